This is an optimization exercise on Yosys and OpenROAD, whose aim is small area and a short achievable clock period, not a production implementation. Where RTL was checked, it was by simulation tests only, not by an equivalence proof against the original. Runs are listed by start time; runs that overlapped did not see each other's results, and the first one shown may already differ from the original design. The series may have gaps, and a smaller design here may also do less where the tests do not look. For runs 2, 5, 6, 9 to 11, 16, 20, 26 to 28, 31 to 33 and 35 to 38, only the layout was checked, not whether the RTL still works. Power and IR drop assume default switching activity.

===== flow/run.sh =====
#!/bin/bash
# synth_recipe.tcl (not shown) runs the flow's synth.tcl, then flattens the netlist and writes it again
# the make line also repeats each setting of config.mk as NAME=value (left out here)
make -C /OpenROAD-flow-scripts/flow DESIGN_CONFIG=/design/flow/config.mk WORK_HOME=/design/flow/orfs CLKGATE_MAP_FILE= SYNTH_SCRIPT=/design/flow/synth_recipe.tcl finish

===== flow/config.mk =====
export PLATFORM = sky130hd
export DESIGN_NAME = RISC_TOY_SYS
export DESIGN_NICKNAME = RISC_TOY_SYS
export VERILOG_FILES = /design/flow/design.v
export SDC_FILE = /design/flow/constraint.sdc
export NUM_CORES = 8
export LEC_CHECK = 0
export CAP_MARGIN = 30
export CORE_MARGIN = 2
export CORE_UTILIZATION = 40
export SETUP_SLACK_MARGIN = 0.2
export SLEW_MARGIN = 30

===== flow/constraint.sdc =====
create_clock -name core_clock -period 14.0 [get_ports {CLK}]
set_input_delay 2.8000 -clock core_clock [delete_from_list [all_inputs] [get_ports {CLK}]]
set_output_delay 2.8000 -clock core_clock [all_outputs]
set_load 0.01 [all_outputs]

===== flow/design.v =====
module REGFILE #(parameter AW = 5, ENTRY = 32) (
    input    wire                CLK, 
    input    wire                RSTN,	  
    input    wire                WEN,     
    input    wire    [AW-1:0]    WA,      
    input    wire    [31:0]      DI,      
    input    wire    [AW-1:0]    RA0,     
    input    wire    [AW-1:0]    RA1,     
    output   wire    [31:0]      DOUT0,   
    output   wire    [31:0]      DOUT1,   
	output   wire    [31:0]      CONSIG   
);
    reg        [31:0]        ram[0:ENTRY-1];
    always @ (posedge CLK or negedge RSTN)
    begin
        if(~RSTN)
        begin
            ram[0] 	<= 32'b0;	ram[1] 	<= 32'b0;	ram[2] 	<= 32'b0;   ram[3] 	<= 32'b0;
            ram[4] 	<= 32'b0;	ram[5] 	<= 32'b0;   ram[6] 	<= 32'b0;   ram[7] 	<= 32'b0;
            ram[8] 	<= 32'b0;  	ram[9] 	<= 32'b0;   ram[10] <= 32'b0;  	ram[11] <= 32'b0;
            ram[12] <= 32'b0;  	ram[13] <= 32'b0;  	ram[14] <= 32'b0;  	ram[15] <= 32'b0;
            ram[16] <= 32'b0;  	ram[17] <= 32'b0;  	ram[18] <= 32'b0;  	ram[19] <= 32'b0;
            ram[20] <= 32'b0;  	ram[21] <= 32'b0;  	ram[22] <= 32'b0;  	ram[23] <= 32'b0;
            ram[24] <= 32'b0;  	ram[25] <= 32'b0;  	ram[26] <= 32'b0;  	ram[27] <= 32'b0;
            ram[28] <= 32'b0;  	ram[29] <= 32'b0;  	ram[30] <= 32'b0;  	ram[31] <= 32'b0;
        end
        else
        begin
            if (~WEN)    ram[WA] <= DI;		 
        end
    end
    assign  DOUT0   = ram[RA0];
    assign  DOUT1   = ram[RA1];
	assign				CONSIG	= ram[31];	
endmodule
module CONTROL (
    input  wire [4:0]  opcode,
    input  wire [4:0]  rb,
    input  wire [2:0]  br_cond_field,
    output reg         RegWrite_ID,
    output reg  [2:0]  MemRW_ID,
    output reg  [1:0]  ALUSrc_ID,
    output reg  [3:0]  ALUControl_ID,
    output reg         Branch_ID,
    output reg         Jump_ID,
    output reg  [1:0]  ResultSrc_ID,
    output reg         rb1111check_ID,
    output reg  [1:0]  LoadStoreSrc_ID,
    output reg  [2:0]  BR_cond_ID
);
    always @(*) begin
        RegWrite_ID     = 1'b0;
        MemRW_ID        = 3'b000;   
        ALUSrc_ID       = 2'b00; 
        ALUControl_ID   = 4'b0000;
        Branch_ID       = 1'b0;
        Jump_ID         = 1'b0;
        ResultSrc_ID    = 2'b00; 
        LoadStoreSrc_ID = 2'b00; 
        rb1111check_ID  = (rb == 5'b11111);
		  BR_cond_ID      = 3'b000;
        case (opcode)
            5'b00000: begin RegWrite_ID = 1; ALUControl_ID = 4'b0000; end  
            5'b00010: begin RegWrite_ID = 1; ALUControl_ID = 4'b0001; end  
            5'b00011: begin RegWrite_ID = 1; ALUControl_ID = 4'b0110; end  
            5'b00100: begin RegWrite_ID = 1; ALUControl_ID = 4'b0101; end  
            5'b00101: begin RegWrite_ID = 1; ALUControl_ID = 4'b0010; end  
            5'b00111: begin RegWrite_ID = 1; ALUControl_ID = 4'b0011; end  
            5'b01001: begin RegWrite_ID = 1; ALUControl_ID = 4'b0100; end  
            5'b01010: begin RegWrite_ID = 1; ALUControl_ID = 4'b1000; end  
            5'b01011: begin RegWrite_ID = 1; ALUControl_ID = 4'b1001; end  
            5'b01100: begin RegWrite_ID = 1; ALUControl_ID = 4'b0111; end  
            5'b01101: begin RegWrite_ID = 1; ALUControl_ID = 4'b1010; end  
            5'b00001: begin  
                RegWrite_ID = 1; ALUSrc_ID = 2'b01; ALUControl_ID = 4'b0000;
            end
            5'b00110: begin  
                RegWrite_ID = 1; ALUSrc_ID = 2'b01; ALUControl_ID = 4'b0010;
            end
            5'b01000: begin  
                RegWrite_ID = 1; ALUSrc_ID = 2'b01; ALUControl_ID = 4'b0011;
            end
            5'b01110: begin  
                RegWrite_ID = 1; ALUSrc_ID = 2'b01; ALUControl_ID = 4'b1011; 
            end
            5'b01111: begin  
                Jump_ID = 1; ALUSrc_ID = 2'b11; ALUControl_ID = 4'b1111;
            end
            5'b10000: begin  
                RegWrite_ID = 1; ResultSrc_ID = 2'b11; Jump_ID = 1; ALUControl_ID = 4'b1011; ALUSrc_ID = 2'b11;
                LoadStoreSrc_ID = 2'b01;
            end
            5'b10001: begin  
                Branch_ID = 1'b1; BR_cond_ID = br_cond_field; ALUControl_ID = 4'b1011; ALUSrc_ID = 2'b00;
            end
            5'b10010: begin  
                RegWrite_ID = 1; ResultSrc_ID = 2'b10; 
                Branch_ID = 1'b1; BR_cond_ID = br_cond_field;
                ALUControl_ID = 4'b1011; ALUSrc_ID = 2'b00;
                LoadStoreSrc_ID = 2'b00;  
            end
            5'b10011: begin  
                MemRW_ID = 3'b001; ALUSrc_ID = 2'b01; LoadStoreSrc_ID = 2'b00;
                ALUControl_ID = 4'b0000; 
                rb1111check_ID = (rb == 5'b11111);
            end
            5'b10100: begin  
                MemRW_ID = 3'b001; ALUSrc_ID = 2'b01; LoadStoreSrc_ID = 2'b01; 
                ALUControl_ID = 4'b0000; 
            end
            5'b10101: begin  
                RegWrite_ID = 1; MemRW_ID = 3'b101; ALUSrc_ID = 2'b01; LoadStoreSrc_ID = 2'b00;
                ResultSrc_ID = 2'b01; ALUControl_ID = 4'b0000;
                rb1111check_ID = (rb == 5'b11111);
            end
            5'b10110: begin  
                RegWrite_ID = 1; MemRW_ID = 3'b101; ALUSrc_ID = 2'b01; LoadStoreSrc_ID = 2'b01; 
                ResultSrc_ID = 2'b01; ALUControl_ID = 4'b0000;
            end
            5'b10111: begin  
                RegWrite_ID = 1'b0; MemRW_ID = 3'b111; ALUSrc_ID = 2'b01; 
                LoadStoreSrc_ID = 2'b10; 
                ResultSrc_ID = 2'b01; ALUControl_ID = 4'b1011; 
            end
            5'b11000: begin  
                MemRW_ID = 3'b011; ALUSrc_ID = 2'b01; 
                LoadStoreSrc_ID = 2'b10; 
                ALUControl_ID = 4'b1011; 
            end
            5'b11111: begin
                ALUControl_ID = 4'b1111;  
            end
        endcase
    end
endmodule
module HAZARD_UNIT (
    input  wire [4:0] ra_ID,
    input  wire [4:0] rb_ID,
    input  wire [4:0] rac_EX,
    input  wire [2:0] MemRW_EX,  
    output reg        stall_pipeline
);
    always @(*) begin
        stall_pipeline = 1'b0;  
        if (MemRW_EX[2] == 1'b1) begin
            if ( (rac_EX != 5'b0) && ((rac_EX == ra_ID) || (rac_EX == rb_ID)) ) begin
                stall_pipeline = 1'b1;
            end
        end
    end
endmodule
module FORWARDING (
    input  wire       RSTN,
    input  wire [4:0] ra_EX,  
    input  wire [4:0] rb_EX,  
    input  wire [4:0] ra_MEM,  
    input  wire       RegWrite_MEM,
    input  wire [4:0] ra_WB,   
    input  wire       RegWrite_WB,
    output reg [1:0]  ForwardA,  
    output reg [1:0]  ForwardB   
);
    always @(*) begin
        ForwardA = 2'b00;
        ForwardB = 2'b00;
        if (!RSTN) begin
            ForwardA = 2'b00;
            ForwardB = 2'b00;
        end else begin
            if (RegWrite_MEM && (ra_MEM != 5'b0) && (ra_MEM == ra_EX)) begin
                ForwardA = 2'b10;  
            end
            else if (RegWrite_WB && (ra_WB != 5'b0) && (ra_WB == ra_EX)) begin
                ForwardA = 2'b01;  
            end
            if (RegWrite_MEM && (ra_MEM != 5'b0) && (ra_MEM == rb_EX)) begin
                ForwardB = 2'b10;  
            end
            else if (RegWrite_WB && (ra_WB != 5'b0) && (ra_WB == rb_EX)) begin
                ForwardB = 2'b01;  
            end
        end
    end
endmodule
module stage_IF (
    input  wire        CLK,
    input  wire        RSTN,
    input  wire        branch_ID,  
	 input  wire        stall_PC, 
    input  wire [1:0]  PCSrc_ID,
    input  wire [31:0] PCTarget_ID,
    input  wire [1:0]  PCSrc_EX,     
    input  wire [31:0] PCTarget_EX,
    output wire [31:0] PC_IF,
    output wire [31:0] PCadd4_IF,
    output wire        IREQ,
    output wire [29:0] IADDR  
);
    reg [31:0] PC;
    reg [31:0] PC_next;
    reg        PCWrite_IF;
	 always @(*) begin
        if (stall_PC) begin
            PC_next = PC; 
        end
        else if (PCSrc_ID != 2'b00) begin
            PC_next = PCTarget_ID;
        end 
        else if (PCSrc_EX != 2'b00) begin
            PC_next = PCTarget_EX;
        end 
        else begin
            PC_next = PC + 32'd4;
        end
    end
    always @(*) begin
        if (!RSTN) begin
             PCWrite_IF = 1'b0;
		  end else if (stall_PC) begin   
             PCWrite_IF = 1'b0;
        end else begin
             PCWrite_IF = 1'b1;  
        end
    end
    always @(posedge CLK or negedge RSTN) begin
        if (!RSTN) begin
            PC <= 32'b0;
        end else if (PCWrite_IF) begin
            PC <= PC_next;
        end 
    end
    assign PC_IF = PC;
    assign PCadd4_IF = PC+32'd4; 
    assign IREQ = (RSTN) ? 1'b1 : 1'b0;     
    assign IADDR = PC[29:0]; 
endmodule
module stage_ID (
    input  wire [31:0] instruction_ID,
    input  wire [31:0] RD1,
    input  wire [31:0] RD2,
    input  wire [31:0] PC_ID,  
    output wire         RegWrite_ID,
    output wire  [2:0]  MemRW_ID,
    output wire  [1:0]  ALUSrc_ID,
    output wire  [3:0]  ALUControl_ID,
    output wire         Branch_ID,
    output wire         Jump_ID,
    output wire  [1:0]  ResultSrc_ID,
    output wire         rb1111check_ID,
    output wire  [1:0]  LoadStoreSrc_ID,
    output wire [5:0]   shift_amount_ID,
    output reg  [4:0]  ra,  
    output reg  [4:0]  rb,  
    output wire [4:0]  rac_ID,  
    output wire [2:0]  BR_cond_ID,  
    output wire [31:0] RD1_ID,
    output wire [31:0] RD2_ID,
    output reg  [31:0] immExtend_ID,
    output wire [31:0] PCTarget_ID,  
    output wire [1:0]  PCSrc_ID      
);
    wire [4:0] opcode_field = instruction_ID[31:27];
    wire [4:0] ra_field     = instruction_ID[26:22];
    wire [4:0] rb_field     = instruction_ID[21:17];
    wire [4:0] rc_field     = instruction_ID[16:12];
    wire [4:0] shamt_field  = instruction_ID[4:0];
    wire [2:0] br_cond_field = instruction_ID[2:0];
    wire [16:0] imm17       = instruction_ID[16:0];
    wire [21:0] imm22       = instruction_ID[21:0];
    wire [2:0]  cond_field  = instruction_ID[2:0];
    CONTROL control_unit (
        .opcode         (opcode_field),
        .rb             (rb_field),
        .RegWrite_ID    (RegWrite_ID),
        .MemRW_ID       (MemRW_ID),
        .ALUSrc_ID      (ALUSrc_ID),
        .ALUControl_ID  (ALUControl_ID),
        .Branch_ID      (Branch_ID),
        .Jump_ID        (Jump_ID),
        .ResultSrc_ID   (ResultSrc_ID),
        .rb1111check_ID (rb1111check_ID),
        .LoadStoreSrc_ID(LoadStoreSrc_ID)
    );
    assign shift_amount_ID = instruction_ID[5:0];
    assign RD1_ID = RD1;
    assign RD2_ID = RD2;
    assign BR_cond_ID = cond_field;
    assign rac_ID = ra_field;
    always @(*) begin
        ra = rb_field;
        rb = rc_field;
        case (opcode_field)
            5'b10011: begin 
                ra = rb_field; 
                rb = ra_field; 
            end
            5'b10100: begin 
                ra = 5'b00000; 
                rb = ra_field; 
            end
				5'b00011, 5'b00100: begin
                ra = rc_field;  
                rb = 5'b00000; 
            end
            default: begin
            end
        endcase
    end
    always @(*) begin
        immExtend_ID = 32'b0;
        case (opcode_field)
            5'b01111: begin  
                immExtend_ID = {{10{imm22[21]}}, imm22}; 
            end
            5'b10000: begin  
                immExtend_ID = {{10{imm22[21]}}, imm22}; 
            end
            5'b10011: begin  
                if (rb_field == 5'b11111) begin
                    immExtend_ID = {15'b0, imm17};  
                end else begin
                    immExtend_ID = {{15{imm17[16]}}, imm17};  
                end
            end
            5'b10100: begin  
                immExtend_ID = {{10{imm22[21]}}, imm22}; 
            end
            5'b10101: begin  
                if (rb_field == 5'b11111) begin
                    immExtend_ID = {15'b0, imm17};  
                end else begin
                    immExtend_ID = {{15{imm17[16]}}, imm17};  
                end
            end
            5'b10110: begin  
                immExtend_ID = {{10{imm22[21]}}, imm22}; 
            end
            5'b10111: begin  
                immExtend_ID = {10'b0, imm22}; 
            end
            5'b11000: begin  
                immExtend_ID = {10'b0, imm22}; 
            end
            default: begin
                immExtend_ID = {{15{imm17[16]}}, imm17};
            end
        endcase
    end
	assign PCTarget_ID = (Jump_ID) ? (PC_ID + 32'd4 + immExtend_ID) : 32'b0;
    assign PCSrc_ID    = (Jump_ID) ? 2'b01 : 2'b00;  
endmodule
module stage_EX (
    input  wire [31:0] RD1_EX,
    input  wire [31:0] RD2_EX,
    input  wire [31:0] Result_WB,
    input  wire [31:0] ALU_result_MEM,
    input  wire [1:0]  ForwardA,
    input  wire [1:0]  ForwardB,   
    input  wire [2:0]  BR_cond_ID,
    input  wire [1:0]  ALUSrc_EX,         
    input  wire [1:0]  LoadStoreSrc_EX,   
    input  wire [3:0]  ALUControl_EX,
    input  wire [31:0] immExtend_EX,
    input  wire [31:0] PC_EX,
    input  wire [5:0]  shift_amount_EX,
    input  wire        Branch_EX,         
    input  wire        Jump_EX,
    input  wire        rb1111check_EX,
    input  wire [2:0]  BR_cond_EX,  
    output wire [31:0] RD1_EX_a,          
    output wire [31:0] RD2_EX_a,          
    output wire [31:0] ALU_result_EX,
    output wire [31:0] PCTarget_EX,
    output wire [1:0]  PCSrc_EX           
);
    reg [31:0] RD1_fwd;
    reg [31:0] RD2_fwd;
    always @(*) begin
        case (ForwardA)
            2'b00: RD1_fwd = RD1_EX;
            2'b01: RD1_fwd = Result_WB;
            2'b10: RD1_fwd = ALU_result_MEM;
            2'b11: RD1_fwd = Result_WB;
            default: RD1_fwd = RD1_EX;
        endcase
    end
    always @(*) begin
        case (ForwardB)
            2'b00: RD2_fwd = RD2_EX;
            2'b01: RD2_fwd = Result_WB;
            2'b10: RD2_fwd = ALU_result_MEM;
            default: RD2_fwd = RD2_EX;
        endcase
    end
    assign RD1_EX_a = RD1_fwd;  
    assign RD2_EX_a = RD2_fwd;  
    reg [31:0] ALU_in_A;
    reg [31:0] ALU_in_B;
    always @(*) begin
        case (LoadStoreSrc_EX)
            2'b01: ALU_in_A = PC_EX;     
            2'b10: ALU_in_A = 32'b0;
            default: ALU_in_A = (rb1111check_EX) ? 32'b0 : RD1_fwd;  
        endcase
        case (ALUSrc_EX)
            2'b00: ALU_in_B = RD2_fwd;       
            2'b01: ALU_in_B = immExtend_EX;  
            2'b10: ALU_in_B = immExtend_EX + PC_EX;  
            2'b11: ALU_in_B = immExtend_EX + PC_EX + 32'd4;  
            default: ALU_in_B = RD2_fwd;
        endcase
    end
	 wire [4:0] final_shamt = (shift_amount_EX[5]) ? ALU_in_B[4:0] : shift_amount_EX[4:0];
    reg [31:0] alu_out;
    reg        zero_flag;  
    always @(*) begin
        case (ALUControl_EX)
            4'b0000: alu_out = ALU_in_A + ALU_in_B;                
            4'b0001: alu_out = ALU_in_A - ALU_in_B;                
            4'b0010: alu_out = ALU_in_A & ALU_in_B;                
            4'b0011: alu_out = ALU_in_A | ALU_in_B;                
            4'b0100: alu_out = ALU_in_A ^ ALU_in_B;                
            4'b0101: alu_out = ~ALU_in_A;                          
            4'b0110: alu_out = -ALU_in_A;                          
            4'b0111: alu_out = ALU_in_A <<  final_shamt;       
            4'b1000: alu_out = ALU_in_A >>  final_shamt;       
            4'b1001: alu_out = $signed(ALU_in_A) >>> final_shamt;  
            4'b1010: alu_out = (ALU_in_A >> final_shamt) | (ALU_in_A << (32 - final_shamt));    
            4'b1011: alu_out = ALU_in_B;                           
            4'b1111: alu_out = 32'b0;                         
            default: alu_out = 32'b0;
        endcase
        case (BR_cond_EX)
            3'b000: zero_flag = 1'b0;  
            3'b001: zero_flag = 1'b1;  
            3'b010: zero_flag = (alu_out == 32'b0);  
            3'b011: zero_flag = (alu_out != 32'b0);  
            3'b100: zero_flag = ($signed(alu_out) >= 0);  
            3'b101: zero_flag = ($signed(alu_out) < 0);   
            default: zero_flag = 1'b0;
        endcase
    end
    assign ALU_result_EX = alu_out;   
    assign PCTarget_EX = (Branch_EX & zero_flag) ? ALU_in_A : 32'b0;  
    wire branch_taken;
    assign branch_taken = (Branch_EX & zero_flag);  
    assign PCSrc_EX = (branch_taken) ? 2'b01 : 2'b00;
endmodule
module stage_MEM (
    input  wire [2:0]  MemRW_MEM,       
    input  wire [31:0] ALU_result_MEM,  
    input  wire [31:0] RD2_MEM,  
    input  wire [31:0] ALU_result_EX,
    output wire        DREQ,            
    output wire [1:0]  DRW,             
    output wire [31:0] DADDR,           
    output wire [31:0] DWDATA,          
    input  wire [31:0] DRDATA,          
    output wire [31:0] ReadData_Out     
);
    assign DREQ = MemRW_MEM[0];
    assign DRW[1:0] = MemRW_MEM[2:1]; 
    assign DADDR = ALU_result_MEM; 
    assign DWDATA = RD2_MEM;
    assign ReadData_Out = DRDATA;
endmodule
module stage_WB (
    input  wire [1:0]  ResultSrc_WB,
    input  wire [31:0] ALU_result_WB,
    input  wire [31:0] ReadData_MEM,
    input  wire [31:0] PCadd4_WB,
    input  wire [31:0] PC_WB,   
    output reg [31:0] Result_WB
);
    always @(*) begin
        case (ResultSrc_WB)
            2'b00: Result_WB = ALU_result_WB;
            2'b01: Result_WB = ReadData_MEM;
            2'b10: Result_WB = PC_WB;
            2'b11: Result_WB = PC_WB+32'd4;
            default: Result_WB = 32'b0;
        endcase
    end
endmodule
module reg_IFID (
    input  wire        CLK,
    input  wire        RSTN,
    input  wire        stall_IFID,
    input  wire        flush_IFID,
    input  wire [31:0] instruction_IF,
    input  wire [31:0] PC_IF,
    input  wire [31:0] PCadd4_IF,
    output wire  [31:0] instruction_ID,
    output reg  [31:0] PC_ID,
    output reg  [31:0] PCadd4_ID
);
	 assign instruction_ID = (!RSTN || flush_IFID) ? 32'hF8000000 : instruction_IF;    
    always @(posedge CLK or negedge RSTN) begin
        if (!RSTN) begin
            PC_ID          <= 32'b0;
            PCadd4_ID      <= 32'b0;
        end else if (flush_IFID) begin
            PC_ID          <= 32'b0;
            PCadd4_ID      <= 32'b0;
        end else if (!stall_IFID) begin
            PC_ID          <= PC_IF;
            PCadd4_ID      <= PCadd4_IF;
        end 
    end
endmodule
module reg_IDEX (
    input  wire        CLK,
    input  wire        RSTN,
    input  wire        stall_IDEX,
    input  wire        flush_IDEX,
    input  wire        RegWrite_ID,
    input  wire [2:0]  MemRW_ID,
    input  wire [1:0]  ALUSrc_ID,
    input  wire [3:0]  ALUControl_ID,
    input  wire        Branch_ID,
    input  wire        Jump_ID,
    input  wire [1:0]  ResultSrc_ID,
    input  wire        rb1111check_ID,
    input  wire [1:0]  LoadStoreSrc_ID,
    input  wire [5:0]  shift_amount_ID,
    input  wire [2:0]  BR_cond_ID,
    input  wire [31:0] PC_ID,
    input  wire [31:0] RD1_ID,
    input  wire [31:0] RD2_ID,
    input  wire [31:0] immExtend_ID,
    input  wire [4:0]  ra_ID,
    input  wire [4:0]  rb_ID,
    input  wire [4:0]  rac_ID,
    output reg         RegWrite_EX,
    output reg  [2:0]  MemRW_EX,
    output reg  [1:0]  ALUSrc_EX,
    output reg  [3:0]  ALUControl_EX,
    output reg         Branch_EX,
    output reg         Jump_EX,
    output reg  [1:0]  ResultSrc_EX,
    output reg         rb1111check_EX,
    output reg  [1:0]  LoadStoreSrc_EX,
    output reg  [5:0]  shift_amount_EX,
    output reg  [2:0]  BR_cond_EX,
    output reg  [31:0] PC_EX,
    output reg  [31:0] RD1_EX,
    output reg  [31:0] RD2_EX,
    output reg  [31:0] immExtend_EX,
    output reg  [4:0]  ra_EX,
    output reg  [4:0]  rb_EX,
    output reg  [4:0]  rac_EX
);
    always @(posedge CLK or negedge RSTN) begin
        if (!RSTN) begin
            RegWrite_EX      <= 1'b0;
            MemRW_EX         <= 3'b000;
            ALUSrc_EX        <= 2'b00;
            ALUControl_EX    <= 4'b0000;
            Branch_EX        <= 1'b0;
            Jump_EX          <= 1'b0;
            ResultSrc_EX     <= 2'b00;
            rb1111check_EX   <= 1'b0;
            LoadStoreSrc_EX  <= 2'b00;
            shift_amount_EX  <= 6'b0;
            BR_cond_EX       <= 3'b0;
            PC_EX            <= 32'b0;
            RD1_EX           <= 32'b0;
            RD2_EX           <= 32'b0;
            immExtend_EX     <= 32'b0;
            ra_EX            <= 5'b0;
            rb_EX            <= 5'b0;
            rac_EX           <= 5'b0;
        end else if (flush_IDEX) begin
            RegWrite_EX      <= 1'b0;
            MemRW_EX         <= 3'b000;
            ALUSrc_EX        <= 2'b00;
            ALUControl_EX    <= 4'b1111;  
            Branch_EX        <= 1'b0;
            Jump_EX          <= 1'b0;
            ResultSrc_EX     <= 2'b00;
            rb1111check_EX   <= 1'b0;
            LoadStoreSrc_EX  <= 2'b00;
            shift_amount_EX  <= 5'b0;
            BR_cond_EX       <= 3'b0;
            PC_EX            <= 32'b0;
            RD1_EX           <= 32'b0;
            RD2_EX           <= 32'b0;
            immExtend_EX     <= 32'b0;
            ra_EX            <= 5'b0;
            rb_EX            <= 5'b0;
            rac_EX           <= 5'b0;
        end else if (!stall_IDEX) begin
            RegWrite_EX      <= RegWrite_ID;
            MemRW_EX         <= MemRW_ID;
            ALUSrc_EX        <= ALUSrc_ID;
            ALUControl_EX    <= ALUControl_ID;
            Branch_EX        <= Branch_ID;
            Jump_EX          <= Jump_ID;
            ResultSrc_EX     <= ResultSrc_ID;
            rb1111check_EX   <= rb1111check_ID;
            LoadStoreSrc_EX  <= LoadStoreSrc_ID;
            shift_amount_EX  <= shift_amount_ID;
            BR_cond_EX       <= BR_cond_ID;
            PC_EX            <= PC_ID;
            RD1_EX           <= RD1_ID;
            RD2_EX           <= RD2_ID;
            immExtend_EX     <= immExtend_ID;
            ra_EX            <= ra_ID;
            rb_EX            <= rb_ID;
            rac_EX           <= rac_ID;
        end
    end
endmodule
module reg_EXMEM (
    input  wire        CLK,
    input  wire        RSTN,
    input  wire        stall_EXMEM,
    input  wire        flush_EXMEM,
    input  wire        RegWrite_EX,
    input  wire [2:0]  MemRW_EX,
    input  wire [1:0]  ResultSrc_EX,
    input  wire [31:0] PC_EX,
    input  wire [31:0] PCadd4_EX,
    input  wire [31:0] ALU_result_EX,
    input  wire [31:0] RD2_EX,
    input  wire [4:0]  rac_EX,
    output reg         RegWrite_MEM,
    output reg  [2:0]  MemRW_MEM,
    output reg  [1:0]  ResultSrc_MEM,
    output reg  [31:0] PC_MEM,
    output reg  [31:0] PCadd4_MEM,
    output reg  [31:0] ALU_result_MEM,
    output reg  [31:0] RD2_MEM,
    output reg  [4:0]  rac_MEM
);
    always @(posedge CLK or negedge RSTN) begin
        if (!RSTN) begin
            RegWrite_MEM     <= 1'b0;
            MemRW_MEM        <= 3'b000;
            ResultSrc_MEM    <= 2'b00;
            PC_MEM           <= 32'b0;
            PCadd4_MEM       <= 32'b0;
            ALU_result_MEM   <= 32'b0;
            RD2_MEM          <= 32'b0;
            rac_MEM          <= 5'b0;
        end else if (flush_EXMEM) begin
            RegWrite_MEM     <= 1'b0;
            MemRW_MEM        <= 3'b000;
            ResultSrc_MEM    <= 2'b00;
            PC_MEM           <= 32'b0;
            PCadd4_MEM       <= 32'b0;
            ALU_result_MEM   <= 32'b0;
            RD2_MEM          <= 32'b0;
            rac_MEM          <= 5'b0;
        end else if (!stall_EXMEM) begin
            RegWrite_MEM     <= RegWrite_EX;
            MemRW_MEM        <= MemRW_EX;
            ResultSrc_MEM    <= ResultSrc_EX;
            PC_MEM           <= PC_EX;
            PCadd4_MEM       <= PCadd4_EX;
            ALU_result_MEM   <= ALU_result_EX;
            RD2_MEM          <= RD2_EX;
            rac_MEM          <= rac_EX;
        end
    end
endmodule
module reg_MEMWB (
    input  wire        CLK,
    input  wire        RSTN,
    input  wire        flush_MEMWB,
    input  wire        RegWrite_MEM,
    input  wire [1:0]  ResultSrc_MEM,
    input  wire [31:0] ReadData_MEM, 
    input  wire [31:0] ALU_result_MEM,
    input  wire [31:0] PC_MEM,
    input  wire [31:0] PCadd4_MEM,
    input  wire [4:0]  rac_MEM,
    output reg         RegWrite_WB,
    output reg  [1:0]  ResultSrc_WB,
    output reg  [31:0] ReadData_WB, 
    output reg  [31:0] ALU_result_WB,
    output reg  [31:0] PCadd4_WB,
    output reg  [4:0]  rac_WB,
    output reg  [31:0] PC_WB
);
    always @(posedge CLK or negedge RSTN) begin
        if (!RSTN) begin
            RegWrite_WB    <= 1'b0;
            ResultSrc_WB   <= 2'b00;
            ReadData_WB    <= 32'b0;
            ALU_result_WB  <= 32'b0;
            PCadd4_WB      <= 32'b0;
            rac_WB         <= 5'b0;
        end else if (flush_MEMWB) begin
            RegWrite_WB    <= 1'b0;
            ResultSrc_WB   <= 2'b00;
            ReadData_WB    <= 32'b0;
            ALU_result_WB  <= 32'b0;
            PCadd4_WB      <= 32'b0;
            rac_WB         <= 5'b0;
        end else begin
            RegWrite_WB    <= RegWrite_MEM;
            ResultSrc_WB   <= ResultSrc_MEM;
            ReadData_WB    <= ReadData_MEM;
            ALU_result_WB  <= ALU_result_MEM;
            PC_WB          <= PC_MEM;
            PCadd4_WB      <= PCadd4_MEM;
            rac_WB         <= rac_MEM;
        end
    end
endmodule
module RISC_TOY (
    input      wire              CLK,
    input      wire              RSTN,
    output     wire              IREQ,
    output     wire    [29:0]    IADDR,
    input      wire    [31:0]    INSTR,
    output     wire              DREQ,
    output     wire    [1:0]     DRW,
    output     wire    [29:0]    DADDR,
    output     wire    [31:0]    DWDATA,
    output     wire    [31:0]    CONSIG,
    input      wire    [31:0]    DRDATA
);
    wire [31:0] PC_IF;
    wire [31:0] PCadd4_IF;
    wire [31:0] instruction_IF = INSTR;
    wire [31:0] PCTarget_ID;
    wire [1:0]  PCSrc_ID;
    wire [31:0] PCTarget_EX;
    wire [1:0]  PCSrc_EX;
    wire Branch_ID;
    wire Jump_ID;
    wire stall_branch_signal = (Branch_ID || Jump_ID);
    wire stall_pipeline;  
    stage_IF stage_if_inst (
        .CLK(CLK),
        .RSTN(RSTN),
        .branch_ID(stall_branch_signal),
        .stall_PC(stall_pipeline),         
        .PCSrc_ID(PCSrc_ID),               
        .PCTarget_ID(PCTarget_ID),         
        .PCTarget_EX(PCTarget_EX),         
        .PCSrc_EX(PCSrc_EX),               
        .IREQ(IREQ),
        .IADDR(IADDR),
        .PC_IF(PC_IF),
        .PCadd4_IF(PCadd4_IF)
    );
    wire stall_IFID  = stall_pipeline;
    wire stall_IDEX  = 1'b0;
    wire stall_EXMEM = 1'b0;
    reg PCSrc_ID_delayed;
    always @(posedge CLK or negedge RSTN) begin
        if (!RSTN) 
            PCSrc_ID_delayed <= 1'b0;
        else 
            PCSrc_ID_delayed <= (PCSrc_ID != 2'b00); 
    end
    assign flush_IFID  = (RSTN) ? ((PCSrc_EX != 2'b00) || PCSrc_ID_delayed) : 1'b0;    
    assign flush_IDEX  = stall_pipeline;
    wire flush_EXMEM = 1'b0;
    wire flush_MEMWB = 1'b0;
    wire [31:0] instruction_ID;
    wire [31:0] PC_ID;
    wire [31:0] PCadd4_ID;
    reg_IFID reg_ifid (
        .CLK(CLK),
        .RSTN(RSTN),
        .stall_IFID(stall_IFID),
        .flush_IFID(flush_IFID),
        .instruction_IF(instruction_IF),
        .PC_IF(PC_IF),
        .PCadd4_IF(PCadd4_IF),
        .instruction_ID(instruction_ID),
        .PC_ID(PC_ID),
        .PCadd4_ID(PCadd4_ID)
    );
    wire        RegWrite_WB;
    wire [4:0]  rac_WB;
    wire [31:0] Result_WB;
    wire [31:0] RD1_RF;
    wire [31:0] RD2_RF;
    wire [4:0]  ra_ID;
    wire [4:0]  rb_ID;
    REGFILE #(.AW(5), .ENTRY(32)) RegFile (
        .CLK   (CLK),
        .RSTN  (RSTN),
        .WEN   (~RegWrite_WB),
        .WA    (rac_WB),
        .DI    (Result_WB),
        .RA0   (ra_ID),
        .RA1   (rb_ID),
        .DOUT0 (RD1_RF),
        .DOUT1 (RD2_RF),
        .CONSIG(CONSIG)
    );
    wire        RegWrite_ID;
    wire [2:0]  MemRW_ID;
    wire [1:0]  ALUSrc_ID;
    wire [3:0]  ALUControl_ID;
    wire [1:0]  ResultSrc_ID;
    wire        rb1111check_ID;
    wire [1:0]  LoadStoreSrc_ID;
    wire [5:0]  shift_amount_ID;
    wire [4:0]  rac_ID;
    wire [2:0]  BR_cond_ID;  
    wire [31:0] RD1_ID;
    wire [31:0] RD2_ID;
    wire [31:0] immExtend_ID;
    wire [31:0] RD1_Final = (RegWrite_WB && (rac_WB != 5'b0) && (rac_WB == ra_ID)) ? Result_WB : RD1_RF;
    wire [31:0] RD2_Final = (RegWrite_WB && (rac_WB != 5'b0) && (rac_WB == rb_ID)) ? Result_WB : RD2_RF;
    stage_ID stage_id (
        .instruction_ID(instruction_ID),
        .RD1(RD1_Final),  
        .RD2(RD2_Final),  
        .PC_ID(PC_ID),    
        .RegWrite_ID(RegWrite_ID),
        .MemRW_ID(MemRW_ID),
        .ALUSrc_ID(ALUSrc_ID),
        .ALUControl_ID(ALUControl_ID),
        .Branch_ID(Branch_ID),
        .Jump_ID(Jump_ID),
        .ResultSrc_ID(ResultSrc_ID),
        .rb1111check_ID(rb1111check_ID),
        .LoadStoreSrc_ID(LoadStoreSrc_ID),
        .shift_amount_ID(shift_amount_ID),
        .BR_cond_ID(BR_cond_ID),  
        .ra(ra_ID),
        .rb(rb_ID),
        .rac_ID(rac_ID),
        .RD1_ID(RD1_ID),
        .RD2_ID(RD2_ID),
        .immExtend_ID(immExtend_ID),
        .PCTarget_ID(PCTarget_ID),  
        .PCSrc_ID(PCSrc_ID)         
    );
    wire        RegWrite_EX;
    wire [2:0]  MemRW_EX;       
    wire [1:0]  ALUSrc_EX;
    wire [3:0]  ALUControl_EX;
    wire        Branch_EX;
    wire        Jump_EX;
    wire [1:0]  ResultSrc_EX;
    wire        rb1111check_EX;
    wire [1:0]  LoadStoreSrc_EX;
    wire [5:0]  shift_amount_EX;
    wire [2:0]  BR_cond_EX; 
    wire [31:0] PC_EX;
    wire [31:0] RD1_EX;
    wire [31:0] RD2_EX;
    wire [31:0] immExtend_EX;
    wire [4:0]  ra_EX;
    wire [4:0]  rb_EX;
    wire [4:0]  rac_EX;         
    HAZARD_UNIT hazard_unit (
        .ra_ID(ra_ID),          
        .rb_ID(rb_ID),          
        .rac_EX(rac_EX),        
        .MemRW_EX(MemRW_EX),    
        .stall_pipeline(stall_pipeline) 
    );
    reg_IDEX reg_idex (
        .CLK(CLK),
        .RSTN(RSTN),
        .stall_IDEX(stall_IDEX),
        .flush_IDEX(flush_IDEX),
        .RegWrite_ID(RegWrite_ID),
        .MemRW_ID(MemRW_ID),
        .ALUSrc_ID(ALUSrc_ID),
        .ALUControl_ID(ALUControl_ID),
        .Branch_ID(Branch_ID),
        .Jump_ID(Jump_ID),
        .ResultSrc_ID(ResultSrc_ID),
        .rb1111check_ID(rb1111check_ID),
        .LoadStoreSrc_ID(LoadStoreSrc_ID),
        .shift_amount_ID(shift_amount_ID),
        .BR_cond_ID(BR_cond_ID), 
        .PC_ID(PC_ID),
        .RD1_ID(RD1_ID),
        .RD2_ID(RD2_ID),
        .immExtend_ID(immExtend_ID),
        .ra_ID(ra_ID),
        .rb_ID(rb_ID),
        .rac_ID(rac_ID),
        .RegWrite_EX(RegWrite_EX),
        .MemRW_EX(MemRW_EX),
        .ALUSrc_EX(ALUSrc_EX),
        .ALUControl_EX(ALUControl_EX),
        .Branch_EX(Branch_EX),
        .Jump_EX(Jump_EX),
        .ResultSrc_EX(ResultSrc_EX),
        .rb1111check_EX(rb1111check_EX),
        .LoadStoreSrc_EX(LoadStoreSrc_EX),
        .shift_amount_EX(shift_amount_EX),
        .BR_cond_EX(BR_cond_EX), 
        .PC_EX(PC_EX),
        .RD1_EX(RD1_EX),
        .RD2_EX(RD2_EX),
        .immExtend_EX(immExtend_EX),
        .ra_EX(ra_EX),
        .rb_EX(rb_EX),
        .rac_EX(rac_EX)
    );
    wire [1:0] ForwardA;
    wire [1:0] ForwardB;
    wire [4:0]  rac_MEM; 
    wire        RegWrite_MEM;
    FORWARDING forwarding_inst (
        .RSTN(RSTN),
        .ra_EX(ra_EX),
        .rb_EX(rb_EX),
        .ra_MEM(rac_MEM),
        .RegWrite_MEM(RegWrite_MEM),
        .ra_WB(rac_WB),
        .RegWrite_WB(RegWrite_WB),
        .ForwardA(ForwardA),
        .ForwardB(ForwardB)
    );
    wire [31:0] ALU_result_EX;
    wire [31:0] RD1_EX_a;  
    wire [31:0] RD2_EX_a;  
    wire [31:0] PCadd4_EX = PC_EX + 32'd4;
    wire [31:0] ALU_result_MEM;
    stage_EX stage_ex (
        .ALUSrc_EX(ALUSrc_EX),
        .ALUControl_EX(ALUControl_EX),
        .Branch_EX(Branch_EX),
        .Jump_EX(Jump_EX),
        .rb1111check_EX(rb1111check_EX),
        .LoadStoreSrc_EX(LoadStoreSrc_EX),
        .shift_amount_EX(shift_amount_EX),
        .BR_cond_EX(BR_cond_EX),  
        .RD1_EX(RD1_EX),
        .RD2_EX(RD2_EX),
        .immExtend_EX(immExtend_EX),
        .PC_EX(PC_EX),
        .ForwardA(ForwardA),
        .ForwardB(ForwardB),
        .Result_WB(Result_WB),
        .ALU_result_MEM(ALU_result_MEM), 
        .PCSrc_EX(PCSrc_EX),
        .PCTarget_EX(PCTarget_EX),
        .ALU_result_EX(ALU_result_EX),
        .RD1_EX_a(RD1_EX_a),
        .RD2_EX_a(RD2_EX_a)
    );
    wire [2:0]  MemRW_MEM;
    wire [1:0]  ResultSrc_MEM;
    wire [31:0] PC_MEM;
    wire [31:0] PCadd4_MEM;
    wire [31:0] RD2_MEM;
    reg_EXMEM reg_exmem (
        .CLK(CLK),
        .RSTN(RSTN),
        .stall_EXMEM(stall_EXMEM),
        .flush_EXMEM(flush_EXMEM),
        .RegWrite_EX(RegWrite_EX),
        .MemRW_EX(MemRW_EX),
        .ResultSrc_EX(ResultSrc_EX),
        .PC_EX(PC_EX),
        .PCadd4_EX(PCadd4_EX),
        .ALU_result_EX(ALU_result_EX),
        .RD2_EX(RD2_EX_a),  
        .rac_EX(rac_EX),
        .RegWrite_MEM(RegWrite_MEM),
        .MemRW_MEM(MemRW_MEM),
        .ResultSrc_MEM(ResultSrc_MEM),
        .PC_MEM(PC_MEM),
        .PCadd4_MEM(PCadd4_MEM),
        .ALU_result_MEM(ALU_result_MEM),
        .RD2_MEM(RD2_MEM),
        .rac_MEM(rac_MEM)
    );
    wire [31:0] ReadData_MEM;
    stage_MEM stage_mem (
        .MemRW_MEM(MemRW_MEM),
        .ALU_result_MEM(ALU_result_MEM),
        .RD2_MEM(RD2_MEM),
        .DREQ(DREQ),
        .DRW(DRW),
        .DADDR(DADDR),
        .DWDATA(DWDATA),
        .DRDATA(DRDATA),
        .ReadData_Out(ReadData_MEM)
    );
    wire [1:0]  ResultSrc_WB;
    wire [31:0] ReadData_WB;
    wire [31:0] ALU_result_WB;
    wire [31:0] PCadd4_WB;
    wire [31:0] PC_WB;   
    reg_MEMWB reg_memwb (
        .CLK(CLK),
        .RSTN(RSTN),
        .flush_MEMWB(flush_MEMWB),
        .RegWrite_MEM(RegWrite_MEM),
        .ResultSrc_MEM(ResultSrc_MEM),
        .ReadData_MEM(ReadData_MEM),
        .ALU_result_MEM(ALU_result_MEM),
        .PC_MEM(PC_MEM),
        .PCadd4_MEM(PCadd4_MEM),
        .rac_MEM(rac_MEM),
        .RegWrite_WB(RegWrite_WB),
        .ResultSrc_WB(ResultSrc_WB),
        .ReadData_WB(ReadData_WB),
        .ALU_result_WB(ALU_result_WB),
        .PCadd4_WB(PCadd4_WB),
        .PC_WB(PC_WB), 
        .rac_WB(rac_WB)
    );
    stage_WB stage_wb (
        .ResultSrc_WB(ResultSrc_WB),
        .ALU_result_WB(ALU_result_WB),
        .ReadData_MEM(ReadData_MEM),
        .PCadd4_WB(PCadd4_WB),
        .PC_WB(PC_WB), 
        .Result_WB(Result_WB)
    );
endmodule
module MAC (
    input  wire signed[3:0]  a_in,
    input  wire signed[3:0]  b_in,
    input  wire               CLK,
    input  wire               RSTN,
    input  wire               clr,  
    output reg  signed[3:0]  a_out,
    output reg  signed[3:0]  b_out,
    output reg  signed[19:0] result,
    output reg                done,
    input  wire               enable,
    input  wire               update_ready
);
    wire acc_en  = enable & update_ready;
    always @(posedge CLK or negedge RSTN) begin
        if (!RSTN) begin
            a_out <= 4'sd0;
            b_out <= 4'sd0;
            done  <= 1'b0;
        end else begin
            done <= acc_en;
            if (enable) begin
                a_out <= a_in;
                b_out <= b_in;
            end
        end
    end
    always @(posedge CLK or negedge RSTN) begin
        if (!RSTN) begin
            result <= 20'sd0;
        end else if (!acc_en) begin
            result <= result;
        end else if (clr) begin
            result <= 20'sd0;
        end else begin
            result <= result + ($signed(a_in) * $signed(b_in));
        end
    end
endmodule
module macarray_4x4 (
    input  wire               CLK,
    input  wire               RSTN,
    input  wire               clr,
    input  wire        [1:0]  enable,
    input  wire               update_ready,
    input  wire signed [3:0]  a_in_row0,
    input  wire signed [3:0]  a_in_row1,
    input  wire signed [3:0]  a_in_row2,
    input  wire signed [3:0]  a_in_row3,
    input  wire signed [3:0]  b_in_col0,
    input  wire signed [3:0]  b_in_col1,
    input  wire signed [3:0]  b_in_col2,
    input  wire signed [3:0]  b_in_col3,
    output wire signed [19:0] C00, C01, C02, C03,
    output wire signed [19:0] C10, C11, C12, C13,
    output wire signed [19:0] C20, C21, C22, C23,
    output wire signed [19:0] C30, C31, C32, C33,
    output wire signed [15:0] a_out
);
    wire signed [3:0] a_0_1, a_0_2, a_0_3;
    wire signed [3:0] a_1_1, a_1_2, a_1_3;
    wire signed [3:0] a_2_1, a_2_2, a_2_3;
    wire signed [3:0] a_3_1, a_3_2, a_3_3;
    wire signed [3:0] b_1_0, b_2_0, b_3_0;
    wire signed [3:0] b_1_1, b_2_1, b_3_1;
    wire signed [3:0] b_1_2, b_2_2, b_3_2;
    wire signed [3:0] b_1_3, b_2_3, b_3_3;
    wire d00, d01, d02, d03;
    wire d10, d11, d12, d13;
    wire d20, d21, d22, d23;
    wire d30, d31, d32, d33;
    assign a_out = {a_in_row3, a_in_row2, a_in_row1, a_in_row0};
    MAC pe00 (.a_in(a_in_row0), .b_in(b_in_col0), .CLK(CLK), .RSTN(RSTN), .clr(clr), .a_out(a_0_1), .b_out(b_1_0), .result(C00), .done(d00), .enable(enable[0]), .update_ready(update_ready));
    MAC pe01 (.a_in(a_0_1),     .b_in(b_in_col1), .CLK(CLK), .RSTN(RSTN), .clr(clr), .a_out(a_0_2), .b_out(b_1_1), .result(C01), .done(d01), .enable(enable[0]), .update_ready(update_ready));
    MAC pe02 (.a_in(a_0_2),     .b_in(b_in_col2), .CLK(CLK), .RSTN(RSTN), .clr(clr), .a_out(a_0_3), .b_out(b_1_2), .result(C02), .done(d02), .enable(enable[0]), .update_ready(update_ready));
    MAC pe03 (.a_in(a_0_3),     .b_in(b_in_col3), .CLK(CLK), .RSTN(RSTN), .clr(clr), .a_out( ), .b_out(b_1_3), .result(C03), .done(d03), .enable(enable[1]), .update_ready(update_ready));
    MAC pe10 (.a_in(a_in_row1), .b_in(b_1_0), .CLK(CLK), .RSTN(RSTN), .clr(clr), .a_out(a_1_1), .b_out(b_2_0), .result(C10), .done(d10), .enable(enable[0]), .update_ready(update_ready));
    MAC pe11 (.a_in(a_1_1),     .b_in(b_1_1), .CLK(CLK), .RSTN(RSTN), .clr(clr), .a_out(a_1_2), .b_out(b_2_1), .result(C11), .done(d11), .enable(enable[0]), .update_ready(update_ready));
    MAC pe12 (.a_in(a_1_2),     .b_in(b_1_2), .CLK(CLK), .RSTN(RSTN), .clr(clr), .a_out(a_1_3), .b_out(b_2_2), .result(C12), .done(d12), .enable(enable[0]), .update_ready(update_ready));
    MAC pe13 (.a_in(a_1_3),     .b_in(b_1_3), .CLK(CLK), .RSTN(RSTN), .clr(clr), .a_out( ), .b_out(b_2_3), .result(C13), .done(d13), .enable(enable[1]), .update_ready(update_ready));
    MAC pe20 (.a_in(a_in_row2), .b_in(b_2_0), .CLK(CLK), .RSTN(RSTN), .clr(clr), .a_out(a_2_1), .b_out(b_3_0), .result(C20), .done(d20), .enable(enable[0]), .update_ready(update_ready));
    MAC pe21 (.a_in(a_2_1),     .b_in(b_2_1), .CLK(CLK), .RSTN(RSTN), .clr(clr), .a_out(a_2_2), .b_out(b_3_1), .result(C21), .done(d21), .enable(enable[0]), .update_ready(update_ready));
    MAC pe22 (.a_in(a_2_2),     .b_in(b_2_2), .CLK(CLK), .RSTN(RSTN), .clr(clr), .a_out(a_2_3), .b_out(b_3_2), .result(C22), .done(d22), .enable(enable[0]), .update_ready(update_ready));
    MAC pe23 (.a_in(a_2_3),     .b_in(b_2_3), .CLK(CLK), .RSTN(RSTN), .clr(clr), .a_out( ), .b_out(b_3_3), .result(C23), .done(d23), .enable(enable[1]), .update_ready(update_ready));
    MAC pe30 (.a_in(a_in_row3), .b_in(b_3_0), .CLK(CLK), .RSTN(RSTN), .clr(clr), .a_out(a_3_1), .b_out( ), .result(C30), .done(d30), .enable(enable[1]), .update_ready(update_ready));
    MAC pe31 (.a_in(a_3_1),     .b_in(b_3_1), .CLK(CLK), .RSTN(RSTN), .clr(clr), .a_out(a_3_2), .b_out( ), .result(C31), .done(d31), .enable(enable[1]), .update_ready(update_ready));
    MAC pe32 (.a_in(a_3_2),     .b_in(b_3_2), .CLK(CLK), .RSTN(RSTN), .clr(clr), .a_out(a_3_3), .b_out( ), .result(C32), .done(d32), .enable(enable[1]), .update_ready(update_ready));
    MAC pe33 (.a_in(a_3_3),     .b_in(b_3_3), .CLK(CLK), .RSTN(RSTN), .clr(clr), .a_out( ), .b_out( ), .result(C33), .done(d33), .enable(enable[1]), .update_ready(update_ready));
endmodule
module CUSTOM_IP(
    input   wire            CLK,
    input   wire            RSTN,
    input   wire   [31:0]   IPIN,
    input   wire   [31:0]   CON,     
    output  wire    [31:0]   IPOUT
);
    reg [16:0] input_buffer [0:7];
    reg [31:0] IPOUT_reg;
    reg receiving_enable; 
    reg computing_enable;
    reg [3:0] cnt; 
    reg [4:0] exec_cnt;  
    wire start_bit = CON[2];
    wire is_3x3    = CON[0];
    wire init_bit   = CON[1];  
    integer i;
    reg clr_mac;
    reg update_ready;
    reg [1:0] mac_enable;
    reg signed [3:0] a_in_row [0:3];
    reg signed [3:0] b_in_col [0:3];
    wire signed [19:0] C[0:3][0:3];
    macarray_4x4 u_mac_array (
        .CLK(CLK),
        .RSTN(RSTN),
        .clr(clr_mac),
        .enable(mac_enable),
        .update_ready(update_ready),
        .a_in_row0(a_in_row[0]), .a_in_row1(a_in_row[1]), .a_in_row2(a_in_row[2]), .a_in_row3(a_in_row[3]),
        .b_in_col0(b_in_col[0]), .b_in_col1(b_in_col[1]), .b_in_col2(b_in_col[2]), .b_in_col3(b_in_col[3]),
        .C00(C[0][0]), .C01(C[0][1]), .C02(C[0][2]), .C03(C[0][3]),
        .C10(C[1][0]), .C11(C[1][1]), .C12(C[1][2]), .C13(C[1][3]),
        .C20(C[2][0]), .C21(C[2][1]), .C22(C[2][2]), .C23(C[2][3]),
        .C30(C[3][0]), .C31(C[3][1]), .C32(C[3][2]), .C33(C[3][3]),
        .a_out()
    );
    reg last_start_bit;
    reg last_init_bit;
    always @(posedge CLK or negedge RSTN) begin
        if (!RSTN) begin
            receiving_enable <= 1'b0;
            computing_enable <= 1'b0;
            cnt <= 0;
            exec_cnt <= 0;
            clr_mac <= 0;
            last_start_bit <= 0;
            last_init_bit <= 0;
            for(i=0; i<8; i=i+1) begin
                input_buffer[i] <= 17'd0;
            end
        end
        else begin
            last_start_bit <= start_bit;
            last_init_bit <= init_bit;
            if (init_bit) begin
                for(i=0; i<8; i=i+1) begin
                    input_buffer[i] <= 17'd0;
                end
                receiving_enable <= 1'b0;
                computing_enable <= 1'b0;
                cnt <= 0;
                exec_cnt <= 0;
                clr_mac <= 1'b1;
                update_ready <= 1'b1;
                mac_enable <= (is_3x3) ? 2'b01 : 2'b11;
            end
            if (start_bit && !last_start_bit && !receiving_enable && !computing_enable) begin
                receiving_enable <= 1'b1;
                cnt <= 1; 
                for(i=0; i<8; i=i+1) begin
                    input_buffer[i] <= 17'd0;
                end
                input_buffer[0] <= IPIN[16:0];  
            end
            else if (receiving_enable) begin
                if (is_3x3 && (cnt == 3 || cnt == 7)) begin
                    input_buffer[cnt] <= 17'd0;
                end
                else begin
                    input_buffer[cnt] <= IPIN[16:0];
                end
                if (cnt == 7) begin
                    receiving_enable <= 1'b0;
                    cnt <= 0;
                    computing_enable <= 1'b1;
                    exec_cnt <= 0;
                end
                else begin
                    cnt <= cnt + 1;
                end
            end
            if (computing_enable && !init_bit) begin
                exec_cnt <= exec_cnt + 1;
                if (exec_cnt == 0) begin
                    clr_mac <= 1'b1;
                    update_ready <= 1'b1; 
                    mac_enable <= (is_3x3) ? 2'b01 : 2'b11;
                end
                else if (exec_cnt == 1) begin
                    clr_mac <= 1'b0;  
                end
                else if (exec_cnt > 12) begin 
                    computing_enable <= 1'b0;
                    update_ready <= 1'b0;
                    mac_enable <= 2'b00;
                    exec_cnt <= 0;
                end
            end
            else begin
                if (init_bit) begin
                    clr_mac <= 1'b1;
                    update_ready <= 1'b1;
                    mac_enable <= (is_3x3) ? 2'b01 : 2'b11;
                end
                else begin
                    clr_mac <= 1'b0;
                    update_ready <= 1'b0;
                    mac_enable <= 2'b00;
                end
            end
        end
    end
    function signed [3:0] get_element;
        input [16:0] row_data;
        input integer idx;
        begin
            case (idx)
                0: get_element = row_data[3:0];
                1: get_element = row_data[7:4];
                2: get_element = row_data[11:8];
                3: begin
                    if (is_3x3) get_element = 4'sd0;
                    else        get_element = row_data[15:12];
                end
                default: get_element = 4'sd0;
            endcase
        end
    endfunction
    integer k, r, c;
    always @(*) begin
        for (r=0; r<4; r=r+1) a_in_row[r] = 4'sd0;
        for (c=0; c<4; c=c+1) b_in_col[c] = 4'sd0;
        if (computing_enable && exec_cnt >= 2) begin
            k = exec_cnt - 2;  
            for (r=0; r<4; r=r+1) begin
                if ((k >= r) && (k < r + 4)) begin
                   if (!is_3x3 || r < 3) begin
                        a_in_row[r] = get_element(input_buffer[r], k - r);
                   end
                end
            end
            for (c=0; c<4; c=c+1) begin
                if ((k >= c) && (k < c + 4)) begin
                    if (!is_3x3 || c < 3) begin
                         b_in_col[c] = get_element(input_buffer[4 + (k - c)], c);
                    end
                end
            end
        end
    end
    always @(*) begin
        if(CON[8]) begin
            IPOUT_reg = C[CON[7:6]][CON[5:4]];
        end else begin
            IPOUT_reg = 32'd0;
        end
    end 
assign IPOUT = IPOUT_reg;
endmodule
module RISC_TOY_SYS (
    input  wire          CLK,
    input  wire          RSTN,
    output wire          IREQ,
    output wire [29:0]   IADDR,
    input  wire [31:0]   INSTR,
    output wire          DREQ,
    output wire [1:0]    DRW,
    output wire [29:0]   DADDR,
    output wire [31:0]   DWDATA,
    input  wire [31:0]   DRDATA,
    output wire [31:0]   CONSIG,
    input  wire [31:0]   IPIN,
    output wire [31:0]   IPOUT
);
    RISC_TOY u_core (
        .CLK    (CLK),
        .RSTN   (RSTN),
        .IREQ   (IREQ),
        .IADDR  (IADDR),
        .INSTR  (INSTR),
        .DREQ   (DREQ),
        .DRW    (DRW),
        .DADDR  (DADDR),
        .DWDATA (DWDATA),
        .CONSIG (CONSIG),
        .DRDATA (DRDATA)
    );
    CUSTOM_IP u_ip (
        .CLK    (CLK),
        .RSTN   (RSTN),
        .IPIN   (IPIN),
        .CON    (CONSIG),
        .IPOUT  (IPOUT)
    );
endmodule

==> metrics.cfg, run 1 <==
[global_routing]
grtUsageTotal = 0.437
grt_max_degree = 175
met2_usage = 0.612
gr-usage-met3 = 0.161
antenna_found_initial = 94
top_usage_layer = met2
grtUsageMet1 = 0.551
overflow = 0
grt_pass1_vias = 127000
grt_pass1_wl_um = 1020000

[timing]
fmax_mhz = 74.3
worst_slew_pin_slew_ns = 1.26
period_share = 0.961
skew_ns = 0.160
rsz0062_at_grt = no
finalMaxSlewViolations = 0
relSlewSlack = 0.157
hold_viol = 0
holdWs_ns = 0.304
setup_viol = 0
fin_crit_ns = 13.46

[hold_path]
min-delay-start = u_core.reg_exmem.PC_MEM[26]
min_to = u_core.reg_memwb.PC_WB[26]
worstHoldPathCells = 0
hold_class = reg2reg

[setup_path]
rrSetupSlack_ns = 0.90
start_kind = input port
critPathCaptureType = register
cp_slowest_cell = or4_1
cp_data_arrival_time_ns = 14.28
path_max_fanout = 13
reg2reg_to = u_core.stage_if_inst.PC[31]
crit_buf_inv = 8
regToRegStartpoint = u_core.reg_idex.PC_EX[0]
cp.required_ns = 14.83
crit_family = compound AO/OA/AOI/OAI gates
reg2reg_depth = 61
slowest_delay_ns = 0.56
critical_path_class = in2reg

[layout]
fillers = 30900
final_common_cell = nand2_1
regMostFlops = u_core.RegFile.ram
area_growth_pct = 22.2
final_cell_mix = nand2_1, dfrtp_1, buf_4
drive_gt1_frac = 0.176
largest_register_ffs = 1024
layout.nets = 16900
design_area_um2 = 160000
largestRegisters = u_core.RegFile.ram x1024, u_ip.input_buffer x128
fin_cells = 20500

[clock_network]
root_buffer = clkbuf_16
tritoncts = built
cts_sinks = 1977
htreeDepth = 4
clock_latency_ns = 1.10
clockBufferDepth = 4
cts_inserted_buffers = 234
path_clk_slew_ns = 0.06

[route]
viasPerCell = 6.62
drtIter0Drc = 21400
remaining_drc_errors = 0
drt-total-wl_um = 747000
avgRoutedWirePerCell_um = 36.4
vias = 136000
firstDrtPassIters = 9
ant_nets = 0

[flow_run]
maxCapViolCount = 0

[run_status]
status = timing/DRC/antenna clean

[yosys]
synth_area_um2 = 131000
synth_enable_flop_cells = 35
synthFlopType = dfrtp_1
yosysSeqAreaShare = 0.380
async_flop_share = 0.982
ys_ff_latch = 1977
syn_inst = 14700
synth.avg_cell_area_um2 = 8.87
synth_cell_types = 123
yosysWarningCount = 25

[floorplan]
io_pins = 258
num_rows = 209
dieArea_um2 = 331000
die_h_um = 576
start_util = 0.403
die_x_um = 576
coreArea_um2 = 325000

[placement]
portBuffers = 241
routabilityCongestion = 1.09
dp_hpwl_um = 544000
post_dp_cell_area_um2 = 150000
place_inst = 20000

[pwr]
powerDensity_nw_per_um2 = 147
p_leak_nw = 73.3
vdd_drop_max_v = 0.000126

[power by group]
| part | total, mW | internal, mW | leakage, nW | switching (mW) |
|---|---|---|---|---|
| clock | 6.78 | 3.96 | 4.05 | 2.81 |
| sequential | 7.89 | 6.67 | 22.9 | 1.21 |
| combinational | 8.80 | 3.27 | 46.4 | 5.53 |
[Yosys cell counts (56+ instances only)]
master	n	area, µm²
nand2_1	2118	7950
dfrtp_1	1942	48600
o21ai_0	1457	7290
clkbuf_1	853	3200
a21oi_1	839	4200
ha_1	715	8950
inv_1	560	2100
a22oi_1	546	4100
nor2_1	535	2010
nand3_1	456	2280
a22o_1	443	3880
xnor2_1	368	3220
a221oi_1	242	2120
and2_1	216	1350
xor2_1	213	1870
nor3_1	207	1040
nand4_1	200	1250
fa_1	163	3260
o21bai_1	149	1120
a211oi_1	130	976
a21o_1	128	961
buf_2	128	641
o211ai_1	122	916
nand2b_1	120	751
mux2_2	108	1220
mux2i_1	107	1070
buf_4	94	706
a32oi_1	92	806
a31oi_1	89	557
nor4_1	86	538
and3_1	81	507
nor2b_1	80	500
o22ai_1	75	469
buf_1	69	259
o221ai_1	62	543
a222oi_1	57	571
o31ai_1	56	420
[metrics by stage]
step,power (mW),util,setup TNS [ns],worst slack (ns)
finish,23.5,0.492,0,0.544
global route,24.0,0.492,0,0.197
CTS,22.9,0.490,0,0.220
detailed placement,16.2,0.464,-10.29,-1.49
global placement,16.2,0.463,-11.02,-1.54
floorplan,11.0,-,0,0.212
[layout make-up]
class	count	area [µm²]	share of cell area
multi-input combinational	11000	75600	0.474
sequential	1977	49700	0.311
timing repair buffer	2123	18400	0.115
clock buffer	324	6720	0.0420
tap	4325	5410	0.0339
inverter	579	2180	0.0136
clock inverter	108	1600	0.0100
antenna	65	163	0.00102
[repair_timing]
action / in CTS / in global routing
pin swaps: 21 / 57
gates resized for setup: 41 / 67
hold buffers: 0 / 0
setup endpoints to repair: 7 / 9
gates cloned: 0 / 0
buffers inserted: 4 / 16
[metal layers]
metal / part of all wire / vias to the layer above
met4: 0.092 / 72
met3: 0.13 / 3248
li1: - / 56500
met5: 0.0014 / -
met2: 0.40 / 10000
met1: 0.38 / 66100
[logic make-up after synthesis]
group / Yosys count / synth area share
adder cells (fa/ha/maj): 879 / 0.0935
AND/OR/NAND/NOR: 4305 / 0.152
XOR/XNOR: 581 / 0.0389
AO/OA/AOI/OAI: 5024 / 0.260
flip-flops: 1977 / 0.380
multiplexers: 240 / 0.0206
buffers and inverters: 1733 / 0.0543
[worst max path at each step]
stage,slack [ns],cells after the start,startpoint,to
after global placement,-1.54,61,RSTN,u_core.stage_if_inst.PC[31]
after detailed placement,-1.49,61,RSTN,u_core.stage_if_inst.PC[31]
after CTS,0.22,65,RSTN,u_core.stage_if_inst.PC[31]
after floorplan,0.21,61,RSTN,u_core.stage_if_inst.PC[31]
after global routing,0.20,61,RSTN,u_core.stage_if_inst.PC[31]
final,0.54,61,RSTN,u_core.stage_if_inst.PC[31]
## Run 2: large edit since run 1, in outline
flow/design.v: 1314 -> 508 lines; modules unchanged: 1
  REGFILE: edited, 35 -> 42 lines, not shown
  RISC_TOY: edited, 308 -> 252 lines, shown in part
  CUSTOM_IP: edited, 170 -> 178 lines, not shown
  removed: CONTROL, HAZARD_UNIT, FORWARDING, stage_IF, stage_ID, stage_EX, stage_MEM, stage_WB, reg_IFID, reg_IDEX, reg_EXMEM, reg_MEMWB, MAC, macarray_4x4
==> module RISC_TOY, changes in run 2, first 29 of 556 lines <==
@@ -1,308 +1,252 @@
 module RISC_TOY (
-    input      wire              CLK,
-    input      wire              RSTN,
-    output     wire              IREQ,
-    output     wire    [29:0]    IADDR,
-    input      wire    [31:0]    INSTR,
-    output     wire              DREQ,
-    output     wire    [1:0]     DRW,
-    output     wire    [29:0]    DADDR,
-    output     wire    [31:0]    DWDATA,
-    output     wire    [31:0]    CONSIG,
-    input      wire    [31:0]    DRDATA
+    input  wire        CLK,
+    input  wire        RSTN,
+    output wire        IREQ,
+    output wire [29:0] IADDR,
+    input  wire [31:0] INSTR,
+    output wire        DREQ,
+    output wire [1:0]  DRW,
+    output wire [29:0] DADDR,
+    output wire [31:0] DWDATA,
+    output wire [31:0] CONSIG,
+    input  wire [31:0] DRDATA
 );
-    wire [31:0] PC_IF;
-    wire [31:0] PCadd4_IF;
-    wire [31:0] instruction_IF = INSTR;
-    wire [31:0] PCTarget_ID;
==> run 2 against run 1 <==
  * Clock skew fell by 0.036 ns
  * Largest power group is now registers
  * Still clean on timing, DRC and antenna
  * Maximum frequency grew 51%
  * Die area down 22%
  * Clock power is 19% lower
  * Cell area down 28%
==> metrics.cfg, run 2 <==
[run_status]
status = timing/DRC/antenna clean

[pwr]
p_int_mw = 11.3  ; -19%
p_leak_nw = 44.4  ; -39%
seq_power_share = 0.410  ; +0.074
powerDensity_nw_per_um2 = 153  ; +4.3%
p_sw_mw = 6.32  ; -34%
p_sw_frac = 0.359  ; -0.0488
pwr-share-comb = 0.277  ; -0.098
clockPowerShare = 0.313  ; +0.024
vdd_drop_max_v = 0.000138  ; +10%

[global_routing]
grtUsageTotal = 0.338  ; -0.0994
grt_max_degree = 88  ; -50%
overflow = 0  ; unchanged
grt_pass1_vias = 80900  ; -36%
grt_pass1_wl_um = 619000  ; -39%
antenna_found_initial = 60  ; -36%

[yosys]
yosysSeqAreaShare = 0.490  ; +0.110
post_synth_mux_area_share = 0.0625  ; +0.0419
synthTopCellsByArea = edfxtp_1, dfrtp_1, ha_1, dfxtp_1, a22oi_1
synth-adder-area-share = 0.0926  ; -0.000903
synth_cell_types = 92  ; -25%
yosysWarningCount = 389  ; +1500%
synth_area_um2 = 101000  ; -22%
synth.avg_cell_area_um2 = 11.4  ; +28%
synthFlopType = edfxtp_1
async_flop_share = 0.142  ; -0.840
yosysMostFrequentCell = edfxtp_1
yosysTopAreaCell = edfxtp_1
syn_inst = 8893  ; -40%
synth_common_cells = edfxtp_1, nand2_1, a22oi_1, nor2_1, ha_1
synth-compound-area-share = 0.171  ; -0.0897
synth_top_cell_area_share = 0.379  ; +0.00762
synth_enable_flop_cells = 1280  ; +3600%
synth_top_family_by_area = compound AO/OA/AOI/OAI gates
synth-simple-area-share = 0.103  ; -0.0497
ys_ff_latch = 1775  ; -10%
synth_xor_xnor_area_share = 0.0399  ; +0.00101

[route]
drt-total-wl_um = 451000  ; -40%
vias = 85600  ; -37%
drtIter0Drc = 17900  ; -16%
avgRoutedWirePerCell_um = 36.1  ; -0.74%
ant_nets = 0  ; unchanged
viasPerCell = 6.85  ; +3.5%
firstDrtPassIters = 13  ; +4
remaining_drc_errors = 0  ; unchanged

[floorplan]
dieArea_um2 = 257000  ; -22%
coreArea_um2 = 252000  ; -22%
die_h_um = 507  ; -12%
start_util = 0.403  ; about the same
die_x_um = 507  ; -12%
io_pins = 258  ; unchanged
num_rows = 184  ; -12%

[layout]
largestRegisters = u_core.u_rf.rf x992, u_ip.acc_q x160
fillers = 22600  ; -27%
largest_register_ffs = 992  ; -3.1%
design_area_um2 = 115000  ; -28%
drive_gt1_frac = 0.120  ; -0.0555
regMostFlops = u_core.u_rf.rf
seqCellArea_um2 = 49600  ; about the same
final_cell_mix = edfxtp_1, nand2_1, a22oi_1
layout.nets = 9683  ; -43%
final_common_cell = edfxtp_1
multi_input_area_um2 = 48500  ; -36%
area_growth_pct = 13.5
fin_util = 0.457  ; -0.0352

[setup_path]
start_kind = register
path_max_fanout = 19  ; +6
critical_path_class = reg2reg
critPathCaptureType = register
cp_data_arrival_time_ns = 9.48  ; -4.80 ns
cp.required_ns = 14.57  ; -0.26 ns

[timing]
setup_viol = 0  ; unchanged
finalMaxSlewViolations = 0  ; unchanged
skew_ns = 0.124  ; -0.0364 ns
relSlewSlack = 0.178  ; +0.0206
fmax_mhz = 112  ; +51%
rsz0062_at_grt = no
fin_tns_setup_ns = 0  ; unchanged
hold_viol = 0  ; unchanged
worst_slew_pin_slew_ns = 1.22  ; -0.0434 ns
period_share = 0.636  ; -0.325
holdWs_ns = 0.325  ; +0.0211 ns
fin_crit_ns = 8.91  ; -4.55 ns

[clock_network]
cts_resized = 0  ; -100%
path_clk_slew_ns = 0.06  ; about the same
cts_sinks = 1775  ; -10%
clock_latency_ns = 0.96  ; -0.14 ns
tritoncts = built
postCtsHoldBufs = 0  ; unchanged
htreeDepth = 4  ; unchanged
root_buffer = clkbuf_16
postCtsSetupBuffers = 0  ; -4
cts_inserted_buffers = 197  ; -16%
clockBufferDepth = 3  ; -1

[flow_run]
maxCapViolCount = 0  ; unchanged

[hold_path]
hold_class = reg2reg

[placement]
dp_hpwl_um = 290000  ; -47%
portBuffers = 241  ; unchanged
routabilityCongestion = 1.01  ; -7.6%
post_dp_cell_area_um2 = 108000  ; -28%

run 2: cell families after synthesis:
| group | count (synthesis) |
|---|---|
| XOR/XNOR | 450 |
| adder cells (fa/ha/maj) | 652 |
| AO/OA/AOI/OAI | 2347 |
| buffers and inverters | 1026 |
| AND/OR/NAND/NOR | 2153 |
| multiplexers | 490 |
| flip-flops | 1775 |
run 2: metal layers:
layer  track usage  wire length (µm)  vias up  part of all wire
li1              -                 -    34100                 -
met1         0.438            166000    41700              0.37
met2         0.475            181000     7760              0.40
met3         0.137             71100     1936              0.16
met4         0.191             32200       42             0.072
met5       0.00815               528        -            0.0012
run 2: power by group through the flow:
stage / clock [mW] / sequential (mW) / combinational [mW]
after floorplan: 0 / 6.85 / 2.96
after global placement: 0 / 7.27 / 4.60
after detailed placement: 0 / 7.28 / 4.67
after CTS: 5.54 / 7.18 / 4.69
after global routing: 5.75 / 7.23 / 5.12
final: 5.52 / 7.22 / 4.88
run 2: worst max-delay path: stages, from the launching register on:
cell and delay [ns]:
dfrtp_1 0.68, inv_1 0.31, ha_1 0.88, inv_1 0.29
ha_1 0.57, nor4b_1 0.72, a22oi_1 0.20, a21oi_1 0.66
nand2_1 0.16, fa_1 0.51, fa_1 0.51, fa_1 0.54
inv_1 0.04, ha_1 0.21, fa_1 0.40, a21o_1 0.19
a21oi_1 0.18, xnor2_1 0.11, xnor2_1 0.54, ha_1 0.34
inv_1 0.10, o21bai_1 0.10, a21oi_1 0.16, xor3_1 0.17
nor2_1 0.04
run 2: worst paths after layout:
kind | start | to | slack [ns] | depth (start not counted)
max | u_ip.exec_cnt[1] | u_ip.acc_q[49] | 5.09 | 24
max reg2reg | u_ip.exec_cnt[1] | u_ip.acc_q[49] | 5.09 | 24
min | u_core.LDRES_EX | u_core.LDRES_MEM | 0.32 | 0
min reg2reg | u_core.LDRES_EX | u_core.LDRES_MEM | 0.32 | 0
max in group asynchronous | RSTN | u_core.PC[28] | 10.22 | 3
min in group asynchronous | RSTN | u_core.u_rf.r31[17] | 1.81 | 1
run 2: final cells by class:
class	instances	share of cell area
diodes	32	0.000696
well taps	3348	0.0364
inverters	395	0.0129
clock buffers	248	0.0469
multi-input cells	6092	0.421
flip-flops and latches	1775	0.432
clock inverters	126	0.0132
repair buffers	473	0.0370
run 2: through the flow:
stage	cells	power, mW	setup slack [ns]
5_1_grt	12500	18.1	4.66
2_1_floorplan	8893	9.82	6.63
4_1_cts	12500	17.4	5.17
3_5_place_dp	12100	12.0	5.17
6_report	12500	17.6	5.09
3_3_place_gp	12100	11.9	5.23
==> run 3, diff against run 2 <==
--- a/flow/design.v
+++ b/flow/design.v
@@ -14,10 +14,10 @@
     reg [30:0] valid;
     reg [31*32-1:0] rf;
     wire [31:0] wdec = WE ? (32'd1 << WA) : 32'd0;
-    integer k;
+    integer w;
     always @(posedge CLK) begin
-        for (k = 0; k < 31; k = k + 1)
-            if (wdec[k]) rf[k*32 +: 32] <= DI;
+        for (w = 0; w < 31; w = w + 1)
+            if (wdec[w]) rf[w*32 +: 32] <= DI;
     end
     always @(posedge CLK or negedge RSTN) begin
         if (!RSTN) begin
@@ -31,6 +31,7 @@
     assign CONSIG = r31;
     wire [31:0] s0 = (32'd1 << RA0) & {1'b1, valid};
     wire [31:0] s1 = (32'd1 << RA1) & {1'b1, valid};
+    integer k;
     always @(*) begin
         DOUT0 = {32{s0[31]}} & r31;
         DOUT1 = {32{s1[31]}} & r31;
@@ -175,7 +176,7 @@
             jump_d <= jump & ~flush;
         end
     end
-    assign IREQ  = RSTN;
+    assign IREQ  = RSTN ? 1'b1 : 1'b0;
     assign IADDR = PC[29:0];
     wire [2:0] bc = INSTR[2:0];
     always @(posedge CLK or negedge RSTN) begin
@@ -392,56 +393,58 @@
     assign row[5] = buf5 & zm;
     assign row[6] = buf6 & zm;
     assign row[7] = buf7;
-    function [3:0] get_element;
-        input [15:0] rd;
-        input integer idx;
-        input         m3;
-        begin
-            case (idx)
-                0: get_element = rd[3:0];
-                1: get_element = rd[7:4];
-                2: get_element = rd[11:8];
-                3: get_element = m3 ? 4'd0 : rd[15:12];
-                default: get_element = 4'd0;
-            endcase
+    wire [13:0] d;
+    genvar ge;
+    generate
+        for (ge = 0; ge < 14; ge = ge + 1) begin : g_dec
+            assign d[ge] = computing_enable & (exec_cnt == ge);
         end
-    endfunction
+    endgenerate
     reg [3:0] a_in_row [0:3];
     reg [3:0] b_in_col [0:3];
-    integer k, r, c;
+    integer r, c, t;
     always @(*) begin
-        for (r = 0; r < 4; r = r + 1) a_in_row[r] = 4'd0;
-        for (c = 0; c < 4; c = c + 1) b_in_col[c] = 4'd0;
-        k = 0;
-        if (computing_enable && exec_cnt >= 5'd2) begin
-            k = exec_cnt - 2;
-            for (r = 0; r < 4; r = r + 1)
-                if ((k >= r) && (k < r + 4) && (!is_3x3 || r < 3))
-                    a_in_row[r] = get_element(row[r], k - r, is_3x3);
-            for (c = 0; c < 4; c = c + 1)
-                if ((k >= c) && (k < c + 4) && (!is_3x3 || c < 3))
-                    b_in_col[c] = get_element(row[4 + (k - c)], c, is_3x3);
+        for (r = 0; r < 4; r = r + 1) begin
+            a_in_row[r] = 4'd0;
+            for (t = 0; t < 4; t = t + 1)
+                if (d[r + t + 2] && !(is_3x3 && (r == 3 || t == 3)))
+                    a_in_row[r] = a_in_row[r] | row[r][t*4 +: 4];
+        end
+        for (c = 0; c < 4; c = c + 1) begin
+            b_in_col[c] = 4'd0;
+            for (t = 0; t < 4; t = t + 1)
+                if (d[c + t + 2] && !(is_3x3 && c == 3))
+                    b_in_col[c] = b_in_col[c] | row[4 + t][c*4 +: 4];
         end
     end
     reg  [63:0]  a_q, b_q;
     reg  [159:0] acc_q;
     reg  [1:0]   gvalid;
-    reg  [63:0]  pa, pb;
-    reg  [15:0]  en;
-    reg  [159:0] acc_d;
-    reg  [7:0]   prod;
-    integer i, j, n;
-    always @(*) begin
-        for (i = 0; i < 4; i = i + 1)
-            for (j = 0; j < 4; j = j + 1) begin
-                n = i * 4 + j;
-                en[n] = (i == 3 || j == 3) ? mac_enable[1] : mac_enable[0];
-                pa[n*4 +: 4] = (j == 0) ? a_in_row[i] : a_q[(n-1)*4 +: 4];
-                pb[n*4 +: 4] = (i == 0) ? b_in_col[j] : b_q[(n-4)*4 +: 4];
-                prod = $signed(pa[n*4 +: 4]) * $signed(pb[n*4 +: 4]);
-                acc_d[n*10 +: 10] = clr_mac ? 10'd0 : acc_q[n*10 +: 10] + {{2{prod[7]}}, prod};
+    wire [63:0]  pa, pb;
+    wire [15:0]  en;
+    wire [159:0] acc_d;
+    genvar gi, gj;
+    generate
+        for (gi = 0; gi < 4; gi = gi + 1) begin : g_i
+            for (gj = 0; gj < 4; gj = gj + 1) begin : g_j
+                localparam integer N = gi * 4 + gj;
+                wire signed [7:0] prod;
+                assign en[N] = (gi == 3 || gj == 3) ? mac_enable[1] : mac_enable[0];
+                if (gj == 0) begin : g_a0
+                    assign pa[N*4 +: 4] = a_in_row[gi];
+                end else begin : g_a1
+                    assign pa[N*4 +: 4] = a_q[(N-1)*4 +: 4];
+                end
+                if (gi == 0) begin : g_b0
+                    assign pb[N*4 +: 4] = b_in_col[gj];
+                end else begin : g_b1
+                    assign pb[N*4 +: 4] = b_q[(N-4)*4 +: 4];
+                end
+                assign prod = $signed(pa[N*4 +: 4]) * $signed(pb[N*4 +: 4]);
+                assign acc_d[N*10 +: 10] = clr_mac ? 10'd0 : acc_q[N*10 +: 10] + {{2{prod[7]}}, prod};
             end
-    end
+        end
+    endgenerate
     integer m;
     always @(posedge CLK or negedge RSTN) begin
         if (!RSTN) begin
--- a/flow/config.mk
+++ b/flow/config.mk
@@ -8,5 +8,5 @@
 export CAP_MARGIN = 30
 export CORE_MARGIN = 2
 export CORE_UTILIZATION = 40
-export SETUP_SLACK_MARGIN = 0.2
+export SETUP_SLACK_MARGIN = 5
 export SLEW_MARGIN = 30
==> run 3 against run 2 <==
  * Final cell count shrank 2.0%
  * Clock power shrank 1%
  * Power grew 10%
  * Die area shrank 1.5%
==> metrics.cfg, run 3 <==
[run_status]
status = timing/DRC/antenna clean

[layout]
largest_register_ffs = 992  ; unchanged
layout.nets = 9443  ; -2.5%
largestRegisters = u_core.u_rf.rf x992, u_ip.acc_q x160
final_common_cell = edfxtp_1
area_growth_pct = 14.0
regMostFlops = u_core.u_rf.rf
fin_util = 0.458  ; +0.000869
drive_gt1_frac = 0.128  ; +0.00772
final_cell_mix = edfxtp_1, a22oi_1, nand2_1

[route]
ant_nets = 0  ; unchanged
remaining_drc_errors = 0  ; unchanged
firstDrtPassIters = 14  ; +1
avgRoutedWirePerCell_um = 36.6  ; +1.3%
vias = 83900  ; -2.0%
drtIter0Drc = 18000  ; +0.37%
viasPerCell = 6.86  ; about the same
drt-total-wl_um = 447000  ; -0.79%

[floorplan]
io_pins = 258  ; unchanged
start_util = 0.402  ; -0.000829
num_rows = 183  ; -0.54%
coreArea_um2 = 248000  ; -1.3%
die_x_um = 504  ; -0.73%
die_h_um = 504  ; -0.73%
dieArea_um2 = 254000  ; -1.5%

[clock_network]
cts_inserted_buffers = 193  ; -2.0%
clockBufferDepth = 3  ; unchanged
path_clk_slew_ns = 0.06  ; about the same
cts_resized = 0  ; unchanged
clock_latency_ns = 0.91  ; -0.05 ns
tritoncts = built
htreeDepth = 4  ; unchanged
cts_sinks = 1775  ; unchanged
root_buffer = clkbuf_16
postCtsHoldBufs = 0  ; unchanged
postCtsSetupBuffers = 0  ; unchanged

[timing]
worst_slew_pin_slew_ns = 1.19  ; -0.0281 ns
finalMaxSlewViolations = 0  ; unchanged
relSlewSlack = 0.207  ; +0.0293
rsz0062_at_grt = no
skew_ns = 0.0925  ; -0.0316 ns
fin_crit_ns = 8.15  ; -0.764 ns
fin_tns_setup_ns = 0  ; unchanged
period_share = 0.582  ; -0.0546
setup_viol = 0  ; unchanged
fmax_mhz = 123  ; +9.4%
hold_viol = 0  ; unchanged

[yosys]
synthTopCellsByArea = edfxtp_1, dfrtp_1, ha_1, dfxtp_1, a22oi_1
synth_top_cell_area_share = 0.385  ; +0.00568
synth_enable_flop_cells = 1280  ; unchanged
synth_common_cells = edfxtp_1, nor2_1, a22oi_1, nand2_1, ha_1
synth_area_um2 = 99800  ; -1.5%
ys_ff_latch = 1775  ; unchanged
yosysWarningCount = 5  ; -99%
yosysTopAreaCell = edfxtp_1
async_flop_share = 0.142  ; unchanged
synth.avg_cell_area_um2 = 11.6  ; +2.2%
synth_cell_types = 107  ; +16%
syn_inst = 8576  ; -3.6%
yosysSeqAreaShare = 0.497  ; +0.00733
synthFlopType = edfxtp_1
yosysMostFrequentCell = edfxtp_1

[pwr]
seq_power_share = 0.391  ; -0.019
clockPowerShare = 0.281  ; -0.032
p_int_mw = 12.2  ; +7.9%
power.total_mw = 19.4  ; +10%
p_leak_nw = 43.8  ; -1.5%
pwr-share-comb = 0.327  ; +0.050
p_sw_mw = 7.18  ; +14%
powerDensity_nw_per_um2 = 170  ; +11%
p_sw_frac = 0.370  ; +0.0117
vdd_drop_max_v = 0.000110  ; -20%

[setup_path]
crit_family = buffers and inverters
start_kind = input port
cpMostUsedCell = buf_4
rrSetupSlack_ns = 6.25  ; +1.16 ns
slowest_delay_ns = 1.02  ; +0.14 ns
cp.required_ns = 14.71  ; +0.14 ns
critical_path_class = in2reg
path_max_fanout = 46  ; +27
regToRegStartpoint = u_ip.computing_enable
reg2reg_depth = 22  ; -8.3%
cp_slowest_cell = nor4b_4
cp_data_arrival_time_ns = 8.86  ; -0.62 ns
path_cells = clkdlybuf4s50_1 -> nand3b_1 -> nor2_4 -> buf_4 -> a211oi_2 -> nor4b_4 -> buf_4 -> buf_4 -> a221oi_1 -> nand4_1 -> o22ai_1 -> o21ai_0
crit_buf_inv = 4  ; unchanged
reg2reg_to = u_ip.acc_q[129]
critPathCaptureType = register

[placement]
dp_hpwl_um = 290000  ; +0.13%
portBuffers = 241  ; unchanged
routabilityCongestion = 1.03  ; +2.0%

[global_routing]
antenna_found_initial = 35  ; -42%
overflow = 0  ; unchanged
grt_max_degree = 84  ; -4.5%
grt_pass1_vias = 78700  ; -2.7%
grtUsageTotal = 0.343  ; +0.00478
grt_pass1_wl_um = 613000  ; -1.0%

[hold_path]
min-delay-start = u_core.DRW0_EX
min_to = u_core.DRW_MEM[0]
hold_class = reg2reg
worstHoldPathCells = 0  ; unchanged

[flow_run]
maxCapViolCount = 0  ; unchanged

## run 3: changes by cell type after synthesis, moves of 29 or more
| cell | before | now |
|---|---|---|
| a22oi_1 | 589 | 544 |
| mux2i_1 | 167 | 130 |
| a31oi_1 | 68 | 35 |
| nand2_1 | 688 | 535 |
| a211oi_1 | 36 | 68 |
| a21oi_1 | 320 | 380 |
| nand3_1 | 151 | 96 |
| mux2_2 | 232 | 200 |
| clkbuf_1 | 446 | 309 |
| buf_2 | 48 | 137 |
| xor2_1 | 100 | 129 |
| nor4b_1 | 48 | 1 |
## run 3: layout make-up
type,instances,area (µm²)
antenna,23,57.6
clock buffer,250,5300
sequential,1775,49600
inverter,377,1420
fill,22400,135000
tap,3330,4170
timing repair buffer,541,4820
clock inverter,116,1420
multi-input combinational,5821,47000
## run 3: how the worst max path moves through the flow
stage	from	endpoint	slack, ns	depth (start not counted)
floorplan	DRDATA[1]	u_core.ALU_MEM[31]	7.75	16
global placement	INSTR[29]	u_core.RD2_EX[11]	5.42	13
detailed placement	INSTR[30]	u_core.RD1_EX[16]	5.45	12
CTS	u_ip.computing_enable	u_ip.acc_q[129]	6.19	22
global route	u_ip.computing_enable	u_ip.acc_q[129]	5.84	22
finish	INSTR[30]	u_core.RD1_EX[16]	5.85	12
## run 3: metal layers
metal | wire (µm) | track usage
met1 | 161000 | 0.439
met2 | 179000 | 0.470
met3 | 72900 | 0.152
met4 | 34400 | 0.212
met5 | 161 | 0
## run 3: kinds of logic (layout without fill, tap and decap cells)
logic type                 after synthesis  count (layout)  share of synthesized area
DFF                                   1775            1775                      0.497
adders and majority gates              637             637                     0.0921
buffers and inverters                  980            1284                     0.0430
xor gates and xnor gates               452             452                     0.0398
other                                    0              23                          0
AOI/OAI and AO/OA                     2356            2356                      0.175
muxes                                  429             429                     0.0578
and+or+nand+nor                       1947            1947                     0.0957
## run 3: power groups by stage
stage	clock [mW]	combinational, mW	sequential, mW
2_1_floorplan	0	4.11	7.15
3_3_place_gp	0	5.98	7.62
3_5_place_dp	0	6.12	7.63
4_1_cts	5.46	6.15	7.53
5_1_grt	5.66	6.77	7.61
6_report	5.45	6.34	7.59
## run 3: stage by stage
stage / cells / setup slack [ns] / hold slack, ns / cell area, µm²
final: 12200 / 5.85 / 0.333 / 114000
after global routing: 12200 / 5.84 / 0.333 / 114000
after CTS: 12200 / 6.19 / 0.330 / 114000
after detailed placement: 11800 / 5.45 / 0.312 / 107000
after global placement: 11800 / 5.42 / 0.312 / 107000
after floorplan: 8576 / 7.75 / 0.310 / 99800
==> run 4, diff against run 3 <==
==> flow/flow/run.sh (new file) <==
#!/bin/bash
# Own flow: the standard layout (standard synthesis unchanged), with
# small port buffers instead of the delay cells buffer_ports picks by
# default, and repair_timing aimed at a shorter period than the clock's.
set -euo pipefail
bash standard.sh \
  "BUFFER_PORTS_ARGS=-buffer_cell sky130_fd_sc_hd__buf_2" \
  "SETUP_SLACK_MARGIN=7.5" \
  finish > standard_flow.log 2>&1
==> flow/standard.sh (new file) <==
#!/bin/bash
# synth_recipe.tcl (not shown) runs the flow's synth.tcl, then flattens the netlist and writes it again
# the make line also repeats each setting of config.mk as NAME=value (left out here)
make -C /OpenROAD-flow-scripts/flow DESIGN_CONFIG=/design/flow/config.mk WORK_HOME=/design/flow/orfs CLKGATE_MAP_FILE= SYNTH_SCRIPT=/design/flow/synth_recipe.tcl "${@:-finish}"
--- a/flow/config.mk
+++ b/flow/config.mk
@@ -8,5 +8,5 @@
 export CAP_MARGIN = 30
 export CORE_MARGIN = 2
 export CORE_UTILIZATION = 40
-export SETUP_SLACK_MARGIN = 5
+export SETUP_SLACK_MARGIN = 0.2
 export SLEW_MARGIN = 30
removed: flow/run.sh
==> run 4 against run 3 <==
  * Power down 0.53%
  * Critical path depth down 3
  * Still clean on timing, DRC and antenna
  * Synthesized area unchanged
  * Routed wire length up 0.48%
  * Highest routed layer unchanged
  * Final cell count up 0.16%
  * Combinational power down 2%
  * Hold slack worse by 0.010 ns
  * Die area unchanged
  * Maximum frequency up 22%
  * Cell area down 0.55%
  * Sequential share of layout area up 0.25 points
  * Worst setup slack better by 1.5 ns
==> metrics.cfg, run 4 <==
[setup_path]
path_cells = buf_2 -> or3b_1 -> a21oi_4 -> nand3_2 -> a2111oi_4 -> buf_4 -> a211oi_1 -> nand4_1 -> a2bb2oi_1
crit_family = compound AO/OA/AOI/OAI gates
path_max_fanout = 28  ; -39%
cp_data_arrival_time_ns = 7.41  ; -1.45 ns
cp_slowest_cell = a2111oi_4
crit_buf_inv = 2  ; -2
critical_path_class = in2reg
slowest_delay_ns = 0.97  ; -0.05 ns
cp.required_ns = 14.74  ; +0.03 ns
critPathCaptureType = register
start_kind = input port

[route]
firstDrtPassIters = 12  ; -2
vias = 83700  ; -0.25%
viasPerCell = 6.83  ; -0.40%
drt-total-wl_um = 449000  ; +0.48%
avgRoutedWirePerCell_um = 36.7  ; +0.32%
drtIter0Drc = 17500  ; -2.8%
ant_nets = 0  ; unchanged
remaining_drc_errors = 0  ; unchanged

[pwr]
vdd_drop_max_v = 0.000122  ; +11%
power.total_mw = 19.3  ; -0.53%
powerDensity_nw_per_um2 = 170  ; about the same
p_leak_nw = 44.1  ; +0.83%

[yosys]
synthFlopType = edfxtp_1
yosysTopAreaCell = edfxtp_1
synth_cell_types = 107  ; unchanged
synth_common_cells = edfxtp_1, nor2_1, a22oi_1, nand2_1, ha_1
syn_inst = 8576  ; unchanged
synth_enable_flop_cells = 1280  ; unchanged
synthTopCellsByArea = edfxtp_1, dfrtp_1, ha_1, dfxtp_1, a22oi_1
synth.avg_cell_area_um2 = 11.6  ; unchanged
async_flop_share = 0.142  ; unchanged
synth_top_cell_area_share = 0.385  ; unchanged
yosysWarningCount = 5  ; unchanged
ys_ff_latch = 1775  ; unchanged
synth_area_um2 = 99800  ; unchanged
yosysSeqAreaShare = 0.497  ; unchanged
yosysMostFrequentCell = edfxtp_1

[global_routing]
overflow = 0  ; unchanged
gr-usage-met3 = 0.148  ; -0.00430
grt_max_degree = 122  ; +45%
met2_usage = 0.476  ; +0.00515
grtUsageTotal = 0.345  ; +0.00182
antenna_found_initial = 45  ; +29%
top_usage_layer = met2
grt_pass1_vias = 79000  ; +0.40%
grtUsageMet1 = 0.440  ; +0.00165
grt_pass1_wl_um = 616000  ; +0.53%

[floorplan]
die_h_um = 504  ; unchanged
dieArea_um2 = 254000  ; unchanged
die_x_um = 504  ; unchanged
num_rows = 183  ; unchanged
io_pins = 258  ; unchanged
start_util = 0.402  ; unchanged
coreArea_um2 = 248000  ; unchanged

[timing]
worst_slew_pin_slew_ns = 1.16  ; -0.0315 ns
fin_crit_ns = 6.66  ; -1.48 ns
rsz0062_at_grt = yes
setup_viol = 0  ; unchanged
period_share = 0.476  ; -0.106
hold_viol = 0  ; unchanged
finalMaxSlewViolations = 0  ; unchanged
fin_tns_setup_ns = 0  ; unchanged
holdWs_ns = 0.323  ; -0.0102 ns
fmax_mhz = 150  ; +22%
skew_ns = 0.0811  ; -0.0114 ns
relSlewSlack = 0.207  ; about the same

[hold_path]
hold_class = reg2reg

[clock_network]
postCtsHoldBufs = 0  ; unchanged
clock_latency_ns = 0.93  ; +0.02 ns
root_buffer = clkbuf_16
clockBufferDepth = 3  ; unchanged
cts_inserted_buffers = 193  ; unchanged
tritoncts = built
htreeDepth = 4  ; unchanged
cts_sinks = 1775  ; unchanged
path_clk_slew_ns = 0.06  ; about the same

[layout]
largest_register_ffs = 992  ; unchanged
drive_gt1_frac = 0.162  ; +0.0343
final_cell_mix = edfxtp_1, a22oi_1, nand2_1
area_growth_pct = 13.4
layout.nets = 9456  ; +0.14%
fin_cells = 12300  ; +0.16%
largestRegisters = u_core.u_rf.rf x992, u_ip.acc_q x160
regMostFlops = u_core.u_rf.rf
fillers = 22500  ; +0.42%
final_common_cell = edfxtp_1

[placement]
routabilityCongestion = 1.01  ; -1.6%
place_inst = 11800  ; -0.13%
portBuffers = 241  ; unchanged
dp_hpwl_um = 289000  ; -0.51%

[flow_run]
maxCapViolCount = 0  ; unchanged

[run_status]
status = timing/DRC/antenna clean

-- run 4: cell types whose count changed in the layout (fill, tap and decap cells not counted), sizes merged --
cell and change:
clkdlybuf4s50 -240, inv -1, clkinv -7, clkinvlp -4
and2 +1, diode +6, clkbuf +10, buf +252
bufinv +2
-- run 4: cells by family (layout without fill, tap and decap cells) --
group | count (synthesis) | after routing | synth area share
compound gates | 2356 | 2356 | 0.175
xor+xnor | 452 | 452 | 0.0398
fa+ha+maj | 637 | 637 | 0.0921
buf+inv | 980 | 1296 | 0.0430
flops | 1775 | 1775 | 0.497
mux | 429 | 429 | 0.0578
other cells | 0 | 29 | 0
simple gates | 1947 | 1948 | 0.0957
-- run 4: area by class of cell --
cell class	instances	area, µm²	share of cell area
Clock buffer	260	5300	0.0468
Tap cell	3330	4170	0.0368
Sequential cell	1775	49600	0.439
Timing Repair Buffer	553	3760	0.0332
Clock inverter	106	1430	0.0126
Antenna cell	29	72.6	0.000641
Inverter	377	1420	0.0125
Multi-Input combinational cell	5822	47400	0.419
-- run 4: through the flow --
stage,worst slack [ns],instance area [µm²],util
after detailed placement,6.02,105000,0.425
after CTS,7.47,112000,0.453
after global placement,6.08,105000,0.424
final,7.34,113000,0.455
after global routing,7.49,113000,0.455
after floorplan,7.75,99800,-
-- run 4: per-layer routing --
metal	part of all wire	vias to the layer above
met4	0.078	34
li1	-	33300
met1	0.36	41000
met2	0.40	7424
met3	0.16	1904
met5	0.0011	-
-- run 4: what timing repair did --
action,CTS,global route
pin swaps,3,14
gates resized for setup,62,58
gates cloned,1,0
setup buffers,4,23
setup endpoints to repair,99,72
-- run 4: power by group --
part | internal [mW] | switching (mW) | total (mW) | leakage [nW]
logic | 2.29 | 3.93 | 6.22 | 24.0
clock network | 3.13 | 2.34 | 5.47 | 3.25
registers | 6.67 | 0.918 | 7.59 | 16.9
total | 12.1 | 7.18 | 19.3 | 44.1
-- run 4: final timing paths --
kind,cells after the start,slack (ns),startpoint,to
worst min-delay path,0,0.32,u_core.LINK_EX,u_core.LINK_MEM
worst max-delay path,9,7.34,INSTR[29],u_core.RD2_EX[12]
worst min register to register,0,0.32,u_core.LINK_EX,u_core.LINK_MEM
min in group asynchronous,1,1.93,RSTN,u_core.DREQ_MEM
worst max register to register,21,7.82,u_ip.exec_cnt[4],u_ip.acc_q[89]
max in group asynchronous,3,9.98,RSTN,u_ip.b_q[9]
-- run 4: worst reg2reg max path: cells and delay by family (launching register included) --
kind,cells,cell delay (ns)
buffers and inverters,2,0.34
AO/OA/AOI/OAI,6,1.31
AND/OR/NAND/NOR,4,0.81
flip-flops,1,0.44
adder cells (fa/ha/maj),6,2.45
XOR/XNOR,3,0.56
## Run 5: large edit since run 4, in outline
flow/design.v: 511 -> 582 lines; modules unchanged: 0
  REGFILE: edited, 43 -> 34 lines, not shown
  RFREAD: new, 12 lines, not shown
  RISC_TOY: edited, 252 -> 258 lines, not shown
  MAC10: new, 46 lines, not shown
  CUSTOM_IP: edited, 180 -> 193 lines, not shown
  and 1 more new or edited module, 0 of them shown
changed, not shown: flow/flow/run.sh
==> flow/flow/gen_rfread.py (new file) <==
#!/usr/bin/env python3
"""Writes flow/rfread_gl.v: a gate-level RFREAD (34-way one-hot AND-OR,
32 bits) from sky130hd cells, used by flow/run.sh in place of the RTL one."""
import sys
NT, W = 34, 32
P = "sky130_fd_sc_hd__"
o = []
o.append("// Generated by gen/gen_rfread.py: gate-level RFREAD for the own flow.")
o.append("module RFREAD (S, D, Y);")
o.append(f"  input [{NT-1}:0] S;")
o.append(f"  input [{NT*W-1}:0] D;")
o.append(f"  output [{W-1}:0] Y;")
for b in range(W):
    o.append(f"  wire [11:0] n{b};")
    o.append(f"  wire [2:0] p{b};")
    for g in range(11):
        t = [3*g, 3*g+1, 3*g+2]
        o.append(f"  {P}a222oi_1 a{b}_{g} (.A1(S[{t[0]}]), .A2(D[{t[0]*W+b}]), .B1(S[{t[1]}]), .B2(D[{t[1]*W+b}]), .C1(S[{t[2]}]), .C2(D[{t[2]*W+b}]), .Y(n{b}[{g}]));")
    o.append(f"  {P}nand2_1 x{b} (.A(S[33]), .B(D[{33*W+b}]), .Y(n{b}[11]));")
    for g in range(3):
        o.append(f"  {P}nand4_1 q{b}_{g} (.A(n{b}[{4*g}]), .B(n{b}[{4*g+1}]), .C(n{b}[{4*g+2}]), .D(n{b}[{4*g+3}]), .Y(p{b}[{g}]));")
    o.append(f"  {P}or3_1 r{b} (.A(p{b}[0]), .B(p{b}[1]), .C(p{b}[2]), .X(Y[{b}]));")
o.append("endmodule")
open(sys.argv[1] if len(sys.argv) > 1 else "rfread_gl.v", "w").write("\n".join(o) + "\n")
==> run 5 against run 4 <==
  * Global-route usage decreased by 1.1 points
  * Clock-buffer cell count increased by 12
  * Largest power group unchanged
  * Register-to-register slack improved by 0.64 ns
  * Clock skew increased by 0.057 ns
  * Power decreased by 6.4%
  * Flip-flop and latch count increased by 16
  * Still clean
  * Synthesized area decreased by 6.4%
  * Via count decreased by 5.9%
==> metrics.cfg, run 5 <==
[floorplan]
coreArea_um2 = 232000  ; -6.5%
die_x_um = 487  ; -3.2%
io_pins = 258  ; unchanged
start_util = 0.402  ; about the same
dieArea_um2 = 237000  ; -6.4%
die_h_um = 487  ; -3.2%
num_rows = 177  ; -3.3%

[layout]
drive_gt1_frac = 0.186  ; +0.0232
area_growth_pct = 16.1
final_cell_mix = edfxtp_1, a222oi_1, nand2_1
final_common_cell = edfxtp_1
largestRegisters = u_core.u_rf.rf x992, u_ip.acc_q x160
fin_util = 0.467  ; +0.0115
largest_register_ffs = 992  ; unchanged
regMostFlops = u_core.u_rf.rf
layout.nets = 8659  ; -8.4%

[setup_path]
cp.required_ns = 14.78  ; +0.04 ns
critPathCaptureType = register
cp_data_arrival_time_ns = 7.11  ; -0.30 ns
critical_path_class = in2reg
path_max_fanout = 7  ; -75%
start_kind = input port

[route]
firstDrtPassIters = 15  ; +3
avgRoutedWirePerCell_um = 37.4  ; +1.9%
vias = 78700  ; -5.9%
drtIter0Drc = 16000  ; -8.1%
ant_nets = 0  ; unchanged
drt-total-wl_um = 424000  ; -5.7%
remaining_drc_errors = 0  ; unchanged
viasPerCell = 6.94  ; +1.6%

[timing]
finalMaxSlewViolations = 0  ; unchanged
fmax_mhz = 158  ; +5.3%
relSlewSlack = 0.0908  ; -0.116
period_share = 0.452  ; -0.0239
skew_ns = 0.138  ; +0.0571 ns
fin_tns_setup_ns = 0  ; unchanged
rsz0062_at_grt = yes
fin_crit_ns = 6.33  ; -0.335 ns
holdWs_ns = 0.253  ; -0.0702 ns
worst_slew_pin_slew_ns = 1.36  ; +0.206 ns
hold_viol = 0  ; unchanged
setup_viol = 0  ; unchanged

[global_routing]
grt_max_degree = 145  ; +19%
grtUsageTotal = 0.333  ; -0.0112
grt_pass1_wl_um = 562000  ; -8.8%
antenna_found_initial = 67  ; +49%
grt_pass1_vias = 72000  ; -8.9%
overflow = 0  ; unchanged

[yosys]
ys_ff_latch = 1791  ; +0.90%
synth_area_um2 = 93400  ; -6.4%
synth-simple-area-share = 0.108  ; +0.0128
synth-compound-area-share = 0.165  ; -0.00984
yosysTopAreaCell = edfxtp_1
synthFlopType = edfxtp_1
async_flop_share = 0.150  ; +0.00767
synth_enable_flop_cells = 1280  ; unchanged
synth_xor_xnor_area_share = 0.0299  ; -0.00993
post_synth_mux_area_share = 0.0458  ; -0.0120
yosysWarningCount = 5  ; unchanged
syn_inst = 7711  ; -10%
synth_common_cells = edfxtp_1, a222oi_1, nand2_1, nor2_1, inv_1
synth_top_cell_area_share = 0.412  ; +0.0264
synthTopCellsByArea = edfxtp_1, a222oi_1, dfrtp_1, dfxtp_1, fa_1
yosysMostFrequentCell = edfxtp_1
synth-adder-area-share = 0.0787  ; -0.0134
synth_top_family_by_area = compound AO/OA/AOI/OAI gates
synth.avg_cell_area_um2 = 12.1  ; +4.1%
yosysSeqAreaShare = 0.535  ; +0.0383
synth_cell_types = 96  ; -10%

[clock_network]
clockBufferDepth = 3  ; unchanged
tritoncts = built
cts_inserted_buffers = 190  ; -1.6%
path_clk_slew_ns = 0.07  ; about the same
htreeDepth = 4  ; unchanged
cts_sinks = 1791  ; +0.90%
root_buffer = clkbuf_16
clock_latency_ns = 0.92  ; about the same

[hold_path]
hold_class = reg2reg

[pwr]
p_leak_nw = 40.3  ; -8.7%
vdd_drop_max_v = 0.000132  ; +8.3%
powerDensity_nw_per_um2 = 166  ; -2.4%
power.total_mw = 18.0  ; -6.4%

[run_status]
status = timing/DRC/antenna clean

[placement]
dp_hpwl_um = 270000  ; -6.6%
routabilityCongestion = 1.00  ; -1.2%
portBuffers = 241  ; unchanged

[flow_run]
maxCapViolCount = 0  ; unchanged

## run 5: cell families (layout without fill, tap and decap cells)
logic type      Yosys count  in the layout
fa+ha+maj               461            461
simple gates           2079           2122
xor+xnor                317            317
mux                     365            365
other cells               0             33
buf+inv                 790           1304
compound gates         1908           1908
flops                  1791           1791
## run 5: timing repair
item	CTS	global route
pin swaps	78	194
hold buffers	0	0
resized for setup	157	212
gates cloned	21	29
buffers inserted	57	93
endpoints found under the setup margin	185	143
## run 5: worst paths after layout
| check | startpoint | endpoint | slack (ns) | cells past startpoint |
|---|---|---|---|---|
| max | INSTR[29] | u_core.RD1_EX[29] | 7.67 | 16 |
| min in group asynchronous | RSTN | u_core.u_rf.r31[1] | 1.86 | 1 |
| max in group asynchronous | RSTN | u_core.PC_ID[21] | 8.79 | 6 |
| min reg2reg | u_core.LDRES_EX | u_core.LDRES_MEM | 0.25 | 0 |
| min | u_core.LDRES_EX | u_core.LDRES_MEM | 0.25 | 0 |
| max reg2reg | u_ip.exec_cnt[4] | u_ip.acc_q[129] | 8.46 | 19 |
## run 5: worst max-delay path, stage by stage
cell,delay [ns]
buf_12,0.11
and3b_2,0.30
o21ai_4,0.07
buf_12,0.17
mux2i_4,0.20
nor2_4,0.27
xnor2_2,0.17
o2111ai_2,0.16
o211ai_1,0.31
buf_4,0.25
nor2_4,0.07
and3_4,0.23
buf_12,0.14
a222oi_1,0.51
nand4_1,0.70
or3_4,0.63
## run 5: final cells by class
type / count / area, µm²
diodes: 33 / 82.6
clock buffers: 272 / 5350
clock inverters: 88 / 1290
fillers: 20700 / 124000
inverters: 397 / 1510
multi-input cells: 5173 / 42200
flip-flops and latches: 1791 / 50000
well taps: 3043 / 3810
repair buffers: 547 / 4250
## run 5: power by group
part,leakage (nW),switching [mW],internal (mW)
Sequential,17.2,0.898,6.59
Clock,3.19,2.28,3.06
Combinational,20.0,3.51,1.71
## run 5: metrics by stage
step                worst slack [ns]  area, µm²  cells
finish                          7.67     108000  11300
global route                    7.75     108000  11300
CTS                             8.08     106000  11200
detailed placement              6.00      98300  10800
global placement                6.08      98300  10700
floorplan                       8.05      93800   7711
## run 5: per-layer routing
layer  routed length, µm  global-route usage  up-vias  share of wire
li1                    -                   -    31500              -
met1              157000               0.443    39400           0.37
met2              174000               0.474     6392           0.41
met3               58700               0.101     1352           0.14
met4               33600               0.207       36          0.079
met5                 251                   0        -        0.00059
==> run 6, diff against run 5 <==
--- a/flow/config.mk
+++ b/flow/config.mk
@@ -7,6 +7,7 @@
 export LEC_CHECK = 0
 export CAP_MARGIN = 30
 export CORE_MARGIN = 2
-export CORE_UTILIZATION = 40
+export CORE_UTILIZATION = 55
+export CTS_BUF_LIST = sky130_fd_sc_hd__clkbuf_4 sky130_fd_sc_hd__clkbuf_8
 export SETUP_SLACK_MARGIN = 0.2
 export SLEW_MARGIN = 30
==> run 6 against run 5 <==
  * Sequential share of layout area increased by 1.2 points
  * Critical path type unchanged
  * Largest cell class unchanged
  * Still clean on timing, DRC and antenna
  * Die area decreased by 27%
  * First-iteration DRC count decreased by 12%
==> metrics.cfg, run 6 <==
[layout]
largest_register_ffs = 992  ; unchanged
drive_gt1_frac = 0.189  ; +0.00386
regMostFlops = u_core.u_rf.rf
layout.nets = 8707  ; +0.55%
final_cell_mix = edfxtp_1, a222oi_1, nand2_1
area_growth_pct = 13.1
largestRegisters = u_core.u_rf.rf x992, u_ip.acc_q x160
final_common_cell = edfxtp_1

[pwr]
p_int_mw = 10.9  ; -3.7%
pg_seq_mw = 7.52  ; about the same
vdd_drop_max_v = 0.000147  ; +11%
comb_cell_power_mw = 4.85  ; -7.1%
seq_power_share = 0.434  ; +0.019
power.total_mw = 17.3  ; -4.0%
maxPowerGroup = registers
clk-power_mw = 4.95  ; -7.1%
p_leak_nw = 39.9  ; -0.98%
pwr-share-comb = 0.280  ; -0.009
p_sw_frac = 0.368  ; -0.00229
p_sw_mw = 6.38  ; -4.6%
powerDensity_nw_per_um2 = 164  ; -1.5%
clockPowerShare = 0.286  ; -0.010

[global_routing]
grtUsageTotal = 0.435  ; +0.102
antenna_found_initial = 65  ; -3.0%
grt_pass1_wl_um = 536000  ; -4.7%
grt_max_degree = 145  ; unchanged
overflow = 0  ; unchanged
grt_pass1_vias = 72200  ; +0.40%

[floorplan]
dieArea_um2 = 173000  ; -27%
coreArea_um2 = 169000  ; -27%
die_h_um = 416  ; -15%
start_util = 0.552  ; +0.150
io_pins = 258  ; unchanged
die_x_um = 416  ; -15%
num_rows = 151  ; -15%

[timing]
skew_ns = 0.0761  ; -0.0621 ns
relSlewSlack = 0.124  ; +0.0337
hold_viol = 0  ; unchanged
worst_slew_pin_slew_ns = 1.31  ; -0.0550 ns
fin_crit_ns = 6.16  ; -0.172 ns
finalMaxSlewViolations = 0  ; unchanged
period_share = 0.440  ; -0.0123
rsz0062_at_grt = yes
fmax_mhz = 162  ; +2.8%
fin_tns_setup_ns = 0  ; unchanged
setup_viol = 0  ; unchanged

[yosys]
synth_top_cell_area_share = 0.412  ; unchanged
synth.avg_cell_area_um2 = 12.1  ; unchanged
yosysMostFrequentCell = edfxtp_1
ys_ff_latch = 1791  ; unchanged
yosysSeqAreaShare = 0.535  ; unchanged
synthTopCellsByArea = edfxtp_1, a222oi_1, dfrtp_1, dfxtp_1, fa_1
async_flop_share = 0.150  ; unchanged
yosysTopAreaCell = edfxtp_1
synthFlopType = edfxtp_1
syn_inst = 7711  ; unchanged
synth_cell_types = 96  ; unchanged
synth_common_cells = edfxtp_1, a222oi_1, nand2_1, nor2_1, inv_1
synth_area_um2 = 93400  ; unchanged
yosysWarningCount = 5  ; unchanged
synth_enable_flop_cells = 1280  ; unchanged

[placement]
routabilityCongestion = 1.03  ; +3.1%
dp_hpwl_um = 252000  ; -6.7%
portBuffers = 241  ; unchanged

[flow_run]
maxCapViolCount = 0  ; unchanged

[setup_path]
critPathCaptureType = register
path_max_fanout = 10  ; +3
cp_data_arrival_time_ns = 7.12  ; about the same
cp.required_ns = 14.96  ; +0.18 ns
start_kind = input port
critical_path_class = in2reg

[route]
viasPerCell = 7.23  ; +4.2%
drtIter0Drc = 14100  ; -12%
ant_nets = 0  ; unchanged
vias = 77200  ; -2.0%
remaining_drc_errors = 0  ; unchanged
drt-total-wl_um = 392000  ; -7.5%
avgRoutedWirePerCell_um = 36.7  ; -1.7%
firstDrtPassIters = 14  ; -1

[clock_network]
clock_latency_ns = 1.12  ; +0.20 ns
clockBufferDepth = 4  ; +1
htreeDepth = 5  ; +1
tritoncts = built
cts_inserted_buffers = 320  ; +68%
root_buffer = clkbuf_8
cts_sinks = 1791  ; unchanged
path_clk_slew_ns = 0.06  ; about the same

[hold_path]
hold_class = reg2reg

[run_status]
status = timing/DRC/antenna clean

run 6: cell counts after synthesis:
Identical to the previous run, type by type.
run 6: kinds of logic (layout without fill, tap and decap cells):
| group | Yosys count | count (layout) | share of synthesized area |
|---|---|---|---|
| flops | 1791 | 1791 | 0.535 |
| mux | 365 | 365 | 0.0458 |
| xor+xnor | 317 | 317 | 0.0299 |
| compound gates | 1908 | 1909 | 0.165 |
| simple gates | 2079 | 2111 | 0.108 |
| fa+ha+maj | 461 | 461 | 0.0787 |
| buf+inv | 790 | 1436 | 0.0371 |
| other cells | 0 | 60 | 0 |
run 6: area by class of cell:
type | count | area [µm²]
Antenna cell | 60 | 150
Inverter | 397 | 1490
Timing Repair Buffer | 475 | 3360
Clock inverter | 86 | 488
Multi-Input combinational cell | 5163 | 41500
Fill cell | 13400 | 63400
Clock buffer | 478 | 5850
Sequential cell | 1791 | 50000
Tap cell | 2218 | 2780
run 6: critical path, stage by stage:
cell       delay (ns)
buf_16           0.13
nor3b_4          0.23
buf_6            0.14
o21ai_4          0.05
buf_12           0.16
mux2i_4          0.21
nor2_2           0.21
and4_1           0.23
o2111ai_2        0.14
o211ai_1         0.14
buf_4            0.21
nor2_4           0.08
and3_4           0.28
buf_6            0.14
a222oi_1         0.31
nand4_1          0.90
or3_1            0.69
run 6: metrics by stage:
step	worst slack (ns)	std cells	instance area [µm²]	util	hold slack, ns
after floorplan	8.05	7711	93800	-	0.310
after global placement	6.15	9898	97000	0.574	0.311
after detailed placement	6.15	9899	97100	0.574	0.314
after CTS	8.14	10500	104000	0.617	0.328
after global routing	7.96	10700	106000	0.625	0.346
final	7.84	10700	106000	0.625	0.326
run 6: metal layers:
| metal | GRT usage | vias up | part of all wire |
|---|---|---|---|
| li1 | - | 31600 | - |
| met1 | 0.542 | 38100 | 0.35 |
| met2 | 0.647 | 6010 | 0.43 |
| met3 | 0.131 | 1390 | 0.13 |
| met4 | 0.315 | 16 | 0.090 |
| met5 | 0.000278 | - | 0.00025 |
run 6: what timing repair did:
action / CTS / global route
gates resized for setup: 79 / 111
buffers inserted: 35 / 70
hold buffers: 0 / 0
endpoints found under the setup margin: 119 / 86
pin swaps: 47 / 98
cloned: 23 / 13
run 6: worst paths after layout:
kind	start	end	slack (ns)	depth (start not counted)
max	INSTR[28]	u_core.RD1_EX[30]	7.84	17
min	u_core.DRW0_EX	u_core.DRW_MEM[0]	0.33	0
max reg2reg	u_ip.exec_cnt[4]	u_ip.acc_q[39]	8.42	19
min reg2reg	u_core.DRW0_EX	u_core.DRW_MEM[0]	0.33	0
max in group asynchronous	RSTN	u_core.u_rf.r31[28]	10.11	6
min in group asynchronous	RSTN	u_ip.b_q[16]	1.64	1
--- run 7: outline of the changes from run 6 ---
flow/design.v: 582 -> 603 lines; modules unchanged: 5
  RISC_TOY: edited, 258 -> 279 lines, not shown
--- a/flow/flow/run.sh
+++ b/flow/flow/run.sh
@@ -31,5 +31,5 @@
   "VERILOG_FILES=$W/design_gl.v" \
   "SYNTH_SCRIPT=$W/my_synth.tcl" \
   "BUFFER_PORTS_ARGS=-buffer_cell sky130_fd_sc_hd__buf_2" \
-  "SETUP_SLACK_MARGIN=8.2" \
+  "SETUP_SLACK_MARGIN=8.5" \
   finish > standard_flow.log 2>&1
--- a/flow/config.mk
+++ b/flow/config.mk
@@ -8,6 +8,7 @@
 export CAP_MARGIN = 30
 export CORE_MARGIN = 2
 export CORE_UTILIZATION = 55
-export CTS_BUF_LIST = sky130_fd_sc_hd__clkbuf_4 sky130_fd_sc_hd__clkbuf_8
+export CTS_CLUSTER_DIAMETER = 150
+export CTS_CLUSTER_SIZE = 20
 export SETUP_SLACK_MARGIN = 0.2
 export SLEW_MARGIN = 30
==> run 7 against run 6 <==
  * Global-route usage decreased by 0.89 points
  * Still clean
  * Maximum frequency up 5.3%
  * Register-to-register slack better by 0.26 ns
  * Clock-buffer cell count is 297 lower
  * First-iteration DRC count is 5.6% higher
  * Critical path type is now in2out
  * Cell area decreased by 1.3%
  * Sequential power decreased by 2%
  * Synthesized cell count increased by 2.5%
==> metrics.cfg, run 7 <==
[timing]
hold_viol = 0  ; unchanged
skew_ns = 0.0517  ; -0.0244 ns
worst_slew_pin_slew_ns = 1.04  ; -0.265 ns
setup_viol = 0  ; unchanged
relSlewSlack = 0.305  ; +0.180
period_share = 0.418  ; -0.0220
finalMaxSlewViolations = 0  ; unchanged
fin_tns_setup_ns = 0  ; unchanged
rsz0062_at_grt = yes
fin_crit_ns = 5.85  ; -0.308 ns
fmax_mhz = 171  ; +5.3%
setup_slack_ns = 8.15  ; +0.308 ns

[global_routing]
grt_max_degree = 152  ; +4.8%
overflow = 0  ; unchanged
grtUsageTotal = 0.426  ; -0.00895
grt_pass1_wl_um = 531000  ; -0.82%
antenna_found_initial = 65  ; unchanged
grt_pass1_vias = 71200  ; -1.4%

[setup_path]
reg2reg_depth = 22  ; +3
start_kind = input port
critPathCaptureType = primary output
cp_slowest_cell = buf_16
cp.depth = 2  ; -15
crit_buf_inv = 2  ; -3
path_cells = buf_16 -> buf_6
path_max_fanout = 3  ; -7
cp.required_ns = 11.20  ; -3.76 ns
crit_family = buffers and inverters
slowest_delay_ns = 0.12  ; -0.78 ns
critical_path_class = in2out
cp_data_arrival_time_ns = 3.05  ; -4.07 ns

[hold_path]
hold_class = reg2reg
worstHoldPathCells = 0  ; unchanged

[floorplan]
num_rows = 152  ; +0.66%
start_util = 0.552  ; -0.000601
die_x_um = 418  ; +0.55%
dieArea_um2 = 175000  ; +1.1%
io_pins = 258  ; unchanged
die_h_um = 418  ; +0.55%
coreArea_um2 = 171000  ; +1.2%

[yosys]
synth_enable_flop_cells = 1280  ; unchanged
yosysSeqAreaShare = 0.530  ; -0.00505
synth.avg_cell_area_um2 = 11.9  ; -1.4%
synth_xor_xnor_area_share = 0.0306  ; +0.000717
synth-adder-area-share = 0.0778  ; -0.000868
synth_area_um2 = 94400  ; +1.1%
syn_inst = 7904  ; +2.5%
yosysTopAreaCell = edfxtp_1
synth_top_family_by_area = compound AO/OA/AOI/OAI gates
synthTopCellsByArea = edfxtp_1, a222oi_1, dfrtp_1, dfxtp_1, fa_1
synthFlopType = edfxtp_1
async_flop_share = 0.149  ; -0.000333
post_synth_mux_area_share = 0.0425  ; -0.00333
yosysMostFrequentCell = edfxtp_1
yosysWarningCount = 5  ; unchanged
synth-simple-area-share = 0.109  ; +0.000593
synth_common_cells = edfxtp_1, a222oi_1, nand2_1, nor2_1, inv_1
synth_top_cell_area_share = 0.407  ; -0.00454
synth_cell_types = 92  ; -4.2%
ys_ff_latch = 1795  ; +0.22%
synth-compound-area-share = 0.170  ; +0.00543

[route]
wl_met1_um = 137000  ; +0.90%
drt-total-wl_um = 384000  ; -1.9%
avgRoutedWirePerCell_um = 36.6  ; -0.32%
met2_length_um = 167000  ; -1.2%
firstDrtPassIters = 14  ; unchanged
viasPerCell = 7.37  ; +1.9%
ant_nets = 0  ; unchanged
vias = 77400  ; +0.30%
top_layer = met5
wl_met3_um = 49800  ; -4.4%
drtIter0Drc = 14900  ; +5.6%
remaining_drc_errors = 0  ; unchanged

[placement]
place_inst = 10100  ; +2.3%
place_ws_ns = 6.57  ; +0.417 ns
dp_hpwl_um = 258000  ; +2.3%
routabilityCongestion = 1.00  ; -2.5%
portBuffers = 241  ; unchanged

[layout]
fillers = 13800  ; +2.6%
final_cell_mix = edfxtp_1, a222oi_1, nand2_1
layout.nets = 8667  ; -0.46%
fin_cells = 10500  ; -1.6%
largest_register_ffs = 992  ; unchanged
drive_gt1_frac = 0.155  ; -0.0344
largestRegisters = u_core.u_rf.rf x992, u_ip.acc_q x160
final_common_cell = edfxtp_1
regMostFlops = u_core.u_rf.rf
area_growth_pct = 10.5

[pwr]
power.total_mw = 15.2  ; -13%
powerDensity_nw_per_um2 = 145  ; -11%
p_leak_nw = 38.1  ; -4.5%
vdd_drop_max_v = 0.000127  ; -14%

[clock_network]
cts_sinks = 1795  ; +0.22%
cts_inserted_buffers = 101  ; -68%
clock_latency_ns = 0.82  ; -0.30 ns
htreeDepth = 3  ; -2
clockBufferDepth = 3  ; -1
tritoncts = built
path_clk_slew_ns = 0.08  ; +0.02 ns
root_buffer = clkbuf_16

[flow_run]
maxCapViolCount = 0  ; unchanged

[run_status]
status = timing/DRC/antenna clean

run 7: final cells by class:
class                   instances  area (µm²)  share of cell area
repair buffers                531        3950              0.0378
well taps                    2233        2790              0.0268
inverters                     419        1630              0.0156
diodes                         67         168             0.00161
clock buffers                 181        2850              0.0273
clock inverters                10         188             0.00180
multi-input cells            5260       42700               0.409
flip-flops and latches       1795       50100               0.480
run 7: report_power, final:
part | internal [mW] | total [mW] | leakage [nW] | switching [mW]
combinational | 1.52 | 4.54 | 19.5 | 3.02
clock | 1.41 | 3.24 | 1.44 | 1.83
sequential | 6.54 | 7.37 | 17.2 | 0.835
run 7: final timing paths:
check                            startpoint             endpoint  slack, ns
setup / recovery                       RSTN                 IREQ       8.15
hold / removal               u_core.LINK_EX      u_core.LINK_MEM       0.33
setup reg to reg           u_ip.exec_cnt[2]      u_ip.acc_q[128]       8.68
hold reg to reg              u_core.LINK_EX      u_core.LINK_MEM       0.33
max in group asynchronous              RSTN  u_core.u_rf.r31[20]       9.63
min in group asynchronous              RSTN   u_ip.mac_enable[1]       1.97
run 7: metrics by stage:
step / hold WS [ns] / utilization / cell area, µm²
3_5_place_dp: 0.314 / 0.577 / 98800
2_1_floorplan: 0.310 / - / 95200
6_report: 0.332 / 0.610 / 104000
3_3_place_gp: 0.315 / 0.577 / 98700
5_1_grt: 0.341 / 0.610 / 104000
4_1_cts: 0.334 / 0.601 / 103000
run 7: timing repair:
action | CTS | global route
setup endpoints to repair | 211 | 148
setup buffers | 31 | 67
gates cloned | 6 | 5
resized for setup | 160 | 148
pin swaps | 36 | 71
hold buffers | 0 | 0
run 7: logic make-up (layout without fill, tap and decap cells):
group | count (synthesis) | in the layout
AOI/OAI and AO/OA | 2014 | 2014
xor gates and xnor gates | 330 | 330
adders and majority gates | 461 | 461
buffers and inverters | 850 | 1141
DFF | 1795 | 1795
muxes | 345 | 345
other | 0 | 67
and+or+nand+nor | 2109 | 2110
run 7: worst register-to-register path: cells and delay by family (launching register included):
| kind | cells | cell delay (ns) |
|---|---|---|
| AO/OA/AOI/OAI | 3 | 0.52 |
| XOR/XNOR | 1 | 0.13 |
| adder cells (fa/ha/maj) | 5 | 2.09 |
| buffers and inverters | 7 | 0.90 |
| flip-flops | 1 | 0.45 |
| AND/OR/NAND/NOR | 6 | 0.95 |
run 7: per-layer routing:
layer,up-vias,track usage
met2,5892,0.632
met5,-,0
met3,1032,0.0993
met1,38700,0.561
met4,18,0.282
li1,31700,-
==> run 8, diff against run 7 <==
==> flow/config.mk (replaced) <==
export PLATFORM = sky130hd
export DESIGN_NAME = RISC_TOY_SYS
export DESIGN_NICKNAME = RISC_TOY_SYS
export VERILOG_FILES = /design/flow/design.v
export SDC_FILE = /design/flow/constraint.sdc
export NUM_CORES = 8
export LEC_CHECK = 0
export CAP_MARGIN = 20
export CORE_MARGIN = 2
export CORE_UTILIZATION = 55
export CTS_CLUSTER_DIAMETER = 100
export CTS_CLUSTER_SIZE = 24
export SETUP_SLACK_MARGIN = 0.2
export SLEW_MARGIN = 20
==> run 8 against run 7 <==
  * Still clean
  * Clock power decreased by 3%
  * Maximum frequency hardly changed
  * Synthesized cell count unchanged
  * Routed wire length is 0.13% lower
  * Critical path depth is the same
  * Flip-flop and latch count unchanged
  * Worst setup slack gained 0.0037 ns
  * Die area stayed put
  * Sequential power is essentially flat
  * Power fell by 0.81%
  * Largest cell class unchanged
==> metrics.cfg, run 8 <==
[clock_network]
clock_latency_ns = 0.83  ; about the same
htreeDepth = 3  ; unchanged
root_buffer = clkbuf_16
postCtsHoldBufs = 0  ; unchanged
cts_sinks = 1795  ; unchanged
clockBufferDepth = 3  ; unchanged
cts_inserted_buffers = 90  ; -11%
path_clk_slew_ns = 0.10  ; +0.02 ns
tritoncts = built

[floorplan]
die_x_um = 418  ; unchanged
die_h_um = 418  ; unchanged
dieArea_um2 = 175000  ; unchanged
coreArea_um2 = 171000  ; unchanged
io_pins = 258  ; unchanged
num_rows = 152  ; unchanged
start_util = 0.552  ; unchanged

[layout]
regMostFlops = u_core.u_rf.rf
final_common_cell = edfxtp_1
fillers = 13800  ; +0.55%
design_area_um2 = 104000  ; -0.28%
multi_input_area_um2 = 42600  ; -0.11%
final_cell_mix = edfxtp_1, a222oi_1, nand2_1
area_growth_pct = 10.2
largestRegisters = u_core.u_rf.rf x992, u_ip.acc_q x160
seqCellArea_um2 = 50100  ; about the same
drive_gt1_frac = 0.154  ; -0.00131
layout.nets = 8650  ; -0.20%
largest_register_ffs = 992  ; unchanged

[timing]
hold_viol = 0  ; unchanged
fmax_mhz = 171  ; about the same
worst_slew_pin_slew_ns = 1.21  ; +0.164 ns
period_share = 0.418  ; about the same
fin_tns_setup_ns = 0  ; unchanged
setup_viol = 0  ; unchanged
rsz0062_at_grt = yes
fin_crit_ns = 5.85  ; -0.00371 ns
skew_ns = 0.0524  ; +0.000659 ns
relSlewSlack = 0.195  ; -0.110
holdWs_ns = 0.335  ; +0.00282 ns
finalMaxSlewViolations = 0  ; unchanged

[setup_path]
cp_slowest_cell = buf_16
start_kind = input port
slowest_delay_ns = 0.12  ; about the same
path_cells = buf_16 -> buf_6
reg2reg_to = u_ip.acc_q[128]
critical_path_class = in2out
crit_family = buffers and inverters
cp_data_arrival_time_ns = 3.05  ; about the same
reg2reg_depth = 22  ; unchanged
rrSetupSlack_ns = 8.68  ; about the same
critPathCaptureType = primary output
crit_buf_inv = 2  ; unchanged
regToRegStartpoint = u_ip.exec_cnt[1]
cp.required_ns = 11.20  ; about the same
path_max_fanout = 3  ; unchanged

[global_routing]
overflow = 0  ; unchanged
grtUsageTotal = 0.427  ; +0.00103
grt_max_degree = 152  ; unchanged
grtUsageMet1 = 0.556  ; -0.00492
top_usage_layer = met2
grt_pass1_vias = 71400  ; +0.19%
gr-usage-met3 = 0.111  ; +0.0120
grt_pass1_wl_um = 532000  ; +0.16%
met2_usage = 0.629  ; -0.00331
antenna_found_initial = 60  ; -7.7%

[yosys]
synth_area_um2 = 94400  ; unchanged
synth_enable_flop_cells = 1280  ; unchanged
async_flop_share = 0.149  ; unchanged
synth_top_family_by_area = compound AO/OA/AOI/OAI gates
post_synth_mux_area_share = 0.0425  ; unchanged
synth_common_cells = edfxtp_1, a222oi_1, nand2_1, nor2_1, inv_1
yosysWarningCount = 5  ; unchanged
synthTopCellsByArea = edfxtp_1, a222oi_1, dfrtp_1, dfxtp_1, fa_1
yosysMostFrequentCell = edfxtp_1
synth_top_cell_area_share = 0.407  ; unchanged
synth.avg_cell_area_um2 = 11.9  ; unchanged
ys_ff_latch = 1795  ; unchanged
syn_inst = 7904  ; unchanged
yosysSeqAreaShare = 0.530  ; unchanged
synth-simple-area-share = 0.109  ; unchanged
synth-adder-area-share = 0.0778  ; unchanged
synth_xor_xnor_area_share = 0.0306  ; unchanged
synthFlopType = edfxtp_1
synth_cell_types = 92  ; unchanged
yosysTopAreaCell = edfxtp_1
synth-compound-area-share = 0.170  ; unchanged

[route]
drt-total-wl_um = 384000  ; -0.13%
vias = 76800  ; -0.80%
viasPerCell = 7.32  ; -0.66%
ant_nets = 0  ; unchanged
remaining_drc_errors = 0  ; unchanged
firstDrtPassIters = 15  ; +1
drtIter0Drc = 15000  ; +0.27%
avgRoutedWirePerCell_um = 36.6  ; about the same

[pwr]
vdd_drop_max_v = 0.000138  ; +8.8%
p_leak_nw = 38.0  ; -0.34%
powerDensity_nw_per_um2 = 144  ; -0.53%

[flow_run]
maxCapViolCount = 0  ; unchanged

[placement]
dp_hpwl_um = 257000  ; about the same
routabilityCongestion = 1.00  ; unchanged
portBuffers = 241  ; unchanged
post_dp_cell_area_um2 = 98700  ; about the same

[hold_path]
min_to = u_core.DRW_MEM[0]
worstHoldPathCells = 0  ; unchanged
hold_class = reg2reg
min-delay-start = u_core.DRW0_EX

[run_status]
status = timing/DRC/antenna clean

run 8: cell counts after synthesis:
No cell type changed its count.
run 8: kinds of logic after synthesis:
group,after synthesis
flops,1795
mux,345
buf+inv,850
xor+xnor,330
fa+ha+maj,461
compound gates,2014
simple gates,2109
run 8: worst max-delay path by stage:
stage / endpoint / slack [ns] / start / cells after the start
after detailed placement: u_core.RD2_EX[15] / 6.60 / INSTR[31] / 11
after global routing: IREQ / 8.15 / RSTN / 2
after CTS: IREQ / 8.15 / RSTN / 2
after global placement: u_core.RD2_EX[15] / 6.61 / INSTR[31] / 11
final: IREQ / 8.15 / RSTN / 2
after floorplan: u_core.ALU_MEM[24] / 8.27 / DRDATA[1] / 16
run 8: final cells by class:
type / instances / share of cell area
well taps: 2233 / 0.0268
flip-flops and latches: 1795 / 0.482
multi-input cells: 5260 / 0.410
clock buffers: 146 / 0.0239
repair buffers: 525 / 0.0369
inverters: 419 / 0.0156
clock inverters: 23 / 0.00379
diodes: 80 / 0.00192
run 8: power by group:
| group | switching [mW] | internal (mW) |
|---|---|---|
| Sequential | 0.833 | 6.54 |
| Combinational | 3.01 | 1.51 |
| Clock | 1.84 | 1.30 |
| Total | 5.69 | 9.34 |
run 8: timing repair:
action,in CTS,in global routing
pin swaps,44,62
setup buffers,38,58
gates resized for setup,168,137
cloned,7,2
setup endpoints to repair,215,120
run 8: stage by stage:
stage | power [mW] | setup slack (ns) | util | std cells
finish | 15.0 | 8.15 | 0.608 | 10500
global route | 15.5 | 8.15 | 0.608 | 10500
CTS | 14.7 | 8.15 | 0.601 | 10300
detailed placement | 11.6 | 6.60 | 0.577 | 10100
global placement | 11.5 | 6.61 | 0.577 | 10100
floorplan | 9.79 | 8.27 | - | 7904
run 8: routing by layer:
layer,share of wire,vias up,routed length (µm)
li1,-,31700,-
met1,0.35,38400,136000
met2,0.43,5701,167000
met3,0.13,978,50200
met4,0.081,10,31000
met5,0.00018,-,69
--- run 9: outline of the changes from run 8 ---
flow/design.v: 603 -> 614 lines; modules unchanged: 4
  RFREAD: edited, 12 -> 12 lines
  OPMUX: new, 8 lines
  RISC_TOY: edited, 279 -> 282 lines, shown in part
==> module RFREAD as of run 9 <==
module RFREAD (
    input  wire [32:0]      S,
    input  wire [33*32-1:0] D,
    output reg  [31:0]      Y
);
    integer k;
    always @(*) begin
        Y = 32'd0;
        for (k = 0; k < 33; k = k + 1)
            Y = Y | ({32{S[k]}} & D[k*32 +: 32]);
    end
endmodule
==> module OPMUX as of run 9 <==
module OPMUX (
    input  wire [31:0] E,
    input  wire        S,
    input  wire [31:0] L,
    output wire [31:0] Y
);
    assign Y = E | ({32{S}} & L);
endmodule
==> module RISC_TOY, changes in run 9, first 12 of 121 lines <==
@@ -17,14 +17,14 @@
     reg [31:0] RD1_EX, RD2_EX, IMM_EX;
     reg        RW_EX, DREQ_EX, LD_EX;                    
     reg        BAL_EX, BZ_EX, BNZ_EX, BPOS_EX, BNEG_EX;   
-    reg        DRW0_EX, LDRES_EX, LINK_EX, BRL_EX;
+    reg        DRW0_EX, LDRES_EX, LINK_EX;
     reg [4:0]  RAC_EX;
     reg [3:0]  SA_EX, SB_EX;         
     reg [4:0]  SBB_EX;               
     reg        SHREG_EX;             
     reg [4:0]  SHIMM_EX;
     reg        OP_ADD, OP_SUB, OP_NEG, OP_AND, OP_OR, OP_XOR, OP_NOT, OP_PASSB;
changed, not shown: flow/flow/run.sh
new, not shown: flow/flow/gen_gl.py
removed: flow/flow/gen_rfread.py
==> run 9 against run 8 <==
  * Critical path depth rose by 17
  * Worst setup slack got worse by 0.11 ns
  * Flip-flop and latch count did not move
  * Sequential power rose by 0.9%
  * Cell area rose by 0.10%
  * Global-route usage fell by 0.97 points
  * Sequential share of layout area barely moved
  * Power rose by 0.59%
  * Clock-buffer cell count rose by 5
==> metrics.cfg, run 9 <==
[placement]
place_ws_ns = 6.52  ; -0.0749 ns
post_dp_cell_area_um2 = 98300  ; -0.41%
dp_hpwl_um = 246000  ; -4.3%
portBuffers = 241  ; unchanged
routabilityCongestion = 0.995  ; -0.97%

[layout]
largest_register_ffs = 992  ; unchanged
drive_gt1_frac = 0.159  ; +0.00524
layout.nets = 8563  ; -1.0%
fin_util = 0.609  ; +0.00131
largestRegisters = u_core.u_rf.rf x992, u_ip.acc_q x160
fillers = 13800  ; -0.37%
regMostFlops = u_core.u_rf.rf
area_growth_pct = 10.4
design_area_um2 = 104000  ; +0.10%
final_common_cell = edfxtp_1
final_cell_mix = edfxtp_1, a222oi_1, nand2_1

[clock_network]
postCtsHoldBufs = 0  ; unchanged
root_buffer = clkbuf_16
clockBufferDepth = 3  ; unchanged
clock_latency_ns = 0.82  ; about the same
tritoncts = built
cts_sinks = 1795  ; unchanged
htreeDepth = 3  ; unchanged
path_clk_slew_ns = 0.10  ; about the same
cts_inserted_buffers = 89  ; -1.1%

[global_routing]
grt_max_degree = 71  ; -53%
grt_pass1_wl_um = 523000  ; -1.7%
antenna_found_initial = 56  ; -6.7%
overflow = 0  ; unchanged
grtUsageTotal = 0.418  ; -0.00974
grt_pass1_vias = 71500  ; +0.14%

[route]
viasPerCell = 7.35  ; +0.39%
avgRoutedWirePerCell_um = 36.3  ; -0.87%
vias = 76300  ; -0.60%
remaining_drc_errors = 0  ; unchanged
firstDrtPassIters = 17  ; +2
drtIter0Drc = 15100  ; +1.0%
drt-total-wl_um = 377000  ; -1.8%
ant_nets = 0  ; unchanged

[pwr]
p_leak_nw = 39.4  ; +3.8%
power.total_mw = 15.1  ; +0.59%
powerDensity_nw_per_um2 = 145  ; +0.49%
vdd_drop_max_v = 0.000152  ; +9.8%

[timing]
relSlewSlack = 0.142  ; -0.0528
period_share = 0.426  ; +0.00817
setup_slack_ns = 8.04  ; -0.114 ns
hold_viol = 0  ; unchanged
finalMaxSlewViolations = 0  ; unchanged
rsz0062_at_grt = yes
fmax_mhz = 168  ; -1.9%
worst_slew_pin_slew_ns = 1.28  ; +0.0779 ns
fin_tns_setup_ns = 0  ; unchanged
setup_viol = 0  ; unchanged
fin_crit_ns = 5.96  ; +0.114 ns
skew_ns = 0.0659  ; +0.0135 ns

[yosys]
synthTopCellsByArea = edfxtp_1, a222oi_1, dfrtp_1, dfxtp_1, fa_1
ys_ff_latch = 1795  ; unchanged
synth_enable_flop_cells = 1280  ; unchanged
synth_area_um2 = 94400  ; about the same
synthFlopType = edfxtp_1
async_flop_share = 0.149  ; unchanged
syn_inst = 7808  ; -1.2%
yosysSeqAreaShare = 0.531  ; about the same
synth_top_cell_area_share = 0.407  ; about the same
yosysMostFrequentCell = edfxtp_1
synth_cell_types = 100  ; +8.7%
yosysWarningCount = 5  ; unchanged
synth_common_cells = edfxtp_1, a222oi_1, nand2_1, inv_1, nor2_1
yosysTopAreaCell = edfxtp_1
synth.avg_cell_area_um2 = 12.1  ; +1.2%

[floorplan]
start_util = 0.552  ; about the same
num_rows = 152  ; unchanged
coreArea_um2 = 171000  ; -0.11%
dieArea_um2 = 175000  ; about the same
die_x_um = 418  ; about the same
die_h_um = 418  ; about the same
io_pins = 258  ; unchanged

[setup_path]
path_max_fanout = 5  ; +2
cp.required_ns = 14.64  ; +3.44 ns
start_kind = input port
rrSetupSlack_ns = 8.72  ; +0.04 ns
critical_path_class = in2reg
cp_data_arrival_time_ns = 6.60  ; +3.55 ns
critPathCaptureType = register

[run_status]
status = timing/DRC/antenna clean

[hold_path]
hold_class = reg2reg

[flow_run]
maxCapViolCount = 0  ; unchanged

==> run 9: cell types whose count changed after synthesis, moves of 64 or more <==
cell     before  now
nand2_1     647  542
nand4_1     235  171
a21o_1       29  122
inv_1       412  483
nand3_1      99  179
a22oi_1     224  130
nor3_1      162   94
==> run 9: layout make-up <==
type	count	area (µm²)	area share
repair buffers	522	3950	0.0379
flip-flops and latches	1795	50100	0.481
well taps	2233	2790	0.0268
clock buffers	151	2500	0.0240
diodes	64	160	0.00154
multi-input cells	5112	42500	0.408
inverters	484	1820	0.0174
clock inverters	17	325	0.00312
==> run 9: cell families after synthesis <==
kind of cell,Yosys count,share of synthesized area
fa+ha+maj,461,0.0779
compound gates,2019,0.172
buf+inv,907,0.0416
flops,1795,0.531
simple gates,1935,0.101
mux,366,0.0460
xor+xnor,325,0.0302
==> run 9: power by group <==
group | total, mW | internal (mW) | switching, mW | leakage [nW]
sequential | 7.44 | 6.53 | 0.905 | 17.2
combinational | 4.57 | 1.65 | 2.92 | 20.9
clock | 3.11 | 1.29 | 1.82 | 1.33
total | 15.1 | 9.48 | 5.64 | 39.4
==> run 9: metal layers <==
metal | GRT usage | wire length (µm) | vias up
li1 | - | - | 31300
met1 | 0.559 | 138000 | 38200
met2 | 0.606 | 162000 | 5762
met3 | 0.103 | 48500 | 1048
met4 | 0.275 | 28800 | 10
met5 | 0 | 97 | -
==> run 9: final timing paths <==
path	from	endpoint	depth (start not counted)
max	INSTR[30]	u_core.IMM_EX[25]	19
min	u_core.DRW0_EX	u_core.DRW_MEM[0]	0
max reg2reg	u_ip.exec_cnt[0]	u_ip.acc_q[129]	22
min reg2reg	u_core.DRW0_EX	u_core.DRW_MEM[0]	0
max in group asynchronous	RSTN	u_core.u_rf.r31[10]	6
min in group asynchronous	RSTN	u_ip.a_q[53]	1
==> run 9: critical path, cell delays in order <==
cell	delay (ns)
buf_12	0.10
or4b_4	0.56
buf_6	0.15
o21ai_4	0.18
buf_12	0.16
buf_8	0.12
nand2_2	0.06
xnor2_2	0.14
ha_1	0.34
o211ai_1	0.16
o211a_4	0.30
o21a_4	0.25
nor3_4	0.19
nor2_4	0.09
buf_6	0.13
o21ai_4	0.15
a21oi_2	0.08
xor2_1	0.15
o211ai_1	0.48
==> run 9: what timing repair did <==
item,CTS,global route
cloned,9,4
setup buffers,47,59
pin swaps,52,114
gates resized for setup,172,178
endpoints found under the setup margin,174,144
==> run 9: metrics by stage <==
step / hold slack, ns / instances
finish: 0.340 / 10400
floorplan: 0.310 / 7808
global route: 0.348 / 10400
CTS: 0.341 / 10200
detailed placement: 0.318 / 10000
global placement: 0.310 / 10000
--- run 10: outline of the changes from run 9 ---
flow/design.v: 614 -> 612 lines; modules unchanged: 5
  RISC_TOY: edited, 282 -> 281 lines, not shown
  CUSTOM_IP: edited, 193 -> 192 lines, not shown
--- a/flow/flow/run.sh
+++ b/flow/flow/run.sh
@@ -7,7 +7,7 @@
 #     gate (OPMUX, a21o). They have no registers, so the registers are the
 #     standard synthesis's.
 #  2. Synthesis is synth_recipe.tcl with the ABC pass called through a Tcl
-#     proc (same script and arguments).
+#     proc (same arguments; the script is flow/abc.script if present).
 #  3. the standard layout (standard.sh) with small port buffers
 #     (buf_2) instead of buffer_ports' default delay cells, and repair_timing
 #     aimed below the clock period (the SDC is unchanged).
@@ -26,14 +26,20 @@
 open(sys.argv[3], "w").write(src + "\n" + gl)
 print("design_gl.v written")
 PY
+# ABC: ORFS's script, or flow/abc.script when there is one
+if [[ -f flow/abc.script ]]; then
+  ABCP="set i [lsearch \$args -script]; if {\$i >= 0} { lset args [expr {\$i+1}] $W/flow/abc.script }; "
+else
+  ABCP=""
+fi
 {
   echo 'proc synth {args} { yosys synth -nofsm -noshare {*}$args }'
-  echo 'proc abc {args} { yosys abc {*}$args }'
+  echo "proc abc {args} { ${ABCP}yosys abc {*}\$args }"
   tail -n +2 synth_recipe.tcl
 } > my_synth.tcl
 bash standard.sh \
   "VERILOG_FILES=$W/design_gl.v" \
   "SYNTH_SCRIPT=$W/my_synth.tcl" \
   "BUFFER_PORTS_ARGS=-buffer_cell sky130_fd_sc_hd__buf_2" \
-  "SETUP_SLACK_MARGIN=8.5" \
+  "SETUP_SLACK_MARGIN=8.4" \
   finish > standard_flow.log 2>&1
==> run 10 against run 9 <==
  * Still clean on timing, DRC and antenna
  * Maximum frequency rose by 2.3%
  * Core utilization fell by 0.16 points
  * Global-route usage is 0.97 points higher
  * Clock power hardly changed
==> metrics.cfg, run 10 <==
[run_status]
status = timing/DRC/antenna clean

[hold_path]
worstHoldPathCells = 0  ; unchanged
hold_class = reg2reg
min-delay-start = u_core.DRW0_EX
min_to = u_core.DRW_MEM[0]

[pwr]
p_int_mw = 11.4  ; +20%
p_sw_frac = 0.404  ; +0.0305
power.total_mw = 19.1  ; +26%
pwr-share-comb = 0.412  ; +0.110
p_sw_mw = 7.70  ; +37%
seq_power_share = 0.425  ; -0.067
vdd_drop_max_v = 0.000167  ; +9.8%
powerDensity_nw_per_um2 = 186  ; +28%
clockPowerShare = 0.162  ; -0.044
p_leak_nw = 38.8  ; -1.7%

[timing]
fin_tns_setup_ns = 0  ; unchanged
setup_viol = 0  ; unchanged
hold_viol = 0  ; unchanged
skew_ns = 0.0657  ; -0.000125 ns
rsz0062_at_grt = yes
worst_slew_pin_slew_ns = 1.35  ; +0.0608 ns
period_share = 0.416  ; -0.00938
relSlewSlack = 0.0938  ; -0.0479
fmax_mhz = 172  ; +2.3%
finalMaxSlewViolations = 0  ; unchanged
fin_crit_ns = 5.83  ; -0.131 ns

[yosys]
synth_xor_xnor_area_share = 0.0270  ; -0.00319
async_flop_share = 0.149  ; about the same
synth-simple-area-share = 0.106  ; +0.00435
synth_top_family_by_area = compound AO/OA/AOI/OAI gates
ys_ff_latch = 1794  ; -0.056%
synth_common_cells = edfxtp_1, a222oi_1, nand2_1, nor2_1, inv_1
synth-adder-area-share = 0.0700  ; -0.00786
yosysTopAreaCell = edfxtp_1
synthFlopType = edfxtp_1
syn_inst = 7684  ; -1.6%
post_synth_mux_area_share = 0.0496  ; +0.00365
synth_cell_types = 90  ; -10%
synth_enable_flop_cells = 1280  ; unchanged
yosysSeqAreaShare = 0.537  ; +0.00618
synth_area_um2 = 93300  ; -1.2%
synth_top_cell_area_share = 0.412  ; +0.00491
synth-compound-area-share = 0.172  ; -0.000726
yosysWarningCount = 5  ; unchanged
synthTopCellsByArea = edfxtp_1, a222oi_1, dfrtp_1, dfxtp_1, fa_1
yosysMostFrequentCell = edfxtp_1
synth.avg_cell_area_um2 = 12.1  ; +0.40%

[floorplan]
num_rows = 151  ; -0.66%
die_h_um = 416  ; -0.59%
die_x_um = 416  ; -0.59%
start_util = 0.552  ; about the same
io_pins = 258  ; unchanged
coreArea_um2 = 169000  ; -1.2%
dieArea_um2 = 173000  ; -1.2%

[global_routing]
grt_pass1_wl_um = 527000  ; +0.71%
grt_pass1_vias = 70600  ; -1.2%
gr-usage-met3 = 0.106  ; +0.00302
grtUsageTotal = 0.427  ; +0.00966
top_usage_layer = met2
antenna_found_initial = 42  ; -25%
overflow = 0  ; unchanged
grt_max_degree = 129  ; +82%
met2_usage = 0.632  ; +0.0262
grtUsageMet1 = 0.557  ; -0.00124

[layout]
layout.nets = 8364  ; -2.3%
final_common_cell = edfxtp_1
design_area_um2 = 103000  ; -1.5%
drive_gt1_frac = 0.155  ; -0.00429
regMostFlops = u_core.u_rf.rf
fin_cells = 10200  ; -1.7%
area_growth_pct = 10.0
largestRegisters = u_core.u_rf.rf x992, u_ip.acc_q x160
fin_util = 0.608  ; -0.00164
largest_register_ffs = 992  ; unchanged
final_cell_mix = edfxtp_1, a222oi_1, nand2_1

[setup_path]
slowest_delay_ns = 0.11  ; -0.45 ns
path_cells = buf_16 -> buf_6
cp.required_ns = 11.20  ; -3.44 ns
reg2reg_to = u_ip.acc_q[29]
reg2reg_depth = 20  ; -9.1%
path_max_fanout = 3  ; -2
crit_family = buffers and inverters
critPathCaptureType = primary output
cp_data_arrival_time_ns = 3.03  ; -3.57 ns
crit_buf_inv = 2  ; -3
rrSetupSlack_ns = 8.60  ; -0.12 ns
critical_path_class = in2out
start_kind = input port
cp_slowest_cell = buf_16
cp.depth = 2  ; -17
regToRegStartpoint = u_ip.exec_cnt[0]

[route]
firstDrtPassIters = 13  ; -4
viasPerCell = 7.39  ; +0.56%
vias = 75400  ; -1.1%
ant_nets = 0  ; unchanged
drtIter0Drc = 15900  ; +4.8%
avgRoutedWirePerCell_um = 37.4  ; +3.1%
drt-total-wl_um = 382000  ; +1.3%
remaining_drc_errors = 0  ; unchanged

[flow_run]
maxCapViolCount = 0  ; unchanged

[clock_network]
clock_latency_ns = 0.82  ; about the same
tritoncts = built
htreeDepth = 3  ; unchanged
cts_sinks = 1794  ; -0.056%
postCtsHoldBufs = 0  ; unchanged
path_clk_slew_ns = 0.10  ; about the same
clockBufferDepth = 3  ; unchanged
cts_inserted_buffers = 90  ; +1.1%
root_buffer = clkbuf_16

[placement]
place_inst = 9863  ; -1.6%
post_dp_cell_area_um2 = 97200  ; -1.1%
portBuffers = 241  ; unchanged
routabilityCongestion = 1.02  ; +2.2%
dp_hpwl_um = 254000  ; +3.1%

run 10: cell types whose count changed in the layout (fill, tap and decap cells not counted), moves of 22 or more:
| cell | change |
|---|---|
| mux2_2 | -25 |
| diode_2 | -22 |
| nor2_1 | +54 |
| a31oi_1 | +35 |
| ha_1 | -79 |
| a222oi_1 | +40 |
| mux2i_1 | +36 |
| inv_1 | -70 |
| a21o_1 | +26 |
| a22oi_1 | -57 |
| and2_1 | +27 |
run 10: worst max-delay path by stage:
stage	start	endpoint
after floorplan	INSTR[27]	u_core.RD1_EX[0]
after global placement	INSTR[31]	u_core.IMM_EX[22]
after detailed placement	INSTR[31]	u_core.IMM_EX[22]
after CTS	RSTN	IREQ
after global routing	INSTR[30]	u_core.IMM_EX[28]
final	RSTN	IREQ
run 10: layout make-up:
cell class,count,area (µm²)
fill,13600,66300
sequential,1794,50100
multi-input combinational,5048,41400
timing repair buffer,520,3870
tap,2218,2780
clock buffer,146,2500
inverter,416,1570
clock inverter,19,294
antenna,42,105
run 10: per-layer routing:
metal  up-vias  share of wire
li1      30900              -
met2      5743           0.43
met5         -        0.00018
met1     37700           0.36
met4        10          0.082
met3      1091           0.13
run 10: repair_timing:
item | CTS | global route
buffers inserted | 60 | 58
setup endpoints to repair | 169 | 111
pin swaps | 49 | 82
resized for setup | 119 | 131
cloned | 7 | 4
run 10: power groups by stage:
stage | combinational, mW | sequential (mW) | clock (mW)
2_1_floorplan | 5.55 | 7.48 | 0
3_3_place_gp | 7.17 | 8.15 | 0
3_5_place_dp | 7.35 | 8.16 | 0
4_1_cts | 7.57 | 8.05 | 3.11
5_1_grt | 8.64 | 8.15 | 3.27
6_report | 7.87 | 8.12 | 3.09
run 10: kinds of logic (layout without fill, tap and decap cells):
| group | Yosys count | in the layout |
|---|---|---|
| adders and majority gates | 396 | 396 |
| and+or+nand+nor | 2008 | 2011 |
| AOI/OAI and AO/OA | 1968 | 1968 |
| muxes | 385 | 385 |
| buffers and inverters | 845 | 1101 |
| other | 0 | 42 |
| DFF | 1794 | 1794 |
| xor gates and xnor gates | 288 | 288 |
run 10: per-stage QoR:
stage               worst slack, ns  hold WS, ns
floorplan                      7.76        0.310
global placement               6.72        0.314
detailed placement             6.68        0.318
CTS                            8.16        0.341
global route                   8.14        0.343
finish                         8.17        0.338
==> run 11, diff against run 10 <==
--- a/flow/design.v
+++ b/flow/design.v
@@ -154,7 +154,8 @@
     wire [31:0] sext22 = {{10{INSTR[21]}}, INSTR[21:0]};
     wire [31:0] zext22 = {10'd0, INSTR[21:0]};
     wire [31:0] P4_ID  = PC_ID + 32'd4;
-    wire [31:0] target = (jump ? P4_ID : PC_ID) + sext22;
+    wire        tbase  = ~(INSTR[31] & INSTR[29]);
+    wire [31:0] target = (tbase ? P4_ID : PC_ID) + sext22;
     reg [31:0] imm_ID;
     always @(*) begin
         if (jump)                      imm_ID = P4_ID;       
==> run 11 against run 10 <==
  * Core utilization fell by 0.31 points
  * Largest cell class unchanged
  * Register-to-register slack worse by 0.03 ns
  * Critical path type unchanged
  * Sequential share of layout area is 0.68 points higher
  * Routed wire length is 1.6% lower
  * Die area fell by 0.43%
==> metrics.cfg, run 11 <==
[timing]
fmax_mhz = 171  ; -0.15%
holdWs_ns = 0.353  ; +0.0146 ns
fin_tns_setup_ns = 0  ; unchanged
period_share = 0.417  ; +0.000619
finalMaxSlewViolations = 0  ; unchanged
relSlewSlack = 0.185  ; +0.0910
setup_viol = 0  ; unchanged
skew_ns = 0.0971  ; +0.0314 ns
fin_crit_ns = 5.84  ; +0.00866 ns
rsz0062_at_grt = yes
worst_slew_pin_slew_ns = 1.22  ; -0.124 ns
hold_viol = 0  ; unchanged

[flow_run]
maxCapViolCount = 0  ; unchanged

[setup_path]
slowest_delay_ns = 0.12  ; about the same
path_cells = buf_16 -> buf_6
critPathCaptureType = primary output
path_max_fanout = 3  ; unchanged
crit_buf_inv = 2  ; unchanged
cp_slowest_cell = buf_16
critical_path_class = in2out
cp_data_arrival_time_ns = 3.04  ; about the same
cp.required_ns = 11.20  ; about the same
start_kind = input port
crit_family = buffers and inverters

[yosys]
ys_ff_latch = 1794  ; unchanged
synth.avg_cell_area_um2 = 12.3  ; +1.0%
yosysWarningCount = 5  ; unchanged
yosysMostFrequentCell = edfxtp_1
synth_cell_types = 88  ; -2.2%
syn_inst = 7571  ; -1.5%
synth_area_um2 = 92900  ; -0.44%
synthTopCellsByArea = edfxtp_1, a222oi_1, dfrtp_1, dfxtp_1, fa_1
synth_top_cell_area_share = 0.414  ; +0.00182
yosysSeqAreaShare = 0.539  ; +0.00237
synth_common_cells = edfxtp_1, a222oi_1, nand2_1, nor2_1, inv_1
synthFlopType = edfxtp_1
yosysTopAreaCell = edfxtp_1
async_flop_share = 0.149  ; unchanged
synth_enable_flop_cells = 1280  ; unchanged

[clock_network]
path_clk_slew_ns = 0.10  ; about the same
cts_inserted_buffers = 88  ; -2.2%
postCtsHoldBufs = 0  ; unchanged
htreeDepth = 3  ; unchanged
clock_latency_ns = 0.83  ; about the same
tritoncts = built
cts_sinks = 1794  ; unchanged
clockBufferDepth = 3  ; unchanged
root_buffer = clkbuf_16

[layout]
layout.nets = 8214  ; -1.8%
drive_gt1_frac = 0.147  ; -0.00784
seqCellArea_um2 = 50100  ; about the same
fin_cells = 10000  ; -1.7%
regMostFlops = u_core.u_rf.rf
fin_util = 0.605  ; -0.00311
final_cell_mix = edfxtp_1, a222oi_1, nand2_1
area_growth_pct = 8.99
largest_register_ffs = 992  ; unchanged
fillers = 13600  ; +0.29%
largestRegisters = u_core.u_rf.rf x992, u_ip.acc_q x160
multi_input_area_um2 = 40700  ; -1.8%
final_common_cell = edfxtp_1

[route]
avgRoutedWirePerCell_um = 37.5  ; about the same
remaining_drc_errors = 0  ; unchanged
viasPerCell = 7.42  ; +0.39%
vias = 74500  ; -1.3%
drt-total-wl_um = 376000  ; -1.6%
drtIter0Drc = 17000  ; +6.9%
firstDrtPassIters = 14  ; +1
ant_nets = 0  ; unchanged

[pwr]
p_sw_mw = 7.52  ; -2.4%
p_int_mw = 11.2  ; -1.8%
powerDensity_nw_per_um2 = 185  ; -0.68%
vdd_drop_max_v = 0.000149  ; -10%
p_leak_nw = 37.9  ; -2.3%
pwr-share-comb = 0.404  ; -0.008
seq_power_share = 0.431  ; +0.006
clockPowerShare = 0.164  ; +0.002
p_sw_frac = 0.402  ; -0.00156
power.total_mw = 18.7  ; -2.1%

[floorplan]
io_pins = 258  ; unchanged
start_util = 0.555  ; +0.00248
num_rows = 150  ; -0.66%
die_h_um = 415  ; -0.22%
dieArea_um2 = 172000  ; -0.43%
coreArea_um2 = 167000  ; -0.88%
die_x_um = 415  ; -0.22%

[hold_path]
hold_class = reg2reg

[placement]
portBuffers = 241  ; unchanged
routabilityCongestion = 0.998  ; -1.9%
dp_hpwl_um = 247000  ; -2.9%
place_inst = 9773  ; -0.91%

[global_routing]
grtUsageTotal = 0.423  ; -0.00423
grt_pass1_vias = 69400  ; -1.7%
grt_pass1_wl_um = 521000  ; -1.1%
gr-usage-met3 = 0.105  ; -0.00144
antenna_found_initial = 42  ; unchanged
top_usage_layer = met2
grtUsageMet1 = 0.558  ; +0.000609
met2_usage = 0.618  ; -0.0137
grt_max_degree = 78  ; -40%
overflow = 0  ; unchanged

[run_status]
status = timing/DRC/antenna clean

-- run 11: path summary, 6_finish.rpt --
check | to | cells past startpoint | slack (ns) | startpoint
worst max-delay path | IREQ | 2 | 8.16 | RSTN
worst max register to register | u_ip.acc_q[29] | 19 | 8.57 | u_ip.exec_cnt[2]
worst min-delay path | u_core.LDRES_MEM | 0 | 0.35 | u_core.LDRES_EX
min in group asynchronous | u_ip.b_q[23] | 1 | 1.93 | RSTN
worst min register to register | u_core.LDRES_MEM | 0 | 0.35 | u_core.LDRES_EX
max in group asynchronous | u_core.PC[6] | 4 | 9.85 | RSTN
-- run 11: timing repair --
| action | CTS | global route |
|---|---|---|
| setup buffers | 12 | 38 |
| cloned | 4 | 5 |
| pin swaps | 20 | 43 |
| setup endpoints to repair | 176 | 157 |
| gates resized for setup | 60 | 117 |
-- run 11: cell type report --
class,count,share of cell area
Sequential cell,1794,0.495
Clock inverter,18,0.00297
Multi-Input combinational cell,4961,0.402
Timing Repair Buffer,479,0.0332
Tap cell,2204,0.0272
Antenna cell,32,0.000791
Inverter,396,0.0147
Clock buffer,147,0.0243
-- run 11: routing by layer --
layer | wire (µm) | vias up
met1 | 134000 | 37100
met5 | 53 | -
li1 | - | 30400
met2 | 161000 | 5787
met3 | 49100 | 1105
met4 | 31400 | 8
-- run 11: logic make-up (layout without fill, tap and decap cells) --
family	count (synthesis)	count (layout)	synth area share
muxes	380	380	0.0532
and+or+nand+nor	1952	1954	0.102
other	0	32	0
AOI/OAI and AO/OA	1934	1934	0.169
buffers and inverters	818	1040	0.0385
adders and majority gates	396	396	0.0703
DFF	1794	1794	0.539
xor gates and xnor gates	297	297	0.0280
-- run 11: power by group through the flow --
stage | registers (mW) | clock network [mW] | logic (mW)
floorplan | 7.47 | 0 | 5.50
finish | 8.06 | 3.07 | 7.55
global placement | 8.09 | 0 | 7.10
detailed placement | 8.10 | 0 | 7.30
CTS | 7.99 | 3.08 | 7.38
global route | 8.09 | 3.25 | 8.31
-- run 11: metrics by stage --
| stage | area [µm²] | setup WS [ns] |
|---|---|---|
| final | 101000 | 8.16 |
| after global routing | 101000 | 8.16 |
| after CTS | 100000 | 8.16 |
| after detailed placement | 97000 | 6.90 |
| after global placement | 97000 | 6.87 |
| after floorplan | 93100 | 8.21 |
==> run 12, diff against run 11 <==
--- a/flow/design.v
+++ b/flow/design.v
@@ -340,45 +340,43 @@
     input  wire [3:0] b,
     output wire [9:0] s
 );
-    wire t1 = acc[1] ^ (a[0] & b[1]) ^ (a[1] & b[0]);
-    wire t2 = (acc[1] & (a[0] & b[1])) | (acc[1] & (a[1] & b[0])) | ((a[0] & b[1]) & (a[1] & b[0]));
-    wire t3 = acc[2] ^ (a[0] & b[2]) ^ (a[1] & b[1]);
-    wire t4 = (acc[2] & (a[0] & b[2])) | (acc[2] & (a[1] & b[1])) | ((a[0] & b[2]) & (a[1] & b[1]));
-    wire t5 = acc[3] ^ (a[1] & b[2]) ^ (a[2] & b[1]);
-    wire t6 = (acc[3] & (a[1] & b[2])) | (acc[3] & (a[2] & b[1])) | ((a[1] & b[2]) & (a[2] & b[1]));
-    wire t7 = ~(a[3] & b[0]) ^ ~(a[0] & b[3]);
-    wire t8 = ~(a[3] & b[0]) & ~(a[0] & b[3]);
-    wire t9 = acc[4] ^ (a[2] & b[2]) ^ ~(a[3] & b[1]);
-    wire t10 = (acc[4] & (a[2] & b[2])) | (acc[4] & ~(a[3] & b[1])) | ((a[2] & b[2]) & ~(a[3] & b[1]));
-    wire t11 = ~(a[1] & b[3]) ^ 1'b1;
-    wire t12 = ~(a[1] & b[3]) & 1'b1;
-    wire t13 = acc[5] ^ ~(a[3] & b[2]) ^ ~(a[2] & b[3]);
-    wire t14 = (acc[5] & ~(a[3] & b[2])) | (acc[5] & ~(a[2] & b[3])) | (~(a[3] & b[2]) & ~(a[2] & b[3]));
-    wire t15 = t2 ^ t3 ^ (a[2] & b[0]);
-    wire t16 = (t2 & t3) | (t2 & (a[2] & b[0])) | (t3 & (a[2] & b[0]));
-    wire t17 = t4 ^ t5 ^ t7;
-    wire t18 = (t4 & t5) | (t4 & t7) | (t5 & t7);
-    wire t19 = t6 ^ t8 ^ t9;
-    wire t20 = (t6 & t8) | (t6 & t9) | (t8 & t9);
-    wire t21 = t10 ^ t12 ^ t13;
-    wire t22 = (t10 & t12) | (t10 & t13) | (t12 & t13);
-    wire t23 = t14 ^ acc[6] ^ (a[3] & b[3]);
-    wire t24 = (t14 & acc[6]) | (t14 & (a[3] & b[3])) | (acc[6] & (a[3] & b[3]));
-    wire t25 = t18 ^ t19 ^ t11;
-    wire t26 = (t18 & t19) | (t18 & t11) | (t19 & t11);
-    wire t27 = t24 ^ acc[7] ^ 1'b1;
-    wire t28 = (t24 & acc[7]) | (t24 & 1'b1) | (acc[7] & 1'b1);
-    wire t29 = t26 ^ t20 ^ t21;
-    wire t30 = (t26 & t20) | (t26 & t21) | (t20 & t21);
-    wire t31 = t28 ^ acc[8] ^ 1'b1;
-    wire t32 = (t28 & acc[8]) | (t28 & 1'b1) | (acc[8] & 1'b1);
-    wire t33 = t30 ^ t22 ^ t23;
-    wire t34 = (t30 & t22) | (t30 & t23) | (t22 & t23);
-    wire t35 = t32 ^ acc[9] ^ 1'b1;
-    wire t36 = (t32 & acc[9]) | (t32 & 1'b1) | (acc[9] & 1'b1);
-    wire [9:0] x = {t35, t31, t34, t33, t29, t25, t16, t15, t1, acc[0]};
-    wire [9:0] y = {1'b0, 1'b0, t27, 1'b0, 1'b0, 1'b0, t17, 1'b0, 1'b0, (a[0] & b[0])};
-    assign s = x + y;
+    wire t1 = acc[3] ^ (a[1] & b[2]);
+    wire t2 = acc[3] & (a[1] & b[2]);
+    wire t3 = acc[4] ^ (a[2] & b[2]) ^ ~(a[3] & b[1]);
+    wire t4 = (acc[4] & (a[2] & b[2])) | (acc[4] & ~(a[3] & b[1])) | ((a[2] & b[2]) & ~(a[3] & b[1]));
+    wire t5 = acc[2] ^ (a[0] & b[2]);
+    wire t6 = acc[2] & (a[0] & b[2]);
+    wire t7 = (a[2] & b[1]) ^ ~(a[3] & b[0]) ^ ~(a[0] & b[3]);
+    wire t8 = ((a[2] & b[1]) & ~(a[3] & b[0])) | ((a[2] & b[1]) & ~(a[0] & b[3])) | (~(a[3] & b[0]) & ~(a[0] & b[3]));
+    wire t9 = ~(a[1] & b[3]) ^ 1'b1 ^ t3;
+    wire t10 = (~(a[1] & b[3]) & 1'b1) | (~(a[1] & b[3]) & t3) | (1'b1 & t3);
+    wire t11 = acc[5] ^ ~(a[3] & b[2]) ^ ~(a[2] & b[3]);
+    wire t12 = (acc[5] & ~(a[3] & b[2])) | (acc[5] & ~(a[2] & b[3])) | (~(a[3] & b[2]) & ~(a[2] & b[3]));
+    wire t13 = acc[1] ^ (a[0] & b[1]);
+    wire t14 = acc[1] & (a[0] & b[1]);
+    wire t15 = (a[1] & b[1]) ^ (a[2] & b[0]) ^ t5;
+    wire t16 = ((a[1] & b[1]) & (a[2] & b[0])) | ((a[1] & b[1]) & t5) | ((a[2] & b[0]) & t5);
+    wire t17 = t1 ^ t7 ^ t6;
+    wire t18 = (t1 & t7) | (t1 & t6) | (t7 & t6);
+    wire t19 = t2 ^ t9 ^ t8;
+    wire t20 = (t2 & t9) | (t2 & t8) | (t9 & t8);
+    wire t21 = t4 ^ t11 ^ t10;
+    wire t22 = (t4 & t11) | (t4 & t10) | (t11 & t10);
+    wire t23 = acc[6] ^ (a[3] & b[3]) ^ t12;
+    wire t24 = (acc[6] & (a[3] & b[3])) | (acc[6] & t12) | ((a[3] & b[3]) & t12);
+    wire t25 = acc[7] ^ 1'b1;
+    wire t26 = acc[7] & 1'b1;
+    wire t27 = acc[8] ^ 1'b1;
+    wire t28 = acc[8] & 1'b1;
+    wire t29 = acc[9] ^ 1'b1;
+    wire t30 = acc[9] & 1'b1;
+    wire [9:0] x = {t29, t27, t25, t23, t21, t19, t17, t15, (a[1] & b[0]), acc[0]};
+    wire [9:0] y = {t28, t26, t24, t22, t20, t18, t16, t14, t13, (a[0] & b[0])};
+    wire [10:0] c; assign c[0] = 1'b0;
+    genvar i; generate for (i = 0; i < 10; i = i + 1) begin : g
+        assign s[i] = x[i] ^ y[i] ^ c[i];
+        assign c[i+1] = (x[i] & y[i]) | (x[i] & c[i]) | (y[i] & c[i]);
+    end endgenerate
 endmodule
 module CUSTOM_IP (
     input  wire        CLK,
--- a/flow/flow/run.sh
+++ b/flow/flow/run.sh
@@ -10,7 +10,8 @@
 #     proc (same arguments; the script is flow/abc.script if present).
 #  3. the standard layout (standard.sh) with small port buffers
 #     (buf_2) instead of buffer_ports' default delay cells, and repair_timing
-#     aimed below the clock period (the SDC is unchanged).
+#     aimed below the clock period (the SDC is unchanged); RSTN and IREQ
+#     pins placed side by side (flow/io.tcl).
 # Each tool's output goes to a log file of its own here.
 set -euo pipefail
 W=$(pwd)
@@ -42,4 +43,5 @@
   "SYNTH_SCRIPT=$W/my_synth.tcl" \
   "BUFFER_PORTS_ARGS=-buffer_cell sky130_fd_sc_hd__buf_2" \
   "SETUP_SLACK_MARGIN=8.4" \
+  "IO_CONSTRAINTS=$W/flow/io.tcl" \
   finish > standard_flow.log 2>&1
==> flow/flow/io.tcl (new file) <==
# Keep RSTN and IREQ (IREQ = RSTN through the two port buffers) side by side.
set_io_pin_constraint -pin_names {RSTN IREQ} -group -order
==> run 12 against run 11 <==
  * Sequential share of layout area is 0.49 points higher
  * Core utilization is 0.20 points higher
  * Flip-flop and latch count unchanged
  * Synthesized cell count shrank 4.2%
  * Highest routed layer unchanged
  * Critical path depth is the same
  * Clock-buffer cell count up 1
  * Via count shrank 1.9%
  * Largest power group unchanged
  * Worst setup slack better by 0.027 ns
  * Routed wire length shrank 3.4%
  * Global-route usage down 0.87 points
  * First-iteration DRC count is 2.6% lower
==> metrics.cfg, run 12 <==
[run_status]
status = timing/DRC/antenna clean

[setup_path]
cp_slowest_cell = buf_6
critical_path_class = in2out
rrSetupSlack_ns = 8.22  ; -0.35 ns
start_kind = input port
path_max_fanout = 3  ; unchanged
crit_family = buffers and inverters
path_cells = buf_16 -> buf_6
critPathCaptureType = primary output
cp_data_arrival_time_ns = 3.01  ; -0.03 ns
cp.required_ns = 11.20  ; about the same
crit_buf_inv = 2  ; unchanged
slowest_delay_ns = 0.11  ; about the same

[timing]
relSlewSlack = 0.160  ; -0.0251
skew_ns = 0.0553  ; -0.0419 ns
fin_tns_setup_ns = 0  ; unchanged
holdWs_ns = 0.336  ; -0.0167 ns
finalMaxSlewViolations = 0  ; unchanged
setup_viol = 0  ; unchanged
rsz0062_at_grt = yes
hold_viol = 0  ; unchanged
worst_slew_pin_slew_ns = 1.24  ; +0.0198 ns
fin_crit_ns = 5.81  ; -0.0273 ns
period_share = 0.415  ; -0.00195
fmax_mhz = 172  ; +0.47%

[route]
viasPerCell = 7.50  ; +0.98%
drt-total-wl_um = 363000  ; -3.4%
vias = 73100  ; -1.9%
remaining_drc_errors = 0  ; unchanged
ant_nets = 0  ; unchanged
firstDrtPassIters = 15  ; +1
drtIter0Drc = 16500  ; -2.6%
avgRoutedWirePerCell_um = 37.2  ; -0.62%

[pwr]
vdd_drop_max_v = 0.000149  ; about the same
maxPowerGroup = registers
p_sw_mw = 6.76  ; -10%
pwr-share-comb = 0.364  ; -0.040
pg_seq_mw = 8.09  ; about the same
p_int_mw = 10.7  ; -3.9%
powerDensity_nw_per_um2 = 175  ; -5.4%
comb_cell_power_mw = 6.37  ; -16%
seq_power_share = 0.462  ; +0.031
p_leak_nw = 37.6  ; -0.86%
clockPowerShare = 0.174  ; +0.010
p_sw_frac = 0.386  ; -0.0158
clk-power_mw = 3.05  ; about the same

[placement]
post_dp_cell_area_um2 = 95600  ; -1.4%
dp_hpwl_um = 240000  ; -2.6%
place_inst = 9460  ; -3.2%
routabilityCongestion = 1.04  ; +4.7%
portBuffers = 241  ; unchanged

[global_routing]
grt_pass1_vias = 66700  ; -3.9%
grtUsageTotal = 0.414  ; -0.00868
grt_pass1_wl_um = 501000  ; -3.8%
overflow = 0  ; unchanged
grt_max_degree = 172  ; +120%
antenna_found_initial = 51  ; +21%

[floorplan]
die_h_um = 412  ; -0.73%
io_pins = 258  ; unchanged
die_x_um = 412  ; -0.73%
start_util = 0.554  ; -0.000699
dieArea_um2 = 170000  ; -1.4%
coreArea_um2 = 165000  ; -1.3%
num_rows = 149  ; -0.67%

[layout]
final_cell_mix = edfxtp_1, a222oi_1, nand2_1
area_growth_pct = 9.49
fin_cells = 9746  ; -2.8%
drive_gt1_frac = 0.165  ; +0.0181
design_area_um2 = 100000  ; -1.0%
layout.nets = 7971  ; -3.0%
largest_register_ffs = 992  ; unchanged
final_common_cell = edfxtp_1
largestRegisters = u_core.u_rf.rf x992, u_ip.acc_q x160
regMostFlops = u_core.u_rf.rf

[yosys]
synth.avg_cell_area_um2 = 12.6  ; +2.9%
synth_top_cell_area_share = 0.420  ; +0.00613
ys_ff_latch = 1794  ; unchanged
synthFlopType = edfxtp_1
synthTopCellsByArea = edfxtp_1, a222oi_1, dfrtp_1, fa_1, dfxtp_1
synth_common_cells = edfxtp_1, a222oi_1, nand2_1, nor2_1, inv_1
syn_inst = 7253  ; -4.2%
yosysSeqAreaShare = 0.547  ; +0.00798
async_flop_share = 0.149  ; unchanged
synth_area_um2 = 91500  ; -1.5%
yosysTopAreaCell = edfxtp_1
yosysWarningCount = 5  ; unchanged
synth_cell_types = 94  ; +6.8%
synth_enable_flop_cells = 1280  ; unchanged
yosysMostFrequentCell = edfxtp_1

[clock_network]
postCtsHoldBufs = 0  ; unchanged
clockBufferDepth = 3  ; unchanged
cts_inserted_buffers = 88  ; unchanged
tritoncts = built
root_buffer = clkbuf_16
cts_sinks = 1794  ; unchanged
path_clk_slew_ns = 0.10  ; about the same
clock_latency_ns = 0.80  ; -0.03 ns
htreeDepth = 3  ; unchanged

[flow_run]
maxCapViolCount = 0  ; unchanged

[hold_path]
hold_class = reg2reg

==> run 12: area by class of cell <==
type / count / area (µm²)
Clock buffer: 148 / 2450
Multi-Input combinational cell: 4675 / 39600
Antenna cell: 19 / 47.5
Clock inverter: 18 / 289
Sequential cell: 1794 / 50100
Tap cell: 2189 / 2740
Fill cell: 13200 / 65000
Timing Repair Buffer: 528 / 3550
Inverter: 375 / 1410
==> run 12: metal layers <==
layer / wire (µm) / up-vias / track usage
met4: 18400 / 44 / 0.165
met2: 152000 / 5812 / 0.591
met3: 55600 / 941 / 0.135
li1: - / 29400 / -
met5: 292 / - / 0
met1: 137000 / 36900 / 0.586
==> run 12: what timing repair did <==
action                                  in CTS  in global routing
endpoints found under the hold margin        0                  0
resized for setup                          160                120
cloned                                       7                  2
endpoints found under the setup margin     169                121
setup buffers                               52                 40
pin swaps                                   60                 87
==> run 12: worst paths after layout <==
kind	from	endpoint	depth (start not counted)
setup reg to reg	u_ip.computing_enable	u_ip.acc_q[8]	24
min in group asynchronous	RSTN	u_ip.rsel[14]	1
hold / removal	u_core.LDRES_EX	u_core.LDRES_MEM	0
max in group asynchronous	RSTN	u_core.u_rf.r31[29]	4
hold reg to reg	u_core.LDRES_EX	u_core.LDRES_MEM	0
setup / recovery	RSTN	IREQ	2
==> run 12: stage by stage <==
| step | util | total power, mW | setup WS [ns] |
|---|---|---|---|
| 2_1_floorplan | - | 11.9 | 7.79 |
| 3_3_place_gp | 0.579 | 14.1 | 6.99 |
| 3_5_place_dp | 0.579 | 14.3 | 6.99 |
| 4_1_cts | 0.602 | 17.3 | 8.19 |
| 5_1_grt | 0.606 | 18.3 | 8.11 |
| 6_report | 0.607 | 17.5 | 8.19 |
==> run 12: worst reg2reg max path: stages (launching register included) <==
cell and delay, ns:
dfrtp_1 0.39, nor2b_4 0.13, and3b_2 0.25, buf_6 0.13, and2_4 0.13, nor2b_4 0.13, buf_6 0.12, buf_6 0.12
nor2b_4 0.14, buf_4 0.16, buf_6 0.12, a221oi_4 0.28, nor2_2 0.07, fa_1 0.53, inv_1 0.04, ha_1 0.26
inv_1 0.05, fa_1 0.47, fa_2 0.36, fa_2 0.37, fa_2 0.40, fa_2 0.36, inv_2 0.07, fa_2 0.42
nor2_1 0.10
==> run 12: cell families after synthesis <==
logic type | share of synthesized area
AO/OA/AOI/OAI | 0.168
AND/OR/NAND/NOR | 0.0995
flip-flops | 0.547
buffers and inverters | 0.0375
adder cells (fa/ha/maj) | 0.0774
multiplexers | 0.0491
XOR/XNOR | 0.0211
==> run 13, diff against run 12 <==
--- a/flow/flow/run.sh
+++ b/flow/flow/run.sh
@@ -10,8 +10,7 @@
 #     proc (same arguments; the script is flow/abc.script if present).
 #  3. the standard layout (standard.sh) with small port buffers
 #     (buf_2) instead of buffer_ports' default delay cells, and repair_timing
-#     aimed below the clock period (the SDC is unchanged); RSTN and IREQ
-#     pins placed side by side (flow/io.tcl).
+#     aimed below the clock period (the SDC is unchanged).
 # Each tool's output goes to a log file of its own here.
 set -euo pipefail
 W=$(pwd)
@@ -43,5 +42,4 @@
   "SYNTH_SCRIPT=$W/my_synth.tcl" \
   "BUFFER_PORTS_ARGS=-buffer_cell sky130_fd_sc_hd__buf_2" \
   "SETUP_SLACK_MARGIN=8.4" \
-  "IO_CONSTRAINTS=$W/flow/io.tcl" \
   finish > standard_flow.log 2>&1
==> flow/flow/abc.script (new file) <==
strash
dch
amap
topo
stime -c
buffer -c
upsize -c
dnsize -c
removed: flow/flow/io.tcl
==> run 13 against run 12 <==
  * Flip-flop and latch count unchanged
  * Clock-buffer cell count increased by 2
  * First-iteration DRC count increased by 4.9%
  * Largest power group unchanged
  * Critical path type is now reg2out
  * Critical path depth increased by 10
  * Highest routed layer unchanged
  * Final cell count increased by 6.0%
  * Synthesized area decreased by 1.4%
  * Maximum frequency decreased by 12%
  * Register-to-register slack got worse by 0.14 ns
  * Still clean on timing, DRC and antenna
==> metrics.cfg, run 13 <==
[route]
met2_length_um = 159000  ; +4.8%
wl_met3_um = 61600  ; +11%
viasPerCell = 7.54  ; +0.57%
remaining_drc_errors = 0  ; unchanged
ant_nets = 0  ; unchanged
drtIter0Drc = 17300  ; +4.9%
avgRoutedWirePerCell_um = 37.2  ; about the same
drt-total-wl_um = 384000  ; +5.9%
top_layer = met5
wl_met1_um = 136000  ; -0.36%
vias = 77900  ; +6.6%
firstDrtPassIters = 15  ; unchanged

[clock_network]
cts_resized = 464  ; +190%
clockBufferDepth = 3  ; unchanged
clock_latency_ns = 0.79  ; about the same
postCtsSetupBuffers = 207  ; +300%
cts_sinks = 1794  ; unchanged
htreeDepth = 3  ; unchanged
path_clk_slew_ns = 0.10  ; about the same
root_buffer = clkbuf_16
tritoncts = built
cts_inserted_buffers = 90  ; +2.3%
postCtsHoldBufs = 0  ; unchanged

[floorplan]
dieArea_um2 = 167000  ; -1.4%
die_x_um = 409  ; -0.70%
start_util = 0.554  ; about the same
coreArea_um2 = 163000  ; -1.5%
io_pins = 258  ; unchanged
num_rows = 148  ; -0.67%
die_h_um = 409  ; -0.70%

[flow_run]
maxCapViolCount = 0  ; unchanged

[setup_path]
path_max_fanout = 5  ; +2
start_kind = register
critPathCaptureType = primary output
cp_data_arrival_time_ns = 3.82  ; +0.81 ns
cp.required_ns = 11.20  ; about the same
critical_path_class = reg2out

[yosys]
yosysWarningCount = 5  ; unchanged
synth.avg_cell_area_um2 = 11.8  ; -6.6%
yosysSeqAreaShare = 0.555  ; +0.00785
syn_inst = 7657  ; +5.6%
synthFlopType = edfxtp_1
async_flop_share = 0.149  ; unchanged
synth_top_cell_area_share = 0.426  ; +0.00603
synth_area_um2 = 90200  ; -1.4%
synthTopCellsByArea = edfxtp_1, a222oi_1, dfrtp_1, fa_1, dfxtp_1
yosysMostFrequentCell = edfxtp_1
synth_enable_flop_cells = 1280  ; unchanged
synth_common_cells = edfxtp_1, a222oi_1, inv_1, nor2_1, nand2_1
synth_cell_types = 80  ; -15%
yosysTopAreaCell = edfxtp_1
ys_ff_latch = 1794  ; unchanged

[pwr]
pwr-share-comb = 0.353  ; -0.011
powerDensity_nw_per_um2 = 159  ; -8.9%
p_sw_mw = 6.48  ; -4.2%
p_sw_frac = 0.394  ; +0.00738
clockPowerShare = 0.191  ; +0.017
seq_power_share = 0.457  ; -0.005
power.total_mw = 16.4  ; -6.0%
p_leak_nw = 37.8  ; +0.65%
p_int_mw = 9.97  ; -7.1%
vdd_drop_max_v = 0.000141  ; -5.9%

[timing]
setup_viol = 0  ; unchanged
finalMaxSlewViolations = 0  ; unchanged
relSlewSlack = 0.147  ; -0.0130
fmax_mhz = 151  ; -12%
fin_crit_ns = 6.62  ; +0.813 ns
fin_tns_setup_ns = 0  ; unchanged
worst_slew_pin_slew_ns = 1.28  ; +0.0392 ns
hold_viol = 0  ; unchanged
skew_ns = 0.0676  ; +0.0124 ns
period_share = 0.473  ; +0.0581
rsz0062_at_grt = yes

[run_status]
status = timing/DRC/antenna clean

[placement]
post_dp_cell_area_um2 = 94800  ; -0.81%
routabilityCongestion = 1.03  ; -1.2%
portBuffers = 241  ; unchanged
dp_hpwl_um = 245000  ; +1.8%

[layout]
largestRegisters = u_core.u_rf.rf x992, u_ip.acc_q x160
drive_gt1_frac = 0.195  ; +0.0301
fillers = 12600  ; -4.6%
final_cell_mix = edfxtp_1, a222oi_1, inv_1
area_growth_pct = 14.6
design_area_um2 = 103000  ; +3.2%
final_common_cell = edfxtp_1
layout.nets = 8555  ; +7.3%
largest_register_ffs = 992  ; unchanged
regMostFlops = u_core.u_rf.rf

[global_routing]
grtUsageMet1 = 0.581  ; -0.00508
grt_pass1_vias = 72900  ; +9.3%
grtUsageTotal = 0.442  ; +0.0275
top_usage_layer = met2
gr-usage-met3 = 0.173  ; +0.0379
met2_usage = 0.621  ; +0.0300
grt_max_degree = 112  ; -35%
antenna_found_initial = 48  ; -5.9%
grt_pass1_wl_um = 529000  ; +5.5%
overflow = 0  ; unchanged

[hold_path]
hold_class = reg2reg

run 13: changes by cell type after synthesis, sizes merged, moves of 102 or more:
| cell | previous run | this run |
|---|---|---|
| nand2 | 498 | 396 |
| inv | 374 | 744 |
| o22ai | 27 | 392 |
| o22a | 7 | 138 |
| nor2 | 378 | 576 |
| xor2 | 110 | 0 |
| xnor2 | 110 | 1 |
| and2 | 169 | 0 |
| mux2 | 206 | 0 |
run 13: logic make-up after synthesis:
family	share of synthesized area
AOI/OAI and AO/OA	0.213
xor gates and xnor gates	0.0000971
adders and majority gates	0.0785
buffers and inverters	0.0558
DFF	0.555
and+or+nand+nor	0.0980
run 13: through the flow:
stage          worst slack (ns)  hold slack [ns]  utilization  cells
6_report                   7.38            0.349        0.635  10300
3_5_place_dp               5.94            0.316        0.582   9827
4_1_cts                    7.43            0.349        0.622  10200
5_1_grt                    7.21            0.352        0.635  10300
3_3_place_gp               5.92            0.313        0.582   9827
2_1_floorplan              7.68            0.310            -   7657
run 13: path summary, 6_finish.rpt:
check / start / end / slack (ns) / depth (start not counted)
max: u_ip.rsel[1] / IPOUT[6] / 7.38 / 12
min in group asynchronous: RSTN / u_core.PC_ID[9] / 1.97 / 1
max reg2reg: u_ip.exec_cnt[0] / u_ip.acc_q[49] / 8.08 / 27
min: u_core.LDRES_EX / u_core.LDRES_MEM / 0.35 / 0
min reg2reg: u_core.LDRES_EX / u_core.LDRES_MEM / 0.35 / 0
max in group asynchronous: RSTN / u_ip.mac_enable[0] / 9.24 / 6
run 13: power groups by stage:
stage	Clock [mW]	Combinational (mW)	Sequential [mW]
floorplan	0	3.20	7.19
global placement	0	4.78	7.53
detailed placement	0	4.85	7.54
CTS	3.13	5.27	7.44
global route	3.31	6.13	7.53
finish	3.14	5.80	7.51
run 13: area by class of cell:
cell class,instances,area [µm²],share of cell area
Inverter,753,2940,0.0284
Clock buffer,150,2530,0.0245
Sequential cell,1794,50100,0.484
Multi-Input combinational cell,4661,38800,0.375
Clock inverter,18,357,0.00345
Timing Repair Buffer,742,5890,0.0570
Tap cell,2175,2720,0.0263
Timing Repair inverter,4,25.0,0.000242
Antenna cell,32,80.1,0.000774
run 13: worst max-delay path, cell delays in order, from the launching register on:
cell and delay [ns]:
dfrtp_2 0.48, a222oi_1 0.58, o21ai_1 0.16, a21oi_1 0.18, o21ai_1 0.13, a221oi_2 0.23, o21ai_1 0.14, a221oi_2 0.28
o21ai_2 0.13, a221oi_2 0.26, o21ai_1 0.13, o21bai_1 0.18, buf_2 0.16
==> run 14, diff against run 13 <==
removed: flow/flow/abc.script
==> run 14 against run 13 <==
  * Sequential share of layout area rose by 1.4 points
  * Global-route usage down 2.8 points
  * Critical path type is now in2out
  * Via count is 6.2% lower
  * Combinational power up about 10%
  * Flip-flop and latch count unchanged
  * Sequential power up 7.7%
  * Hold slack improved by 0.00050 ns
  * Final cell count is 5.6% lower
==> metrics.cfg, run 14 <==
[timing]
skew_ns = 0.0588  ; -0.00884 ns
setup_slack_ns = 8.19  ; +0.816 ns
fin_tns_setup_ns = 0  ; unchanged
worst_slew_pin_slew_ns = 1.32  ; +0.0355 ns
fin_crit_ns = 5.81  ; -0.816 ns
setup_viol = 0  ; unchanged
hold_viol = 0  ; unchanged
finalMaxSlewViolations = 0  ; unchanged
relSlewSlack = 0.114  ; -0.0329
fmax_mhz = 172  ; +14%
rsz0062_at_grt = yes
period_share = 0.415  ; -0.0583

[yosys]
async_flop_share = 0.149  ; unchanged
synthFlopType = edfxtp_1
synth_cell_types = 94  ; +18%
synth_xor_xnor_area_share = 0.0211  ; +0.0210
synth-compound-area-share = 0.168  ; -0.0444
yosysTopAreaCell = edfxtp_1
synth_area_um2 = 91500  ; +1.4%
synthTopCellsByArea = edfxtp_1, a222oi_1, dfrtp_1, fa_1, dfxtp_1
synth_common_cells = edfxtp_1, a222oi_1, nand2_1, nor2_1, inv_1
yosysMostFrequentCell = edfxtp_1
ys_ff_latch = 1794  ; unchanged
yosysWarningCount = 5  ; unchanged
syn_inst = 7253  ; -5.3%
synth-adder-area-share = 0.0774  ; -0.00111
synth_top_family_by_area = compound AO/OA/AOI/OAI gates
synth_enable_flop_cells = 1280  ; unchanged
synth_top_cell_area_share = 0.420  ; -0.00603
synth.avg_cell_area_um2 = 12.6  ; +7.1%
yosysSeqAreaShare = 0.547  ; -0.00785
synth-simple-area-share = 0.0995  ; +0.00153
post_synth_mux_area_share = 0.0491  ; +0.0491

[placement]
dp_hpwl_um = 241000  ; -1.4%
post_dp_cell_area_um2 = 95600  ; +0.88%
routabilityCongestion = 1.03  ; -0.71%
place_ws_ns = 6.85  ; +0.902 ns
portBuffers = 241  ; unchanged

[setup_path]
crit_buf_inv = 2  ; +1
cp_data_arrival_time_ns = 3.01  ; -0.81 ns
path_max_fanout = 3  ; -2
critical_path_class = in2out
cp.required_ns = 11.20  ; about the same
cp_slowest_cell = buf_6
path_cells = buf_16 -> buf_6
crit_family = buffers and inverters
slowest_delay_ns = 0.11  ; -0.47 ns
critPathCaptureType = primary output
start_kind = input port

[hold_path]
hold_class = reg2reg

[global_routing]
antenna_found_initial = 43  ; -10%
grt_pass1_wl_um = 500000  ; -5.4%
grt_pass1_vias = 67100  ; -8.0%
overflow = 0  ; unchanged
grtUsageTotal = 0.414  ; -0.0277
grt_max_degree = 90  ; -20%

[layout]
drive_gt1_frac = 0.168  ; -0.0275
largestRegisters = u_core.u_rf.rf x992, u_ip.acc_q x160
regMostFlops = u_core.u_rf.rf
final_cell_mix = edfxtp_1, a222oi_1, nand2_1
largest_register_ffs = 992  ; unchanged
area_growth_pct = 9.78
design_area_um2 = 100000  ; -2.8%
layout.nets = 7973  ; -6.8%
final_common_cell = edfxtp_1

[route]
avgRoutedWirePerCell_um = 37.3  ; +0.17%
remaining_drc_errors = 0  ; unchanged
viasPerCell = 7.49  ; -0.66%
ant_nets = 0  ; unchanged
vias = 73000  ; -6.2%
firstDrtPassIters = 17  ; +2
drt-total-wl_um = 363000  ; -5.4%
drtIter0Drc = 16500  ; -4.5%

[floorplan]
dieArea_um2 = 170000  ; +1.4%
start_util = 0.554  ; about the same
coreArea_um2 = 165000  ; +1.5%
die_h_um = 412  ; +0.71%
num_rows = 149  ; +0.68%
io_pins = 258  ; unchanged
die_x_um = 412  ; +0.71%

[clock_network]
clock_latency_ns = 0.79  ; about the same
cts_sinks = 1794  ; unchanged
postCtsHoldBufs = 0  ; unchanged
tritoncts = built
clockBufferDepth = 3  ; unchanged
root_buffer = clkbuf_16
htreeDepth = 3  ; unchanged
cts_inserted_buffers = 90  ; unchanged
path_clk_slew_ns = 0.09  ; about the same

[pwr]
power.total_mw = 17.6  ; +7.1%
powerDensity_nw_per_um2 = 175  ; +10%
vdd_drop_max_v = 0.000119  ; -16%
p_leak_nw = 37.6  ; -0.49%

[flow_run]
maxCapViolCount = 0  ; unchanged

[run_status]
status = timing/DRC/antenna clean

-- run 14: path summary, 6_finish.rpt --
check	startpoint	end	slack [ns]	cells past startpoint
hold / removal	u_core.DRW0_EX	u_core.DRW_MEM[0]	0.35	0
max in group asynchronous	RSTN	u_ip.clr_mac	9.15	5
hold reg to reg	u_core.DRW0_EX	u_core.DRW_MEM[0]	0.35	0
setup / recovery	RSTN	IREQ	8.19	2
setup reg to reg	u_ip.computing_enable	u_ip.acc_q[8]	8.42	18
min in group asynchronous	RSTN	u_core.PC_ID[16]	1.96	1
-- run 14: power by group --
| group | leakage [nW] | switching [mW] | internal [mW] |
|---|---|---|---|
| sequential | 17.1 | 1.17 | 6.93 |
| clock | 1.35 | 1.82 | 1.30 |
| combinational | 19.2 | 3.83 | 2.57 |
-- run 14: what timing repair did --
item,in CTS,in global routing
gates cloned,6,4
endpoints found under the hold margin,0,0
endpoints found under the setup margin,202,115
setup buffers,49,36
resized for setup,158,142
pin swaps,72,105
-- run 14: area by class of cell --
| cell class | instances | area, µm² |
|---|---|---|
| fill | 13200 | 64700 |
| sequential | 1794 | 50100 |
| multi-input combinational | 4673 | 39700 |
| timing repair buffer | 530 | 3660 |
| tap | 2189 | 2740 |
| clock buffer | 148 | 2520 |
| inverter | 375 | 1410 |
| clock inverter | 19 | 314 |
| antenna | 24 | 60.1 |
-- run 14: logic make-up after synthesis --
group	Yosys count
xor+xnor	220
buf+inv	788
fa+ha+maj	411
compound gates	1862
simple gates	1830
flops	1794
mux	348
-- run 14: metal layers --
metal / vias to the layer above / GRT usage / routed length, µm
met5: - / 0 / 198
met4: 32 / 0.184 / 18700
met3: 887 / 0.125 / 54400
met2: 5825 / 0.589 / 153000
met1: 36900 / 0.586 / 137000
li1: 29400 / - / -
-- run 14: per-stage QoR --
step | util | hold slack [ns] | std cells
after floorplan | - | 0.310 | 7253
after global placement | 0.579 | 0.336 | 9465
after detailed placement | 0.579 | 0.336 | 9466
after CTS | 0.603 | 0.356 | 9688
after global routing | 0.608 | 0.372 | 9732
final | 0.608 | 0.349 | 9752
==> run 15, diff against run 14 <==
--- a/flow/config.mk
+++ b/flow/config.mk
@@ -7,8 +7,9 @@
 export LEC_CHECK = 0
 export CAP_MARGIN = 20
 export CORE_MARGIN = 2
-export CORE_UTILIZATION = 55
+export CORE_UTILIZATION = 65
 export CTS_CLUSTER_DIAMETER = 100
 export CTS_CLUSTER_SIZE = 24
+export PLACE_DENSITY = 0.72
 export SETUP_SLACK_MARGIN = 0.2
 export SLEW_MARGIN = 20
==> run 15 against run 14 <==
  * Now fails the layout checks on antenna rules
  * Maximum frequency is essentially flat
  * Cell area shrank 1.2%
  * Clock power shrank 4%
  * Critical path depth is the same
  * Clock-buffer cell count is the same
  * Register-to-register slack lost 0.06 ns
  * Core utilization grew 10 points
  * Die area shrank 15%
  * Critical endpoint unchanged
  * Largest cell class unchanged
==> metrics.cfg, run 15 <==
[global_routing]
grt_max_degree = 145  ; +61%
top_usage_layer = met2
grtUsageTotal = 0.471  ; +0.0566
grt_pass1_vias = 68200  ; +1.6%
grt_pass1_wl_um = 485000  ; -3.1%
met2_usage = 0.656  ; +0.0669
gr-usage-met3 = 0.177  ; +0.0516
antenna_found_initial = 56  ; +30%
grtUsageMet1 = 0.651  ; +0.0644
overflow = 0  ; unchanged

[timing]
fin_crit_ns = 5.81  ; +0.00225 ns
hold_viol = 0  ; unchanged
fin_tns_setup_ns = 0  ; unchanged
worst_slew_pin_slew_ns = 1.07  ; -0.249 ns
rsz0062_at_grt = yes
finalMaxSlewViolations = 0  ; unchanged
fmax_mhz = 172  ; about the same
setup_slack_ns = 8.19  ; -0.00225 ns
setup_viol = 0  ; unchanged
relSlewSlack = 0.280  ; +0.166
period_share = 0.415  ; about the same
skew_ns = 0.0546  ; -0.00423 ns

[layout]
largestRegisters = u_core.u_rf.rf x992, u_ip.acc_q x160
regMostFlops = u_core.u_rf.rf
layout.nets = 7945  ; -0.35%
final_cell_mix = edfxtp_1, a222oi_1, nand2_1
fillers = 9554  ; -28%
final_common_cell = edfxtp_1
fin_util = 0.711  ; +0.102
design_area_um2 = 99300  ; -1.2%
drive_gt1_frac = 0.156  ; -0.0111
area_growth_pct = 8.49
multi_input_area_um2 = 39300  ; -1.0%
seqCellArea_um2 = 50100  ; about the same
largest_register_ffs = 992  ; unchanged

[route]
remaining_drc_errors = 0  ; unchanged
firstDrtPassIters = 17  ; unchanged
avgRoutedWirePerCell_um = 36.9  ; -0.90%
drt-total-wl_um = 347000  ; -4.4%
vias = 74300  ; +1.7%
ant_nets = 1  ; +1
drtIter0Drc = 19100  ; +15%
viasPerCell = 7.89  ; +5.3%

[yosys]
async_flop_share = 0.149  ; unchanged
synth_area_um2 = 91500  ; unchanged
synth.avg_cell_area_um2 = 12.6  ; unchanged
yosysSeqAreaShare = 0.547  ; unchanged
yosysTopAreaCell = edfxtp_1
yosysWarningCount = 5  ; unchanged
yosysMostFrequentCell = edfxtp_1
ys_ff_latch = 1794  ; unchanged
synthFlopType = edfxtp_1
synth_cell_types = 94  ; unchanged
syn_inst = 7253  ; unchanged
synth_top_cell_area_share = 0.420  ; unchanged
synth_common_cells = edfxtp_1, a222oi_1, nand2_1, nor2_1, inv_1
synthTopCellsByArea = edfxtp_1, a222oi_1, dfrtp_1, fa_1, dfxtp_1
synth_enable_flop_cells = 1280  ; unchanged

[setup_path]
critical_path_class = in2out
cp_data_arrival_time_ns = 3.01  ; about the same
slowest_delay_ns = 0.11  ; about the same
critPathCaptureType = primary output
path_max_fanout = 3  ; unchanged
path_cells = buf_16 -> buf_6
start_kind = input port
crit_buf_inv = 2  ; unchanged
cp.required_ns = 11.20  ; about the same
crit_family = buffers and inverters
cp_slowest_cell = buf_6

[clock_network]
tritoncts = built
htreeDepth = 3  ; unchanged
root_buffer = clkbuf_16
clockBufferDepth = 3  ; unchanged
cts_inserted_buffers = 87  ; -3.3%
path_clk_slew_ns = 0.10  ; about the same
clock_latency_ns = 0.78  ; about the same
cts_sinks = 1794  ; unchanged

[pwr]
vdd_drop_max_v = 0.000160  ; +35%
powerDensity_nw_per_um2 = 176  ; +0.15%
p_int_mw = 10.7  ; -0.91%
clockPowerShare = 0.172  ; -0.005
power.total_mw = 17.4  ; -1.0%
seq_power_share = 0.466  ; +0.007
p_leak_nw = 37.5  ; -0.38%
pwr-share-comb = 0.362  ; about the same
p_sw_frac = 0.386  ; -0.000775
p_sw_mw = 6.73  ; -1.2%

[floorplan]
die_x_um = 379  ; -7.9%
die_h_um = 379  ; -7.9%
io_pins = 258  ; unchanged
num_rows = 137  ; -8.1%
coreArea_um2 = 140000  ; -15%
start_util = 0.655  ; +0.101
dieArea_um2 = 144000  ; -15%

[run_status]
status = failed layout checks
so_faults = antenna rules

[placement]
post_dp_cell_area_um2 = 94900  ; -0.72%
place_ws_ns = 6.86  ; +0.0115 ns
routabilityCongestion = 1.09  ; +6.0%
dp_hpwl_um = 231000  ; -4.3%
portBuffers = 241  ; unchanged

[flow_run]
maxCapViolCount = 0  ; unchanged

[hold_path]
hold_class = reg2reg

-- run 15: cell counts after synthesis --
No cell type changed its count.
-- run 15: layout make-up --
cell class,instances,share of cell area
tap,1876,0.0236
clock buffer,148,0.0245
timing repair buffer,503,0.0346
antenna,26,0.000655
inverter,375,0.0142
multi-input combinational,4675,0.395
clock inverter,15,0.00256
sequential,1794,0.504
-- run 15: power groups by stage --
stage / clock network, mW / logic (mW) / registers (mW)
after floorplan: 0 / 4.41 / 7.50
after global placement: 0 / 5.77 / 8.10
final: 3.00 / 6.31 / 8.13
after CTS: 2.98 / 6.09 / 8.02
after global routing: 3.16 / 6.90 / 8.13
after detailed placement: 0 / 6.02 / 8.12
-- run 15: logic make-up (layout without fill, tap and decap cells) --
logic type	Yosys count	in the layout	synth area share
mux	348	348	0.0491
simple gates	1830	1833	0.0995
flops	1794	1794	0.547
xor+xnor	220	220	0.0211
buf+inv	788	1041	0.0375
compound gates	1862	1863	0.168
other cells	0	26	0
fa+ha+maj	411	411	0.0774
-- run 15: per-stage QoR --
stage	instances	hold slack [ns]
4_1_cts	9350	0.343
3_3_place_gp	9134	0.315
5_1_grt	9391	0.346
2_1_floorplan	7253	0.310
3_5_place_dp	9134	0.320
6_report	9412	0.340
-- run 15: final timing paths --
kind / startpoint / to / slack [ns] / cells past startpoint
min in group asynchronous: RSTN / u_core.PC[25] / 1.97 / 1
max in group asynchronous: RSTN / u_ip.mac_enable[0] / 10.55 / 3
max: RSTN / IREQ / 8.19 / 2
min reg2reg: u_core.DRW0_EX / u_core.DRW_MEM[0] / 0.34 / 0
min: u_core.DRW0_EX / u_core.DRW_MEM[0] / 0.34 / 0
max reg2reg: u_ip.computing_enable / u_ip.acc_q[8] / 8.36 / 22
-- run 15: layer usage --
| layer | vias to the layer above | wire length [µm] | part of all wire |
|---|---|---|---|
| li1 | 29300 | - | - |
| met5 | - | 388 | 0.0011 |
| met2 | 7088 | 142000 | 0.41 |
| met1 | 36500 | 121000 | 0.35 |
| met4 | 56 | 22300 | 0.064 |
| met3 | 1265 | 61800 | 0.18 |
-- run 15: timing repair --
action / CTS / global route
hold buffers: 0 / 0
setup buffers: 49 / 31
gates cloned: 4 / 4
endpoints found under the hold margin: 0 / 0
setup endpoints to repair: 176 / 113
resized for setup: 109 / 118
pin swaps: 46 / 81
--- run 16: outline of the changes from run 15 ---
flow/design.v: 611 -> 610 lines; modules unchanged: 4
  REGFILE: edited, 34 -> 43 lines, not shown
  RFREAD: edited, 12 -> 12 lines
  RISC_TOY: edited, 282 -> 272 lines, not shown
==> module RFREAD as of run 16 <==
module RFREAD (
    input  wire [31:0]      S,
    input  wire [32*32-1:0] D,
    output reg  [31:0]      Y
);
    integer k;
    always @(*) begin
        Y = 32'd0;
        for (k = 0; k < 32; k = k + 1)
            Y = Y | ({32{S[k]}} & D[k*32 +: 32]);
    end
endmodule
changed, not shown: flow/flow/gen_gl.py
--- a/flow/config.mk
+++ b/flow/config.mk
@@ -7,9 +7,8 @@
 export LEC_CHECK = 0
 export CAP_MARGIN = 20
 export CORE_MARGIN = 2
-export CORE_UTILIZATION = 65
+export CORE_UTILIZATION = 55
 export CTS_CLUSTER_DIAMETER = 100
 export CTS_CLUSTER_SIZE = 24
-export PLACE_DENSITY = 0.72
 export SETUP_SLACK_MARGIN = 0.2
 export SLEW_MARGIN = 20
==> run 16 against run 15 <==
  * The run now finishes clean
  * Routed wire length is 4.2% higher
  * Synthesized area decreased by 1.0%
  * Core utilization fell by 9.0 points
  * Largest cell class unchanged
  * Flip-flop and latch count down 21
==> metrics.cfg, run 16 <==
[pwr]
comb_cell_power_mw = 6.60  ; +4.6%
power.total_mw = 17.6  ; +1.2%
vdd_drop_max_v = 0.000181  ; +13%
clk-power_mw = 3.02  ; about the same
pg_seq_mw = 8.01  ; -1%
clockPowerShare = 0.171  ; about the same
maxPowerGroup = registers
p_int_mw = 10.8  ; +1.2%
p_sw_mw = 6.81  ; +1.2%
p_sw_frac = 0.386  ; about the same
p_leak_nw = 37.9  ; +1.0%
seq_power_share = 0.454  ; -0.012
pwr-share-comb = 0.374  ; +0.012
powerDensity_nw_per_um2 = 174  ; -0.77%

[placement]
place_inst = 9247  ; +1.2%
portBuffers = 241  ; unchanged
place_ws_ns = 7.02  ; +0.160 ns
dp_hpwl_um = 232000  ; +0.39%
routabilityCongestion = 1.02  ; -6.4%

[yosys]
synth_cell_types = 83  ; -12%
synthFlopType = edfxtp_1
synth_common_cells = edfxtp_1, a222oi_1, nand2_1, inv_1, nor2_1
synth_top_cell_area_share = 0.435  ; +0.0150
yosysWarningCount = 5  ; unchanged
async_flop_share = 0.152  ; +0.00233
syn_inst = 7042  ; -2.9%
yosysSeqAreaShare = 0.552  ; +0.00466
synth_area_um2 = 90600  ; -1.0%
synth.avg_cell_area_um2 = 12.9  ; +1.9%
yosysMostFrequentCell = edfxtp_1
synthTopCellsByArea = edfxtp_1, a222oi_1, dfrtp_1, fa_1, dfxtp_1
yosysTopAreaCell = edfxtp_1
synth_enable_flop_cells = 1312  ; +2.5%
ys_ff_latch = 1773  ; -1.2%

[global_routing]
overflow = 0  ; unchanged
grtUsageTotal = 0.415  ; -0.0558
grt_pass1_wl_um = 496000  ; +2.4%
grt_max_degree = 75  ; -48%
antenna_found_initial = 39  ; -30%
grt_pass1_vias = 67400  ; -1.1%

[layout]
final_cell_mix = edfxtp_1, a222oi_1, nand2_1
drive_gt1_frac = 0.200  ; +0.0439
layout.nets = 7847  ; -1.2%
final_common_cell = edfxtp_1
area_growth_pct = 11.8
fin_cells = 9608  ; +2.1%
fin_util = 0.621  ; -0.0901
regMostFlops = u_core.u_rf.rf
largest_register_ffs = 992  ; unchanged
largestRegisters = u_core.u_rf.rf x992, u_ip.acc_q x160

[setup_path]
reg2reg_depth = 19  ; -14%
critical_path_class = reg2reg
path_max_fanout = 8  ; +5
regToRegStartpoint = u_core.RB_EX[4]
critPathCaptureType = register
cp.required_ns = 14.65  ; +3.45 ns
start_kind = register
rrSetupSlack_ns = 8.08  ; -0.28 ns
cp_data_arrival_time_ns = 6.57  ; +3.56 ns
reg2reg_to = u_core.ALU_MEM[30]

[clock_network]
root_buffer = clkbuf_16
path_clk_slew_ns = 0.10  ; about the same
cts_sinks = 1773  ; -1.2%
clock_latency_ns = 0.78  ; about the same
tritoncts = built
postCtsHoldBufs = 0  ; unchanged
cts_inserted_buffers = 87  ; unchanged
htreeDepth = 3  ; unchanged
clockBufferDepth = 3  ; unchanged

[route]
drtIter0Drc = 15000  ; -22%
viasPerCell = 7.42  ; -6.0%
drt-total-wl_um = 362000  ; +4.2%
remaining_drc_errors = 0  ; unchanged
firstDrtPassIters = 15  ; -2
vias = 71300  ; -4.0%
avgRoutedWirePerCell_um = 37.7  ; +2.1%
ant_nets = 0  ; -1

[run_status]
status = timing/DRC/antenna clean

[flow_run]
maxCapViolCount = 0  ; unchanged

[timing]
setup_viol = 0  ; unchanged
finalMaxSlewViolations = 0  ; unchanged
rsz0062_at_grt = yes
period_share = 0.423  ; +0.00802
fin_crit_ns = 5.92  ; +0.112 ns
fmax_mhz = 169  ; -1.9%
relSlewSlack = 0.229  ; -0.0513
worst_slew_pin_slew_ns = 1.16  ; +0.0905 ns
hold_viol = 0  ; unchanged
setup_slack_ns = 8.08  ; -0.112 ns
fin_tns_setup_ns = 0  ; unchanged
skew_ns = 0.0505  ; -0.00403 ns

[hold_path]
min_to = u_core.DRW_MEM[0]
hold_class = reg2reg
worstHoldPathCells = 0  ; unchanged
min-delay-start = u_core.DRW0_EX

[floorplan]
die_x_um = 410  ; +8.1%
coreArea_um2 = 163000  ; +17%
die_h_um = 410  ; +8.1%
num_rows = 148  ; +8.0%
dieArea_um2 = 168000  ; +17%
io_pins = 258  ; unchanged
start_util = 0.555  ; -0.0999

[run 16: cell types whose count changed after synthesis, sizes merged, moves of 32 or more]
cell,previous run,this run
a21oi,205,171
edfxtp,1280,1312
and3,42,90
nand2,498,454
nor2,378,331
a222oi,822,763
a22oi,68,123
dfxtp,246,192
[run 16: final cells by class]
| type | count | area (µm²) |
|---|---|---|
| clock buffer | 147 | 2410 |
| timing repair buffer | 604 | 4700 |
| fill | 12600 | 61900 |
| multi-input combinational | 4521 | 39800 |
| tap | 2175 | 2720 |
| inverter | 351 | 1320 |
| sequential | 1773 | 50000 |
| clock inverter | 16 | 253 |
| antenna | 21 | 52.6 |
[run 16: repair_timing]
item	CTS	global route
setup buffers	80	81
gates resized for setup	286	355
pin swaps	123	221
cloned	8	8
endpoints found under the setup margin	168	134
[run 16: logic make-up after synthesis]
family | Yosys count | synth area share
adder cells (fa/ha/maj) | 411 | 0.0782
flip-flops | 1773 | 0.552
AND/OR/NAND/NOR | 1766 | 0.0986
AO/OA/AOI/OAI | 1771 | 0.162
XOR/XNOR | 203 | 0.0196
buffers and inverters | 749 | 0.0363
multiplexers | 369 | 0.0540
[run 16: worst max path at each step]
stage                    start                  to  slack [ns]  cells after the start
2_1_floorplan             RSTN                IREQ        8.30                      1
3_3_place_gp         INSTR[29]   u_core.IMM_EX[26]        7.04                     14
3_5_place_dp         INSTR[29]   u_core.IMM_EX[26]        7.02                     14
4_1_cts                   RSTN                IREQ        8.13                      2
5_1_grt                   RSTN                IREQ        8.14                      2
6_report       u_core.RB_EX[4]  u_core.ALU_MEM[30]        8.08                     19
[run 16: worst max-delay path: stages (launching register included)]
cell and delay, ns:
dfxtp_4 0.42, and3b_2 0.27, and3_4 0.22, buf_12 0.17
buf_8 0.16, a222oi_1 0.39, nand4_1 0.40, or3_1 0.65
a222oi_1 0.40, nand2_1 0.09, a21o_1 0.24, xor2_1 0.17
ha_1 0.44, nor2b_1 0.12, a221oi_4 0.50, nand2_1 0.17
a221oi_1 0.25, o21ai_0 0.21, a31oi_4 0.36, o21ai_2 0.14
[run 16: through the flow]
step / hold WS, ns / instance area [µm²]
3_5_place_dp: 0.318 / 94400
6_report: 0.345 / 101000
2_1_floorplan: 0.310 / 90700
3_3_place_gp: 0.313 / 94400
5_1_grt: 0.344 / 101000
4_1_cts: 0.340 / 99000
[run 16: metal layers]
metal | wire length (µm) | share of wire | global-route usage
met5 | 276 | 0.00076 | 0.00230
met1 | 126000 | 0.35 | 0.533
met2 | 158000 | 0.44 | 0.619
met3 | 49400 | 0.14 | 0.119
met4 | 27800 | 0.077 | 0.266
==> run 17, diff against run 16 <==
==> flow/design.v: back to that of run 12 <==
--- a/flow/flow/run.sh
+++ b/flow/flow/run.sh
@@ -10,7 +10,8 @@
 #     proc (same arguments; the script is flow/abc.script if present).
 #  3. the standard layout (standard.sh) with small port buffers
 #     (buf_2) instead of buffer_ports' default delay cells, and repair_timing
-#     aimed below the clock period (the SDC is unchanged).
+#     aimed below the clock period (the SDC is unchanged); clock tree
+#     synthesis without dummy loads.
 # Each tool's output goes to a log file of its own here.
 set -euo pipefail
 W=$(pwd)
@@ -42,4 +43,5 @@
   "SYNTH_SCRIPT=$W/my_synth.tcl" \
   "BUFFER_PORTS_ARGS=-buffer_cell sky130_fd_sc_hd__buf_2" \
   "SETUP_SLACK_MARGIN=8.4" \
+  "CTS_ARGS=-sink_clustering_enable -repair_clock_nets -sink_clustering_size 24 -sink_clustering_max_diameter 100 -dont_use_dummy_load" \
   finish > standard_flow.log 2>&1
--- a/flow/flow/gen_gl.py
+++ b/flow/flow/gen_gl.py
@@ -1,11 +1,11 @@
 #!/usr/bin/env python3
 """Writes gate-level (sky130hd cells) versions of two RTL modules, used by
 flow/run.sh in place of the RTL ones:
-  RFREAD (rtl/model.v): 32-way one-hot AND-OR, 32 bits (a222oi tree);
+  RFREAD (rtl/model.v): 33-way one-hot AND-OR, 32 bits (a222oi tree);
   OPMUX (rtl/stage_EX.v): Y = E | (S & L), 32 bits (one a21o per bit)."""
 import sys
 P = "sky130_fd_sc_hd__"
-NT, W = 32, 32
+NT, W = 33, 32
 o = ["// Generated by flow/gen_gl.py for the own flow.",
      "module RFREAD (S, D, Y);",
      f"  input [{NT-1}:0] S;",
@@ -14,10 +14,9 @@
 for b in range(W):
     o.append(f"  wire [10:0] n{b};")
     o.append(f"  wire [2:0] p{b};")
-    for g in range(10):
+    for g in range(11):
         t = [3*g, 3*g+1, 3*g+2]
         o.append(f"  {P}a222oi_1 a{b}_{g} (.A1(S[{t[0]}]), .A2(D[{t[0]*W+b}]), .B1(S[{t[1]}]), .B2(D[{t[1]*W+b}]), .C1(S[{t[2]}]), .C2(D[{t[2]*W+b}]), .Y(n{b}[{g}]));")
-    o.append(f"  {P}a22oi_1 a{b}_10 (.A1(S[30]), .A2(D[{30*W+b}]), .B1(S[31]), .B2(D[{31*W+b}]), .Y(n{b}[10]));")
     o.append(f"  {P}nand4_1 q{b}_0 (.A(n{b}[0]), .B(n{b}[1]), .C(n{b}[2]), .D(n{b}[3]), .Y(p{b}[0]));")
     o.append(f"  {P}nand4_1 q{b}_1 (.A(n{b}[4]), .B(n{b}[5]), .C(n{b}[6]), .D(n{b}[7]), .Y(p{b}[1]));")
     o.append(f"  {P}nand3_1 q{b}_2 (.A(n{b}[8]), .B(n{b}[9]), .C(n{b}[10]), .Y(p{b}[2]));")
==> run 17 against run 16 <==
  * Still clean on timing, DRC and antenna
  * First-iteration DRC count increased by 6.0%
  * Clock power down 6%
  * Non-clock buffer count is 84 lower
  * Hold slack got worse by 0.0013 ns
  * Synthesized area increased by 1.0%
  * Power decreased by 1.6%
  * Sequential power up 1%
  * Core utilization is 1.6 points lower
  * Clock skew grew 0.082 ns
  * Final cell count is 0.60% higher
  * Flip-flop and latch count up 21
  * Critical path type is now in2out
==> metrics.cfg, run 17 <==
[run_status]
status = timing/DRC/antenna clean

[setup_path]
start_kind = input port
cp_data_arrival_time_ns = 3.01  ; -3.56 ns
critPathCaptureType = primary output
critical_path_class = in2out
crit_buf_inv = 2  ; unchanged
path_max_fanout = 3  ; -5
crit_family = buffers and inverters
cp_slowest_cell = buf_6
reg2reg_to = u_ip.acc_q[48]
rrSetupSlack_ns = 8.37  ; +0.29 ns
regToRegStartpoint = u_ip.computing_enable
cp.required_ns = 11.20  ; -3.45 ns
path_cells = buf_16 -> buf_6
slowest_delay_ns = 0.11  ; -0.54 ns
reg2reg_depth = 20  ; +1

[layout]
seqCellArea_um2 = 50100  ; +0.12%
fin_cells = 9666  ; +0.60%
regMostFlops = u_core.u_rf.rf
layout.nets = 7963  ; +1.5%
fin_util = 0.604  ; -0.0164
design_area_um2 = 99800  ; -1.4%
multi_input_area_um2 = 39700  ; -0.13%
largestRegisters = u_core.u_rf.rf x992, u_ip.acc_q x160
area_growth_pct = 9.06
final_common_cell = edfxtp_1
largest_register_ffs = 992  ; unchanged
drive_gt1_frac = 0.166  ; -0.0342
fillers = 13300  ; +5.1%
final_cell_mix = edfxtp_1, a222oi_1, nand2_1

[global_routing]
grt_pass1_vias = 66900  ; -0.74%
grtUsageTotal = 0.414  ; -0.00102
grt_pass1_wl_um = 500000  ; +0.72%
grt_max_degree = 90  ; +20%
overflow = 0  ; unchanged
antenna_found_initial = 49  ; +26%

[floorplan]
die_h_um = 412  ; +0.52%
dieArea_um2 = 170000  ; +1.0%
io_pins = 258  ; unchanged
num_rows = 149  ; +0.68%
die_x_um = 412  ; +0.52%
start_util = 0.554  ; -0.00111
coreArea_um2 = 165000  ; +1.2%

[timing]
setup_slack_ns = 8.19  ; +0.114 ns
holdWs_ns = 0.344  ; -0.00132 ns
setup_viol = 0  ; unchanged
rsz0062_at_grt = yes
finalMaxSlewViolations = 0  ; unchanged
skew_ns = 0.132  ; +0.0817 ns
worst_slew_pin_slew_ns = 1.27  ; +0.108 ns
fin_crit_ns = 5.81  ; -0.114 ns
period_share = 0.415  ; -0.00812
relSlewSlack = 0.148  ; -0.0810
fmax_mhz = 172  ; +2.0%
fin_tns_setup_ns = 0  ; unchanged
hold_viol = 0  ; unchanged

[pwr]
powerDensity_nw_per_um2 = 174  ; -0.20%
power.total_mw = 17.4  ; -1.6%
vdd_drop_max_v = 0.000114  ; -37%
p_leak_nw = 37.3  ; -1.4%

[placement]
routabilityCongestion = 1.03  ; +0.89%
post_dp_cell_area_um2 = 95600  ; +1.3%
portBuffers = 241  ; unchanged
place_inst = 9466  ; +2.4%
dp_hpwl_um = 241000  ; +4.1%
place_ws_ns = 6.85  ; -0.171 ns

[clock_network]
clock_latency_ns = 0.79  ; about the same
path_clk_slew_ns = 0.09  ; about the same
clockBufferDepth = 3  ; unchanged
cts_inserted_buffers = 90  ; +3.4%
htreeDepth = 3  ; unchanged
tritoncts = built
cts_sinks = 1794  ; +1.2%
postCtsHoldBufs = 0  ; unchanged
root_buffer = clkbuf_16

[yosys]
synthTopCellsByArea = edfxtp_1, a222oi_1, dfrtp_1, fa_1, dfxtp_1
yosysTopAreaCell = edfxtp_1
yosysMostFrequentCell = edfxtp_1
yosysWarningCount = 5  ; unchanged
synth_cell_types = 94  ; +13%
synthFlopType = edfxtp_1
async_flop_share = 0.149  ; -0.00233
syn_inst = 7253  ; +3.0%
synth_enable_flop_cells = 1280  ; -2.4%
synth_top_cell_area_share = 0.420  ; -0.0150
synth.avg_cell_area_um2 = 12.6  ; -1.9%
synth_common_cells = edfxtp_1, a222oi_1, nand2_1, nor2_1, inv_1
ys_ff_latch = 1794  ; +1.2%
yosysSeqAreaShare = 0.547  ; -0.00466
synth_area_um2 = 91500  ; +1.0%

[route]
ant_nets = 0  ; unchanged
drtIter0Drc = 15900  ; +6.0%
viasPerCell = 7.54  ; +1.7%
firstDrtPassIters = 15  ; unchanged
drt-total-wl_um = 363000  ; +0.18%
vias = 72900  ; +2.3%
avgRoutedWirePerCell_um = 37.5  ; -0.43%
remaining_drc_errors = 0  ; unchanged

[hold_path]
min-delay-start = u_core.DREQ_EX
min_to = u_core.DREQ_MEM
hold_class = reg2reg
worstHoldPathCells = 0  ; unchanged

[flow_run]
maxCapViolCount = 0  ; unchanged

==> run 17: cell count changes after synthesis, moves of 33 or more <==
cell	change
and3_1	-48
a21oi_1	+33
a222oi_1	+59
nor2_1	+47
a22oi_1	-55
dfxtp_1	+54
nand2_1	+44
==> run 17: area by class of cell <==
class / instances / area share
sequential: 1794 / 0.502
multi-input combinational: 4673 / 0.398
timing repair buffer: 520 / 0.0356
tap: 2189 / 0.0274
clock buffer: 90 / 0.0226
inverter: 375 / 0.0141
antenna: 25 / 0.000627
==> run 17: how the worst max path moves through the flow <==
stage                              end      start  slack (ns)  cells after the start
floorplan             u_core.RD1_EX[0]  INSTR[28]        7.79                     10
global placement    u_core.ALU_MEM[30]  DRDATA[0]        6.85                     13
detailed placement  u_core.ALU_MEM[30]  DRDATA[0]        6.85                     13
CTS                               IREQ       RSTN        8.19                      2
global route                      IREQ       RSTN        8.19                      2
finish                            IREQ       RSTN        8.19                      2
==> run 17: report_power, final <==
| part | switching, mW | internal [mW] |
|---|---|---|
| Combinational | 3.85 | 2.59 |
| Sequential | 1.17 | 6.93 |
| Clock | 1.68 | 1.15 |
==> run 17: metal layers <==
layer | routed length (µm) | global-route usage | vias up
li1 | - | - | 29300
met1 | 137000 | 0.582 | 36700
met2 | 152000 | 0.590 | 5887
met3 | 54300 | 0.131 | 911
met4 | 18900 | 0.181 | 40
met5 | 391 | 0.00311 | -
==> run 17: kinds of logic after synthesis <==
family	Yosys count	share of synthesized area
compound gates	1862	0.168
xor+xnor	220	0.0211
fa+ha+maj	411	0.0774
buf+inv	788	0.0375
flops	1794	0.547
mux	348	0.0491
simple gates	1830	0.0995
==> run 17: what timing repair did <==
action	CTS	global route
setup buffers	45	32
gates cloned	6	2
setup endpoints to repair	205	110
gates resized for setup	168	132
pin swaps	70	92
==> run 18, diff against run 17 <==
--- a/flow/flow/run.sh
+++ b/flow/flow/run.sh
@@ -10,8 +10,7 @@
 #     proc (same arguments; the script is flow/abc.script if present).
 #  3. the standard layout (standard.sh) with small port buffers
 #     (buf_2) instead of buffer_ports' default delay cells, and repair_timing
-#     aimed below the clock period (the SDC is unchanged); clock tree
-#     synthesis without dummy loads.
+#     aimed below the clock period (the SDC is unchanged).
 # Each tool's output goes to a log file of its own here.
 set -euo pipefail
 W=$(pwd)
@@ -43,5 +42,4 @@
   "SYNTH_SCRIPT=$W/my_synth.tcl" \
   "BUFFER_PORTS_ARGS=-buffer_cell sky130_fd_sc_hd__buf_2" \
   "SETUP_SLACK_MARGIN=8.4" \
-  "CTS_ARGS=-sink_clustering_enable -repair_clock_nets -sink_clustering_size 24 -sink_clustering_max_diameter 100 -dont_use_dummy_load" \
   finish > standard_flow.log 2>&1
--- a/flow/config.mk
+++ b/flow/config.mk
@@ -8,7 +8,8 @@
 export CAP_MARGIN = 20
 export CORE_MARGIN = 2
 export CORE_UTILIZATION = 55
-export CTS_CLUSTER_DIAMETER = 100
-export CTS_CLUSTER_SIZE = 24
+export CTS_BUF_LIST = sky130_fd_sc_hd__clkbuf_8
+export CTS_CLUSTER_DIAMETER = 80
+export CTS_CLUSTER_SIZE = 14
 export SETUP_SLACK_MARGIN = 0.2
 export SLEW_MARGIN = 20
==> run 18 against run 17 <==
  * Critical path depth unchanged
  * Hold slack worse by 0.0052 ns
  * Die area unchanged
  * Core utilization up 0.20 points
  * Power up 0.83%
  * Combinational power down 0.8%
  * Routed wire length up 0.41%
  * Global-route usage up 0.28 points
  * Largest power group unchanged
  * Sequential share of layout area down 0.15 points
  * Critical endpoint unchanged
==> metrics.cfg, run 18 <==
[global_routing]
overflow = 0  ; unchanged
antenna_found_initial = 54  ; +10%
grt_pass1_vias = 67700  ; +1.2%
grtUsageTotal = 0.417  ; +0.00281
grt_pass1_wl_um = 503000  ; +0.59%
grt_max_degree = 90  ; unchanged

[setup_path]
path_cells = buf_16 -> buf_6
rrSetupSlack_ns = 8.42  ; +0.05 ns
cp_slowest_cell = buf_6
start_kind = input port
reg2reg_depth = 23  ; +15%
path_max_fanout = 3  ; unchanged
cp.required_ns = 11.20  ; about the same
crit_buf_inv = 2  ; unchanged
worstSetupStartpoint = RSTN
critPathCaptureType = primary output
critical_path_class = in2out
cp.depth = 2  ; unchanged
regToRegStartpoint = u_ip.computing_enable
slowest_delay_ns = 0.11  ; about the same
cp_data_arrival_time_ns = 3.01  ; about the same
reg2reg_to = u_ip.acc_q[129]
crit_family = buffers and inverters

[layout]
layout.nets = 8019  ; +0.70%
regMostFlops = u_core.u_rf.rf
area_growth_pct = 9.43
design_area_um2 = 100000  ; +0.34%
final_cell_mix = edfxtp_1, a222oi_1, nand2_1
fin_util = 0.606  ; +0.00204
drive_gt1_frac = 0.170  ; +0.00372
final_common_cell = edfxtp_1
largestRegisters = u_core.u_rf.rf x992, u_ip.acc_q x160
largest_register_ffs = 992  ; unchanged

[yosys]
synth_top_family_by_area = compound AO/OA/AOI/OAI gates
synth_xor_xnor_area_share = 0.0211  ; unchanged
synthTopCellsByArea = edfxtp_1, a222oi_1, dfrtp_1, fa_1, dfxtp_1
synthFlopType = edfxtp_1
yosysMostFrequentCell = edfxtp_1
yosysTopAreaCell = edfxtp_1
synth-simple-area-share = 0.0995  ; unchanged
synth.avg_cell_area_um2 = 12.6  ; unchanged
synth_area_um2 = 91500  ; unchanged
synth_common_cells = edfxtp_1, a222oi_1, nand2_1, nor2_1, inv_1
synth-adder-area-share = 0.0774  ; unchanged
synth_top_cell_area_share = 0.420  ; unchanged
ys_ff_latch = 1794  ; unchanged
yosysSeqAreaShare = 0.547  ; unchanged
synth-compound-area-share = 0.168  ; unchanged
yosysWarningCount = 5  ; unchanged
post_synth_mux_area_share = 0.0491  ; unchanged
syn_inst = 7253  ; unchanged
synth_enable_flop_cells = 1280  ; unchanged
synth_cell_types = 94  ; unchanged
async_flop_share = 0.149  ; unchanged

[route]
top_layer = met5
avgRoutedWirePerCell_um = 37.0  ; -1.4%
ant_nets = 0  ; unchanged
viasPerCell = 7.43  ; -1.6%
firstDrtPassIters = 17  ; +2
wl_met1_um = 136000  ; -0.52%
wl_met3_um = 55800  ; +2.6%
met2_length_um = 152000  ; +0.18%
drtIter0Drc = 15900  ; +0.069%
vias = 73100  ; +0.25%
drt-total-wl_um = 364000  ; +0.41%
remaining_drc_errors = 0  ; unchanged

[timing]
fin_tns_setup_ns = 0  ; unchanged
relSlewSlack = 0.0922  ; -0.0555
finalMaxSlewViolations = 0  ; unchanged
hold_viol = 0  ; unchanged
fin_crit_ns = 5.81  ; -0.000630 ns
skew_ns = 0.0674  ; -0.0649 ns
fmax_mhz = 172  ; about the same
setup_viol = 0  ; unchanged
worst_slew_pin_slew_ns = 1.35  ; +0.0824 ns
rsz0062_at_grt = yes
period_share = 0.415  ; about the same

[clock_network]
htreeDepth = 4  ; +1
root_buffer = clkbuf_8
postCtsHoldBufs = 0  ; unchanged
cts_inserted_buffers = 153  ; +70%
clockBufferDepth = 3  ; unchanged
tritoncts = built
path_clk_slew_ns = 0.09  ; about the same
clock_latency_ns = 0.97  ; +0.18 ns
cts_sinks = 1794  ; unchanged

[placement]
portBuffers = 241  ; unchanged
post_dp_cell_area_um2 = 95600  ; unchanged
dp_hpwl_um = 241000  ; unchanged
routabilityCongestion = 1.03  ; unchanged

[hold_path]
min_to = u_core.DREQ_MEM
min-delay-start = u_core.DREQ_EX
worstHoldPathCells = 0  ; unchanged
hold_class = reg2reg

[floorplan]
coreArea_um2 = 165000  ; unchanged
dieArea_um2 = 170000  ; unchanged
die_h_um = 412  ; unchanged
die_x_um = 412  ; unchanged
num_rows = 149  ; unchanged
start_util = 0.554  ; unchanged
io_pins = 258  ; unchanged

[pwr]
powerDensity_nw_per_um2 = 175  ; +0.49%
p_leak_nw = 37.9  ; +1.6%
vdd_drop_max_v = 0.000124  ; +8.5%

[flow_run]
maxCapViolCount = 0  ; unchanged

[run_status]
status = timing/DRC/antenna clean

## run 18: cell counts after synthesis
Identical to the previous run, type by type.
## run 18: repair_timing
item                                    in CTS  in global routing
endpoints found under the setup margin     118                 84
resized for setup                          157                101
cloned                                       6                  0
setup buffers                               50                 22
pin swaps                                   70                 51
## run 18: layer usage
metal / vias up / global-route usage
li1: 29500 / -
met1: 36500 / 0.582
met2: 5988 / 0.590
met3: 1000 / 0.141
met4: 50 / 0.188
met5: - / 0
## run 18: kinds of logic after synthesis
kind of cell               count (synthesis)
AOI/OAI and AO/OA                       1862
and+or+nand+nor                         1830
DFF                                     1794
buffers and inverters                    788
adders and majority gates                411
muxes                                    348
xor gates and xnor gates                 220
## run 18: layout make-up
| type | instances | area [µm²] |
|---|---|---|
| Fill cell | 13300 | 65000 |
| Sequential cell | 1794 | 50100 |
| Multi-Input combinational cell | 4672 | 39500 |
| Timing Repair Buffer | 514 | 3490 |
| Tap cell | 2189 | 2740 |
| Clock buffer | 161 | 2220 |
| Inverter | 375 | 1410 |
| Clock inverter | 120 | 659 |
| Antenna cell | 18 | 45.0 |
## run 18: how the worst max path moves through the flow
stage | to | slack (ns)
floorplan | u_core.RD1_EX[0] | 7.79
global placement | u_core.ALU_MEM[30] | 6.85
detailed placement | u_core.ALU_MEM[30] | 6.85
CTS | IREQ | 8.19
global route | IREQ | 8.19
finish | IREQ | 8.19
## run 18: metrics by stage
step / cells / power [mW] / setup slack, ns / hold WS [ns]
final: 9843 / 17.5 / 8.19 / 0.339
after global routing: 9830 / 18.3 / 8.19 / 0.355
after CTS: 9803 / 17.3 / 8.19 / 0.339
after detailed placement: 9466 / 14.3 / 6.85 / 0.336
after global placement: 9465 / 14.1 / 6.85 / 0.336
after floorplan: 7253 / 11.9 / 7.79 / 0.310
## run 18: power by group
| part | total, mW | switching, mW | internal (mW) | leakage [nW] |
|---|---|---|---|---|
| clock network | 3.02 | 1.88 | 1.14 | 1.79 |
| registers | 8.10 | 1.17 | 6.93 | 17.0 |
| logic | 6.38 | 3.82 | 2.56 | 19.1 |
==> run 19, diff against run 18 <==
--- a/flow/flow/run.sh
+++ b/flow/flow/run.sh
@@ -9,8 +9,9 @@
 #  2. Synthesis is synth_recipe.tcl with the ABC pass called through a Tcl
 #     proc (same arguments; the script is flow/abc.script if present).
 #  3. the standard layout (standard.sh) with small port buffers
-#     (buf_2) instead of buffer_ports' default delay cells, and repair_timing
-#     aimed below the clock period (the SDC is unchanged).
+#     (buf_1) instead of buffer_ports' default delay cells, and repair_timing
+#     aimed below the clock period (the SDC is unchanged); clock tree
+#     synthesis without dummy loads.
 # Each tool's output goes to a log file of its own here.
 set -euo pipefail
 W=$(pwd)
@@ -40,6 +41,8 @@
 bash standard.sh \
   "VERILOG_FILES=$W/design_gl.v" \
   "SYNTH_SCRIPT=$W/my_synth.tcl" \
-  "BUFFER_PORTS_ARGS=-buffer_cell sky130_fd_sc_hd__buf_2" \
+  "BUFFER_PORTS_ARGS=-buffer_cell sky130_fd_sc_hd__buf_1" \
   "SETUP_SLACK_MARGIN=8.4" \
+  "MAX_REPAIR_ANTENNAS_ITER_DRT=10" \
+  "CTS_ARGS=-sink_clustering_enable -repair_clock_nets -sink_clustering_size 14 -sink_clustering_max_diameter 80 -buf_list sky130_fd_sc_hd__clkbuf_8 -dont_use_dummy_load" \
   finish > standard_flow.log 2>&1
--- a/flow/config.mk
+++ b/flow/config.mk
@@ -7,9 +7,10 @@
 export LEC_CHECK = 0
 export CAP_MARGIN = 20
 export CORE_MARGIN = 2
-export CORE_UTILIZATION = 55
+export CORE_UTILIZATION = 62
 export CTS_BUF_LIST = sky130_fd_sc_hd__clkbuf_8
 export CTS_CLUSTER_DIAMETER = 80
 export CTS_CLUSTER_SIZE = 14
+export PLACE_DENSITY = 0.68
 export SETUP_SLACK_MARGIN = 0.2
 export SLEW_MARGIN = 20
==> run 19 against run 18 <==
  * Non-clock buffer count increased by 8
  * Die area down 11%
  * Still clean on timing, DRC and antenna
  * Cell area shrank 1.2%
  * Clock skew grew 0.053 ns
  * Clock power is 12% lower
  * Combinational power hardly changed
  * Clock-buffer cell count shrank 9
  * Maximum frequency decreased by 0.36%
  * Via count increased by 1.6%
  * Core utilization up 7.1 points
==> metrics.cfg, run 19 <==
[run_status]
status = timing/DRC/antenna clean

[layout]
area_growth_pct = 8.08
largest_register_ffs = 992  ; unchanged
largestRegisters = u_core.u_rf.rf x992, u_ip.acc_q x160
layout.nets = 8031  ; +0.15%
regMostFlops = u_core.u_rf.rf
fin_util = 0.677  ; +0.0707
drive_gt1_frac = 0.141  ; -0.0290
final_common_cell = edfxtp_1
final_cell_mix = edfxtp_1, a222oi_1, nand2_1

[timing]
fmax_mhz = 172  ; -0.36%
setup_viol = 0  ; unchanged
worst_slew_pin_slew_ns = 1.08  ; -0.269 ns
hold_viol = 0  ; unchanged
finalMaxSlewViolations = 0  ; unchanged
skew_ns = 0.120  ; +0.0529 ns
rsz0062_at_grt = yes
fin_crit_ns = 5.83  ; +0.0210 ns
fin_tns_setup_ns = 0  ; unchanged
period_share = 0.416  ; +0.00150
relSlewSlack = 0.281  ; +0.189

[yosys]
synth_xor_xnor_area_share = 0.0211  ; unchanged
synthFlopType = edfxtp_1
synth_enable_flop_cells = 1280  ; unchanged
ys_ff_latch = 1794  ; unchanged
synth-simple-area-share = 0.0995  ; unchanged
yosysTopAreaCell = edfxtp_1
yosysWarningCount = 5  ; unchanged
synth_cell_types = 94  ; unchanged
synth_area_um2 = 91500  ; unchanged
synth-adder-area-share = 0.0774  ; unchanged
synth.avg_cell_area_um2 = 12.6  ; unchanged
yosysSeqAreaShare = 0.547  ; unchanged
synthTopCellsByArea = edfxtp_1, a222oi_1, dfrtp_1, fa_1, dfxtp_1
synth_top_family_by_area = compound AO/OA/AOI/OAI gates
yosysMostFrequentCell = edfxtp_1
synth_common_cells = edfxtp_1, a222oi_1, nand2_1, nor2_1, inv_1
post_synth_mux_area_share = 0.0491  ; unchanged
syn_inst = 7253  ; unchanged
synth_top_cell_area_share = 0.420  ; unchanged
synth-compound-area-share = 0.168  ; unchanged
async_flop_share = 0.149  ; unchanged

[clock_network]
clockBufferDepth = 3  ; unchanged
cts_sinks = 1794  ; unchanged
clock_latency_ns = 0.97  ; about the same
cts_inserted_buffers = 152  ; -0.65%
root_buffer = clkbuf_8
path_clk_slew_ns = 0.05  ; -0.04 ns
tritoncts = built
htreeDepth = 4  ; unchanged

[pwr]
vdd_drop_max_v = 0.000137  ; +11%
pwr-share-comb = 0.371  ; +0.007
p_sw_mw = 6.72  ; -2.1%
powerDensity_nw_per_um2 = 173  ; -0.74%
p_leak_nw = 36.5  ; -3.7%
seq_power_share = 0.474  ; +0.011
clockPowerShare = 0.155  ; -0.018
p_int_mw = 10.4  ; -1.9%
p_sw_frac = 0.392  ; -0.000596

[floorplan]
die_x_um = 388  ; -5.8%
io_pins = 258  ; unchanged
die_h_um = 388  ; -5.8%
start_util = 0.626  ; +0.0724
coreArea_um2 = 146000  ; -12%
dieArea_um2 = 151000  ; -11%
num_rows = 140  ; -6.0%

[placement]
portBuffers = 241  ; unchanged
dp_hpwl_um = 235000  ; -2.5%
routabilityCongestion = 1.09  ; +6.5%

[route]
avgRoutedWirePerCell_um = 37.6  ; +1.5%
remaining_drc_errors = 0  ; unchanged
ant_nets = 0  ; unchanged
drt-total-wl_um = 355000  ; -2.5%
firstDrtPassIters = 19  ; +2
drtIter0Drc = 17500  ; +10%
vias = 74200  ; +1.6%
viasPerCell = 7.85  ; +5.7%

[setup_path]
cp.depth = 2  ; unchanged
cp_data_arrival_time_ns = 3.03  ; +0.02 ns
path_cells = clkbuf_16 -> buf_6
rrSetupSlack_ns = 8.28  ; -0.14 ns
critPathCaptureType = primary output
reg2reg_depth = 20  ; -13%
slowest_delay_ns = 0.12  ; about the same
start_kind = input port
critical_path_class = in2out
cp.required_ns = 11.20  ; about the same
crit_buf_inv = 2  ; unchanged
cp_slowest_cell = clkbuf_16
path_max_fanout = 2  ; -1
crit_family = buffers and inverters

[global_routing]
overflow = 0  ; unchanged
grtUsageTotal = 0.459  ; +0.0421
grt_max_degree = 151  ; +68%
grt_pass1_wl_um = 497000  ; -1.1%
grt_pass1_vias = 69000  ; +1.9%
antenna_found_initial = 59  ; +9.3%

[hold_path]
worstHoldPathCells = 0  ; unchanged
hold_class = reg2reg

[flow_run]
maxCapViolCount = 0  ; unchanged

[run 19: routing by layer]
metal	part of all wire	up-vias	track usage
met2	0.41	7016	0.647
met5	0.0010	-	0
met3	0.17	1349	0.176
li1	-	29400	-
met1	0.35	36400	0.622
met4	0.063	56	0.229
[run 19: final cells by class]
class / count / area [µm²]
diodes: 20 / 50.0
clock buffers: 152 / 2090
fillers: 10600 / 47200
inverters: 375 / 1410
multi-input cells: 4677 / 39600
flip-flops and latches: 1794 / 50100
well taps: 1917 / 2400
repair buffers: 522 / 3220
[run 19: logic make-up (layout without fill, tap and decap cells)]
| kind of cell | count (synthesis) | count (layout) |
|---|---|---|
| DFF | 1794 | 1794 |
| muxes | 348 | 348 |
| other | 0 | 20 |
| xor gates and xnor gates | 220 | 220 |
| buffers and inverters | 788 | 1049 |
| and+or+nand+nor | 1830 | 1832 |
| adders and majority gates | 411 | 411 |
| AOI/OAI and AO/OA | 1862 | 1866 |
[run 19: metrics by stage]
stage	cell area, µm²	hold WS (ns)	power, mW	setup slack [ns]	instances
after detailed placement	94800	0.327	14.2	6.32	9178
final	98900	0.340	17.2	8.17	9457
after CTS	98000	0.339	16.8	8.17	9394
after global routing	98900	0.338	18.0	8.15	9440
after global placement	94800	0.311	13.9	6.42	9177
after floorplan	91800	0.310	11.9	7.79	7253
[run 19: power groups by stage]
stage	Sequential [mW]	Combinational (mW)	Clock, mW
after detailed placement	8.13	6.06	0
final	8.13	6.36	2.67
after floorplan	7.50	4.41	0
after global routing	8.15	6.97	2.83
after CTS	8.03	6.13	2.65
after global placement	8.11	5.83	0
[run 19: final timing paths]
kind | startpoint | endpoint
worst max-delay path | RSTN | IREQ
max in group asynchronous | RSTN | u_ip.clr_mac
worst min register to register | u_core.DRW0_EX | u_core.DRW_MEM[0]
worst max register to register | u_ip.computing_enable | u_ip.acc_q[18]
min in group asynchronous | RSTN | u_core.PC_ID[5]
worst min-delay path | u_core.DRW0_EX | u_core.DRW_MEM[0]
[run 19: what timing repair did]
item / 4_1_cts / 5_1_grt
gates resized for setup: 152 / 138
buffers inserted: 59 / 37
hold buffers: 0 / 0
pin swaps: 57 / 115
endpoints found under the setup margin: 213 / 171
gates cloned: 5 / 4
==> run 20, diff against run 19 <==
--- a/flow/design.v
+++ b/flow/design.v
@@ -530,18 +530,19 @@
             end
         end
     endgenerate
-    integer m;
+    reg  [1:0] flush;
     always @(posedge CLK or negedge RSTN) begin
-        if (!RSTN) begin
-            a_q <= 64'd0;
-            b_q <= 64'd0;
-        end else begin
-            for (m = 0; m < 16; m = m + 1)
-                if (en[m]) begin
-                    a_q[m*4 +: 4] <= pa[m*4 +: 4];
-                    b_q[m*4 +: 4] <= pb[m*4 +: 4];
-                end
-        end
+        if (!RSTN)               flush <= 2'd3;
+        else if (flush != 2'd0)  flush <= flush - 2'd1;
+    end
+    wire fl = (flush != 2'd0);
+    integer m;
+    always @(posedge CLK) begin
+        for (m = 0; m < 16; m = m + 1)
+            if (en[m] | fl) begin
+                a_q[m*4 +: 4] <= pa[m*4 +: 4];
+                b_q[m*4 +: 4] <= pb[m*4 +: 4];
+            end
     end
     integer q;
     always @(posedge CLK) begin
--- a/flow/flow/run.sh
+++ b/flow/flow/run.sh
@@ -9,7 +9,7 @@
 #  2. Synthesis is synth_recipe.tcl with the ABC pass called through a Tcl
 #     proc (same arguments; the script is flow/abc.script if present).
 #  3. the standard layout (standard.sh) with small port buffers
-#     (buf_1) instead of buffer_ports' default delay cells, and repair_timing
+#     (buf_2) instead of buffer_ports' default delay cells, and repair_timing
 #     aimed below the clock period (the SDC is unchanged); clock tree
 #     synthesis without dummy loads.
 # Each tool's output goes to a log file of its own here.
@@ -41,8 +41,7 @@
 bash standard.sh \
   "VERILOG_FILES=$W/design_gl.v" \
   "SYNTH_SCRIPT=$W/my_synth.tcl" \
-  "BUFFER_PORTS_ARGS=-buffer_cell sky130_fd_sc_hd__buf_1" \
+  "BUFFER_PORTS_ARGS=-buffer_cell sky130_fd_sc_hd__buf_2" \
   "SETUP_SLACK_MARGIN=8.4" \
-  "MAX_REPAIR_ANTENNAS_ITER_DRT=10" \
   "CTS_ARGS=-sink_clustering_enable -repair_clock_nets -sink_clustering_size 14 -sink_clustering_max_diameter 80 -buf_list sky130_fd_sc_hd__clkbuf_8 -dont_use_dummy_load" \
   finish > standard_flow.log 2>&1
--- a/flow/config.mk
+++ b/flow/config.mk
@@ -7,10 +7,9 @@
 export LEC_CHECK = 0
 export CAP_MARGIN = 20
 export CORE_MARGIN = 2
-export CORE_UTILIZATION = 62
+export CORE_UTILIZATION = 55
 export CTS_BUF_LIST = sky130_fd_sc_hd__clkbuf_8
 export CTS_CLUSTER_DIAMETER = 80
 export CTS_CLUSTER_SIZE = 14
-export PLACE_DENSITY = 0.68
 export SETUP_SLACK_MARGIN = 0.2
 export SLEW_MARGIN = 20
==> run 20 against run 19 <==
  * Worst setup slack got worse by 0.081 ns
  * Still clean on timing, DRC and antenna
  * Combinational power decreased by 23%
  * Largest power group unchanged
  * Largest cell class unchanged
  * Via count down 4.1%
==> metrics.cfg, run 20 <==
[run_status]
status = timing/DRC/antenna clean

[timing]
period_share = 0.422  ; +0.00576
finalMaxSlewViolations = 0  ; unchanged
setup_slack_ns = 8.09  ; -0.0806 ns
setup_viol = 0  ; unchanged
fin_tns_setup_ns = 0  ; unchanged
rsz0062_at_grt = yes
skew_ns = 0.123  ; +0.00237 ns
hold_viol = 0  ; unchanged
relSlewSlack = 0.180  ; -0.101
fin_crit_ns = 5.91  ; +0.0806 ns
fmax_mhz = 169  ; -1.4%
worst_slew_pin_slew_ns = 1.23  ; +0.151 ns

[yosys]
synth_cell_types = 85  ; -9.6%
yosysSeqAreaShare = 0.559  ; +0.0120
synthFlopType = edfxtp_1
synth_area_um2 = 90500  ; -1.1%
syn_inst = 7064  ; -2.6%
yosysTopAreaCell = edfxtp_1
yosysWarningCount = 5  ; unchanged
synthTopCellsByArea = edfxtp_1, a222oi_1, fa_1, dfxtp_1, dfrtp_1
synth_enable_flop_cells = 1376  ; +7.5%
synth_top_cell_area_share = 0.457  ; +0.0366
synth.avg_cell_area_um2 = 12.8  ; +1.5%
synth_common_cells = edfxtp_1, a222oi_1, nand2_1, inv_1, nor2_1
async_flop_share = 0.0969  ; -0.0525
ys_ff_latch = 1796  ; +0.11%
yosysMostFrequentCell = edfxtp_1

[route]
firstDrtPassIters = 14  ; -5
drtIter0Drc = 15600  ; -11%
ant_nets = 0  ; unchanged
viasPerCell = 7.48  ; -4.8%
drt-total-wl_um = 354000  ; -0.50%
avgRoutedWirePerCell_um = 37.1  ; -1.2%
remaining_drc_errors = 0  ; unchanged
vias = 71200  ; -4.1%

[pwr]
p_leak_nw = 36.8  ; +0.62%
powerDensity_nw_per_um2 = 156  ; -10%
power.total_mw = 15.3  ; -11%
vdd_drop_max_v = 0.000120  ; -13%

[hold_path]
worstHoldPathCells = 0  ; unchanged
hold_class = reg2reg

[clock_network]
cts_sinks = 1796  ; +0.11%
clockBufferDepth = 3  ; unchanged
root_buffer = clkbuf_8
path_clk_slew_ns = 0.10  ; +0.05 ns
postCtsHoldBufs = 0  ; unchanged
htreeDepth = 4  ; unchanged
clock_latency_ns = 0.97  ; about the same
tritoncts = built
cts_inserted_buffers = 150  ; -1.3%

[layout]
drive_gt1_frac = 0.164  ; +0.0229
regMostFlops = u_core.u_rf.rf
area_growth_pct = 8.77
fin_util = 0.603  ; -0.0736
layout.nets = 7848  ; -2.3%
fillers = 13000  ; +22%
largestRegisters = u_core.u_rf.rf x992, u_ip.acc_q x160
final_common_cell = edfxtp_1
largest_register_ffs = 992  ; unchanged
final_cell_mix = edfxtp_1, a222oi_1, nand2_1
design_area_um2 = 98400  ; -0.47%

[global_routing]
grt_pass1_wl_um = 494000  ; -0.70%
overflow = 0  ; unchanged
antenna_found_initial = 58  ; -1.7%
grt_max_degree = 76  ; -50%
grt_pass1_vias = 66500  ; -3.6%
grtUsageTotal = 0.410  ; -0.0485

[flow_run]
maxCapViolCount = 0  ; unchanged

[floorplan]
start_util = 0.555  ; -0.0717
num_rows = 148  ; +5.7%
coreArea_um2 = 163000  ; +12%
die_x_um = 410  ; +5.5%
dieArea_um2 = 168000  ; +11%
die_h_um = 410  ; +5.5%
io_pins = 258  ; unchanged

[setup_path]
critical_path_class = reg2reg
cp_data_arrival_time_ns = 6.54  ; +3.51 ns
cpMostUsedCell = fa_2
critPathCaptureType = register
cp.required_ns = 14.63  ; +3.43 ns
path_max_fanout = 6  ; +4
reg2reg_depth = 25  ; +25%
start_kind = register
cp_slowest_cell = fa_1
slowest_delay_ns = 0.54  ; +0.42 ns

[placement]
portBuffers = 241  ; unchanged
post_dp_cell_area_um2 = 94400  ; -0.44%
place_ws_ns = 6.54  ; +0.224 ns
dp_hpwl_um = 234000  ; -0.52%
routabilityCongestion = 1.00  ; -8.1%

[run 20: path summary, 6_finish.rpt]
check,from,to,slack (ns)
worst min-delay path,u_core.DRW0_EX,u_core.DRW_MEM[0],0.35
min in group asynchronous,RSTN,u_core.PC[30],1.79
max in group asynchronous,RSTN,u_ip.clr_mac,10.09
worst max-delay path,u_ip.exec_cnt[2],u_ip.acc_q[19],8.09
worst max register to register,u_ip.exec_cnt[2],u_ip.acc_q[19],8.09
worst min register to register,u_core.DRW0_EX,u_core.DRW_MEM[0],0.35
[run 20: power breakdown]
| group | switching (mW) | internal, mW |
|---|---|---|
| sequential | 0.983 | 6.79 |
| combinational | 3.04 | 1.84 |
| clock | 1.72 | 0.958 |
| total | 5.74 | 9.59 |
[run 20: metal layers]
layer,GRT usage,up-vias,part of all wire
li1,-,28700,-
met1,0.586,35700,0.38
met2,0.587,5857,0.42
met3,0.128,897,0.16
met4,0.159,44,0.045
met5,0,-,0.0010
[run 20: cell families after synthesis]
logic type / after synthesis / synth area share
adders and majority gates: 413 / 0.0785
AOI/OAI and AO/OA: 1790 / 0.164
xor gates and xnor gates: 218 / 0.0211
muxes: 286 / 0.0418
buffers and inverters: 767 / 0.0371
DFF: 1796 / 0.559
and+or+nand+nor: 1794 / 0.0983
[run 20: stage by stage]
| stage | hold WS, ns | std cells |
|---|---|---|
| finish | 0.348 | 9525 |
| global placement | 0.315 | 9249 |
| floorplan | 0.310 | 7064 |
| CTS | 0.343 | 9485 |
| detailed placement | 0.316 | 9250 |
| global route | 0.360 | 9515 |
[run 20: what timing repair did]
item / in CTS / in global routing
buffers inserted: 80 / 22
gates cloned: 5 / 2
pin swaps: 89 / 71
gates resized for setup: 196 / 78
endpoints found under the setup margin: 149 / 110
[run 20: area by class of cell]
type,count,area [µm²],share of cell area
inverter,373,1400,0.0142
antenna,15,37.5,0.000381
multi-input combinational,4504,38000,0.386
sequential,1796,50600,0.514
timing repair buffer,512,3550,0.0361
tap,2175,2720,0.0276
clock buffer,150,2060,0.0210
[run 20: critical path, delay by kind of cell, from the launching register on]
kind,cells,cell delay [ns]
xor+xnor,2,0.32
simple gates,6,0.72
fa+ha+maj,9,2.90
buf+inv,7,0.79
flops,1,0.42
compound gates,1,0.42
==> run 21, diff against run 20 <==
--- a/flow/design.v
+++ b/flow/design.v
@@ -372,12 +372,60 @@
     wire t30 = acc[9] & 1'b1;
     wire [9:0] x = {t29, t27, t25, t23, t21, t19, t17, t15, (a[1] & b[0]), acc[0]};
     wire [9:0] y = {t28, t26, t24, t22, t20, t18, t16, t14, t13, (a[0] & b[0])};
-    wire [10:0] c; assign c[0] = 1'b0;
-    genvar i; generate for (i = 0; i < 10; i = i + 1) begin : g
+    wire [10:0] c;
+    assign c[0] = 1'b0;
+    genvar i;
+    generate for (i = 0; i < 10; i = i + 1) begin : g_rc
         assign s[i] = x[i] ^ y[i] ^ c[i];
         assign c[i+1] = (x[i] & y[i]) | (x[i] & c[i]) | (y[i] & c[i]);
     end endgenerate
 endmodule
+module MAC10F (
+    input  wire [9:0] acc,
+    input  wire [3:0] a,
+    input  wire [3:0] b,
+    output wire [9:0] s
+);
+    wire t1 = acc[1] ^ (a[0] & b[1]) ^ (a[1] & b[0]);
+    wire t2 = (acc[1] & (a[0] & b[1])) | (acc[1] & (a[1] & b[0])) | ((a[0] & b[1]) & (a[1] & b[0]));
+    wire t3 = acc[2] ^ (a[0] & b[2]) ^ (a[1] & b[1]);
+    wire t4 = (acc[2] & (a[0] & b[2])) | (acc[2] & (a[1] & b[1])) | ((a[0] & b[2]) & (a[1] & b[1]));
+    wire t5 = acc[3] ^ (a[1] & b[2]) ^ (a[2] & b[1]);
+    wire t6 = (acc[3] & (a[1] & b[2])) | (acc[3] & (a[2] & b[1])) | ((a[1] & b[2]) & (a[2] & b[1]));
+    wire t7 = ~(a[3] & b[0]) ^ ~(a[0] & b[3]);
+    wire t8 = ~(a[3] & b[0]) & ~(a[0] & b[3]);
+    wire t9 = acc[4] ^ (a[2] & b[2]) ^ ~(a[3] & b[1]);
+    wire t10 = (acc[4] & (a[2] & b[2])) | (acc[4] & ~(a[3] & b[1])) | ((a[2] & b[2]) & ~(a[3] & b[1]));
+    wire t11 = ~(a[1] & b[3]) ^ 1'b1;
+    wire t12 = ~(a[1] & b[3]) & 1'b1;
+    wire t13 = acc[5] ^ ~(a[3] & b[2]) ^ ~(a[2] & b[3]);
+    wire t14 = (acc[5] & ~(a[3] & b[2])) | (acc[5] & ~(a[2] & b[3])) | (~(a[3] & b[2]) & ~(a[2] & b[3]));
+    wire t15 = t2 ^ t3 ^ (a[2] & b[0]);
+    wire t16 = (t2 & t3) | (t2 & (a[2] & b[0])) | (t3 & (a[2] & b[0]));
+    wire t17 = t4 ^ t5 ^ t7;
+    wire t18 = (t4 & t5) | (t4 & t7) | (t5 & t7);
+    wire t19 = t6 ^ t8 ^ t9;
+    wire t20 = (t6 & t8) | (t6 & t9) | (t8 & t9);
+    wire t21 = t10 ^ t12 ^ t13;
+    wire t22 = (t10 & t12) | (t10 & t13) | (t12 & t13);
+    wire t23 = t14 ^ acc[6] ^ (a[3] & b[3]);
+    wire t24 = (t14 & acc[6]) | (t14 & (a[3] & b[3])) | (acc[6] & (a[3] & b[3]));
+    wire t25 = t18 ^ t19 ^ t11;
+    wire t26 = (t18 & t19) | (t18 & t11) | (t19 & t11);
+    wire t27 = t24 ^ acc[7] ^ 1'b1;
+    wire t28 = (t24 & acc[7]) | (t24 & 1'b1) | (acc[7] & 1'b1);
+    wire t29 = t26 ^ t20 ^ t21;
+    wire t30 = (t26 & t20) | (t26 & t21) | (t20 & t21);
+    wire t31 = t28 ^ acc[8] ^ 1'b1;
+    wire t32 = (t28 & acc[8]) | (t28 & 1'b1) | (acc[8] & 1'b1);
+    wire t33 = t30 ^ t22 ^ t23;
+    wire t34 = (t30 & t22) | (t30 & t23) | (t22 & t23);
+    wire t35 = t32 ^ acc[9] ^ 1'b1;
+    wire t36 = (t32 & acc[9]) | (t32 & 1'b1) | (acc[9] & 1'b1);
+    wire [9:0] x = {t35, t31, t34, t33, t29, t25, t16, t15, t1, acc[0]};
+    wire [9:0] y = {1'b0, 1'b0, t27, 1'b0, 1'b0, 1'b0, t17, 1'b0, 1'b0, (a[0] & b[0])};
+    assign s = x + y;
+endmodule
 module CUSTOM_IP (
     input  wire        CLK,
     input  wire        RSTN,
@@ -525,7 +573,11 @@
                 end else begin : g_b1
                     assign pb[N*4 +: 4] = b_q[(N-4)*4 +: 4];
                 end
-                MAC10 u_mac (.acc(acc_q[N*10 +: 10]), .a(pa[N*4 +: 4]), .b(pb[N*4 +: 4]), .s(macs));
+                if (gi == 0 || gj == 0) begin : g_fast    
+                    MAC10F u_mac (.acc(acc_q[N*10 +: 10]), .a(pa[N*4 +: 4]), .b(pb[N*4 +: 4]), .s(macs));
+                end else begin : g_small
+                    MAC10  u_mac (.acc(acc_q[N*10 +: 10]), .a(pa[N*4 +: 4]), .b(pb[N*4 +: 4]), .s(macs));
+                end
                 assign acc_d[N*10 +: 10] = clr_mac ? 10'd0 : macs;
             end
         end
==> run 21 against run 20 <==
  * Flip-flop and latch count unchanged
  * Register-to-register slack improved by 0.50 ns
  * Hold slack lost 0.012 ns
  * Die area rose by 1.0%
  * Sequential power shrank 0.9%
  * First-iteration DRC count is 0.58% lower
  * Global-route usage is 0.26 points higher
  * Via count grew 0.95%
  * Cell area up 0.20%
  * Critical endpoint is now IREQ
  * Largest power group unchanged
==> metrics.cfg, run 21 <==
[layout]
fin_cells = 9644  ; +1.2%
largestRegisters = u_core.u_rf.rf x992, u_ip.acc_q x160
drive_gt1_frac = 0.142  ; -0.0222
largest_register_ffs = 992  ; unchanged
final_common_cell = edfxtp_1
layout.nets = 7910  ; +0.79%
regMostFlops = u_core.u_rf.rf
design_area_um2 = 98600  ; +0.20%
fin_util = 0.598  ; -0.00555
area_growth_pct = 7.90
fillers = 13300  ; +2.0%
final_cell_mix = edfxtp_1, a222oi_1, nand2_1

[setup_path]
critPathCaptureType = primary output
regToRegStartpoint = u_ip.exec_cnt[4]
cp-endpoint = IREQ
path_max_fanout = 3  ; -3
rrSetupSlack_ns = 8.59  ; +0.50 ns
worstSetupStartpoint = RSTN
start_kind = input port
slowest_delay_ns = 0.13  ; -0.41 ns
cp_slowest_cell = buf_16
crit_family = buffers and inverters
cp.required_ns = 11.20  ; -3.43 ns
path_cells = buf_16 -> buf_6
cp_data_arrival_time_ns = 3.07  ; -3.47 ns
crit_buf_inv = 2  ; -5
cp.depth = 2  ; -92%
critical_path_class = in2out
reg2reg_depth = 19  ; -24%
reg2reg_to = u_ip.acc_q[88]

[placement]
place_ws_ns = 6.65  ; +0.114 ns
post_dp_cell_area_um2 = 95500  ; +1.2%
portBuffers = 241  ; unchanged
dp_hpwl_um = 234000  ; about the same
place_inst = 9410  ; +1.7%
routabilityCongestion = 1.01  ; +0.45%

[yosys]
synth_cell_types = 90  ; +5.9%
synth_common_cells = edfxtp_1, a222oi_1, nand2_1, inv_1, nor2_1
synthTopCellsByArea = edfxtp_1, a222oi_1, dfxtp_1, fa_1, dfrtp_1
syn_inst = 7212  ; +2.1%
synth_top_cell_area_share = 0.452  ; -0.00456
ys_ff_latch = 1796  ; unchanged
yosysSeqAreaShare = 0.554  ; -0.00558
synth_area_um2 = 91400  ; +1.0%
synthFlopType = edfxtp_1
yosysWarningCount = 5  ; unchanged
yosysTopAreaCell = edfxtp_1
yosysMostFrequentCell = edfxtp_1
async_flop_share = 0.0969  ; unchanged
synth.avg_cell_area_um2 = 12.7  ; -1.1%
synth_enable_flop_cells = 1376  ; unchanged

[clock_network]
cts_inserted_buffers = 150  ; unchanged
clockBufferDepth = 3  ; unchanged
path_clk_slew_ns = 0.09  ; about the same
cts_sinks = 1796  ; unchanged
postCtsHoldBufs = 0  ; unchanged
tritoncts = built
htreeDepth = 4  ; unchanged
root_buffer = clkbuf_8
clock_latency_ns = 0.99  ; +0.02 ns

[pwr]
p_sw_frac = 0.376  ; +0.00198
p_int_mw = 9.58  ; -0.13%
p_sw_mw = 5.78  ; +0.72%
powerDensity_nw_per_um2 = 156  ; about the same
clockPowerShare = 0.174  ; about the same
vdd_drop_max_v = 0.000105  ; -13%
pwr-share-comb = 0.324  ; +0.006
p_leak_nw = 36.7  ; -0.23%
power.total_mw = 15.4  ; +0.19%
seq_power_share = 0.502  ; -0.005

[global_routing]
grt_max_degree = 81  ; +6.6%
overflow = 0  ; unchanged
antenna_found_initial = 43  ; -26%
grtUsageTotal = 0.413  ; +0.00259
grt_pass1_vias = 67500  ; +1.4%
grt_pass1_wl_um = 499000  ; +1.1%

[floorplan]
coreArea_um2 = 165000  ; +1.1%
num_rows = 149  ; +0.68%
die_h_um = 412  ; +0.50%
start_util = 0.554  ; -0.000685
io_pins = 258  ; unchanged
dieArea_um2 = 169000  ; +1.0%
die_x_um = 412  ; +0.50%

[timing]
setup_slack_ns = 8.13  ; +0.0356 ns
finalMaxSlewViolations = 0  ; unchanged
setup_viol = 0  ; unchanged
period_share = 0.420  ; -0.00254
skew_ns = 0.119  ; -0.00398 ns
rsz0062_at_grt = yes
fin_crit_ns = 5.87  ; -0.0356 ns
fmax_mhz = 170  ; +0.61%
hold_viol = 0  ; unchanged
worst_slew_pin_slew_ns = 1.26  ; +0.0255 ns
relSlewSlack = 0.161  ; -0.0190
fin_tns_setup_ns = 0  ; unchanged
holdWs_ns = 0.336  ; -0.0124 ns

[route]
avgRoutedWirePerCell_um = 37.1  ; about the same
ant_nets = 0  ; unchanged
firstDrtPassIters = 14  ; unchanged
vias = 71900  ; +0.95%
drtIter0Drc = 15500  ; -0.58%
viasPerCell = 7.45  ; -0.30%
remaining_drc_errors = 0  ; unchanged
drt-total-wl_um = 358000  ; +1.3%

[flow_run]
maxCapViolCount = 0  ; unchanged

[hold_path]
hold_class = reg2reg

[run_status]
status = timing/DRC/antenna clean

[run 21: cell count changes after synthesis, moves of 19 or more]
cell	delta
nand3_1	+30
nor2_1	+20
a22oi_1	+19
fa_1	-21
nor2b_1	-33
xor2_1	+24
[run 21: cell type report]
type | instances | area [µm²] | area share
multi-input combinational | 4640 | 38700 | 0.393
timing repair buffer | 434 | 2910 | 0.0295
inverter | 384 | 1440 | 0.0146
clock buffer | 150 | 2060 | 0.0209
sequential | 1796 | 50600 | 0.513
antenna | 51 | 128 | 0.00129
tap | 2189 | 2740 | 0.0278
[run 21: repair_timing]
item	in CTS	in global routing
endpoints found under the hold margin	0	0
buffers inserted	10	13
pin swaps	10	16
resized for setup	59	73
cloned	3	4
setup endpoints to repair	175	82
[run 21: cell families (layout without fill, tap and decap cells)]
| family | Yosys count | after routing | share of synthesized area |
|---|---|---|---|
| AND/OR/NAND/NOR | 1830 | 1831 | 0.0991 |
| adder cells (fa/ha/maj) | 406 | 406 | 0.0750 |
| other | 0 | 51 | 0 |
| AO/OA/AOI/OAI | 1841 | 1841 | 0.166 |
| XOR/XNOR | 259 | 259 | 0.0249 |
| buffers and inverters | 777 | 968 | 0.0372 |
| flip-flops | 1796 | 1796 | 0.554 |
| multiplexers | 303 | 303 | 0.0439 |
[run 21: layer usage]
layer / track usage / share of wire
met1: 0.562 / 0.37
met3: 0.0988 / 0.13
met2: 0.602 / 0.43
met5: 0 / 0.00015
met4: 0.249 / 0.072
[run 21: worst min path at each step]
stage	start	end	cells after the start	slack [ns]
after floorplan	u_core.DRW0_EX	u_core.DRW_MEM[0]	0	0.31
after global placement	u_core.DRW0_EX	u_core.DRW_MEM[0]	0	0.31
after detailed placement	u_core.DRW0_EX	u_core.DRW_MEM[0]	0	0.31
after CTS	u_core.LDRES_EX	u_core.LDRES_MEM	0	0.33
after global routing	u_core.DRW0_EX	u_core.DRW_MEM[0]	0	0.35
final	u_core.LDRES_EX	u_core.LDRES_MEM	0	0.34
[run 21: worst reg2reg max path, delay by kind of cell (launching register included)]
| family | cells | cell delay [ns] |
|---|---|---|
| adders and majority gates | 5 | 2.23 |
| xor gates and xnor gates | 1 | 0.15 |
| buffers and inverters | 3 | 0.47 |
| AOI/OAI and AO/OA | 2 | 0.25 |
| DFF | 1 | 0.41 |
| and+or+nand+nor | 8 | 1.61 |
[run 21: power by group through the flow]
| stage | logic [mW] | clock network, mW | registers [mW] |
|---|---|---|---|
| after global routing | 5.40 | 2.86 | 7.73 |
| after detailed placement | 4.79 | 0 | 7.76 |
| after CTS | 4.84 | 2.69 | 7.65 |
| after global placement | 4.69 | 0 | 7.75 |
| final | 4.98 | 2.67 | 7.71 |
| after floorplan | 3.36 | 0 | 7.24 |
==> run 22, diff against run 21 <==
==> flow/design.v: back to that of run 12 <==
==> run 22 against run 21 <==
  * Combinational power is 28% higher
  * Clock power hardly changed
  * Critical path type unchanged
  * Non-clock buffer count is 90 higher
  * Global-route usage is 0.35 points higher
  * Critical path depth stayed put
  * Register-to-register slack worse by 0.22 ns
  * Power is 12% higher
  * Hold slack worse by 0.043 ns
  * Still clean on timing, DRC and antenna
  * Worst setup slack better by 0.066 ns
  * Synthesized area is 0.11% higher
  * Synthesized cell count is 0.57% higher
  * First-iteration DRC count is 3.2% higher
==> metrics.cfg, run 22 <==
[run_status]
status = timing/DRC/antenna clean

[yosys]
ys_ff_latch = 1794  ; -0.11%
syn_inst = 7253  ; +0.57%
synth_top_cell_area_share = 0.420  ; -0.0320
async_flop_share = 0.149  ; +0.0525
yosysTopAreaCell = edfxtp_1
synth_area_um2 = 91500  ; +0.11%
synth.avg_cell_area_um2 = 12.6  ; -0.46%
yosysMostFrequentCell = edfxtp_1
yosysWarningCount = 5  ; unchanged
synthTopCellsByArea = edfxtp_1, a222oi_1, dfrtp_1, fa_1, dfxtp_1
yosysSeqAreaShare = 0.547  ; -0.00643
synth_cell_types = 94  ; +4.4%
synthFlopType = edfxtp_1
synth_enable_flop_cells = 1280  ; -7.0%
synth_common_cells = edfxtp_1, a222oi_1, nand2_1, nor2_1, inv_1

[clock_network]
tritoncts = built
cts_sinks = 1794  ; -0.11%
root_buffer = clkbuf_8
clock_latency_ns = 0.96  ; -0.03 ns
clockBufferDepth = 3  ; unchanged
cts_inserted_buffers = 153  ; +2.0%
path_clk_slew_ns = 0.09  ; about the same
postCtsHoldBufs = 0  ; unchanged
htreeDepth = 4  ; unchanged

[floorplan]
dieArea_um2 = 170000  ; +0.11%
coreArea_um2 = 165000  ; +0.11%
num_rows = 149  ; unchanged
io_pins = 258  ; unchanged
start_util = 0.554  ; about the same
die_x_um = 412  ; about the same
die_h_um = 412  ; about the same

[setup_path]
crit_family = buffers and inverters
crit_buf_inv = 2  ; unchanged
slowest_delay_ns = 0.11  ; -0.02 ns
start_kind = input port
cp.depth = 2  ; unchanged
critPathCaptureType = primary output
cp.required_ns = 11.20  ; about the same
critical_path_class = in2out
regToRegStartpoint = u_ip.computing_enable
cp_slowest_cell = buf_6
reg2reg_depth = 23  ; +4
path_max_fanout = 3  ; unchanged
path_cells = buf_16 -> buf_6
worstSetupStartpoint = RSTN
cp_data_arrival_time_ns = 3.01  ; -0.06 ns

[route]
top_layer = met5
drt-total-wl_um = 364000  ; +1.5%
ant_nets = 0  ; unchanged
vias = 72800  ; +1.3%
viasPerCell = 7.49  ; +0.50%
wl_met1_um = 138000  ; +4.0%
wl_met3_um = 53800  ; +14%
met2_length_um = 152000  ; -0.20%
drtIter0Drc = 16000  ; +3.2%
avgRoutedWirePerCell_um = 37.4  ; +0.70%
firstDrtPassIters = 14  ; unchanged
remaining_drc_errors = 0  ; unchanged

[layout]
largestRegisters = u_core.u_rf.rf x992, u_ip.acc_q x160
final_common_cell = edfxtp_1
fillers = 13300  ; +0.66%
final_cell_mix = edfxtp_1, a222oi_1, nand2_1
drive_gt1_frac = 0.171  ; +0.0298
layout.nets = 8029  ; +1.5%
fin_cells = 9724  ; +0.83%
regMostFlops = u_core.u_rf.rf
area_growth_pct = 8.78
largest_register_ffs = 992  ; unchanged

[timing]
period_share = 0.415  ; -0.00472
rsz0062_at_grt = yes
relSlewSlack = 0.150  ; -0.0113
fin_crit_ns = 5.81  ; -0.0661 ns
hold_viol = 0  ; unchanged
holdWs_ns = 0.293  ; -0.0431 ns
skew_ns = 0.111  ; -0.00806 ns
setup_viol = 0  ; unchanged
fin_tns_setup_ns = 0  ; unchanged
worst_slew_pin_slew_ns = 1.26  ; +0.00666 ns
finalMaxSlewViolations = 0  ; unchanged
fmax_mhz = 172  ; +1.1%

[global_routing]
grt_pass1_wl_um = 502000  ; +0.71%
antenna_found_initial = 56  ; +30%
grt_max_degree = 90  ; +11%
overflow = 0  ; unchanged
grt_pass1_vias = 67500  ; +0.040%
grtUsageTotal = 0.416  ; +0.00347

[hold_path]
hold_class = reg2reg
worstHoldPathCells = 0  ; unchanged
min-delay-start = u_core.DREQ_EX

[pwr]
powerDensity_nw_per_um2 = 173  ; +11%
clockPowerShare = 0.157  ; -0.017
p_sw_mw = 6.72  ; +16%
p_int_mw = 10.5  ; +9.3%
power.total_mw = 17.2  ; +12%
p_sw_frac = 0.391  ; +0.0145
vdd_drop_max_v = 0.000117  ; +12%
p_leak_nw = 37.3  ; +1.8%
pwr-share-comb = 0.372  ; +0.048
seq_power_share = 0.471  ; -0.031

[placement]
routabilityCongestion = 1.03  ; +1.8%
dp_hpwl_um = 241000  ; +3.2%
place_inst = 9466  ; +0.60%
portBuffers = 241  ; unchanged

[flow_run]
maxCapViolCount = 0  ; unchanged

[run 22: changes by cell type after synthesis, sizes merged, moves of 18 or more]
cell    before   now
dfrtp      172   268
edfxtp    1376  1280
mux2       148   206
nor2b      104   141
a22oi       90    68
o21ai      192   170
fa         237   258
xnor2      131   110
a21oi      187   205
a31oi       58    76
xor2       128   110
[run 22: metal layers]
layer	global-route usage	vias to the layer above
li1	-	29400
met1	0.583	36500
met2	0.588	5875
met5	0	-
met3	0.140	978
met4	0.190	52
[run 22: logic make-up after synthesis]
| group | synth area share |
|---|---|
| AND/OR/NAND/NOR | 0.0995 |
| AO/OA/AOI/OAI | 0.168 |
| flip-flops | 0.547 |
| XOR/XNOR | 0.0211 |
| adder cells (fa/ha/maj) | 0.0774 |
| buffers and inverters | 0.0375 |
| multiplexers | 0.0491 |
[run 22: power groups by stage]
stage | logic [mW] | registers (mW) | clock network, mW
after floorplan | 4.41 | 7.50 | 0
after global placement | 5.98 | 8.11 | 0
after detailed placement | 6.19 | 8.12 | 0
after CTS | 6.24 | 8.01 | 2.70
after global routing | 7.01 | 8.13 | 2.88
final | 6.39 | 8.09 | 2.70
[run 22: cell type report]
type,count,area (µm²),share of cell area
Tap cell,2189,2740,0.0275
Inverter,375,1410,0.0141
Multi-Input combinational cell,4672,39600,0.397
Timing Repair Buffer,524,3590,0.0361
Antenna cell,17,42.5,0.000427
Sequential cell,1794,50100,0.503
Clock buffer,153,2110,0.0212
[run 22: path summary, 6_finish.rpt]
kind | slack (ns) | end
max in group asynchronous | 9.23 | u_ip.clr_mac
worst min register to register | 0.29 | u_core.DREQ_MEM
worst max-delay path | 8.19 | IREQ
worst min-delay path | 0.29 | u_core.DREQ_MEM
worst max register to register | 8.37 | u_ip.acc_q[38]
min in group asynchronous | 1.82 | u_core.PC[15]
[run 22: per-stage QoR]
stage / setup slack [ns] / utilization / cell area (µm²)
after floorplan: 7.79 / - / 91800
after global placement: 6.85 / 0.579 / 95600
after detailed placement: 6.85 / 0.579 / 95600
after CTS: 8.19 / 0.599 / 98900
after global routing: 8.19 / 0.602 / 99500
final: 8.19 / 0.603 / 99500
[run 22: repair_timing]
item	CTS	global route
pin swaps	74	84
setup endpoints to repair	125	93
cloned	6	1
gates resized for setup	162	111
buffers inserted	52	29
==> run 23, diff against run 22 <==
==> flow/design.v: back to that of run 21 <==
==> flow/flow/abc.script (new file) <==
&get -n
&st
&dch
&nf
&st
&syn2
&if -g -K 6
&synch2
&nf
&st
&syn2
&if -g -K 6
&synch2
&nf
&st
&syn2
&if -g -K 6
&synch2
&nf
&st
&syn2
&if -g -K 6
&synch2
&nf
&st
&syn2
&if -g -K 6
&synch2
&nf
&put
topo
stime -c
==> run 23 against run 22 <==
  * Still clean
  * Clock power hardly changed
  * Critical path depth stayed put
  * Flip-flop and latch count is 2 higher
  * Routed wire length is 1.7% lower
  * Critical path type unchanged
  * Critical endpoint unchanged
  * Largest power group unchanged
==> metrics.cfg, run 23 <==
[floorplan]
start_util = 0.554  ; about the same
die_h_um = 409  ; -0.70%
io_pins = 258  ; unchanged
dieArea_um2 = 167000  ; -1.4%
num_rows = 148  ; -0.67%
coreArea_um2 = 163000  ; -1.5%
die_x_um = 409  ; -0.70%

[pwr]
p_leak_nw = 35.2  ; -5.7%
powerDensity_nw_per_um2 = 156  ; -9.9%
vdd_drop_max_v = 0.000127  ; +8.0%

[global_routing]
met2_usage = 0.598  ; +0.0104
grtUsageTotal = 0.416  ; about the same
antenna_found_initial = 51  ; -8.9%
overflow = 0  ; unchanged
grt_pass1_vias = 66400  ; -1.6%
grt_max_degree = 86  ; -4.4%
grt_pass1_wl_um = 496000  ; -1.2%
grtUsageMet1 = 0.562  ; -0.0211
top_usage_layer = met2
gr-usage-met3 = 0.118  ; -0.0220

[timing]
fmax_mhz = 171  ; -0.92%
period_share = 0.419  ; +0.00383
fin_tns_setup_ns = 0  ; unchanged
worst_slew_pin_slew_ns = 1.27  ; +0.00516 ns
skew_ns = 0.141  ; +0.0300 ns
hold_viol = 0  ; unchanged
finalMaxSlewViolations = 0  ; unchanged
setup_viol = 0  ; unchanged
rsz0062_at_grt = yes
holdWs_ns = 0.308  ; +0.0151 ns
relSlewSlack = 0.153  ; +0.00345
fin_crit_ns = 5.86  ; +0.0536 ns

[yosys]
syn_inst = 6934  ; -4.4%
yosysMostFrequentCell = edfxtp_1
synthFlopType = edfxtp_1
synth_top_cell_area_share = 0.458  ; +0.0379
synthTopCellsByArea = edfxtp_1, a222oi_1, dfxtp_1, fa_1, dfrtp_1
synth_cell_types = 73  ; -22%
yosysSeqAreaShare = 0.561  ; +0.0137
async_flop_share = 0.0969  ; -0.0525
synth_enable_flop_cells = 1376  ; +7.5%
yosysTopAreaCell = edfxtp_1
synth_area_um2 = 90200  ; -1.4%
synth_common_cells = edfxtp_1, a222oi_1, nand2_1, clkinv_1, nor2_1
ys_ff_latch = 1796  ; +0.11%
yosysWarningCount = 5  ; unchanged
synth.avg_cell_area_um2 = 13.0  ; +3.1%

[setup_path]
critPathCaptureType = primary output
cp.required_ns = 11.20  ; about the same
slowest_delay_ns = 0.13  ; +0.02 ns
cp_slowest_cell = buf_16
rrSetupSlack_ns = 8.61  ; +0.24 ns
path_cells = buf_16 -> buf_6
cp_data_arrival_time_ns = 3.06  ; +0.05 ns
path_max_fanout = 2  ; -1
start_kind = input port
critical_path_class = in2out
crit_buf_inv = 2  ; unchanged
crit_family = buffers and inverters

[layout]
design_area_um2 = 98700  ; -0.79%
layout.nets = 7936  ; -1.2%
largestRegisters = u_core.u_rf.rf x992, u_ip.acc_q x160
seqCellArea_um2 = 50600  ; +1.0%
multi_input_area_um2 = 38700  ; -2.1%
area_growth_pct = 9.45
drive_gt1_frac = 0.119  ; -0.0519
largest_register_ffs = 992  ; unchanged
fillers = 13000  ; -2.9%
final_cell_mix = edfxtp_1, a222oi_1, nand2_1
fin_util = 0.607  ; +0.00406
fin_cells = 9650  ; -0.76%
regMostFlops = u_core.u_rf.rf
final_common_cell = edfxtp_1

[clock_network]
path_clk_slew_ns = 0.09  ; about the same
htreeDepth = 4  ; unchanged
root_buffer = clkbuf_8
cts_inserted_buffers = 153  ; unchanged
tritoncts = built
postCtsHoldBufs = 0  ; unchanged
cts_sinks = 1796  ; +0.11%
clockBufferDepth = 3  ; unchanged
clock_latency_ns = 0.99  ; +0.03 ns

[route]
drtIter0Drc = 15800  ; -1.3%
vias = 71800  ; -1.4%
ant_nets = 0  ; unchanged
firstDrtPassIters = 14  ; unchanged
remaining_drc_errors = 0  ; unchanged
viasPerCell = 7.44  ; -0.62%
drt-total-wl_um = 357000  ; -1.7%
avgRoutedWirePerCell_um = 37.0  ; -0.97%

[placement]
routabilityCongestion = 1.06  ; +3.4%
place_inst = 9414  ; -0.55%
dp_hpwl_um = 233000  ; -3.5%
portBuffers = 241  ; unchanged
post_dp_cell_area_um2 = 95600  ; about the same

[hold_path]
hold_class = reg2reg

[flow_run]
maxCapViolCount = 0  ; unchanged

[run_status]
status = timing/DRC/antenna clean

==> run 23: cell count changes after synthesis, moves of 37 or more <==
cell | before | now
mux2_2 | 204 | 0
and2_1 | 167 | 0
inv_1 | 374 | 0
clkbuf_1 | 240 | 0
and2_0 | 2 | 165
dfrtp_1 | 268 | 172
clkinv_1 | 1 | 384
nor2b_1 | 141 | 104
mux2_1 | 2 | 148
edfxtp_1 | 1280 | 1376
==> run 23: where the power goes <==
part	switching [mW]	internal [mW]	leakage [nW]	total, mW
combinational	3.15	1.85	17.2	5.00
clock	1.71	0.975	1.10	2.69
sequential	0.917	6.76	16.8	7.68
total	5.78	9.59	35.2	15.4
==> run 23: layer usage <==
layer	wire, µm	vias up
li1	-	29200
met1	130000	35900
met2	152000	5666
met3	50000	1012
met4	26100	18
met5	118	-
==> run 23: metrics by stage <==
stage                     total power [mW]  worst slack, ns
after detailed placement              12.5             6.75
after global placement                12.4             6.75
final                                 15.4             8.14
after floorplan                       10.6             7.03
after global routing                  16.0             8.13
after CTS                             15.2             8.13
==> run 23: cell families after synthesis <==
family,synth area share
AOI/OAI and AO/OA,0.168
and+or+nand+nor,0.100
xor gates and xnor gates,0.0251
buffers and inverters,0.0255
adders and majority gates,0.0760
DFF,0.561
muxes,0.0441
==> run 23: area by class of cell <==
type,count,area share
flip-flops and latches,1796,0.513
clock buffers,153,0.0213
repair buffers,453,0.0305
inverters,384,0.0146
multi-input cells,4644,0.392
well taps,2175,0.0276
diodes,45,0.00114
==> run 23: worst paths after layout <==
kind | start | endpoint | depth (start not counted)
max | RSTN | IREQ | 2
min | u_core.DRW0_EX | u_core.DRW_MEM[0] | 0
max reg2reg | u_ip.exec_cnt[0] | u_ip.acc_q[49] | 21
min reg2reg | u_core.DRW0_EX | u_core.DRW_MEM[0] | 0
max in group asynchronous | RSTN | u_core.u_rf.r31[10] | 5
min in group asynchronous | RSTN | u_ip.computing_enable | 1
==> run 23: what timing repair did <==
action,CTS,global route
buffers inserted,16,12
cloned,6,3
setup endpoints to repair,151,112
resized for setup,58,75
pin swaps,11,30
==> run 24, diff against run 23 <==
--- a/flow/flow/run.sh
+++ b/flow/flow/run.sh
@@ -11,7 +11,8 @@
 #  3. the standard layout (standard.sh) with small port buffers
 #     (buf_2) instead of buffer_ports' default delay cells, and repair_timing
 #     aimed below the clock period (the SDC is unchanged); clock tree
-#     synthesis without dummy loads.
+#     synthesis without dummy loads; RSTN and IREQ pins side by side
+#     (flow/io.tcl).
 # Each tool's output goes to a log file of its own here.
 set -euo pipefail
 W=$(pwd)
@@ -43,5 +44,6 @@
   "SYNTH_SCRIPT=$W/my_synth.tcl" \
   "BUFFER_PORTS_ARGS=-buffer_cell sky130_fd_sc_hd__buf_2" \
   "SETUP_SLACK_MARGIN=8.4" \
+  "IO_CONSTRAINTS=$W/flow/io.tcl" \
   "CTS_ARGS=-sink_clustering_enable -repair_clock_nets -sink_clustering_size 14 -sink_clustering_max_diameter 80 -buf_list sky130_fd_sc_hd__clkbuf_8 -dont_use_dummy_load" \
   finish > standard_flow.log 2>&1
==> flow/flow/io.tcl (new file) <==
# Keep RSTN and IREQ (IREQ = RSTN through the two port buffers) side by side.
set_io_pin_constraint -pin_names {RSTN IREQ} -group -order
removed: flow/flow/abc.script
==> run 24 against run 23 <==
  * Synthesized area grew 1.3%
  * Sequential share of layout area grew 0.15 points
  * Global-route usage shrank 0.47 points
  * Synthesized cell count grew 4.0%
  * Final cell count shrank 0.39%
==> metrics.cfg, run 24 <==
[run_status]
status = timing/DRC/antenna clean

[route]
drtIter0Drc = 15400  ; -2.6%
ant_nets = 0  ; unchanged
avgRoutedWirePerCell_um = 37.1  ; +0.13%
viasPerCell = 7.44  ; about the same
vias = 71500  ; -0.48%
firstDrtPassIters = 17  ; +3
remaining_drc_errors = 0  ; unchanged
drt-total-wl_um = 356000  ; -0.26%

[global_routing]
grt_pass1_vias = 67200  ; +1.2%
antenna_found_initial = 45  ; -12%
grt_pass1_wl_um = 497000  ; +0.11%
grtUsageTotal = 0.412  ; -0.00472
grt_max_degree = 86  ; unchanged
overflow = 0  ; unchanged

[layout]
fin_cells = 9612  ; -0.39%
final_cell_mix = edfxtp_1, a222oi_1, nand2_1
fin_util = 0.597  ; -0.00986
regMostFlops = u_core.u_rf.rf
drive_gt1_frac = 0.139  ; +0.0199
largest_register_ffs = 992  ; unchanged
design_area_um2 = 98500  ; -0.28%
largestRegisters = u_core.u_rf.rf x992, u_ip.acc_q x160
final_common_cell = edfxtp_1
layout.nets = 7902  ; -0.43%
area_growth_pct = 7.73

[yosys]
synth.avg_cell_area_um2 = 12.7  ; -2.6%
synth_area_um2 = 91400  ; +1.3%
synth_top_cell_area_share = 0.452  ; -0.00593
ys_ff_latch = 1796  ; unchanged
synth_cell_types = 90  ; +23%
synth_common_cells = edfxtp_1, a222oi_1, nand2_1, inv_1, nor2_1
yosysTopAreaCell = edfxtp_1
yosysMostFrequentCell = edfxtp_1
synthFlopType = edfxtp_1
async_flop_share = 0.0969  ; unchanged
yosysSeqAreaShare = 0.554  ; -0.00726
synthTopCellsByArea = edfxtp_1, a222oi_1, dfxtp_1, fa_1, dfrtp_1
syn_inst = 7212  ; +4.0%
yosysWarningCount = 5  ; unchanged
synth_enable_flop_cells = 1376  ; unchanged

[timing]
holdWs_ns = 0.332  ; +0.0242 ns
finalMaxSlewViolations = 0  ; unchanged
fin_tns_setup_ns = 0  ; unchanged
fmax_mhz = 172  ; +0.55%
setup_viol = 0  ; unchanged
relSlewSlack = 0.143  ; -0.0104
fin_crit_ns = 5.83  ; -0.0319 ns
worst_slew_pin_slew_ns = 1.28  ; +0.0156 ns
hold_viol = 0  ; unchanged
setup_slack_ns = 8.17  ; +0.0319 ns
period_share = 0.416  ; -0.00228
rsz0062_at_grt = yes
skew_ns = 0.120  ; -0.0203 ns

[setup_path]
start_kind = input port
path_max_fanout = 3  ; +1
crit_family = buffers and inverters
cp.required_ns = 11.20  ; about the same
cp_data_arrival_time_ns = 3.03  ; -0.03 ns
path_cells = clkbuf_16 -> buf_6
critical_path_class = in2out
slowest_delay_ns = 0.12  ; about the same
crit_buf_inv = 2  ; unchanged
critPathCaptureType = primary output
cp_slowest_cell = clkbuf_16

[floorplan]
num_rows = 149  ; +0.68%
die_h_um = 412  ; +0.65%
coreArea_um2 = 165000  ; +1.4%
dieArea_um2 = 169000  ; +1.3%
start_util = 0.554  ; about the same
die_x_um = 412  ; +0.65%
io_pins = 258  ; unchanged

[pwr]
p_leak_nw = 36.6  ; +4.1%
powerDensity_nw_per_um2 = 156  ; about the same
vdd_drop_max_v = 0.000102  ; -19%
power.total_mw = 15.3  ; -0.19%

[clock_network]
tritoncts = built
htreeDepth = 4  ; unchanged
path_clk_slew_ns = 0.07  ; -0.02 ns
root_buffer = clkbuf_8
postCtsHoldBufs = 0  ; unchanged
cts_sinks = 1796  ; unchanged
clockBufferDepth = 3  ; unchanged
cts_inserted_buffers = 151  ; -1.3%
clock_latency_ns = 1.03  ; +0.04 ns

[placement]
post_dp_cell_area_um2 = 95500  ; -0.15%
dp_hpwl_um = 232000  ; -0.23%
place_inst = 9401  ; -0.14%
routabilityCongestion = 1.01  ; -4.7%
portBuffers = 241  ; unchanged
place_ws_ns = 6.81  ; +0.0598 ns

[flow_run]
maxCapViolCount = 0  ; unchanged

[hold_path]
hold_class = reg2reg

## run 24: changes by cell type in the layout (fill, tap and decap cells not counted), moves of 143 or more
| cell | previous run | this run |
|---|---|---|
| clkinv_1 | 380 | 1 |
| inv_1 | 0 | 378 |
| and2_0 | 155 | 3 |
| and2_1 | 5 | 157 |
| mux2_2 | 0 | 146 |
| mux2_1 | 143 | 0 |
## run 24: routing by layer
layer  wire length, µm  GRT usage
met2            150000      0.590
met5               101          0
met4             27100      0.263
met3             49100      0.112
met1            130000      0.554
## run 24: final timing paths
path | end | startpoint | slack [ns] | depth (start not counted)
min | u_core.DRW_MEM[0] | u_core.DRW0_EX | 0.33 | 0
max | IREQ | RSTN | 8.17 | 2
min in group asynchronous | u_core.u_rf.r31[25] | RSTN | 1.66 | 1
min reg2reg | u_core.DRW_MEM[0] | u_core.DRW0_EX | 0.33 | 0
max reg2reg | u_ip.acc_q[18] | u_ip.exec_cnt[0] | 8.63 | 19
max in group asynchronous | u_core.PC_ID[4] | RSTN | 10.02 | 4
## run 24: cell families after synthesis
kind of cell | Yosys count | share of synthesized area
AND/OR/NAND/NOR | 1830 | 0.0991
multiplexers | 303 | 0.0439
AO/OA/AOI/OAI | 1841 | 0.166
flip-flops | 1796 | 0.554
buffers and inverters | 777 | 0.0372
XOR/XNOR | 259 | 0.0249
adder cells (fa/ha/maj) | 406 | 0.0750
## run 24: what timing repair did
item / in CTS / in global routing
endpoints found under the setup margin: 129 / 79
setup buffers: 5 / 18
pin swaps: 6 / 23
resized for setup: 58 / 58
gates cloned: 4 / 2
## run 24: report_power, final
group / total [mW] / internal [mW] / switching (mW)
logic: 4.94 / 1.85 / 3.10
clock network: 2.69 / 0.963 / 1.72
registers: 7.71 / 6.77 / 0.940
## run 24: area by class of cell
type	instances	area, µm²
timing repair buffer	425	2840
fill	13400	66500
clock buffer	151	2080
antenna	27	67.6
inverter	384	1440
multi-input combinational	4640	38700
tap	2189	2740
sequential	1796	50600
==> run 25, diff against run 24 <==
--- a/flow/flow/run.sh
+++ b/flow/flow/run.sh
@@ -43,7 +43,7 @@
   "VERILOG_FILES=$W/design_gl.v" \
   "SYNTH_SCRIPT=$W/my_synth.tcl" \
   "BUFFER_PORTS_ARGS=-buffer_cell sky130_fd_sc_hd__buf_2" \
-  "SETUP_SLACK_MARGIN=8.4" \
+  "SETUP_SLACK_MARGIN=8.3" \
   "IO_CONSTRAINTS=$W/flow/io.tcl" \
   "CTS_ARGS=-sink_clustering_enable -repair_clock_nets -sink_clustering_size 14 -sink_clustering_max_diameter 80 -buf_list sky130_fd_sc_hd__clkbuf_8 -dont_use_dummy_load" \
   finish > standard_flow.log 2>&1
==> run 25 against run 24 <==
  * Maximum frequency rose by 0.31%
  * Via count barely moved
  * Flip-flop and latch count did not move
  * First-iteration DRC count fell by 0.70%
  * Largest cell class unchanged
  * Synthesized area did not move
  * Combinational power rose by 1%
  * Highest routed layer unchanged
  * Die area did not move
  * Worst setup slack improved by 0.018 ns
==> metrics.cfg, run 25 <==
[route]
viasPerCell = 7.42  ; -0.22%
avgRoutedWirePerCell_um = 36.9  ; -0.59%
drt-total-wl_um = 355000  ; -0.42%
vias = 71500  ; -0.057%
drtIter0Drc = 15300  ; -0.70%
remaining_drc_errors = 0  ; unchanged
firstDrtPassIters = 14  ; -3
ant_nets = 0  ; unchanged

[run_status]
status = timing/DRC/antenna clean

[yosys]
yosysMostFrequentCell = edfxtp_1
synth-adder-area-share = 0.0750  ; unchanged
synth_top_family_by_area = compound AO/OA/AOI/OAI gates
synth_common_cells = edfxtp_1, a222oi_1, nand2_1, inv_1, nor2_1
synth_area_um2 = 91400  ; unchanged
synth_xor_xnor_area_share = 0.0249  ; unchanged
synthTopCellsByArea = edfxtp_1, a222oi_1, dfxtp_1, fa_1, dfrtp_1
synth.avg_cell_area_um2 = 12.7  ; unchanged
async_flop_share = 0.0969  ; unchanged
synth_top_cell_area_share = 0.452  ; unchanged
synth-simple-area-share = 0.0991  ; unchanged
post_synth_mux_area_share = 0.0439  ; unchanged
synth-compound-area-share = 0.166  ; unchanged
synthFlopType = edfxtp_1
syn_inst = 7212  ; unchanged
ys_ff_latch = 1796  ; unchanged
synth_enable_flop_cells = 1376  ; unchanged
yosysWarningCount = 5  ; unchanged
yosysSeqAreaShare = 0.554  ; unchanged
synth_cell_types = 90  ; unchanged
yosysTopAreaCell = edfxtp_1

[layout]
layout.nets = 7912  ; +0.13%
design_area_um2 = 98400  ; about the same
largestRegisters = u_core.u_rf.rf x992, u_ip.acc_q x160
regMostFlops = u_core.u_rf.rf
area_growth_pct = 7.70  ; about the same
seqCellArea_um2 = 50600  ; about the same
fillers = 13200  ; -1.3%
multi_input_area_um2 = 38600  ; -0.19%
final_common_cell = edfxtp_1
largest_register_ffs = 992  ; unchanged
final_cell_mix = edfxtp_1, a222oi_1, nand2_1
drive_gt1_frac = 0.138  ; -0.00113

[hold_path]
worstHoldPathCells = 0  ; unchanged
min-delay-start = u_core.DRW0_EX
hold_class = reg2reg
min_to = u_core.DRW_MEM[0]

[timing]
worst_slew_pin_slew_ns = 1.24  ; -0.0411 ns
skew_ns = 0.113  ; -0.00740 ns
setup_viol = 0  ; unchanged
fmax_mhz = 172  ; +0.31%
rsz0062_at_grt = yes
finalMaxSlewViolations = 0  ; unchanged
fin_tns_setup_ns = 0  ; unchanged
fin_crit_ns = 5.81  ; -0.0178 ns
period_share = 0.415  ; -0.00127
relSlewSlack = 0.171  ; +0.0277
holdWs_ns = 0.344  ; +0.0124 ns
hold_viol = 0  ; unchanged

[setup_path]
reg2reg_depth = 17  ; -2
reg2reg_to = u_ip.acc_q[39]
critical_path_class = in2out
regToRegStartpoint = u_ip.exec_cnt[0]
slowest_delay_ns = 0.11  ; about the same
start_kind = input port
cp_data_arrival_time_ns = 3.01  ; -0.02 ns
critPathCaptureType = primary output
rrSetupSlack_ns = 8.48  ; -0.15 ns
path_max_fanout = 3  ; unchanged
crit_buf_inv = 2  ; unchanged
cp.required_ns = 11.20  ; about the same
cp_slowest_cell = buf_6
path_cells = buf_16 -> buf_6
crit_family = buffers and inverters

[floorplan]
die_x_um = 412  ; unchanged
start_util = 0.554  ; unchanged
die_h_um = 412  ; unchanged
coreArea_um2 = 165000  ; unchanged
io_pins = 258  ; unchanged
dieArea_um2 = 169000  ; unchanged
num_rows = 149  ; unchanged

[placement]
routabilityCongestion = 1.02  ; +0.75%
post_dp_cell_area_um2 = 95600  ; about the same
portBuffers = 241  ; unchanged
dp_hpwl_um = 233000  ; +0.21%

[pwr]
seq_power_share = 0.500  ; -0.002
p_sw_frac = 0.376  ; about the same
powerDensity_nw_per_um2 = 156  ; +0.13%
p_sw_mw = 5.77  ; about the same
p_leak_nw = 36.7  ; +0.15%
clockPowerShare = 0.175  ; about the same
pwr-share-comb = 0.325  ; +0.003
p_int_mw = 9.59  ; +0.10%
vdd_drop_max_v = 0.000105  ; +2.6%

[global_routing]
grt_pass1_vias = 66800  ; -0.54%
grt_pass1_wl_um = 492000  ; -0.91%
grt_max_degree = 90  ; +4.7%
overflow = 0  ; unchanged
grtUsageTotal = 0.408  ; -0.00349
antenna_found_initial = 43  ; -4.4%

[clock_network]
root_buffer = clkbuf_8
cts_sinks = 1796  ; unchanged
postCtsHoldBufs = 0  ; unchanged
clockBufferDepth = 3  ; unchanged
htreeDepth = 4  ; unchanged
cts_inserted_buffers = 152  ; +0.66%
path_clk_slew_ns = 0.10  ; +0.03 ns
clock_latency_ns = 1.00  ; -0.03 ns
tritoncts = built

[flow_run]
maxCapViolCount = 0  ; unchanged

run 25: how the worst max path moves through the flow:
stage / start / to / slack (ns) / depth (start not counted)
after floorplan: INSTR[31] / u_core.PC[28] / 8.29 / 16
after detailed placement: DRDATA[21] / u_core.PC[27] / 6.63 / 13
final: RSTN / IREQ / 8.19 / 2
after CTS: RSTN / IREQ / 8.19 / 2
after global routing: RSTN / IREQ / 8.19 / 2
after global placement: DRDATA[21] / u_core.PC[27] / 6.59 / 13
run 25: cell families (layout without fill, tap and decap cells):
kind of cell / count (synthesis) / in the layout
buffers and inverters: 777 / 970
xor gates and xnor gates: 259 / 259
and+or+nand+nor: 1830 / 1831
AOI/OAI and AO/OA: 1841 / 1841
DFF: 1796 / 1796
muxes: 303 / 303
other: 0 / 33
adders and majority gates: 406 / 406
run 25: power by group through the flow:
stage	clock, mW	sequential (mW)	combinational [mW]
after global placement	0	7.73	4.70
after detailed placement	0	7.74	4.82
after global routing	2.87	7.70	5.42
after floorplan	0	7.24	3.35
final	2.68	7.68	4.99
after CTS	2.69	7.62	4.86
run 25: what timing repair did:
item | CTS | global route
gates cloned | 3 | 4
pin swaps | 6 | 16
endpoints found under the setup margin | 159 | 84
setup buffers | 7 | 14
resized for setup | 39 | 58
run 25: final cells by class:
cell class / count / share of cell area
clock buffer: 152 / 0.0213
multi-input combinational: 4640 / 0.392
tap: 2189 / 0.0278
antenna: 33 / 0.000839
inverter: 384 / 0.0146
timing repair buffer: 434 / 0.0291
sequential: 1796 / 0.514
run 25: per-layer routing:
metal  vias to the layer above  GRT usage  wire [µm]
li1                      29200          -          -
met1                     35800      0.550     130000
met2                      5499      0.596     152000
met3                       913     0.0990      47100
met4                        20      0.253      26100
met5                         -    0.00311        172
run 25: through the flow:
stage	utilization	total power, mW	setup slack, ns	instances
2_1_floorplan	-	10.6	8.29	7212
3_3_place_gp	0.579	12.4	6.59	9414
3_5_place_dp	0.579	12.6	6.63	9415
4_1_cts	0.594	15.2	8.19	9577
5_1_grt	0.596	16.0	8.19	9614
6_report	0.597	15.4	8.19	9628
==> run 26, diff against run 25 <==
--- a/flow/design.v
+++ b/flow/design.v
@@ -153,7 +153,7 @@
     wire [31:0] zext17 = {15'd0, INSTR[16:0]};
     wire [31:0] sext22 = {{10{INSTR[21]}}, INSTR[21:0]};
     wire [31:0] zext22 = {10'd0, INSTR[21:0]};
-    wire [31:0] P4_ID  = PC_ID + 32'd4;
+    wire [31:0] P4_ID  = inc4(PC_ID);
     wire        tbase  = ~(INSTR[31] & INSTR[29]);
     wire [31:0] target = (tbase ? P4_ID : PC_ID) + sext22;
     reg [31:0] imm_ID;
@@ -199,7 +199,20 @@
     wire [3:0] sb_ID = fmB   ? 4'b0010 :
                        fwB   ? (LDRES_MEM ? 4'b1000 : 4'b0100) : 4'b0001;
     wire [31:0] A_EX;
-    wire [31:0] PCp4 = PC + 32'd4;
+    function [31:0] inc4;
+        input [31:0] v;
+        integer ii;
+        reg c;
+        begin
+            inc4[1:0] = v[1:0];
+            c = 1'b1;
+            for (ii = 2; ii < 32; ii = ii + 1) begin
+                inc4[ii] = v[ii] ^ c;
+                c = c & v[ii];
+            end
+        end
+    endfunction
+    wire [31:0] PCp4 = inc4(PC);
     wire [31:0] pc_base = (hz & ~jump_d) ? PC : (jump & ~jump_d) ? target : PCp4;
     wire [31:0] pc_next = taken ? A_EX : pc_base;
     always @(posedge CLK or negedge RSTN) begin
@@ -290,19 +303,19 @@
     endfunction
     wire [31:0] SX = OP_SHL ? rev32(A) : A;
     wire [31:0] RR = (({SX, SX}) >> sh);
-    wire [31:0] MK = 32'hFFFFFFFF >> sh;
+    wire [31:0] MK = (32'hFFFFFFFF >> sh) | {32{OP_ROR}};    
     wire [31:0] T  = RR & MK;
     wire [31:0] SHR = T | ({32{OP_ASR & A[31]}} & ~MK);
+    reg [31:0] LOGIC;
+    integer li;
+    always @(*) for (li = 0; li < 32; li = li + 1) LOGIC[li] = LUT_EX[{A[li], B[li]}];
     wire [31:0] alu =
         ({32{OP_ADD | OP_SUB}} & SUM) |
-        ({32{LUT_EX[0]}} & ~A & ~B) |
-        ({32{LUT_EX[1]}} & ~A &  B) |
-        ({32{LUT_EX[2]}} &  A & ~B) |
-        ({32{LUT_EX[3]}} &  A &  B) |
+        LOGIC |
         ({32{OP_PC}}    & PC) |
         ({32{OP_SHL}}   & rev32(T)) |
-        ({32{OP_LSR | OP_ASR}} & SHR) |
-        ({32{OP_ROR}}   & RR);
+        ({32{OP_LSR | OP_ASR | OP_ROR}} & SHR) |
+        32'd0;
     always @(posedge CLK or negedge RSTN) begin
         if (!RSTN) begin
             RW_MEM   <= 1'b0;
--- a/flow/flow/run.sh
+++ b/flow/flow/run.sh
@@ -43,7 +43,7 @@
   "VERILOG_FILES=$W/design_gl.v" \
   "SYNTH_SCRIPT=$W/my_synth.tcl" \
   "BUFFER_PORTS_ARGS=-buffer_cell sky130_fd_sc_hd__buf_2" \
-  "SETUP_SLACK_MARGIN=8.3" \
+  "SETUP_SLACK_MARGIN=8.4" \
   "IO_CONSTRAINTS=$W/flow/io.tcl" \
   "CTS_ARGS=-sink_clustering_enable -repair_clock_nets -sink_clustering_size 14 -sink_clustering_max_diameter 80 -buf_list sky130_fd_sc_hd__clkbuf_8 -dont_use_dummy_load" \
   finish > standard_flow.log 2>&1
==> run 26 against run 25 <==
  * First-iteration DRC count shrank 7.7%
  * Sequential power shrank 0.5%
  * Routed wire length shrank 0.64%
  * Global-route usage grew 0.16 points
  * Highest routed layer unchanged
  * Register-to-register slack lost 0.85 ns
==> metrics.cfg, run 26 <==
[timing]
hold_viol = 0  ; unchanged
period_share = 0.455  ; +0.0401
fin_tns_setup_ns = 0  ; unchanged
skew_ns = 0.126  ; +0.0130 ns
setup_viol = 0  ; unchanged
relSlewSlack = 0.167  ; -0.00346
finalMaxSlewViolations = 0  ; unchanged
fin_crit_ns = 6.37  ; +0.561 ns
rsz0062_at_grt = yes
holdWs_ns = 0.336  ; -0.00808 ns
fmax_mhz = 157  ; -8.8%
worst_slew_pin_slew_ns = 1.25  ; +0.00479 ns

[yosys]
yosysTopAreaCell = edfxtp_1
synth_common_cells = edfxtp_1, a222oi_1, nand2_1, inv_1, nor2_1
yosysSeqAreaShare = 0.559  ; +0.00560
synth_enable_flop_cells = 1376  ; unchanged
ys_ff_latch = 1796  ; unchanged
synth_area_um2 = 90500  ; -1.0%
synth_cell_types = 81  ; -10%
yosysWarningCount = 5  ; unchanged
yosysMostFrequentCell = edfxtp_1
synthTopCellsByArea = edfxtp_1, a222oi_1, dfxtp_1, fa_1, dfrtp_1
syn_inst = 7002  ; -2.9%
synth_top_cell_area_share = 0.457  ; +0.00458
synth.avg_cell_area_um2 = 12.9  ; +2.0%
synthFlopType = edfxtp_1
async_flop_share = 0.0969  ; unchanged

[global_routing]
grt_max_degree = 75  ; -17%
grt_pass1_wl_um = 491000  ; -0.39%
overflow = 0  ; unchanged
grt_pass1_vias = 66600  ; -0.29%
grtUsageTotal = 0.410  ; +0.00160
antenna_found_initial = 45  ; +4.7%

[setup_path]
rrSetupSlack_ns = 7.63  ; -0.85 ns
cpMostUsedCell = ha_4
crit_buf_inv = 0  ; -2
slowest_delay_ns = 0.40  ; +0.29 ns
cp.required_ns = 14.78  ; +3.58 ns
cp.depth = 35  ; +33
start_kind = register
cp_data_arrival_time_ns = 7.16  ; +4.15 ns
reg2reg_depth = 35  ; +18
crit_family = adder cells
critPathCaptureType = register
critical_path_class = reg2reg
cp_slowest_cell = dfrtp_1
path_max_fanout = 3  ; unchanged

[pwr]
vdd_drop_max_v = 0.000115  ; +9.3%
p_sw_frac = 0.370  ; -0.00541
powerDensity_nw_per_um2 = 156  ; about the same
pwr-share-comb = 0.330  ; +0.005
p_leak_nw = 36.6  ; -0.31%
seq_power_share = 0.497  ; -0.003
clockPowerShare = 0.173  ; -0.002
p_int_mw = 9.68  ; +0.95%
p_sw_mw = 5.69  ; -1.4%

[layout]
fin_util = 0.604  ; +0.00783
layout.nets = 7772  ; -1.8%
drive_gt1_frac = 0.160  ; +0.0216
final_cell_mix = edfxtp_1, a222oi_1, nand2_1
design_area_um2 = 98600  ; +0.18%
largest_register_ffs = 992  ; unchanged
area_growth_pct = 8.98
largestRegisters = u_core.u_rf.rf x992, u_ip.acc_q x160
regMostFlops = u_core.u_rf.rf
final_common_cell = edfxtp_1

[floorplan]
num_rows = 148  ; -0.67%
io_pins = 258  ; unchanged
start_util = 0.555  ; +0.000662
die_h_um = 410  ; -0.50%
coreArea_um2 = 163000  ; -1.1%
die_x_um = 410  ; -0.50%
dieArea_um2 = 168000  ; -0.99%

[placement]
dp_hpwl_um = 229000  ; -1.4%
post_dp_cell_area_um2 = 95300  ; -0.24%
routabilityCongestion = 1.02  ; -0.14%
portBuffers = 241  ; unchanged

[hold_path]
hold_class = reg2reg
worstHoldPathCells = 0  ; unchanged

[clock_network]
cts_sinks = 1796  ; unchanged
cts_inserted_buffers = 150  ; -1.3%
clock_latency_ns = 0.98  ; -0.02 ns
path_clk_slew_ns = 0.10  ; about the same
postCtsHoldBufs = 0  ; unchanged
clockBufferDepth = 3  ; unchanged
tritoncts = built
root_buffer = clkbuf_8
htreeDepth = 4  ; unchanged

[route]
vias = 69700  ; -2.4%
remaining_drc_errors = 0  ; unchanged
ant_nets = 0  ; unchanged
drtIter0Drc = 14100  ; -7.7%
drt-total-wl_um = 353000  ; -0.64%
viasPerCell = 7.41  ; -0.16%
avgRoutedWirePerCell_um = 37.5  ; +1.6%
firstDrtPassIters = 15  ; +1

[flow_run]
maxCapViolCount = 0  ; unchanged

[run_status]
status = timing/DRC/antenna clean

-- run 26: changes by cell type after synthesis, moves of 17 or more --
cell     previous run  this run
o21ai_0           190       160
a31oi_1            58        31
nor3_1             83        66
a21oi_1           187       220
a22oi_1            90        68
mux2_2            147       167
nor2_1            384       308
xor2_1            128       108
xnor2_1           130       109
ha_1              169       223
and3_1             47        24
-- run 26: area by class of cell --
cell class,count,area [µm²]
antenna,25,62.6
clock buffer,150,2060
fill,12900,64500
inverter,373,1400
multi-input combinational,4457,38900
sequential,1796,50600
tap,2175,2720
timing repair buffer,436,2870
-- run 26: per-stage QoR --
step / worst slack, ns / instances / total power, mW
2_1_floorplan: 7.90 / 7002 / 10.6
3_3_place_gp: 6.91 / 9200 / 12.4
3_5_place_dp: 6.89 / 9200 / 12.4
4_1_cts: 7.62 / 9370 / 15.1
5_1_grt: 7.53 / 9398 / 16.0
6_report: 7.63 / 9412 / 15.4
-- run 26: kinds of logic after synthesis --
family / after synthesis / synth area share
compound gates: 1773 / 0.162
xor+xnor: 217 / 0.0210
buf+inv: 751 / 0.0363
flops: 1796 / 0.559
fa+ha+maj: 460 / 0.0833
simple gates: 1695 / 0.0928
mux: 310 / 0.0453
-- run 26: path summary, 6_finish.rpt --
check                           startpoint                     to
max                        u_core.PC_ID[3]          u_core.PC[31]
min                        u_core.LDRES_EX       u_core.LDRES_MEM
max reg2reg                u_core.PC_ID[3]          u_core.PC[31]
min reg2reg                u_core.LDRES_EX       u_core.LDRES_MEM
max in group asynchronous             RSTN           u_core.PC[3]
min in group asynchronous             RSTN  u_core.u_rf.valid[30]
-- run 26: power groups by stage --
stage	logic [mW]	clock network (mW)	registers, mW
after floorplan	3.36	0	7.22
final	5.07	2.66	7.64
after detailed placement	4.76	0	7.69
after global placement	4.67	0	7.69
after CTS	4.90	2.67	7.58
after global routing	5.49	2.85	7.65
-- run 26: layer usage --
metal	routed length, µm	GRT usage	part of all wire	vias up
met1	127000	0.542	0.36	34900
met5	119	0	0.00034	-
li1	-	-	-	28500
met3	46500	0.111	0.13	1059
met2	151000	0.592	0.43	5341
met4	27900	0.276	0.079	18
-- run 26: timing repair --
item / 4_1_cts / 5_1_grt
setup buffers: 17 / 12
setup endpoints to repair: 149 / 100
gates cloned: 3 / 2
pin swaps: 27 / 31
resized for setup: 86 / 97
-- run 26: worst reg2reg max path: cells and delay by family (launching register included) --
kind / cells / cell delay (ns)
adder cells (fa/ha/maj): 28 / 4.60
multiplexers: 1 / 0.27
flip-flops: 1 / 0.40
AND/OR/NAND/NOR: 3 / 0.35
XOR/XNOR: 1 / 0.18
AO/OA/AOI/OAI: 2 / 0.47
==> run 27, diff against run 26 <==
--- a/flow/design.v
+++ b/flow/design.v
@@ -52,6 +52,29 @@
 );
     assign Y = E | ({32{S}} & L);
 endmodule
+module ADD32SK (
+    input  wire [31:0] a,
+    input  wire [31:0] b,
+    input  wire        ci,
+    output wire [31:0] s
+);
+    wire [31:0] p = a ^ b;
+    wire [31:0] g0 = a & b;
+    wire [31:0] g = {g0[31:1], g0[0] | (p[0] & ci)};
+    reg  [31:0] G, P;
+    integer l, i, j;
+    always @(*) begin
+        G = g; P = p;
+        for (l = 0; l < 5; l = l + 1)
+            for (i = 0; i < 32; i = i + 1)
+                if (i[l]) begin
+                    j = ((i >> l) << l) - 1;
+                    G[i] = G[i] | (P[i] & G[j]);
+                    P[i] = P[i] & P[j];
+                end
+    end
+    assign s = p ^ {G[30:0], ci};
+endmodule
 module RISC_TOY (
     input  wire        CLK,
     input  wire        RSTN,
@@ -155,7 +178,8 @@
     wire [31:0] zext22 = {10'd0, INSTR[21:0]};
     wire [31:0] P4_ID  = inc4(PC_ID);
     wire        tbase  = ~(INSTR[31] & INSTR[29]);
-    wire [31:0] target = (tbase ? P4_ID : PC_ID) + sext22;
+    wire [31:0] target;
+    ADD32SK u_tadd (.a(tbase ? P4_ID : PC_ID), .b(sext22), .ci(1'b0), .s(target));
     reg [31:0] imm_ID;
     always @(*) begin
         if (jump)                      imm_ID = P4_ID;       
@@ -292,7 +316,8 @@
     assign taken = BAL_EX | (BZ_EX & r2z) | (BNZ_EX & ~r2z) |
                    (BPOS_EX & ~R2[31]) | (BNEG_EX & R2[31]);
     wire [31:0] Y   = B ^ {32{OP_SUB}};
-    wire [31:0] SUM = A + Y + {31'd0, OP_SUB};
+    wire [31:0] SUM;
+    ADD32SK u_sum (.a(A), .b(Y), .ci(OP_SUB), .s(SUM));
     wire [4:0] sh = SHREG_EX ? R2[4:0] : SHIMM_EX;
     function [31:0] rev32;
         input [31:0] v;
==> run 27 against run 26 <==
  * Clock power about the same
  * Worst setup slack improved by 0.059 ns
  * Clock skew decreased by 0.019 ns
  * Sequential power increased by 9.4%
  * Via count decreased by 0.31%
  * Maximum frequency increased by 0.93%
  * Register-to-register slack improved by 0.06 ns
  * Critical endpoint is now u_core.IMM_EX[31]
  * Global-route usage decreased by 0.53 points
  * Core utilization decreased by 0.12 points
  * Synthesized cell count decreased by 0.31%
==> metrics.cfg, run 27 <==
[route]
drtIter0Drc = 14700  ; +4.6%
viasPerCell = 7.38  ; -0.39%
avgRoutedWirePerCell_um = 37.0  ; -1.2%
drt-total-wl_um = 349000  ; -1.1%
ant_nets = 0  ; unchanged
firstDrtPassIters = 13  ; -2
remaining_drc_errors = 0  ; unchanged
vias = 69500  ; -0.31%

[yosys]
synth_enable_flop_cells = 1376  ; unchanged
synth_cell_types = 94  ; +16%
yosysTopAreaCell = edfxtp_1
syn_inst = 6980  ; -0.31%
synthFlopType = edfxtp_1
synth_area_um2 = 90400  ; -0.12%
yosysWarningCount = 6  ; +1
synthTopCellsByArea = edfxtp_1, a222oi_1, dfxtp_1, fa_1, dfrtp_1
synth_top_cell_area_share = 0.457  ; +0.000569
synth.avg_cell_area_um2 = 12.9  ; +0.19%
ys_ff_latch = 1796  ; unchanged
yosysMostFrequentCell = edfxtp_1
async_flop_share = 0.0969  ; unchanged
synth_common_cells = edfxtp_1, a222oi_1, nand2_1, inv_1, nor2_1
yosysSeqAreaShare = 0.560  ; +0.000697

[floorplan]
start_util = 0.555  ; about the same
die_x_um = 409  ; about the same
die_h_um = 409  ; about the same
dieArea_um2 = 168000  ; -0.12%
coreArea_um2 = 163000  ; -0.11%
num_rows = 148  ; unchanged
io_pins = 258  ; unchanged

[timing]
holdWs_ns = 0.332  ; -0.00439 ns
relSlewSlack = 0.0963  ; -0.0710
fin_tns_setup_ns = 0  ; unchanged
setup_viol = 0  ; unchanged
rsz0062_at_grt = yes
skew_ns = 0.107  ; -0.0190 ns
period_share = 0.451  ; -0.00419
hold_viol = 0  ; unchanged
fmax_mhz = 158  ; +0.93%
fin_crit_ns = 6.32  ; -0.0586 ns
worst_slew_pin_slew_ns = 1.34  ; +0.0954 ns
finalMaxSlewViolations = 0  ; unchanged

[clock_network]
postCtsHoldBufs = 0  ; unchanged
cts_sinks = 1796  ; unchanged
clockBufferDepth = 3  ; unchanged
path_clk_slew_ns = 0.10  ; about the same
tritoncts = built
clock_latency_ns = 0.99  ; about the same
root_buffer = clkbuf_8
htreeDepth = 4  ; unchanged
cts_inserted_buffers = 153  ; +2.0%

[pwr]
power.total_mw = 18.7  ; +22%
vdd_drop_max_v = 0.000198  ; +72%
p_leak_nw = 36.6  ; about the same
powerDensity_nw_per_um2 = 190  ; +22%

[global_routing]
overflow = 0  ; unchanged
antenna_found_initial = 49  ; +8.9%
grt_max_degree = 77  ; +2.7%
grt_pass1_wl_um = 483000  ; -1.5%
grt_pass1_vias = 65800  ; -1.2%
grtUsageTotal = 0.404  ; -0.00531

[setup_path]
cp.required_ns = 14.76  ; -0.02 ns
path_max_fanout = 3  ; unchanged
crit_buf_inv = 0  ; unchanged
critical_path_class = reg2reg
critPathCaptureType = register
cp_data_arrival_time_ns = 7.08  ; -0.08 ns
start_kind = register
crit_family = adder cells
cpMostUsedCell = ha_4
cp_slowest_cell = dfrtp_1
slowest_delay_ns = 0.43  ; +0.03 ns

[layout]
area_growth_pct = 8.78
largest_register_ffs = 992  ; unchanged
fin_util = 0.603  ; -0.00119
largestRegisters = u_core.u_rf.rf x992, u_ip.acc_q x160
final_common_cell = edfxtp_1
design_area_um2 = 98300  ; -0.31%
regMostFlops = u_core.u_rf.rf
final_cell_mix = edfxtp_1, a222oi_1, nand2_1
drive_gt1_frac = 0.156  ; -0.00352
layout.nets = 7773  ; +0.013%

[hold_path]
hold_class = reg2reg

[placement]
post_dp_cell_area_um2 = 94900  ; -0.41%
routabilityCongestion = 1.00  ; -1.1%
portBuffers = 241  ; unchanged
dp_hpwl_um = 226000  ; -1.6%

[run_status]
status = timing/DRC/antenna clean

[flow_run]
maxCapViolCount = 0  ; unchanged

run 27: report_power, final:
part	switching [mW]	internal, mW
Clock	1.71	0.976
Combinational	4.46	3.17
Sequential	1.18	7.18
run 27: cell type report:
type	count	area [µm²]
Inverter	385	1450
Fill cell	13000	64600
Timing Repair Buffer	438	2890
Sequential cell	1796	50600
Multi-Input combinational cell	4436	38400
Clock buffer	153	2110
Antenna cell	37	92.6
Tap cell	2175	2720
run 27: kinds of logic (layout without fill, tap and decap cells):
group                    after synthesis  count (layout)  synth area share
flip-flops                          1796            1796             0.560
other                                  0              37                 0
AND/OR/NAND/NOR                     1681            1687            0.0928
multiplexers                         331             331            0.0443
XOR/XNOR                             199             199            0.0193
buffers and inverters                754             976            0.0369
AO/OA/AOI/OAI                       1754            1754             0.162
adder cells (fa/ha/maj)              465             465            0.0847
run 27: through the flow:
stage          worst slack [ns]  cells
5_1_grt                    7.53   9408
4_1_cts                    7.70   9352
3_5_place_dp               6.73   9170
2_1_floorplan              7.90   6980
6_report                   7.68   9420
3_3_place_gp               6.76   9168
run 27: routing by layer:
metal  up-vias  wire length [µm]  track usage
li1      28400                 -            -
met3      1000             46700        0.102
met5         -               105            0
met4        18             26400        0.260
met2      5405            150000        0.587
met1     34700            126000        0.543
run 27: worst paths after layout:
check	cells after the start	endpoint	startpoint	slack, ns
setup / recovery	35	u_core.IMM_EX[31]	u_core.PC_ID[2]	7.68
hold / removal	0	u_core.DRW_MEM[0]	u_core.DRW0_EX	0.33
setup reg to reg	35	u_core.IMM_EX[31]	u_core.PC_ID[2]	7.68
hold reg to reg	0	u_core.DRW_MEM[0]	u_core.DRW0_EX	0.33
max in group asynchronous	4	u_core.PC[3]	RSTN	10.08
min in group asynchronous	1	u_core.u_rf.valid[30]	RSTN	1.77
run 27: repair_timing:
item	in CTS	in global routing
endpoints found under the hold margin	0	0
setup buffers	25	24
gates cloned	4	6
pin swaps	41	31
resized for setup	74	60
setup endpoints to repair	163	108
==> run 28, diff against run 27 <==
--- a/flow/design.v
+++ b/flow/design.v
@@ -52,29 +52,6 @@
 );
     assign Y = E | ({32{S}} & L);
 endmodule
-module ADD32SK (
-    input  wire [31:0] a,
-    input  wire [31:0] b,
-    input  wire        ci,
-    output wire [31:0] s
-);
-    wire [31:0] p = a ^ b;
-    wire [31:0] g0 = a & b;
-    wire [31:0] g = {g0[31:1], g0[0] | (p[0] & ci)};
-    reg  [31:0] G, P;
-    integer l, i, j;
-    always @(*) begin
-        G = g; P = p;
-        for (l = 0; l < 5; l = l + 1)
-            for (i = 0; i < 32; i = i + 1)
-                if (i[l]) begin
-                    j = ((i >> l) << l) - 1;
-                    G[i] = G[i] | (P[i] & G[j]);
-                    P[i] = P[i] & P[j];
-                end
-    end
-    assign s = p ^ {G[30:0], ci};
-endmodule
 module RISC_TOY (
     input  wire        CLK,
     input  wire        RSTN,
@@ -176,10 +153,9 @@
     wire [31:0] zext17 = {15'd0, INSTR[16:0]};
     wire [31:0] sext22 = {{10{INSTR[21]}}, INSTR[21:0]};
     wire [31:0] zext22 = {10'd0, INSTR[21:0]};
-    wire [31:0] P4_ID  = inc4(PC_ID);
+    wire [31:0] P4_ID  = PC_ID + 32'd4;
     wire        tbase  = ~(INSTR[31] & INSTR[29]);
-    wire [31:0] target;
-    ADD32SK u_tadd (.a(tbase ? P4_ID : PC_ID), .b(sext22), .ci(1'b0), .s(target));
+    wire [31:0] target = (tbase ? P4_ID : PC_ID) + sext22;
     reg [31:0] imm_ID;
     always @(*) begin
         if (jump)                      imm_ID = P4_ID;       
@@ -223,20 +199,7 @@
     wire [3:0] sb_ID = fmB   ? 4'b0010 :
                        fwB   ? (LDRES_MEM ? 4'b1000 : 4'b0100) : 4'b0001;
     wire [31:0] A_EX;
-    function [31:0] inc4;
-        input [31:0] v;
-        integer ii;
-        reg c;
-        begin
-            inc4[1:0] = v[1:0];
-            c = 1'b1;
-            for (ii = 2; ii < 32; ii = ii + 1) begin
-                inc4[ii] = v[ii] ^ c;
-                c = c & v[ii];
-            end
-        end
-    endfunction
-    wire [31:0] PCp4 = inc4(PC);
+    wire [31:0] PCp4 = PC + 32'd4;
     wire [31:0] pc_base = (hz & ~jump_d) ? PC : (jump & ~jump_d) ? target : PCp4;
     wire [31:0] pc_next = taken ? A_EX : pc_base;
     always @(posedge CLK or negedge RSTN) begin
@@ -316,8 +279,7 @@
     assign taken = BAL_EX | (BZ_EX & r2z) | (BNZ_EX & ~r2z) |
                    (BPOS_EX & ~R2[31]) | (BNEG_EX & R2[31]);
     wire [31:0] Y   = B ^ {32{OP_SUB}};
-    wire [31:0] SUM;
-    ADD32SK u_sum (.a(A), .b(Y), .ci(OP_SUB), .s(SUM));
+    wire [31:0] SUM = A + Y + {31'd0, OP_SUB};
     wire [4:0] sh = SHREG_EX ? R2[4:0] : SHIMM_EX;
     function [31:0] rev32;
         input [31:0] v;
==> run 28 against run 27 <==
  * Clock-buffer cell count is 1 higher
  * Via count grew 5.2%
  * Critical path depth is 33 lower
  * Die area grew 1.9%
  * Final cell count is 3.2% higher
  * Worst setup slack improved by 0.50 ns
  * Register-to-register slack better by 0.96 ns
  * Combinational power is 34% lower
  * Largest cell class unchanged
==> metrics.cfg, run 28 <==
[setup_path]
crit_buf_inv = 2  ; +2
cp_slowest_cell = buf_6
start_kind = input port
cp.depth = 2  ; -94%
reg2reg_depth = 19  ; -46%
path_cells = buf_16 -> buf_6
path_max_fanout = 3  ; unchanged
cp_data_arrival_time_ns = 3.01  ; -4.07 ns
crit_family = buffers and inverters
critPathCaptureType = primary output
slowest_delay_ns = 0.11  ; -0.32 ns
cp.required_ns = 11.20  ; -3.56 ns
critical_path_class = in2out

[clock_network]
path_clk_slew_ns = 0.05  ; -0.05 ns
postCtsHoldBufs = 0  ; unchanged
cts_sinks = 1796  ; unchanged
clock_latency_ns = 0.98  ; about the same
clockBufferDepth = 3  ; unchanged
tritoncts = built
htreeDepth = 4  ; unchanged
root_buffer = clkbuf_8
cts_inserted_buffers = 154  ; +0.65%

[floorplan]
num_rows = 150  ; +1.4%
die_x_um = 413  ; +0.92%
start_util = 0.552  ; -0.00214
io_pins = 258  ; unchanged
die_h_um = 413  ; +0.92%
coreArea_um2 = 167000  ; +2.3%
dieArea_um2 = 171000  ; +1.9%

[timing]
skew_ns = 0.122  ; +0.0155 ns
setup_viol = 0  ; unchanged
hold_viol = 0  ; unchanged
finalMaxSlewViolations = 0  ; unchanged
fin_crit_ns = 5.81  ; -0.503 ns
worst_slew_pin_slew_ns = 1.26  ; -0.0841 ns
fmax_mhz = 172  ; +8.7%
rsz0062_at_grt = yes
relSlewSlack = 0.161  ; +0.0644
period_share = 0.415  ; -0.0360
fin_tns_setup_ns = 0  ; unchanged

[global_routing]
met2_usage = 0.603  ; +0.0163
grt_pass1_wl_um = 510000  ; +5.5%
top_usage_layer = met2
grtUsageTotal = 0.422  ; +0.0173
grt_pass1_vias = 68300  ; +3.7%
antenna_found_initial = 56  ; +14%
gr-usage-met3 = 0.121  ; +0.0184
grtUsageMet1 = 0.562  ; +0.0190
grt_max_degree = 73  ; -5.2%
overflow = 0  ; unchanged

[yosys]
async_flop_share = 0.0969  ; unchanged
syn_inst = 7287  ; +4.4%
synthFlopType = edfxtp_1
synth_common_cells = edfxtp_1, a222oi_1, nand2_1, nor2_1, inv_1
synth.avg_cell_area_um2 = 12.6  ; -2.4%
synth_cell_types = 100  ; +6.4%
synth_top_cell_area_share = 0.449  ; -0.00842
synth_enable_flop_cells = 1376  ; unchanged
yosysTopAreaCell = edfxtp_1
ys_ff_latch = 1796  ; unchanged
yosysMostFrequentCell = edfxtp_1
synthTopCellsByArea = edfxtp_1, a222oi_1, dfxtp_1, fa_1, dfrtp_1
synth_area_um2 = 92100  ; +1.9%
yosysWarningCount = 5  ; -1
yosysSeqAreaShare = 0.550  ; -0.0103

[placement]
post_dp_cell_area_um2 = 95800  ; +0.95%
dp_hpwl_um = 239000  ; +5.9%
routabilityCongestion = 1.02  ; +1.1%
portBuffers = 241  ; unchanged

[hold_path]
worstHoldPathCells = 0  ; unchanged
hold_class = reg2reg

[layout]
fillers = 13600  ; +4.5%
final_cell_mix = edfxtp_1, a222oi_1, nand2_1
layout.nets = 7958  ; +2.4%
largestRegisters = u_core.u_rf.rf x992, u_ip.acc_q x160
largest_register_ffs = 992  ; unchanged
drive_gt1_frac = 0.142  ; -0.0140
regMostFlops = u_core.u_rf.rf
design_area_um2 = 99100  ; +0.83%
final_common_cell = edfxtp_1
area_growth_pct = 7.66

[pwr]
powerDensity_nw_per_um2 = 156  ; -18%
seq_power_share = 0.500  ; +0.052
clockPowerShare = 0.174  ; +0.030
vdd_drop_max_v = 0.000107  ; -46%
p_sw_mw = 5.89  ; -20%
p_sw_frac = 0.380  ; -0.0139
p_int_mw = 9.61  ; -15%
p_leak_nw = 36.7  ; +0.23%
pwr-share-comb = 0.326  ; -0.082

[run_status]
status = timing/DRC/antenna clean

[route]
drtIter0Drc = 15300  ; +4.1%
remaining_drc_errors = 0  ; unchanged
ant_nets = 0  ; unchanged
avgRoutedWirePerCell_um = 37.8  ; +2.2%
viasPerCell = 7.52  ; +1.9%
vias = 73100  ; +5.2%
drt-total-wl_um = 368000  ; +5.5%
firstDrtPassIters = 15  ; +2

[flow_run]
maxCapViolCount = 0  ; unchanged

==> run 28: worst paths after layout <==
path	from	endpoint	slack, ns
max	RSTN	IREQ	8.19
min	u_core.DRW0_EX	u_core.DRW_MEM[0]	0.32
max reg2reg	u_ip.exec_cnt[2]	u_ip.acc_q[38]	8.64
min reg2reg	u_core.DRW0_EX	u_core.DRW_MEM[0]	0.32
max in group asynchronous	RSTN	u_core.PC_ID[11]	10.14
min in group asynchronous	RSTN	u_core.u_rf.valid[17]	1.79
==> run 28: area by class of cell <==
class	instances	area (µm²)	share of cell area
clock buffer	154	2120	0.0214
multi-input combinational	4686	39100	0.395
timing repair buffer	428	2880	0.0291
tap	2204	2760	0.0278
inverter	388	1460	0.0147
sequential	1796	50600	0.511
antenna	64	160	0.00162
==> run 28: per-layer routing <==
layer,share of wire,routed length [µm]
met3,0.14,50600
met5,0.00049,179
met2,0.43,157000
met1,0.36,133000
met4,0.075,27700
==> run 28: stage by stage <==
step,hold slack (ns),setup slack [ns],utilization,std cells,total power [mW]
after floorplan,0.310,8.30,-,7287,10.7
after global placement,0.311,6.89,0.575,9459,12.5
after detailed placement,0.312,6.93,0.575,9459,12.6
after CTS,0.323,8.19,0.590,9625,15.3
after global routing,0.332,8.18,0.594,9699,16.1
final,0.323,8.19,0.595,9720,15.5
==> run 28: worst reg2reg max path: cells and delay by family (launching register included) <==
family | cells | cell delay (ns)
adder cells (fa/ha/maj) | 5 | 2.22
buffers and inverters | 3 | 0.29
flip-flops | 1 | 0.45
AND/OR/NAND/NOR | 8 | 1.35
AO/OA/AOI/OAI | 2 | 0.60
XOR/XNOR | 1 | 0.15
==> run 28: cells by family (layout without fill, tap and decap cells) <==
kind of cell / Yosys count / in the layout / synth area share
buf+inv: 808 / 970 / 0.0386
mux: 301 / 301 / 0.0460
compound gates: 1889 / 1891 / 0.168
xor+xnor: 245 / 245 / 0.0233
flops: 1796 / 1796 / 0.550
other cells: 0 / 64 / 0
simple gates: 1842 / 1843 / 0.100
fa+ha+maj: 406 / 406 / 0.0745
==> run 28: timing repair <==
action | in CTS | in global routing
gates cloned | 5 | 2
setup buffers | 7 | 22
gates resized for setup | 46 | 75
endpoints found under the setup margin | 161 | 109
pin swaps | 10 | 16
==> run 28: power by group through the flow <==
stage                     Sequential, mW  Combinational [mW]  Clock, mW
after floorplan                     7.23                3.43          0
after global placement              7.77                4.75          0
after detailed placement            7.79                4.85          0
after CTS                           7.67                4.89       2.72
after global routing                7.76                5.48       2.89
final                               7.75                5.05       2.70
==> run 29, diff against run 28 <==
--- a/flow/design.v
+++ b/flow/design.v
@@ -52,6 +52,29 @@
 );
     assign Y = E | ({32{S}} & L);
 endmodule
+module ADD32SK (
+    input  wire [31:0] a,
+    input  wire [31:0] b,
+    input  wire        ci,
+    output wire [31:0] s
+);
+    wire [31:0] p = a ^ b;
+    wire [31:0] g0 = a & b;
+    wire [31:0] g = {g0[31:1], g0[0] | (p[0] & ci)};
+    reg  [31:0] G, P;
+    integer l, i, j;
+    always @(*) begin
+        G = g; P = p;
+        for (l = 0; l < 5; l = l + 1)
+            for (i = 0; i < 32; i = i + 1)
+                if (i[l]) begin
+                    j = ((i >> l) << l) - 1;
+                    G[i] = G[i] | (P[i] & G[j]);
+                    P[i] = P[i] & P[j];
+                end
+    end
+    assign s = p ^ {G[30:0], ci};
+endmodule
 module RISC_TOY (
     input  wire        CLK,
     input  wire        RSTN,
@@ -155,7 +178,8 @@
     wire [31:0] zext22 = {10'd0, INSTR[21:0]};
     wire [31:0] P4_ID  = PC_ID + 32'd4;
     wire        tbase  = ~(INSTR[31] & INSTR[29]);
-    wire [31:0] target = (tbase ? P4_ID : PC_ID) + sext22;
+    wire [31:0] target;
+    ADD32SK u_tadd (.a(tbase ? P4_ID : PC_ID), .b(sext22), .ci(1'b0), .s(target));
     reg [31:0] imm_ID;
     always @(*) begin
         if (jump)                      imm_ID = P4_ID;       
@@ -279,7 +303,8 @@
     assign taken = BAL_EX | (BZ_EX & r2z) | (BNZ_EX & ~r2z) |
                    (BPOS_EX & ~R2[31]) | (BNEG_EX & R2[31]);
     wire [31:0] Y   = B ^ {32{OP_SUB}};
-    wire [31:0] SUM = A + Y + {31'd0, OP_SUB};
+    wire [31:0] SUM;
+    ADD32SK u_sum (.a(A), .b(Y), .ci(OP_SUB), .s(SUM));
     wire [4:0] sh = SHREG_EX ? R2[4:0] : SHIMM_EX;
     function [31:0] rev32;
         input [31:0] v;
==> run 29 against run 28 <==
  * Critical endpoint unchanged
  * Synthesized area decreased by 1.5%
  * Clock-buffer cell count decreased by 2
  * Highest routed layer unchanged
  * Clock skew decreased by 0.029 ns
==> metrics.cfg, run 29 <==
[setup_path]
path_cells = buf_16 -> buf_6
slowest_delay_ns = 0.11  ; about the same
cp_slowest_cell = buf_6
cp_data_arrival_time_ns = 3.01  ; about the same
crit_buf_inv = 2  ; unchanged
regToRegStartpoint = u_ip.exec_cnt[1]
reg2reg_depth = 21  ; +2
critPathCaptureType = primary output
crit_family = buffers and inverters
cp.required_ns = 11.20  ; about the same
reg2reg_to = u_ip.acc_q[89]
critical_path_class = in2out
start_kind = input port
path_max_fanout = 3  ; unchanged
rrSetupSlack_ns = 8.51  ; -0.13 ns

[clock_network]
postCtsHoldBufs = 0  ; unchanged
cts_sinks = 1796  ; unchanged
htreeDepth = 4  ; unchanged
clock_latency_ns = 0.98  ; about the same
cts_inserted_buffers = 152  ; -1.3%
root_buffer = clkbuf_8
tritoncts = built
clockBufferDepth = 3  ; unchanged
path_clk_slew_ns = 0.09  ; +0.04 ns

[timing]
worst_slew_pin_slew_ns = 1.25  ; -0.0105 ns
hold_viol = 0  ; unchanged
setup_viol = 0  ; unchanged
holdWs_ns = 0.341  ; +0.0180 ns
period_share = 0.415  ; about the same
rsz0062_at_grt = yes
fin_crit_ns = 5.81  ; -0.00258 ns
finalMaxSlewViolations = 0  ; unchanged
relSlewSlack = 0.167  ; +0.00617
fmax_mhz = 172  ; about the same
skew_ns = 0.0931  ; -0.0294 ns
fin_tns_setup_ns = 0  ; unchanged

[pwr]
powerDensity_nw_per_um2 = 155  ; -1.2%
vdd_drop_max_v = 0.000111  ; +3.6%
seq_power_share = 0.507  ; +0.007
p_sw_mw = 5.60  ; -4.8%
p_sw_frac = 0.370  ; -0.00952
clockPowerShare = 0.178  ; +0.004
p_leak_nw = 36.4  ; -0.71%
pwr-share-comb = 0.315  ; -0.011
p_int_mw = 9.53  ; -0.87%

[hold_path]
hold_class = reg2reg
worstHoldPathCells = 0  ; unchanged
min-delay-start = u_core.LDRES_EX
min_to = u_core.LDRES_MEM

[layout]
regMostFlops = u_core.u_rf.rf
drive_gt1_frac = 0.143  ; +0.00120
largestRegisters = u_core.u_rf.rf x992, u_ip.acc_q x160
seqCellArea_um2 = 50600  ; about the same
final_common_cell = edfxtp_1
design_area_um2 = 97900  ; -1.2%
multi_input_area_um2 = 37900  ; -3.0%
largest_register_ffs = 992  ; unchanged
fillers = 13400  ; -1.1%
area_growth_pct = 7.91
layout.nets = 7796  ; -2.0%
final_cell_mix = edfxtp_1, a222oi_1, nand2_1

[flow_run]
maxCapViolCount = 0  ; unchanged

[yosys]
synth_common_cells = edfxtp_1, a222oi_1, nand2_1, inv_1, nor2_1
ys_ff_latch = 1796  ; unchanged
yosysMostFrequentCell = edfxtp_1
yosysTopAreaCell = edfxtp_1
synth_area_um2 = 90700  ; -1.5%
synth.avg_cell_area_um2 = 12.8  ; +1.3%
synthFlopType = edfxtp_1
async_flop_share = 0.0969  ; unchanged
yosysWarningCount = 6  ; +1
synth_cell_types = 98  ; -2.0%
yosysSeqAreaShare = 0.558  ; +0.00818
synth_enable_flop_cells = 1376  ; unchanged
syn_inst = 7089  ; -2.7%
synth_top_cell_area_share = 0.455  ; +0.00668
synthTopCellsByArea = edfxtp_1, a222oi_1, dfxtp_1, fa_1, dfrtp_1

[route]
avgRoutedWirePerCell_um = 37.0  ; -2.2%
drt-total-wl_um = 353000  ; -4.0%
ant_nets = 0  ; unchanged
remaining_drc_errors = 0  ; unchanged
drtIter0Drc = 14400  ; -6.0%
firstDrtPassIters = 17  ; +2
viasPerCell = 7.41  ; -1.5%
vias = 70600  ; -3.4%

[floorplan]
coreArea_um2 = 164000  ; -1.3%
io_pins = 258  ; unchanged
start_util = 0.552  ; -0.000719
dieArea_um2 = 168000  ; -1.5%
die_x_um = 410  ; -0.73%
die_h_um = 410  ; -0.73%
num_rows = 149  ; -0.67%

[global_routing]
grt_pass1_vias = 66300  ; -2.9%
grt_max_degree = 82  ; +12%
grtUsageTotal = 0.410  ; -0.0120
grt_pass1_wl_um = 490000  ; -3.8%
overflow = 0  ; unchanged
antenna_found_initial = 55  ; -1.8%

[placement]
dp_hpwl_um = 229000  ; -4.3%
post_dp_cell_area_um2 = 94600  ; -1.2%
routabilityCongestion = 1.01  ; -0.19%
portBuffers = 241  ; unchanged

[run_status]
status = timing/DRC/antenna clean

==> run 29: per-layer routing <==
layer / GRT usage / routed length [µm] / share of wire / up-vias
met5: 0 / 125 / 0.00035 / -
met3: 0.112 / 46600 / 0.13 / 998
met4: 0.271 / 27200 / 0.077 / 22
met1: 0.544 / 128000 / 0.36 / 35500
met2: 0.590 / 152000 / 0.43 / 5412
li1: - / - / - / 28700
==> run 29: logic make-up (layout without fill, tap and decap cells) <==
logic type | count (synthesis) | count (layout) | synth area share
mux | 282 | 282 | 0.0413
compound gates | 1793 | 1793 | 0.164
flops | 1796 | 1796 | 0.558
simple gates | 1780 | 1781 | 0.0979
fa+ha+maj | 411 | 411 | 0.0770
xor+xnor | 244 | 244 | 0.0236
other cells | 0 | 61 | 0
buf+inv | 783 | 978 | 0.0383
==> run 29: final cells by class <==
class,count,share of cell area
Antenna cell,61,0.00156
Multi-Input combinational cell,4511,0.388
Inverter,392,0.0150
Clock buffer,152,0.0214
Sequential cell,1796,0.517
Timing Repair Buffer,434,0.0293
Tap cell,2189,0.0280
==> run 29: worst max path at each step <==
| stage | from | endpoint | slack (ns) | depth (start not counted) |
|---|---|---|---|---|
| after global routing | RSTN | IREQ | 8.18 | 2 |
| after CTS | RSTN | IREQ | 8.19 | 2 |
| after global placement | INSTR[29] | u_core.RD2_EX[11] | 6.93 | 10 |
| after detailed placement | INSTR[29] | u_core.RD2_EX[30] | 6.81 | 10 |
| after floorplan | DRDATA[0] | u_core.ALU_MEM[17] | 7.99 | 14 |
| final | RSTN | IREQ | 8.19 | 2 |
==> run 29: power by group through the flow <==
stage / registers (mW) / clock network (mW) / logic (mW)
after floorplan: 7.23 / 0 / 3.23
after global placement: 7.71 / 0 / 4.47
after detailed placement: 7.72 / 0 / 4.58
after CTS: 7.61 / 2.71 / 4.62
after global routing: 7.69 / 2.89 / 5.19
final: 7.67 / 2.69 / 4.77
==> run 29: through the flow <==
stage               instances  total power, mW  utilization  setup slack (ns)
floorplan                7089             10.5            -              7.99
global placement         9275             12.2        0.575              6.93
detailed placement       9276             12.3        0.576              6.81
CTS                      9449             14.9        0.591              8.19
global route             9516             15.8        0.595              8.18
finish                   9535             15.1        0.595              8.19
==> run 29: what timing repair did <==
item / 4_1_cts / 5_1_grt
pin swaps: 14 / 42
buffers inserted: 18 / 22
cloned: 3 / 2
setup endpoints to repair: 148 / 74
gates resized for setup: 49 / 93
==> run 30, diff against run 29 <==
--- a/flow/flow/run.sh
+++ b/flow/flow/run.sh
@@ -9,7 +9,7 @@
 #  2. Synthesis is synth_recipe.tcl with the ABC pass called through a Tcl
 #     proc (same arguments; the script is flow/abc.script if present).
 #  3. the standard layout (standard.sh) with small port buffers
-#     (buf_2) instead of buffer_ports' default delay cells, and repair_timing
+#     (buf_1) instead of buffer_ports' default delay cells, and repair_timing
 #     aimed below the clock period (the SDC is unchanged); clock tree
 #     synthesis without dummy loads; RSTN and IREQ pins side by side
 #     (flow/io.tcl).
@@ -42,7 +42,7 @@
 bash standard.sh \
   "VERILOG_FILES=$W/design_gl.v" \
   "SYNTH_SCRIPT=$W/my_synth.tcl" \
-  "BUFFER_PORTS_ARGS=-buffer_cell sky130_fd_sc_hd__buf_2" \
+  "BUFFER_PORTS_ARGS=-buffer_cell sky130_fd_sc_hd__buf_1" \
   "SETUP_SLACK_MARGIN=8.4" \
   "IO_CONSTRAINTS=$W/flow/io.tcl" \
   "CTS_ARGS=-sink_clustering_enable -repair_clock_nets -sink_clustering_size 14 -sink_clustering_max_diameter 80 -buf_list sky130_fd_sc_hd__clkbuf_8 -dont_use_dummy_load" \
==> run 30 against run 29 <==
  * Clock-buffer cell count increased by 5
  * Core utilization is 0.14 points higher
  * Critical path type unchanged
  * Critical path depth did not move
  * Flip-flop and latch count unchanged
  * Routed wire length rose by 0.78%
  * Still clean
==> metrics.cfg, run 30 <==
[route]
remaining_drc_errors = 0  ; unchanged
ant_nets = 0  ; unchanged
viasPerCell = 7.40  ; -0.14%
drtIter0Drc = 15200  ; +5.3%
avgRoutedWirePerCell_um = 37.2  ; +0.41%
vias = 70800  ; +0.23%
firstDrtPassIters = 15  ; -2
drt-total-wl_um = 356000  ; +0.78%

[clock_network]
htreeDepth = 4  ; unchanged
clockBufferDepth = 3  ; unchanged
tritoncts = built
postCtsHoldBufs = 0  ; unchanged
path_clk_slew_ns = 0.09  ; about the same
root_buffer = clkbuf_8
cts_sinks = 1796  ; unchanged
clock_latency_ns = 0.98  ; about the same
cts_inserted_buffers = 157  ; +3.3%

[global_routing]
grt_pass1_vias = 66100  ; -0.35%
grt_max_degree = 86  ; +4.9%
grt_pass1_wl_um = 492000  ; +0.30%
antenna_found_initial = 55  ; unchanged
grtUsageTotal = 0.412  ; +0.00219
overflow = 0  ; unchanged

[layout]
layout.nets = 7836  ; +0.51%
largestRegisters = u_core.u_rf.rf x992, u_ip.acc_q x160
design_area_um2 = 98100  ; +0.24%
fin_util = 0.597  ; +0.00140
final_cell_mix = edfxtp_1, a222oi_1, nand2_1
drive_gt1_frac = 0.117  ; -0.0260
area_growth_pct = 8.17
largest_register_ffs = 992  ; unchanged
fin_cells = 9570  ; +0.37%
regMostFlops = u_core.u_rf.rf
final_common_cell = edfxtp_1
fillers = 13500  ; +0.18%

[placement]
place_inst = 9290  ; +0.15%
routabilityCongestion = 1.07  ; +5.5%
place_ws_ns = 6.94  ; +0.123 ns
portBuffers = 241  ; unchanged
dp_hpwl_um = 231000  ; +0.80%
post_dp_cell_area_um2 = 94500  ; -0.13%

[flow_run]
maxCapViolCount = 0  ; unchanged

[yosys]
synth_xor_xnor_area_share = 0.0236  ; unchanged
synth_area_um2 = 90700  ; unchanged
synth_common_cells = edfxtp_1, a222oi_1, nand2_1, inv_1, nor2_1
synth_top_family_by_area = compound AO/OA/AOI/OAI gates
yosysWarningCount = 6  ; unchanged
yosysSeqAreaShare = 0.558  ; unchanged
yosysMostFrequentCell = edfxtp_1
synth-compound-area-share = 0.164  ; unchanged
synthTopCellsByArea = edfxtp_1, a222oi_1, dfxtp_1, fa_1, dfrtp_1
synth_top_cell_area_share = 0.455  ; unchanged
synth_cell_types = 98  ; unchanged
syn_inst = 7089  ; unchanged
synth.avg_cell_area_um2 = 12.8  ; unchanged
async_flop_share = 0.0969  ; unchanged
synth-simple-area-share = 0.0979  ; unchanged
synth_enable_flop_cells = 1376  ; unchanged
yosysTopAreaCell = edfxtp_1
synth-adder-area-share = 0.0770  ; unchanged
post_synth_mux_area_share = 0.0413  ; unchanged
ys_ff_latch = 1796  ; unchanged
synthFlopType = edfxtp_1

[hold_path]
min-delay-start = u_core.LDRES_EX
hold_class = reg2reg

[timing]
fmax_mhz = 172  ; -0.34%
relSlewSlack = 0.169  ; +0.00246
hold_viol = 0  ; unchanged
rsz0062_at_grt = yes
worst_slew_pin_slew_ns = 1.24  ; -0.00369 ns
setup_slack_ns = 8.17  ; -0.0198 ns
period_share = 0.416  ; +0.00142
fin_tns_setup_ns = 0  ; unchanged
setup_viol = 0  ; unchanged
holdWs_ns = 0.340  ; -0.00176 ns
finalMaxSlewViolations = 0  ; unchanged
skew_ns = 0.124  ; +0.0305 ns
fin_crit_ns = 5.83  ; +0.0198 ns

[pwr]
p_leak_nw = 35.9  ; -1.4%
vdd_drop_max_v = 0.000113  ; +1.4%
p_int_mw = 9.54  ; +0.10%
clockPowerShare = 0.180  ; +0.002
p_sw_mw = 5.63  ; +0.41%
power.total_mw = 15.2  ; +0.22%
p_sw_frac = 0.371  ; +0.000712
pwr-share-comb = 0.312  ; -0.003
seq_power_share = 0.508  ; about the same
powerDensity_nw_per_um2 = 155  ; about the same

[run_status]
status = timing/DRC/antenna clean

[floorplan]
coreArea_um2 = 164000  ; unchanged
num_rows = 149  ; unchanged
io_pins = 258  ; unchanged
dieArea_um2 = 168000  ; unchanged
start_util = 0.552  ; unchanged
die_x_um = 410  ; unchanged
die_h_um = 410  ; unchanged

[setup_path]
critical_path_class = in2out
worstSetupStartpoint = RSTN
path_cells = clkbuf_16 -> buf_6
crit_buf_inv = 2  ; unchanged
start_kind = input port
cp.required_ns = 11.20  ; about the same
path_max_fanout = 2  ; -1
cp_slowest_cell = clkbuf_16
slowest_delay_ns = 0.12  ; about the same
crit_family = buffers and inverters
critPathCaptureType = primary output
cp_data_arrival_time_ns = 3.03  ; +0.02 ns
regToRegStartpoint = u_core.u_rf.r31[0]

run 30: cell counts after synthesis:
Identical to the previous run, type by type.
run 30: repair_timing:
item | CTS | global route
buffers inserted | 20 | 37
endpoints found under the setup margin | 188 | 115
resized for setup | 50 | 102
gates cloned | 3 | 4
pin swaps | 13 | 37
run 30: area by class of cell:
cell class              instances  area, µm²  share of cell area
diodes                         56        140             0.00143
clock buffers                 157       2160              0.0220
inverters                     392       1470              0.0150
multi-input cells            4512      38000               0.387
flip-flops and latches       1796      50600               0.516
well taps                    2189       2740              0.0279
repair buffers                468       2990              0.0305
run 30: power groups by stage:
| stage | logic [mW] | registers [mW] | clock network (mW) |
|---|---|---|---|
| 6_report | 4.72 | 7.71 | 2.73 |
| 5_1_grt | 5.13 | 7.73 | 2.92 |
| 4_1_cts | 4.56 | 7.66 | 2.74 |
| 3_5_place_dp | 4.51 | 7.77 | 0 |
| 3_3_place_gp | 4.39 | 7.76 | 0 |
| 2_1_floorplan | 3.23 | 7.23 | 0 |
run 30: path summary, 6_finish.rpt:
path	depth (start not counted)	endpoint	slack (ns)
max	2	IREQ	8.17
min	0	u_core.LDRES_MEM	0.34
max reg2reg	16	u_ip.acc_q[128]	8.59
min reg2reg	0	u_core.LDRES_MEM	0.34
max in group asynchronous	5	u_core.PC_ID[11]	10.12
min in group asynchronous	1	u_core.u_rf.r31[29]	1.68
run 30: cell families after synthesis:
group                    count (synthesis)
AO/OA/AOI/OAI                         1793
XOR/XNOR                               244
adder cells (fa/ha/maj)                411
buffers and inverters                  783
flip-flops                            1796
multiplexers                           282
AND/OR/NAND/NOR                       1780
run 30: layer usage:
layer | track usage | vias to the layer above | wire length, µm
li1 | - | 28800 | -
met1 | 0.557 | 35700 | 129000
met2 | 0.603 | 5305 | 154000
met3 | 0.0964 | 961 | 46700
met4 | 0.254 | 12 | 26200
met5 | 0 | - | 67
--- run 31: outline of the changes from run 30 ---
flow/design.v: 689 -> 631 lines; modules unchanged: 6
  MAC10: edited, 46 -> 44 lines, not shown
  CUSTOM_IP: edited, 197 -> 187 lines, not shown
  removed: MAC10F
--- a/flow/flow/run.sh
+++ b/flow/flow/run.sh
@@ -9,7 +9,7 @@
 #  2. Synthesis is synth_recipe.tcl with the ABC pass called through a Tcl
 #     proc (same arguments; the script is flow/abc.script if present).
 #  3. the standard layout (standard.sh) with small port buffers
-#     (buf_1) instead of buffer_ports' default delay cells, and repair_timing
+#     (buf_2) instead of buffer_ports' default delay cells, and repair_timing
 #     aimed below the clock period (the SDC is unchanged); clock tree
 #     synthesis without dummy loads; RSTN and IREQ pins side by side
 #     (flow/io.tcl).
@@ -42,7 +42,7 @@
 bash standard.sh \
   "VERILOG_FILES=$W/design_gl.v" \
   "SYNTH_SCRIPT=$W/my_synth.tcl" \
-  "BUFFER_PORTS_ARGS=-buffer_cell sky130_fd_sc_hd__buf_1" \
+  "BUFFER_PORTS_ARGS=-buffer_cell sky130_fd_sc_hd__buf_2" \
   "SETUP_SLACK_MARGIN=8.4" \
   "IO_CONSTRAINTS=$W/flow/io.tcl" \
   "CTS_ARGS=-sink_clustering_enable -repair_clock_nets -sink_clustering_size 14 -sink_clustering_max_diameter 80 -buf_list sky130_fd_sc_hd__clkbuf_8 -dont_use_dummy_load" \
==> run 31 against run 30 <==
  * Clock skew grew 0.019 ns
  * Worst setup slack gained 0.016 ns
  * Via count shrank 1.5%
  * Global-route usage shrank 0.49 points
  * Sequential share of layout area grew 0.46 points
==> metrics.cfg, run 31 <==
[run_status]
status = timing/DRC/antenna clean

[floorplan]
coreArea_um2 = 163000  ; -1.0%
start_util = 0.554  ; +0.00233
die_h_um = 409  ; -0.29%
die_x_um = 409  ; -0.29%
io_pins = 258  ; unchanged
num_rows = 148  ; -0.67%
dieArea_um2 = 167000  ; -0.59%

[layout]
final_common_cell = edfxtp_1
fin_util = 0.600  ; +0.00349
largest_register_ffs = 992  ; unchanged
regMostFlops = u_core.u_rf.rf
final_cell_mix = edfxtp_1, a222oi_1, nand2_1
area_growth_pct = 8.34
drive_gt1_frac = 0.152  ; +0.0350
fillers = 12900  ; -3.7%
layout.nets = 7705  ; -1.7%
largestRegisters = u_core.u_rf.rf x992, u_ip.acc_q x160

[timing]
holdWs_ns = 0.338  ; -0.00114 ns
setup_viol = 0  ; unchanged
skew_ns = 0.143  ; +0.0191 ns
hold_viol = 0  ; unchanged
fmax_mhz = 172  ; +0.27%
period_share = 0.415  ; -0.00113
rsz0062_at_grt = yes
finalMaxSlewViolations = 0  ; unchanged
relSlewSlack = 0.139  ; -0.0308
worst_slew_pin_slew_ns = 1.28  ; +0.0356 ns
fin_crit_ns = 5.81  ; -0.0158 ns
fin_tns_setup_ns = 0  ; unchanged

[setup_path]
cp_data_arrival_time_ns = 3.01  ; -0.02 ns
crit_buf_inv = 2  ; unchanged
path_cells = buf_16 -> buf_6
start_kind = input port
cp_slowest_cell = buf_6
cp.required_ns = 11.20  ; about the same
crit_family = buffers and inverters
critical_path_class = in2out
critPathCaptureType = primary output
slowest_delay_ns = 0.11  ; about the same
path_max_fanout = 4  ; +2

[route]
vias = 69700  ; -1.5%
drt-total-wl_um = 352000  ; -1.1%
avgRoutedWirePerCell_um = 37.4  ; +0.57%
ant_nets = 0  ; unchanged
top_layer = met5
drtIter0Drc = 14900  ; -1.6%
viasPerCell = 7.41  ; +0.17%
wl_met1_um = 128000  ; -0.70%
met2_length_um = 152000  ; -1.3%
wl_met3_um = 46100  ; -1.2%
firstDrtPassIters = 15  ; unchanged
remaining_drc_errors = 0  ; unchanged

[yosys]
synth_top_cell_area_share = 0.458  ; +0.00271
synth-simple-area-share = 0.0949  ; -0.00294
post_synth_mux_area_share = 0.0417  ; +0.000454
synthFlopType = edfxtp_1
synthTopCellsByArea = edfxtp_1, a222oi_1, fa_1, dfxtp_1, dfrtp_1
yosysWarningCount = 6  ; unchanged
yosysSeqAreaShare = 0.564  ; +0.00583
synth_enable_flop_cells = 1376  ; unchanged
async_flop_share = 0.101  ; +0.00450
synth_cell_types = 84  ; -14%
synth.avg_cell_area_um2 = 12.9  ; +1.0%
synth_xor_xnor_area_share = 0.0203  ; -0.00334
syn_inst = 6976  ; -1.6%
synth_common_cells = edfxtp_1, a222oi_1, nor2_1, nand2_1, inv_1
synth-adder-area-share = 0.0796  ; +0.00262
synth_top_family_by_area = compound AO/OA/AOI/OAI gates
yosysMostFrequentCell = edfxtp_1
ys_ff_latch = 1805  ; +0.50%
synth_area_um2 = 90200  ; -0.59%
yosysTopAreaCell = edfxtp_1
synth-compound-area-share = 0.162  ; -0.00203

[pwr]
p_sw_mw = 5.89  ; +4.8%
clockPowerShare = 0.171  ; -0.009
p_leak_nw = 36.0  ; +0.36%
vdd_drop_max_v = 0.000127  ; +13%
p_int_mw = 9.87  ; +3.5%
power.total_mw = 15.8  ; +4.0%
p_sw_frac = 0.374  ; +0.00283
powerDensity_nw_per_um2 = 161  ; +4.4%
pwr-share-comb = 0.330  ; +0.018
seq_power_share = 0.500  ; -0.008

[placement]
routabilityCongestion = 1.00  ; -6.4%
portBuffers = 241  ; unchanged
dp_hpwl_um = 227000  ; -1.5%

[clock_network]
tritoncts = built
root_buffer = clkbuf_8
clockBufferDepth = 3  ; unchanged
postCtsHoldBufs = 0  ; unchanged
htreeDepth = 4  ; unchanged
path_clk_slew_ns = 0.09  ; about the same
cts_sinks = 1805  ; +0.50%
clock_latency_ns = 1.01  ; +0.03 ns
cts_inserted_buffers = 153  ; -2.5%

[global_routing]
grtUsageTotal = 0.407  ; -0.00494
grt_max_degree = 73  ; -15%
grt_pass1_wl_um = 486000  ; -1.2%
antenna_found_initial = 34  ; -38%
overflow = 0  ; unchanged
grt_pass1_vias = 65600  ; -0.71%

[hold_path]
hold_class = reg2reg

[flow_run]
maxCapViolCount = 0  ; unchanged

-- run 31: changes by cell type after synthesis, moves of 25 or more --
cell | before | now
nor2_1 | 381 | 413
a21oi_1 | 205 | 180
o21ai_0 | 144 | 170
nand2_1 | 466 | 377
mux2_2 | 129 | 162
o21ai_1 | 30 | 3
-- run 31: final timing paths --
path / from / end / slack [ns] / cells past startpoint
hold / removal: u_core.LDRES_EX / u_core.LDRES_MEM / 0.34 / 0
min in group asynchronous: RSTN / u_core.u_rf.r31[15] / 1.74 / 1
setup / recovery: RSTN / IREQ / 8.19 / 2
hold reg to reg: u_core.LDRES_EX / u_core.LDRES_MEM / 0.34 / 0
setup reg to reg: u_ip.exec_oh[4] / u_ip.acc_q[49] / 8.41 / 18
max in group asynchronous: RSTN / u_core.PC[0] / 9.91 / 4
-- run 31: layout make-up --
| cell class | instances | area [µm²] | area share |
|---|---|---|---|
| sequential | 1805 | 50900 | 0.521 |
| multi-input combinational | 4406 | 37400 | 0.382 |
| inverter | 374 | 1410 | 0.0144 |
| tap | 2175 | 2720 | 0.0279 |
| timing repair buffer | 453 | 3150 | 0.0322 |
| clock buffer | 153 | 2110 | 0.0216 |
| antenna | 41 | 103 | 0.00105 |
-- run 31: kinds of logic (layout without fill, tap and decap cells) --
kind of cell    Yosys count  after routing
other cells               0             41
mux                     306            306
flops                  1805           1805
fa+ha+maj               414            414
simple gates           1716           1722
buf+inv                 771            980
compound gates         1755           1755
xor+xnor                209            209
-- run 31: repair_timing --
item	4_1_cts	5_1_grt
endpoints found under the setup margin	124	101
setup buffers	5	35
resized for setup	69	116
cloned	3	8
pin swaps	11	53
-- run 31: power by group through the flow --
stage	Combinational [mW]	Clock [mW]	Sequential [mW]
final	5.20	2.69	7.88
after global routing	5.71	2.89	7.90
after CTS	5.06	2.71	7.82
after detailed placement	5.01	0	7.93
after global placement	4.87	0	7.92
after floorplan	3.53	0	7.39
-- run 31: metal layers --
metal | up-vias | GRT usage
met2 | 5514 | 0.597
met4 | 8 | 0.254
li1 | 28300 | -
met3 | 895 | 0.0998
met5 | - | 0
met1 | 35000 | 0.546
-- run 31: stage by stage --
step,instances,worst slack (ns),cell area (µm²)
floorplan,6976,8.30,90600
global placement,9158,6.90,94200
detailed placement,9159,6.89,94300
CTS,9320,8.19,96800
global route,9390,8.18,97700
finish,9407,8.19,97700
==> run 32, diff against run 31 <==
--- a/flow/design.v
+++ b/flow/design.v
@@ -299,9 +299,10 @@
     OPMUX u_opr (.E(R2_e), .S(SB_EX[3]),  .L(DRDATA), .Y(R2));
     OPMUX u_opb (.E(B_e),  .S(SBB_EX[3]), .L(DRDATA), .Y(B));
     assign A_EX = A;
-    wire r2z = (R2 == 32'd0);
+    wire r2z = (R2_e == 32'd0) & (~SB_EX[3] | (DRDATA == 32'd0));
+    wire r2s = R2_e[31] | (SB_EX[3] & DRDATA[31]);
     assign taken = BAL_EX | (BZ_EX & r2z) | (BNZ_EX & ~r2z) |
-                   (BPOS_EX & ~R2[31]) | (BNEG_EX & R2[31]);
+                   (BPOS_EX & ~r2s) | (BNEG_EX & r2s);
     wire [31:0] Y   = B ^ {32{OP_SUB}};
     wire [31:0] SUM;
     ADD32SK u_sum (.a(A), .b(Y), .ci(OP_SUB), .s(SUM));
==> run 32 against run 31 <==
  * Core utilization is 0.091 points lower
  * First-iteration DRC count is 2.5% higher
  * Critical path depth unchanged
  * Highest routed layer unchanged
  * Combinational power down 3%
  * Clock skew down 0.021 ns
  * Synthesized cell count is 0.69% higher
  * Critical endpoint unchanged
==> metrics.cfg, run 32 <==
[clock_network]
clockBufferDepth = 3  ; unchanged
cts_inserted_buffers = 152  ; -0.65%
clock_latency_ns = 1.00  ; about the same
root_buffer = clkbuf_8
tritoncts = built
cts_sinks = 1805  ; unchanged
htreeDepth = 4  ; unchanged
path_clk_slew_ns = 0.09  ; about the same

[layout]
multi_input_area_um2 = 37500  ; +0.30%
regMostFlops = u_core.u_rf.rf
largest_register_ffs = 992  ; unchanged
drive_gt1_frac = 0.147  ; -0.00511
area_growth_pct = 8.03
fillers = 13200  ; +1.8%
final_cell_mix = edfxtp_1, a222oi_1, nand2_1
seqCellArea_um2 = 50900  ; about the same
final_common_cell = edfxtp_1
largestRegisters = u_core.u_rf.rf x992, u_ip.acc_q x160
layout.nets = 7752  ; +0.61%

[placement]
dp_hpwl_um = 229000  ; +0.63%
place_ws_ns = 6.94  ; +0.0548 ns
portBuffers = 241  ; unchanged
routabilityCongestion = 1.06  ; +6.4%

[setup_path]
slowest_delay_ns = 0.11  ; about the same
cp_data_arrival_time_ns = 3.01  ; about the same
start_kind = input port
path_cells = buf_16 -> buf_6
crit_buf_inv = 2  ; unchanged
cp_slowest_cell = buf_6
path_max_fanout = 3  ; -1
crit_family = buffers and inverters
critPathCaptureType = primary output
critical_path_class = in2out
cp.required_ns = 11.20  ; about the same

[route]
viasPerCell = 7.44  ; +0.39%
remaining_drc_errors = 0  ; unchanged
met2_length_um = 154000  ; +1.2%
wl_met3_um = 46200  ; +0.36%
ant_nets = 0  ; unchanged
top_layer = met5
avgRoutedWirePerCell_um = 37.5  ; +0.37%
firstDrtPassIters = 15  ; unchanged
drt-total-wl_um = 355000  ; +0.85%
vias = 70300  ; +0.87%
drtIter0Drc = 15300  ; +2.5%
wl_met1_um = 129000  ; +0.79%

[yosys]
synth_top_cell_area_share = 0.456  ; -0.00166
synth_enable_flop_cells = 1376  ; unchanged
yosysSeqAreaShare = 0.562  ; -0.00204
yosysMostFrequentCell = edfxtp_1
synthTopCellsByArea = edfxtp_1, a222oi_1, fa_1, dfxtp_1, dfrtp_1
ys_ff_latch = 1805  ; unchanged
yosysWarningCount = 6  ; unchanged
yosysTopAreaCell = edfxtp_1
async_flop_share = 0.101  ; unchanged
synth_cell_types = 83  ; -1.2%
synth_area_um2 = 90500  ; +0.36%
synthFlopType = edfxtp_1
syn_inst = 7024  ; +0.69%
synth.avg_cell_area_um2 = 12.9  ; -0.32%
synth_common_cells = edfxtp_1, a222oi_1, nand2_1, inv_1, nor2_1

[timing]
setup_viol = 0  ; unchanged
worst_slew_pin_slew_ns = 1.26  ; -0.0216 ns
rsz0062_at_grt = yes
period_share = 0.415  ; about the same
relSlewSlack = 0.162  ; +0.0234
fin_crit_ns = 5.81  ; -0.00255 ns
fin_tns_setup_ns = 0  ; unchanged
hold_viol = 0  ; unchanged
finalMaxSlewViolations = 0  ; unchanged
fmax_mhz = 172  ; about the same
setup_slack_ns = 8.19  ; +0.00255 ns
skew_ns = 0.122  ; -0.0206 ns

[global_routing]
grt_pass1_wl_um = 493000  ; +1.3%
met2_usage = 0.603  ; +0.00668
gr-usage-met3 = 0.104  ; +0.00408
overflow = 0  ; unchanged
top_usage_layer = met2
grtUsageMet1 = 0.552  ; +0.00686
grtUsageTotal = 0.412  ; +0.00554
grt_max_degree = 83  ; +14%
grt_pass1_vias = 66400  ; +1.2%
antenna_found_initial = 49  ; +44%

[floorplan]
die_x_um = 410  ; +0.18%
io_pins = 258  ; unchanged
num_rows = 148  ; unchanged
start_util = 0.555  ; +0.000752
die_h_um = 410  ; +0.18%
dieArea_um2 = 168000  ; +0.36%
coreArea_um2 = 163000  ; +0.23%

[flow_run]
maxCapViolCount = 0  ; unchanged

[pwr]
seq_power_share = 0.503  ; +0.003
vdd_drop_max_v = 0.000131  ; +2.7%
clockPowerShare = 0.173  ; +0.002
powerDensity_nw_per_um2 = 159  ; -1.4%
p_sw_mw = 5.84  ; -0.82%
p_sw_frac = 0.376  ; +0.00182
p_leak_nw = 36.4  ; +0.94%
pwr-share-comb = 0.324  ; -0.006
p_int_mw = 9.72  ; -1.6%

[run_status]
status = timing/DRC/antenna clean

[hold_path]
hold_class = reg2reg

-- run 32: changes by cell type after synthesis, moves of 12 or more --
cell and delta:
nand3_1 +37, nor4_1 -12, inv_1 +21, nor2_1 -79
buf_2 +17, nand4_1 +14, a221oi_1 -15, mux2i_1 +16
nor3_1 -22, a21oi_1 +29, nand2_1 +57, xnor2_1 -16
-- run 32: power groups by stage --
| stage | Clock [mW] | Sequential [mW] | Combinational [mW] |
|---|---|---|---|
| 5_1_grt | 2.89 | 7.85 | 5.50 |
| 6_report | 2.69 | 7.83 | 5.03 |
| 4_1_cts | 2.71 | 7.76 | 4.91 |
| 2_1_floorplan | 0 | 7.32 | 3.38 |
| 3_3_place_gp | 0 | 7.88 | 4.71 |
| 3_5_place_dp | 0 | 7.88 | 4.85 |
-- run 32: metrics by stage --
step	hold WS [ns]	utilization	instances	cell area (µm²)	power, mW
after CTS	0.351	0.596	9389	97200	15.4
after floorplan	0.310	-	7024	91000	10.7
after global routing	0.365	0.599	9430	97700	16.2
after detailed placement	0.315	0.580	9211	94600	12.7
final	0.348	0.599	9452	97800	15.6
after global placement	0.316	0.580	9211	94600	12.6
-- run 32: timing repair --
action,4_1_cts,5_1_grt
endpoints found under the setup margin,154,134
pin swaps,9,27
hold buffers,0,0
resized for setup,61,63
setup buffers,22,21
gates cloned,4,0
-- run 32: cell families (layout without fill, tap and decap cells) --
family	Yosys count	after routing	synth area share
AOI/OAI and AO/OA	1786	1786	0.163
xor gates and xnor gates	195	195	0.0190
adders and majority gates	415	415	0.0794
buffers and inverters	793	1004	0.0383
DFF	1805	1805	0.562
muxes	328	328	0.0447
other	0	40	0
and+or+nand+nor	1702	1704	0.0941
-- run 32: worst reg2reg max path: cells and delay by family (launching register included) --
kind / cells / cell delay, ns
compound gates: 2 / 0.65
xor+xnor: 2 / 0.35
buf+inv: 5 / 0.64
flops: 1 / 0.47
fa+ha+maj: 9 / 2.87
simple gates: 2 / 0.20
-- run 32: final timing paths --
path / cells past startpoint / from / end / slack (ns)
max: 2 / RSTN / IREQ / 8.19
min: 0 / u_core.LDRES_EX / u_core.LDRES_MEM / 0.35
max reg2reg: 20 / u_ip.exec_oh[4] / u_ip.acc_q[29] / 8.59
min reg2reg: 0 / u_core.LDRES_EX / u_core.LDRES_MEM / 0.35
max in group asynchronous: 3 / RSTN / u_core.PC[14] / 10.87
min in group asynchronous: 1 / RSTN / u_ip.cnt[0] / 1.81
-- run 32: final cells by class --
cell class / count / share of cell area
diodes: 40 / 0.00102
clock buffers: 152 / 0.0214
inverters: 396 / 0.0153
multi-input cells: 4428 / 0.383
flip-flops and latches: 1805 / 0.520
well taps: 2175 / 0.0278
repair buffers: 456 / 0.0311
--- run 33: outline of the changes from run 32 ---
flow/design.v: 632 -> 690 lines; modules unchanged: 6
  MAC10: edited, 44 -> 46 lines, not shown
  MAC10F: new, 46 lines, not shown
  CUSTOM_IP: edited, 187 -> 197 lines, shown in part
==> module CUSTOM_IP, changes in run 33, first 27 of 87 lines <==
@@ -11,7 +11,7 @@
     wire init_bit  = CON[1];
     reg        receiving_enable, computing_enable;
     reg [2:0]  cnt;
-    reg [13:0] exec_oh;       
+    reg [4:0]  exec_cnt;
     reg        clr_mac, update_ready;
     reg [1:0]  mac_enable;
     reg        last_start_bit;
@@ -23,7 +23,7 @@
             receiving_enable <= 1'b0;
             computing_enable <= 1'b0;
             cnt              <= 3'd0;
-            exec_oh          <= 14'd1;
+            exec_cnt         <= 5'd0;
             clr_mac          <= 1'b0;
             update_ready     <= 1'b0;
             mac_enable       <= 2'b00;
@@ -35,7 +35,7 @@
                 receiving_enable <= 1'b0;
                 computing_enable <= 1'b0;
                 cnt              <= 3'd0;
-                exec_oh          <= 14'd1;
+                exec_cnt         <= 5'd0;
             end
             if (start_evt) begin
                 receiving_enable <= 1'b1;
==> run 33 against run 32 <==
  * Sequential power is 2% lower
  * Die area is 0.17% higher
  * Routed wire length is 0.21% lower
  * Register-to-register slack hardly changed
  * Synthesized area is 0.17% higher
  * Via count is 0.13% lower
  * Critical path depth is 9 higher
  * Critical endpoint is now u_core.RD1_EX[1]
  * Worst setup slack worse by 0.044 ns
  * Maximum frequency is 0.76% lower
  * Power is 3.3% lower
  * Flip-flop and latch count is 9 lower
  * Non-clock buffer count is 21 lower
  * Still clean on timing, DRC and antenna
==> metrics.cfg, run 33 <==
[yosys]
synth_enable_flop_cells = 1376  ; unchanged
async_flop_share = 0.0969  ; -0.00450
synth_area_um2 = 90700  ; +0.17%
syn_inst = 7081  ; +0.81%
synth_cell_types = 86  ; +3.6%
yosysTopAreaCell = edfxtp_1
ys_ff_latch = 1796  ; -0.50%
synth_common_cells = edfxtp_1, a222oi_1, nand2_1, inv_1, nor2_1
synth.avg_cell_area_um2 = 12.8  ; -0.64%
yosysWarningCount = 6  ; unchanged
synth_top_cell_area_share = 0.456  ; -0.000769
synthFlopType = edfxtp_1
yosysMostFrequentCell = edfxtp_1
yosysSeqAreaShare = 0.558  ; -0.00344
synthTopCellsByArea = edfxtp_1, a222oi_1, dfxtp_1, fa_1, dfrtp_1

[pwr]
pwr-share-comb = 0.313  ; -0.011
clockPowerShare = 0.177  ; +0.004
vdd_drop_max_v = 0.000119  ; -8.9%
seq_power_share = 0.511  ; +0.008
power.total_mw = 15.0  ; -3.3%
p_sw_frac = 0.370  ; -0.00580
powerDensity_nw_per_um2 = 154  ; -3.0%
p_sw_mw = 5.57  ; -4.8%
p_int_mw = 9.48  ; -2.4%
p_leak_nw = 36.3  ; -0.25%

[layout]
layout.nets = 7784  ; +0.41%
design_area_um2 = 97500  ; -0.26%
largestRegisters = u_core.u_rf.rf x992, u_ip.acc_q x160
drive_gt1_frac = 0.140  ; -0.00692
final_cell_mix = edfxtp_1, a222oi_1, nand2_1
regMostFlops = u_core.u_rf.rf
fillers = 13500  ; +2.6%
largest_register_ffs = 992  ; unchanged
final_common_cell = edfxtp_1
area_growth_pct = 7.57

[setup_path]
critPathCaptureType = register
worstSetupStartpoint = INSTR[29]
regToRegStartpoint = u_ip.exec_cnt[0]
slowest_delay_ns = 0.83  ; +0.72 ns
cp.required_ns = 14.81  ; +3.61 ns
reg2reg_to = u_ip.acc_q[128]
rrSetupSlack_ns = 8.58  ; about the same
start_kind = input port
path_cells = buf_6 -> or3b_4 -> a21oi_4 -> nand2b_1 -> buf_4 -> nand3_1 -> a21oi_4 -> buf_4 -> a222oi_1 -> nand4_1 -> or3_4
path_max_fanout = 38  ; +35
reg2reg_depth = 22  ; +10%
cp-endpoint = u_core.RD1_EX[1]
cp_slowest_cell = nand4_1
cp_data_arrival_time_ns = 6.67  ; +3.66 ns
critical_path_class = in2reg

[clock_network]
clockBufferDepth = 3  ; unchanged
path_clk_slew_ns = 0.09  ; about the same
postCtsHoldBufs = 0  ; unchanged
cts_inserted_buffers = 150  ; -1.3%
root_buffer = clkbuf_8
cts_sinks = 1796  ; -0.50%
htreeDepth = 4  ; unchanged
clock_latency_ns = 0.98  ; -0.02 ns
tritoncts = built

[global_routing]
grtUsageTotal = 0.410  ; -0.00291
grt_pass1_vias = 66100  ; -0.38%
grt_max_degree = 85  ; +2.4%
overflow = 0  ; unchanged
grt_pass1_wl_um = 490000  ; -0.44%
antenna_found_initial = 44  ; -10%

[timing]
relSlewSlack = 0.152  ; -0.00966
finalMaxSlewViolations = 0  ; unchanged
worst_slew_pin_slew_ns = 1.27  ; +0.0115 ns
fin_tns_setup_ns = 0  ; unchanged
period_share = 0.418  ; +0.00316
fmax_mhz = 171  ; -0.76%
hold_viol = 0  ; unchanged
holdWs_ns = 0.305  ; -0.0428 ns
rsz0062_at_grt = yes
setup_slack_ns = 8.15  ; -0.0443 ns
setup_viol = 0  ; unchanged
skew_ns = 0.115  ; -0.00690 ns
fin_crit_ns = 5.85  ; +0.0443 ns

[flow_run]
maxCapViolCount = 0  ; unchanged

[placement]
dp_hpwl_um = 231000  ; +0.76%
post_dp_cell_area_um2 = 94700  ; +0.12%
place_ws_ns = 6.77  ; -0.170 ns
routabilityCongestion = 1.01  ; -4.7%
portBuffers = 241  ; unchanged

[route]
drtIter0Drc = 15000  ; -2.3%
vias = 70200  ; -0.13%
firstDrtPassIters = 20  ; +5
ant_nets = 0  ; unchanged
remaining_drc_errors = 0  ; unchanged
drt-total-wl_um = 354000  ; -0.21%
viasPerCell = 7.39  ; -0.62%
avgRoutedWirePerCell_um = 37.3  ; -0.70%

[run_status]
status = timing/DRC/antenna clean

[floorplan]
die_x_um = 410  ; about the same
io_pins = 258  ; unchanged
start_util = 0.551  ; -0.00342
die_h_um = 410  ; about the same
coreArea_um2 = 164000  ; +0.79%
num_rows = 149  ; +0.68%
dieArea_um2 = 168000  ; +0.17%

[hold_path]
hold_class = reg2reg

run 33: cell count changes after synthesis, sizes merged, moves of 17 or more:
cell / delta
xnor2: +38
nor3: +18
mux2: -27
ha: +17
nor2b: -21
o21ai: -25
mux4: +20
nand2: +28
mux2i: -31
nand2b: +19
fa: -21
run 33: power groups by stage:
stage / clock network (mW) / registers, mW / logic, mW
5_1_grt: 2.84 / 7.70 / 5.11
6_report: 2.66 / 7.68 / 4.71
2_1_floorplan: 0 / 7.21 / 3.21
3_3_place_gp: 0 / 7.72 / 4.42
3_5_place_dp: 0 / 7.73 / 4.53
4_1_cts: 2.68 / 7.62 / 4.58
run 33: per-layer routing:
metal  up-vias  track usage  wire length [µm]
met5         -      0.00230               153
met4        22        0.247             24600
met3       953        0.109             46200
met2      5304        0.603            154000
met1     35300        0.545            129000
li1      28700            -                 -
run 33: critical path: cells and delay by family:
family / cells / cell delay (ns)
buffers and inverters: 3 / 0.79
AO/OA/AOI/OAI: 3 / 0.70
AND/OR/NAND/NOR: 5 / 2.27
run 33: layout make-up:
cell class,instances,area (µm²),area share
flip-flops and latches,1796,50600,0.519
multi-input cells,4494,37700,0.387
repair buffers,435,2790,0.0286
well taps,2189,2740,0.0281
clock buffers,150,2060,0.0212
inverters,398,1490,0.0153
diodes,37,92.6,0.000949
run 33: worst min path at each step:
stage               cells past startpoint             from                 to  slack [ns]
floorplan                               0   u_core.DRW0_EX  u_core.DRW_MEM[0]        0.31
global placement                        0   u_core.DRW0_EX  u_core.DRW_MEM[0]        0.32
detailed placement                      0  u_core.LDRES_EX   u_core.LDRES_MEM        0.31
CTS                                     0   u_core.DRW0_EX  u_core.DRW_MEM[0]        0.30
global route                            0   u_core.DRW0_EX  u_core.DRW_MEM[0]        0.31
finish                                  0   u_core.DRW0_EX  u_core.DRW_MEM[0]        0.31
run 33: what timing repair did:
item / 4_1_cts / 5_1_grt
setup endpoints to repair: 132 / 92
pin swaps: 7 / 28
setup buffers: 10 / 17
gates cloned: 3 / 0
resized for setup: 41 / 57
run 33: cells by family (layout without fill, tap and decap cells):
family	count (synthesis)	in the layout	synth area share
DFF	1796	1796	0.558
AOI/OAI and AO/OA	1774	1774	0.162
and+or+nand+nor	1785	1786	0.0989
buffers and inverters	792	983	0.0383
other	0	37	0
xor gates and xnor gates	233	233	0.0226
muxes	290	290	0.0427
adders and majority gates	411	411	0.0770
run 33: per-stage QoR:
step	utilization	cells
6_report	0.593	9499
5_1_grt	0.593	9484
4_1_cts	0.591	9445
3_5_place_dp	0.576	9282
3_3_place_gp	0.576	9282
2_1_floorplan	-	7081
==> run 34, diff against run 33 <==
--- a/flow/design.v
+++ b/flow/design.v
@@ -299,10 +299,9 @@
     OPMUX u_opr (.E(R2_e), .S(SB_EX[3]),  .L(DRDATA), .Y(R2));
     OPMUX u_opb (.E(B_e),  .S(SBB_EX[3]), .L(DRDATA), .Y(B));
     assign A_EX = A;
-    wire r2z = (R2_e == 32'd0) & (~SB_EX[3] | (DRDATA == 32'd0));
-    wire r2s = R2_e[31] | (SB_EX[3] & DRDATA[31]);
+    wire r2z = (R2 == 32'd0);
     assign taken = BAL_EX | (BZ_EX & r2z) | (BNZ_EX & ~r2z) |
-                   (BPOS_EX & ~r2s) | (BNEG_EX & r2s);
+                   (BPOS_EX & ~R2[31]) | (BNEG_EX & R2[31]);
     wire [31:0] Y   = B ^ {32{OP_SUB}};
     wire [31:0] SUM;
     ADD32SK u_sum (.a(A), .b(Y), .ci(OP_SUB), .s(SUM));
--- a/flow/flow/run.sh
+++ b/flow/flow/run.sh
@@ -45,5 +45,5 @@
   "BUFFER_PORTS_ARGS=-buffer_cell sky130_fd_sc_hd__buf_2" \
   "SETUP_SLACK_MARGIN=8.4" \
   "IO_CONSTRAINTS=$W/flow/io.tcl" \
-  "CTS_ARGS=-sink_clustering_enable -repair_clock_nets -sink_clustering_size 14 -sink_clustering_max_diameter 80 -buf_list sky130_fd_sc_hd__clkbuf_8 -dont_use_dummy_load" \
+  "CTS_ARGS=-sink_clustering_enable -repair_clock_nets -sink_clustering_size 18 -sink_clustering_max_diameter 60 -buf_list sky130_fd_sc_hd__clkbuf_8 -dont_use_dummy_load" \
   finish > standard_flow.log 2>&1
--- a/flow/config.mk
+++ b/flow/config.mk
@@ -9,7 +9,7 @@
 export CORE_MARGIN = 2
 export CORE_UTILIZATION = 55
 export CTS_BUF_LIST = sky130_fd_sc_hd__clkbuf_8
-export CTS_CLUSTER_DIAMETER = 80
-export CTS_CLUSTER_SIZE = 14
+export CTS_CLUSTER_DIAMETER = 60
+export CTS_CLUSTER_SIZE = 18
 export SETUP_SLACK_MARGIN = 0.2
 export SLEW_MARGIN = 20
==> run 34 against run 33 <==
  * Still clean on timing, DRC and antenna
  * Non-clock buffer count shrank 3
  * Core utilization grew 0.21 points
  * First-iteration DRC count shrank 1.7%
  * Hold slack gained 0.037 ns
  * Via count grew 0.32%
  * Worst setup slack gained 0.0061 ns
  * Final cell count grew 0.28%
  * Sequential power is essentially flat
  * Power grew 0.25%
  * Routed wire length is essentially flat
==> metrics.cfg, run 34 <==
[yosys]
synth_cell_types = 98  ; +14%
async_flop_share = 0.0969  ; unchanged
synthFlopType = edfxtp_1
post_synth_mux_area_share = 0.0413  ; -0.00143
synth-adder-area-share = 0.0770  ; about the same
synth_common_cells = edfxtp_1, a222oi_1, nand2_1, inv_1, nor2_1
yosysMostFrequentCell = edfxtp_1
synth_xor_xnor_area_share = 0.0236  ; +0.00105
synth.avg_cell_area_um2 = 12.8  ; about the same
ys_ff_latch = 1796  ; unchanged
synth-simple-area-share = 0.0979  ; -0.000999
synth-compound-area-share = 0.164  ; +0.00182
synth_top_family_by_area = compound AO/OA/AOI/OAI gates
yosysWarningCount = 6  ; unchanged
syn_inst = 7089  ; +0.11%
synth_enable_flop_cells = 1376  ; unchanged
yosysTopAreaCell = edfxtp_1
synthTopCellsByArea = edfxtp_1, a222oi_1, dfxtp_1, fa_1, dfrtp_1
synth_top_cell_area_share = 0.455  ; about the same
yosysSeqAreaShare = 0.558  ; about the same
synth_area_um2 = 90700  ; about the same

[layout]
fin_util = 0.595  ; +0.00211
area_growth_pct = 7.89
final_cell_mix = edfxtp_1, a222oi_1, nand2_1
drive_gt1_frac = 0.143  ; +0.00281
layout.nets = 7795  ; +0.14%
final_common_cell = edfxtp_1
largestRegisters = u_core.u_rf.rf x992, u_ip.acc_q x160
largest_register_ffs = 992  ; unchanged
fillers = 13400  ; -0.67%
fin_cells = 9526  ; +0.28%
regMostFlops = u_core.u_rf.rf

[setup_path]
reg2reg_to = u_ip.acc_q[49]
cp_data_arrival_time_ns = 6.76  ; +0.09 ns
path_cells = buf_2 -> or3b_4 -> a21oi_4 -> buf_4 -> nand3_1 -> nor2b_1 -> a22oi_1 -> nor2_2 -> a222oi_1 -> nand3_1 -> or3_1
crit_family = simple AND/OR/NAND/NOR gates
slowest_delay_ns = 1.11  ; +0.28 ns
reg2reg_depth = 18  ; -18%
critical_path_class = in2reg
cpMostUsedCell = nand3_1
crit_buf_inv = 2  ; -1
rrSetupSlack_ns = 8.59  ; about the same
critPathCaptureType = register
regToRegStartpoint = u_ip.computing_enable
cp.required_ns = 14.91  ; +0.10 ns
path_max_fanout = 22  ; -42%
cp_slowest_cell = nor2_2
start_kind = input port

[timing]
fin_tns_setup_ns = 0  ; unchanged
fin_crit_ns = 5.85  ; -0.00608 ns
hold_viol = 0  ; unchanged
rsz0062_at_grt = yes
holdWs_ns = 0.342  ; +0.0367 ns
relSlewSlack = 0.0238  ; -0.129
finalMaxSlewViolations = 0  ; unchanged
worst_slew_pin_slew_ns = 1.45  ; +0.180 ns
skew_ns = 0.116  ; +0.00123 ns
period_share = 0.418  ; -0.000434
fmax_mhz = 171  ; +0.10%
setup_viol = 0  ; unchanged

[floorplan]
coreArea_um2 = 164000  ; unchanged
start_util = 0.552  ; about the same
die_h_um = 410  ; about the same
num_rows = 149  ; unchanged
dieArea_um2 = 168000  ; about the same
io_pins = 258  ; unchanged
die_x_um = 410  ; about the same

[global_routing]
grtUsageTotal = 0.407  ; -0.00219
grt_pass1_vias = 66300  ; +0.23%
overflow = 0  ; unchanged
antenna_found_initial = 49  ; +11%
grt_pass1_wl_um = 488000  ; -0.42%
grt_max_degree = 82  ; -3.5%

[hold_path]
hold_class = reg2reg
worstHoldPathCells = 0  ; unchanged
min-delay-start = u_core.DRW0_EX
min_to = u_core.DRW_MEM[0]

[route]
met2_length_um = 151000  ; -1.8%
drt-total-wl_um = 354000  ; about the same
top_layer = met5
vias = 70500  ; +0.32%
wl_met1_um = 127000  ; -1.5%
avgRoutedWirePerCell_um = 37.1  ; -0.34%
remaining_drc_errors = 0  ; unchanged
drtIter0Drc = 14700  ; -1.7%
ant_nets = 0  ; unchanged
firstDrtPassIters = 15  ; -25%
wl_met3_um = 48000  ; +3.9%
viasPerCell = 7.40  ; about the same

[clock_network]
cts_sinks = 1796  ; unchanged
clockBufferDepth = 3  ; unchanged
root_buffer = clkbuf_8
htreeDepth = 4  ; unchanged
clock_latency_ns = 0.99  ; about the same
cts_inserted_buffers = 149  ; -0.67%
tritoncts = built
path_clk_slew_ns = 0.10  ; about the same
postCtsHoldBufs = 0  ; unchanged

[placement]
portBuffers = 241  ; unchanged
routabilityCongestion = 1.01  ; -0.11%
place_inst = 9276  ; -0.065%
dp_hpwl_um = 229000  ; -0.71%

[pwr]
p_leak_nw = 36.4  ; +0.44%
p_int_mw = 9.50  ; +0.17%
p_sw_mw = 5.59  ; +0.38%
clockPowerShare = 0.176  ; about the same
power.total_mw = 15.1  ; +0.25%
seq_power_share = 0.509  ; -0.002
vdd_drop_max_v = 0.000114  ; -4.0%
p_sw_frac = 0.370  ; +0.000487
pwr-share-comb = 0.316  ; +0.003
powerDensity_nw_per_um2 = 154  ; -0.11%

[run_status]
status = timing/DRC/antenna clean

[flow_run]
maxCapViolCount = 0  ; unchanged

run 34: cell families (layout without fill, tap and decap cells):
| group | count (synthesis) | after routing |
|---|---|---|
| DFF | 1796 | 1796 |
| adders and majority gates | 411 | 411 |
| other | 0 | 53 |
| buffers and inverters | 783 | 973 |
| muxes | 282 | 282 |
| AOI/OAI and AO/OA | 1793 | 1793 |
| and+or+nand+nor | 1780 | 1785 |
| xor gates and xnor gates | 244 | 244 |
run 34: routing by layer:
layer  up-vias  global-route usage
met5         -                   0
met4        22               0.271
met3       979               0.111
met2      5467               0.586
met1     35300               0.542
li1      28700                   -
run 34: worst max-delay path by stage:
stage	start	end	slack, ns	depth (start not counted)
after global routing	RSTN	IREQ	8.18	2
final	INSTR[28]	u_core.RD2_EX[10]	8.15	11
after floorplan	DRDATA[0]	u_core.ALU_MEM[17]	7.99	14
after global placement	INSTR[29]	u_core.RD2_EX[11]	6.93	10
after CTS	RSTN	IREQ	8.19	2
after detailed placement	INSTR[29]	u_core.RD2_EX[30]	6.81	10
run 34: metrics by stage:
step	area (µm²)	worst slack [ns]
CTS	97100	8.19
detailed placement	94600	6.81
global route	97900	8.18
finish	97900	8.15
floorplan	91000	7.99
global placement	94600	6.93
run 34: layout make-up:
class,instances,area (µm²),share of cell area
flip-flops and latches,1796,50600,0.517
inverters,392,1470,0.0150
multi-input cells,4515,38000,0.388
repair buffers,432,2850,0.0291
diodes,53,133,0.00135
clock buffers,149,2050,0.0210
well taps,2189,2740,0.0280
run 34: power by group through the flow:
stage / sequential, mW / combinational, mW / clock (mW)
global placement: 7.71 / 4.47 / 0
finish: 7.68 / 4.76 / 2.65
CTS: 7.61 / 4.62 / 2.66
global route: 7.69 / 5.18 / 2.83
floorplan: 7.23 / 3.23 / 0
detailed placement: 7.72 / 4.58 / 0
run 34: what timing repair did:
item / CTS / global route
buffers inserted: 14 / 24
resized for setup: 43 / 105
endpoints found under the setup margin: 151 / 98
cloned: 3 / 6
pin swaps: 14 / 40
==> run 35, diff against run 34 <==
--- a/flow/design.v
+++ b/flow/design.v
@@ -75,6 +75,19 @@
     end
     assign s = p ^ {G[30:0], ci};
 endmodule
+module ROT32 (
+    input  wire [31:0] X,
+    input  wire        REV,
+    input  wire [4:0]  S,
+    output wire [31:0] Y
+);
+    reg [31:0] SX;
+    integer i;
+    always @(*)
+        for (i = 0; i < 32; i = i + 1) SX[i] = REV ? X[31-i] : X[i];
+    wire [63:0] SS = {SX, SX} >> S;
+    assign Y = SS[31:0];
+endmodule
 module RISC_TOY (
     input  wire        CLK,
     input  wire        RSTN,
@@ -313,8 +326,8 @@
             for (i = 0; i < 32; i = i + 1) rev32[i] = v[31-i];
         end
     endfunction
-    wire [31:0] SX = OP_SHL ? rev32(A) : A;
-    wire [31:0] RR = (({SX, SX}) >> sh);
+    wire [31:0] RR;
+    ROT32 u_rot (.X(A), .REV(OP_SHL), .S(sh), .Y(RR));    
     wire [31:0] MK = (32'hFFFFFFFF >> sh) | {32{OP_ROR}};    
     wire [31:0] T  = RR & MK;
     wire [31:0] SHR = T | ({32{OP_ASR & A[31]}} & ~MK);
--- a/flow/flow/run.sh
+++ b/flow/flow/run.sh
@@ -1,11 +1,11 @@
 #!/bin/bash
 # Own flow for RISC_TOY_SYS. Runs in the standard flow's work folder (design.v,
 # config.mk, standard.sh, synth_recipe.tcl, flow/, out/).
-#  1. design_gl.v: design.v with two combinational modules replaced by
+#  1. design_gl.v: design.v with three combinational modules replaced by
 #     gate-level ones (flow/gen_gl.py): the register file's read selector
-#     (RFREAD, an a222oi AND-OR tree) and the EX operand selector's last
-#     gate (OPMUX, a21o). They have no registers, so the registers are the
-#     standard synthesis's.
+#     (RFREAD, an a222oi AND-OR tree), the EX operand selector's last gate
+#     (OPMUX, a21o) and the shifter's rotator (ROT32, mux2i). They have no
+#     registers, so the registers are the standard synthesis's.
 #  2. Synthesis is synth_recipe.tcl with the ABC pass called through a Tcl
 #     proc (same arguments; the script is flow/abc.script if present).
 #  3. the standard layout (standard.sh) with small port buffers
@@ -21,7 +21,7 @@
 import re, sys
 src = open(sys.argv[1]).read()
 gl = open(sys.argv[2]).read()
-for m in ("RFREAD", "OPMUX"):
+for m in ("RFREAD", "OPMUX", "ROT32"):
     pat = re.compile(r"\bmodule\s+" + m + r"\b.*?\bendmodule\b", re.S)
     assert len(pat.findall(src)) == 1, m + " not found exactly once"
     src = pat.sub("", src)
@@ -45,5 +45,5 @@
   "BUFFER_PORTS_ARGS=-buffer_cell sky130_fd_sc_hd__buf_2" \
   "SETUP_SLACK_MARGIN=8.4" \
   "IO_CONSTRAINTS=$W/flow/io.tcl" \
-  "CTS_ARGS=-sink_clustering_enable -repair_clock_nets -sink_clustering_size 18 -sink_clustering_max_diameter 60 -buf_list sky130_fd_sc_hd__clkbuf_8 -dont_use_dummy_load" \
+  "CTS_ARGS=-sink_clustering_enable -repair_clock_nets -sink_clustering_size 14 -sink_clustering_max_diameter 80 -buf_list sky130_fd_sc_hd__clkbuf_8 -dont_use_dummy_load" \
   finish > standard_flow.log 2>&1
--- a/flow/flow/gen_gl.py
+++ b/flow/flow/gen_gl.py
@@ -2,7 +2,9 @@
 """Writes gate-level (sky130hd cells) versions of two RTL modules, used by
 flow/run.sh in place of the RTL ones:
   RFREAD (rtl/model.v): 33-way one-hot AND-OR, 32 bits (a222oi tree);
-  OPMUX (rtl/stage_EX.v): Y = E | (S & L), 32 bits (one a21o per bit)."""
+  OPMUX (rtl/stage_EX.v): Y = E | (S & L), 32 bits (one a21o per bit);
+  ROT32 (rtl/stage_EX.v): Y = ROR(REV ? reverse(X) : X, S), six levels of
+  inverting 2:1 muxes (mux2i)."""
 import sys
 P = "sky130_fd_sc_hd__"
 NT, W = 33, 32
@@ -27,4 +29,20 @@
 for b in range(32):
     o.append(f"  {P}a21o_1 m{b} (.A1(S), .A2(L[{b}]), .B1(E[{b}]), .X(Y[{b}]));")
 o.append("endmodule")
+o += ["module ROT32 (X, REV, S, Y);",
+      "  input [31:0] X;", "  input REV;", "  input [4:0] S;", "  output [31:0] Y;"]
+# stage 0: reversal (inverting mux), stages 1..5: rotate right by 1, 2, 4, 8,
+# 16 (inverting muxes); six inversions in all
+o.append("  wire [31:0] n0, n1, n2, n3, n4, n5;")
+for i in range(32):
+    o.append(f"  {P}mux2i_1 v{i} (.A0(X[{i}]), .A1(X[{31-i}]), .S(REV), .Y(n0[{i}]));")
+src = "n0"
+for k in range(5):
+    dst = f"n{k+1}" if k < 4 else "Y"
+    if k == 4:
+        pass
+    for i in range(32):
+        o.append(f"  {P}mux2i_1 r{k}_{i} (.A0({src}[{i}]), .A1({src}[{(i + (1 << k)) % 32}]), .S(S[{k}]), .Y({dst}[{i}]));")
+    src = dst
+o.append("endmodule")
 open(sys.argv[1], "w").write("\n".join(o) + "\n")
--- a/flow/config.mk
+++ b/flow/config.mk
@@ -9,7 +9,7 @@
 export CORE_MARGIN = 2
 export CORE_UTILIZATION = 55
 export CTS_BUF_LIST = sky130_fd_sc_hd__clkbuf_8
-export CTS_CLUSTER_DIAMETER = 60
-export CTS_CLUSTER_SIZE = 18
+export CTS_CLUSTER_DIAMETER = 80
+export CTS_CLUSTER_SIZE = 14
 export SETUP_SLACK_MARGIN = 0.2
 export SLEW_MARGIN = 20
==> run 35 against run 34 <==
  * Largest cell class unchanged
  * Synthesized cell count is 1.2% lower
  * Still clean on timing, DRC and antenna
  * Core utilization increased by 0.42 points
  * Clock power increased by 2%
  * Flip-flop and latch count is the same
  * Register-to-register slack worse by 0.04 ns
  * Combinational power down 0.8%
==> metrics.cfg, run 35 <==
[setup_path]
cp_data_arrival_time_ns = 3.01  ; -3.75 ns
cp_slowest_cell = buf_6
crit_family = buffers and inverters
reg2reg_depth = 17  ; -1
critPathCaptureType = primary output
rrSetupSlack_ns = 8.55  ; -0.04 ns
path_cells = buf_16 -> buf_6
regToRegStartpoint = u_ip.exec_cnt[0]
cp.required_ns = 11.20  ; -3.71 ns
reg2reg_to = u_ip.acc_q[48]
crit_buf_inv = 2  ; unchanged
path_max_fanout = 3  ; -86%
start_kind = input port
slowest_delay_ns = 0.11  ; -1.00 ns
critical_path_class = in2out

[layout]
largestRegisters = u_core.u_rf.rf x992, u_ip.acc_q x160
regMostFlops = u_core.u_rf.rf
layout.nets = 7758  ; -0.47%
final_cell_mix = edfxtp_1, a222oi_1, nand2_1
fin_util = 0.599  ; +0.00419
area_growth_pct = 8.17
largest_register_ffs = 992  ; unchanged
drive_gt1_frac = 0.135  ; -0.00781
final_common_cell = edfxtp_1
fin_cells = 9456  ; -0.73%

[route]
viasPerCell = 7.30  ; -1.2%
firstDrtPassIters = 22  ; +7
ant_nets = 0  ; unchanged
drtIter0Drc = 14500  ; -1.5%
top_layer = met5
drt-total-wl_um = 348000  ; -1.6%
wl_met1_um = 126000  ; -0.79%
met2_length_um = 150000  ; -0.57%
wl_met3_um = 44900  ; -6.4%
remaining_drc_errors = 0  ; unchanged
avgRoutedWirePerCell_um = 36.8  ; -0.88%
vias = 69100  ; -2.0%

[clock_network]
cts_inserted_buffers = 154  ; +3.4%
clockBufferDepth = 3  ; unchanged
htreeDepth = 4  ; unchanged
postCtsHoldBufs = 0  ; unchanged
path_clk_slew_ns = 0.09  ; about the same
clock_latency_ns = 0.97  ; -0.02 ns
tritoncts = built
root_buffer = clkbuf_8
cts_sinks = 1796  ; unchanged

[placement]
routabilityCongestion = 1.11  ; +9.6%
portBuffers = 241  ; unchanged
dp_hpwl_um = 225000  ; -1.7%
place_inst = 9201  ; -0.81%

[yosys]
async_flop_share = 0.0969  ; unchanged
synth_cell_types = 78  ; -20%
yosysWarningCount = 6  ; unchanged
syn_inst = 7004  ; -1.2%
synthTopCellsByArea = edfxtp_1, a222oi_1, dfxtp_1, fa_1, dfrtp_1
yosysMostFrequentCell = edfxtp_1
synth_enable_flop_cells = 1376  ; unchanged
synth_top_cell_area_share = 0.458  ; +0.00209
yosysTopAreaCell = edfxtp_1
yosysSeqAreaShare = 0.560  ; +0.00256
synth_area_um2 = 90300  ; -0.46%
synthFlopType = edfxtp_1
synth.avg_cell_area_um2 = 12.9  ; +0.75%
ys_ff_latch = 1796  ; unchanged
synth_common_cells = edfxtp_1, a222oi_1, nand2_1, inv_1, nor2_1

[timing]
hold_viol = 0  ; unchanged
setup_viol = 0  ; unchanged
fmax_mhz = 172  ; +0.67%
period_share = 0.415  ; -0.00280
fin_tns_setup_ns = 0  ; unchanged
skew_ns = 0.117  ; +0.000470 ns
worst_slew_pin_slew_ns = 1.29  ; -0.160 ns
relSlewSlack = 0.139  ; +0.115
rsz0062_at_grt = yes
finalMaxSlewViolations = 0  ; unchanged
fin_crit_ns = 5.81  ; -0.0392 ns

[floorplan]
dieArea_um2 = 167000  ; -0.45%
start_util = 0.554  ; +0.00245
die_h_um = 409  ; -0.23%
io_pins = 258  ; unchanged
die_x_um = 409  ; -0.23%
num_rows = 148  ; -0.67%
coreArea_um2 = 163000  ; -0.90%

[flow_run]
maxCapViolCount = 0  ; unchanged

[global_routing]
grt_pass1_wl_um = 484000  ; -0.96%
grtUsageTotal = 0.405  ; -0.00220
antenna_found_initial = 41  ; -16%
overflow = 0  ; unchanged
grt_pass1_vias = 66000  ; -0.50%
grt_max_degree = 89  ; +8.5%

[run_status]
status = timing/DRC/antenna clean

[pwr]
vdd_drop_max_v = 0.000118  ; +3.3%
p_sw_mw = 5.54  ; -0.76%
clockPowerShare = 0.179  ; +0.003
seq_power_share = 0.508  ; about the same
pwr-share-comb = 0.313  ; -0.003
powerDensity_nw_per_um2 = 154  ; +0.10%
p_int_mw = 9.53  ; +0.29%
p_leak_nw = 36.6  ; +0.48%
p_sw_frac = 0.368  ; -0.00244

[hold_path]
hold_class = reg2reg
worstHoldPathCells = 0  ; unchanged
min-delay-start = u_core.DRW0_EX
min_to = u_core.DRW_MEM[0]

==> run 35: cell types whose count changed after synthesis, sizes merged, moves of 19 or more <==
| cell | change |
|---|---|
| nor2 | -35 |
| nand2b | +19 |
| mux2i | +151 |
| o21ai | -47 |
| mux4 | -29 |
| a21oi | -57 |
==> run 35: stage by stage <==
step                worst slack (ns)  cell area (µm²)  total power [mW]  hold slack [ns]
floorplan                       8.26            90600              10.4            0.310
global placement                6.88            94300              12.1            0.312
detailed placement              6.85            94300              12.2            0.320
CTS                             8.19            96900              14.9            0.349
global route                    8.18            97700              15.7            0.357
finish                          8.19            97700              15.1            0.347
==> run 35: power by group through the flow <==
stage                     Sequential, mW  Clock [mW]  Combinational, mW
after floorplan                     7.23           0               3.19
after global placement              7.70           0               4.43
after detailed placement            7.70           0               4.53
after CTS                           7.59        2.72               4.59
after global routing                7.68        2.90               5.15
final                               7.66        2.70               4.72
==> run 35: metal layers <==
| metal | vias to the layer above | global-route usage |
|---|---|---|
| met3 | 961 | 0.107 |
| met5 | - | 0 |
| met2 | 5089 | 0.591 |
| met4 | 20 | 0.267 |
| met1 | 34700 | 0.535 |
| li1 | 28300 | - |
==> run 35: what timing repair did <==
action / CTS / global route
endpoints found under the setup margin: 144 / 100
gates resized for setup: 58 / 63
pin swaps: 17 / 40
cloned: 6 / 3
setup buffers: 18 / 36
==> run 35: worst max-delay path by stage <==
stage / start / to / slack [ns] / cells past startpoint
final: RSTN / IREQ / 8.19 / 2
after global routing: RSTN / IREQ / 8.18 / 2
after CTS: RSTN / IREQ / 8.19 / 2
after detailed placement: INSTR[29] / u_core.PC[17] / 6.85 / 15
after global placement: INSTR[29] / u_core.PC[17] / 6.88 / 15
after floorplan: INSTR[29] / u_core.PC[31] / 8.26 / 16
==> run 35: worst reg2reg max path, delay by kind of cell, from the launching register on <==
kind	cells	cell delay, ns
adders and majority gates	6	2.47
xor gates and xnor gates	1	0.14
and+or+nand+nor	6	1.07
DFF	1	0.46
AOI/OAI and AO/OA	2	0.72
buffers and inverters	2	0.27
==> run 35: cell type report <==
cell class              count  area [µm²]
diodes                     35        87.6
repair buffers            445        3050
inverters                 404        1530
fillers                 13200       65300
well taps                2175        2720
flip-flops and latches   1796       50600
multi-input cells        4445       37500
clock buffers             154        2120
repair inverters            2        15.0
==> run 35: cells by family (layout without fill, tap and decap cells) <==
group	after synthesis	after routing	synth area share
flip-flops	1796	1796	0.560
AND/OR/NAND/NOR	1739	1741	0.0964
AO/OA/AOI/OAI	1636	1637	0.154
buffers and inverters	766	1005	0.0368
adder cells (fa/ha/maj)	412	412	0.0774
multiplexers	404	404	0.0509
XOR/XNOR	251	251	0.0243
other	0	35	0
==> run 36, diff against run 35 <==
--- a/flow/design.v
+++ b/flow/design.v
@@ -75,10 +75,12 @@
     end
     assign s = p ^ {G[30:0], ci};
 endmodule
-module ROT32 (
+module SHIFT32 (
     input  wire [31:0] X,
     input  wire        REV,
     input  wire [4:0]  S,
+    input  wire [31:0] MK,
+    input  wire        FILL,
     output wire [31:0] Y
 );
     reg [31:0] SX;
@@ -86,7 +88,7 @@
     always @(*)
         for (i = 0; i < 32; i = i + 1) SX[i] = REV ? X[31-i] : X[i];
     wire [63:0] SS = {SX, SX} >> S;
-    assign Y = SS[31:0];
+    assign Y = (SS[31:0] & MK) | ({32{FILL}} & ~MK);
 endmodule
 module RISC_TOY (
     input  wire        CLK,
@@ -326,11 +328,9 @@
             for (i = 0; i < 32; i = i + 1) rev32[i] = v[31-i];
         end
     endfunction
-    wire [31:0] RR;
-    ROT32 u_rot (.X(A), .REV(OP_SHL), .S(sh), .Y(RR));    
     wire [31:0] MK = (32'hFFFFFFFF >> sh) | {32{OP_ROR}};    
-    wire [31:0] T  = RR & MK;
-    wire [31:0] SHR = T | ({32{OP_ASR & A[31]}} & ~MK);
+    wire [31:0] SHR;
+    SHIFT32 u_shf (.X(A), .REV(OP_SHL), .S(sh), .MK(MK), .FILL(OP_ASR & A[31]), .Y(SHR));
     reg [31:0] LOGIC;
     integer li;
     always @(*) for (li = 0; li < 32; li = li + 1) LOGIC[li] = LUT_EX[{A[li], B[li]}];
@@ -338,7 +338,7 @@
         ({32{OP_ADD | OP_SUB}} & SUM) |
         LOGIC |
         ({32{OP_PC}}    & PC) |
-        ({32{OP_SHL}}   & rev32(T)) |
+        ({32{OP_SHL}}   & rev32(SHR)) |
         ({32{OP_LSR | OP_ASR | OP_ROR}} & SHR) |
         32'd0;
     always @(posedge CLK or negedge RSTN) begin
--- a/flow/flow/run.sh
+++ b/flow/flow/run.sh
@@ -4,7 +4,7 @@
 #  1. design_gl.v: design.v with three combinational modules replaced by
 #     gate-level ones (flow/gen_gl.py): the register file's read selector
 #     (RFREAD, an a222oi AND-OR tree), the EX operand selector's last gate
-#     (OPMUX, a21o) and the shifter's rotator (ROT32, mux2i). They have no
+#     (OPMUX, a21o) and the shifter (SHIFT32, mux2/mux2i). They have no
 #     registers, so the registers are the standard synthesis's.
 #  2. Synthesis is synth_recipe.tcl with the ABC pass called through a Tcl
 #     proc (same arguments; the script is flow/abc.script if present).
@@ -21,7 +21,7 @@
 import re, sys
 src = open(sys.argv[1]).read()
 gl = open(sys.argv[2]).read()
-for m in ("RFREAD", "OPMUX", "ROT32"):
+for m in ("RFREAD", "OPMUX", "SHIFT32"):
     pat = re.compile(r"\bmodule\s+" + m + r"\b.*?\bendmodule\b", re.S)
     assert len(pat.findall(src)) == 1, m + " not found exactly once"
     src = pat.sub("", src)
--- a/flow/flow/gen_gl.py
+++ b/flow/flow/gen_gl.py
@@ -3,8 +3,8 @@
 flow/run.sh in place of the RTL ones:
   RFREAD (rtl/model.v): 33-way one-hot AND-OR, 32 bits (a222oi tree);
   OPMUX (rtl/stage_EX.v): Y = E | (S & L), 32 bits (one a21o per bit);
-  ROT32 (rtl/stage_EX.v): Y = ROR(REV ? reverse(X) : X, S), six levels of
-  inverting 2:1 muxes (mux2i)."""
+  SHIFT32 (rtl/stage_EX.v): the shifter, Y = MK ? ROR(REV ? reverse(X) : X,
+  S) : FILL, as 2:1 muxes (mux2 for the reversal, mux2i for the rest)."""
 import sys
 P = "sky130_fd_sc_hd__"
 NT, W = 33, 32
@@ -29,20 +29,22 @@
 for b in range(32):
     o.append(f"  {P}a21o_1 m{b} (.A1(S), .A2(L[{b}]), .B1(E[{b}]), .X(Y[{b}]));")
 o.append("endmodule")
-o += ["module ROT32 (X, REV, S, Y);",
-      "  input [31:0] X;", "  input REV;", "  input [4:0] S;", "  output [31:0] Y;"]
-# stage 0: reversal (inverting mux), stages 1..5: rotate right by 1, 2, 4, 8,
-# 16 (inverting muxes); six inversions in all
+o += ["module SHIFT32 (X, REV, S, MK, FILL, Y);",
+      "  input [31:0] X;", "  input REV;", "  input [4:0] S;", "  input [31:0] MK;",
+      "  input FILL;", "  output [31:0] Y;"]
+# reversal (mux2), five rotate-right stages by 1, 2, 4, 8, 16 (inverting
+# mux2i: the rotation comes out inverted), then the mask stage (mux2i of the
+# inverted rotation and the inverted fill)
 o.append("  wire [31:0] n0, n1, n2, n3, n4, n5;")
+o.append("  wire fn;")
+o.append(f"  {P}inv_1 fi (.A(FILL), .Y(fn));")
 for i in range(32):
-    o.append(f"  {P}mux2i_1 v{i} (.A0(X[{i}]), .A1(X[{31-i}]), .S(REV), .Y(n0[{i}]));")
-src = "n0"
+    o.append(f"  {P}mux2_1 v{i} (.A0(X[{i}]), .A1(X[{31-i}]), .S(REV), .X(n0[{i}]));")
 for k in range(5):
-    dst = f"n{k+1}" if k < 4 else "Y"
-    if k == 4:
-        pass
+    src, dst = f"n{k}", f"n{k+1}"
     for i in range(32):
         o.append(f"  {P}mux2i_1 r{k}_{i} (.A0({src}[{i}]), .A1({src}[{(i + (1 << k)) % 32}]), .S(S[{k}]), .Y({dst}[{i}]));")
-    src = dst
+for i in range(32):
+    o.append(f"  {P}mux2i_1 m{i} (.A0(fn), .A1(n5[{i}]), .S(MK[{i}]), .Y(Y[{i}]));")
 o.append("endmodule")
 open(sys.argv[1], "w").write("\n".join(o) + "\n")
==> run 36 against run 35 <==
  * Die area shrank 0.23%
  * Hold slack improved by 0.0014 ns
  * Global-route usage down 0.17 points
  * Routed wire length decreased by 0.27%
  * Largest power group unchanged
  * Highest routed layer unchanged
  * Critical path type is now in2reg
  * Maximum frequency down 3.2%
  * Now fails the layout checks on capacitance limit, slew limit
==> metrics.cfg, run 36 <==
[run_status]
status = failed layout checks
so_faults = capacitance limit, slew limit

[setup_path]
cp_data_arrival_time_ns = 6.90  ; +3.89 ns
critPathCaptureType = register
start_kind = input port
path_max_fanout = 23  ; +20
critical_path_class = in2reg
cp.required_ns = 14.90  ; +3.70 ns

[clock_network]
root_buffer = clkbuf_8
htreeDepth = 4  ; unchanged
clock_latency_ns = 0.97  ; about the same
path_clk_slew_ns = 0.10  ; about the same
tritoncts = built
cts_sinks = 1796  ; unchanged
clockBufferDepth = 3  ; unchanged
cts_inserted_buffers = 151  ; -1.9%

[global_routing]
overflow = 0  ; unchanged
grt_pass1_wl_um = 481000  ; -0.46%
grtUsageTotal = 0.403  ; -0.00174
grt_max_degree = 87  ; -2.2%
antenna_found_initial = 43  ; +4.9%
grt_pass1_vias = 65200  ; -1.1%

[timing]
skew_ns = 0.126  ; +0.00927 ns
rsz0062_at_grt = yes
fin_tns_setup_ns = 0  ; unchanged
hold_viol = 0  ; unchanged
fmax_mhz = 167  ; -3.2%
period_share = 0.429  ; +0.0137
worst_slew_pin_slew_ns = 1.65  ; +0.364 ns
finalMaxSlewViolations = 4  ; +4
relSlewSlack = -0.113  ; -0.252
holdWs_ns = 0.349  ; +0.00143 ns
setup_viol = 0  ; unchanged
fin_crit_ns = 6.00  ; +0.191 ns

[yosys]
synthFlopType = edfxtp_1
yosysWarningCount = 6  ; unchanged
synth_common_cells = edfxtp_1, a222oi_1, nand2_1, inv_1, nor2_1
synth_top_cell_area_share = 0.459  ; +0.00107
synth.avg_cell_area_um2 = 13.0  ; +0.72%
synth_enable_flop_cells = 1376  ; unchanged
synthTopCellsByArea = edfxtp_1, a222oi_1, dfxtp_1, fa_1, dfrtp_1
yosysMostFrequentCell = edfxtp_1
synth_cell_types = 89  ; +14%
yosysSeqAreaShare = 0.562  ; +0.00131
yosysTopAreaCell = edfxtp_1
ys_ff_latch = 1796  ; unchanged
async_flop_share = 0.0969  ; unchanged
syn_inst = 6938  ; -0.94%
synth_area_um2 = 90100  ; -0.23%

[pwr]
p_leak_nw = 36.4  ; -0.54%
powerDensity_nw_per_um2 = 154  ; -0.33%
power.total_mw = 15.0  ; -0.73%
vdd_drop_max_v = 0.000145  ; +23%

[floorplan]
io_pins = 258  ; unchanged
dieArea_um2 = 167000  ; -0.23%
die_h_um = 409  ; -0.11%
num_rows = 148  ; unchanged
die_x_um = 409  ; -0.11%
coreArea_um2 = 163000  ; -0.11%
start_util = 0.554  ; -0.000661

[layout]
largest_register_ffs = 992  ; unchanged
drive_gt1_frac = 0.135  ; -0.000167
largestRegisters = u_core.u_rf.rf x992, u_ip.acc_q x160
seqCellArea_um2 = 50600  ; about the same
fin_util = 0.598  ; -0.00175
final_cell_mix = edfxtp_1, a222oi_1, nand2_1
final_common_cell = edfxtp_1
multi_input_area_um2 = 37500  ; -0.25%
layout.nets = 7692  ; -0.85%
fillers = 13000  ; -1.5%
area_growth_pct = 7.98
regMostFlops = u_core.u_rf.rf

[route]
vias = 68800  ; -0.34%
viasPerCell = 7.33  ; +0.30%
drt-total-wl_um = 347000  ; -0.27%
avgRoutedWirePerCell_um = 36.9  ; +0.37%
drtIter0Drc = 14700  ; +1.2%
ant_nets = 0  ; unchanged
firstDrtPassIters = 12  ; -45%
remaining_drc_errors = 0  ; unchanged

[placement]
dp_hpwl_um = 224000  ; -0.66%
routabilityCongestion = 1.01  ; -8.7%
portBuffers = 241  ; unchanged

[flow_run]
maxCapViolCount = 1  ; +1

[hold_path]
hold_class = reg2reg

run 36: cell count changes after synthesis, sizes merged, moves of 16 or more:
| cell | change |
|---|---|
| a31oi | -34 |
| mux2 | +29 |
| a21oi | +33 |
| o21ai | +16 |
| mux2i | -30 |
| nand3 | +28 |
| nand2 | -25 |
| nor2 | -63 |
run 36: layout make-up:
class / instances / area share
repair buffers: 437 / 0.0289
inverters: 398 / 0.0154
diodes: 40 / 0.00103
repair inverters: 1 / 0.0000772
clock buffers: 151 / 0.0214
well taps: 2175 / 0.0280
flip-flops and latches: 1796 / 0.520
multi-input cells: 4398 / 0.385
run 36: repair_timing:
action / CTS / global route
cloned: 4 / 4
resized for setup: 29 / 55
pin swaps: 6 / 21
setup buffers: 16 / 17
hold buffers: 0 / 0
endpoints found under the setup margin: 134 / 79
run 36: worst max-delay path, stage by stage:
cell	delay, ns
clkbuf_4	0.23
or3b_4	0.46
a21oi_2	0.47
nand2_1	0.14
nor3_1	0.46
a22oi_1	0.39
nor2_2	1.07
a222oi_1	0.29
nand3_1	0.38
or3_1	0.18
run 36: cells by family after synthesis:
family	synth area share
AOI/OAI and AO/OA	0.158
xor gates and xnor gates	0.0219
adders and majority gates	0.0775
buffers and inverters	0.0362
DFF	0.562
muxes	0.0513
other	0.0000416
and+or+nand+nor	0.0939
run 36: through the flow:
step / instance area (µm²) / worst slack [ns] / std cells
final: 97300 / 8.00 / 9396
after global routing: 97300 / 8.19 / 9379
after CTS: 96800 / 8.19 / 9333
after detailed placement: 94300 / 6.93 / 9162
after global placement: 94300 / 6.96 / 9162
after floorplan: 90300 / 8.22 / 6938
run 36: power by group:
part	internal, mW	total [mW]	switching, mW
sequential	6.76	7.66	0.906
clock	0.963	2.67	1.71
combinational	1.77	4.63	2.86
total	9.49	15.0	5.47
run 36: worst paths after layout:
kind                             startpoint                  end  slack (ns)  cells past startpoint
max                               INSTR[28]     u_core.RD2_EX[6]        8.00                     10
min                          u_core.DRW0_EX    u_core.DRW_MEM[0]        0.35                      0
max reg2reg                u_ip.exec_cnt[1]      u_ip.acc_q[129]        8.57                     20
min reg2reg                  u_core.DRW0_EX    u_core.DRW_MEM[0]        0.35                      0
max in group asynchronous              RSTN     u_core.PC_ID[10]        9.79                      4
min in group asynchronous              RSTN  u_core.u_rf.r31[11]        1.81                      1
run 36: per-layer routing:
layer	global-route usage	vias up	wire length (µm)
met5	0.00287	-	128
met4	0.252	20	26100
met1	0.537	34500	126000
met2	0.594	5181	151000
li1	-	28200	-
met3	0.102	937	44100
==> run 37, diff against run 36 <==
--- a/flow/flow/run.sh
+++ b/flow/flow/run.sh
@@ -43,7 +43,7 @@
   "VERILOG_FILES=$W/design_gl.v" \
   "SYNTH_SCRIPT=$W/my_synth.tcl" \
   "BUFFER_PORTS_ARGS=-buffer_cell sky130_fd_sc_hd__buf_2" \
-  "SETUP_SLACK_MARGIN=8.4" \
+  "SETUP_SLACK_MARGIN=8.5" \
   "IO_CONSTRAINTS=$W/flow/io.tcl" \
   "CTS_ARGS=-sink_clustering_enable -repair_clock_nets -sink_clustering_size 14 -sink_clustering_max_diameter 80 -buf_list sky130_fd_sc_hd__clkbuf_8 -dont_use_dummy_load" \
   finish > standard_flow.log 2>&1
--- a/flow/config.mk
+++ b/flow/config.mk
@@ -5,11 +5,11 @@
 export SDC_FILE = /design/flow/constraint.sdc
 export NUM_CORES = 8
 export LEC_CHECK = 0
-export CAP_MARGIN = 20
+export CAP_MARGIN = 25
 export CORE_MARGIN = 2
 export CORE_UTILIZATION = 55
 export CTS_BUF_LIST = sky130_fd_sc_hd__clkbuf_8
 export CTS_CLUSTER_DIAMETER = 80
 export CTS_CLUSTER_SIZE = 14
 export SETUP_SLACK_MARGIN = 0.2
-export SLEW_MARGIN = 20
+export SLEW_MARGIN = 25
==> run 37 against run 36 <==
  * Die area unchanged
  * Global-route usage up 0.46 points
  * Routed wire length rose by 1.1%
  * Worst setup slack improved by 0.19 ns
  * Power grew 0.33%
  * Largest cell class unchanged
  * Clock power barely moved
  * Clock skew fell by 0.0078 ns
  * Critical endpoint is now IREQ
  * Now clean on timing, DRC and antenna
  * Synthesized cell count unchanged
  * Final cell count grew 0.44%
  * Flip-flop and latch count unchanged
==> metrics.cfg, run 37 <==
[global_routing]
overflow = 0  ; unchanged
antenna_found_initial = 46  ; +7.0%
grt_max_degree = 86  ; -1.1%
grt_pass1_vias = 66100  ; +1.3%
grt_pass1_wl_um = 486000  ; +0.95%
grtUsageTotal = 0.408  ; +0.00456

[route]
top_layer = met5
drtIter0Drc = 14200  ; -2.9%
remaining_drc_errors = 0  ; unchanged
ant_nets = 0  ; unchanged
avgRoutedWirePerCell_um = 37.2  ; +0.69%
wl_met3_um = 45200  ; +2.5%
wl_met1_um = 127000  ; +0.67%
vias = 69700  ; +1.3%
viasPerCell = 7.39  ; +0.85%
met2_length_um = 152000  ; +0.86%
drt-total-wl_um = 351000  ; +1.1%
firstDrtPassIters = 15  ; +3

[setup_path]
cp.required_ns = 11.20  ; -3.70 ns
reg2reg_to = u_ip.acc_q[128]
reg2reg_depth = 18  ; -10%
slowest_delay_ns = 0.11  ; -0.96 ns
critical_path_class = in2out
crit_buf_inv = 2  ; +1
rrSetupSlack_ns = 8.63  ; +0.06 ns
crit_family = buffers and inverters
cp_data_arrival_time_ns = 3.01  ; -3.89 ns
critPathCaptureType = primary output
cp_slowest_cell = buf_6
regToRegStartpoint = u_ip.exec_cnt[0]
path_max_fanout = 3  ; -87%
start_kind = input port
path_cells = buf_16 -> buf_6

[timing]
fmax_mhz = 172  ; +3.3%
rsz0062_at_grt = yes
skew_ns = 0.118  ; -0.00780 ns
finalMaxSlewViolations = 0  ; -4
period_share = 0.415  ; -0.0135
hold_viol = 0  ; unchanged
worst_slew_pin_slew_ns = 1.42  ; -0.232 ns
setup_viol = 0  ; unchanged
fin_tns_setup_ns = 0  ; unchanged
relSlewSlack = 0.0430  ; +0.156
fin_crit_ns = 5.81  ; -0.189 ns

[layout]
drive_gt1_frac = 0.145  ; +0.00937
seqCellArea_um2 = 50600  ; about the same
fillers = 13000  ; +0.23%
final_common_cell = edfxtp_1
layout.nets = 7711  ; +0.25%
final_cell_mix = edfxtp_1, a222oi_1, nand2_1
multi_input_area_um2 = 37600  ; +0.37%
regMostFlops = u_core.u_rf.rf
largestRegisters = u_core.u_rf.rf x992, u_ip.acc_q x160
fin_util = 0.603  ; +0.00488
largest_register_ffs = 992  ; unchanged
area_growth_pct = 8.87

[floorplan]
dieArea_um2 = 167000  ; unchanged
num_rows = 148  ; unchanged
start_util = 0.554  ; unchanged
coreArea_um2 = 163000  ; unchanged
die_h_um = 409  ; unchanged
io_pins = 258  ; unchanged
die_x_um = 409  ; unchanged

[yosys]
async_flop_share = 0.0969  ; unchanged
yosysTopAreaCell = edfxtp_1
yosysMostFrequentCell = edfxtp_1
synthFlopType = edfxtp_1
synth_top_cell_area_share = 0.459  ; unchanged
synth.avg_cell_area_um2 = 13.0  ; unchanged
yosysWarningCount = 6  ; unchanged
ys_ff_latch = 1796  ; unchanged
yosysSeqAreaShare = 0.562  ; unchanged
synthTopCellsByArea = edfxtp_1, a222oi_1, dfxtp_1, fa_1, dfrtp_1
syn_inst = 6938  ; unchanged
synth_cell_types = 89  ; unchanged
synth_enable_flop_cells = 1376  ; unchanged
synth_area_um2 = 90100  ; unchanged
synth_common_cells = edfxtp_1, a222oi_1, nand2_1, inv_1, nor2_1

[clock_network]
path_clk_slew_ns = 0.07  ; -0.03 ns
cts_inserted_buffers = 151  ; unchanged
tritoncts = built
htreeDepth = 4  ; unchanged
clock_latency_ns = 0.98  ; about the same
root_buffer = clkbuf_8
postCtsHoldBufs = 0  ; unchanged
clockBufferDepth = 3  ; unchanged
cts_sinks = 1796  ; unchanged

[pwr]
vdd_drop_max_v = 0.000138  ; -4.8%
powerDensity_nw_per_um2 = 153  ; -0.49%
p_leak_nw = 36.7  ; +0.73%
power.total_mw = 15.0  ; +0.33%

[run_status]
status = timing/DRC/antenna clean

[hold_path]
worstHoldPathCells = 0  ; unchanged
min_to = u_core.DRW_MEM[0]
min-delay-start = u_core.DRW0_EX
hold_class = reg2reg

[flow_run]
maxCapViolCount = 0  ; -1

[placement]
portBuffers = 241  ; unchanged
dp_hpwl_um = 227000  ; +1.6%
routabilityCongestion = 1.01  ; -0.38%

-- run 37: cell types whose count changed in the layout (fill, tap and decap cells not counted), moves of 14 or more --
cell,delta
o21ai_1,+19
buf_4,-14
o21ai_0,-19
diode_2,+22
-- run 37: layer usage --
layer	up-vias	global-route usage
met1	35000	0.533
met5	-	0.000575
met2	5397	0.601
met3	1042	0.108
met4	14	0.269
li1	28300	-
-- run 37: per-stage QoR --
stage,hold slack (ns),worst slack [ns],cells,area [µm²]
after global placement,0.311,7.05,9153,94300
after CTS,0.328,8.19,9329,97000
after global routing,0.346,8.19,9416,98000
after detailed placement,0.312,7.04,9162,94500
final,0.329,8.19,9437,98100
after floorplan,0.310,8.22,6938,90400
-- run 37: power breakdown --
group	total, mW	internal, mW	switching, mW
combinational	4.67	1.77	2.90
clock	2.68	0.964	1.71
sequential	7.67	6.76	0.908
total	15.0	9.50	5.52
-- run 37: cells by family after synthesis --
kind of cell,Yosys count,share of synthesized area
flip-flops,1796,0.562
AO/OA/AOI/OAI,1685,0.158
AND/OR/NAND/NOR,1668,0.0939
buffers and inverters,749,0.0362
adder cells (fa/ha/maj),411,0.0775
multiplexers,403,0.0513
XOR/XNOR,225,0.0219
other,1,0.0000416
-- run 37: how the worst max path moves through the flow --
stage               depth (start not counted)                 end  startpoint
floorplan                                  17       u_core.PC[17]   INSTR[31]
finish                                      2                IREQ        RSTN
detailed placement                         13  u_core.ALU_MEM[18]   DRDATA[0]
global route                                2                IREQ        RSTN
global placement                           13  u_core.ALU_MEM[18]   DRDATA[0]
CTS                                         2                IREQ        RSTN
-- run 37: cell type report --
type / count / share of cell area
flip-flops and latches: 1796 / 0.516
clock buffers: 151 / 0.0212
inverters: 398 / 0.0154
well taps: 2175 / 0.0277
multi-input cells: 4397 / 0.383
repair buffers: 457 / 0.0344
repair inverters: 1 / 0.0000765
diodes: 62 / 0.00158
-- run 37: what timing repair did --
item                       4_1_cts  5_1_grt
gates cloned                     4        6
setup endpoints to repair      145      127
buffers inserted                12       34
resized for setup               41      118
pin swaps                       10       45
==> run 38, diff against run 37 <==
--- a/flow/flow/run.sh
+++ b/flow/flow/run.sh
@@ -43,7 +43,7 @@
   "VERILOG_FILES=$W/design_gl.v" \
   "SYNTH_SCRIPT=$W/my_synth.tcl" \
   "BUFFER_PORTS_ARGS=-buffer_cell sky130_fd_sc_hd__buf_2" \
-  "SETUP_SLACK_MARGIN=8.5" \
+  "SETUP_SLACK_MARGIN=8.4" \
   "IO_CONSTRAINTS=$W/flow/io.tcl" \
   "CTS_ARGS=-sink_clustering_enable -repair_clock_nets -sink_clustering_size 14 -sink_clustering_max_diameter 80 -buf_list sky130_fd_sc_hd__clkbuf_8 -dont_use_dummy_load" \
   finish > standard_flow.log 2>&1
==> run 38 against run 37 <==
  * Core utilization shrank 0.37 points
  * Critical path depth unchanged
  * Non-clock buffer count fell by 22
  * Maximum frequency about the same
  * Clock skew is 0.0060 ns lower
  * Largest power group unchanged
  * Die area unchanged
  * Synthesized cell count did not move
  * Combinational power shrank 2%
  * Sequential power hardly changed
  * Still clean
  * Flip-flop and latch count unchanged
==> metrics.cfg, run 38 <==
[route]
remaining_drc_errors = 0  ; unchanged
met2_length_um = 150000  ; -1.5%
viasPerCell = 7.35  ; -0.48%
ant_nets = 0  ; unchanged
top_layer = met5
drt-total-wl_um = 346000  ; -1.4%
vias = 69100  ; -0.84%
wl_met3_um = 43300  ; -4.3%
firstDrtPassIters = 14  ; -1
wl_met1_um = 127000  ; -0.17%
avgRoutedWirePerCell_um = 36.8  ; -1.1%
drtIter0Drc = 14700  ; +3.6%

[yosys]
ys_ff_latch = 1796  ; unchanged
synth-simple-area-share = 0.0939  ; unchanged
synth.avg_cell_area_um2 = 13.0  ; unchanged
async_flop_share = 0.0969  ; unchanged
synthFlopType = edfxtp_1
synth_cell_types = 89  ; unchanged
post_synth_mux_area_share = 0.0513  ; unchanged
yosysWarningCount = 6  ; unchanged
synth_top_family_by_area = compound AO/OA/AOI/OAI gates
synth_top_cell_area_share = 0.459  ; unchanged
synth-adder-area-share = 0.0775  ; unchanged
synth_enable_flop_cells = 1376  ; unchanged
synthTopCellsByArea = edfxtp_1, a222oi_1, dfxtp_1, fa_1, dfrtp_1
yosysSeqAreaShare = 0.562  ; unchanged
synth_area_um2 = 90100  ; unchanged
yosysTopAreaCell = edfxtp_1
yosysMostFrequentCell = edfxtp_1
synth_xor_xnor_area_share = 0.0219  ; unchanged
synth-compound-area-share = 0.158  ; unchanged
synth_common_cells = edfxtp_1, a222oi_1, nand2_1, inv_1, nor2_1
syn_inst = 6938  ; unchanged

[clock_network]
cts_inserted_buffers = 153  ; +1.3%
clock_latency_ns = 1.00  ; +0.02 ns
cts_sinks = 1796  ; unchanged
path_clk_slew_ns = 0.09  ; +0.02 ns
htreeDepth = 4  ; unchanged
root_buffer = clkbuf_8
clockBufferDepth = 3  ; unchanged
tritoncts = built

[floorplan]
coreArea_um2 = 163000  ; unchanged
die_h_um = 409  ; unchanged
start_util = 0.554  ; unchanged
num_rows = 148  ; unchanged
io_pins = 258  ; unchanged
dieArea_um2 = 167000  ; unchanged
die_x_um = 409  ; unchanged

[placement]
portBuffers = 241  ; unchanged
place_inst = 9166  ; +0.044%
post_dp_cell_area_um2 = 94500  ; about the same
routabilityCongestion = 1.01  ; +0.39%
place_ws_ns = 6.95  ; -0.0958 ns
dp_hpwl_um = 224000  ; -1.3%

[global_routing]
grt_max_degree = 87  ; +1.2%
grt_pass1_wl_um = 480000  ; -1.2%
met2_usage = 0.590  ; -0.0110
grtUsageTotal = 0.403  ; -0.00527
antenna_found_initial = 40  ; -13%
grtUsageMet1 = 0.532  ; -0.00122
gr-usage-met3 = 0.102  ; -0.00608
overflow = 0  ; unchanged
top_usage_layer = met2
grt_pass1_vias = 65400  ; -1.1%

[pwr]
p_sw_mw = 5.47  ; -0.80%
clockPowerShare = 0.180  ; +0.002
power.total_mw = 15.0  ; -0.36%
p_sw_frac = 0.366  ; -0.00162
pwr-share-comb = 0.307  ; -0.004
p_leak_nw = 36.5  ; -0.63%
vdd_drop_max_v = 0.000142  ; +3.1%
p_int_mw = 9.49  ; -0.10%
powerDensity_nw_per_um2 = 153  ; +0.26%
seq_power_share = 0.512  ; about the same

[flow_run]
maxCapViolCount = 0  ; unchanged

[setup_path]
slowest_delay_ns = 0.11  ; about the same
regToRegStartpoint = u_core.u_rf.r31[0]
cp_slowest_cell = buf_16
critPathCaptureType = primary output
crit_buf_inv = 2  ; unchanged
rrSetupSlack_ns = 8.67  ; +0.04 ns
cp_data_arrival_time_ns = 3.02  ; about the same
reg2reg_depth = 17  ; -1
worstSetupStartpoint = RSTN
cp-endpoint = IREQ
critical_path_class = in2out
start_kind = input port
reg2reg_to = u_ip.acc_q[128]
cp.depth = 2  ; unchanged
path_max_fanout = 3  ; unchanged
cp.required_ns = 11.20  ; about the same
crit_family = buffers and inverters
path_cells = buf_16 -> buf_6

[layout]
fillers = 12900  ; -0.86%
largest_register_ffs = 992  ; unchanged
layout.nets = 7689  ; -0.29%
regMostFlops = u_core.u_rf.rf
area_growth_pct = 8.20
largestRegisters = u_core.u_rf.rf x992, u_ip.acc_q x160
final_common_cell = edfxtp_1
fin_cells = 9403  ; -0.36%
drive_gt1_frac = 0.136  ; -0.00875
design_area_um2 = 97500  ; -0.61%
final_cell_mix = edfxtp_1, a222oi_1, nand2_1

[timing]
finalMaxSlewViolations = 0  ; unchanged
hold_viol = 0  ; unchanged
skew_ns = 0.112  ; -0.00603 ns
worst_slew_pin_slew_ns = 1.41  ; -0.00823 ns
period_share = 0.415  ; about the same
fmax_mhz = 172  ; about the same
setup_viol = 0  ; unchanged
fin_tns_setup_ns = 0  ; unchanged
setup_slack_ns = 8.18  ; -0.00369 ns
rsz0062_at_grt = yes
relSlewSlack = 0.0485  ; +0.00555
fin_crit_ns = 5.82  ; +0.00369 ns

[hold_path]
hold_class = reg2reg

[run_status]
status = timing/DRC/antenna clean

## run 38: changes by cell type in the layout (fill, tap and decap cells not counted), sizes merged
cell	delta
bufbuf	-1
a21o	-1
diode	-12
clkbuf	+1
clkinv	+8
buf	-20
inv	-8
nor2	-1
## run 38: logic make-up (layout without fill, tap and decap cells)
kind of cell               after synthesis  after routing
muxes                                  403            403
buffers and inverters                  749            987
and+or+nand+nor                       1668           1670
xor gates and xnor gates               225            225
AOI/OAI and AO/OA                     1685           1685
adders and majority gates              411            411
other                                    1             51
DFF                                   1796           1796
## run 38: timing repair
action / CTS / global route
gates resized for setup: 33 / 66
hold endpoints to repair: 0 / 0
buffers inserted: 15 / 11
setup endpoints to repair: 117 / 115
cloned: 3 / 2
hold buffers: 0 / 0
pin swaps: 8 / 21
## run 38: through the flow
stage / hold WS [ns] / util
after floorplan: 0.310 / -
after global placement: 0.313 / 0.580
after detailed placement: 0.318 / 0.580
after CTS: 0.280 / 0.595
after global routing: 0.286 / 0.599
final: 0.290 / 0.599
## run 38: worst min path at each step
stage / endpoint / slack (ns) / cells after the start / from
2_1_floorplan: u_core.DRW_MEM[0] / 0.31 / 0 / u_core.DRW0_EX
3_3_place_gp: u_core.DRW_MEM[0] / 0.31 / 0 / u_core.DRW0_EX
3_5_place_dp: u_core.DRW_MEM[0] / 0.32 / 0 / u_core.DRW0_EX
4_1_cts: u_core.DRW_MEM[0] / 0.28 / 0 / u_core.DRW0_EX
5_1_grt: u_core.DRW_MEM[0] / 0.29 / 0 / u_core.DRW0_EX
6_report: u_core.DRW_MEM[0] / 0.29 / 0 / u_core.DRW0_EX
## run 38: power groups by stage
stage | clock, mW | combinational (mW) | sequential, mW
floorplan | 0 | 3.15 | 7.23
global placement | 0 | 4.34 | 7.71
detailed placement | 0 | 4.44 | 7.71
CTS | 2.72 | 4.49 | 7.60
global route | 2.89 | 5.01 | 7.68
finish | 2.70 | 4.59 | 7.66
## run 38: worst reg2reg max path, delay by kind of cell, from the launching register on
kind                     cells  cell delay (ns)
AND/OR/NAND/NOR              6             0.93
AO/OA/AOI/OAI                2             0.74
flip-flops                   1             0.69
adder cells (fa/ha/maj)      5             2.21
buffers and inverters        3             0.32
XOR/XNOR                     1             0.14
## run 38: final cells by class
| cell class | count | area, µm² | share of cell area |
|---|---|---|---|
| Timing Repair Buffer | 435 | 2950 | 0.0302 |
| Sequential cell | 1796 | 50600 | 0.519 |
| Antenna cell | 50 | 125 | 0.00128 |
| Tap cell | 2175 | 2720 | 0.0279 |
| Clock buffer | 153 | 2110 | 0.0216 |
| Timing Repair inverter | 1 | 7.51 | 0.0000770 |
| Inverter | 398 | 1510 | 0.0155 |
| Multi-Input combinational cell | 4395 | 37400 | 0.384 |
--- run 39: outline of the changes from run 38 ---
flow/design.v: 702 -> 645 lines; modules unchanged: 6
  RISC_TOY: edited, 282 -> 283 lines, not shown
  MAC10: edited, 46 -> 44 lines, not shown
  CUSTOM_IP: edited, 197 -> 187 lines, shown in part
  removed: MAC10F
==> module CUSTOM_IP, changes in run 39, first 27 of 87 lines <==
@@ -11,7 +11,7 @@
     wire init_bit  = CON[1];
     reg        receiving_enable, computing_enable;
     reg [2:0]  cnt;
-    reg [4:0]  exec_cnt;
+    reg [13:0] exec_oh;       
     reg        clr_mac, update_ready;
     reg [1:0]  mac_enable;
     reg        last_start_bit;
@@ -23,7 +23,7 @@
             receiving_enable <= 1'b0;
             computing_enable <= 1'b0;
             cnt              <= 3'd0;
-            exec_cnt         <= 5'd0;
+            exec_oh          <= 14'd1;
             clr_mac          <= 1'b0;
             update_ready     <= 1'b0;
             mac_enable       <= 2'b00;
@@ -35,7 +35,7 @@
                 receiving_enable <= 1'b0;
                 computing_enable <= 1'b0;
                 cnt              <= 3'd0;
-                exec_cnt         <= 5'd0;
+                exec_oh          <= 14'd1;
             end
             if (start_evt) begin
                 receiving_enable <= 1'b1;
==> run 39 against run 38 <==
  * Via count shrank 1.0%
  * Critical path type unchanged
  * Hold slack gained 0.058 ns
  * Combinational power grew 12%
  * Clock-buffer cell count shrank 1
  * Sequential power grew 2%
  * Critical endpoint unchanged
  * Clock skew grew 0.027 ns
  * Flip-flop and latch count grew 9
==> metrics.cfg, run 39 <==
[floorplan]
start_util = 0.553  ; -0.000695
io_pins = 258  ; unchanged
die_x_um = 408  ; -0.17%
die_h_um = 408  ; -0.17%
num_rows = 148  ; unchanged
dieArea_um2 = 166000  ; -0.35%
coreArea_um2 = 162000  ; -0.23%

[yosys]
synth_area_um2 = 89800  ; -0.35%
syn_inst = 6815  ; -1.8%
synthFlopType = edfxtp_1
synth_top_cell_area_share = 0.460  ; +0.00162
async_flop_share = 0.101  ; +0.00450
ys_ff_latch = 1805  ; +0.50%
synth_common_cells = edfxtp_1, a222oi_1, inv_1, nand2_1, nor2_1
synth.avg_cell_area_um2 = 13.2  ; +1.4%
synth_enable_flop_cells = 1376  ; unchanged
yosysMostFrequentCell = edfxtp_1
yosysWarningCount = 6  ; unchanged
synthTopCellsByArea = edfxtp_1, a222oi_1, fa_1, dfxtp_1, dfrtp_1
synth_cell_types = 81  ; -9.0%
yosysTopAreaCell = edfxtp_1
yosysSeqAreaShare = 0.566  ; +0.00451

[layout]
largestRegisters = u_core.u_rf.rf x992, u_ip.acc_q x160
area_growth_pct = 8.94
final_common_cell = edfxtp_1
regMostFlops = u_core.u_rf.rf
drive_gt1_frac = 0.154  ; +0.0178
layout.nets = 7604  ; -1.1%
final_cell_mix = edfxtp_1, a222oi_1, inv_1
design_area_um2 = 97800  ; +0.33%
fin_util = 0.602  ; +0.00333
largest_register_ffs = 992  ; unchanged

[timing]
fin_crit_ns = 5.81  ; -0.00394 ns
relSlewSlack = 0.190  ; +0.142
hold_viol = 0  ; unchanged
setup_viol = 0  ; unchanged
period_share = 0.415  ; about the same
skew_ns = 0.139  ; +0.0265 ns
fmax_mhz = 172  ; about the same
holdWs_ns = 0.348  ; +0.0581 ns
finalMaxSlewViolations = 0  ; unchanged
worst_slew_pin_slew_ns = 1.21  ; -0.198 ns
rsz0062_at_grt = yes
fin_tns_setup_ns = 0  ; unchanged

[setup_path]
cp_data_arrival_time_ns = 3.01  ; about the same
cp_slowest_cell = buf_6
critPathCaptureType = primary output
slowest_delay_ns = 0.11  ; about the same
critical_path_class = in2out
path_max_fanout = 3  ; unchanged
start_kind = input port
cp.required_ns = 11.20  ; about the same
crit_family = buffers and inverters
path_cells = buf_16 -> buf_6
crit_buf_inv = 2  ; unchanged

[placement]
portBuffers = 241  ; unchanged
post_dp_cell_area_um2 = 94200  ; -0.24%
dp_hpwl_um = 226000  ; +0.83%
routabilityCongestion = 1.00  ; -1.1%

[run_status]
status = timing/DRC/antenna clean

[pwr]
vdd_drop_max_v = 0.000111  ; -22%
clockPowerShare = 0.173  ; -0.007
p_sw_frac = 0.372  ; +0.00620
p_sw_mw = 5.82  ; +6.3%
powerDensity_nw_per_um2 = 160  ; +4.2%
pwr-share-comb = 0.328  ; +0.021
p_leak_nw = 36.4  ; -0.25%
seq_power_share = 0.499  ; -0.013
p_int_mw = 9.82  ; +3.5%

[global_routing]
antenna_found_initial = 44  ; +10%
grtUsageTotal = 0.405  ; +0.00263
overflow = 0  ; unchanged
grt_max_degree = 88  ; +1.1%
grt_pass1_vias = 65500  ; +0.23%
grt_pass1_wl_um = 483000  ; +0.49%

[route]
avgRoutedWirePerCell_um = 37.4  ; +1.5%
firstDrtPassIters = 14  ; unchanged
remaining_drc_errors = 0  ; unchanged
vias = 68400  ; -1.0%
viasPerCell = 7.35  ; about the same
drtIter0Drc = 14700  ; -0.020%
drt-total-wl_um = 348000  ; +0.48%
ant_nets = 0  ; unchanged

[clock_network]
postCtsHoldBufs = 0  ; unchanged
cts_inserted_buffers = 152  ; -0.65%
tritoncts = built
htreeDepth = 4  ; unchanged
root_buffer = clkbuf_8
clock_latency_ns = 1.00  ; about the same
cts_sinks = 1805  ; +0.50%
clockBufferDepth = 3  ; unchanged
path_clk_slew_ns = 0.08  ; about the same

[hold_path]
hold_class = reg2reg

[flow_run]
maxCapViolCount = 0  ; unchanged

==> run 39: cell types whose count changed after synthesis, sizes merged, moves of 24 or more <==
cell and delta:
nand3 -53, xnor2 -25, a31oi +26, a21oi -30, and2 -24, nor2 +34
nor2b +29, inv -27, nand2 -97
==> run 39: cell type report <==
cell class	instances	area, µm²
Sequential cell	1805	50900
Timing Repair inverter	1	7.51
Inverter	373	1420
Clock buffer	152	2090
Multi-Input combinational cell	4274	37000
Fill cell	13200	64600
Timing Repair Buffer	485	3590
Antenna cell	43	108
Tap cell	2175	2720
==> run 39: power groups by stage <==
stage,Sequential (mW),Combinational (mW),Clock [mW]
floorplan,7.33,3.47,0
global placement,7.87,4.78,0
detailed placement,7.89,4.90,0
CTS,7.77,4.98,2.72
global route,7.83,5.60,2.89
finish,7.81,5.12,2.70
==> run 39: cell families after synthesis <==
logic type | synth area share
DFF | 0.566
AOI/OAI and AO/OA | 0.159
and+or+nand+nor | 0.0902
buffers and inverters | 0.0358
adders and majority gates | 0.0799
muxes | 0.0511
xor gates and xnor gates | 0.0182
other | 0.0000418
==> run 39: timing repair <==
action | 4_1_cts | 5_1_grt
gates resized for setup | 66 | 108
endpoints found under the setup margin | 170 | 92
pin swaps | 9 | 59
cloned | 4 | 3
setup buffers | 17 | 43
==> run 39: per-layer routing <==
metal  track usage  vias to the layer above  share of wire
met3         0.102                      933           0.12
met1         0.534                    34600           0.37
li1              -                    27900              -
met5             0                        -        0.00035
met4         0.254                       20          0.072
met2         0.603                     4968           0.44
==> run 39: worst paths after layout <==
| kind | from | to | slack, ns | cells after the start |
|---|---|---|---|---|
| min reg2reg | u_core.LDRES_EX | u_core.LDRES_MEM | 0.35 | 0 |
| max reg2reg | u_ip.exec_oh[4] | u_ip.acc_q[89] | 8.49 | 19 |
| max in group asynchronous | RSTN | u_core.PC_ID[26] | 9.92 | 4 |
| min in group asynchronous | RSTN | u_core.u_rf.valid[30] | 1.75 | 1 |
| min | u_core.LDRES_EX | u_core.LDRES_MEM | 0.35 | 0 |
| max | RSTN | IREQ | 8.19 | 2 |
==> run 39: per-stage QoR <==
stage	worst slack, ns	instances	total power [mW]
finish	8.19	9308	15.6
CTS	8.19	9214	15.5
floorplan	8.30	6815	10.8
global placement	6.68	9030	12.6
detailed placement	6.83	9041	12.8
global route	8.18	9298	16.3
==> run 40, diff against run 39 <==
--- a/flow/flow/run.sh
+++ b/flow/flow/run.sh
@@ -43,7 +43,7 @@
   "VERILOG_FILES=$W/design_gl.v" \
   "SYNTH_SCRIPT=$W/my_synth.tcl" \
   "BUFFER_PORTS_ARGS=-buffer_cell sky130_fd_sc_hd__buf_2" \
-  "SETUP_SLACK_MARGIN=8.4" \
+  "SETUP_SLACK_MARGIN=8.45" \
   "IO_CONSTRAINTS=$W/flow/io.tcl" \
   "CTS_ARGS=-sink_clustering_enable -repair_clock_nets -sink_clustering_size 14 -sink_clustering_max_diameter 80 -buf_list sky130_fd_sc_hd__clkbuf_8 -dont_use_dummy_load" \
   finish > standard_flow.log 2>&1
==> run 40 against run 39 <==
  * Critical endpoint unchanged
  * Sequential power about the same
  * Clock skew decreased by 0.0086 ns
  * Die area unchanged
  * Critical path depth unchanged
  * Non-clock buffer count decreased by 1
  * Hold slack got worse by 0.0025 ns
  * Largest cell class unchanged
  * Worst setup slack about the same
  * Clock-buffer cell count increased by 1
  * Register-to-register slack improved by 0.09 ns
  * Via count about the same
==> metrics.cfg, run 40 <==
[run_status]
status = timing/DRC/antenna clean

[setup_path]
regToRegStartpoint = u_ip.zrows
path_cells = buf_16 -> buf_6
crit_family = buffers and inverters
cp_data_arrival_time_ns = 3.01  ; about the same
cp_slowest_cell = buf_6
critPathCaptureType = primary output
worstSetupStartpoint = RSTN
cp.required_ns = 11.20  ; about the same
start_kind = input port
slowest_delay_ns = 0.11  ; about the same
critical_path_class = in2out
path_max_fanout = 4  ; +1
crit_buf_inv = 2  ; unchanged

[pwr]
p_int_mw = 9.85  ; +0.32%
p_sw_mw = 5.81  ; -0.11%
power.total_mw = 15.7  ; +0.16%
pwr-share-comb = 0.328  ; about the same
p_sw_frac = 0.371  ; -0.00102
clockPowerShare = 0.173  ; about the same
powerDensity_nw_per_um2 = 160  ; about the same
p_leak_nw = 36.4  ; about the same
seq_power_share = 0.499  ; about the same
vdd_drop_max_v = 0.000113  ; +2.0%

[route]
avgRoutedWirePerCell_um = 37.1  ; -0.54%
remaining_drc_errors = 0  ; unchanged
viasPerCell = 7.36  ; +0.15%
ant_nets = 0  ; unchanged
firstDrtPassIters = 15  ; +1
drt-total-wl_um = 345000  ; -0.66%
vias = 68400  ; +0.037%
drtIter0Drc = 14200  ; -3.5%

[yosys]
synth_area_um2 = 89800  ; unchanged
yosysTopAreaCell = edfxtp_1
yosysMostFrequentCell = edfxtp_1
syn_inst = 6815  ; unchanged
synth_top_cell_area_share = 0.460  ; unchanged
synth_cell_types = 81  ; unchanged
synth_enable_flop_cells = 1376  ; unchanged
synth.avg_cell_area_um2 = 13.2  ; unchanged
async_flop_share = 0.101  ; unchanged
synthTopCellsByArea = edfxtp_1, a222oi_1, fa_1, dfxtp_1, dfrtp_1
synth_common_cells = edfxtp_1, a222oi_1, inv_1, nand2_1, nor2_1
yosysSeqAreaShare = 0.566  ; unchanged
synthFlopType = edfxtp_1
yosysWarningCount = 6  ; unchanged
ys_ff_latch = 1805  ; unchanged

[layout]
largestRegisters = u_core.u_rf.rf x992, u_ip.acc_q x160
final_common_cell = edfxtp_1
fillers = 12900  ; -1.8%
design_area_um2 = 98000  ; +0.23%
area_growth_pct = 9.19
regMostFlops = u_core.u_rf.rf
layout.nets = 7604  ; unchanged
final_cell_mix = edfxtp_1, a222oi_1, inv_1
fin_cells = 9297  ; -0.12%
fin_util = 0.604  ; +0.00136
largest_register_ffs = 992  ; unchanged
drive_gt1_frac = 0.157  ; +0.00324

[placement]
routabilityCongestion = 1.02  ; +1.5%
place_ws_ns = 6.78  ; -0.0503 ns
place_inst = 9034  ; -0.077%
dp_hpwl_um = 222000  ; -1.6%
post_dp_cell_area_um2 = 94200  ; about the same
portBuffers = 241  ; unchanged

[global_routing]
grt_pass1_wl_um = 481000  ; -0.45%
grt_pass1_vias = 65400  ; -0.23%
grt_max_degree = 77  ; -13%
grtUsageTotal = 0.404  ; -0.00131
antenna_found_initial = 38  ; -14%
overflow = 0  ; unchanged

[timing]
fmax_mhz = 172  ; about the same
worst_slew_pin_slew_ns = 1.15  ; -0.0689 ns
relSlewSlack = 0.235  ; +0.0446
setup_viol = 0  ; unchanged
setup_slack_ns = 8.19  ; -0.000120 ns
hold_viol = 0  ; unchanged
finalMaxSlewViolations = 0  ; unchanged
rsz0062_at_grt = yes
holdWs_ns = 0.345  ; -0.00254 ns
fin_tns_setup_ns = 0  ; unchanged
skew_ns = 0.130  ; -0.00857 ns
period_share = 0.415  ; about the same
fin_crit_ns = 5.81  ; +0.000120 ns

[clock_network]
cts_inserted_buffers = 153  ; +0.66%
htreeDepth = 4  ; unchanged
path_clk_slew_ns = 0.10  ; +0.02 ns
cts_sinks = 1805  ; unchanged
tritoncts = built
root_buffer = clkbuf_8
clock_latency_ns = 1.00  ; about the same
clockBufferDepth = 3  ; unchanged
postCtsHoldBufs = 0  ; unchanged

[flow_run]
maxCapViolCount = 0  ; unchanged

[floorplan]
dieArea_um2 = 166000  ; unchanged
die_x_um = 408  ; unchanged
die_h_um = 408  ; unchanged
coreArea_um2 = 162000  ; unchanged
num_rows = 148  ; unchanged
io_pins = 258  ; unchanged
start_util = 0.553  ; unchanged

[hold_path]
min-delay-start = u_core.LDRES_EX
hold_class = reg2reg

-- run 40: cells by family (layout without fill, tap and decap cells) --
kind of cell / count (synthesis) / after routing / share of synthesized area
AO/OA/AOI/OAI: 1687 / 1687 / 0.159
XOR/XNOR: 187 / 187 / 0.0182
adder cells (fa/ha/maj): 414 / 414 / 0.0799
buffers and inverters: 737 / 1011 / 0.0358
flip-flops: 1805 / 1805 / 0.566
multiplexers: 400 / 400 / 0.0511
other: 1 / 33 / 0.0000418
AND/OR/NAND/NOR: 1584 / 1585 / 0.0902
-- run 40: layout make-up --
cell class / count / area, µm² / share of cell area
Timing Repair Buffer: 484 / 3630 / 0.0370
Antenna cell: 32 / 80.1 / 0.000817
Clock buffer: 153 / 2110 / 0.0215
Tap cell: 2175 / 2720 / 0.0278
Sequential cell: 1805 / 50900 / 0.519
Multi-Input combinational cell: 4274 / 37200 / 0.379
Timing Repair inverter: 1 / 7.51 / 0.0000766
Inverter: 373 / 1430 / 0.0146
-- run 40: power by group through the flow --
stage                     Sequential, mW  Combinational [mW]  Clock [mW]
after detailed placement            7.86                4.92           0
after CTS                           7.75                5.00        2.72
after global routing                7.83                5.67        2.91
after floorplan                     7.33                3.47           0
final                               7.81                5.14        2.70
after global placement              7.86                4.77           0
-- run 40: what timing repair did --
action | in CTS | in global routing
pin swaps | 12 | 70
cloned | 5 | 5
buffers inserted | 27 | 37
resized for setup | 86 | 125
setup endpoints to repair | 195 | 85
-- run 40: worst paths after layout --
kind                                  endpoint  slack [ns]  depth (start not counted)
max in group asynchronous        u_core.PC[21]       10.32                          4
hold / removal                u_core.LDRES_MEM        0.35                          0
hold reg to reg               u_core.LDRES_MEM        0.35                          0
min in group asynchronous  u_core.u_rf.r31[21]        1.78                          1
setup / recovery                          IREQ        8.19                          2
setup reg to reg                 u_ip.acc_q[9]        8.58                         22
-- run 40: routing by layer --
metal | global-route usage | vias to the layer above | part of all wire | wire length [µm]
li1 | - | 27900 | - | -
met1 | 0.530 | 34300 | 0.36 | 125000
met2 | 0.593 | 5227 | 0.43 | 150000
met3 | 0.111 | 983 | 0.13 | 45600
met4 | 0.261 | 14 | 0.073 | 25200
met5 | 0 | - | 0.00019 | 66
==> run 41, diff against run 40 <==
--- a/flow/flow/run.sh
+++ b/flow/flow/run.sh
@@ -11,7 +11,8 @@
 #  3. the standard layout (standard.sh) with small port buffers
 #     (buf_2) instead of buffer_ports' default delay cells, and repair_timing
 #     aimed below the clock period (the SDC is unchanged); clock tree
-#     synthesis without dummy loads; RSTN and IREQ pins side by side
+#     synthesis without dummy loads; the floorplan step only removes
+#     synthesis buffers (no timing repair before placement); RSTN and IREQ pins side by side
 #     (flow/io.tcl).
 # Each tool's output goes to a log file of its own here.
 set -euo pipefail
@@ -43,7 +44,8 @@
   "VERILOG_FILES=$W/design_gl.v" \
   "SYNTH_SCRIPT=$W/my_synth.tcl" \
   "BUFFER_PORTS_ARGS=-buffer_cell sky130_fd_sc_hd__buf_2" \
-  "SETUP_SLACK_MARGIN=8.45" \
+  "SETUP_SLACK_MARGIN=8.4" \
+  "REMOVE_ABC_BUFFERS=1" \
   "IO_CONSTRAINTS=$W/flow/io.tcl" \
   "CTS_ARGS=-sink_clustering_enable -repair_clock_nets -sink_clustering_size 14 -sink_clustering_max_diameter 80 -buf_list sky130_fd_sc_hd__clkbuf_8 -dont_use_dummy_load" \
   finish > standard_flow.log 2>&1
==> run 41 against run 40 <==
  * Global-route usage increased by 0.052 points
  * Largest power group unchanged
  * Power about the same
  * Synthesized cell count unchanged
  * Critical endpoint unchanged
  * Sequential power about the same
  * Core utilization decreased by 0.25 points
  * Still clean
  * Final cell count about the same
  * Critical path type unchanged
  * Combinational power about the same
  * Register-to-register slack got worse by 0.07 ns
  * Flip-flop and latch count unchanged
  * Clock power about the same
==> metrics.cfg, run 41 <==
[run_status]
status = timing/DRC/antenna clean

[pwr]
seq_power_share = 0.499  ; about the same
clockPowerShare = 0.172  ; about the same
p_sw_frac = 0.372  ; +0.00121
p_leak_nw = 36.3  ; -0.34%
p_int_mw = 9.82  ; -0.28%
powerDensity_nw_per_um2 = 160  ; +0.32%
vdd_drop_max_v = 0.000163  ; +44%
pwr-share-comb = 0.328  ; about the same
p_sw_mw = 5.82  ; +0.24%

[timing]
fin_tns_setup_ns = 0  ; unchanged
hold_viol = 0  ; unchanged
period_share = 0.415  ; unchanged
fmax_mhz = 172  ; unchanged
setup_viol = 0  ; unchanged
worst_slew_pin_slew_ns = 1.19  ; +0.0447 ns
relSlewSlack = 0.205  ; -0.0298
rsz0062_at_grt = yes
finalMaxSlewViolations = 0  ; unchanged
skew_ns = 0.123  ; -0.00711 ns
fin_crit_ns = 5.81  ; unchanged

[yosys]
syn_inst = 6815  ; unchanged
yosysMostFrequentCell = edfxtp_1
synth_enable_flop_cells = 1376  ; unchanged
synth_top_cell_area_share = 0.460  ; unchanged
synth_area_um2 = 89800  ; unchanged
ys_ff_latch = 1805  ; unchanged
yosysSeqAreaShare = 0.566  ; unchanged
synth_common_cells = edfxtp_1, a222oi_1, inv_1, nand2_1, nor2_1
yosysWarningCount = 6  ; unchanged
synthTopCellsByArea = edfxtp_1, a222oi_1, fa_1, dfxtp_1, dfrtp_1
yosysTopAreaCell = edfxtp_1
async_flop_share = 0.101  ; unchanged
synth_cell_types = 81  ; unchanged
synth.avg_cell_area_um2 = 13.2  ; unchanged
synthFlopType = edfxtp_1

[layout]
fin_util = 0.601  ; -0.00247
regMostFlops = u_core.u_rf.rf
largestRegisters = u_core.u_rf.rf x992, u_ip.acc_q x160
area_growth_pct = 8.74
final_cell_mix = edfxtp_1, a222oi_1, inv_1
final_common_cell = edfxtp_1
multi_input_area_um2 = 37000  ; -0.42%
fillers = 13000  ; +0.87%
seqCellArea_um2 = 50900  ; about the same
largest_register_ffs = 992  ; unchanged
drive_gt1_frac = 0.151  ; -0.00551
layout.nets = 7598  ; -0.079%

[clock_network]
root_buffer = clkbuf_8
clockBufferDepth = 3  ; unchanged
clock_latency_ns = 0.99  ; about the same
cts_inserted_buffers = 151  ; -1.3%
path_clk_slew_ns = 0.09  ; about the same
tritoncts = built
htreeDepth = 4  ; unchanged
cts_sinks = 1805  ; unchanged

[setup_path]
path_cells = buf_16 -> buf_6
cp_data_arrival_time_ns = 3.01  ; about the same
start_kind = input port
cp.required_ns = 11.20  ; about the same
critical_path_class = in2out
crit_family = buffers and inverters
rrSetupSlack_ns = 8.51  ; -0.07 ns
cp_slowest_cell = buf_6
critPathCaptureType = primary output
slowest_delay_ns = 0.11  ; about the same
path_max_fanout = 3  ; -1
crit_buf_inv = 2  ; unchanged

[global_routing]
antenna_found_initial = 33  ; -13%
grt_pass1_wl_um = 481000  ; +0.19%
overflow = 0  ; unchanged
grtUsageTotal = 0.405  ; +0.000521
grt_pass1_vias = 65100  ; -0.42%
grt_max_degree = 96  ; +25%

[floorplan]
die_x_um = 408  ; unchanged
io_pins = 258  ; unchanged
num_rows = 148  ; unchanged
dieArea_um2 = 166000  ; unchanged
coreArea_um2 = 162000  ; unchanged
start_util = 0.553  ; unchanged
die_h_um = 408  ; unchanged

[placement]
portBuffers = 241  ; unchanged
dp_hpwl_um = 224000  ; +0.80%
routabilityCongestion = 0.978  ; -3.9%

[route]
remaining_drc_errors = 0  ; unchanged
ant_nets = 0  ; unchanged
drt-total-wl_um = 346000  ; +0.22%
vias = 68600  ; +0.19%
drtIter0Drc = 14100  ; -0.81%
viasPerCell = 7.37  ; +0.17%
firstDrtPassIters = 15  ; unchanged
avgRoutedWirePerCell_um = 37.2  ; +0.20%

[flow_run]
maxCapViolCount = 0  ; unchanged

[hold_path]
hold_class = reg2reg

run 41: cell counts after synthesis:
Identical to the previous run, type by type.
run 41: area by class of cell:
cell class                      instances  area share
Multi-Input combinational cell       4274       0.379
Clock buffer                          151      0.0213
Sequential cell                      1805       0.521
Inverter                              373      0.0145
Timing Repair Buffer                  481      0.0351
Antenna cell                           40     0.00103
Tap cell                             2175      0.0279
run 41: routing by layer:
layer  up-vias  wire (µm)  GRT usage
met5         -         98          0
met4        16      26000      0.257
met3       955      43800      0.105
met2      5148     150000      0.597
met1     34600     127000      0.534
li1      27900          -          -
run 41: power by group through the flow:
stage          Sequential, mW  Combinational (mW)  Clock [mW]
6_report                 7.81                5.13        2.70
5_1_grt                  7.84                5.61        2.88
4_1_cts                  7.75                4.99        2.71
3_5_place_dp             7.86                4.91           0
3_3_place_gp             7.85                4.78           0
2_1_floorplan            7.47                3.13           0
run 41: timing repair:
item | CTS | global route
gates cloned | 3 | 4
pin swaps | 14 | 74
setup endpoints to repair | 138 | 112
buffers inserted | 12 | 33
gates resized for setup | 72 | 127
hold buffers | 0 | 0
run 41: final timing paths:
kind                                 startpoint             endpoint  depth (start not counted)
worst max-delay path                       RSTN                 IREQ                          2
worst min-delay path             u_core.DREQ_EX      u_core.DREQ_MEM                          0
worst max register to register  u_ip.exec_oh[4]       u_ip.acc_q[89]                         20
worst min register to register   u_core.DREQ_EX      u_core.DREQ_MEM                          0
max in group asynchronous                  RSTN     u_core.PC_ID[19]                          4
min in group asynchronous                  RSTN  u_core.u_rf.r31[23]                          1
run 41: kinds of logic after synthesis:
kind of cell,share of synthesized area
buffers and inverters,0.0358
and+or+nand+nor,0.0902
DFF,0.566
xor gates and xnor gates,0.0182
adders and majority gates,0.0799
AOI/OAI and AO/OA,0.159
muxes,0.0511
other,0.0000418
run 41: stage by stage:
step / hold slack [ns] / cell area, µm² / setup slack, ns / total power, mW / instances
after CTS: 0.332 / 96700 / 8.19 / 15.5 / 9221
after global routing: 0.344 / 97600 / 8.18 / 16.3 / 9284
after detailed placement: 0.328 / 94200 / 6.24 / 12.8 / 9055
final: 0.328 / 97600 / 8.19 / 15.6 / 9299
after global placement: 0.319 / 94000 / 6.30 / 12.6 / 9049
after floorplan: 0.310 / 88000 / 4.60 / 10.6 / 6451
==> run 42, diff against run 41 <==
--- a/flow/flow/run.sh
+++ b/flow/flow/run.sh
@@ -11,8 +11,8 @@
 #  3. the standard layout (standard.sh) with small port buffers
 #     (buf_2) instead of buffer_ports' default delay cells, and repair_timing
 #     aimed below the clock period (the SDC is unchanged); clock tree
-#     synthesis without dummy loads; the floorplan step only removes
-#     synthesis buffers (no timing repair before placement); RSTN and IREQ pins side by side
+#     synthesis without dummy loads; timing repaired after global routing
+#     only (not after clock tree synthesis); RSTN and IREQ pins side by side
 #     (flow/io.tcl).
 # Each tool's output goes to a log file of its own here.
 set -euo pipefail
@@ -45,7 +45,7 @@
   "SYNTH_SCRIPT=$W/my_synth.tcl" \
   "BUFFER_PORTS_ARGS=-buffer_cell sky130_fd_sc_hd__buf_2" \
   "SETUP_SLACK_MARGIN=8.4" \
-  "REMOVE_ABC_BUFFERS=1" \
+  "SKIP_CTS_REPAIR_TIMING=1" \
   "IO_CONSTRAINTS=$W/flow/io.tcl" \
   "CTS_ARGS=-sink_clustering_enable -repair_clock_nets -sink_clustering_size 14 -sink_clustering_max_diameter 80 -buf_list sky130_fd_sc_hd__clkbuf_8 -dont_use_dummy_load" \
   finish > standard_flow.log 2>&1
==> run 42 against run 41 <==
  * Routed wire length grew 0.29%
  * Sequential power about the same
  * Final cell count about the same
  * Hold slack improved by 0.024 ns
==> metrics.cfg, run 42 <==
[layout]
final_cell_mix = edfxtp_1, a222oi_1, inv_1
layout.nets = 7598  ; unchanged
fin_util = 0.602  ; about the same
largest_register_ffs = 992  ; unchanged
largestRegisters = u_core.u_rf.rf x992, u_ip.acc_q x160
multi_input_area_um2 = 37000  ; -0.18%
seqCellArea_um2 = 50900  ; about the same
final_common_cell = edfxtp_1
drive_gt1_frac = 0.151  ; -0.000423
area_growth_pct = 8.84  ; about the same
regMostFlops = u_core.u_rf.rf
fillers = 13200  ; +0.87%

[hold_path]
min-delay-start = u_core.LDRES_EX
hold_class = reg2reg

[pwr]
seq_power_share = 0.500  ; about the same
vdd_drop_max_v = 0.000109  ; -33%
p_leak_nw = 36.3  ; +0.18%
clockPowerShare = 0.173  ; about the same
powerDensity_nw_per_um2 = 160  ; -0.22%
pwr-share-comb = 0.328  ; about the same
p_sw_frac = 0.372  ; -0.000722
p_int_mw = 9.82  ; about the same
p_sw_mw = 5.81  ; -0.32%

[yosys]
synth_common_cells = edfxtp_1, a222oi_1, inv_1, nand2_1, nor2_1
ys_ff_latch = 1805  ; unchanged
synth.avg_cell_area_um2 = 13.2  ; unchanged
synth_enable_flop_cells = 1376  ; unchanged
synth_top_cell_area_share = 0.460  ; unchanged
yosysSeqAreaShare = 0.566  ; unchanged
syn_inst = 6815  ; unchanged
synth_cell_types = 81  ; unchanged
yosysTopAreaCell = edfxtp_1
yosysMostFrequentCell = edfxtp_1
synthFlopType = edfxtp_1
synth_area_um2 = 89800  ; unchanged
async_flop_share = 0.101  ; unchanged
yosysWarningCount = 6  ; unchanged
synthTopCellsByArea = edfxtp_1, a222oi_1, fa_1, dfxtp_1, dfrtp_1

[timing]
finalMaxSlewViolations = 0  ; unchanged
rsz0062_at_grt = yes
holdWs_ns = 0.352  ; +0.0236 ns
skew_ns = 0.135  ; +0.0118 ns
fin_crit_ns = 5.81  ; -0.00145 ns
setup_viol = 0  ; unchanged
fin_tns_setup_ns = 0  ; unchanged
period_share = 0.415  ; about the same
relSlewSlack = 0.222  ; +0.0167
fmax_mhz = 172  ; about the same
hold_viol = 0  ; unchanged
worst_slew_pin_slew_ns = 1.17  ; -0.0222 ns

[clock_network]
path_clk_slew_ns = 0.08  ; about the same
cts_inserted_buffers = 152  ; +0.66%
cts_sinks = 1805  ; unchanged
root_buffer = clkbuf_8
clock_latency_ns = 0.99  ; about the same
htreeDepth = 4  ; unchanged
clockBufferDepth = 3  ; unchanged
tritoncts = built

[setup_path]
cp_data_arrival_time_ns = 3.01  ; about the same
critical_path_class = in2out
crit_family = buffers and inverters
cp_slowest_cell = buf_6
path_cells = buf_16 -> buf_6
path_max_fanout = 3  ; unchanged
start_kind = input port
crit_buf_inv = 2  ; unchanged
critPathCaptureType = primary output
worstSetupStartpoint = RSTN
regToRegStartpoint = u_ip.zrows
cp.required_ns = 11.20  ; about the same
slowest_delay_ns = 0.11  ; about the same

[route]
ant_nets = 0  ; unchanged
avgRoutedWirePerCell_um = 37.3  ; +0.30%
firstDrtPassIters = 17  ; +2
remaining_drc_errors = 0  ; unchanged
drtIter0Drc = 14400  ; +1.8%
viasPerCell = 7.38  ; +0.12%
drt-total-wl_um = 347000  ; +0.29%
vias = 68600  ; +0.11%

[global_routing]
overflow = 0  ; unchanged
grt_max_degree = 88  ; -8.3%
antenna_found_initial = 41  ; +24%
met2_usage = 0.597  ; +0.000673
grtUsageTotal = 0.403  ; -0.00154
top_usage_layer = met2
grt_pass1_vias = 65300  ; +0.36%
grtUsageMet1 = 0.529  ; -0.00476
grt_pass1_wl_um = 480000  ; -0.23%
gr-usage-met3 = 0.103  ; -0.00127

[flow_run]
maxCapViolCount = 0  ; unchanged

[floorplan]
coreArea_um2 = 162000  ; unchanged
io_pins = 258  ; unchanged
num_rows = 148  ; unchanged
die_x_um = 408  ; unchanged
dieArea_um2 = 166000  ; unchanged
die_h_um = 408  ; unchanged
start_util = 0.553  ; unchanged

[run_status]
status = timing/DRC/antenna clean

[placement]
routabilityCongestion = 1.00  ; +2.5%
dp_hpwl_um = 226000  ; +0.85%
portBuffers = 241  ; unchanged

==> run 42: layout make-up <==
type	instances	share of cell area
multi-input cells	4274	0.378
clock buffers	152	0.0214
repair buffers	479	0.0362
well taps	2175	0.0278
inverters	373	0.0146
diodes	39	0.000999
flip-flops and latches	1805	0.521
repair inverters	1	0.0000768
==> run 42: kinds of logic after synthesis <==
kind of cell    synth area share
flops                      0.566
compound gates             0.159
simple gates              0.0902
buf+inv                   0.0358
fa+ha+maj                 0.0799
mux                       0.0511
xor+xnor                  0.0182
other cells            0.0000418
==> run 42: power by group through the flow <==
stage	clock network [mW]	logic (mW)	registers, mW
finish	2.70	5.12	7.81
CTS	2.72	4.93	7.77
floorplan	0	3.47	7.33
global route	2.89	5.60	7.83
global placement	0	4.78	7.87
detailed placement	0	4.90	7.89
==> run 42: per-layer routing <==
| metal | part of all wire | wire [µm] |
|---|---|---|
| met5 | 0.00033 | 115 |
| met4 | 0.075 | 26000 |
| met1 | 0.36 | 126000 |
| met2 | 0.43 | 151000 |
| met3 | 0.13 | 43700 |
==> run 42: per-stage QoR <==
stage / instance area (µm²) / setup slack (ns) / instances / power, mW
floorplan: 90100 / 8.30 / 6815 / 10.8
global placement: 94000 / 6.68 / 9030 / 12.6
detailed placement: 94200 / 6.83 / 9041 / 12.8
CTS: 96300 / 7.46 / 9193 / 15.4
global route: 97700 / 8.19 / 9288 / 16.3
finish: 97700 / 8.19 / 9298 / 15.6
==> run 42: worst paths after layout <==
check	end	slack [ns]	cells past startpoint
setup / recovery	IREQ	8.19	2
hold / removal	u_core.LDRES_MEM	0.35	0
setup reg to reg	u_ip.acc_q[9]	8.50	20
hold reg to reg	u_core.LDRES_MEM	0.35	0
max in group asynchronous	u_core.PC_ID[26]	9.86	4
min in group asynchronous	u_core.u_rf.valid[30]	1.66	1
==> run 43, diff against run 42 <==
--- a/flow/config.mk
+++ b/flow/config.mk
@@ -5,11 +5,11 @@
 export SDC_FILE = /design/flow/constraint.sdc
 export NUM_CORES = 8
 export LEC_CHECK = 0
-export CAP_MARGIN = 25
+export CAP_MARGIN = 20
 export CORE_MARGIN = 2
 export CORE_UTILIZATION = 55
 export CTS_BUF_LIST = sky130_fd_sc_hd__clkbuf_8
 export CTS_CLUSTER_DIAMETER = 80
 export CTS_CLUSTER_SIZE = 14
 export SETUP_SLACK_MARGIN = 0.2
-export SLEW_MARGIN = 25
+export SLEW_MARGIN = 20
==> run 43 against run 42 <==
  * Hold slack better by 0.0020 ns
  * Sequential power barely moved
  * Flip-flop and latch count stayed put
  * Non-clock buffer count fell by 8
  * Largest cell class unchanged
  * Highest routed layer unchanged
==> metrics.cfg, run 43 <==
[timing]
fin_tns_setup_ns = 0  ; unchanged
skew_ns = 0.151  ; +0.0157 ns
setup_viol = 0  ; unchanged
relSlewSlack = 0.181  ; -0.0407
rsz0062_at_grt = yes
fmax_mhz = 172  ; about the same
setup_slack_ns = 8.19  ; +0.000370 ns
worst_slew_pin_slew_ns = 1.23  ; +0.0581 ns
finalMaxSlewViolations = 0  ; unchanged
period_share = 0.415  ; about the same
fin_crit_ns = 5.81  ; -0.000370 ns
hold_viol = 0  ; unchanged

[yosys]
synth_xor_xnor_area_share = 0.0182  ; unchanged
synth_top_family_by_area = compound AO/OA/AOI/OAI gates
synth_area_um2 = 89800  ; unchanged
synthFlopType = edfxtp_1
synth_common_cells = edfxtp_1, a222oi_1, inv_1, nand2_1, nor2_1
yosysMostFrequentCell = edfxtp_1
syn_inst = 6815  ; unchanged
yosysTopAreaCell = edfxtp_1
async_flop_share = 0.101  ; unchanged
synthTopCellsByArea = edfxtp_1, a222oi_1, fa_1, dfxtp_1, dfrtp_1
ys_ff_latch = 1805  ; unchanged
yosysSeqAreaShare = 0.566  ; unchanged
synth_enable_flop_cells = 1376  ; unchanged
post_synth_mux_area_share = 0.0511  ; unchanged
synth_cell_types = 81  ; unchanged
synth_top_cell_area_share = 0.460  ; unchanged
synth.avg_cell_area_um2 = 13.2  ; unchanged
synth-simple-area-share = 0.0902  ; unchanged
synth-adder-area-share = 0.0799  ; unchanged
synth-compound-area-share = 0.159  ; unchanged
yosysWarningCount = 6  ; unchanged

[clock_network]
clock_latency_ns = 1.01  ; +0.02 ns
clockBufferDepth = 3  ; unchanged
cts_sinks = 1805  ; unchanged
path_clk_slew_ns = 0.09  ; about the same
root_buffer = clkbuf_8
htreeDepth = 4  ; unchanged
cts_inserted_buffers = 153  ; +0.66%
tritoncts = built

[floorplan]
coreArea_um2 = 162000  ; unchanged
die_h_um = 408  ; unchanged
num_rows = 148  ; unchanged
io_pins = 258  ; unchanged
dieArea_um2 = 166000  ; unchanged
die_x_um = 408  ; unchanged
start_util = 0.553  ; unchanged

[pwr]
vdd_drop_max_v = 0.000110  ; +1.1%
powerDensity_nw_per_um2 = 160  ; +0.17%
p_leak_nw = 36.3  ; -0.22%
power.total_mw = 15.6  ; about the same

[setup_path]
crit_buf_inv = 2  ; unchanged
path_cells = buf_16 -> buf_6
cp_slowest_cell = buf_6
cp.required_ns = 11.20  ; about the same
reg2reg_depth = 19  ; -5.0%
slowest_delay_ns = 0.11  ; about the same
path_max_fanout = 3  ; unchanged
critPathCaptureType = primary output
start_kind = input port
critical_path_class = in2out
rrSetupSlack_ns = 8.44  ; -0.06 ns
cp_data_arrival_time_ns = 3.01  ; about the same
regToRegStartpoint = u_ip.exec_oh[3]
crit_family = buffers and inverters
reg2reg_to = u_ip.acc_q[9]

[layout]
largest_register_ffs = 992  ; unchanged
area_growth_pct = 8.65
largestRegisters = u_core.u_rf.rf x992, u_ip.acc_q x160
final_cell_mix = edfxtp_1, a222oi_1, inv_1
regMostFlops = u_core.u_rf.rf
drive_gt1_frac = 0.151  ; about the same
final_common_cell = edfxtp_1
layout.nets = 7592  ; -0.079%

[route]
avgRoutedWirePerCell_um = 37.4  ; +0.30%
drtIter0Drc = 13700  ; -4.7%
drt-total-wl_um = 348000  ; +0.32%
firstDrtPassIters = 15  ; -2
remaining_drc_errors = 0  ; unchanged
viasPerCell = 7.39  ; +0.14%
vias = 68800  ; +0.17%
ant_nets = 0  ; unchanged

[flow_run]
maxCapViolCount = 0  ; unchanged

[placement]
dp_hpwl_um = 224000  ; -0.80%
routabilityCongestion = 1.00  ; unchanged
portBuffers = 241  ; unchanged
place_ws_ns = 6.75  ; -0.0787 ns

[run_status]
status = timing/DRC/antenna clean

[hold_path]
min_to = u_core.LDRES_MEM
hold_class = reg2reg
min-delay-start = u_core.LDRES_EX
worstHoldPathCells = 0  ; unchanged

[global_routing]
grt_pass1_vias = 65300  ; +0.014%
overflow = 0  ; unchanged
antenna_found_initial = 40  ; -2.4%
grtUsageTotal = 0.404  ; +0.00111
grt_max_degree = 88  ; unchanged
grt_pass1_wl_um = 481000  ; +0.23%

run 43: changes by cell type in the layout (fill, tap and decap cells not counted), sizes merged:
cell / delta
diode: +8
nor2b: +1
clkbuf: -1
buf: -6
run 43: routing by layer:
metal | wire length, µm | track usage
met5 | 126 | 0
met4 | 27500 | 0.259
met3 | 45400 | 0.107
met2 | 149000 | 0.595
met1 | 126000 | 0.532
run 43: metrics by stage:
stage / area (µm²) / hold slack, ns / utilization / instances
4_1_cts: 96100 / 0.352 / 0.592 / 9185
3_5_place_dp: 94000 / 0.321 / 0.579 / 9032
6_report: 97600 / 0.354 / 0.601 / 9300
5_1_grt: 97500 / 0.368 / 0.600 / 9280
3_3_place_gp: 94000 / 0.312 / 0.579 / 9030
2_1_floorplan: 90100 / 0.310 / - / 6815
run 43: cells by family after synthesis:
group / count (synthesis)
buf+inv: 737
xor+xnor: 187
fa+ha+maj: 414
compound gates: 1687
simple gates: 1584
mux: 400
flops: 1805
other cells: 1
run 43: how the worst max path moves through the flow:
stage                  startpoint                 to  slack [ns]  cells past startpoint
3_3_place_gp            INSTR[29]   u_core.RD2_EX[5]        6.68                     11
2_1_floorplan                RSTN               IREQ        8.30                      1
6_report                     RSTN               IREQ        8.19                      2
4_1_cts        u_core.u_rf.r31[0]      u_ip.acc_q[9]        7.55                     19
5_1_grt                      RSTN               IREQ        8.19                      2
3_5_place_dp            INSTR[29]  u_core.RD2_EX[13]        6.75                     11
run 43: final cells by class:
| cell class | count | area [µm²] |
|---|---|---|
| multi-input combinational | 4275 | 37000 |
| clock buffer | 153 | 2110 |
| inverter | 373 | 1420 |
| sequential | 1805 | 50900 |
| timing repair inverter | 1 | 7.51 |
| tap | 2175 | 2720 |
| fill | 13200 | 64800 |
| timing repair buffer | 471 | 3320 |
| antenna | 47 | 118 |
run 43: power by group:
part           switching (mW)  internal [mW]  total [mW]
sequential              0.969           6.86        7.83
clock                    1.73          0.975        2.70
combinational            3.11           1.98        5.10
total                    5.81           9.82        15.6
==> run 44, diff against run 43 <==
--- a/flow/flow/run.sh
+++ b/flow/flow/run.sh
@@ -12,7 +12,8 @@
 #     (buf_2) instead of buffer_ports' default delay cells, and repair_timing
 #     aimed below the clock period (the SDC is unchanged); clock tree
 #     synthesis without dummy loads; timing repaired after global routing
-#     only (not after clock tree synthesis); RSTN and IREQ pins side by side
+#     only (not after clock tree synthesis, nor before placement, where
+#     synthesis buffers are just removed); RSTN and IREQ pins side by side
 #     (flow/io.tcl).
 # Each tool's output goes to a log file of its own here.
 set -euo pipefail
@@ -46,6 +47,7 @@
   "BUFFER_PORTS_ARGS=-buffer_cell sky130_fd_sc_hd__buf_2" \
   "SETUP_SLACK_MARGIN=8.4" \
   "SKIP_CTS_REPAIR_TIMING=1" \
+  "REMOVE_ABC_BUFFERS=1" \
   "IO_CONSTRAINTS=$W/flow/io.tcl" \
   "CTS_ARGS=-sink_clustering_enable -repair_clock_nets -sink_clustering_size 14 -sink_clustering_max_diameter 80 -buf_list sky130_fd_sc_hd__clkbuf_8 -dont_use_dummy_load" \
   finish > standard_flow.log 2>&1
--- a/flow/config.mk
+++ b/flow/config.mk
@@ -5,11 +5,11 @@
 export SDC_FILE = /design/flow/constraint.sdc
 export NUM_CORES = 8
 export LEC_CHECK = 0
-export CAP_MARGIN = 20
+export CAP_MARGIN = 25
 export CORE_MARGIN = 2
 export CORE_UTILIZATION = 55
 export CTS_BUF_LIST = sky130_fd_sc_hd__clkbuf_8
 export CTS_CLUSTER_DIAMETER = 80
 export CTS_CLUSTER_SIZE = 14
 export SETUP_SLACK_MARGIN = 0.2
-export SLEW_MARGIN = 20
+export SLEW_MARGIN = 25
==> run 44 against run 43 <==
  * Sequential power barely moved
  * Hold slack got worse by 0.029 ns
  * Flip-flop and latch count did not move
  * Routed wire length barely moved
  * Core utilization rose by 0.22 points
  * Power rose by 0.22%
  * Synthesized cell count did not move
  * Clock-buffer cell count fell by 2
  * Global-route usage fell by 0.13 points
  * Critical path depth did not move
  * Largest power group unchanged
==> metrics.cfg, run 44 <==
[floorplan]
start_util = 0.553  ; unchanged
dieArea_um2 = 166000  ; unchanged
num_rows = 148  ; unchanged
io_pins = 258  ; unchanged
coreArea_um2 = 162000  ; unchanged
die_x_um = 408  ; unchanged
die_h_um = 408  ; unchanged

[run_status]
status = timing/DRC/antenna clean

[pwr]
p_leak_nw = 36.4  ; +0.48%
clockPowerShare = 0.172  ; about the same
seq_power_share = 0.499  ; -0.002
powerDensity_nw_per_um2 = 160  ; -0.15%
p_int_mw = 9.83  ; +0.17%
p_sw_frac = 0.372  ; about the same
vdd_drop_max_v = 0.000162  ; +47%
p_sw_mw = 5.83  ; +0.29%
pwr-share-comb = 0.329  ; +0.003

[clock_network]
tritoncts = built
clock_latency_ns = 0.99  ; -0.02 ns
htreeDepth = 4  ; unchanged
clockBufferDepth = 3  ; unchanged
root_buffer = clkbuf_8
cts_sinks = 1805  ; unchanged
cts_inserted_buffers = 151  ; -1.3%
path_clk_slew_ns = 0.09  ; about the same

[timing]
fin_tns_setup_ns = 0  ; unchanged
hold_viol = 0  ; unchanged
worst_slew_pin_slew_ns = 1.23  ; +0.00204 ns
finalMaxSlewViolations = 0  ; unchanged
setup_slack_ns = 8.19  ; -0.00180 ns
relSlewSlack = 0.173  ; -0.00807
rsz0062_at_grt = yes
setup_viol = 0  ; unchanged
fmax_mhz = 172  ; about the same
fin_crit_ns = 5.81  ; +0.00180 ns
period_share = 0.415  ; about the same
skew_ns = 0.119  ; -0.0313 ns

[placement]
place_ws_ns = 6.24  ; -0.508 ns
routabilityCongestion = 0.978  ; -2.5%
portBuffers = 241  ; unchanged
dp_hpwl_um = 224000  ; about the same

[global_routing]
grt_pass1_wl_um = 479000  ; -0.43%
top_usage_layer = met2
grtUsageMet1 = 0.532  ; +0.000559
grt_max_degree = 96  ; +9.1%
met2_usage = 0.591  ; -0.00416
overflow = 0  ; unchanged
antenna_found_initial = 35  ; -13%
grt_pass1_vias = 64900  ; -0.60%
gr-usage-met3 = 0.103  ; -0.00362
grtUsageTotal = 0.403  ; -0.00132

[flow_run]
maxCapViolCount = 0  ; unchanged

[layout]
final_cell_mix = edfxtp_1, a222oi_1, inv_1
layout.nets = 7624  ; +0.42%
area_growth_pct = 9.05
final_common_cell = edfxtp_1
largest_register_ffs = 992  ; unchanged
largestRegisters = u_core.u_rf.rf x992, u_ip.acc_q x160
drive_gt1_frac = 0.152  ; +0.00129
regMostFlops = u_core.u_rf.rf

[setup_path]
path_cells = buf_16 -> buf_6
crit_family = buffers and inverters
slowest_delay_ns = 0.11  ; about the same
critPathCaptureType = primary output
cp.required_ns = 11.20  ; about the same
crit_buf_inv = 2  ; unchanged
start_kind = input port
path_max_fanout = 3  ; unchanged
cp_slowest_cell = buf_6
cp_data_arrival_time_ns = 3.01  ; about the same
critical_path_class = in2out

[route]
firstDrtPassIters = 14  ; -1
drt-total-wl_um = 348000  ; about the same
ant_nets = 0  ; unchanged
viasPerCell = 7.36  ; -0.42%
vias = 68600  ; -0.17%
avgRoutedWirePerCell_um = 37.4  ; -0.20%
remaining_drc_errors = 0  ; unchanged
drtIter0Drc = 14000  ; +2.0%

[yosys]
synth_top_cell_area_share = 0.460  ; unchanged
ys_ff_latch = 1805  ; unchanged
yosysWarningCount = 6  ; unchanged
synth_cell_types = 81  ; unchanged
synth_enable_flop_cells = 1376  ; unchanged
synthTopCellsByArea = edfxtp_1, a222oi_1, fa_1, dfxtp_1, dfrtp_1
synth_area_um2 = 89800  ; unchanged
synth_common_cells = edfxtp_1, a222oi_1, inv_1, nand2_1, nor2_1
syn_inst = 6815  ; unchanged
yosysTopAreaCell = edfxtp_1
yosysSeqAreaShare = 0.566  ; unchanged
synth.avg_cell_area_um2 = 13.2  ; unchanged
yosysMostFrequentCell = edfxtp_1
async_flop_share = 0.101  ; unchanged
synthFlopType = edfxtp_1

[hold_path]
hold_class = reg2reg

run 44: cell count changes in the layout (fill, tap and decap cells not counted), sizes merged:
| cell | previous run | this run |
|---|---|---|
| buf | 466 | 497 |
| clkbuf | 158 | 161 |
| clkinv | 3 | 6 |
| diode | 47 | 38 |
| inv | 369 | 365 |
| nor2b | 141 | 140 |
run 44: cell type report:
class	instances	area [µm²]
diodes	38	95.1
multi-input cells	4274	37000
repair buffers	507	3760
fillers	13000	64500
clock buffers	151	2080
well taps	2175	2720
flip-flops and latches	1805	50900
inverters	373	1410
run 44: cell families after synthesis:
family,count (synthesis),share of synthesized area
AOI/OAI and AO/OA,1687,0.159
muxes,400,0.0511
adders and majority gates,414,0.0799
and+or+nand+nor,1584,0.0902
DFF,1805,0.566
other,1,0.0000418
xor gates and xnor gates,187,0.0182
buffers and inverters,737,0.0358
run 44: through the flow:
step | hold WS [ns] | std cells | util | total power [mW] | cell area [µm²]
after detailed placement | 0.328 | 9055 | 0.580 | 12.8 | 94200
after global placement | 0.319 | 9049 | 0.579 | 12.6 | 94000
after floorplan | 0.310 | 6451 | - | 10.6 | 88000
final | 0.326 | 9323 | 0.603 | 15.7 | 97900
after global routing | 0.343 | 9312 | 0.603 | 16.4 | 97900
after CTS | 0.332 | 9206 | 0.593 | 15.4 | 96300
run 44: routing by layer:
metal | share of wire | wire length [µm] | vias to the layer above
met5 | 0.00079 | 274 | -
li1 | - | - | 27900
met4 | 0.075 | 26000 | 14
met2 | 0.43 | 151000 | 5235
met3 | 0.13 | 44700 | 944
met1 | 0.36 | 127000 | 34600
run 44: worst paths after layout:
check	from	endpoint	slack, ns	depth (start not counted)
setup / recovery	RSTN	IREQ	8.19	2
hold / removal	u_core.DREQ_EX	u_core.DREQ_MEM	0.33	0
setup reg to reg	u_ip.exec_oh[3]	u_ip.acc_q[49]	8.53	19
hold reg to reg	u_core.DREQ_EX	u_core.DREQ_MEM	0.33	0
max in group asynchronous	RSTN	u_core.PC_ID[19]	10.24	4
min in group asynchronous	RSTN	u_core.u_rf.r31[22]	1.67	1
run 44: power by group through the flow:
stage / Sequential (mW) / Clock [mW] / Combinational (mW)
after floorplan: 7.47 / 0 / 3.13
after detailed placement: 7.86 / 0 / 4.91
final: 7.81 / 2.70 / 5.15
after global placement: 7.85 / 0 / 4.78
after CTS: 7.75 / 2.71 / 4.95
after global routing: 7.84 / 2.88 / 5.63
==> run 45, diff against run 44 <==
--- a/flow/flow/run.sh
+++ b/flow/flow/run.sh
@@ -12,8 +12,7 @@
 #     (buf_2) instead of buffer_ports' default delay cells, and repair_timing
 #     aimed below the clock period (the SDC is unchanged); clock tree
 #     synthesis without dummy loads; timing repaired after global routing
-#     only (not after clock tree synthesis, nor before placement, where
-#     synthesis buffers are just removed); RSTN and IREQ pins side by side
+#     only (not after clock tree synthesis); RSTN and IREQ pins side by side
 #     (flow/io.tcl).
 # Each tool's output goes to a log file of its own here.
 set -euo pipefail
@@ -45,9 +44,8 @@
   "VERILOG_FILES=$W/design_gl.v" \
   "SYNTH_SCRIPT=$W/my_synth.tcl" \
   "BUFFER_PORTS_ARGS=-buffer_cell sky130_fd_sc_hd__buf_2" \
-  "SETUP_SLACK_MARGIN=8.4" \
+  "SETUP_SLACK_MARGIN=8.45" \
   "SKIP_CTS_REPAIR_TIMING=1" \
-  "REMOVE_ABC_BUFFERS=1" \
   "IO_CONSTRAINTS=$W/flow/io.tcl" \
   "CTS_ARGS=-sink_clustering_enable -repair_clock_nets -sink_clustering_size 14 -sink_clustering_max_diameter 80 -buf_list sky130_fd_sc_hd__clkbuf_8 -dont_use_dummy_load" \
   finish > standard_flow.log 2>&1
==> run 45 against run 44 <==
  * Still clean on timing, DRC and antenna
  * Sequential power about the same
  * Maximum frequency about the same
  * Final cell count down 0.33%
  * Sequential share of layout area about the same
  * Critical path type unchanged
  * Critical endpoint unchanged
  * Largest power group unchanged
  * Highest routed layer unchanged
==> metrics.cfg, run 45 <==
[run_status]
status = timing/DRC/antenna clean

[setup_path]
reg2reg_depth = 18  ; -1
cp.depth = 2  ; unchanged
critPathCaptureType = primary output
regToRegStartpoint = u_ip.exec_oh[5]
crit_family = buffers and inverters
cp.required_ns = 11.20  ; about the same
slowest_delay_ns = 0.11  ; about the same
crit_buf_inv = 2  ; unchanged
rrSetupSlack_ns = 8.45  ; -0.08 ns
worstSetupStartpoint = RSTN
reg2reg_to = u_ip.acc_q[89]
cp-endpoint = IREQ
critical_path_class = in2out
path_max_fanout = 4  ; +1
path_cells = buf_16 -> buf_6
cp_slowest_cell = buf_6
start_kind = input port
cp_data_arrival_time_ns = 3.01  ; about the same

[clock_network]
root_buffer = clkbuf_8
htreeDepth = 4  ; unchanged
cts_inserted_buffers = 153  ; +1.3%
path_clk_slew_ns = 0.11  ; +0.02 ns
cts_sinks = 1805  ; unchanged
tritoncts = built
clock_latency_ns = 1.00  ; about the same
clockBufferDepth = 3  ; unchanged

[route]
firstDrtPassIters = 17  ; +3
ant_nets = 0  ; unchanged
avgRoutedWirePerCell_um = 37.2  ; -0.50%
vias = 68500  ; -0.17%
drt-total-wl_um = 346000  ; -0.83%
drtIter0Drc = 14400  ; +3.3%
remaining_drc_errors = 0  ; unchanged
viasPerCell = 7.38  ; +0.17%

[floorplan]
die_h_um = 408  ; unchanged
num_rows = 148  ; unchanged
die_x_um = 408  ; unchanged
io_pins = 258  ; unchanged
dieArea_um2 = 166000  ; unchanged
coreArea_um2 = 162000  ; unchanged
start_util = 0.553  ; unchanged

[yosys]
synth_area_um2 = 89800  ; unchanged
yosysWarningCount = 6  ; unchanged
yosysTopAreaCell = edfxtp_1
syn_inst = 6815  ; unchanged
yosysSeqAreaShare = 0.566  ; unchanged
synth_cell_types = 81  ; unchanged
synthFlopType = edfxtp_1
synthTopCellsByArea = edfxtp_1, a222oi_1, fa_1, dfxtp_1, dfrtp_1
yosysMostFrequentCell = edfxtp_1
synth_top_cell_area_share = 0.460  ; unchanged
synth_common_cells = edfxtp_1, a222oi_1, inv_1, nand2_1, nor2_1
async_flop_share = 0.101  ; unchanged
synth_enable_flop_cells = 1376  ; unchanged
ys_ff_latch = 1805  ; unchanged
synth.avg_cell_area_um2 = 13.2  ; unchanged

[layout]
area_growth_pct = 9.02  ; about the same
fin_util = 0.603  ; about the same
largestRegisters = u_core.u_rf.rf x992, u_ip.acc_q x160
layout.nets = 7597  ; -0.35%
final_common_cell = edfxtp_1
final_cell_mix = edfxtp_1, a222oi_1, inv_1
fin_cells = 9292  ; -0.33%
regMostFlops = u_core.u_rf.rf
drive_gt1_frac = 0.156  ; +0.00340
design_area_um2 = 97900  ; about the same
fillers = 12900  ; -0.68%
largest_register_ffs = 992  ; unchanged

[global_routing]
grt_max_degree = 80  ; -17%
overflow = 0  ; unchanged
grt_pass1_vias = 65000  ; +0.12%
grt_pass1_wl_um = 478000  ; -0.34%
grtUsageTotal = 0.402  ; -0.00111
antenna_found_initial = 41  ; +17%

[timing]
fin_crit_ns = 5.81  ; -0.000680 ns
fin_tns_setup_ns = 0  ; unchanged
rsz0062_at_grt = yes
holdWs_ns = 0.349  ; +0.0236 ns
finalMaxSlewViolations = 0  ; unchanged
worst_slew_pin_slew_ns = 1.22  ; -0.00839 ns
fmax_mhz = 172  ; about the same
relSlewSlack = 0.187  ; +0.0138
setup_slack_ns = 8.19  ; +0.000680 ns
setup_viol = 0  ; unchanged
hold_viol = 0  ; unchanged
skew_ns = 0.132  ; +0.0130 ns
period_share = 0.415  ; about the same

[pwr]
p_sw_mw = 5.81  ; -0.24%
clockPowerShare = 0.173  ; about the same
power.total_mw = 15.7  ; about the same
p_sw_frac = 0.371  ; -0.000965
powerDensity_nw_per_um2 = 160  ; about the same
seq_power_share = 0.499  ; about the same
p_int_mw = 9.85  ; +0.17%
p_leak_nw = 36.3  ; -0.30%
pwr-share-comb = 0.329  ; about the same
vdd_drop_max_v = 0.000114  ; -30%

[placement]
routabilityCongestion = 1.02  ; +4.1%
place_ws_ns = 6.78  ; +0.537 ns
place_inst = 9034  ; -0.23%
dp_hpwl_um = 222000  ; -0.79%
portBuffers = 241  ; unchanged
post_dp_cell_area_um2 = 94200  ; about the same

[hold_path]
hold_class = reg2reg

[flow_run]
maxCapViolCount = 0  ; unchanged

-- run 45: power by group through the flow --
stage	Clock [mW]	Combinational, mW	Sequential [mW]
after floorplan	0	3.47	7.33
after global placement	0	4.77	7.86
after detailed placement	0	4.92	7.86
after CTS	2.72	4.95	7.75
after global routing	2.91	5.66	7.83
final	2.70	5.15	7.81
-- run 45: worst register-to-register path, stage by stage (launching register included) --
cell,delay [ns]
dfrtp_4,0.54
buf_12,0.16
a222oi_1,0.38
o21ai_2,0.21
and2_1,0.23
fa_1,0.54
inv_1,0.04
ha_1,0.26
inv_1,0.05
fa_1,0.48
fa_1,0.46
fa_1,0.39
fa_2,0.41
fa_1,0.40
inv_1,0.09
fa_1,0.18
xor2_1,0.18
xnor2_1,0.14
nor2_1,0.06
-- run 45: worst min path at each step --
| stage | endpoint | cells past startpoint | startpoint |
|---|---|---|---|
| finish | u_core.LDRES_MEM | 0 | u_core.LDRES_EX |
| global route | u_core.DRW_MEM[0] | 0 | u_core.DRW0_EX |
| detailed placement | u_core.LDRES_MEM | 0 | u_core.LDRES_EX |
| floorplan | u_core.DRW_MEM[0] | 0 | u_core.DRW0_EX |
| CTS | u_core.LDRES_MEM | 0 | u_core.LDRES_EX |
| global placement | u_core.DRW_MEM[0] | 0 | u_core.DRW0_EX |
-- run 45: final cells by class --
type	instances	area, µm²	area share
timing repair inverter	1	7.51	0.0000767
clock buffer	153	2110	0.0215
sequential	1805	50900	0.520
inverter	373	1430	0.0146
antenna	34	85.1	0.000869
tap	2175	2720	0.0278
multi-input combinational	4274	37200	0.380
timing repair buffer	477	3480	0.0355
-- run 45: cells by family (layout without fill, tap and decap cells) --
logic type               count (synthesis)  after routing  share of synthesized area
flip-flops                            1805           1805                      0.566
AO/OA/AOI/OAI                         1687           1687                      0.159
AND/OR/NAND/NOR                       1584           1585                     0.0902
buffers and inverters                  737           1004                     0.0358
adder cells (fa/ha/maj)                414            414                     0.0799
multiplexers                           400            400                     0.0511
XOR/XNOR                               187            187                     0.0182
other                                    1             35                  0.0000418
-- run 45: routing by layer --
layer,wire (µm),global-route usage,vias to the layer above
met3,45300,0.104,968
met4,25700,0.258,12
met2,150000,0.589,5271
met5,64,0,-
li1,-,-,27900
met1,125000,0.532,34400

afterwards: timing with drivers on the ports:
In the flow no input, the clock included, has a driving cell. The finished layouts below were timed again as built, in two steps. Step 1, drivers: a clkbuf_16 drives CLK and a buf_2 each remaining input, both assumed. Step 2 times the ports against the registers' clock, not the clock port: input delays grow and output delays shrink by t, the midpoint of the rising clock arrivals with the driver on. Slacks: ideal ports / drivers / drivers and shift; pairs: ideal ports / drivers.
| run | t, ns | slack for setup (ns) | clock arrival spread, ns | slew at the worst register clock pin (ns) | pins driven straight from the clock port |
|---|---|---|---|---|---|
| run 1 | 1.145 | 0.544 / 0.584 / -0.561 | 0.161 / 0.161 | 0.07 / 0.07 | 1 |
| run 2 | 0.979 | 5.090 / 5.090 / 4.860 | 0.160 / 0.160 | 0.08 / 0.08 | 1 |
| run 3 | 0.975 | 5.853 / 5.881 / 4.906 | 0.102 / 0.102 | 0.07 / 0.07 | 1 |
| run 4 | 0.983 | 7.335 / 7.248 / 6.265 | 0.101 / 0.100 | 0.07 / 0.07 | 1 |
| run 5 | 0.954 | 7.670 / 7.685 / 6.731 | 0.142 / 0.141 | 0.07 / 0.07 | 1 |
| run 6 | 1.164 | 7.841 / 7.749 / 6.584 | 0.091 / 0.091 | 0.07 / 0.07 | 1 |
| run 7 | 0.881 | 8.150 / 7.911 / 7.419 | 0.054 / 0.054 | 0.10 / 0.10 | 1 |
| run 8 | 0.888 | 8.153 / 7.918 / 7.306 | 0.064 / 0.064 | 0.11 / 0.11 | 1 |
| run 9 | 0.876 | 8.039 / 7.953 / 7.103 | 0.067 / 0.066 | 0.11 / 0.11 | 1 |
| run 10 | 0.882 | 8.170 / 7.997 / 7.259 | 0.068 / 0.068 | 0.11 / 0.11 | 1 |
| run 11 | 0.872 | 8.161 / 7.924 / 7.304 | 0.097 / 0.098 | 0.11 / 0.11 | 1 |
| run 12 | 0.866 | 8.189 / 7.943 / 7.448 | 0.056 / 0.056 | 0.12 / 0.12 | 1 |
| run 13 | 0.859 | 7.375 / 7.289 / 6.465 | 0.095 / 0.094 | 0.11 / 0.11 | 1 |
| run 14 | 0.857 | 8.191 / 8.039 / 7.463 | 0.063 / 0.064 | 0.11 / 0.11 | 1 |
| run 15 | 0.836 | 8.189 / 8.020 / 7.455 | 0.060 / 0.060 | 0.11 / 0.11 | 1 |
| run 16 | 0.839 | 8.077 / 8.022 / 7.711 | 0.053 / 0.053 | 0.11 / 0.11 | 1 |
| run 17 | 0.826 | 8.191 / 8.000 / 7.510 | 0.138 / 0.137 | 0.11 / 0.11 | 1 |
| run 18 | 1.031 | 8.191 / 8.014 / 7.188 | 0.071 / 0.072 | 0.11 / 0.11 | 1 |
| run 19 | 0.998 | 8.170 / 8.102 / 7.297 | 0.127 / 0.126 | 0.10 / 0.10 | 1 |
| run 20 | 0.989 | 8.090 / 8.063 / 7.246 | 0.124 / 0.124 | 0.11 / 0.11 | 1 |
| run 21 | 1.019 | 8.125 / 7.849 / 7.252 | 0.119 / 0.119 | 0.11 / 0.11 | 1 |
| run 22 | 0.996 | 8.191 / 8.053 / 7.380 | 0.112 / 0.112 | 0.10 / 0.10 | 1 |
| run 23 | 1.012 | 8.138 / 7.873 / 7.183 | 0.141 / 0.141 | 0.11 / 0.11 | 1 |
| run 24 | 1.052 | 8.170 / 7.917 / 7.250 | 0.121 / 0.121 | 0.10 / 0.10 | 1 |
| run 25 | 1.023 | 8.187 / 7.942 / 7.204 | 0.118 / 0.118 | 0.10 / 0.10 | 1 |
| run 26 | 1.005 | 7.626 / 7.626 / 7.152 | 0.131 / 0.132 | 0.11 / 0.11 | 1 |
| run 27 | 1.027 | 7.685 / 7.685 / 7.170 | 0.119 / 0.118 | 0.11 / 0.11 | 1 |
| run 28 | 1.009 | 8.188 / 7.941 / 7.184 | 0.124 / 0.124 | 0.11 / 0.11 | 1 |
| run 29 | 1.021 | 8.191 / 7.933 / 7.292 | 0.097 / 0.098 | 0.11 / 0.11 | 1 |
| run 30 | 1.015 | 8.171 / 8.063 / 7.335 | 0.124 / 0.124 | 0.11 / 0.11 | 1 |
| run 31 | 1.041 | 8.187 / 7.932 / 7.259 | 0.146 / 0.146 | 0.10 / 0.10 | 1 |
| run 32 | 1.034 | 8.189 / 7.889 / 7.226 | 0.122 / 0.122 | 0.11 / 0.11 | 1 |
| run 33 | 1.015 | 8.145 / 7.945 / 7.128 | 0.128 / 0.128 | 0.11 / 0.11 | 1 |
| run 34 | 1.021 | 8.151 / 7.931 / 7.118 | 0.122 / 0.122 | 0.12 / 0.12 | 1 |
| run 35 | 1.003 | 8.190 / 7.936 / 7.216 | 0.132 / 0.132 | 0.11 / 0.11 | 1 |
| run 36 | 0.997 | 7.999 / 7.941 / 6.957 | 0.130 / 0.131 | 0.11 / 0.11 | 1 |
| run 37 | 1.008 | 8.188 / 7.938 / 7.302 | 0.120 / 0.121 | 0.11 / 0.11 | 1 |
| run 38 | 1.030 | 8.185 / 7.873 / 7.283 | 0.122 / 0.121 | 0.10 / 0.10 | 1 |
| run 39 | 1.026 | 8.189 / 7.921 / 7.290 | 0.139 / 0.139 | 0.11 / 0.11 | 1 |
| run 40 | 1.018 | 8.189 / 7.917 / 7.297 | 0.131 / 0.131 | 0.11 / 0.11 | 1 |
| run 41 | 1.022 | 8.189 / 7.971 / 7.240 | 0.124 / 0.123 | 0.11 / 0.11 | 1 |
| run 42 | 1.017 | 8.190 / 7.874 / 7.302 | 0.139 / 0.138 | 0.11 / 0.11 | 1 |
| run 43 | 1.020 | 8.190 / 7.883 / 7.261 | 0.151 / 0.151 | 0.10 / 0.10 | 1 |
| run 44 | 1.015 | 8.189 / 7.844 / 7.229 | 0.120 / 0.120 | 0.11 / 0.11 | 1 |
| run 45 | 1.022 | 8.189 / 7.718 / 7.256 | 0.134 / 0.133 | 0.11 / 0.11 | 1 |
With both steps, setup timing fails in run 1, where it was met with ideal ports. For run 6, which loses most, drivers alone change the setup slack by -0.092 ns; drivers and shift together by -1.257 ns.
